From an optimization exercise on the open Yosys and OpenROAD flow, aimed at small area; shortcuts taken in it are not production practice. Function was checked by simulation only, so behaviour that the tests miss may differ from the original. Order is by start time. A run may have started before the one above it ended, and the first run may already hold edits. Some runs may be left out. An edit can pass the tests and still lose a function that they never use. The clock port is modelled as an ideal driver; clocking choices that lean on that would not hold on a real chip.

### flow/config.mk
export PLATFORM = sky130hd
export DESIGN_NAME = dct_top
export DESIGN_NICKNAME = dct_top
export VERILOG_FILES = /design/flow/design.v
export SDC_FILE = /design/flow/constraint.sdc
export NUM_CORES = 4
export LEC_CHECK = 0
export CAP_MARGIN = 20
export CORE_MARGIN = 2
export CORE_UTILIZATION = 40
export SLEW_MARGIN = 20
### flow/constraint.sdc
create_clock -name core_clock -period 12.0 [get_ports {clk}]
set_input_delay 2.4000 -clock core_clock [delete_from_list [all_inputs] [get_ports {clk}]]
set_output_delay 2.4000 -clock core_clock [all_outputs]
set_load 0.01 [all_outputs]
### flow/design.v
`timescale 1ns / 1ps
module apad0b1(
    input A,
    input B,
    input Cin,
    output S,
    output Cout
    );
assign S = A ^ B ^ Cin;
assign Cout = (A & B) | (A & Cin) | (B & Cin);
endmodule
module apad1b1(
    input A,
    input B,
    input Cin,
    output S,
    output Cout
    );
assign S = (A ==0  & B ==0 & Cin ==0 ) ? 1'b0 : 
           (A ==0  & B ==0 & Cin ==1 ) ? 1'b0 : 
			  (A ==0  & B ==1 & Cin ==0 ) ? 1'b1 : 
           (A ==0  & B ==1 & Cin ==1 ) ? 1'b0 : 
			  (A ==1  & B ==0 & Cin ==0 ) ? 1'b1 : 
           (A ==1  & B ==0 & Cin ==1 ) ? 1'b0 : 
			  (A ==1  & B ==1 & Cin ==0 ) ? 1'b0 : 
           (A ==1  & B ==1 & Cin ==1 ) ? 1'b1 : 
			  0;
assign Cout = (A ==0  & B ==0 & Cin ==0 ) ? 1'b0 : 
				  (A ==0  & B ==0 & Cin ==1 ) ? 1'b1 : 
				  (A ==0  & B ==1 & Cin ==0 ) ? 1'b0 : 
				  (A ==0  & B ==1 & Cin ==1 ) ? 1'b1 : 
				  (A ==1  & B ==0 & Cin ==0 ) ? 1'b0 : 
				  (A ==1  & B ==0 & Cin ==1 ) ? 1'b1 : 
				  (A ==1  & B ==1 & Cin ==0 ) ? 1'b1 : 
				  (A ==1  & B ==1 & Cin ==1 ) ? 1'b1 : 
				  0;
endmodule
module apad2b1(
    input A,
    input B,
    input Cin,
    output S,
    output Cout
    );
assign S = (A ==0  & B ==0 & Cin ==0 ) ? 1'b0 : 
           (A ==0  & B ==0 & Cin ==1 ) ? 1'b1 : 
			  (A ==0  & B ==1 & Cin ==0 ) ? 1'b1 : 
           (A ==0  & B ==1 & Cin ==1 ) ? 1'b1 : 
			  (A ==1  & B ==0 & Cin ==0 ) ? 1'b0 : 
           (A ==1  & B ==0 & Cin ==1 ) ? 1'b0 : 
			  (A ==1  & B ==1 & Cin ==0 ) ? 1'b0 : 
           (A ==1  & B ==1 & Cin ==1 ) ? 1'b1 : 
			  0;
assign Cout = (A ==0  & B ==0 & Cin ==0 ) ? 1'b0 : 
				  (A ==0  & B ==0 & Cin ==1 ) ? 1'b0 : 
				  (A ==0  & B ==1 & Cin ==0 ) ? 1'b0 : 
				  (A ==0  & B ==1 & Cin ==1 ) ? 1'b0 : 
				  (A ==1  & B ==0 & Cin ==0 ) ? 1'b1 : 
				  (A ==1  & B ==0 & Cin ==1 ) ? 1'b1 : 
				  (A ==1  & B ==1 & Cin ==0 ) ? 1'b1 : 
				  (A ==1  & B ==1 & Cin ==1 ) ? 1'b1 : 
				  0;
endmodule
module apad3b1( input A,
    input B,
    input Cin,
    output S,
    output Cout
    );
assign S = (A ==0  & B ==0 & Cin ==0 ) ? 1'b0 : 
           (A ==0  & B ==0 & Cin ==1 ) ? 1'b1 : 
			  (A ==0  & B ==1 & Cin ==0 ) ? 1'b1 : 
           (A ==0  & B ==1 & Cin ==1 ) ? 1'b1 : 
			  (A ==1  & B ==0 & Cin ==0 ) ? 1'b0 : 
           (A ==1  & B ==0 & Cin ==1 ) ? 1'b0 : 
			  (A ==1  & B ==1 & Cin ==0 ) ? 1'b1 : 
           (A ==1  & B ==1 & Cin ==1 ) ? 1'b1 : 
			  0;
assign Cout = (A ==0  & B ==0 & Cin ==0 ) ? 1'b0 : 
				  (A ==0  & B ==0 & Cin ==1 ) ? 1'b0 : 
				  (A ==0  & B ==1 & Cin ==0 ) ? 1'b0 : 
				  (A ==0  & B ==1 & Cin ==1 ) ? 1'b0 : 
				  (A ==1  & B ==0 & Cin ==0 ) ? 1'b1 : 
				  (A ==1  & B ==0 & Cin ==1 ) ? 1'b1 : 
				  (A ==1  & B ==1 & Cin ==0 ) ? 1'b1 : 
				  (A ==1  & B ==1 & Cin ==1 ) ? 1'b1 : 
				  0;
endmodule
module apad4b1( input A,
   input B,
    input Cin,
    output S,
    output Cout
    );
assign S = B;
assign Cout = A;
endmodule
`timescale 1ns / 1ps
module apads2000_(
    input [12:0] A,
    input [12:0] B,
    input Cin,
    output [12:0] S,
    output Cout
    );
	(*KEEP="TRUE"*)wire S0 , S1 ,  S2 ,  S3 , S4 , S5 ,  S6 ,  S7 , S8 , S9 , S10 ,S11 , S12;
	(*KEEP="TRUE"*)wire Cout0 , Cout1 , Cout2 , Cout3 ,  Cout4  , Cout5 , Cout6 ,  Cout7, Cout8,	
							  Cout9 , Cout10 , Cout11 , Cout12 ;
(*KEEP_HIERARCHY="TRUE"*)
apad2b1 ins0 (
    .A(A[0]), 
    .B(B[0]^Cin), 
    .Cin(Cin), 
    .S(S0), 
    .Cout(Cout0)
    );
(*KEEP_HIERARCHY="TRUE"*) 
apad0b1 inst1 (
    .A(A[1]), 
    .B(B[1]^Cin), 
    .Cin(Cout0), 
    .S(S1), 
    .Cout(Cout1)
    );
(*KEEP_HIERARCHY="TRUE"*)
apad0b1 inst2 (
    .A(A[2]), 
    .B(B[2]^Cin), 
    .Cin(Cout1), 
    .S(S2), 
    .Cout(Cout2)
    );
(*KEEP_HIERARCHY="TRUE"*)	 
apad0b1 inst3 (
    .A(A[3]), 
    .B(B[3]^Cin), 
    .Cin(Cout2), 
    .S(S3), 
    .Cout(Cout3)
    );
(*KEEP_HIERARCHY="TRUE"*)	 
apad0b1 inst4 (
    .A(A[4]), 
    .B(B[4]^Cin), 
    .Cin(Cout3), 
    .S(S4), 
    .Cout(Cout4)
    );
(*KEEP_HIERARCHY="TRUE"*)	 
apad0b1 inst5 (
    .A(A[5]), 
    .B(B[5]^Cin), 
    .Cin(Cout4), 
    .S(S5), 
    .Cout(Cout5)
    );
(*KEEP_HIERARCHY="TRUE"*)	 
apad0b1 inst6 (
    .A(A[6]), 
    .B(B[6]^Cin), 
    .Cin(Cout5), 
    .S(S6), 
    .Cout(Cout6)
    );
(*KEEP_HIERARCHY="TRUE"*)	 
apad0b1 inst7 (
    .A(A[7]), 
    .B(B[7]^Cin), 
    .Cin(Cout6), 
    .S(S7), 
    .Cout(Cout7)
    );
(*KEEP_HIERARCHY="TRUE"*)	 
apad0b1 inst8 (
    .A(A[8]), 
    .B(B[8]^Cin), 
    .Cin(Cout7), 
    .S(S8), 
    .Cout(Cout8)
    );
(*KEEP_HIERARCHY="TRUE"*)	 
apad0b1 inst9 (
    .A(A[9]), 
    .B(B[9]^Cin), 
    .Cin(Cout8), 
    .S(S9), 
    .Cout(Cout9)
    );
(*KEEP_HIERARCHY="TRUE"*)	 
apad0b1 inst10 (
    .A(A[10]), 
    .B(B[10]^Cin), 
    .Cin(Cout9), 
    .S(S10), 
    .Cout(Cout10)
    );
(*KEEP_HIERARCHY="TRUE"*)	 
apad0b1 inst11 (
    .A(A[11]), 
    .B(B[11]^Cin), 
    .Cin(Cout10), 
    .S(S11), 
    .Cout(Cout11)
    );
(*KEEP_HIERARCHY="TRUE"*)	 
apad0b1 inst12 (
    .A(A[12]), 
    .B(B[12]^Cin), 
    .Cin(Cout11), 
    .S(S12), 
    .Cout(Cout12)
    );
assign Cout = ((A[12]^B[12])^Cout12)^Cin ;
 assign S = {S12, S11, S10, S9 , S8, S7 , S6 ,  S5 ,  S4 , S3 , S2 ,  S1 ,  S0 };
endmodule
module apads4000_(
    input [12:0] A,
    input [12:0] B,
    input Cin,
    output [12:0] S,
    output Cout
    );
	(*KEEP="TRUE"*)wire S0 , S1 ,  S2 ,  S3 , S4 , S5 ,  S6 ,  S7 , S8 , S9 , S10 ,S11 , S12;
	(*KEEP="TRUE"*)wire Cout0 , Cout1 , Cout2 , Cout3 ,  Cout4  , Cout5 , Cout6 ,  Cout7, Cout8,	
							  Cout9 , Cout10 , Cout11 , Cout12 ;
	(*KEEP="TRUE"*)wire cin_w;
	assign cin_w = Cin;
(*KEEP_HIERARCHY="TRUE"*)
apad4b1 ins0 (
    .A(A[0]), 
    .B(B[0]^Cin), 
    .Cin(cin_w), 
    .S(S0), 
    .Cout(Cout0)
    );
apad0b1 inst1 (
    .A(A[1]), 
    .B(B[1]^Cin), 
    .Cin(Cout0), 
    .S(S1), 
    .Cout(Cout1)
    );
apad0b1 inst2 (
    .A(A[2]), 
    .B(B[2]^Cin), 
    .Cin(Cout1), 
    .S(S2), 
    .Cout(Cout2)
    );
apad0b1 inst3 (
    .A(A[3]), 
    .B(B[3]^Cin), 
    .Cin(Cout2), 
    .S(S3), 
    .Cout(Cout3)
    );
apad0b1 inst4 (
    .A(A[4]), 
    .B(B[4]^Cin), 
    .Cin(Cout3), 
    .S(S4), 
    .Cout(Cout4)
    );
apad0b1 inst5 (
    .A(A[5]), 
    .B(B[5]^Cin), 
    .Cin(Cout4), 
    .S(S5), 
    .Cout(Cout5)
    );
apad0b1 inst6 (
    .A(A[6]), 
    .B(B[6]^Cin), 
    .Cin(Cout5), 
    .S(S6), 
    .Cout(Cout6)
    );
apad0b1 inst7 (
    .A(A[7]), 
    .B(B[7]^Cin), 
    .Cin(Cout6), 
    .S(S7), 
    .Cout(Cout7)
    );
(*KEEP_HIERARCHY="TRUE"*)	 
apad0b1 inst8 (
    .A(A[8]), 
    .B(B[8]^Cin), 
    .Cin(Cout7), 
    .S(S8), 
    .Cout(Cout8)
    );
(*KEEP_HIERARCHY="TRUE"*)	 
apad0b1 inst9 (
    .A(A[9]), 
    .B(B[9]^Cin), 
    .Cin(Cout8), 
    .S(S9), 
    .Cout(Cout9)
    );
(*KEEP_HIERARCHY="TRUE"*)	 
apad0b1 inst10 (
    .A(A[10]), 
    .B(B[10]^Cin), 
    .Cin(Cout9), 
    .S(S10), 
    .Cout(Cout10)
    );
(*KEEP_HIERARCHY="TRUE"*)	 
apad0b1 inst11 (
    .A(A[11]), 
    .B(B[11]^Cin), 
    .Cin(Cout10), 
    .S(S11), 
    .Cout(Cout11)
    );
(*KEEP_HIERARCHY="TRUE"*)	 
apad0b1 inst12 (
    .A(A[12]), 
    .B(B[12]^Cin), 
    .Cin(Cout11), 
    .S(S12), 
    .Cout(Cout12)
    );
 assign Cout = ((A[12]^B[12])^Cout12)^Cin ;
 assign S = {S12, S11, S10, S9 , S8, S7 , S6 ,  S5 ,  S4 , S3 , S2 ,  S1 ,  S0 };
endmodule
module apads4443(
    input [12:0] A,
    input [12:0] B,
    input Cin,
    output [12:0] S,
    output Cout
    );
	(*KEEP="TRUE"*)wire S0 , S1 ,  S2 ,  S3 , S4 , S5 ,  S6 ,  S7 , S8 , S9 , S10 ,S11 , S12;
	(*KEEP="TRUE"*)wire Cout0 , Cout1 , Cout2 , Cout3 ,  Cout4  , Cout5 , Cout6 ,  Cout7, Cout8,	
							  Cout9 , Cout10 , Cout11 , Cout12 ;
(*KEEP_HIERARCHY="TRUE"*)
apad4b1 ins0 (
    .A(A[0]), 
    .B(B[0]^Cin), 
    .Cin(Cin), 
    .S(S0), 
    .Cout(Cout0)
    );
(*KEEP_HIERARCHY="TRUE"*) 
apad4b1 inst1 (
    .A(A[1]), 
    .B(B[1]^Cin), 
    .Cin(Cout0), 
    .S(S1), 
    .Cout(Cout1)
    );
(*KEEP_HIERARCHY="TRUE"*)
apad4b1 inst2 (
    .A(A[2]), 
    .B(B[2]^Cin), 
    .Cin(Cout1), 
    .S(S2), 
    .Cout(Cout2)
    );
(*KEEP_HIERARCHY="TRUE"*)	 
apad3b1 inst3 (
    .A(A[3]), 
    .B(B[3]^Cin), 
    .Cin(Cout2), 
    .S(S3), 
    .Cout(Cout3)
    );
(*KEEP_HIERARCHY="TRUE"*)	 
apad0b1 inst4 (
    .A(A[4]), 
    .B(B[4]^Cin), 
    .Cin(Cout3), 
    .S(S4), 
    .Cout(Cout4)
    );
(*KEEP_HIERARCHY="TRUE"*)	 
apad0b1 inst5 (
    .A(A[5]), 
    .B(B[5]^Cin), 
    .Cin(Cout4), 
    .S(S5), 
    .Cout(Cout5)
    );
(*KEEP_HIERARCHY="TRUE"*)	 
apad0b1 inst6 (
    .A(A[6]), 
    .B(B[6]^Cin), 
    .Cin(Cout5), 
    .S(S6), 
    .Cout(Cout6)
    );
(*KEEP_HIERARCHY="TRUE"*)	 
apad0b1 inst7 (
    .A(A[7]), 
    .B(B[7]^Cin), 
    .Cin(Cout6), 
    .S(S7), 
    .Cout(Cout7)
    );
(*KEEP_HIERARCHY="TRUE"*)	 
apad0b1 inst8 (
    .A(A[8]), 
    .B(B[8]^Cin), 
    .Cin(Cout7), 
    .S(S8), 
    .Cout(Cout8)
    );
(*KEEP_HIERARCHY="TRUE"*)	 
apad0b1 inst9 (
    .A(A[9]), 
    .B(B[9]^Cin), 
    .Cin(Cout8), 
    .S(S9), 
    .Cout(Cout9)
    );
(*KEEP_HIERARCHY="TRUE"*)	 
apad0b1 inst10 (
    .A(A[10]), 
    .B(B[10]^Cin), 
    .Cin(Cout9), 
    .S(S10), 
    .Cout(Cout10)
    );
(*KEEP_HIERARCHY="TRUE"*)	 
apad0b1 inst11 (
    .A(A[11]), 
    .B(B[11]^Cin), 
    .Cin(Cout10), 
    .S(S11), 
    .Cout(Cout11)
    );
(*KEEP_HIERARCHY="TRUE"*)	 
apad0b1 inst12 (
    .A(A[12]), 
    .B(B[12]^Cin), 
    .Cin(Cout11), 
    .S(S12), 
    .Cout(Cout12)
    );
 assign Cout = ((A[12]^B[12])^Cout12)^Cin ;
 assign S = {S12, S11, S10, S9 , S8, S7 , S6 ,  S5 ,  S4 , S3 , S2 ,  S1 ,  S0 };
endmodule
module apads221(
    input [12:0] A,
    input [12:0] B,
    input Cin,
    output [12:0] S,
    output Cout
    );
	(*KEEP="TRUE"*)wire S0 , S1 ,  S2 ,  S3 , S4 , S5 ,  S6 ,  S7 , S8 , S9 , S10 ,S11 , S12;
	(*KEEP="TRUE"*)wire Cout0 , Cout1 , Cout2 , Cout3 ,  Cout4  , Cout5 , Cout6 ,  Cout7, Cout8,	
							  Cout9 , Cout10 , Cout11 , Cout12 ;
(*KEEP_HIERARCHY="TRUE"*)
apad2b1 ins0 (
    .A(A[0]), 
    .B(B[0]^Cin), 
    .Cin(Cin), 
    .S(S0), 
    .Cout(Cout0)
    );
(*KEEP_HIERARCHY="TRUE"*) 
apad2b1 inst1 (
    .A(A[1]), 
    .B(B[1]^Cin), 
    .Cin(Cout0), 
    .S(S1), 
    .Cout(Cout1)
    );
(*KEEP_HIERARCHY="TRUE"*)
apad1b1 inst2 (
    .A(A[2]), 
    .B(B[2]^Cin), 
    .Cin(Cout1), 
    .S(S2), 
    .Cout(Cout2)
    );
(*KEEP_HIERARCHY="TRUE"*)	 
apad0b1 inst3 (
    .A(A[3]), 
    .B(B[3]^Cin), 
    .Cin(Cout2), 
    .S(S3), 
    .Cout(Cout3)
    );
(*KEEP_HIERARCHY="TRUE"*)	 
apad0b1 inst4 (
    .A(A[4]), 
    .B(B[4]^Cin), 
    .Cin(Cout3), 
    .S(S4), 
    .Cout(Cout4)
    );
(*KEEP_HIERARCHY="TRUE"*)	 
apad0b1 inst5 (
    .A(A[5]), 
    .B(B[5]^Cin), 
    .Cin(Cout4), 
    .S(S5), 
    .Cout(Cout5)
    );
(*KEEP_HIERARCHY="TRUE"*)	 
apad0b1 inst6 (
    .A(A[6]), 
    .B(B[6]^Cin), 
    .Cin(Cout5), 
    .S(S6), 
    .Cout(Cout6)
    );
(*KEEP_HIERARCHY="TRUE"*)	 
apad0b1 inst7 (
    .A(A[7]), 
    .B(B[7]^Cin), 
    .Cin(Cout6), 
    .S(S7), 
    .Cout(Cout7)
    );
(*KEEP_HIERARCHY="TRUE"*)	 
apad0b1 inst8 (
    .A(A[8]), 
    .B(B[8]^Cin), 
    .Cin(Cout7), 
    .S(S8), 
    .Cout(Cout8)
    );
(*KEEP_HIERARCHY="TRUE"*)	 
apad0b1 inst9 (
    .A(A[9]), 
    .B(B[9]^Cin), 
    .Cin(Cout8), 
    .S(S9), 
    .Cout(Cout9)
    );
(*KEEP_HIERARCHY="TRUE"*)	 
apad0b1 inst10 (
    .A(A[10]), 
    .B(B[10]^Cin), 
    .Cin(Cout9), 
    .S(S10), 
    .Cout(Cout10)
    );
(*KEEP_HIERARCHY="TRUE"*)	 
apad0b1 inst11 (
    .A(A[11]), 
    .B(B[11]^Cin), 
    .Cin(Cout10), 
    .S(S11), 
    .Cout(Cout11)
    );
(*KEEP_HIERARCHY="TRUE"*)	 
apad0b1 inst12 (
    .A(A[12]), 
    .B(B[12]^Cin), 
    .Cin(Cout11), 
    .S(S12), 
    .Cout(Cout12)
    );
 assign Cout = ((A[12]^B[12])^Cout12)^Cin ;
 assign S = {S12, S11, S10, S9 , S8, S7 , S6 ,  S5 ,  S4 , S3 , S2 ,  S1 ,  S0 };
endmodule
module uns_apads2000_(
    input [12:0] A,
    input [12:0] B,
    input Cin,
    output [12:0] S,
    output Cout
    );
	(*KEEP="TRUE"*)wire S0 , S1 ,  S2 ,  S3 , S4 , S5 ,  S6 ,  S7 , S8 , S9 , S10 ,S11 , S12;
	(*KEEP="TRUE"*)wire Cout0 , Cout1 , Cout2 , Cout3 ,  Cout4  , Cout5 , Cout6 ,  Cout7, Cout8,	
							  Cout9 , Cout10 , Cout11 , Cout12 ;
(*KEEP_HIERARCHY="TRUE"*)
apad2b1 ins0 (
    .A(A[0]), 
    .B(B[0]^Cin), 
    .Cin(Cin), 
    .S(S0), 
    .Cout(Cout0)
    );
(*KEEP_HIERARCHY="TRUE"*) 
apad0b1 inst1 (
    .A(A[1]), 
    .B(B[1]^Cin), 
    .Cin(Cout0), 
    .S(S1), 
    .Cout(Cout1)
    );
(*KEEP_HIERARCHY="TRUE"*)
apad0b1 inst2 (
    .A(A[2]), 
    .B(B[2]^Cin), 
    .Cin(Cout1), 
    .S(S2), 
    .Cout(Cout2)
    );
(*KEEP_HIERARCHY="TRUE"*)	 
apad0b1 inst3 (
    .A(A[3]), 
    .B(B[3]^Cin), 
    .Cin(Cout2), 
    .S(S3), 
    .Cout(Cout3)
    );
(*KEEP_HIERARCHY="TRUE"*)	 
apad0b1 inst4 (
    .A(A[4]), 
    .B(B[4]^Cin), 
    .Cin(Cout3), 
    .S(S4), 
    .Cout(Cout4)
    );
(*KEEP_HIERARCHY="TRUE"*)	 
apad0b1 inst5 (
    .A(A[5]), 
    .B(B[5]^Cin), 
    .Cin(Cout4), 
    .S(S5), 
    .Cout(Cout5)
    );
(*KEEP_HIERARCHY="TRUE"*)	 
apad0b1 inst6 (
    .A(A[6]), 
    .B(B[6]^Cin), 
    .Cin(Cout5), 
    .S(S6), 
    .Cout(Cout6)
    );
(*KEEP_HIERARCHY="TRUE"*)	 
apad0b1 inst7 (
    .A(A[7]), 
    .B(B[7]^Cin), 
    .Cin(Cout6), 
    .S(S7), 
    .Cout(Cout7)
    );
(*KEEP_HIERARCHY="TRUE"*)	 
apad0b1 inst8 (
    .A(A[8]), 
    .B(B[8]^Cin), 
    .Cin(Cout7), 
    .S(S8), 
    .Cout(Cout8)
    );
(*KEEP_HIERARCHY="TRUE"*)	 
apad0b1 inst9 (
    .A(A[9]), 
    .B(B[9]^Cin), 
    .Cin(Cout8), 
    .S(S9), 
    .Cout(Cout9)
    );
(*KEEP_HIERARCHY="TRUE"*)	 
apad0b1 inst10 (
    .A(A[10]), 
    .B(B[10]^Cin), 
    .Cin(Cout9), 
    .S(S10), 
    .Cout(Cout10)
    );
(*KEEP_HIERARCHY="TRUE"*)	 
apad0b1 inst11 (
    .A(A[11]), 
    .B(B[11]^Cin), 
    .Cin(Cout10), 
    .S(S11), 
    .Cout(Cout11)
    );
(*KEEP_HIERARCHY="TRUE"*)	 
apad0b1 inst12 (
    .A(A[12]), 
    .B(B[12]^Cin), 
    .Cin(Cout11), 
    .S(S12), 
    .Cout(Cout12)
    );
 assign Cout = (B==13'b0) ? Cout12: 
					  (Cin && ~Cout12) || (~Cin && Cout12);
 assign S = {S12, S11, S10, S9 , S8, S7 , S6 ,  S5 ,  S4 , S3 , S2 ,  S1 ,  S0 };
endmodule
module uns_apads4443(
    input [12:0] A,
    input [12:0] B,
    input Cin,
    output [12:0] S,
    output Cout
    );
	(*KEEP="TRUE"*)wire S0 , S1 ,  S2 ,  S3 , S4 , S5 ,  S6 ,  S7 , S8 , S9 , S10 ,S11 , S12;
	(*KEEP="TRUE"*)wire Cout0 , Cout1 , Cout2 , Cout3 ,  Cout4  , Cout5 , Cout6 ,  Cout7, Cout8,	
							  Cout9 , Cout10 , Cout11 , Cout12 ;
(*KEEP_HIERARCHY="TRUE"*)
apad4b1 ins0 (
    .A(A[0]), 
    .B(B[0]^Cin), 
    .Cin(Cin), 
    .S(S0), 
    .Cout(Cout0)
    );
(*KEEP_HIERARCHY="TRUE"*) 
apad4b1 inst1 (
    .A(A[1]), 
    .B(B[1]^Cin), 
    .Cin(Cout0), 
    .S(S1), 
    .Cout(Cout1)
    );
(*KEEP_HIERARCHY="TRUE"*)
apad4b1 inst2 (
    .A(A[2]), 
    .B(B[2]^Cin), 
    .Cin(Cout1), 
    .S(S2), 
    .Cout(Cout2)
    );
(*KEEP_HIERARCHY="TRUE"*)	 
apad3b1 inst3 (
    .A(A[3]), 
    .B(B[3]^Cin), 
    .Cin(Cout2), 
    .S(S3), 
    .Cout(Cout3)
    );
(*KEEP_HIERARCHY="TRUE"*)	 
apad0b1 inst4 (
    .A(A[4]), 
    .B(B[4]^Cin), 
    .Cin(Cout3), 
    .S(S4), 
    .Cout(Cout4)
    );
(*KEEP_HIERARCHY="TRUE"*)	 
apad0b1 inst5 (
    .A(A[5]), 
    .B(B[5]^Cin), 
    .Cin(Cout4), 
    .S(S5), 
    .Cout(Cout5)
    );
(*KEEP_HIERARCHY="TRUE"*)	 
apad0b1 inst6 (
    .A(A[6]), 
    .B(B[6]^Cin), 
    .Cin(Cout5), 
    .S(S6), 
    .Cout(Cout6)
    );
(*KEEP_HIERARCHY="TRUE"*)	 
apad0b1 inst7 (
    .A(A[7]), 
    .B(B[7]^Cin), 
    .Cin(Cout6), 
    .S(S7), 
    .Cout(Cout7)
    );
(*KEEP_HIERARCHY="TRUE"*)	 
apad0b1 inst8 (
    .A(A[8]), 
    .B(B[8]^Cin), 
    .Cin(Cout7), 
    .S(S8), 
    .Cout(Cout8)
    );
(*KEEP_HIERARCHY="TRUE"*)	 
apad0b1 inst9 (
    .A(A[9]), 
    .B(B[9]^Cin), 
    .Cin(Cout8), 
    .S(S9), 
    .Cout(Cout9)
    );
(*KEEP_HIERARCHY="TRUE"*)	 
apad0b1 inst10 (
    .A(A[10]), 
    .B(B[10]^Cin), 
    .Cin(Cout9), 
    .S(S10), 
    .Cout(Cout10)
    );
(*KEEP_HIERARCHY="TRUE"*)	 
apad0b1 inst11 (
    .A(A[11]), 
    .B(B[11]^Cin), 
    .Cin(Cout10), 
    .S(S11), 
    .Cout(Cout11)
    );
(*KEEP_HIERARCHY="TRUE"*)	 
apad0b1 inst12 (
    .A(A[12]), 
    .B(B[12]^Cin), 
    .Cin(Cout11), 
    .S(S12), 
    .Cout(Cout12)
    );
 assign Cout = (B==13'b0) ? Cout12: 
					  (Cin && ~Cout12) || (~Cin && Cout12);
 assign S = {S12, S11, S10, S9 , S8, S7 , S6 ,  S5 ,  S4 , S3 , S2 ,  S1 ,  S0 };
endmodule
module apads9 (
    input [12:0] A,
    input [12:0] B,
    input Cin,
    output [12:0] S,
    output Cout
    );
	(*KEEP="TRUE"*)wire S0 , S1 ,  S2 ,  S3 , S4 , S5 ,  S6 ,  S7 , S8 , S9 , S10 ,S11 , S12;
	(*KEEP="TRUE"*)wire Cout0 , Cout1 , Cout2 , Cout3 ,  Cout4  , Cout5 , Cout6 ,  Cout7, Cout8,	
							  Cout9 , Cout10 , Cout11 , Cout12 ;
(*KEEP_HIERARCHY="TRUE"*)
apad2b1 ins0 (
    .A(A[0]), 
    .B(B[0]^Cin), 
    .Cin(Cin), 
    .S(S0), 
    .Cout(Cout0)
    );
(*KEEP_HIERARCHY="TRUE"*) 
apad0b1 inst1 (
    .A(A[1]), 
    .B(B[1]^Cin), 
    .Cin(1'b0), 
    .S(S1), 
    .Cout(Cout1)
    );
(*KEEP_HIERARCHY="TRUE"*)
apad0b1 inst2 (
    .A(A[2]), 
    .B(B[2]^Cin), 
    .Cin(Cout1), 
    .S(S2), 
    .Cout(Cout2)
    );
(*KEEP_HIERARCHY="TRUE"*)	 
apad0b1 inst3 (
    .A(A[3]), 
    .B(B[3]^Cin), 
    .Cin(Cout2), 
    .S(S3), 
    .Cout(Cout3)
    );
(*KEEP_HIERARCHY="TRUE"*)	 
apad0b1 inst4 (
    .A(A[4]), 
    .B(B[4]^Cin), 
    .Cin(Cout3), 
    .S(S4), 
    .Cout(Cout4)
    );
(*KEEP_HIERARCHY="TRUE"*)	 
apad0b1 inst5 (
    .A(A[5]), 
    .B(B[5]^Cin), 
    .Cin(Cout4), 
    .S(S5), 
    .Cout(Cout5)
    );
(*KEEP_HIERARCHY="TRUE"*)	 
apad0b1 inst6 (
    .A(A[6]), 
    .B(B[6]^Cin), 
    .Cin(Cout5), 
    .S(S6), 
    .Cout(Cout6)
    );
(*KEEP_HIERARCHY="TRUE"*)	 
apad0b1 inst7 (
    .A(A[7]), 
    .B(B[7]^Cin), 
    .Cin(Cout6), 
    .S(S7), 
    .Cout(Cout7)
    );
(*KEEP_HIERARCHY="TRUE"*)	 
apad0b1 inst8 (
    .A(A[8]), 
    .B(B[8]^Cin), 
    .Cin(Cout7), 
    .S(S8), 
    .Cout(Cout8)
    );
(*KEEP_HIERARCHY="TRUE"*)	 
apad0b1 inst9 (
    .A(A[9]), 
    .B(B[9]^Cin), 
    .Cin(Cout8), 
    .S(S9), 
    .Cout(Cout9)
    );
(*KEEP_HIERARCHY="TRUE"*)	 
apad0b1 inst10 (
    .A(A[10]), 
    .B(B[10]^Cin), 
    .Cin(Cout9), 
    .S(S10), 
    .Cout(Cout10)
    );
(*KEEP_HIERARCHY="TRUE"*)	 
apad0b1 inst11 (
    .A(A[11]), 
    .B(B[11]^Cin), 
    .Cin(Cout10), 
    .S(S11), 
    .Cout(Cout11)
    );
(*KEEP_HIERARCHY="TRUE"*)	 
apad0b1 inst12 (
    .A(A[12]), 
    .B(B[12]^Cin), 
    .Cin(Cout11), 
    .S(S12), 
    .Cout(Cout12)
    );
assign Cout = ((A[12]^B[12])^Cout12)^Cin ;
 assign S = {S12, S11, S10, S9 , S8, S7 , S6 ,  S5 ,  S4 , S3 , S2 ,  S1 ,  1'b0};
endmodule
module apad_exact (
    input [12:0] A,
    input [12:0] B,
    input Cin,
    output [12:0] S,
    output Cout
    );
	(*KEEP="TRUE"*)wire S0 , S1 ,  S2 ,  S3 , S4 , S5 ,  S6 ,  S7 , S8 , S9 , S10 ,S11 , S12;
	(*KEEP="TRUE"*)wire Cout0 , Cout1 , Cout2 , Cout3 ,  Cout4  , Cout5 , Cout6 ,  Cout7, Cout8,	
							  Cout9 , Cout10 , Cout11 , Cout12 ;
(*KEEP_HIERARCHY="TRUE"*)
apad0b1 ins0 (
    .A(A[0]), 
    .B(B[0]^Cin), 
    .Cin(Cin), 
    .S(S0), 
    .Cout(Cout0)
    );
(*KEEP_HIERARCHY="TRUE"*) 
apad0b1 inst1 (
    .A(A[1]), 
    .B(B[1]^Cin), 
    .Cin(Cout0), 
    .S(S1), 
    .Cout(Cout1)
    );
(*KEEP_HIERARCHY="TRUE"*)
apad0b1 inst2 (
    .A(A[2]), 
    .B(B[2]^Cin), 
    .Cin(Cout1), 
    .S(S2), 
    .Cout(Cout2)
    );
(*KEEP_HIERARCHY="TRUE"*)	 
apad0b1 inst3 (
    .A(A[3]), 
    .B(B[3]^Cin), 
    .Cin(Cout2), 
    .S(S3), 
    .Cout(Cout3)
    );
(*KEEP_HIERARCHY="TRUE"*)	 
apad0b1 inst4 (
    .A(A[4]), 
    .B(B[4]^Cin), 
    .Cin(Cout3), 
    .S(S4), 
    .Cout(Cout4)
    );
(*KEEP_HIERARCHY="TRUE"*)	 
apad0b1 inst5 (
    .A(A[5]), 
    .B(B[5]^Cin), 
    .Cin(Cout4), 
    .S(S5), 
    .Cout(Cout5)
    );
(*KEEP_HIERARCHY="TRUE"*)	 
apad0b1 inst6 (
    .A(A[6]), 
    .B(B[6]^Cin), 
    .Cin(Cout5), 
    .S(S6), 
    .Cout(Cout6)
    );
(*KEEP_HIERARCHY="TRUE"*)	 
apad0b1 inst7 (
    .A(A[7]), 
    .B(B[7]^Cin), 
    .Cin(Cout6), 
    .S(S7), 
    .Cout(Cout7)
    );
(*KEEP_HIERARCHY="TRUE"*)	 
apad0b1 inst8 (
    .A(A[8]), 
    .B(B[8]^Cin), 
    .Cin(Cout7), 
    .S(S8), 
    .Cout(Cout8)
    );
(*KEEP_HIERARCHY="TRUE"*)	 
apad0b1 inst9 (
    .A(A[9]), 
    .B(B[9]^Cin), 
    .Cin(Cout8), 
    .S(S9), 
    .Cout(Cout9)
    );
(*KEEP_HIERARCHY="TRUE"*)	 
apad0b1 inst10 (
    .A(A[10]), 
    .B(B[10]^Cin), 
    .Cin(Cout9), 
    .S(S10), 
    .Cout(Cout10)
    );
(*KEEP_HIERARCHY="TRUE"*)	 
apad0b1 inst11 (
    .A(A[11]), 
    .B(B[11]^Cin), 
    .Cin(Cout10), 
    .S(S11), 
    .Cout(Cout11)
    );
(*KEEP_HIERARCHY="TRUE"*)	 
apad0b1 inst12 (
    .A(A[12]), 
    .B(B[12]^Cin), 
    .Cin(Cout11), 
    .S(S12), 
    .Cout(Cout12)
    );
assign Cout = ((A[12]^B[12])^Cout12)^Cin ;
 assign S = {S12, S11, S10, S9 , S8, S7 , S6 ,  S5 ,  S4 , S3 , S2 ,  S1 ,  S0};
 endmodule
module apads4(input [12:0] A, input [12:0] B, input Cin, output [12:0] S, output Cout);
(*KEEP="TRUE"*)wire S0 , S1 ,  S2 ,  S3 , S4 , S5 ,  S6 ,  S7 , S8 , S9 , S10 ,S11 , S12;
(*KEEP="TRUE"*)wire Cout0 , Cout1 , Cout2 , Cout3 ,  Cout4  , Cout5 , Cout6 ,  Cout7, Cout8, Cout9 , Cout10 , Cout11 , Cout12;
(*KEEP_HIERARCHY="TRUE"*)
apad4b1 ins0 (
    .A(A[0]),
    .B(B[0]^Cin),
    .Cin(Cin),
    .S(S0),
    .Cout(Cout0) );
(*KEEP_HIERARCHY="TRUE"*)
apad0b1 ins1 (
    .A(A[1]),
    .B(B[1]^Cin),
    .Cin(Cout0),
    .S(S1),
    .Cout(Cout1) );
(*KEEP_HIERARCHY="TRUE"*)
apad0b1 ins2 (
    .A(A[2]),
    .B(B[2]^Cin),
    .Cin(Cout1),
    .S(S2),
    .Cout(Cout2) );
(*KEEP_HIERARCHY="TRUE"*)
apad0b1 ins3 (
    .A(A[3]),
    .B(B[3]^Cin),
    .Cin(Cout2),
    .S(S3),
    .Cout(Cout3) );
(*KEEP_HIERARCHY="TRUE"*)
apad0b1 ins4 (
    .A(A[4]),
    .B(B[4]^Cin),
    .Cin(Cout3),
    .S(S4),
    .Cout(Cout4) );
(*KEEP_HIERARCHY="TRUE"*)
apad0b1 ins5 (
    .A(A[5]),
    .B(B[5]^Cin),
    .Cin(Cout4),
    .S(S5),
    .Cout(Cout5) );
(*KEEP_HIERARCHY="TRUE"*)
apad0b1 ins6 (
    .A(A[6]),
    .B(B[6]^Cin),
    .Cin(Cout5),
    .S(S6),
    .Cout(Cout6) );
(*KEEP_HIERARCHY="TRUE"*)
apad0b1 ins7 (
    .A(A[7]),
    .B(B[7]^Cin),
    .Cin(Cout6),
    .S(S7),
    .Cout(Cout7) );
(*KEEP_HIERARCHY="TRUE"*)
apad0b1 ins8 (
    .A(A[8]),
    .B(B[8]^Cin),
    .Cin(Cout7),
    .S(S8),
    .Cout(Cout8) );
(*KEEP_HIERARCHY="TRUE"*)
apad0b1 ins9 (
    .A(A[9]),
    .B(B[9]^Cin),
    .Cin(Cout8),
    .S(S9),
    .Cout(Cout9) );
(*KEEP_HIERARCHY="TRUE"*)
apad0b1 ins10 (
    .A(A[10]),
    .B(B[10]^Cin),
    .Cin(Cout9),
    .S(S10),
    .Cout(Cout10) );
(*KEEP_HIERARCHY="TRUE"*)
apad0b1 ins11 (
    .A(A[11]),
    .B(B[11]^Cin),
    .Cin(Cout10),
    .S(S11),
    .Cout(Cout11) );
(*KEEP_HIERARCHY="TRUE"*)
apad0b1 ins12 (
    .A(A[12]),
    .B(B[12]^Cin),
    .Cin(Cout11),
    .S(S12),
    .Cout(Cout12) );
 assign Cout = ((A[12]^B[12])^Cout12)^Cin ;
assign S = {S12, S11, S10, S9 , S8, S7 , S6 ,  S5 ,  S4 , S3 , S2 ,  S1 ,  S0 };
endmodule
module uns_apads44433(input [12:0] A, input [12:0] B, input Cin, output [12:0] S, output Cout);
(*KEEP="TRUE"*)wire S0 , S1 ,  S2 ,  S3 , S4 , S5 ,  S6 ,  S7 , S8 , S9 , S10 ,S11 , S12;
(*KEEP="TRUE"*)wire Cout0 , Cout1 , Cout2 , Cout3 ,  Cout4  , Cout5 , Cout6 ,  Cout7, Cout8, Cout9 , Cout10 , Cout11 , Cout12;
(*KEEP_HIERARCHY="TRUE"*)
apad4b1 inst0(
.A(A[0]),
.B(B[0]^Cin),
.Cin(Cin),
.S(S0),
.Cout(Cout0) );
(*KEEP_HIERARCHY="TRUE"*)
apad4b1 inst1(
.A(A[1]),
.B(B[1]^Cin),
.Cin(Cout0),
.S(S1),
.Cout(Cout1) );
(*KEEP_HIERARCHY="TRUE"*)
apad4b1 inst2(
.A(A[2]),
.B(B[2]^Cin),
.Cin(Cout1),
.S(S2),
.Cout(Cout2) );
(*KEEP_HIERARCHY="TRUE"*)
apad3b1 inst3(
.A(A[3]),
.B(B[3]^Cin),
.Cin(Cout2),
.S(S3),
.Cout(Cout3) );
(*KEEP_HIERARCHY="TRUE"*)
apad3b1 inst4(
.A(A[4]),
.B(B[4]^Cin),
.Cin(Cout3),
.S(S4),
.Cout(Cout4) );
(*KEEP_HIERARCHY="TRUE"*)
apad0b1 inst5(
.A(A[5]),
.B(B[5]^Cin),
.Cin(Cout4),
.S(S5),
.Cout(Cout5) );
(*KEEP_HIERARCHY="TRUE"*)
apad0b1 inst6(
.A(A[6]),
.B(B[6]^Cin),
.Cin(Cout5),
.S(S6),
.Cout(Cout6) );
(*KEEP_HIERARCHY="TRUE"*)
apad0b1 inst7(
.A(A[7]),
.B(B[7]^Cin),
.Cin(Cout6),
.S(S7),
.Cout(Cout7) );
(*KEEP_HIERARCHY="TRUE"*)
apad0b1 inst8(
.A(A[8]),
.B(B[8]^Cin),
.Cin(Cout7),
.S(S8),
.Cout(Cout8) );
(*KEEP_HIERARCHY="TRUE"*)
apad0b1 inst9(
.A(A[9]),
.B(B[9]^Cin),
.Cin(Cout8),
.S(S9),
.Cout(Cout9) );
(*KEEP_HIERARCHY="TRUE"*)
apad0b1 inst10(
.A(A[10]),
.B(B[10]^Cin),
.Cin(Cout9),
.S(S10),
.Cout(Cout10) );
(*KEEP_HIERARCHY="TRUE"*)
apad0b1 inst11(
.A(A[11]),
.B(B[11]^Cin),
.Cin(Cout10),
.S(S11),
.Cout(Cout11) );
(*KEEP_HIERARCHY="TRUE"*)
apad0b1 inst12(
.A(A[12]),
.B(B[12]^Cin),
.Cin(Cout11),
.S(S12),
.Cout(Cout12) );
 assign Cout = (B==13'b0) ? Cout12: 
 (Cin && ~Cout12) || (~Cin && Cout12);
assign S = {S12, S11, S10, S9 , S8, S7 , S6 ,  S5 ,  S4 , S3 , S2 ,  S1 ,  S0 };
endmodule
module uns_apads44(input [12:0] A, input [12:0] B, input Cin, output [12:0] S, output Cout);
(*KEEP="TRUE"*)wire S0 , S1 ,  S2 ,  S3 , S4 , S5 ,  S6 ,  S7 , S8 , S9 , S10 ,S11 , S12;
(*KEEP="TRUE"*)wire Cout0 , Cout1 , Cout2 , Cout3 ,  Cout4  , Cout5 , Cout6 ,  Cout7, Cout8, Cout9 , Cout10 , Cout11 , Cout12;
(*KEEP_HIERARCHY="TRUE"*)
apad4b1 inst0(
.A(A[0]),
.B(B[0]^Cin),
.Cin(Cin),
.S(S0),
.Cout(Cout0) );
(*KEEP_HIERARCHY="TRUE"*)
apad4b1 inst1(
.A(A[1]),
.B(B[1]^Cin),
.Cin(Cout0),
.S(S1),
.Cout(Cout1) );
(*KEEP_HIERARCHY="TRUE"*)
apad0b1 inst2(
.A(A[2]),
.B(B[2]^Cin),
.Cin(Cout1),
.S(S2),
.Cout(Cout2) );
(*KEEP_HIERARCHY="TRUE"*)
apad0b1 inst3(
.A(A[3]),
.B(B[3]^Cin),
.Cin(Cout2),
.S(S3),
.Cout(Cout3) );
(*KEEP_HIERARCHY="TRUE"*)
apad0b1 inst4(
.A(A[4]),
.B(B[4]^Cin),
.Cin(Cout3),
.S(S4),
.Cout(Cout4) );
(*KEEP_HIERARCHY="TRUE"*)
apad0b1 inst5(
.A(A[5]),
.B(B[5]^Cin),
.Cin(Cout4),
.S(S5),
.Cout(Cout5) );
(*KEEP_HIERARCHY="TRUE"*)
apad0b1 inst6(
.A(A[6]),
.B(B[6]^Cin),
.Cin(Cout5),
.S(S6),
.Cout(Cout6) );
(*KEEP_HIERARCHY="TRUE"*)
apad0b1 inst7(
.A(A[7]),
.B(B[7]^Cin),
.Cin(Cout6),
.S(S7),
.Cout(Cout7) );
(*KEEP_HIERARCHY="TRUE"*)
apad0b1 inst8(
.A(A[8]),
.B(B[8]^Cin),
.Cin(Cout7),
.S(S8),
.Cout(Cout8) );
(*KEEP_HIERARCHY="TRUE"*)
apad0b1 inst9(
.A(A[9]),
.B(B[9]^Cin),
.Cin(Cout8),
.S(S9),
.Cout(Cout9) );
(*KEEP_HIERARCHY="TRUE"*)
apad0b1 inst10(
.A(A[10]),
.B(B[10]^Cin),
.Cin(Cout9),
.S(S10),
.Cout(Cout10) );
(*KEEP_HIERARCHY="TRUE"*)
apad0b1 inst11(
.A(A[11]),
.B(B[11]^Cin),
.Cin(Cout10),
.S(S11),
.Cout(Cout11) );
(*KEEP_HIERARCHY="TRUE"*)
apad0b1 inst12(
.A(A[12]),
.B(B[12]^Cin),
.Cin(Cout11),
.S(S12),
.Cout(Cout12) );
 assign Cout = (B==13'b0) ? Cout12: 
 (Cin && ~Cout12) || (~Cin && Cout12);
assign S = {S12, S11, S10, S9 , S8, S7 , S6 ,  S5 ,  S4 , S3 , S2 ,  S1 ,  S0 };
endmodule
module apads43(input [12:0] A, input [12:0] B, input Cin, output [12:0] S, output Cout);
(*KEEP="TRUE"*)wire S0 , S1 ,  S2 ,  S3 , S4 , S5 ,  S6 ,  S7 , S8 , S9 , S10 ,S11 , S12;
(*KEEP="TRUE"*)wire Cout0 , Cout1 , Cout2 , Cout3 ,  Cout4  , Cout5 , Cout6 ,  Cout7, Cout8, Cout9 , Cout10 , Cout11 , Cout12;
(*KEEP_HIERARCHY="TRUE"*)
apad4b1 ins0 (
    .A(A[0]),
    .B(B[0]^Cin),
    .Cin(Cin),
    .S(S0),
    .Cout(Cout0) );
(*KEEP_HIERARCHY="TRUE"*)
apad3b1 ins1 (
    .A(A[1]),
    .B(B[1]^Cin),
    .Cin(Cout0),
    .S(S1),
    .Cout(Cout1) );
(*KEEP_HIERARCHY="TRUE"*)
apad0b1 ins2 (
    .A(A[2]),
    .B(B[2]^Cin),
    .Cin(Cout1),
    .S(S2),
    .Cout(Cout2) );
(*KEEP_HIERARCHY="TRUE"*)
apad0b1 ins3 (
    .A(A[3]),
    .B(B[3]^Cin),
    .Cin(Cout2),
    .S(S3),
    .Cout(Cout3) );
(*KEEP_HIERARCHY="TRUE"*)
apad0b1 ins4 (
    .A(A[4]),
    .B(B[4]^Cin),
    .Cin(Cout3),
    .S(S4),
    .Cout(Cout4) );
(*KEEP_HIERARCHY="TRUE"*)
apad0b1 ins5 (
    .A(A[5]),
    .B(B[5]^Cin),
    .Cin(Cout4),
    .S(S5),
    .Cout(Cout5) );
(*KEEP_HIERARCHY="TRUE"*)
apad0b1 ins6 (
    .A(A[6]),
    .B(B[6]^Cin),
    .Cin(Cout5),
    .S(S6),
    .Cout(Cout6) );
(*KEEP_HIERARCHY="TRUE"*)
apad0b1 ins7 (
    .A(A[7]),
    .B(B[7]^Cin),
    .Cin(Cout6),
    .S(S7),
    .Cout(Cout7) );
(*KEEP_HIERARCHY="TRUE"*)
apad0b1 ins8 (
    .A(A[8]),
    .B(B[8]^Cin),
    .Cin(Cout7),
    .S(S8),
    .Cout(Cout8) );
(*KEEP_HIERARCHY="TRUE"*)
apad0b1 ins9 (
    .A(A[9]),
    .B(B[9]^Cin),
    .Cin(Cout8),
    .S(S9),
    .Cout(Cout9) );
(*KEEP_HIERARCHY="TRUE"*)
apad0b1 ins10 (
    .A(A[10]),
    .B(B[10]^Cin),
    .Cin(Cout9),
    .S(S10),
    .Cout(Cout10) );
(*KEEP_HIERARCHY="TRUE"*)
apad0b1 ins11 (
    .A(A[11]),
    .B(B[11]^Cin),
    .Cin(Cout10),
    .S(S11),
    .Cout(Cout11) );
(*KEEP_HIERARCHY="TRUE"*)
apad0b1 ins12 (
    .A(A[12]),
    .B(B[12]^Cin),
    .Cin(Cout11),
    .S(S12),
    .Cout(Cout12) );
 assign Cout = ((A[12]^B[12])^Cout12)^Cin ;
assign S = {S12, S11, S10, S9 , S8, S7 , S6 ,  S5 ,  S4 , S3 , S2 ,  S1 ,  S0 };
endmodule
module apads4444(input [12:0] A, input [12:0] B, input Cin, output [12:0] S, output Cout);
(*KEEP="TRUE"*)wire S0 , S1 ,  S2 ,  S3 , S4 , S5 ,  S6 ,  S7 , S8 , S9 , S10 ,S11 , S12;
(*KEEP="TRUE"*)wire Cout0 , Cout1 , Cout2 , Cout3 ,  Cout4  , Cout5 , Cout6 ,  Cout7, Cout8, Cout9 , Cout10 , Cout11 , Cout12;
(*KEEP_HIERARCHY="TRUE"*)
apad4b1 ins0 (
    .A(A[0]),
    .B(B[0]^Cin),
    .Cin(Cin),
    .S(S0),
    .Cout(Cout0) );
(*KEEP_HIERARCHY="TRUE"*)
apad4b1 ins1 (
    .A(A[1]),
    .B(B[1]^Cin),
    .Cin(Cout0),
    .S(S1),
    .Cout(Cout1) );
(*KEEP_HIERARCHY="TRUE"*)
apad4b1 ins2 (
    .A(A[2]),
    .B(B[2]^Cin),
    .Cin(Cout1),
    .S(S2),
    .Cout(Cout2) );
(*KEEP_HIERARCHY="TRUE"*)
apad4b1 ins3 (
    .A(A[3]),
    .B(B[3]^Cin),
    .Cin(Cout2),
    .S(S3),
    .Cout(Cout3) );
(*KEEP_HIERARCHY="TRUE"*)
apad0b1 ins4 (
    .A(A[4]),
    .B(B[4]^Cin),
    .Cin(Cout3),
    .S(S4),
    .Cout(Cout4) );
(*KEEP_HIERARCHY="TRUE"*)
apad0b1 ins5 (
    .A(A[5]),
    .B(B[5]^Cin),
    .Cin(Cout4),
    .S(S5),
    .Cout(Cout5) );
(*KEEP_HIERARCHY="TRUE"*)
apad0b1 ins6 (
    .A(A[6]),
    .B(B[6]^Cin),
    .Cin(Cout5),
    .S(S6),
    .Cout(Cout6) );
(*KEEP_HIERARCHY="TRUE"*)
apad0b1 ins7 (
    .A(A[7]),
    .B(B[7]^Cin),
    .Cin(Cout6),
    .S(S7),
    .Cout(Cout7) );
(*KEEP_HIERARCHY="TRUE"*)
apad0b1 ins8 (
    .A(A[8]),
    .B(B[8]^Cin),
    .Cin(Cout7),
    .S(S8),
    .Cout(Cout8) );
(*KEEP_HIERARCHY="TRUE"*)
apad0b1 ins9 (
    .A(A[9]),
    .B(B[9]^Cin),
    .Cin(Cout8),
    .S(S9),
    .Cout(Cout9) );
(*KEEP_HIERARCHY="TRUE"*)
apad0b1 ins10 (
    .A(A[10]),
    .B(B[10]^Cin),
    .Cin(Cout9),
    .S(S10),
    .Cout(Cout10) );
(*KEEP_HIERARCHY="TRUE"*)
apad0b1 ins11 (
    .A(A[11]),
    .B(B[11]^Cin),
    .Cin(Cout10),
    .S(S11),
    .Cout(Cout11) );
(*KEEP_HIERARCHY="TRUE"*)
apad0b1 ins12 (
    .A(A[12]),
    .B(B[12]^Cin),
    .Cin(Cout11),
    .S(S12),
    .Cout(Cout12) );
 assign Cout = ((A[12]^B[12])^Cout12)^Cin ;
assign S = {S12, S11, S10, S9 , S8, S7 , S6 ,  S5 ,  S4 , S3 , S2 ,  S1 ,  S0 };
endmodule
module apads42(input [12:0] A, input [12:0] B, input Cin, output [12:0] S, output Cout);
(*KEEP="TRUE"*)wire S0 , S1 ,  S2 ,  S3 , S4 , S5 ,  S6 ,  S7 , S8 , S9 , S10 ,S11 , S12;
(*KEEP="TRUE"*)wire Cout0 , Cout1 , Cout2 , Cout3 ,  Cout4  , Cout5 , Cout6 ,  Cout7, Cout8, Cout9 , Cout10 , Cout11 , Cout12;
(*KEEP_HIERARCHY="TRUE"*)
apad4b1 ins0 (
    .A(A[0]),
    .B(B[0]^Cin),
    .Cin(Cin),
    .S(S0),
    .Cout(Cout0) );
(*KEEP_HIERARCHY="TRUE"*)
apad2b1 ins1 (
    .A(A[1]),
    .B(B[1]^Cin),
    .Cin(Cout0),
    .S(S1),
    .Cout(Cout1) );
(*KEEP_HIERARCHY="TRUE"*)
apad0b1 ins2 (
    .A(A[2]),
    .B(B[2]^Cin),
    .Cin(Cout1),
    .S(S2),
    .Cout(Cout2) );
(*KEEP_HIERARCHY="TRUE"*)
apad0b1 ins3 (
    .A(A[3]),
    .B(B[3]^Cin),
    .Cin(Cout2),
    .S(S3),
    .Cout(Cout3) );
(*KEEP_HIERARCHY="TRUE"*)
apad0b1 ins4 (
    .A(A[4]),
    .B(B[4]^Cin),
    .Cin(Cout3),
    .S(S4),
    .Cout(Cout4) );
(*KEEP_HIERARCHY="TRUE"*)
apad0b1 ins5 (
    .A(A[5]),
    .B(B[5]^Cin),
    .Cin(Cout4),
    .S(S5),
    .Cout(Cout5) );
(*KEEP_HIERARCHY="TRUE"*)
apad0b1 ins6 (
    .A(A[6]),
    .B(B[6]^Cin),
    .Cin(Cout5),
    .S(S6),
    .Cout(Cout6) );
(*KEEP_HIERARCHY="TRUE"*)
apad0b1 ins7 (
    .A(A[7]),
    .B(B[7]^Cin),
    .Cin(Cout6),
    .S(S7),
    .Cout(Cout7) );
(*KEEP_HIERARCHY="TRUE"*)
apad0b1 ins8 (
    .A(A[8]),
    .B(B[8]^Cin),
    .Cin(Cout7),
    .S(S8),
    .Cout(Cout8) );
(*KEEP_HIERARCHY="TRUE"*)
apad0b1 ins9 (
    .A(A[9]),
    .B(B[9]^Cin),
    .Cin(Cout8),
    .S(S9),
    .Cout(Cout9) );
(*KEEP_HIERARCHY="TRUE"*)
apad0b1 ins10 (
    .A(A[10]),
    .B(B[10]^Cin),
    .Cin(Cout9),
    .S(S10),
    .Cout(Cout10) );
(*KEEP_HIERARCHY="TRUE"*)
apad0b1 ins11 (
    .A(A[11]),
    .B(B[11]^Cin),
    .Cin(Cout10),
    .S(S11),
    .Cout(Cout11) );
(*KEEP_HIERARCHY="TRUE"*)
apad0b1 ins12 (
    .A(A[12]),
    .B(B[12]^Cin),
    .Cin(Cout11),
    .S(S12),
    .Cout(Cout12) );
 assign Cout = ((A[12]^B[12])^Cout12)^Cin ;
assign S = {S12, S11, S10, S9 , S8, S7 , S6 ,  S5 ,  S4 , S3 , S2 ,  S1 ,  S0 };
endmodule
module apads443(input [12:0] A, input [12:0] B, input Cin, output [12:0] S, output Cout);
(*KEEP="TRUE"*)wire S0 , S1 ,  S2 ,  S3 , S4 , S5 ,  S6 ,  S7 , S8 , S9 , S10 ,S11 , S12;
(*KEEP="TRUE"*)wire Cout0 , Cout1 , Cout2 , Cout3 ,  Cout4  , Cout5 , Cout6 ,  Cout7, Cout8, Cout9 , Cout10 , Cout11 , Cout12;
(*KEEP_HIERARCHY="TRUE"*)
apad4b1 ins0 (
    .A(A[0]),
    .B(B[0]^Cin),
    .Cin(Cin),
    .S(S0),
    .Cout(Cout0) );
(*KEEP_HIERARCHY="TRUE"*)
apad4b1 ins1 (
    .A(A[1]),
    .B(B[1]^Cin),
    .Cin(Cout0),
    .S(S1),
    .Cout(Cout1) );
(*KEEP_HIERARCHY="TRUE"*)
apad3b1 ins2 (
    .A(A[2]),
    .B(B[2]^Cin),
    .Cin(Cout1),
    .S(S2),
    .Cout(Cout2) );
(*KEEP_HIERARCHY="TRUE"*)
apad0b1 ins3 (
    .A(A[3]),
    .B(B[3]^Cin),
    .Cin(Cout2),
    .S(S3),
    .Cout(Cout3) );
(*KEEP_HIERARCHY="TRUE"*)
apad0b1 ins4 (
    .A(A[4]),
    .B(B[4]^Cin),
    .Cin(Cout3),
    .S(S4),
    .Cout(Cout4) );
(*KEEP_HIERARCHY="TRUE"*)
apad0b1 ins5 (
    .A(A[5]),
    .B(B[5]^Cin),
    .Cin(Cout4),
    .S(S5),
    .Cout(Cout5) );
(*KEEP_HIERARCHY="TRUE"*)
apad0b1 ins6 (
    .A(A[6]),
    .B(B[6]^Cin),
    .Cin(Cout5),
    .S(S6),
    .Cout(Cout6) );
(*KEEP_HIERARCHY="TRUE"*)
apad0b1 ins7 (
    .A(A[7]),
    .B(B[7]^Cin),
    .Cin(Cout6),
    .S(S7),
    .Cout(Cout7) );
(*KEEP_HIERARCHY="TRUE"*)
apad0b1 ins8 (
    .A(A[8]),
    .B(B[8]^Cin),
    .Cin(Cout7),
    .S(S8),
    .Cout(Cout8) );
(*KEEP_HIERARCHY="TRUE"*)
apad0b1 ins9 (
    .A(A[9]),
    .B(B[9]^Cin),
    .Cin(Cout8),
    .S(S9),
    .Cout(Cout9) );
(*KEEP_HIERARCHY="TRUE"*)
apad0b1 ins10 (
    .A(A[10]),
    .B(B[10]^Cin),
    .Cin(Cout9),
    .S(S10),
    .Cout(Cout10) );
(*KEEP_HIERARCHY="TRUE"*)
apad0b1 ins11 (
    .A(A[11]),
    .B(B[11]^Cin),
    .Cin(Cout10),
    .S(S11),
    .Cout(Cout11) );
(*KEEP_HIERARCHY="TRUE"*)
apad0b1 ins12 (
    .A(A[12]),
    .B(B[12]^Cin),
    .Cin(Cout11),
    .S(S12),
    .Cout(Cout12) );
 assign Cout = ((A[12]^B[12])^Cout12)^Cin ;
assign S = {S12, S11, S10, S9 , S8, S7 , S6 ,  S5 ,  S4 , S3 , S2 ,  S1 ,  S0 };
endmodule
module apads44433(input [12:0] A, input [12:0] B, input Cin, output [12:0] S, output Cout);
(*KEEP="TRUE"*)wire S0 , S1 ,  S2 ,  S3 , S4 , S5 ,  S6 ,  S7 , S8 , S9 , S10 ,S11 , S12;
(*KEEP="TRUE"*)wire Cout0 , Cout1 , Cout2 , Cout3 ,  Cout4  , Cout5 , Cout6 ,  Cout7, Cout8, Cout9 , Cout10 , Cout11 , Cout12;
(*KEEP_HIERARCHY="TRUE"*)
apad4b1 ins0 (
    .A(A[0]),
    .B(B[0]^Cin),
    .Cin(Cin),
    .S(S0),
    .Cout(Cout0) );
(*KEEP_HIERARCHY="TRUE"*)
apad4b1 ins1 (
    .A(A[1]),
    .B(B[1]^Cin),
    .Cin(Cout0),
    .S(S1),
    .Cout(Cout1) );
(*KEEP_HIERARCHY="TRUE"*)
apad4b1 ins2 (
    .A(A[2]),
    .B(B[2]^Cin),
    .Cin(Cout1),
    .S(S2),
    .Cout(Cout2) );
(*KEEP_HIERARCHY="TRUE"*)
apad3b1 ins3 (
    .A(A[3]),
    .B(B[3]^Cin),
    .Cin(Cout2),
    .S(S3),
    .Cout(Cout3) );
(*KEEP_HIERARCHY="TRUE"*)
apad3b1 ins4 (
    .A(A[4]),
    .B(B[4]^Cin),
    .Cin(Cout3),
    .S(S4),
    .Cout(Cout4) );
(*KEEP_HIERARCHY="TRUE"*)
apad0b1 ins5 (
    .A(A[5]),
    .B(B[5]^Cin),
    .Cin(Cout4),
    .S(S5),
    .Cout(Cout5) );
(*KEEP_HIERARCHY="TRUE"*)
apad0b1 ins6 (
    .A(A[6]),
    .B(B[6]^Cin),
    .Cin(Cout5),
    .S(S6),
    .Cout(Cout6) );
(*KEEP_HIERARCHY="TRUE"*)
apad0b1 ins7 (
    .A(A[7]),
    .B(B[7]^Cin),
    .Cin(Cout6),
    .S(S7),
    .Cout(Cout7) );
(*KEEP_HIERARCHY="TRUE"*)
apad0b1 ins8 (
    .A(A[8]),
    .B(B[8]^Cin),
    .Cin(Cout7),
    .S(S8),
    .Cout(Cout8) );
(*KEEP_HIERARCHY="TRUE"*)
apad0b1 ins9 (
    .A(A[9]),
    .B(B[9]^Cin),
    .Cin(Cout8),
    .S(S9),
    .Cout(Cout9) );
(*KEEP_HIERARCHY="TRUE"*)
apad0b1 ins10 (
    .A(A[10]),
    .B(B[10]^Cin),
    .Cin(Cout9),
    .S(S10),
    .Cout(Cout10) );
(*KEEP_HIERARCHY="TRUE"*)
apad0b1 ins11 (
    .A(A[11]),
    .B(B[11]^Cin),
    .Cin(Cout10),
    .S(S11),
    .Cout(Cout11) );
(*KEEP_HIERARCHY="TRUE"*)
apad0b1 ins12 (
    .A(A[12]),
    .B(B[12]^Cin),
    .Cin(Cout11),
    .S(S12),
    .Cout(Cout12) );
 assign Cout = ((A[12]^B[12])^Cout12)^Cin ;
assign S = {S12, S11, S10, S9 , S8, S7 , S6 ,  S5 ,  S4 , S3 , S2 ,  S1 ,  S0 };
endmodule
module apads44(input [12:0] A, input [12:0] B, input Cin, output [12:0] S, output Cout);
(*KEEP="TRUE"*)wire S0 , S1 ,  S2 ,  S3 , S4 , S5 ,  S6 ,  S7 , S8 , S9 , S10 ,S11 , S12;
(*KEEP="TRUE"*)wire Cout0 , Cout1 , Cout2 , Cout3 ,  Cout4  , Cout5 , Cout6 ,  Cout7, Cout8, Cout9 , Cout10 , Cout11 , Cout12;
(*KEEP_HIERARCHY="TRUE"*)
apad4b1 ins0 (
    .A(A[0]),
    .B(B[0]^Cin),
    .Cin(Cin),
    .S(S0),
    .Cout(Cout0) );
(*KEEP_HIERARCHY="TRUE"*)
apad4b1 ins1 (
    .A(A[1]),
    .B(B[1]^Cin),
    .Cin(Cout0),
    .S(S1),
    .Cout(Cout1) );
(*KEEP_HIERARCHY="TRUE"*)
apad0b1 ins2 (
    .A(A[2]),
    .B(B[2]^Cin),
    .Cin(Cout1),
    .S(S2),
    .Cout(Cout2) );
(*KEEP_HIERARCHY="TRUE"*)
apad0b1 ins3 (
    .A(A[3]),
    .B(B[3]^Cin),
    .Cin(Cout2),
    .S(S3),
    .Cout(Cout3) );
(*KEEP_HIERARCHY="TRUE"*)
apad0b1 ins4 (
    .A(A[4]),
    .B(B[4]^Cin),
    .Cin(Cout3),
    .S(S4),
    .Cout(Cout4) );
(*KEEP_HIERARCHY="TRUE"*)
apad0b1 ins5 (
    .A(A[5]),
    .B(B[5]^Cin),
    .Cin(Cout4),
    .S(S5),
    .Cout(Cout5) );
(*KEEP_HIERARCHY="TRUE"*)
apad0b1 ins6 (
    .A(A[6]),
    .B(B[6]^Cin),
    .Cin(Cout5),
    .S(S6),
    .Cout(Cout6) );
(*KEEP_HIERARCHY="TRUE"*)
apad0b1 ins7 (
    .A(A[7]),
    .B(B[7]^Cin),
    .Cin(Cout6),
    .S(S7),
    .Cout(Cout7) );
(*KEEP_HIERARCHY="TRUE"*)
apad0b1 ins8 (
    .A(A[8]),
    .B(B[8]^Cin),
    .Cin(Cout7),
    .S(S8),
    .Cout(Cout8) );
(*KEEP_HIERARCHY="TRUE"*)
apad0b1 ins9 (
    .A(A[9]),
    .B(B[9]^Cin),
    .Cin(Cout8),
    .S(S9),
    .Cout(Cout9) );
(*KEEP_HIERARCHY="TRUE"*)
apad0b1 ins10 (
    .A(A[10]),
    .B(B[10]^Cin),
    .Cin(Cout9),
    .S(S10),
    .Cout(Cout10) );
(*KEEP_HIERARCHY="TRUE"*)
apad0b1 ins11 (
    .A(A[11]),
    .B(B[11]^Cin),
    .Cin(Cout10),
    .S(S11),
    .Cout(Cout11) );
(*KEEP_HIERARCHY="TRUE"*)
apad0b1 ins12 (
    .A(A[12]),
    .B(B[12]^Cin),
    .Cin(Cout11),
    .S(S12),
    .Cout(Cout12) );
 assign Cout = ((A[12]^B[12])^Cout12)^Cin ;
assign S = {S12, S11, S10, S9 , S8, S7 , S6 ,  S5 ,  S4 , S3 , S2 ,  S1 ,  S0 };
endmodule
module apads44444(input [12:0] A, input [12:0] B, input Cin, output [12:0] S, output Cout);
(*KEEP="TRUE"*)wire S0 , S1 ,  S2 ,  S3 , S4 , S5 ,  S6 ,  S7 , S8 , S9 , S10 ,S11 , S12;
(*KEEP="TRUE"*)wire Cout0 , Cout1 , Cout2 , Cout3 ,  Cout4  , Cout5 , Cout6 ,  Cout7, Cout8, Cout9 , Cout10 , Cout11 , Cout12;
(*KEEP_HIERARCHY="TRUE"*)
apad4b1 ins0 (
    .A(A[0]),
    .B(B[0]^Cin),
    .Cin(Cin),
    .S(S0),
    .Cout(Cout0) );
(*KEEP_HIERARCHY="TRUE"*)
apad4b1 ins1 (
    .A(A[1]),
    .B(B[1]^Cin),
    .Cin(Cout0),
    .S(S1),
    .Cout(Cout1) );
(*KEEP_HIERARCHY="TRUE"*)
apad4b1 ins2 (
    .A(A[2]),
    .B(B[2]^Cin),
    .Cin(Cout1),
    .S(S2),
    .Cout(Cout2) );
(*KEEP_HIERARCHY="TRUE"*)
apad4b1 ins3 (
    .A(A[3]),
    .B(B[3]^Cin),
    .Cin(Cout2),
    .S(S3),
    .Cout(Cout3) );
(*KEEP_HIERARCHY="TRUE"*)
apad4b1 ins4 (
    .A(A[4]),
    .B(B[4]^Cin),
    .Cin(Cout3),
    .S(S4),
    .Cout(Cout4) );
(*KEEP_HIERARCHY="TRUE"*)
apad0b1 ins5 (
    .A(A[5]),
    .B(B[5]^Cin),
    .Cin(Cout4),
    .S(S5),
    .Cout(Cout5) );
(*KEEP_HIERARCHY="TRUE"*)
apad0b1 ins6 (
    .A(A[6]),
    .B(B[6]^Cin),
    .Cin(Cout5),
    .S(S6),
    .Cout(Cout6) );
(*KEEP_HIERARCHY="TRUE"*)
apad0b1 ins7 (
    .A(A[7]),
    .B(B[7]^Cin),
    .Cin(Cout6),
    .S(S7),
    .Cout(Cout7) );
(*KEEP_HIERARCHY="TRUE"*)
apad0b1 ins8 (
    .A(A[8]),
    .B(B[8]^Cin),
    .Cin(Cout7),
    .S(S8),
    .Cout(Cout8) );
(*KEEP_HIERARCHY="TRUE"*)
apad0b1 ins9 (
    .A(A[9]),
    .B(B[9]^Cin),
    .Cin(Cout8),
    .S(S9),
    .Cout(Cout9) );
(*KEEP_HIERARCHY="TRUE"*)
apad0b1 ins10 (
    .A(A[10]),
    .B(B[10]^Cin),
    .Cin(Cout9),
    .S(S10),
    .Cout(Cout10) );
(*KEEP_HIERARCHY="TRUE"*)
apad0b1 ins11 (
    .A(A[11]),
    .B(B[11]^Cin),
    .Cin(Cout10),
    .S(S11),
    .Cout(Cout11) );
(*KEEP_HIERARCHY="TRUE"*)
apad0b1 ins12 (
    .A(A[12]),
    .B(B[12]^Cin),
    .Cin(Cout11),
    .S(S12),
    .Cout(Cout12) );
 assign Cout = ((A[12]^B[12])^Cout12)^Cin ;
assign S = {S12, S11, S10, S9 , S8, S7 , S6 ,  S5 ,  S4 , S3 , S2 ,  S1 ,  S0 };
endmodule
module apads442(input [12:0] A, input [12:0] B, input Cin, output [12:0] S, output Cout);
(*KEEP="TRUE"*)wire S0 , S1 ,  S2 ,  S3 , S4 , S5 ,  S6 ,  S7 , S8 , S9 , S10 ,S11 , S12;
(*KEEP="TRUE"*)wire Cout0 , Cout1 , Cout2 , Cout3 ,  Cout4  , Cout5 , Cout6 ,  Cout7, Cout8, Cout9 , Cout10 , Cout11 , Cout12;
(*KEEP_HIERARCHY="TRUE"*)
apad4b1 ins0 (
    .A(A[0]),
    .B(B[0]^Cin),
    .Cin(Cin),
    .S(S0),
    .Cout(Cout0) );
(*KEEP_HIERARCHY="TRUE"*)
apad4b1 ins1 (
    .A(A[1]),
    .B(B[1]^Cin),
    .Cin(Cout0),
    .S(S1),
    .Cout(Cout1) );
(*KEEP_HIERARCHY="TRUE"*)
apad2b1 ins2 (
    .A(A[2]),
    .B(B[2]^Cin),
    .Cin(Cout1),
    .S(S2),
    .Cout(Cout2) );
(*KEEP_HIERARCHY="TRUE"*)
apad0b1 ins3 (
    .A(A[3]),
    .B(B[3]^Cin),
    .Cin(Cout2),
    .S(S3),
    .Cout(Cout3) );
(*KEEP_HIERARCHY="TRUE"*)
apad0b1 ins4 (
    .A(A[4]),
    .B(B[4]^Cin),
    .Cin(Cout3),
    .S(S4),
    .Cout(Cout4) );
(*KEEP_HIERARCHY="TRUE"*)
apad0b1 ins5 (
    .A(A[5]),
    .B(B[5]^Cin),
    .Cin(Cout4),
    .S(S5),
    .Cout(Cout5) );
(*KEEP_HIERARCHY="TRUE"*)
apad0b1 ins6 (
    .A(A[6]),
    .B(B[6]^Cin),
    .Cin(Cout5),
    .S(S6),
    .Cout(Cout6) );
(*KEEP_HIERARCHY="TRUE"*)
apad0b1 ins7 (
    .A(A[7]),
    .B(B[7]^Cin),
    .Cin(Cout6),
    .S(S7),
    .Cout(Cout7) );
(*KEEP_HIERARCHY="TRUE"*)
apad0b1 ins8 (
    .A(A[8]),
    .B(B[8]^Cin),
    .Cin(Cout7),
    .S(S8),
    .Cout(Cout8) );
(*KEEP_HIERARCHY="TRUE"*)
apad0b1 ins9 (
    .A(A[9]),
    .B(B[9]^Cin),
    .Cin(Cout8),
    .S(S9),
    .Cout(Cout9) );
(*KEEP_HIERARCHY="TRUE"*)
apad0b1 ins10 (
    .A(A[10]),
    .B(B[10]^Cin),
    .Cin(Cout9),
    .S(S10),
    .Cout(Cout10) );
(*KEEP_HIERARCHY="TRUE"*)
apad0b1 ins11 (
    .A(A[11]),
    .B(B[11]^Cin),
    .Cin(Cout10),
    .S(S11),
    .Cout(Cout11) );
(*KEEP_HIERARCHY="TRUE"*)
apad0b1 ins12 (
    .A(A[12]),
    .B(B[12]^Cin),
    .Cin(Cout11),
    .S(S12),
    .Cout(Cout12) );
 assign Cout = ((A[12]^B[12])^Cout12)^Cin ;
assign S = {S12, S11, S10, S9 , S8, S7 , S6 ,  S5 ,  S4 , S3 , S2 ,  S1 ,  S0 };
endmodule
module apads444433(input [12:0] A, input [12:0] B, input Cin, output [12:0] S, output Cout);
(*KEEP="TRUE"*)wire S0 , S1 ,  S2 ,  S3 , S4 , S5 ,  S6 ,  S7 , S8 , S9 , S10 ,S11 , S12;
(*KEEP="TRUE"*)wire Cout0 , Cout1 , Cout2 , Cout3 ,  Cout4  , Cout5 , Cout6 ,  Cout7, Cout8, Cout9 , Cout10 , Cout11 , Cout12;
(*KEEP_HIERARCHY="TRUE"*)
apad4b1 ins0 (
    .A(A[0]),
    .B(B[0]^Cin),
    .Cin(Cin),
    .S(S0),
    .Cout(Cout0) );
(*KEEP_HIERARCHY="TRUE"*)
apad4b1 ins1 (
    .A(A[1]),
    .B(B[1]^Cin),
    .Cin(Cout0),
    .S(S1),
    .Cout(Cout1) );
(*KEEP_HIERARCHY="TRUE"*)
apad4b1 ins2 (
    .A(A[2]),
    .B(B[2]^Cin),
    .Cin(Cout1),
    .S(S2),
    .Cout(Cout2) );
(*KEEP_HIERARCHY="TRUE"*)
apad4b1 ins3 (
    .A(A[3]),
    .B(B[3]^Cin),
    .Cin(Cout2),
    .S(S3),
    .Cout(Cout3) );
(*KEEP_HIERARCHY="TRUE"*)
apad3b1 ins4 (
    .A(A[4]),
    .B(B[4]^Cin),
    .Cin(Cout3),
    .S(S4),
    .Cout(Cout4) );
(*KEEP_HIERARCHY="TRUE"*)
apad3b1 ins5 (
    .A(A[5]),
    .B(B[5]^Cin),
    .Cin(Cout4),
    .S(S5),
    .Cout(Cout5) );
(*KEEP_HIERARCHY="TRUE"*)
apad0b1 ins6 (
    .A(A[6]),
    .B(B[6]^Cin),
    .Cin(Cout5),
    .S(S6),
    .Cout(Cout6) );
(*KEEP_HIERARCHY="TRUE"*)
apad0b1 ins7 (
    .A(A[7]),
    .B(B[7]^Cin),
    .Cin(Cout6),
    .S(S7),
    .Cout(Cout7) );
(*KEEP_HIERARCHY="TRUE"*)
apad0b1 ins8 (
    .A(A[8]),
    .B(B[8]^Cin),
    .Cin(Cout7),
    .S(S8),
    .Cout(Cout8) );
(*KEEP_HIERARCHY="TRUE"*)
apad0b1 ins9 (
    .A(A[9]),
    .B(B[9]^Cin),
    .Cin(Cout8),
    .S(S9),
    .Cout(Cout9) );
(*KEEP_HIERARCHY="TRUE"*)
apad0b1 ins10 (
    .A(A[10]),
    .B(B[10]^Cin),
    .Cin(Cout9),
    .S(S10),
    .Cout(Cout10) );
(*KEEP_HIERARCHY="TRUE"*)
apad0b1 ins11 (
    .A(A[11]),
    .B(B[11]^Cin),
    .Cin(Cout10),
    .S(S11),
    .Cout(Cout11) );
(*KEEP_HIERARCHY="TRUE"*)
apad0b1 ins12 (
    .A(A[12]),
    .B(B[12]^Cin),
    .Cin(Cout11),
    .S(S12),
    .Cout(Cout12) );
 assign Cout = ((A[12]^B[12])^Cout12)^Cin ;
assign S = {S12, S11, S10, S9 , S8, S7 , S6 ,  S5 ,  S4 , S3 , S2 ,  S1 ,  S0 };
endmodule
module apads444(input [12:0] A, input [12:0] B, input Cin, output [12:0] S, output Cout);
(*KEEP="TRUE"*)wire S0 , S1 ,  S2 ,  S3 , S4 , S5 ,  S6 ,  S7 , S8 , S9 , S10 ,S11 , S12;
(*KEEP="TRUE"*)wire Cout0 , Cout1 , Cout2 , Cout3 ,  Cout4  , Cout5 , Cout6 ,  Cout7, Cout8, Cout9 , Cout10 , Cout11 , Cout12;
(*KEEP_HIERARCHY="TRUE"*)
apad4b1 ins0 (
    .A(A[0]),
    .B(B[0]^Cin),
    .Cin(Cin),
    .S(S0),
    .Cout(Cout0) );
(*KEEP_HIERARCHY="TRUE"*)
apad4b1 ins1 (
    .A(A[1]),
    .B(B[1]^Cin),
    .Cin(Cout0),
    .S(S1),
    .Cout(Cout1) );
(*KEEP_HIERARCHY="TRUE"*)
apad4b1 ins2 (
    .A(A[2]),
    .B(B[2]^Cin),
    .Cin(Cout1),
    .S(S2),
    .Cout(Cout2) );
(*KEEP_HIERARCHY="TRUE"*)
apad0b1 ins3 (
    .A(A[3]),
    .B(B[3]^Cin),
    .Cin(Cout2),
    .S(S3),
    .Cout(Cout3) );
(*KEEP_HIERARCHY="TRUE"*)
apad0b1 ins4 (
    .A(A[4]),
    .B(B[4]^Cin),
    .Cin(Cout3),
    .S(S4),
    .Cout(Cout4) );
(*KEEP_HIERARCHY="TRUE"*)
apad0b1 ins5 (
    .A(A[5]),
    .B(B[5]^Cin),
    .Cin(Cout4),
    .S(S5),
    .Cout(Cout5) );
(*KEEP_HIERARCHY="TRUE"*)
apad0b1 ins6 (
    .A(A[6]),
    .B(B[6]^Cin),
    .Cin(Cout5),
    .S(S6),
    .Cout(Cout6) );
(*KEEP_HIERARCHY="TRUE"*)
apad0b1 ins7 (
    .A(A[7]),
    .B(B[7]^Cin),
    .Cin(Cout6),
    .S(S7),
    .Cout(Cout7) );
(*KEEP_HIERARCHY="TRUE"*)
apad0b1 ins8 (
    .A(A[8]),
    .B(B[8]^Cin),
    .Cin(Cout7),
    .S(S8),
    .Cout(Cout8) );
(*KEEP_HIERARCHY="TRUE"*)
apad0b1 ins9 (
    .A(A[9]),
    .B(B[9]^Cin),
    .Cin(Cout8),
    .S(S9),
    .Cout(Cout9) );
(*KEEP_HIERARCHY="TRUE"*)
apad0b1 ins10 (
    .A(A[10]),
    .B(B[10]^Cin),
    .Cin(Cout9),
    .S(S10),
    .Cout(Cout10) );
(*KEEP_HIERARCHY="TRUE"*)
apad0b1 ins11 (
    .A(A[11]),
    .B(B[11]^Cin),
    .Cin(Cout10),
    .S(S11),
    .Cout(Cout11) );
(*KEEP_HIERARCHY="TRUE"*)
apad0b1 ins12 (
    .A(A[12]),
    .B(B[12]^Cin),
    .Cin(Cout11),
    .S(S12),
    .Cout(Cout12) );
 assign Cout = ((A[12]^B[12])^Cout12)^Cin ;
assign S = {S12, S11, S10, S9 , S8, S7 , S6 ,  S5 ,  S4 , S3 , S2 ,  S1 ,  S0 };
endmodule
module uns_apads444(input [12:0] A, input [12:0] B, input Cin, output [12:0] S, output Cout);
(*KEEP="TRUE"*)wire S0 , S1 ,  S2 ,  S3 , S4 , S5 ,  S6 ,  S7 , S8 , S9 , S10 ,S11 , S12;
(*KEEP="TRUE"*)wire Cout0 , Cout1 , Cout2 , Cout3 ,  Cout4  , Cout5 , Cout6 ,  Cout7, Cout8, Cout9 , Cout10 , Cout11 , Cout12;
(*KEEP_HIERARCHY="TRUE"*)
apad4b1 inst0(
.A(A[0]),
.B(B[0]^Cin),
.Cin(Cin),
.S(S0),
.Cout(Cout0) );
(*KEEP_HIERARCHY="TRUE"*)
apad4b1 inst1(
.A(A[1]),
.B(B[1]^Cin),
.Cin(Cout0),
.S(S1),
.Cout(Cout1) );
(*KEEP_HIERARCHY="TRUE"*)
apad4b1 inst2(
.A(A[2]),
.B(B[2]^Cin),
.Cin(Cout1),
.S(S2),
.Cout(Cout2) );
(*KEEP_HIERARCHY="TRUE"*)
apad0b1 inst3(
.A(A[3]),
.B(B[3]^Cin),
.Cin(Cout2),
.S(S3),
.Cout(Cout3) );
(*KEEP_HIERARCHY="TRUE"*)
apad0b1 inst4(
.A(A[4]),
.B(B[4]^Cin),
.Cin(Cout3),
.S(S4),
.Cout(Cout4) );
(*KEEP_HIERARCHY="TRUE"*)
apad0b1 inst5(
.A(A[5]),
.B(B[5]^Cin),
.Cin(Cout4),
.S(S5),
.Cout(Cout5) );
(*KEEP_HIERARCHY="TRUE"*)
apad0b1 inst6(
.A(A[6]),
.B(B[6]^Cin),
.Cin(Cout5),
.S(S6),
.Cout(Cout6) );
(*KEEP_HIERARCHY="TRUE"*)
apad0b1 inst7(
.A(A[7]),
.B(B[7]^Cin),
.Cin(Cout6),
.S(S7),
.Cout(Cout7) );
(*KEEP_HIERARCHY="TRUE"*)
apad0b1 inst8(
.A(A[8]),
.B(B[8]^Cin),
.Cin(Cout7),
.S(S8),
.Cout(Cout8) );
(*KEEP_HIERARCHY="TRUE"*)
apad0b1 inst9(
.A(A[9]),
.B(B[9]^Cin),
.Cin(Cout8),
.S(S9),
.Cout(Cout9) );
(*KEEP_HIERARCHY="TRUE"*)
apad0b1 inst10(
.A(A[10]),
.B(B[10]^Cin),
.Cin(Cout9),
.S(S10),
.Cout(Cout10) );
(*KEEP_HIERARCHY="TRUE"*)
apad0b1 inst11(
.A(A[11]),
.B(B[11]^Cin),
.Cin(Cout10),
.S(S11),
.Cout(Cout11) );
(*KEEP_HIERARCHY="TRUE"*)
apad0b1 inst12(
.A(A[12]),
.B(B[12]^Cin),
.Cin(Cout11),
.S(S12),
.Cout(Cout12) );
 assign Cout = (B==13'b0) ? Cout12: 
 (Cin && ~Cout12) || (~Cin && Cout12);
assign S = {S12, S11, S10, S9 , S8, S7 , S6 ,  S5 ,  S4 , S3 , S2 ,  S1 ,  S0 };
endmodule
module uns_apads444433(input [12:0] A, input [12:0] B, input Cin, output [12:0] S, output Cout);
(*KEEP="TRUE"*)wire S0 , S1 ,  S2 ,  S3 , S4 , S5 ,  S6 ,  S7 , S8 , S9 , S10 ,S11 , S12;
(*KEEP="TRUE"*)wire Cout0 , Cout1 , Cout2 , Cout3 ,  Cout4  , Cout5 , Cout6 ,  Cout7, Cout8, Cout9 , Cout10 , Cout11 , Cout12;
(*KEEP_HIERARCHY="TRUE"*)
apad4b1 inst0(
.A(A[0]),
.B(B[0]^Cin),
.Cin(Cin),
.S(S0),
.Cout(Cout0) );
(*KEEP_HIERARCHY="TRUE"*)
apad4b1 inst1(
.A(A[1]),
.B(B[1]^Cin),
.Cin(Cout0),
.S(S1),
.Cout(Cout1) );
(*KEEP_HIERARCHY="TRUE"*)
apad4b1 inst2(
.A(A[2]),
.B(B[2]^Cin),
.Cin(Cout1),
.S(S2),
.Cout(Cout2) );
(*KEEP_HIERARCHY="TRUE"*)
apad4b1 inst3(
.A(A[3]),
.B(B[3]^Cin),
.Cin(Cout2),
.S(S3),
.Cout(Cout3) );
(*KEEP_HIERARCHY="TRUE"*)
apad3b1 inst4(
.A(A[4]),
.B(B[4]^Cin),
.Cin(Cout3),
.S(S4),
.Cout(Cout4) );
(*KEEP_HIERARCHY="TRUE"*)
apad3b1 inst5(
.A(A[5]),
.B(B[5]^Cin),
.Cin(Cout4),
.S(S5),
.Cout(Cout5) );
(*KEEP_HIERARCHY="TRUE"*)
apad0b1 inst6(
.A(A[6]),
.B(B[6]^Cin),
.Cin(Cout5),
.S(S6),
.Cout(Cout6) );
(*KEEP_HIERARCHY="TRUE"*)
apad0b1 inst7(
.A(A[7]),
.B(B[7]^Cin),
.Cin(Cout6),
.S(S7),
.Cout(Cout7) );
(*KEEP_HIERARCHY="TRUE"*)
apad0b1 inst8(
.A(A[8]),
.B(B[8]^Cin),
.Cin(Cout7),
.S(S8),
.Cout(Cout8) );
(*KEEP_HIERARCHY="TRUE"*)
apad0b1 inst9(
.A(A[9]),
.B(B[9]^Cin),
.Cin(Cout8),
.S(S9),
.Cout(Cout9) );
(*KEEP_HIERARCHY="TRUE"*)
apad0b1 inst10(
.A(A[10]),
.B(B[10]^Cin),
.Cin(Cout9),
.S(S10),
.Cout(Cout10) );
(*KEEP_HIERARCHY="TRUE"*)
apad0b1 inst11(
.A(A[11]),
.B(B[11]^Cin),
.Cin(Cout10),
.S(S11),
.Cout(Cout11) );
(*KEEP_HIERARCHY="TRUE"*)
apad0b1 inst12(
.A(A[12]),
.B(B[12]^Cin),
.Cin(Cout11),
.S(S12),
.Cout(Cout12) );
 assign Cout = (B==13'b0) ? Cout12: 
 (Cin && ~Cout12) || (~Cin && Cout12);
assign S = {S12, S11, S10, S9 , S8, S7 , S6 ,  S5 ,  S4 , S3 , S2 ,  S1 ,  S0 };
endmodule
module apads99 (
    input [12:0] A,
    input [12:0] B,
    input Cin,
    output [12:0] S,
    output Cout
    );
    (*KEEP="TRUE"*)wire S2 ,  S3 , S4 , S5 ,  S6 ,  S7 , S8 , S9 , S10 ,S11 , S12;
    (*KEEP="TRUE"*)wire Cout2 , Cout3 ,  Cout4  , Cout5 , Cout6 ,  Cout7, Cout8,   
                              Cout9 , Cout10 , Cout11 , Cout12 ;
(*KEEP_HIERARCHY="TRUE"*)
apad0b1 inst2 (
    .A(A[2]),
    .B(B[2]^Cin),
    .Cin(1'b0),
    .S(S2),
    .Cout(Cout2)
    );
(*KEEP_HIERARCHY="TRUE"*)     
apad0b1 inst3 (
    .A(A[3]),
    .B(B[3]^Cin),
    .Cin(Cout2),
    .S(S3),
    .Cout(Cout3)
    );
(*KEEP_HIERARCHY="TRUE"*)     
apad0b1 inst4 (
    .A(A[4]),
    .B(B[4]^Cin),
    .Cin(Cout3),
    .S(S4),
    .Cout(Cout4)
    );
(*KEEP_HIERARCHY="TRUE"*)     
apad0b1 inst5 (
    .A(A[5]),
    .B(B[5]^Cin),
    .Cin(Cout4),
    .S(S5),
    .Cout(Cout5)
    );
(*KEEP_HIERARCHY="TRUE"*)     
apad0b1 inst6 (
    .A(A[6]),
    .B(B[6]^Cin),
    .Cin(Cout5),
    .S(S6),
    .Cout(Cout6)
    );
(*KEEP_HIERARCHY="TRUE"*)     
apad0b1 inst7 (
    .A(A[7]),
    .B(B[7]^Cin),
    .Cin(Cout6),
    .S(S7),
    .Cout(Cout7)
    );
(*KEEP_HIERARCHY="TRUE"*)     
apad0b1 inst8 (
    .A(A[8]),
    .B(B[8]^Cin),
    .Cin(Cout7),
    .S(S8),
    .Cout(Cout8)
    );
(*KEEP_HIERARCHY="TRUE"*)     
apad0b1 inst9 (
    .A(A[9]),
    .B(B[9]^Cin),
    .Cin(Cout8),
    .S(S9),
    .Cout(Cout9)
    );
(*KEEP_HIERARCHY="TRUE"*)     
apad0b1 inst10 (
    .A(A[10]),
    .B(B[10]^Cin),
    .Cin(Cout9),
    .S(S10),
    .Cout(Cout10)
    );
(*KEEP_HIERARCHY="TRUE"*)     
apad0b1 inst11 (
    .A(A[11]),
    .B(B[11]^Cin),
    .Cin(Cout10),
    .S(S11),
    .Cout(Cout11)
    );
(*KEEP_HIERARCHY="TRUE"*)     
apad0b1 inst12 (
    .A(A[12]),
    .B(B[12]^Cin),
    .Cin(Cout11),
    .S(S12),
    .Cout(Cout12)
    );
assign Cout = ((A[12]^B[12])^Cout12)^Cin ;
 assign S = {S12, S11, S10, S9 , S8, S7 , S6 ,  S5 ,  S4 , S3 , S2 , 1'b0 ,  1'b0};
endmodule
module apads999 (
    input [12:0] A,
    input [12:0] B,
    input Cin,
    output [12:0] S,
    output Cout
    );
    (*KEEP="TRUE"*)wire S3 , S4 , S5 ,  S6 ,  S7 , S8 , S9 , S10 ,S11 , S12;
    (*KEEP="TRUE"*)wire Cout3 ,  Cout4  , Cout5 , Cout6 ,  Cout7, Cout8,   
                              Cout9 , Cout10 , Cout11 , Cout12 ;
(*KEEP_HIERARCHY="TRUE"*)     
apad0b1 inst3 (
    .A(A[3]),
    .B(B[3]^Cin),
    .Cin(1'b0),
    .S(S3),
    .Cout(Cout3)
    );
(*KEEP_HIERARCHY="TRUE"*)     
apad0b1 inst4 (
    .A(A[4]),
    .B(B[4]^Cin),
    .Cin(Cout3),
    .S(S4),
    .Cout(Cout4)
    );
(*KEEP_HIERARCHY="TRUE"*)     
apad0b1 inst5 (
    .A(A[5]),
    .B(B[5]^Cin),
    .Cin(Cout4),
    .S(S5),
    .Cout(Cout5)
    );
(*KEEP_HIERARCHY="TRUE"*)     
apad0b1 inst6 (
    .A(A[6]),
    .B(B[6]^Cin),
    .Cin(Cout5),
    .S(S6),
    .Cout(Cout6)
    );
(*KEEP_HIERARCHY="TRUE"*)     
apad0b1 inst7 (
    .A(A[7]),
    .B(B[7]^Cin),
    .Cin(Cout6),
    .S(S7),
    .Cout(Cout7)
    );
(*KEEP_HIERARCHY="TRUE"*)     
apad0b1 inst8 (
    .A(A[8]),
    .B(B[8]^Cin),
    .Cin(Cout7),
    .S(S8),
    .Cout(Cout8)
    );
(*KEEP_HIERARCHY="TRUE"*)     
apad0b1 inst9 (
    .A(A[9]),
    .B(B[9]^Cin),
    .Cin(Cout8),
    .S(S9),
    .Cout(Cout9)
    );
(*KEEP_HIERARCHY="TRUE"*)     
apad0b1 inst10 (
    .A(A[10]),
    .B(B[10]^Cin),
    .Cin(Cout9),
    .S(S10),
    .Cout(Cout10)
    );
(*KEEP_HIERARCHY="TRUE"*)     
apad0b1 inst11 (
    .A(A[11]),
    .B(B[11]^Cin),
    .Cin(Cout10),
    .S(S11),
    .Cout(Cout11)
    );
(*KEEP_HIERARCHY="TRUE"*)     
apad0b1 inst12 (
    .A(A[12]),
    .B(B[12]^Cin),
    .Cin(Cout11),
    .S(S12),
    .Cout(Cout12)
    );
assign Cout = ((A[12]^B[12])^Cout12)^Cin ;
 assign S = {S12, S11, S10, S9 , S8, S7 , S6 ,  S5 ,  S4 , S3 , 1'b0  , 1'b0 ,  1'b0};
endmodule
module apads9999 (
    input [12:0] A,
    input [12:0] B,
    input Cin,
    output [12:0] S,
    output Cout
    );
    (*KEEP="TRUE"*)wire S4 , S5 ,  S6 ,  S7 , S8 , S9 , S10 ,S11 , S12;
    (*KEEP="TRUE"*)wire Cout4  , Cout5 , Cout6 ,  Cout7, Cout8,   
                              Cout9 , Cout10 , Cout11 , Cout12 ;
(*KEEP_HIERARCHY="TRUE"*)     
apad0b1 inst4 (
    .A(A[4]),
    .B(B[4]^Cin),
    .Cin(1'b0),
    .S(S4),
    .Cout(Cout4)
    );
(*KEEP_HIERARCHY="TRUE"*)     
apad0b1 inst5 (
    .A(A[5]),
    .B(B[5]^Cin),
    .Cin(Cout4),
    .S(S5),
    .Cout(Cout5)
    );
(*KEEP_HIERARCHY="TRUE"*)     
apad0b1 inst6 (
    .A(A[6]),
    .B(B[6]^Cin),
    .Cin(Cout5),
    .S(S6),
    .Cout(Cout6)
    );
(*KEEP_HIERARCHY="TRUE"*)     
apad0b1 inst7 (
    .A(A[7]),
    .B(B[7]^Cin),
    .Cin(Cout6),
    .S(S7),
    .Cout(Cout7)
    );
(*KEEP_HIERARCHY="TRUE"*)     
apad0b1 inst8 (
    .A(A[8]),
    .B(B[8]^Cin),
    .Cin(Cout7),
    .S(S8),
    .Cout(Cout8)
    );
(*KEEP_HIERARCHY="TRUE"*)     
apad0b1 inst9 (
    .A(A[9]),
    .B(B[9]^Cin),
    .Cin(Cout8),
    .S(S9),
    .Cout(Cout9)
    );
(*KEEP_HIERARCHY="TRUE"*)     
apad0b1 inst10 (
    .A(A[10]),
    .B(B[10]^Cin),
    .Cin(Cout9),
    .S(S10),
    .Cout(Cout10)
    );
(*KEEP_HIERARCHY="TRUE"*)     
apad0b1 inst11 (
    .A(A[11]),
    .B(B[11]^Cin),
    .Cin(Cout10),
    .S(S11),
    .Cout(Cout11)
    );
(*KEEP_HIERARCHY="TRUE"*)     
apad0b1 inst12 (
    .A(A[12]),
    .B(B[12]^Cin),
    .Cin(Cout11),
    .S(S12),
    .Cout(Cout12)
    );
assign Cout = ((A[12]^B[12])^Cout12)^Cin ;
 assign S = {S12, S11, S10, S9 , S8, S7 , S6 ,  S5 ,  S4 , 1'b0  , 1'b0  , 1'b0 ,  1'b0};
endmodule
module apads99999 (
    input [12:0] A,
    input [12:0] B,
    input Cin,
    output [12:0] S,
    output Cout
    );
    (*KEEP="TRUE"*)wire S5 ,  S6 ,  S7 , S8 , S9 , S10 ,S11 , S12;
    (*KEEP="TRUE"*)wire Cout5 , Cout6 ,  Cout7, Cout8,    Cout9 , Cout10 , Cout11 , Cout12 ;
(*KEEP_HIERARCHY="TRUE"*)     
apad0b1 inst5 (
    .A(A[5]),
    .B(B[5]^Cin),
    .Cin(1'b0),
    .S(S5),
    .Cout(Cout5)
    );
(*KEEP_HIERARCHY="TRUE"*)     
apad0b1 inst6 (
    .A(A[6]),
    .B(B[6]^Cin),
    .Cin(Cout5),
    .S(S6),
    .Cout(Cout6)
    );
(*KEEP_HIERARCHY="TRUE"*)     
apad0b1 inst7 (
    .A(A[7]),
    .B(B[7]^Cin),
    .Cin(Cout6),
    .S(S7),
    .Cout(Cout7)
    );
(*KEEP_HIERARCHY="TRUE"*)     
apad0b1 inst8 (
    .A(A[8]),
    .B(B[8]^Cin),
    .Cin(Cout7),
    .S(S8),
    .Cout(Cout8)
    );
(*KEEP_HIERARCHY="TRUE"*)     
apad0b1 inst9 (
    .A(A[9]),
    .B(B[9]^Cin),
    .Cin(Cout8),
    .S(S9),
    .Cout(Cout9)
    );
(*KEEP_HIERARCHY="TRUE"*)     
apad0b1 inst10 (
    .A(A[10]),
    .B(B[10]^Cin),
    .Cin(Cout9),
    .S(S10),
    .Cout(Cout10)
    );
(*KEEP_HIERARCHY="TRUE"*)     
apad0b1 inst11 (
    .A(A[11]),
    .B(B[11]^Cin),
    .Cin(Cout10),
    .S(S11),
    .Cout(Cout11)
    );
(*KEEP_HIERARCHY="TRUE"*)     
apad0b1 inst12 (
    .A(A[12]),
    .B(B[12]^Cin),
    .Cin(Cout11),
    .S(S12),
    .Cout(Cout12)
    );
assign Cout = ((A[12]^B[12])^Cout12)^Cin ;
 assign S = {S12, S11, S10, S9 , S8, S7 , S6 ,  S5 ,  1'b0  , 1'b0  , 1'b0  , 1'b0 ,  1'b0};
endmodule
module apads99933(input [12:0] A, input [12:0] B, input Cin, output [12:0] S, output Cout);
(*KEEP="TRUE"*)wire S3, S4, S5, S6, S7, S8, S9, S10, S11, Cout12;
(*KEEP="TRUE"*)wire Cout3, Cout4, Cout5, Cout6, Cout7, Cout8, Cout9, Cout10, Cout11, S12;
(*KEEP_HIERARCHY="TRUE"*)
apad3b1 ins3 (
    .A(A[3]),
    .B(B[3]^Cin),
    .Cin(Cin),
    .S(S3),
    .Cout(Cout3) );
(*KEEP_HIERARCHY="TRUE"*)
apad3b1 ins4 (
    .A(A[4]),
    .B(B[4]^Cin),
    .Cin(Cout3),
    .S(S4),
    .Cout(Cout4) );
(*KEEP_HIERARCHY="TRUE"*)
apad0b1 ins5 (
    .A(A[5]),
    .B(B[5]^Cin),
    .Cin(Cout4),
    .S(S5),
    .Cout(Cout5) );
(*KEEP_HIERARCHY="TRUE"*)
apad0b1 ins6 (
    .A(A[6]),
    .B(B[6]^Cin),
    .Cin(Cout5),
    .S(S6),
    .Cout(Cout6) );
(*KEEP_HIERARCHY="TRUE"*)
apad0b1 ins7 (
    .A(A[7]),
    .B(B[7]^Cin),
    .Cin(Cout6),
    .S(S7),
    .Cout(Cout7) );
(*KEEP_HIERARCHY="TRUE"*)
apad0b1 ins8 (
    .A(A[8]),
    .B(B[8]^Cin),
    .Cin(Cout7),
    .S(S8),
    .Cout(Cout8) );
(*KEEP_HIERARCHY="TRUE"*)
apad0b1 ins9 (
    .A(A[9]),
    .B(B[9]^Cin),
    .Cin(Cout8),
    .S(S9),
    .Cout(Cout9) );
(*KEEP_HIERARCHY="TRUE"*)
apad0b1 ins10 (
    .A(A[10]),
    .B(B[10]^Cin),
    .Cin(Cout9),
    .S(S10),
    .Cout(Cout10) );
(*KEEP_HIERARCHY="TRUE"*)
apad0b1 ins11 (
    .A(A[11]),
    .B(B[11]^Cin),
    .Cin(Cout10),
    .S(S11),
    .Cout(Cout11) );
(*KEEP_HIERARCHY="TRUE"*)
apad0b1 ins12 (
    .A(A[12]),
    .B(B[12]^Cin),
    .Cin(Cout11),
    .S(S12),
    .Cout(Cout12) );
 assign Cout = ((A[12]^B[12])^Cout12)^Cin ;
assign S = {S12, S11, S10, S9, S8, S7, S6, S5, S4, S3, 1'b0,1'b0,1'b0};
endmodule
module apads993(input [12:0] A, input [12:0] B, input Cin, output [12:0] S, output Cout);
(*KEEP="TRUE"*)wire S2, S3, S4, S5, S6, S7, S8, S9, S10, S11, Cout12;
(*KEEP="TRUE"*)wire Cout2, Cout3, Cout4, Cout5, Cout6, Cout7, Cout8, Cout9, Cout10, Cout11, S12;
(*KEEP_HIERARCHY="TRUE"*)
apad3b1 ins2 (
    .A(A[2]),
    .B(B[2]^Cin),
    .Cin(Cin),
    .S(S2),
    .Cout(Cout2) );
(*KEEP_HIERARCHY="TRUE"*)
apad0b1 ins3 (
    .A(A[3]),
    .B(B[3]^Cin),
    .Cin(Cout2),
    .S(S3),
    .Cout(Cout3) );
(*KEEP_HIERARCHY="TRUE"*)
apad0b1 ins4 (
    .A(A[4]),
    .B(B[4]^Cin),
    .Cin(Cout3),
    .S(S4),
    .Cout(Cout4) );
(*KEEP_HIERARCHY="TRUE"*)
apad0b1 ins5 (
    .A(A[5]),
    .B(B[5]^Cin),
    .Cin(Cout4),
    .S(S5),
    .Cout(Cout5) );
(*KEEP_HIERARCHY="TRUE"*)
apad0b1 ins6 (
    .A(A[6]),
    .B(B[6]^Cin),
    .Cin(Cout5),
    .S(S6),
    .Cout(Cout6) );
(*KEEP_HIERARCHY="TRUE"*)
apad0b1 ins7 (
    .A(A[7]),
    .B(B[7]^Cin),
    .Cin(Cout6),
    .S(S7),
    .Cout(Cout7) );
(*KEEP_HIERARCHY="TRUE"*)
apad0b1 ins8 (
    .A(A[8]),
    .B(B[8]^Cin),
    .Cin(Cout7),
    .S(S8),
    .Cout(Cout8) );
(*KEEP_HIERARCHY="TRUE"*)
apad0b1 ins9 (
    .A(A[9]),
    .B(B[9]^Cin),
    .Cin(Cout8),
    .S(S9),
    .Cout(Cout9) );
(*KEEP_HIERARCHY="TRUE"*)
apad0b1 ins10 (
    .A(A[10]),
    .B(B[10]^Cin),
    .Cin(Cout9),
    .S(S10),
    .Cout(Cout10) );
(*KEEP_HIERARCHY="TRUE"*)
apad0b1 ins11 (
    .A(A[11]),
    .B(B[11]^Cin),
    .Cin(Cout10),
    .S(S11),
    .Cout(Cout11) );
(*KEEP_HIERARCHY="TRUE"*)
apad0b1 ins12 (
    .A(A[12]),
    .B(B[12]^Cin),
    .Cin(Cout11),
    .S(S12),
    .Cout(Cout12) );
 assign Cout = ((A[12]^B[12])^Cout12)^Cin ;
assign S = {S12, S11, S10, S9, S8, S7, S6, S5, S4, S3, S2, 1'b0,1'b0};
endmodule
module apads9993(input [12:0] A, input [12:0] B, input Cin, output [12:0] S, output Cout);
(*KEEP="TRUE"*)wire S3, S4, S5, S6, S7, S8, S9, S10, S11, Cout12;
(*KEEP="TRUE"*)wire Cout3, Cout4, Cout5, Cout6, Cout7, Cout8, Cout9, Cout10, Cout11, S12;
(*KEEP_HIERARCHY="TRUE"*)
apad3b1 ins3 (
    .A(A[3]),
    .B(B[3]^Cin),
    .Cin(Cin),
    .S(S3),
    .Cout(Cout3) );
(*KEEP_HIERARCHY="TRUE"*)
apad0b1 ins4 (
    .A(A[4]),
    .B(B[4]^Cin),
    .Cin(Cout3),
    .S(S4),
    .Cout(Cout4) );
(*KEEP_HIERARCHY="TRUE"*)
apad0b1 ins5 (
    .A(A[5]),
    .B(B[5]^Cin),
    .Cin(Cout4),
    .S(S5),
    .Cout(Cout5) );
(*KEEP_HIERARCHY="TRUE"*)
apad0b1 ins6 (
    .A(A[6]),
    .B(B[6]^Cin),
    .Cin(Cout5),
    .S(S6),
    .Cout(Cout6) );
(*KEEP_HIERARCHY="TRUE"*)
apad0b1 ins7 (
    .A(A[7]),
    .B(B[7]^Cin),
    .Cin(Cout6),
    .S(S7),
    .Cout(Cout7) );
(*KEEP_HIERARCHY="TRUE"*)
apad0b1 ins8 (
    .A(A[8]),
    .B(B[8]^Cin),
    .Cin(Cout7),
    .S(S8),
    .Cout(Cout8) );
(*KEEP_HIERARCHY="TRUE"*)
apad0b1 ins9 (
    .A(A[9]),
    .B(B[9]^Cin),
    .Cin(Cout8),
    .S(S9),
    .Cout(Cout9) );
(*KEEP_HIERARCHY="TRUE"*)
apad0b1 ins10 (
    .A(A[10]),
    .B(B[10]^Cin),
    .Cin(Cout9),
    .S(S10),
    .Cout(Cout10) );
(*KEEP_HIERARCHY="TRUE"*)
apad0b1 ins11 (
    .A(A[11]),
    .B(B[11]^Cin),
    .Cin(Cout10),
    .S(S11),
    .Cout(Cout11) );
(*KEEP_HIERARCHY="TRUE"*)
apad0b1 ins12 (
    .A(A[12]),
    .B(B[12]^Cin),
    .Cin(Cout11),
    .S(S12),
    .Cout(Cout12) );
 assign Cout = ((A[12]^B[12])^Cout12)^Cin ;
assign S = {S12, S11, S10, S9, S8, S7, S6, S5, S4, S3, 1'b0,1'b0,1'b0};
endmodule
`timescale 1ns / 1ps
module DCT_app(
	 input [7:0]x0,
	 input [7:0]x1,
	 input [7:0]x2,
	 input [7:0]x3,
	 input [7:0]x4,
	 input [7:0]x5,
	 input [7:0]x6,
	 input [7:0]x7,
	 output signed [12:0]y0,
	 output signed [12:0]y1,
	 output signed [12:0]y2,
	 output signed [12:0]y3,
	 output signed [12:0]y4,
	 output signed [12:0]y5, 
	 output signed [12:0]y6,
	 output signed [12:0]y7
    );
	wire signed [12:0]w1[7:0];
	wire signed [12:0]w2[7:0];
	wire signed [12:0]w3[7:0];
apads44   add1({5'd0,x7},{5'd0,x0},1'b0,w1[0],);
apads44   add2({5'd0,x6},{5'd0,x1},1'b0,w1[1],);
apads44   add3({5'd0,x5},{5'd0,x2},1'b0,w1[2],);
apads44   add4({5'd0,x4},{5'd0,x3},1'b0,w1[3],);
apads44   add5({5'd0,x3},{5'd0,x4},1'b1,w1[4],);
apads44   add6({5'd0,x2},{5'd0,x5},1'b1,w1[5],);
apads44   add7({5'd0,x1},{5'd0,x6},1'b1,w1[6],);
apads44   add8({5'd0,x0},{5'd0,x7},1'b1,w1[7],);
apads44   add9( w1[0],w1[3],1'b0,w2[0],);
apads44   add10(w1[1],w1[2],1'b0,w2[1],);
apads44   add11(w1[1],w1[2],1'b1,w2[2],);
apads44   add12(w1[0],w1[3],1'b1,w2[3],);
 assign w2[4] = w1[4];
 assign w2[5] = w1[5];
apads44   add13(w1[6],w1[7],1'b0,w2[6],);
apads44   add14(w1[6],w1[7],1'b1,w2[7],);
apads44   add15(w2[0],w2[1],1'b0,w3[0],);
apads44	add16(w2[0],w2[1],1'b1,w3[1],);
	assign w3[2] = w2[2];
	assign w3[3] = w2[3];
	assign w3[4] = w2[4];
	assign w3[5] = w2[5];
	assign w3[6] = w2[6];
	assign w3[7] = w2[7];
	assign y0 = w3[0];
	assign y1 = w3[6];
	assign y2 = w3[3];
	assign y3 = w3[5];
	assign y4 = w3[1];
	assign y5 = w3[4];
	assign y6 = -w3[7];
	assign y7 = -w3[2];
endmodule
`timescale 1ns / 1ps
module DCT2_app(
	 input [12:0]x0,
	 input [12:0]x1,
	 input [12:0]x2,
	 input [12:0]x3,
	 input [12:0]x4,
	 input [12:0]x5,
	 input [12:0]x6,
	 input [12:0]x7, 
	 input [2:0]addr,
	 output signed [13:0]y0,
	 output signed [13:0]y1,
	 output signed [13:0]y2,
	 output signed [13:0]y3,
	 output signed [13:0]y4,
	 output signed [13:0]y5,
	 output signed [13:0]y6,
	 output signed [13:0]y7
    );
	wire signed [12:0]w1[7:0];
	wire signed [12:0]w2[7:0];
	wire signed [13:0]w3[7:0];
	(*KEEP="TRUE"*)wire [13:0]w3u[1:0];
	uns_apads44 addu15(w2[0],w2[1],1'b0,w3u[0][12:0],w3u[0][13]);
	uns_apads44 addu16(w2[0],w2[1],1'b1,w3u[1][12:0],w3u[1][13]);
apads44   add1(x7,x0,1'b0,w1[0],);
apads44   add2(x6,x1,1'b0,w1[1],);
apads44   add3(x5,x2,1'b0,w1[2],);
apads44   add4(x4,x3,1'b0,w1[3],);
apads44   add5(x3,x4,1'b1,w1[4],); 
apads44   add6(x2,x5,1'b1,w1[5],);
apads44   add7(x1,x6,1'b1,w1[6],);
apads44   add8(x0,x7,1'b1,w1[7],);
apads44   add9( w1[0],w1[3],1'b0,w2[0],);
apads44    add10(w1[1],w1[2],1'b0,w2[1],);
apads44      add11(w1[1],w1[2],1'b1,w2[2],);
apads44     add12(w1[0],w1[3],1'b1,w2[3],);
 assign w2[4] = w1[4];
 assign w2[5] = w1[5];
apads44     add13(w1[6],w1[7],1'b0,w2[6],);
apads44    add14(w1[6],w1[7],1'b1,w2[7],);
apads44   add15(w2[0],w2[1],1'b0,w3[0][12:0],w3[0][13]);
apads44   add16(w2[0],w2[1],1'b1,w3[1][12:0],w3[1][13]);
	assign w3[2] = {w2[2][12],w2[2]};
	assign w3[3] = {w2[3][12],w2[3]};
	assign w3[4] = {w2[4][12],w2[4]};
	assign w3[5] = {w2[5][12],w2[5]};
	assign w3[6] = {w2[6][12],w2[6]};
	assign w3[7] = {w2[7][12],w2[7]};
	assign y0 = (addr==8'b1) ? w3u[0] : w3[0];
	assign y1 = w3[6];
	assign y2 = w3[3];
	assign y3 = w3[5];
	assign y4 = (addr==8'b1) ? w3u[1] : w3[1];
	assign y5 = w3[4];
	assign y6 = -w3[7];
	assign y7 = -w3[2];
endmodule
`timescale 1ns / 1ps
module dct_ram(
	input [12:0]in0,
	input [12:0]in1,
	input [12:0]in2,
	input [12:0]in3,
	input [12:0]in4,
	input [12:0]in5,
	input [12:0]in6,
	input [12:0]in7, 
	input clk,
	input we,
	input [2:0]addr,
	output reg [12:0]out0,
	output reg [12:0]out1,
	output reg [12:0]out2,
	output reg [12:0]out3,
	output reg [12:0]out4,
	output reg [12:0]out5,
	output reg [12:0]out6,
	output reg [12:0]out7
    );
	 reg [12:0]r_0[7:0];
	 reg [12:0]r_1[7:0];
	 reg [12:0]r_2[7:0];
	 reg [12:0]r_3[7:0];
	 reg [12:0]r_4[7:0];
	 reg [12:0]r_5[7:0];
	 reg [12:0]r_6[7:0];
	 reg [12:0]r_7[7:0];
	 always@(posedge clk) 
	 begin
			case(addr)
				0: begin
					if(we) begin
					r_0[0] = in0; r_0[1] = in1; r_0[2] = in2; r_0[3] = in3; 
					r_0[4] = in4; r_0[5] = in5; r_0[6] = in6; r_0[7] = in7;
					end
					else begin
					out0 <= r_0[0]; out1 <= r_1[0]; out2 <= r_2[0]; out3 <= r_3[0];
					out4 <= r_4[0]; out5 <= r_5[0]; out6 <= r_6[0]; out7 <= r_7[0];
					end
				end
				1:begin
				  if(we) begin
					r_1[0] = in0; r_1[1] = in1; r_1[2] = in2; r_1[3] = in3; 
					r_1[4] = in4; r_1[5] = in5; r_1[6] = in6; r_1[7] = in7; 
					end
					else begin
					out0 <= r_0[1]; out1 <= r_1[1]; out2 <= r_2[1]; out3 <= r_3[1];
					out4 <= r_4[1]; out5 <= r_5[1]; out6 <= r_6[1]; out7 <= r_7[1];
					end
				end
				2:begin
					if(we) begin
					r_2[0] = in0; r_2[1] = in1; r_2[2] = in2; r_2[3] = in3; 
					r_2[4] = in4; r_2[5] = in5; r_2[6] = in6; r_2[7] = in7; 
					end
					else begin
					out0 <= r_0[2]; out1 <= r_1[2]; out2 <= r_2[2]; out3 <= r_3[2];
					out4 <= r_4[2]; out5 <= r_5[2]; out6 <= r_6[2]; out7 <= r_7[2];
					end
				end
				3:begin
					if(we) begin
					r_3[0] = in0; r_3[1] = in1; r_3[2] = in2; r_3[3] = in3; 
					r_3[4] = in4; r_3[5] = in5; r_3[6] = in6; r_3[7] = in7; 
					end
					else begin
					out0 <= r_0[3]; out1 <= r_1[3]; out2 <= r_2[3]; out3 <= r_3[3];
					out4 <= r_4[3]; out5 <= r_5[3]; out6 <= r_6[3]; out7 <= r_7[3];
					end
				end
				4:begin
					if(we) begin
					r_4[0] = in0; r_4[1] = in1; r_4[2] = in2; r_4[3] = in3; 
					r_4[4] = in4; r_4[5] = in5; r_4[6] = in6; r_4[7] = in7;
					end
					else begin
					out0 <= r_0[4]; out1 <= r_1[4]; out2 <= r_2[4]; out3 <= r_3[4];
					out4 <= r_4[4]; out5 <= r_5[4]; out6 <= r_6[4]; out7 <= r_7[4];
					end
				end
				5:begin
					if(we) begin
					r_5[0] = in0; r_5[1] = in1; r_5[2] = in2; r_5[3] = in3; 
					r_5[4] = in4; r_5[5] = in5; r_5[6] = in6; r_5[7] = in7;
					end
					else begin
					out0 <= r_0[5]; out1 <= r_1[5]; out2 <= r_2[5]; out3 <= r_3[5];
					out4 <= r_4[5]; out5 <= r_5[5]; out6 <= r_6[5]; out7 <= r_7[5];
					end
				end
				6:begin
					if(we) begin
					r_6[0] = in0; r_6[1] = in1; r_6[2] = in2; r_6[3] = in3; 
					r_6[4] = in4; r_6[5] = in5; r_6[6] = in6; r_6[7] = in7; 
					end
					else begin
					out0 <= r_0[6]; out1 <= r_1[6]; out2 <= r_2[6]; out3 <= r_3[6];
					out4 <= r_4[6]; out5 <= r_5[6]; out6 <= r_6[6]; out7 <= r_7[6];
					end
				end
				7:begin
					if(we) begin
					r_7[0] = in0; r_7[1] = in1; r_7[2] = in2; r_7[3] = in3; 
					r_7[4] = in4; r_7[5] = in5; r_7[6] = in6; r_7[7] = in7; 
					end
					else begin
					out0 <= r_0[7]; out1 <= r_1[7]; out2 <= r_2[7]; out3 <= r_3[7];
					out4 <= r_4[7]; out5 <= r_5[7]; out6 <= r_6[7]; out7 <= r_7[7];
					end
				end
			endcase
	 end
endmodule
`timescale 1ns / 1ps
module dct_top(
	 input [7:0]x0,
	 input [7:0]x1,
	 input [7:0]x2,
	 input [7:0]x3,
	 input [7:0]x4,
	 input [7:0]x5,
	 input [7:0]x6,
	 input [7:0]x7,
	 input en,
	 input clk,
	 input rst,
	 output [13:0]y0,
	 output [13:0]y1,
	 output [13:0]y2,
	 output [13:0]y3,
	 output [13:0]y4,
	 output [13:0]y5,
	 output [13:0]y6,
	 output [13:0]y7 
    );
	reg [2:0]addr;
	wire [12:0]w_0[7:0];
	wire [12:0]w_1[7:0];
	DCT_app dct1(x0,x1,x2,x3,x4,x5,x6,x7,w_0[0],w_0[1],w_0[2],w_0[3],w_0[4],w_0[5],w_0[6],w_0[7]);
	dct_ram dctRAM(w_0[0],w_0[1],w_0[2],w_0[3],w_0[4],w_0[5],w_0[6],w_0[7],clk,en,addr,
						w_1[0],w_1[1],w_1[2],w_1[3],w_1[4],w_1[5],w_1[6],w_1[7]);
	DCT2_app dct2(w_1[0],w_1[1],w_1[2],w_1[3],w_1[4],w_1[5],w_1[6],w_1[7],addr,y0,y1,y2,y3,y4,y5,y6,y7);
	always@(posedge clk) begin
		if (rst) addr <= 3'd0;
		else addr <= addr+1;
	end
endmodule
### flow/run.sh
#!/bin/bash
# synth_recipe.tcl (not shown) runs the flow's synth.tcl, then flattens the netlist and writes it again
# the make line also repeats each setting of config.mk as NAME=value (left out here)
make -C /OpenROAD-flow-scripts/flow DESIGN_CONFIG=/design/flow/config.mk WORK_HOME=/design/flow/orfs CLKGATE_MAP_FILE= SYNTH_SCRIPT=/design/flow/synth_recipe.tcl finish
==> results of run 1 <==
==> layer usage <==
layer / vias up / wire (µm) / track usage, %
met5: - / 0 / 0
met4: 0 / 1540 / 4.65
met3: 88 / 7520 / 2.82
met2: 867 / 43600 / 31.5
met1: 10300 / 40300 / 28.6
li1: 8855 / - / -
==> area by class of cell <==
class / count / area (µm²)
Antenna cell: 2 / 5.00
Clock buffer: 94 / 1990
Clock inverter: 32 / 338
Fill cell: 7942 / 49600
Inverter: 311 / 1170
Multi-Input combinational cell: 1152 / 11800
Sequential cell: 779 / 23400
Tap cell: 1243 / 1560
Timing Repair Buffer: 208 / 2020
==> kinds of logic (layout without fill, tap and decap cells) <==
family | Yosys count | after routing | synth area share (%)
adders and majority gates | 288 | 288 | 14.8
other | 0 | 2 | 0
xor gates and xnor gates | 93 | 93 | 2.25
DFF | 779 | 779 | 62.9
buffers and inverters | 485 | 645 | 5.75
muxes | 131 | 131 | 3.96
and+or+nand+nor | 352 | 352 | 3.98
AOI/OAI and AO/OA | 288 | 288 | 6.40
==> worst paths after layout <==
kind / start / endpoint / slack [ps]
min: addr[0]$_SDFF_PP0_ / addr[0]$_SDFF_PP0_ / 520
min reg2reg: addr[0]$_SDFF_PP0_ / addr[0]$_SDFF_PP0_ / 520
max reg2reg: addr[1]$_SDFF_PP0_ / dctRAM.out4[7]$_DFFE_PP_ / 7700
max: dctRAM.out7[1]$_DFFE_PP_ / y0[13] / 550
==> flip-flops by register name, indices dropped and copies added (netlist names), 13 cells and up <==
signal and flops:
dctRAM.out5 13, dctRAM.out3 13, dctRAM.r_1 80, dctRAM.r_6 80, dctRAM.r_3 87, dctRAM.out7 13, dctRAM.r_4 87, dctRAM.r_5 87
dctRAM.r_7 87, dctRAM.out2 13, dctRAM.out4 13, dctRAM.r_0 80, dctRAM.r_2 87
==> layout by cell type (no fill, tap or decap), types with 5 or more instances in the layout <==
master,n
nand2_1,153
maj3_1,6
fa_1,253
a222oi_1,74
nor2b_1,7
a22oi_1,32
nand3_1,10
a31oi_1,22
nand2b_1,5
a22o_1,7
inv_1,311
clkbuf_1,17
a21boi_0,8
ha_1,22
a211oi_1,5
a41oi_1,65
bufinv_16,7
a221oi_1,16
clkdlybuf4s50_1,175
xnor2_1,63
a21oi_1,27
buf_4,31
clkinv_2,7
mux2_2,128
edfxtp_1,776
nor3_1,12
clkbuf_16,77
xor2_1,26
nor2_1,130
clkinv_1,13
nand4_1,9
==> through the flow <==
step | setup WS, ps | area, µm² | TNS [ps] | hold WS, ps
global placement | 1120 | 39800 | 0 | 486
global route | 38.4 | 42200 | 0 | 554
detailed placement | 1080 | 39800 | 0 | 513
finish | 554 | 42200 | 0 | 518
CTS | 415 | 42200 | 0 | 524
floorplan | -720 | 37100 | -181160 | 454
==> flow_summary_export.csv, run 1 <==
group,metric,value,unit
outcome,status,"complete, no violations",
clock_network,ctsResizeCount,0,
cells_and_area,drive_gt1_share,11.0,%
clock_network,postCtsSetupBuffers,0,
setup_path,r2r.worst_path.cells,9,
cells_and_area,fin_cells,3821,
clock_network,cts-htree-levels,3,
setup_path,path_depth,21,
clock_network,cts_tree,"built",
global_routing,grt_first_pass_wirelength,137000,µm
yosys,synth-edff-count,776,
worst_hold_path,whs_path_depth,1,
clock_network,cts.clk_slew.worst_paths,60,ps
clock_network,insertion_delay,620,ps
yosys,synth.avg_cell_area,15.4,µm²
yosys,synthCells,2416,
timing,setup_viol,0,
setup_path,crit_fanout,8,
route,vias,20100,
run,maxCapViolCount,0,
die,num_rows,111,
timing,fin_crit_sh,95.4,%
yosys,synthTopCellsByArea,"edfxtp_1 (63%), fa_1 (14%), mux2_2 (3.9%)",
place,io_buffers,175,
die,io_pins,179,
yosys,async_reset_ff_share,0,%
clock_network,clockBufferDepth,3,
place,place_inst,3691,
timing,finalHoldViolCount,0,
die,die_y,309,µm
yosys,yosys.area.top_type,"edfxtp_1",
timing,slew_headroom,22.9,%
global_routing,grt_max_degree,82,
worst_hold_path,hold_path.class,"reg2reg",
yosys,ys_seq_area_share,62.9,%
die,die_area,95300,µm²
route,wirelength,92900,µm
yosys,syn_area,37100,µm²
global_routing,grt_pass1_vias,20900,
place,place.gp.congestion,0.874,
setup_path,crit_arrival,9050,ps
global_routing,gr-total-overflow,0,
timing,drv_slew,0,
place,dp_hpwl,65200,µm
setup_path,crit_path_start_kind,"flop",
global_routing,track_usage,19.7,%
route,drt_pre_antenna_iters,6,
setup_path,crit_top_cell,"fa_1",
setup_path,worstPathRequired,9600,ps
setup_path,critPathBufInv,3,
timing,fin_crit,11450,ps
clock_network,cts_hold_buf,0,
cells_and_area,nets,2873,
route,drt_iter0_drc,2283,
setup_path,worst-setup-path-type,"reg2out",
yosys,synthFlopType,"edfxtp_1",
clock_network,clock_sinks,779,
yosys,syn_nets,2762,
global_routing,antenna_found_initial,7,
yosys,yosys_warnings,12,
setup_path,cp_cell_sequence,"fa_1, fa_1, fa_1, fa_1, fa_1, fa_1, fa_1, fa_1, fa_1, fa_1, inv_1, fa_1, xor2_1, inv_1, ha_1, nor2b_1, nor4_1, a21oi_1, o311ai_0, a211oi_1, clkdlybuf4s50_1",
route,wire_per_inst,24.3,µm
route,vias_per_cell,5.26,
yosys,yosysTopAreaCellShare,62.7,%
die,die_w,309,µm
route,drtAntennaViolNets,0,
setup_path,cp_top_family,"adder cells",
die,coreArea,91800,µm²
setup_path,crit_slowest_cell,"clkdlybuf4s50_1",
timing,finalClockSkew,22.0,ps
cells_and_area,fin_util,46.0,%
yosys,yosysMostFrequentCell,"edfxtp_1",
setup_path,slowest_delay,610,ps
clock_network,cts_buffers,75,
timing,rsz0062_at_grt,"false",
timing,fmax,87.4,MHz
timing,worstMarginPinSlew,1160,ps
clock_network,root_buffer,"clkbuf_16",
route,route.detailed.drc,0,
yosys,ys_seq_elements,779,
cells_and_area,syn2layout_area_growth,13.6,%
yosys,synth_cell_types,58,
yosys,synth_commonest_cells,"edfxtp_1 (776), inv_1 (311), fa_1 (253)",
setup_path,crit_path_end_kind,"primary output",
die,start_util,40.5,%
Power of run 1 is left out: the tool's default activity adds up to more than one toggle a clock period on the data nets, which glitch-free logic cannot reach.
==> run 2, diff against run 1 <==
==> flow/design.v (replaced) <==
`timescale 1ns / 1ps
module apadd #(parameter W = 13, parameter SUB = 0) (
    input  [W-1:0] A,
    input  [W-1:0] B,
    output [W-1:0] S,
    output C
);
    wire [W-1:0] Bp = SUB ? ~B : B;
    wire [W:2] c;
    assign c[2] = A[1];
    assign S[1:0] = Bp[1:0];
    genvar i;
    generate for (i = 2; i < W; i = i + 1) begin : g
        assign S[i] = A[i] ^ Bp[i] ^ c[i];
        assign c[i+1] = (A[i] & Bp[i]) | (A[i] & c[i]) | (Bp[i] & c[i]);
    end endgenerate
    assign C = c[W];
endmodule
module negw #(parameter W = 8) (
    input  [W-1:0] A,
    output [W-1:0] Y
);
    wire [W:0] c;
    assign c[0] = 1'b1;
    genvar i;
    generate for (i = 0; i < W; i = i + 1) begin : g
        assign Y[i] = ~A[i] ^ c[i];
        assign c[i+1] = ~A[i] & c[i];
    end endgenerate
endmodule
`timescale 1ns / 1ps
module DCT_app(
    input [7:0] x0, input [7:0] x1, input [7:0] x2, input [7:0] x3,
    input [7:0] x4, input [7:0] x5, input [7:0] x6, input [7:0] x7,
    output [74:0] row
);
  wire [8:0] a1_0;
  apadd #(.W(9), .SUB(0)) u_a1_0 (.A({{1{1'b0}}, x7}), .B({{1{1'b0}}, x0}), .S(a1_0), .C());
  wire [8:0] a1_1;
  apadd #(.W(9), .SUB(0)) u_a1_1 (.A({{1{1'b0}}, x6}), .B({{1{1'b0}}, x1}), .S(a1_1), .C());
  wire [8:0] a1_2;
  apadd #(.W(9), .SUB(0)) u_a1_2 (.A({{1{1'b0}}, x5}), .B({{1{1'b0}}, x2}), .S(a1_2), .C());
  wire [8:0] a1_3;
  apadd #(.W(9), .SUB(0)) u_a1_3 (.A({{1{1'b0}}, x4}), .B({{1{1'b0}}, x3}), .S(a1_3), .C());
  wire [8:0] a1_4;
  apadd #(.W(9), .SUB(1)) u_a1_4 (.A({{1{1'b0}}, x3}), .B({{1{1'b0}}, x4}), .S(a1_4), .C());
  wire [8:0] a1_5;
  apadd #(.W(9), .SUB(1)) u_a1_5 (.A({{1{1'b0}}, x2}), .B({{1{1'b0}}, x5}), .S(a1_5), .C());
  wire [8:0] a1_6;
  apadd #(.W(9), .SUB(1)) u_a1_6 (.A({{1{1'b0}}, x1}), .B({{1{1'b0}}, x6}), .S(a1_6), .C());
  wire [8:0] a1_7;
  apadd #(.W(9), .SUB(1)) u_a1_7 (.A({{1{1'b0}}, x0}), .B({{1{1'b0}}, x7}), .S(a1_7), .C());
  wire [9:0] a2_0;
  apadd #(.W(10), .SUB(0)) u_a2_0 (.A({{1{1'b0}}, a1_0}), .B({{1{1'b0}}, a1_3}), .S(a2_0), .C());
  wire [9:0] a2_1;
  apadd #(.W(10), .SUB(0)) u_a2_1 (.A({{1{1'b0}}, a1_1}), .B({{1{1'b0}}, a1_2}), .S(a2_1), .C());
  wire [9:0] a2_2;
  apadd #(.W(10), .SUB(1)) u_a2_2 (.A({{1{1'b0}}, a1_1}), .B({{1{1'b0}}, a1_2}), .S(a2_2), .C());
  wire [9:0] a2_3;
  apadd #(.W(10), .SUB(1)) u_a2_3 (.A({{1{1'b0}}, a1_0}), .B({{1{1'b0}}, a1_3}), .S(a2_3), .C());
  wire [9:0] a2_6;
  apadd #(.W(10), .SUB(0)) u_a2_6 (.A({{1{a1_6[8]}}, a1_6}), .B({{1{a1_7[8]}}, a1_7}), .S(a2_6), .C());
  wire [9:0] a2_7;
  apadd #(.W(10), .SUB(1)) u_a2_7 (.A({{1{a1_6[8]}}, a1_6}), .B({{1{a1_7[8]}}, a1_7}), .S(a2_7), .C());
  wire [10:0] a3_0;
  apadd #(.W(11), .SUB(0)) u_a3_0 (.A({{1{1'b0}}, a2_0}), .B({{1{1'b0}}, a2_1}), .S(a3_0), .C());
  wire [10:0] a3_1;
  apadd #(.W(11), .SUB(1)) u_a3_1 (.A({{1{1'b0}}, a2_0}), .B({{1{1'b0}}, a2_1}), .S(a3_1), .C());
  wire [10:0] n_7;
  negw #(.W(11)) u_n_7 (.A({{1{a2_7[9]}}, a2_7}), .Y(n_7));
  wire [10:0] n_2;
  negw #(.W(11)) u_n_2 (.A({{1{a2_2[9]}}, a2_2}), .Y(n_2));
  assign row = {n_2[10:2], n_7[10:2], a1_4[8:0], a3_1[10:3], a1_5[8:0], a2_3[9:0], a2_6[9:0], a3_0[10:0]};
endmodule
`timescale 1ns / 1ps
module DCT2_app(
    input [11:0] x0, input [11:0] x1, input [11:0] x2, input [11:0] x3,
    input [11:0] x4, input [11:0] x5, input [11:0] x6, input [11:0] x7,
    input col0,
    output [13:0] y0, output [13:0] y1, output [13:0] y2, output [13:0] y3,
    output [13:0] y4, output [13:0] y5, output [13:0] y6, output [13:0] y7
);
  wire [12:0] a1_0;
  apadd #(.W(13), .SUB(0)) u_a1_0 (.A({{1{x7[11]}}, x7}), .B({{1{x0[11]}}, x0}), .S(a1_0), .C());
  wire [12:0] a1_1;
  apadd #(.W(13), .SUB(0)) u_a1_1 (.A({{1{x6[11]}}, x6}), .B({{1{x1[11]}}, x1}), .S(a1_1), .C());
  wire [12:0] a1_2;
  apadd #(.W(13), .SUB(0)) u_a1_2 (.A({{1{x5[11]}}, x5}), .B({{1{x2[11]}}, x2}), .S(a1_2), .C());
  wire [12:0] a1_3;
  apadd #(.W(13), .SUB(0)) u_a1_3 (.A({{1{x4[11]}}, x4}), .B({{1{x3[11]}}, x3}), .S(a1_3), .C());
  wire [11:0] a1_4;
  apadd #(.W(12), .SUB(1)) u_a1_4 (.A(x3), .B(x4), .S(a1_4), .C());
  wire [11:0] a1_5;
  apadd #(.W(12), .SUB(1)) u_a1_5 (.A(x2), .B(x5), .S(a1_5), .C());
  wire [11:0] a1_6;
  apadd #(.W(12), .SUB(1)) u_a1_6 (.A(x1), .B(x6), .S(a1_6), .C());
  wire [11:0] a1_7;
  apadd #(.W(12), .SUB(1)) u_a1_7 (.A(x0), .B(x7), .S(a1_7), .C());
  wire [12:0] a2_0;
  apadd #(.W(13), .SUB(0)) u_a2_0 (.A(a1_0), .B(a1_3), .S(a2_0), .C());
  wire [12:0] a2_1;
  apadd #(.W(13), .SUB(0)) u_a2_1 (.A(a1_1), .B(a1_2), .S(a2_1), .C());
  wire [12:0] a2_2;
  apadd #(.W(13), .SUB(1)) u_a2_2 (.A(a1_1), .B(a1_2), .S(a2_2), .C());
  wire [12:0] a2_3;
  apadd #(.W(13), .SUB(1)) u_a2_3 (.A(a1_0), .B(a1_3), .S(a2_3), .C());
  wire [12:0] a2_6;
  apadd #(.W(13), .SUB(0)) u_a2_6 (.A({{1{a1_6[11]}}, a1_6}), .B({{1{a1_7[11]}}, a1_7}), .S(a2_6), .C());
  wire [12:0] a2_7;
  apadd #(.W(13), .SUB(1)) u_a2_7 (.A({{1{a1_6[11]}}, a1_6}), .B({{1{a1_7[11]}}, a1_7}), .S(a2_7), .C());
  wire [12:0] p0 = a2_0;
  wire [12:0] p1 = a2_1;
  wire [12:0] s0, s1; wire k0, k1;
  apadd #(.W(13), .SUB(0)) u_s0 (.A(p0), .B(p1), .S(s0), .C(k0));
  apadd #(.W(13), .SUB(1)) u_s1 (.A(p0), .B(p1), .S(s1), .C(k1));
  wire [13:0] n_7;
  negw #(.W(14)) u_n_7 (.A({{1{a2_7[12]}}, a2_7}), .Y(n_7));
  wire [13:0] n_2;
  negw #(.W(14)) u_n_2 (.A({{1{a2_2[12]}}, a2_2}), .Y(n_2));
  assign y0 = {col0 ? k0 : (p0[12] ^ p1[12] ^ k0), s0};
  assign y4 = {col0 ? (k1 ^ (p1 != 13'd0)) : (p0[12] ^ ~p1[12] ^ k1), s1};
  assign y1 = {{1{a2_6[12]}}, a2_6};
  assign y2 = {{1{a2_3[12]}}, a2_3};
  assign y3 = {{2{a1_5[11]}}, a1_5};
  assign y5 = {{2{a1_4[11]}}, a1_4};
  assign y6 = n_7;
  assign y7 = n_2;
endmodule
`timescale 1ns / 1ps
module dct_ram(
    input clk,
    input we,
    input [74:0] din,
    input [7:0] col,
    output [11:0] c0, output [11:0] c1, output [11:0] c2, output [11:0] c3,
    output [11:0] c4, output [11:0] c5, output [11:0] c6, output [11:0] c7
);
  reg [74:0] st0, st1, st2, st3, st4, st5, st6, st7;
  always @(posedge clk) begin
    st0 <= we ? din : st7;
    st1 <= st0;
    st2 <= st1;
    st3 <= st2;
    st4 <= st3;
    st5 <= st4;
    st6 <= st5;
    st7 <= st6;
  end
  assign c0 =
      ({12{col[0]}} & {1'b0, st0[10], st0[9], st0[8], st0[7], st0[6], st0[5], st0[4], st0[3], st0[2], st0[1], st0[0]})
    | ({12{col[1]}} & {st1[20], st1[20], st1[20], st1[19], st1[18], st1[17], st1[16], st1[15], st1[14], st1[13], st1[12], st1[11]})
    | ({12{col[2]}} & {st2[30], st2[30], st2[30], st2[29], st2[28], st2[27], st2[26], st2[25], st2[24], st2[23], st2[22], st2[21]})
    | ({12{col[3]}} & {st3[39], st3[39], st3[39], st3[39], st3[38], st3[37], st3[36], st3[35], st3[34], st3[33], st3[32], st3[31]})
    | ({12{col[4]}} & {st4[47], st4[47], st4[46], st4[45], st4[44], st4[43], st4[42], st4[41], st4[40], ~st4[2], ~st4[1], ~st4[0]})
    | ({12{col[5]}} & {st5[56], st5[56], st5[56], st5[56], st5[55], st5[54], st5[53], st5[52], st5[51], st5[50], st5[49], st5[48]})
    | ({12{col[6]}} & {st6[65], st6[65], st6[64], st6[63], st6[62], st6[61], st6[60], st6[59], st6[58], st6[57], (st6[12] ^ st6[11]), ~st6[11]})
    | ({12{col[7]}} & {st7[74], st7[74], st7[73], st7[72], st7[71], st7[70], st7[69], st7[68], st7[67], st7[66], (st7[1] ^ st7[0]), ~st7[0]});
  assign c1 =
      ({12{col[0]}} & {1'b0, st7[10], st7[9], st7[8], st7[7], st7[6], st7[5], st7[4], st7[3], st7[2], st7[1], st7[0]})
    | ({12{col[1]}} & {st0[20], st0[20], st0[20], st0[19], st0[18], st0[17], st0[16], st0[15], st0[14], st0[13], st0[12], st0[11]})
    | ({12{col[2]}} & {st1[30], st1[30], st1[30], st1[29], st1[28], st1[27], st1[26], st1[25], st1[24], st1[23], st1[22], st1[21]})
    | ({12{col[3]}} & {st2[39], st2[39], st2[39], st2[39], st2[38], st2[37], st2[36], st2[35], st2[34], st2[33], st2[32], st2[31]})
    | ({12{col[4]}} & {st3[47], st3[47], st3[46], st3[45], st3[44], st3[43], st3[42], st3[41], st3[40], ~st3[2], ~st3[1], ~st3[0]})
    | ({12{col[5]}} & {st4[56], st4[56], st4[56], st4[56], st4[55], st4[54], st4[53], st4[52], st4[51], st4[50], st4[49], st4[48]})
    | ({12{col[6]}} & {st5[65], st5[65], st5[64], st5[63], st5[62], st5[61], st5[60], st5[59], st5[58], st5[57], (st5[12] ^ st5[11]), ~st5[11]})
    | ({12{col[7]}} & {st6[74], st6[74], st6[73], st6[72], st6[71], st6[70], st6[69], st6[68], st6[67], st6[66], (st6[1] ^ st6[0]), ~st6[0]});
  assign c2 =
      ({12{col[0]}} & {1'b0, st6[10], st6[9], st6[8], st6[7], st6[6], st6[5], st6[4], st6[3], st6[2], st6[1], st6[0]})
    | ({12{col[1]}} & {st7[20], st7[20], st7[20], st7[19], st7[18], st7[17], st7[16], st7[15], st7[14], st7[13], st7[12], st7[11]})
    | ({12{col[2]}} & {st0[30], st0[30], st0[30], st0[29], st0[28], st0[27], st0[26], st0[25], st0[24], st0[23], st0[22], st0[21]})
    | ({12{col[3]}} & {st1[39], st1[39], st1[39], st1[39], st1[38], st1[37], st1[36], st1[35], st1[34], st1[33], st1[32], st1[31]})
    | ({12{col[4]}} & {st2[47], st2[47], st2[46], st2[45], st2[44], st2[43], st2[42], st2[41], st2[40], ~st2[2], ~st2[1], ~st2[0]})
    | ({12{col[5]}} & {st3[56], st3[56], st3[56], st3[56], st3[55], st3[54], st3[53], st3[52], st3[51], st3[50], st3[49], st3[48]})
    | ({12{col[6]}} & {st4[65], st4[65], st4[64], st4[63], st4[62], st4[61], st4[60], st4[59], st4[58], st4[57], (st4[12] ^ st4[11]), ~st4[11]})
    | ({12{col[7]}} & {st5[74], st5[74], st5[73], st5[72], st5[71], st5[70], st5[69], st5[68], st5[67], st5[66], (st5[1] ^ st5[0]), ~st5[0]});
  assign c3 =
      ({12{col[0]}} & {1'b0, st5[10], st5[9], st5[8], st5[7], st5[6], st5[5], st5[4], st5[3], st5[2], st5[1], st5[0]})
    | ({12{col[1]}} & {st6[20], st6[20], st6[20], st6[19], st6[18], st6[17], st6[16], st6[15], st6[14], st6[13], st6[12], st6[11]})
    | ({12{col[2]}} & {st7[30], st7[30], st7[30], st7[29], st7[28], st7[27], st7[26], st7[25], st7[24], st7[23], st7[22], st7[21]})
    | ({12{col[3]}} & {st0[39], st0[39], st0[39], st0[39], st0[38], st0[37], st0[36], st0[35], st0[34], st0[33], st0[32], st0[31]})
    | ({12{col[4]}} & {st1[47], st1[47], st1[46], st1[45], st1[44], st1[43], st1[42], st1[41], st1[40], ~st1[2], ~st1[1], ~st1[0]})
    | ({12{col[5]}} & {st2[56], st2[56], st2[56], st2[56], st2[55], st2[54], st2[53], st2[52], st2[51], st2[50], st2[49], st2[48]})
    | ({12{col[6]}} & {st3[65], st3[65], st3[64], st3[63], st3[62], st3[61], st3[60], st3[59], st3[58], st3[57], (st3[12] ^ st3[11]), ~st3[11]})
    | ({12{col[7]}} & {st4[74], st4[74], st4[73], st4[72], st4[71], st4[70], st4[69], st4[68], st4[67], st4[66], (st4[1] ^ st4[0]), ~st4[0]});
  assign c4 =
      ({12{col[0]}} & {1'b0, st4[10], st4[9], st4[8], st4[7], st4[6], st4[5], st4[4], st4[3], st4[2], st4[1], st4[0]})
    | ({12{col[1]}} & {st5[20], st5[20], st5[20], st5[19], st5[18], st5[17], st5[16], st5[15], st5[14], st5[13], st5[12], st5[11]})
    | ({12{col[2]}} & {st6[30], st6[30], st6[30], st6[29], st6[28], st6[27], st6[26], st6[25], st6[24], st6[23], st6[22], st6[21]})
    | ({12{col[3]}} & {st7[39], st7[39], st7[39], st7[39], st7[38], st7[37], st7[36], st7[35], st7[34], st7[33], st7[32], st7[31]})
    | ({12{col[4]}} & {st0[47], st0[47], st0[46], st0[45], st0[44], st0[43], st0[42], st0[41], st0[40], ~st0[2], ~st0[1], ~st0[0]})
    | ({12{col[5]}} & {st1[56], st1[56], st1[56], st1[56], st1[55], st1[54], st1[53], st1[52], st1[51], st1[50], st1[49], st1[48]})
    | ({12{col[6]}} & {st2[65], st2[65], st2[64], st2[63], st2[62], st2[61], st2[60], st2[59], st2[58], st2[57], (st2[12] ^ st2[11]), ~st2[11]})
    | ({12{col[7]}} & {st3[74], st3[74], st3[73], st3[72], st3[71], st3[70], st3[69], st3[68], st3[67], st3[66], (st3[1] ^ st3[0]), ~st3[0]});
  assign c5 =
      ({12{col[0]}} & {1'b0, st3[10], st3[9], st3[8], st3[7], st3[6], st3[5], st3[4], st3[3], st3[2], st3[1], st3[0]})
    | ({12{col[1]}} & {st4[20], st4[20], st4[20], st4[19], st4[18], st4[17], st4[16], st4[15], st4[14], st4[13], st4[12], st4[11]})
    | ({12{col[2]}} & {st5[30], st5[30], st5[30], st5[29], st5[28], st5[27], st5[26], st5[25], st5[24], st5[23], st5[22], st5[21]})
    | ({12{col[3]}} & {st6[39], st6[39], st6[39], st6[39], st6[38], st6[37], st6[36], st6[35], st6[34], st6[33], st6[32], st6[31]})
    | ({12{col[4]}} & {st7[47], st7[47], st7[46], st7[45], st7[44], st7[43], st7[42], st7[41], st7[40], ~st7[2], ~st7[1], ~st7[0]})
    | ({12{col[5]}} & {st0[56], st0[56], st0[56], st0[56], st0[55], st0[54], st0[53], st0[52], st0[51], st0[50], st0[49], st0[48]})
    | ({12{col[6]}} & {st1[65], st1[65], st1[64], st1[63], st1[62], st1[61], st1[60], st1[59], st1[58], st1[57], (st1[12] ^ st1[11]), ~st1[11]})
    | ({12{col[7]}} & {st2[74], st2[74], st2[73], st2[72], st2[71], st2[70], st2[69], st2[68], st2[67], st2[66], (st2[1] ^ st2[0]), ~st2[0]});
  assign c6 =
      ({12{col[0]}} & {1'b0, st2[10], st2[9], st2[8], st2[7], st2[6], st2[5], st2[4], st2[3], st2[2], st2[1], st2[0]})
    | ({12{col[1]}} & {st3[20], st3[20], st3[20], st3[19], st3[18], st3[17], st3[16], st3[15], st3[14], st3[13], st3[12], st3[11]})
    | ({12{col[2]}} & {st4[30], st4[30], st4[30], st4[29], st4[28], st4[27], st4[26], st4[25], st4[24], st4[23], st4[22], st4[21]})
    | ({12{col[3]}} & {st5[39], st5[39], st5[39], st5[39], st5[38], st5[37], st5[36], st5[35], st5[34], st5[33], st5[32], st5[31]})
    | ({12{col[4]}} & {st6[47], st6[47], st6[46], st6[45], st6[44], st6[43], st6[42], st6[41], st6[40], ~st6[2], ~st6[1], ~st6[0]})
    | ({12{col[5]}} & {st7[56], st7[56], st7[56], st7[56], st7[55], st7[54], st7[53], st7[52], st7[51], st7[50], st7[49], st7[48]})
    | ({12{col[6]}} & {st0[65], st0[65], st0[64], st0[63], st0[62], st0[61], st0[60], st0[59], st0[58], st0[57], (st0[12] ^ st0[11]), ~st0[11]})
    | ({12{col[7]}} & {st1[74], st1[74], st1[73], st1[72], st1[71], st1[70], st1[69], st1[68], st1[67], st1[66], (st1[1] ^ st1[0]), ~st1[0]});
  assign c7 =
      ({12{col[0]}} & {1'b0, st1[10], st1[9], st1[8], st1[7], st1[6], st1[5], st1[4], st1[3], st1[2], st1[1], st1[0]})
    | ({12{col[1]}} & {st2[20], st2[20], st2[20], st2[19], st2[18], st2[17], st2[16], st2[15], st2[14], st2[13], st2[12], st2[11]})
    | ({12{col[2]}} & {st3[30], st3[30], st3[30], st3[29], st3[28], st3[27], st3[26], st3[25], st3[24], st3[23], st3[22], st3[21]})
    | ({12{col[3]}} & {st4[39], st4[39], st4[39], st4[39], st4[38], st4[37], st4[36], st4[35], st4[34], st4[33], st4[32], st4[31]})
    | ({12{col[4]}} & {st5[47], st5[47], st5[46], st5[45], st5[44], st5[43], st5[42], st5[41], st5[40], ~st5[2], ~st5[1], ~st5[0]})
    | ({12{col[5]}} & {st6[56], st6[56], st6[56], st6[56], st6[55], st6[54], st6[53], st6[52], st6[51], st6[50], st6[49], st6[48]})
    | ({12{col[6]}} & {st7[65], st7[65], st7[64], st7[63], st7[62], st7[61], st7[60], st7[59], st7[58], st7[57], (st7[12] ^ st7[11]), ~st7[11]})
    | ({12{col[7]}} & {st0[74], st0[74], st0[73], st0[72], st0[71], st0[70], st0[69], st0[68], st0[67], st0[66], (st0[1] ^ st0[0]), ~st0[0]});
endmodule
`timescale 1ns / 1ps
module dct_top(
	 input [7:0]x0,
	 input [7:0]x1,
	 input [7:0]x2,
	 input [7:0]x3,
	 input [7:0]x4,
	 input [7:0]x5,
	 input [7:0]x6,
	 input [7:0]x7,
	 input en,
	 input clk,
	 input rst,
	 output [13:0]y0,
	 output [13:0]y1,
	 output [13:0]y2,
	 output [13:0]y3,
	 output [13:0]y4,
	 output [13:0]y5,
	 output [13:0]y6,
	 output [13:0]y7
    );
	reg [2:0]addr;
	wire [74:0] row;
	wire [11:0] c0, c1, c2, c3, c4, c5, c6, c7;
	wire [7:0] col;
	genvar i;
	generate for (i = 0; i < 8; i = i + 1) begin : g
		assign col[i] = (addr == ((i + 1) & 7));
	end endgenerate
	DCT_app dct1(x0,x1,x2,x3,x4,x5,x6,x7,row);
	dct_ram dctRAM(clk,en,row,col,c0,c1,c2,c3,c4,c5,c6,c7);
	DCT2_app dct2(c0,c1,c2,c3,c4,c5,c6,c7,col[0],y0,y1,y2,y3,y4,y5,y6,y7);
	always@(posedge clk) begin
		if (rst) addr <= 3'd0;
		else addr <= addr+1;
	end
endmodule
==> flow_summary_export.csv, run 2 <==
group,metric,value,unit
outcome,status,"complete, no violations",
cells_and_area,final_common_cell,"dfxtp_1",
clock_network,cts_buffers,51,
yosys,yosysTopAreaCellShare,49.2,%
clock_network,clock_sinks,603,
run,maxCapViolCount,0,
setup_path,worst-setup-path-type,"reg2out",
die,die_w,252,µm
setup_path,worstPathRequired,9600,ps
route,drt_pre_antenna_iters,11,
global_routing,grt_max_degree,89,
die,num_rows,90,
worst_hold_path,whs_path_depth,0,
place,dp_hpwl,48600,µm
place,placed_cell_area,27000,µm²
yosys,yosys_warnings,2,
clock_network,root_buffer,"clkbuf_16",
clock_network,insertion_delay,570,ps
yosys,yosys.area.top_type,"dfxtp_1",
timing,rsz0062_at_grt,"false",
cells_and_area,final_area,28700,µm²
place,io_buffers,175,
yosys,synth-edff-count,0,
route,met1_length,24700,µm
route,dr_wl_met3,2540,µm
route,wire_per_inst,21.3,µm
global_routing,track_usage,20.1,%
setup_path,crit_path_start_kind,"flop",
global_routing,gr-total-overflow,0,
die,start_util,40.6,%
yosys,synthFlopType,"dfxtp_1",
route,wirelength,63200,µm
route,route.detailed.drc,0,
timing,worst_slack,461,ps
clock_network,cts.clk_slew.worst_paths,70,ps
timing,fmax,86.7,MHz
global_routing,grt_pass1_vias,16400,
cells_and_area,nets,2535,
setup_path,crit_start,"addr[0]$_SDFF_PP0_",
clock_network,cts_tree,"built",
setup_path,crit_path_end_kind,"primary output",
timing,drv_slew,0,
setup_path,crit_fanout,57,
yosys,syn_nets,2394,
timing,setup_tns,0,ps
timing,slew_headroom,27.7,%
route,drt_iter0_drc,1420,
route,vias,15300,
worst_hold_path,hold_path.class,"reg2reg",
cells_and_area,antennaDiodeCount,0,
yosys,synth_cell_types,55,
setup_path,worst_r2r_endpoint,"addr[2]$_SDFF_PP0_",
cells_and_area,syn2layout_area_growth,16.9,%
worst_hold_path,min_to,"dctRAM.st6[48]$_DFF_P_",
place,dpl_worst_slack,879,ps
die,io_pins,179,
timing,worstMarginPinSlew,1080,ps
timing,fin_crit,11540,ps
die,coreArea,60500,µm²
yosys,synth.avg_cell_area,12.2,µm²
clock_network,cts-htree-levels,2,
yosys,yosysMostFrequentCell,"dfxtp_1",
timing,fin_crit_sh,96.2,%
route,highest_layer,"met4",
yosys,synthCells,2012,
die,die_area,63300,µm²
timing,setup_viol,0,
timing,finalHoldViolCount,0,
worst_hold_path,hold_path.startpoint,"dctRAM.st5[48]$_DFF_P_",
setup_path,ff2ff_setup_slack,10550,ps
setup_path,r2r-start,"addr[2]$_SDFF_PP0_",
yosys,ys_seq_elements,603,
yosys,synth_commonest_cells,"dfxtp_1 (603), inv_1 (300), fa_1 (242)",
timing,finalClockSkew,10.6,ps
die,die_y,252,µm
clock_network,clockBufferDepth,3,
yosys,syn_area,24500,µm²
global_routing,antenna_found_initial,1,
cells_and_area,fin_util,47.4,%
place,place.gp.congestion,0.864,
global_routing,grt_first_pass_wirelength,96900,µm
cells_and_area,drive_gt1_share,7.63,%
yosys,synthTopCellsByArea,"dfxtp_1 (49%), fa_1 (20%), a222oi_1 (6.2%)",
route,drtAntennaViolNets,0,
setup_path,r2r.worst_path.cells,3,
setup_path,crit_arrival,9140,ps
cells_and_area,layout_common_cells,"dfxtp_1 (602), inv_1 (300), fa_1 (242)",
yosys,ys_seq_area_share,49.2,%
route,vias_per_cell,5.16,
yosys,async_reset_ff_share,0,%
route,wl_met2,33200,µm
[run 2: changes by cell type after synthesis, sizes merged, moves of 14 or more]
cell	change
buf	-75
dfxtp	+600
a31oi	-22
a222oi	+79
nor2	-71
mux2	-68
nand2	-38
xnor2	-42
ha	+47
edfxtp	-776
a221o	+14
a41oi	-64
mux2i	+26
a21oi	+43
[run 2: worst max-delay path, cell delays in order (launching register included)]
cell and delay, ps:
dfxtp_1 430, inv_1 150, ha_4 370, a222oi_1 470
mux2i_1 200, a221oi_1 660, inv_1 170, fa_1 570
inv_1 80, fa_1 410, fa_1 400, fa_1 390
fa_1 410, fa_1 420, fa_1 390, fa_1 400
fa_1 390, fa_1 530, inv_1 80, ha_1 210
or3_1 380, o21a_1 140, a21oi_2 130, xnor2_1 150
clkdlybuf4s50_1 590
[run 2: final cells by class]
cell class                      count  area, µm²
Inverter                          301       1130
Clock inverter                     12        165
Sequential cell                   603      12100
Clock buffer                       76       1490
Fill cell                        5327      31800
Tap cell                          782        978
Timing Repair Buffer              189       1870
Multi-Input combinational cell   1007      11000
[run 2: kinds of logic (layout without fill, tap and decap cells)]
logic type / Yosys count / in the layout / synth area share (%)
fa+ha+maj: 316 / 316 / 23.5
mux: 89 / 89 / 3.94
compound gates: 328 / 328 / 11.3
flops: 603 / 603 / 49.2
simple gates: 221 / 221 / 3.90
xor+xnor: 53 / 53 / 1.89
buf+inv: 402 / 578 / 6.26
[run 2: timing repair]
item                       4_1_cts  5_1_grt
hold buffers                     0        0
resized for setup                0        1
setup buffers                    0        0
setup endpoints to repair        0        3
[run 2: through the flow]
step,cells,hold slack (ps)
after floorplan,2012,310
after global placement,2882,312
after detailed placement,2882,312
after CTS,2970,326
after global routing,2970,338
final,2970,325
[run 2: worst max-delay path by stage]
stage,end,slack [ps]
after floorplan,y0[13],1750
after global placement,y0[13],980
after detailed placement,y0[13],880
after CTS,y0[13],240
after global routing,y4[13],7
final,y0[13],460
[run 2: layer usage]
layer	up-vias	global-route usage, %
li1	7100	-
met1	7689	23.9
met2	425	36.7
met3	112	2.21
met4	0	8.32
met5	-	0
Power of run 2 is left out for the same reason.
==> run 3, diff against run 2 <==
--- a/flow/config.mk
+++ b/flow/config.mk
@@ -8,4 +8,6 @@
 export CAP_MARGIN = 20
 export CORE_MARGIN = 2
 export CORE_UTILIZATION = 40
+export CTS_BUF_LIST = sky130_fd_sc_hd__clkbuf_8
+export CTS_CLUSTER_SIZE = 30
 export SLEW_MARGIN = 20
==> flow_summary_export.csv, run 3 <==
group,metric,value,unit
yosys,yosys_warnings,2,
yosys,synthAdderAreaFrac,23.5,%
timing,hold_ws,324,ps
yosys,yosys.area.top_type,"dfxtp_1",
clock_network,insertion_delay,650,ps
timing,fin_crit,11610,ps
setup_path,worstPathRequired,9600,ps
yosys,synth-edff-count,0,
yosys,yosysMostFrequentCell,"dfxtp_1",
cells_and_area,final_area,28900,µm²
setup_path,crit_path_end_kind,"primary output",
place,placed_cell_area,27000,µm²
clock_network,cts_hold_buf,0,
global_routing,gr-total-overflow,0,
route,wirelength,64100,µm
global_routing,track_usage,20.4,%
cells_and_area,drive_gt1_share,9.99,%
cells_and_area,nets,2573,
cells_and_area,layout_common_cells,"dfxtp_1 (602), inv_1 (330), fa_1 (242)",
route,vias,15600,
yosys,ys_seq_elements,603,
die,die_area,63300,µm²
clock_network,clockBufferDepth,3,
setup_path,crit_top_cell,"fa_1",
route,drtAntennaViolNets,0,
yosys,syn_area,24500,µm²
timing,worstMarginPinSlew,1090,ps
route,drt_pre_antenna_iters,9,
global_routing,grt_pass1_vias,16800,
clock_network,cts_tree,"built",
setup_path,crit_slowest_cell,"a221oi_1",
die,die_w,252,µm
global_routing,grt_first_pass_wirelength,98600,µm
yosys,yosysTopAreaCellShare,49.2,%
clock_network,clock_sinks,603,
place,io_buffers,175,
setup_path,crit_fanout,30,
clock_network,cts-htree-levels,3,
yosys,synthTopCellsByArea,"dfxtp_1 (49%), fa_1 (20%), a222oi_1 (6.2%)",
cells_and_area,final_common_cell,"dfxtp_1",
clock_network,cts_buffers,88,
yosys,synth_commonest_cells,"dfxtp_1 (603), inv_1 (300), fa_1 (242)",
global_routing,antenna_found_initial,1,
route,drt_iter0_drc,1367,
global_routing,grt_max_degree,89,
outcome,status,"complete, no violations",
worst_hold_path,hold_path.class,"reg2reg",
cells_and_area,antennaDiodeCount,0,
die,coreArea,60500,µm²
timing,drv_slew,0,
timing,fin_crit_sh,96.7,%
timing,finalClockSkew,30.9,ps
yosys,ys_seq_area_share,49.2,%
yosys,synth_compound_area_share,11.3,%
die,start_util,40.6,%
route,wire_per_inst,21.1,µm
yosys,async_reset_ff_share,0,%
setup_path,cp_top_family,"adder cells",
timing,setup_viol,0,
die,num_rows,90,
setup_path,worst-setup-path-type,"reg2out",
die,die_y,252,µm
setup_path,critPathBufInv,6,
yosys,synthFlopType,"dfxtp_1",
timing,slew_headroom,27.2,%
route,route.detailed.drc,0,
setup_path,crit_path_start_kind,"flop",
clock_network,root_buffer,"clkbuf_8",
die,io_pins,179,
yosys,syn_nets,2394,
place,dp_hpwl,48600,µm
setup_path,slowest_delay,680,ps
yosys,synthSimpleGateAreaFrac,3.90,%
cells_and_area,syn2layout_area_growth,17.7,%
yosys,synth_mux_area_share,3.94,%
timing,fmax,86.2,MHz
yosys,synthCells,2012,
timing,finalHoldViolCount,0,
yosys,synth.avg_cell_area,12.2,µm²
clock_network,cts.clk_slew.worst_paths,60,ps
route,vias_per_cell,5.13,
place,place.gp.congestion,0.864,
yosys,synth_top_family_by_area,"adder cells",
setup_path,crit_arrival,9210,ps
yosys,synthXorXnorAreaFrac,1.89,%
run,maxCapViolCount,0,
yosys,synth_cell_types,55,
==> run 3: worst register-to-register path, stage by stage, from the launching register on <==
cell and delay (ps):
dfxtp_2 690, inv_2 240, ha_2 370, nor2_1 40
==> run 3: what timing repair did <==
action                                  in CTS  in global routing
gates resized for setup                      0                  1
setup buffers                                0                  1
endpoints found under the hold margin        0                  0
endpoints found under the setup margin       0                  3
==> run 3: cell type report <==
| cell class | instances | area, µm² |
|---|---|---|
| inverters | 301 | 1130 |
| flip-flops and latches | 603 | 12100 |
| repair buffers | 190 | 1890 |
| fillers | 5353 | 31600 |
| multi-input cells | 1007 | 11000 |
| well taps | 782 | 978 |
| clock buffers | 113 | 1560 |
| clock inverters | 48 | 274 |
==> run 3: cells by family after synthesis <==
logic type / count (synthesis)
fa+ha+maj: 316
compound gates: 328
flops: 603
simple gates: 221
mux: 89
buf+inv: 402
xor+xnor: 53
==> run 3: metrics by stage <==
step	setup slack [ps]	std cells	TNS [ps]	util [%]
2_1_floorplan	1750	2012	0	-
3_3_place_gp	984	2882	0	44.7
3_5_place_dp	879	2882	0	44.7
4_1_cts	161	3043	0	47.7
5_1_grt	-2.12	3044	-2.12	47.7
6_report	394	3044	0	47.7
==> run 3: worst paths after layout <==
kind / startpoint / slack [ps] / endpoint / depth (start not counted)
max: addr[0]$_SDFF_PP0_ / 390 / y0[13] / 25
max reg2reg: addr[2]$_SDFF_PP0_ / 10550 / addr[2]$_SDFF_PP0_ / 3
min reg2reg: dctRAM.st5[48]$_DFF_P_ / 320 / dctRAM.st6[48]$_DFF_P_ / 0
min: dctRAM.st5[48]$_DFF_P_ / 320 / dctRAM.st6[48]$_DFF_P_ / 0
==> run 3: metal layers <==
metal  GRT usage (%)  wire (µm)  vias to the layer above
li1                -          -                     7207
met1            24.2      25200                     7904
met2            38.1      34600                      399
met3            2.53       2270                       93
met4            6.80       1980                        0
met5               0          0                        -
Power of run 3 is left out for the same reason.
==> run 4, diff against run 3 <==
--- a/flow/config.mk
+++ b/flow/config.mk
@@ -8,6 +8,6 @@
 export CAP_MARGIN = 20
 export CORE_MARGIN = 2
 export CORE_UTILIZATION = 40
-export CTS_BUF_LIST = sky130_fd_sc_hd__clkbuf_8
-export CTS_CLUSTER_SIZE = 30
+export CTS_BUF_LIST = sky130_fd_sc_hd__clkbuf_4
+export CTS_CLUSTER_SIZE = 20
 export SLEW_MARGIN = 20
==> flow_summary_export.csv, run 4 <==
group,metric,value,unit
outcome,status,"complete, no violations",
yosys,synthTopCellsByArea,"dfxtp_1 (49%), fa_1 (20%), a222oi_1 (6.2%)",
yosys,synth.avg_cell_area,12.2,µm²
global_routing,antenna_found_initial,2,
run,maxCapViolCount,0,
route,drtAntennaViolNets,0,
setup_path,slowest_delay,600,ps
yosys,synthCells,2012,
cells_and_area,nets,2628,
timing,fin_crit,11630,ps
setup_path,crit_slowest_cell,"fa_1",
cells_and_area,fin_cells,3118,
clock_network,cts_hold_buf,0,
timing,finalClockSkew,75.5,ps
setup_path,worstPathRequired,9600,ps
timing,setup_viol,0,
route,vias_per_cell,5.10,
yosys,yosys_warnings,2,
setup_path,cp_cell_sequence,"inv_1, ha_4, a222oi_1, mux2i_1, a221o_1, fa_1, inv_1, fa_1, fa_1, fa_1, fa_1, fa_1, fa_1, fa_1, fa_1, fa_1, fa_1, inv_1, ha_1, or3_1, o21a_1, a21oi_2, xnor2_1, clkdlybuf4s50_1",
yosys,syn_area,24500,µm²
yosys,synthFlopType,"dfxtp_1",
cells_and_area,fin_util,47.7,%
global_routing,gr-total-overflow,0,
setup_path,crit_fanout,30,
die,num_rows,90,
cells_and_area,layout_common_cells,"dfxtp_1 (602), inv_1 (300), fa_1 (242)",
timing,worst_slack,375,ps
yosys,async_reset_ff_share,0,%
clock_network,clockBufferDepth,3,
timing,slew_headroom,27.5,%
timing,fin_crit_sh,96.9,%
yosys,ys_seq_elements,603,
timing,worstMarginPinSlew,1090,ps
global_routing,grt_max_degree,89,
route,wirelength,65000,µm
die,die_w,252,µm
yosys,yosysTopAreaCellShare,49.2,%
cells_and_area,nFillCells,5385,
die,start_util,40.6,%
worst_hold_path,hold_path.class,"reg2reg",
clock_network,cts_buffers,140,
timing,hold_ws,291,ps
timing,fmax,86.0,MHz
clock_network,insertion_delay,860,ps
place,place.gp.congestion,0.864,
global_routing,track_usage,20.6,%
route,vias,15900,
place,dp_hpwl,48600,µm
die,coreArea,60500,µm²
yosys,yosys.area.top_type,"dfxtp_1",
yosys,yosysMostFrequentCell,"dfxtp_1",
setup_path,critPathBufInv,4,
clock_network,cts.clk_slew.worst_paths,90,ps
route,wire_per_inst,20.8,µm
clock_network,cts_tree,"built",
place,place_inst,2882,
setup_path,cp_top_family,"adder cells",
setup_path,crit_top_cell,"fa_1",
setup_path,crit_arrival,9230,ps
cells_and_area,final_common_cell,"dfxtp_1",
place,dpl_worst_slack,879,ps
yosys,syn_nets,2394,
yosys,synth_cell_types,55,
timing,drv_slew,0,
clock_network,clock_sinks,603,
die,die_area,63300,µm²
global_routing,grt_first_pass_wirelength,99500,µm
die,die_y,252,µm
die,io_pins,179,
cells_and_area,drive_gt1_share,13.5,%
yosys,ys_seq_area_share,49.2,%
cells_and_area,syn2layout_area_growth,17.7,%
yosys,synth-edff-count,0,
timing,finalHoldViolCount,0,
setup_path,crit_path_start_kind,"flop",
route,drt_pre_antenna_iters,9,
place,io_buffers,175,
route,route.detailed.drc,0,
clock_network,cts-htree-levels,4,
yosys,synth_commonest_cells,"dfxtp_1 (603), inv_1 (300), fa_1 (242)",
clock_network,root_buffer,"clkbuf_4",
route,drt_iter0_drc,1639,
setup_path,worst-setup-path-type,"reg2out",
global_routing,grt_pass1_vias,17200,
setup_path,crit_path_end_kind,"primary output",
==> run 4: path summary, 6_finish.rpt <==
kind                          startpoint                endpoint  slack, ps  cells after the start
setup / recovery      addr[0]$_SDFF_PP0_                  y0[13]        370                     24
hold / removal    dctRAM.st3[29]$_DFF_P_  dctRAM.st4[29]$_DFF_P_        290                      0
setup reg to reg      addr[2]$_SDFF_PP0_      addr[2]$_SDFF_PP0_      10800                      3
hold reg to reg   dctRAM.st3[29]$_DFF_P_  dctRAM.st4[29]$_DFF_P_        290                      0
==> run 4: cell families after synthesis <==
kind of cell / share of synthesized area (%)
AND/OR/NAND/NOR: 3.90
flip-flops: 49.2
buffers and inverters: 6.26
multiplexers: 3.94
adder cells (fa/ha/maj): 23.5
XOR/XNOR: 1.89
AO/OA/AOI/OAI: 11.3
==> run 4: layout make-up <==
type	count	area, µm²	share of cell area (%)
tap	782	978	3.39
inverter	301	1130	3.91
antenna	1	2.50	0.00867
clock buffer	193	1450	5.02
clock inverter	38	285	0.988
timing repair buffer	193	1950	6.74
multi-input combinational	1007	11000	38.1
sequential	603	12100	41.8
==> run 4: what timing repair did <==
action                                  CTS  global route
gates resized for setup                   1             7
setup buffers                             0             4
endpoints found under the setup margin    1             4
pin swaps                                 0             2
==> run 4: worst reg2reg max path, cell delays in order, from the launching register on <==
cell     delay (ps)
dfxtp_4         560
inv_2           210
ha_4            300
nor2_1           30
==> run 4: metal layers <==
metal / routed length (µm) / part of all wire (%) / track usage (%)
met1: 25200 / 39 / 24.1
met2: 34800 / 54 / 38.1
met3: 3030 / 4.7 / 3.49
met4: 1940 / 3.0 / 7.16
met5: 0 / 0 / 0
==> run 4: metrics by stage <==
stage	setup TNS [ps]	instance area, µm²
6_report	0	28900
5_1_grt	-9.21	28900
4_1_cts	0	28700
3_5_place_dp	0	27000
3_3_place_gp	0	27000
2_1_floorplan	0	24500
Power of run 4 is left out for the same reason.
==> run 5, diff against run 4 <==
==> flow/design.v (replaced) <==
`timescale 1ns / 1ps
module apadd #(parameter W = 13, parameter SUB = 0) (
    input  [W-1:0] A,
    input  [W-1:0] B,
    output [W-1:0] S,
    output C
);
    wire [W-1:0] Bp = SUB ? ~B : B;
    wire [W:2] c;
    assign c[2] = A[1];
    assign S[1:0] = Bp[1:0];
    genvar i;
    generate for (i = 2; i < W; i = i + 1) begin : g
        assign S[i] = A[i] ^ Bp[i] ^ c[i];
        assign c[i+1] = (A[i] & Bp[i]) | (A[i] & c[i]) | (Bp[i] & c[i]);
    end endgenerate
    assign C = c[W];
endmodule
module negw #(parameter W = 8) (
    input  [W-1:0] A,
    output [W-1:0] Y
);
    wire [W:0] c;
    assign c[0] = 1'b1;
    genvar i;
    generate for (i = 0; i < W; i = i + 1) begin : g
        assign Y[i] = ~A[i] ^ c[i];
        assign c[i+1] = ~A[i] & c[i];
    end endgenerate
endmodule
`timescale 1ns / 1ps
module DCT_app(
    input [7:0] x0, input [7:0] x1, input [7:0] x2, input [7:0] x3,
    input [7:0] x4, input [7:0] x5, input [7:0] x6, input [7:0] x7,
    output [74:0] row
);
  wire [8:0] a1_0;
  apadd #(.W(9), .SUB(0)) u_a1_0 (.A({{1{1'b0}}, x7}), .B({{1{1'b0}}, x0}), .S(a1_0), .C());
  wire [8:0] a1_1;
  apadd #(.W(9), .SUB(0)) u_a1_1 (.A({{1{1'b0}}, x6}), .B({{1{1'b0}}, x1}), .S(a1_1), .C());
  wire [8:0] a1_2;
  apadd #(.W(9), .SUB(0)) u_a1_2 (.A({{1{1'b0}}, x5}), .B({{1{1'b0}}, x2}), .S(a1_2), .C());
  wire [8:0] a1_3;
  apadd #(.W(9), .SUB(0)) u_a1_3 (.A({{1{1'b0}}, x4}), .B({{1{1'b0}}, x3}), .S(a1_3), .C());
  wire [8:0] a1_4;
  apadd #(.W(9), .SUB(1)) u_a1_4 (.A({{1{1'b0}}, x3}), .B({{1{1'b0}}, x4}), .S(a1_4), .C());
  wire [8:0] a1_5;
  apadd #(.W(9), .SUB(1)) u_a1_5 (.A({{1{1'b0}}, x2}), .B({{1{1'b0}}, x5}), .S(a1_5), .C());
  wire [8:0] a1_6;
  apadd #(.W(9), .SUB(1)) u_a1_6 (.A({{1{1'b0}}, x1}), .B({{1{1'b0}}, x6}), .S(a1_6), .C());
  wire [8:0] a1_7;
  apadd #(.W(9), .SUB(1)) u_a1_7 (.A({{1{1'b0}}, x0}), .B({{1{1'b0}}, x7}), .S(a1_7), .C());
  wire [9:0] a2_0;
  apadd #(.W(10), .SUB(0)) u_a2_0 (.A({{1{1'b0}}, a1_0}), .B({{1{1'b0}}, a1_3}), .S(a2_0), .C());
  wire [9:0] a2_1;
  apadd #(.W(10), .SUB(0)) u_a2_1 (.A({{1{1'b0}}, a1_1}), .B({{1{1'b0}}, a1_2}), .S(a2_1), .C());
  wire [9:0] a2_2;
  apadd #(.W(10), .SUB(1)) u_a2_2 (.A({{1{1'b0}}, a1_1}), .B({{1{1'b0}}, a1_2}), .S(a2_2), .C());
  wire [9:0] a2_3;
  apadd #(.W(10), .SUB(1)) u_a2_3 (.A({{1{1'b0}}, a1_0}), .B({{1{1'b0}}, a1_3}), .S(a2_3), .C());
  wire [9:0] a2_6;
  apadd #(.W(10), .SUB(0)) u_a2_6 (.A({{1{a1_6[8]}}, a1_6}), .B({{1{a1_7[8]}}, a1_7}), .S(a2_6), .C());
  wire [9:0] a2_7;
  apadd #(.W(10), .SUB(1)) u_a2_7 (.A({{1{a1_6[8]}}, a1_6}), .B({{1{a1_7[8]}}, a1_7}), .S(a2_7), .C());
  wire [10:0] a3_0;
  apadd #(.W(11), .SUB(0)) u_a3_0 (.A({{1{1'b0}}, a2_0}), .B({{1{1'b0}}, a2_1}), .S(a3_0), .C());
  wire [10:0] a3_1;
  apadd #(.W(11), .SUB(1)) u_a3_1 (.A({{1{1'b0}}, a2_0}), .B({{1{1'b0}}, a2_1}), .S(a3_1), .C());
  wire [10:0] n_7;
  negw #(.W(11)) u_n_7 (.A({{1{a2_7[9]}}, a2_7}), .Y(n_7));
  wire [10:0] n_2;
  negw #(.W(11)) u_n_2 (.A({{1{a2_2[9]}}, a2_2}), .Y(n_2));
  assign row = {n_2[10:2], n_7[10:2], a1_4[8:0], a3_1[10:3], a1_5[8:0], a2_3[9:0], a2_6[9:0], a3_0[10:0]};
endmodule
`timescale 1ns / 1ps
module DCT2_app(
    input [10:0] x0, input [10:0] x1, input [10:0] x2, input [10:0] x3,
    input [10:0] x4, input [10:0] x5, input [10:0] x6, input [10:0] x7,
    input col0,
    output [13:0] y0, output [13:0] y1, output [13:0] y2, output [13:0] y3,
    output [13:0] y4, output [13:0] y5, output [13:0] y6, output [13:0] y7
);
  wire [11:0] a1_0;
  apadd #(.W(12), .SUB(0)) u_a1_0 (.A({{1{x7[10]}}, x7}), .B({{1{x0[10]}}, x0}), .S(a1_0), .C());
  wire [11:0] a1_1;
  apadd #(.W(12), .SUB(0)) u_a1_1 (.A({{1{x6[10]}}, x6}), .B({{1{x1[10]}}, x1}), .S(a1_1), .C());
  wire [11:0] a1_2;
  apadd #(.W(12), .SUB(0)) u_a1_2 (.A({{1{x5[10]}}, x5}), .B({{1{x2[10]}}, x2}), .S(a1_2), .C());
  wire [11:0] a1_3;
  apadd #(.W(12), .SUB(0)) u_a1_3 (.A({{1{x4[10]}}, x4}), .B({{1{x3[10]}}, x3}), .S(a1_3), .C());
  wire [11:0] a1_4;
  apadd #(.W(12), .SUB(1)) u_a1_4 (.A({{1{x3[10]}}, x3}), .B({{1{x4[10]}}, x4}), .S(a1_4), .C());
  wire [11:0] a1_5;
  apadd #(.W(12), .SUB(1)) u_a1_5 (.A({{1{x2[10]}}, x2}), .B({{1{x5[10]}}, x5}), .S(a1_5), .C());
  wire [11:0] a1_6;
  apadd #(.W(12), .SUB(1)) u_a1_6 (.A({{1{x1[10]}}, x1}), .B({{1{x6[10]}}, x6}), .S(a1_6), .C());
  wire [11:0] a1_7;
  apadd #(.W(12), .SUB(1)) u_a1_7 (.A({{1{x0[10]}}, x0}), .B({{1{x7[10]}}, x7}), .S(a1_7), .C());
  wire [12:0] a2_0;
  apadd #(.W(13), .SUB(0)) u_a2_0 (.A({{1{a1_0[11]}}, a1_0}), .B({{1{a1_3[11]}}, a1_3}), .S(a2_0), .C());
  wire [12:0] a2_1;
  apadd #(.W(13), .SUB(0)) u_a2_1 (.A({{1{a1_1[11]}}, a1_1}), .B({{1{a1_2[11]}}, a1_2}), .S(a2_1), .C());
  wire [12:0] a2_2;
  apadd #(.W(13), .SUB(1)) u_a2_2 (.A({{1{a1_1[11]}}, a1_1}), .B({{1{a1_2[11]}}, a1_2}), .S(a2_2), .C());
  wire [12:0] a2_3;
  apadd #(.W(13), .SUB(1)) u_a2_3 (.A({{1{a1_0[11]}}, a1_0}), .B({{1{a1_3[11]}}, a1_3}), .S(a2_3), .C());
  wire [12:0] a2_6;
  apadd #(.W(13), .SUB(0)) u_a2_6 (.A({{1{a1_6[11]}}, a1_6}), .B({{1{a1_7[11]}}, a1_7}), .S(a2_6), .C());
  wire [12:0] a2_7;
  apadd #(.W(13), .SUB(1)) u_a2_7 (.A({{1{a1_6[11]}}, a1_6}), .B({{1{a1_7[11]}}, a1_7}), .S(a2_7), .C());
  wire [12:0] p0 = a2_0;
  wire [12:0] p1 = a2_1;
  wire [12:0] s0, s1; wire k0, k1;
  apadd #(.W(13), .SUB(0)) u_s0 (.A(p0), .B(p1), .S(s0), .C(k0));
  apadd #(.W(13), .SUB(1)) u_s1 (.A(p0), .B(p1), .S(s1), .C(k1));
  wire [13:0] n_7;
  negw #(.W(14)) u_n_7 (.A({{1{a2_7[12]}}, a2_7}), .Y(n_7));
  wire [13:0] n_2;
  negw #(.W(14)) u_n_2 (.A({{1{a2_2[12]}}, a2_2}), .Y(n_2));
  wire ci0 = s0[12] ^ p0[12] ^ p1[12];
  wire ci1 = s1[12] ^ p0[12] ^ ~p1[12];
  wire u0 = (~p0[12] & ~p1[12]) | (~p0[12] & ci0) | (~p1[12] & ci0);
  wire u1 = (~p0[12] & p1[12]) | (~p0[12] & ci1) | (p1[12] & ci1);
  assign y0 = {col0 ? u0 : (p0[12] ^ p1[12] ^ k0), s0};
  assign y4 = {col0 ? (u1 ^ (p1 != 13'h1000)) : (p0[12] ^ ~p1[12] ^ k1), s1};
  assign y1 = {{1{a2_6[12]}}, a2_6};
  assign y2 = {{1{a2_3[12]}}, a2_3};
  assign y3 = {{2{a1_5[11]}}, a1_5};
  assign y5 = {{2{a1_4[11]}}, a1_4};
  assign y6 = n_7;
  assign y7 = n_2;
endmodule
`timescale 1ns / 1ps
module dct_ram(
    input clk,
    input we,
    input [74:0] din,
    input [7:0] col,
    input [2:0] addr,
    output [10:0] c0, output [10:0] c1, output [10:0] c2, output [10:0] c3,
    output [10:0] c4, output [10:0] c5, output [10:0] c6, output [10:0] c7
);
  reg [74:0] st0, st1, st2, st3, st4, st5, st6, st7;
  always @(posedge clk) begin
    st0 <= we ? din : st7;
    st1 <= st0;
    st2 <= st1;
    st3 <= st2;
    st4 <= st3;
    st5 <= st4;
    st6 <= st5;
    st7 <= st6;
  end
  assign c0 =
      ({11{col[0]}} & {~st0[10], st0[9], st0[8], st0[7], st0[6], st0[5], st0[4], st0[3], st0[2], st0[1], st0[0]})
    | ({11{col[1]}} & {st1[20], st1[20], st1[19], st1[18], st1[17], st1[16], st1[15], st1[14], st1[13], st1[12], st1[11]})
    | ({11{col[2]}} & {st2[30], st2[30], st2[29], st2[28], st2[27], st2[26], st2[25], st2[24], st2[23], st2[22], st2[21]})
    | ({11{col[3]}} & {st3[39], st3[39], st3[39], st3[38], st3[37], st3[36], st3[35], st3[34], st3[33], st3[32], st3[31]})
    | ({11{col[4]}} & {st4[47], st4[46], st4[45], st4[44], st4[43], st4[42], st4[41], st4[40], ~st4[2], ~st4[1], ~st4[0]})
    | ({11{col[5]}} & {st5[56], st5[56], st5[56], st5[55], st5[54], st5[53], st5[52], st5[51], st5[50], st5[49], st5[48]})
    | ({11{col[6]}} & {st6[65], st6[64], st6[63], st6[62], st6[61], st6[60], st6[59], st6[58], st6[57], (st6[12] ^ st6[11]), ~st6[11]})
    | ({11{col[7]}} & {st7[74], st7[73], st7[72], st7[71], st7[70], st7[69], st7[68], st7[67], st7[66], (st7[1] ^ st7[0]), ~st7[0]});
  assign c1 =
      ({11{col[0]}} & {~st7[10], st7[9], st7[8], st7[7], st7[6], st7[5], st7[4], st7[3], st7[2], st7[1], st7[0]})
    | ({11{col[1]}} & {st0[20], st0[20], st0[19], st0[18], st0[17], st0[16], st0[15], st0[14], st0[13], st0[12], st0[11]})
    | ({11{col[2]}} & {st1[30], st1[30], st1[29], st1[28], st1[27], st1[26], st1[25], st1[24], st1[23], st1[22], st1[21]})
    | ({11{col[3]}} & {st2[39], st2[39], st2[39], st2[38], st2[37], st2[36], st2[35], st2[34], st2[33], st2[32], st2[31]})
    | ({11{col[4]}} & {st3[47], st3[46], st3[45], st3[44], st3[43], st3[42], st3[41], st3[40], ~st3[2], ~st3[1], ~st3[0]})
    | ({11{col[5]}} & {st4[56], st4[56], st4[56], st4[55], st4[54], st4[53], st4[52], st4[51], st4[50], st4[49], st4[48]})
    | ({11{col[6]}} & {st5[65], st5[64], st5[63], st5[62], st5[61], st5[60], st5[59], st5[58], st5[57], (st5[12] ^ st5[11]), ~st5[11]})
    | ({11{col[7]}} & {st6[74], st6[73], st6[72], st6[71], st6[70], st6[69], st6[68], st6[67], st6[66], (st6[1] ^ st6[0]), ~st6[0]});
  assign c2 =
      ({11{col[0]}} & {~st6[10], st6[9], st6[8], st6[7], st6[6], st6[5], st6[4], st6[3], st6[2], st6[1], st6[0]})
    | ({11{col[1]}} & {st7[20], st7[20], st7[19], st7[18], st7[17], st7[16], st7[15], st7[14], st7[13], st7[12], st7[11]})
    | ({11{col[2]}} & {st0[30], st0[30], st0[29], st0[28], st0[27], st0[26], st0[25], st0[24], st0[23], st0[22], st0[21]})
    | ({11{col[3]}} & {st1[39], st1[39], st1[39], st1[38], st1[37], st1[36], st1[35], st1[34], st1[33], st1[32], st1[31]})
    | ({11{col[4]}} & {st2[47], st2[46], st2[45], st2[44], st2[43], st2[42], st2[41], st2[40], ~st2[2], ~st2[1], ~st2[0]})
    | ({11{col[5]}} & {st3[56], st3[56], st3[56], st3[55], st3[54], st3[53], st3[52], st3[51], st3[50], st3[49], st3[48]})
    | ({11{col[6]}} & {st4[65], st4[64], st4[63], st4[62], st4[61], st4[60], st4[59], st4[58], st4[57], (st4[12] ^ st4[11]), ~st4[11]})
    | ({11{col[7]}} & {st5[74], st5[73], st5[72], st5[71], st5[70], st5[69], st5[68], st5[67], st5[66], (st5[1] ^ st5[0]), ~st5[0]});
  assign c3 =
      ({11{col[0]}} & {~st5[10], st5[9], st5[8], st5[7], st5[6], st5[5], st5[4], st5[3], st5[2], st5[1], st5[0]})
    | ({11{col[1]}} & {st6[20], st6[20], st6[19], st6[18], st6[17], st6[16], st6[15], st6[14], st6[13], st6[12], st6[11]})
    | ({11{col[2]}} & {st7[30], st7[30], st7[29], st7[28], st7[27], st7[26], st7[25], st7[24], st7[23], st7[22], st7[21]})
    | ({11{col[3]}} & {st0[39], st0[39], st0[39], st0[38], st0[37], st0[36], st0[35], st0[34], st0[33], st0[32], st0[31]})
    | ({11{col[4]}} & {st1[47], st1[46], st1[45], st1[44], st1[43], st1[42], st1[41], st1[40], ~st1[2], ~st1[1], ~st1[0]})
    | ({11{col[5]}} & {st2[56], st2[56], st2[56], st2[55], st2[54], st2[53], st2[52], st2[51], st2[50], st2[49], st2[48]})
    | ({11{col[6]}} & {st3[65], st3[64], st3[63], st3[62], st3[61], st3[60], st3[59], st3[58], st3[57], (st3[12] ^ st3[11]), ~st3[11]})
    | ({11{col[7]}} & {st4[74], st4[73], st4[72], st4[71], st4[70], st4[69], st4[68], st4[67], st4[66], (st4[1] ^ st4[0]), ~st4[0]});
  assign c4 =
      ({11{col[0]}} & {~st4[10], st4[9], st4[8], st4[7], st4[6], st4[5], st4[4], st4[3], st4[2], st4[1], st4[0]})
    | ({11{col[1]}} & {st5[20], st5[20], st5[19], st5[18], st5[17], st5[16], st5[15], st5[14], st5[13], st5[12], st5[11]})
    | ({11{col[2]}} & {st6[30], st6[30], st6[29], st6[28], st6[27], st6[26], st6[25], st6[24], st6[23], st6[22], st6[21]})
    | ({11{col[3]}} & {st7[39], st7[39], st7[39], st7[38], st7[37], st7[36], st7[35], st7[34], st7[33], st7[32], st7[31]})
    | ({11{col[4]}} & {st0[47], st0[46], st0[45], st0[44], st0[43], st0[42], st0[41], st0[40], ~st0[2], ~st0[1], ~st0[0]})
    | ({11{col[5]}} & {st1[56], st1[56], st1[56], st1[55], st1[54], st1[53], st1[52], st1[51], st1[50], st1[49], st1[48]})
    | ({11{col[6]}} & {st2[65], st2[64], st2[63], st2[62], st2[61], st2[60], st2[59], st2[58], st2[57], (st2[12] ^ st2[11]), ~st2[11]})
    | ({11{col[7]}} & {st3[74], st3[73], st3[72], st3[71], st3[70], st3[69], st3[68], st3[67], st3[66], (st3[1] ^ st3[0]), ~st3[0]});
  assign c5 =
      ({11{col[0]}} & {~st3[10], st3[9], st3[8], st3[7], st3[6], st3[5], st3[4], st3[3], st3[2], st3[1], st3[0]})
    | ({11{col[1]}} & {st4[20], st4[20], st4[19], st4[18], st4[17], st4[16], st4[15], st4[14], st4[13], st4[12], st4[11]})
    | ({11{col[2]}} & {st5[30], st5[30], st5[29], st5[28], st5[27], st5[26], st5[25], st5[24], st5[23], st5[22], st5[21]})
    | ({11{col[3]}} & {st6[39], st6[39], st6[39], st6[38], st6[37], st6[36], st6[35], st6[34], st6[33], st6[32], st6[31]})
    | ({11{col[4]}} & {st7[47], st7[46], st7[45], st7[44], st7[43], st7[42], st7[41], st7[40], ~st7[2], ~st7[1], ~st7[0]})
    | ({11{col[5]}} & {st0[56], st0[56], st0[56], st0[55], st0[54], st0[53], st0[52], st0[51], st0[50], st0[49], st0[48]})
    | ({11{col[6]}} & {st1[65], st1[64], st1[63], st1[62], st1[61], st1[60], st1[59], st1[58], st1[57], (st1[12] ^ st1[11]), ~st1[11]})
    | ({11{col[7]}} & {st2[74], st2[73], st2[72], st2[71], st2[70], st2[69], st2[68], st2[67], st2[66], (st2[1] ^ st2[0]), ~st2[0]});
  assign c6 =
      ({11{col[0]}} & {~st2[10], st2[9], st2[8], st2[7], st2[6], st2[5], st2[4], st2[3], st2[2], st2[1], st2[0]})
    | ({11{col[1]}} & {st3[20], st3[20], st3[19], st3[18], st3[17], st3[16], st3[15], st3[14], st3[13], st3[12], st3[11]})
    | ({11{col[2]}} & {st4[30], st4[30], st4[29], st4[28], st4[27], st4[26], st4[25], st4[24], st4[23], st4[22], st4[21]})
    | ({11{col[3]}} & {st5[39], st5[39], st5[39], st5[38], st5[37], st5[36], st5[35], st5[34], st5[33], st5[32], st5[31]})
    | ({11{col[4]}} & {st6[47], st6[46], st6[45], st6[44], st6[43], st6[42], st6[41], st6[40], ~st6[2], ~st6[1], ~st6[0]})
    | ({11{col[5]}} & {st7[56], st7[56], st7[56], st7[55], st7[54], st7[53], st7[52], st7[51], st7[50], st7[49], st7[48]})
    | ({11{col[6]}} & {st0[65], st0[64], st0[63], st0[62], st0[61], st0[60], st0[59], st0[58], st0[57], (st0[12] ^ st0[11]), ~st0[11]})
    | ({11{col[7]}} & {st1[74], st1[73], st1[72], st1[71], st1[70], st1[69], st1[68], st1[67], st1[66], (st1[1] ^ st1[0]), ~st1[0]});
  assign c7 =
      ({11{col[0]}} & {~st1[10], st1[9], st1[8], st1[7], st1[6], st1[5], st1[4], st1[3], st1[2], st1[1], st1[0]})
    | ({11{col[1]}} & {st2[20], st2[20], st2[19], st2[18], st2[17], st2[16], st2[15], st2[14], st2[13], st2[12], st2[11]})
    | ({11{col[2]}} & {st3[30], st3[30], st3[29], st3[28], st3[27], st3[26], st3[25], st3[24], st3[23], st3[22], st3[21]})
    | ({11{col[3]}} & {st4[39], st4[39], st4[39], st4[38], st4[37], st4[36], st4[35], st4[34], st4[33], st4[32], st4[31]})
    | ({11{col[4]}} & {st5[47], st5[46], st5[45], st5[44], st5[43], st5[42], st5[41], st5[40], ~st5[2], ~st5[1], ~st5[0]})
    | ({11{col[5]}} & {st6[56], st6[56], st6[56], st6[55], st6[54], st6[53], st6[52], st6[51], st6[50], st6[49], st6[48]})
    | ({11{col[6]}} & {st7[65], st7[64], st7[63], st7[62], st7[61], st7[60], st7[59], st7[58], st7[57], (st7[12] ^ st7[11]), ~st7[11]})
    | ({11{col[7]}} & {st0[74], st0[73], st0[72], st0[71], st0[70], st0[69], st0[68], st0[67], st0[66], (st0[1] ^ st0[0]), ~st0[0]});
endmodule
`timescale 1ns / 1ps
module dct_top(
	 input [7:0]x0,
	 input [7:0]x1,
	 input [7:0]x2,
	 input [7:0]x3,
	 input [7:0]x4,
	 input [7:0]x5,
	 input [7:0]x6,
	 input [7:0]x7,
	 input en,
	 input clk,
	 input rst,
	 output [13:0]y0,
	 output [13:0]y1,
	 output [13:0]y2,
	 output [13:0]y3,
	 output [13:0]y4,
	 output [13:0]y5,
	 output [13:0]y6,
	 output [13:0]y7
    );
	reg [7:0]addr;
	wire [74:0] row;
	wire [10:0] c0, c1, c2, c3, c4, c5, c6, c7;
	wire [7:0] col = {addr[0], addr[7:1]};
	DCT_app dct1(x0,x1,x2,x3,x4,x5,x6,x7,row);
	dct_ram dctRAM(clk,en,row,col,3'd0,c0,c1,c2,c3,c4,c5,c6,c7);
	DCT2_app dct2(c0,c1,c2,c3,c4,c5,c6,c7,col[0],y0,y1,y2,y3,y4,y5,y6,y7);
	always@(posedge clk) begin
		if (rst) addr <= 8'd1;
		else addr <= {addr[6:0], addr[7]};
	end
endmodule
==> flow/flow/run.sh (new file) <==
#!/bin/bash
# Standard ORFS layout (standard.sh, unchanged synthesis), with two changes:
#  - port buffers use the smallest buffer cell (buf_1) instead of the default choice;
#  - clock tree: larger sink clusters and no dummy loads, so fewer clock buffers.
set -euo pipefail
bash standard.sh \
  BUFFER_PORTS_ARGS="-buffer_cell sky130_fd_sc_hd__buf_1" \
  CTS_ARGS="-sink_clustering_enable -repair_clock_nets -dont_use_dummy_load -sink_clustering_size 25 -sink_clustering_max_diameter 80" \
  finish > standard_make.log 2>&1
==> flow/standard.sh (new file) <==
#!/bin/bash
# synth_recipe.tcl (not shown) runs the flow's synth.tcl, then flattens the netlist and writes it again
# the make line also repeats each setting of config.mk as NAME=value (left out here)
make -C /OpenROAD-flow-scripts/flow DESIGN_CONFIG=/design/flow/config.mk WORK_HOME=/design/flow/orfs CLKGATE_MAP_FILE= SYNTH_SCRIPT=/design/flow/synth_recipe.tcl "${@:-finish}"
--- a/flow/config.mk
+++ b/flow/config.mk
@@ -8,6 +8,4 @@
 export CAP_MARGIN = 20
 export CORE_MARGIN = 2
 export CORE_UTILIZATION = 40
-export CTS_BUF_LIST = sky130_fd_sc_hd__clkbuf_4
-export CTS_CLUSTER_SIZE = 20
 export SLEW_MARGIN = 20
removed: flow/run.sh
==> flow_summary_export.csv, run 5 <==
group,metric,value,unit
place,place.gp.congestion,0.877,
yosys,synthFlopType,"dfxtp_1",
clock_network,cts_tree,"built",
route,wirelength,65000,µm
global_routing,gr-total-overflow,0,
worst_hold_path,hold_path.class,"reg2reg",
timing,fmax,88.0,MHz
timing,fin_crit_sh,94.7,%
clock_network,insertion_delay,590,ps
global_routing,grt_max_degree,59,
clock_network,root_buffer,"clkbuf_16",
timing,worstMarginPinSlew,959,ps
timing,slew_headroom,36.1,%
yosys,yosysMostFrequentCell,"dfxtp_1",
route,route.detailed.drc,0,
yosys,synth.avg_cell_area,12.1,µm²
global_routing,top_usage_layer,"met2",
setup_path,crit_top_cell,"fa_1",
route,wire_per_inst,22.3,µm
timing,setup_tns,0,ps
setup_path,crit_path_end_kind,"primary output",
global_routing,grt_first_pass_wirelength,97900,µm
clock_network,clockBufferDepth,3,
global_routing,grt_use_met2,36.5,%
place,dp_hpwl,50700,µm
die,die_w,250,µm
setup_path,slowest_delay,580,ps
setup_path,worstPathRequired,9600,ps
setup_path,r2r.worst_path.cells,2,
setup_path,crit_path_start_kind,"flop",
yosys,syn_nets,2367,
die,die_area,62700,µm²
die,io_pins,179,
timing,rsz0062_at_grt,"false",
global_routing,antenna_found_initial,3,
route,drt_iter0_drc,1023,
die,die_y,250,µm
place,io_buffers,175,
cells_and_area,syn2layout_area_growth,8.66,%
setup_path,crit_arrival,8960,ps
die,start_util,40.3,%
yosys,async_reset_ff_share,0,%
yosys,syn_area,24300,µm²
global_routing,grt_use_met1,27.1,%
route,drt_pre_antenna_iters,7,
cells_and_area,final_common_cell,"dfxtp_1",
setup_path,r2r-start,"addr[0]$_SDFF_PP1_",
timing,setup_viol,0,
yosys,ys_seq_area_share,50.1,%
global_routing,grt.met3_usage,2.77,%
route,vias,15100,
outcome,status,"complete, no violations",
setup_path,crit_slowest_cell,"dfxtp_2",
timing,fin_crit,11360,ps
timing,finalClockSkew,52.6,ps
clock_network,clock_sinks,608,
place,placed_cell_area,25700,µm²
run,maxCapViolCount,0,
die,coreArea,60200,µm²
yosys,synthCells,2003,
die,num_rows,90,
yosys,yosys_warnings,2,
worst_hold_path,min_to,"dctRAM.st2[71]$_DFF_P_",
clock_network,cts.clk_slew.worst_paths,90,ps
cells_and_area,drive_gt1_share,5.50,%
setup_path,crit_fanout,13,
timing,finalHoldViolCount,0,
route,vias_per_cell,5.18,
yosys,ys_seq_elements,608,
yosys,synth_commonest_cells,"dfxtp_1 (608), inv_1 (296), a22oi_1 (258)",
route,drtAntennaViolNets,0,
cells_and_area,antennaDiodeCount,0,
worst_hold_path,hold_path.startpoint,"dctRAM.st1[71]$_DFF_P_",
setup_path,ff2ff_setup_slack,10200,ps
global_routing,grt_pass1_vias,16000,
yosys,yosysTopAreaCellShare,50.1,%
global_routing,track_usage,20.7,%
timing,drv_slew,0,
yosys,yosys.area.top_type,"dfxtp_1",
yosys,synthTopCellsByArea,"dfxtp_1 (50%), fa_1 (19%), a22oi_1 (8.0%)",
setup_path,worst_r2r_endpoint,"addr[1]$_SDFF_PP0_",
yosys,synth_cell_types,62,
clock_network,cts_buffers,29,
cells_and_area,layout_common_cells,"dfxtp_1 (600), inv_1 (295), a22oi_1 (258)",
cells_and_area,final_area,26400,µm²
cells_and_area,nFillCells,5579,
setup_path,worst-setup-path-type,"reg2out",
clock_network,cts-htree-levels,1,
worst_hold_path,whs_path_depth,0,
cells_and_area,nets,2495,
yosys,synth-edff-count,0,
==> run 5: changes by cell type after synthesis, sizes merged, moves of 16 or more <==
| cell | previous run | this run |
|---|---|---|
| a222oi | 153 | 0 |
| clkbuf | 84 | 64 |
| a22oi | 27 | 258 |
| and4 | 1 | 34 |
| a21oi | 70 | 50 |
| mux2 | 60 | 39 |
| nand2 | 115 | 42 |
| mux2i | 29 | 6 |
| and3 | 1 | 17 |
==> run 5: worst max-delay path by stage <==
stage	to	from	cells past startpoint	slack, ps
floorplan	y4[13]	addr[2]$_SDFF_PP0_	29	1850
global placement	y4[13]	addr[5]$_SDFF_PP0_	29	1220
detailed placement	y4[13]	addr[5]$_SDFF_PP0_	29	1120
CTS	y4[13]	addr[5]$_SDFF_PP0_	29	500
global route	y4[13]	addr[5]$_SDFF_PP0_	30	90
finish	y4[13]	addr[5]$_SDFF_PP0_	30	640
==> run 5: worst max-delay path: cells and delay by family, from the launching register on <==
family / cells / cell delay, ps
xor gates and xnor gates: 2 / 380
buffers and inverters: 5 / 670
and+or+nand+nor: 5 / 830
adders and majority gates: 11 / 4480
AOI/OAI and AO/OA: 7 / 1420
DFF: 1 / 580
==> run 5: metal layers <==
metal	vias up	share of wire [%]
li1	6935	-
met1	7677	43
met2	387	50
met3	74	4.8
met4	6	2.2
met5	-	0.045
==> run 5: metrics by stage <==
step                instances  hold WS, ps  setup WS, ps  util (%)
detailed placement       2879          312          1120      42.6
global route             2911          311          85.9      43.8
floorplan                2003          310          1850         -
global placement         2879          314          1220      42.6
CTS                      2908          306           497      43.8
finish                   2911          311           639      43.8
==> run 5: what timing repair did <==
action / in CTS / in global routing
setup endpoints to repair: 0 / 1
buffers inserted: 0 / 2
hold buffers: 0 / 0
gates resized for setup: 0 / 1
==> run 5: area by class of cell <==
class	count	area [µm²]	area share [%]
repair inverters	1	5.00	0.0190
flip-flops and latches	608	12200	46.1
clock buffers	29	726	2.75
repair buffers	191	781	2.96
inverters	299	1130	4.26
multi-input cells	1001	10600	40.2
well taps	782	978	3.70
==> run 5: cell families after synthesis <==
kind of cell | Yosys count | share of synthesized area, %
adders and majority gates | 304 | 22.8
muxes | 45 | 2.05
buffers and inverters | 394 | 6.26
DFF | 608 | 50.1
AOI/OAI and AO/OA | 393 | 12.0
xor gates and xnor gates | 61 | 2.23
and+or+nand+nor | 198 | 4.56
Power of run 5 is left out for the same reason.
==> run 6, diff against run 5 <==
==> flow/design.v (replaced) <==
`timescale 1ns / 1ps
module apadd #(parameter W = 13, parameter SUB = 0) (
    input  [W-1:0] A,
    input  [W-1:0] B,
    output [W-1:0] S,
    output C
);
    wire [W-1:0] Bp = SUB ? ~B : B;
    wire [W:2] c;
    assign c[2] = A[1];
    assign S[1:0] = Bp[1:0];
    genvar i;
    generate for (i = 2; i < W; i = i + 1) begin : g
        assign S[i] = A[i] ^ Bp[i] ^ c[i];
        assign c[i+1] = (A[i] & Bp[i]) | (A[i] & c[i]) | (Bp[i] & c[i]);
    end endgenerate
    assign C = c[W];
endmodule
module apnegsub #(parameter W = 13) (
    input  [W-1:0] A,
    input  [W-1:0] B,
    output [W-1:0] Y
);
    wire [W-1:2] h;
    wire [W:2] c, d;
    assign c[2] = ~A[1];
    assign d[2] = B[1] & B[0];
    assign Y[1:0] = {B[1] ^ B[0], ~B[0]};
    genvar i;
    generate for (i = 2; i < W; i = i + 1) begin : g
        assign h[i] = ~A[i] ^ B[i] ^ c[i];
        assign c[i+1] = (~A[i] & B[i]) | (~A[i] & c[i]) | (B[i] & c[i]);
        assign Y[i] = h[i] ^ d[i];
        assign d[i+1] = h[i] & d[i];
    end endgenerate
endmodule
module negw #(parameter W = 8) (
    input  [W-1:0] A,
    output [W-1:0] Y
);
    wire [W:0] c;
    assign c[0] = 1'b1;
    genvar i;
    generate for (i = 0; i < W; i = i + 1) begin : g
        assign Y[i] = ~A[i] ^ c[i];
        assign c[i+1] = ~A[i] & c[i];
    end endgenerate
endmodule
`timescale 1ns / 1ps
module DCT_app(
    input [7:0] x0, input [7:0] x1, input [7:0] x2, input [7:0] x3,
    input [7:0] x4, input [7:0] x5, input [7:0] x6, input [7:0] x7,
    output [74:0] row
);
  wire [8:0] a1_0;
  apadd #(.W(9), .SUB(0)) u_a1_0 (.A({{1{1'b0}}, x7}), .B({{1{1'b0}}, x0}), .S(a1_0), .C());
  wire [8:0] a1_1;
  apadd #(.W(9), .SUB(0)) u_a1_1 (.A({{1{1'b0}}, x6}), .B({{1{1'b0}}, x1}), .S(a1_1), .C());
  wire [8:0] a1_2;
  apadd #(.W(9), .SUB(0)) u_a1_2 (.A({{1{1'b0}}, x5}), .B({{1{1'b0}}, x2}), .S(a1_2), .C());
  wire [8:0] a1_3;
  apadd #(.W(9), .SUB(0)) u_a1_3 (.A({{1{1'b0}}, x4}), .B({{1{1'b0}}, x3}), .S(a1_3), .C());
  wire [8:0] a1_4;
  apadd #(.W(9), .SUB(1)) u_a1_4 (.A({{1{1'b0}}, x3}), .B({{1{1'b0}}, x4}), .S(a1_4), .C());
  wire [8:0] a1_5;
  apadd #(.W(9), .SUB(1)) u_a1_5 (.A({{1{1'b0}}, x2}), .B({{1{1'b0}}, x5}), .S(a1_5), .C());
  wire [8:0] a1_6;
  apadd #(.W(9), .SUB(1)) u_a1_6 (.A({{1{1'b0}}, x1}), .B({{1{1'b0}}, x6}), .S(a1_6), .C());
  wire [8:0] a1_7;
  apadd #(.W(9), .SUB(1)) u_a1_7 (.A({{1{1'b0}}, x0}), .B({{1{1'b0}}, x7}), .S(a1_7), .C());
  wire [9:0] a2_0;
  apadd #(.W(10), .SUB(0)) u_a2_0 (.A({{1{1'b0}}, a1_0}), .B({{1{1'b0}}, a1_3}), .S(a2_0), .C());
  wire [9:0] a2_1;
  apadd #(.W(10), .SUB(0)) u_a2_1 (.A({{1{1'b0}}, a1_1}), .B({{1{1'b0}}, a1_2}), .S(a2_1), .C());
  wire [9:0] a2_3;
  apadd #(.W(10), .SUB(1)) u_a2_3 (.A({{1{1'b0}}, a1_0}), .B({{1{1'b0}}, a1_3}), .S(a2_3), .C());
  wire [9:0] a2_6;
  apadd #(.W(10), .SUB(0)) u_a2_6 (.A({{1{a1_6[8]}}, a1_6}), .B({{1{a1_7[8]}}, a1_7}), .S(a2_6), .C());
  wire [10:0] a3_0;
  apadd #(.W(11), .SUB(0)) u_a3_0 (.A({{1{1'b0}}, a2_0}), .B({{1{1'b0}}, a2_1}), .S(a3_0), .C());
  wire [10:0] a3_1;
  apadd #(.W(11), .SUB(1)) u_a3_1 (.A({{1{1'b0}}, a2_0}), .B({{1{1'b0}}, a2_1}), .S(a3_1), .C());
  wire [10:0] n_7;
  apnegsub #(.W(11)) u_n_7 (.A({{2{a1_6[8]}}, a1_6}), .B({{2{a1_7[8]}}, a1_7}), .Y(n_7));
  wire [10:0] n_2;
  apnegsub #(.W(11)) u_n_2 (.A({{2{1'b0}}, a1_1}), .B({{2{1'b0}}, a1_2}), .Y(n_2));
  assign row = {n_2[10:2], n_7[10:2], a1_4[8:0], a3_1[10:3], a1_5[8:0], a2_3[9:0], a2_6[9:0], a3_0[10:0]};
endmodule
`timescale 1ns / 1ps
module DCT2_app(
    input [10:0] x0, input [10:0] x1, input [10:0] x2, input [10:0] x3,
    input [10:0] x4, input [10:0] x5, input [10:0] x6, input [10:0] x7,
    input col0,
    output [13:0] y0, output [13:0] y1, output [13:0] y2, output [13:0] y3,
    output [13:0] y4, output [13:0] y5, output [13:0] y6, output [13:0] y7
);
  wire [11:0] a1_0;
  apadd #(.W(12), .SUB(0)) u_a1_0 (.A({{1{x7[10]}}, x7}), .B({{1{x0[10]}}, x0}), .S(a1_0), .C());
  wire [11:0] a1_1;
  apadd #(.W(12), .SUB(0)) u_a1_1 (.A({{1{x6[10]}}, x6}), .B({{1{x1[10]}}, x1}), .S(a1_1), .C());
  wire [11:0] a1_2;
  apadd #(.W(12), .SUB(0)) u_a1_2 (.A({{1{x5[10]}}, x5}), .B({{1{x2[10]}}, x2}), .S(a1_2), .C());
  wire [11:0] a1_3;
  apadd #(.W(12), .SUB(0)) u_a1_3 (.A({{1{x4[10]}}, x4}), .B({{1{x3[10]}}, x3}), .S(a1_3), .C());
  wire [11:0] a1_4;
  apadd #(.W(12), .SUB(1)) u_a1_4 (.A({{1{x3[10]}}, x3}), .B({{1{x4[10]}}, x4}), .S(a1_4), .C());
  wire [11:0] a1_5;
  apadd #(.W(12), .SUB(1)) u_a1_5 (.A({{1{x2[10]}}, x2}), .B({{1{x5[10]}}, x5}), .S(a1_5), .C());
  wire [11:0] a1_6;
  apadd #(.W(12), .SUB(1)) u_a1_6 (.A({{1{x1[10]}}, x1}), .B({{1{x6[10]}}, x6}), .S(a1_6), .C());
  wire [11:0] a1_7;
  apadd #(.W(12), .SUB(1)) u_a1_7 (.A({{1{x0[10]}}, x0}), .B({{1{x7[10]}}, x7}), .S(a1_7), .C());
  wire [12:0] a2_0;
  apadd #(.W(13), .SUB(0)) u_a2_0 (.A({{1{a1_0[11]}}, a1_0}), .B({{1{a1_3[11]}}, a1_3}), .S(a2_0), .C());
  wire [12:0] a2_1;
  apadd #(.W(13), .SUB(0)) u_a2_1 (.A({{1{a1_1[11]}}, a1_1}), .B({{1{a1_2[11]}}, a1_2}), .S(a2_1), .C());
  wire [12:0] a2_3;
  apadd #(.W(13), .SUB(1)) u_a2_3 (.A({{1{a1_0[11]}}, a1_0}), .B({{1{a1_3[11]}}, a1_3}), .S(a2_3), .C());
  wire [12:0] a2_6;
  apadd #(.W(13), .SUB(0)) u_a2_6 (.A({{1{a1_6[11]}}, a1_6}), .B({{1{a1_7[11]}}, a1_7}), .S(a2_6), .C());
  wire [12:0] p0 = a2_0;
  wire [12:0] p1 = a2_1;
  wire [12:0] s0, s1; wire k0, k1;
  apadd #(.W(13), .SUB(0)) u_s0 (.A(p0), .B(p1), .S(s0), .C(k0));
  apadd #(.W(13), .SUB(1)) u_s1 (.A(p0), .B(p1), .S(s1), .C(k1));
  wire [13:0] n_7;
  apnegsub #(.W(14)) u_n_7 (.A({{2{a1_6[11]}}, a1_6}), .B({{2{a1_7[11]}}, a1_7}), .Y(n_7));
  wire [13:0] n_2;
  apnegsub #(.W(14)) u_n_2 (.A({{2{a1_1[11]}}, a1_1}), .B({{2{a1_2[11]}}, a1_2}), .Y(n_2));
  wire ci0 = s0[12] ^ p0[12] ^ p1[12];
  wire ci1 = s1[12] ^ p0[12] ^ ~p1[12];
  wire u0 = (~p0[12] & ~p1[12]) | (~p0[12] & ci0) | (~p1[12] & ci0);
  wire u1 = (~p0[12] & p1[12]) | (~p0[12] & ci1) | (p1[12] & ci1);
  assign y0 = {col0 ? u0 : (p0[12] ^ p1[12] ^ k0), s0};
  assign y4 = {col0 ? (u1 ^ (p1 != 13'h1000)) : (p0[12] ^ ~p1[12] ^ k1), s1};
  assign y1 = {{1{a2_6[12]}}, a2_6};
  assign y2 = {{1{a2_3[12]}}, a2_3};
  assign y3 = {{2{a1_5[11]}}, a1_5};
  assign y5 = {{2{a1_4[11]}}, a1_4};
  assign y6 = n_7;
  assign y7 = n_2;
endmodule
`timescale 1ns / 1ps
module dct_ram(
    input clk,
    input we,
    input [74:0] din,
    input [7:0] col,
    input [2:0] addr,
    output [10:0] c0, output [10:0] c1, output [10:0] c2, output [10:0] c3,
    output [10:0] c4, output [10:0] c5, output [10:0] c6, output [10:0] c7
);
  reg [74:0] st0, st1, st2, st3, st4, st5, st6, st7;
  always @(posedge clk) begin
    st0 <= we ? din : st7;
    st1 <= st0;
    st2 <= st1;
    st3 <= st2;
    st4 <= st3;
    st5 <= st4;
    st6 <= st5;
    st7 <= st6;
  end
  wire [10:0] o0;
  assign o0[0] = (col[0] & st0[0])
      | (col[1] & st1[11])
      | (col[2] & st2[21])
      | (col[3] & st3[31])
      | (col[4] & ~st4[0])
      | (col[5] & st5[48])
      | (col[6] & ~st6[11])
      | (col[7] & ~st7[0]);
  assign o0[1] = (col[0] & st0[1])
      | (col[1] & st1[12])
      | (col[2] & st2[22])
      | (col[3] & st3[32])
      | (col[4] & ~st4[1])
      | (col[5] & st5[49])
      | (col[6] & (st6[12] ^ st6[11]))
      | (col[7] & (st7[1] ^ st7[0]));
  assign o0[2] = (col[0] & st0[2])
      | (col[1] & st1[13])
      | (col[2] & st2[23])
      | (col[3] & st3[33])
      | (col[4] & ~st4[2])
      | (col[5] & st5[50])
      | (col[6] & st6[57])
      | (col[7] & st7[66]);
  assign o0[3] = (col[0] & st0[3])
      | (col[1] & st1[14])
      | (col[2] & st2[24])
      | (col[3] & st3[34])
      | (col[4] & st4[40])
      | (col[5] & st5[51])
      | (col[6] & st6[58])
      | (col[7] & st7[67]);
  assign o0[4] = (col[0] & st0[4])
      | (col[1] & st1[15])
      | (col[2] & st2[25])
      | (col[3] & st3[35])
      | (col[4] & st4[41])
      | (col[5] & st5[52])
      | (col[6] & st6[59])
      | (col[7] & st7[68]);
  assign o0[5] = (col[0] & st0[5])
      | (col[1] & st1[16])
      | (col[2] & st2[26])
      | (col[3] & st3[36])
      | (col[4] & st4[42])
      | (col[5] & st5[53])
      | (col[6] & st6[60])
      | (col[7] & st7[69]);
  assign o0[6] = (col[0] & st0[6])
      | (col[1] & st1[17])
      | (col[2] & st2[27])
      | (col[3] & st3[37])
      | (col[4] & st4[43])
      | (col[5] & st5[54])
      | (col[6] & st6[61])
      | (col[7] & st7[70]);
  assign o0[7] = (col[0] & st0[7])
      | (col[1] & st1[18])
      | (col[2] & st2[28])
      | (col[3] & st3[38])
      | (col[4] & st4[44])
      | (col[5] & st5[55])
      | (col[6] & st6[62])
      | (col[7] & st7[71]);
  wire g0_8 = (col[3] & st3[39]) | (col[5] & st5[56]);
  assign o0[8] = (col[0] & st0[8])
      | (col[1] & st1[19])
      | (col[2] & st2[29])
      | (col[4] & st4[45])
      | (col[6] & st6[63])
      | (col[7] & st7[72])
      | g0_8;
  wire g0_9 = g0_8 | (col[1] & st1[20]) | (col[2] & st2[30]);
  assign o0[9] = (col[0] & st0[9])
      | (col[4] & st4[46])
      | (col[6] & st6[64])
      | (col[7] & st7[73])
      | g0_9;
  wire g0_10 = g0_9 | (col[0] & ~st0[10]) | (col[4] & st4[47]) | (col[6] & st6[65]) | (col[7] & st7[74]);
  assign o0[10] = g0_10;
  assign c0 = o0;
  wire [10:0] o1;
  assign o1[0] = (col[0] & st7[0])
      | (col[1] & st0[11])
      | (col[2] & st1[21])
      | (col[3] & st2[31])
      | (col[4] & ~st3[0])
      | (col[5] & st4[48])
      | (col[6] & ~st5[11])
      | (col[7] & ~st6[0]);
  assign o1[1] = (col[0] & st7[1])
      | (col[1] & st0[12])
      | (col[2] & st1[22])
      | (col[3] & st2[32])
      | (col[4] & ~st3[1])
      | (col[5] & st4[49])
      | (col[6] & (st5[12] ^ st5[11]))
      | (col[7] & (st6[1] ^ st6[0]));
  assign o1[2] = (col[0] & st7[2])
      | (col[1] & st0[13])
      | (col[2] & st1[23])
      | (col[3] & st2[33])
      | (col[4] & ~st3[2])
      | (col[5] & st4[50])
      | (col[6] & st5[57])
      | (col[7] & st6[66]);
  assign o1[3] = (col[0] & st7[3])
      | (col[1] & st0[14])
      | (col[2] & st1[24])
      | (col[3] & st2[34])
      | (col[4] & st3[40])
      | (col[5] & st4[51])
      | (col[6] & st5[58])
      | (col[7] & st6[67]);
  assign o1[4] = (col[0] & st7[4])
      | (col[1] & st0[15])
      | (col[2] & st1[25])
      | (col[3] & st2[35])
      | (col[4] & st3[41])
      | (col[5] & st4[52])
      | (col[6] & st5[59])
      | (col[7] & st6[68]);
  assign o1[5] = (col[0] & st7[5])
      | (col[1] & st0[16])
      | (col[2] & st1[26])
      | (col[3] & st2[36])
      | (col[4] & st3[42])
      | (col[5] & st4[53])
      | (col[6] & st5[60])
      | (col[7] & st6[69]);
  assign o1[6] = (col[0] & st7[6])
      | (col[1] & st0[17])
      | (col[2] & st1[27])
      | (col[3] & st2[37])
      | (col[4] & st3[43])
      | (col[5] & st4[54])
      | (col[6] & st5[61])
      | (col[7] & st6[70]);
  assign o1[7] = (col[0] & st7[7])
      | (col[1] & st0[18])
      | (col[2] & st1[28])
      | (col[3] & st2[38])
      | (col[4] & st3[44])
      | (col[5] & st4[55])
      | (col[6] & st5[62])
      | (col[7] & st6[71]);
  wire g1_8 = (col[3] & st2[39]) | (col[5] & st4[56]);
  assign o1[8] = (col[0] & st7[8])
      | (col[1] & st0[19])
      | (col[2] & st1[29])
      | (col[4] & st3[45])
      | (col[6] & st5[63])
      | (col[7] & st6[72])
      | g1_8;
  wire g1_9 = g1_8 | (col[1] & st0[20]) | (col[2] & st1[30]);
  assign o1[9] = (col[0] & st7[9])
      | (col[4] & st3[46])
      | (col[6] & st5[64])
      | (col[7] & st6[73])
      | g1_9;
  wire g1_10 = g1_9 | (col[0] & ~st7[10]) | (col[4] & st3[47]) | (col[6] & st5[65]) | (col[7] & st6[74]);
  assign o1[10] = g1_10;
  assign c1 = o1;
  wire [10:0] o2;
  assign o2[0] = (col[0] & st6[0])
      | (col[1] & st7[11])
      | (col[2] & st0[21])
      | (col[3] & st1[31])
      | (col[4] & ~st2[0])
      | (col[5] & st3[48])
      | (col[6] & ~st4[11])
      | (col[7] & ~st5[0]);
  assign o2[1] = (col[0] & st6[1])
      | (col[1] & st7[12])
      | (col[2] & st0[22])
      | (col[3] & st1[32])
      | (col[4] & ~st2[1])
      | (col[5] & st3[49])
      | (col[6] & (st4[12] ^ st4[11]))
      | (col[7] & (st5[1] ^ st5[0]));
  assign o2[2] = (col[0] & st6[2])
      | (col[1] & st7[13])
      | (col[2] & st0[23])
      | (col[3] & st1[33])
      | (col[4] & ~st2[2])
      | (col[5] & st3[50])
      | (col[6] & st4[57])
      | (col[7] & st5[66]);
  assign o2[3] = (col[0] & st6[3])
      | (col[1] & st7[14])
      | (col[2] & st0[24])
      | (col[3] & st1[34])
      | (col[4] & st2[40])
      | (col[5] & st3[51])
      | (col[6] & st4[58])
      | (col[7] & st5[67]);
  assign o2[4] = (col[0] & st6[4])
      | (col[1] & st7[15])
      | (col[2] & st0[25])
      | (col[3] & st1[35])
      | (col[4] & st2[41])
      | (col[5] & st3[52])
      | (col[6] & st4[59])
      | (col[7] & st5[68]);
  assign o2[5] = (col[0] & st6[5])
      | (col[1] & st7[16])
      | (col[2] & st0[26])
      | (col[3] & st1[36])
      | (col[4] & st2[42])
      | (col[5] & st3[53])
      | (col[6] & st4[60])
      | (col[7] & st5[69]);
  assign o2[6] = (col[0] & st6[6])
      | (col[1] & st7[17])
      | (col[2] & st0[27])
      | (col[3] & st1[37])
      | (col[4] & st2[43])
      | (col[5] & st3[54])
      | (col[6] & st4[61])
      | (col[7] & st5[70]);
  assign o2[7] = (col[0] & st6[7])
      | (col[1] & st7[18])
      | (col[2] & st0[28])
      | (col[3] & st1[38])
      | (col[4] & st2[44])
      | (col[5] & st3[55])
      | (col[6] & st4[62])
      | (col[7] & st5[71]);
  wire g2_8 = (col[3] & st1[39]) | (col[5] & st3[56]);
  assign o2[8] = (col[0] & st6[8])
      | (col[1] & st7[19])
      | (col[2] & st0[29])
      | (col[4] & st2[45])
      | (col[6] & st4[63])
      | (col[7] & st5[72])
      | g2_8;
  wire g2_9 = g2_8 | (col[1] & st7[20]) | (col[2] & st0[30]);
  assign o2[9] = (col[0] & st6[9])
      | (col[4] & st2[46])
      | (col[6] & st4[64])
      | (col[7] & st5[73])
      | g2_9;
  wire g2_10 = g2_9 | (col[0] & ~st6[10]) | (col[4] & st2[47]) | (col[6] & st4[65]) | (col[7] & st5[74]);
  assign o2[10] = g2_10;
  assign c2 = o2;
  wire [10:0] o3;
  assign o3[0] = (col[0] & st5[0])
      | (col[1] & st6[11])
      | (col[2] & st7[21])
      | (col[3] & st0[31])
      | (col[4] & ~st1[0])
      | (col[5] & st2[48])
      | (col[6] & ~st3[11])
      | (col[7] & ~st4[0]);
  assign o3[1] = (col[0] & st5[1])
      | (col[1] & st6[12])
      | (col[2] & st7[22])
      | (col[3] & st0[32])
      | (col[4] & ~st1[1])
      | (col[5] & st2[49])
      | (col[6] & (st3[12] ^ st3[11]))
      | (col[7] & (st4[1] ^ st4[0]));
  assign o3[2] = (col[0] & st5[2])
      | (col[1] & st6[13])
      | (col[2] & st7[23])
      | (col[3] & st0[33])
      | (col[4] & ~st1[2])
      | (col[5] & st2[50])
      | (col[6] & st3[57])
      | (col[7] & st4[66]);
  assign o3[3] = (col[0] & st5[3])
      | (col[1] & st6[14])
      | (col[2] & st7[24])
      | (col[3] & st0[34])
      | (col[4] & st1[40])
      | (col[5] & st2[51])
      | (col[6] & st3[58])
      | (col[7] & st4[67]);
  assign o3[4] = (col[0] & st5[4])
      | (col[1] & st6[15])
      | (col[2] & st7[25])
      | (col[3] & st0[35])
      | (col[4] & st1[41])
      | (col[5] & st2[52])
      | (col[6] & st3[59])
      | (col[7] & st4[68]);
  assign o3[5] = (col[0] & st5[5])
      | (col[1] & st6[16])
      | (col[2] & st7[26])
      | (col[3] & st0[36])
      | (col[4] & st1[42])
      | (col[5] & st2[53])
      | (col[6] & st3[60])
      | (col[7] & st4[69]);
  assign o3[6] = (col[0] & st5[6])
      | (col[1] & st6[17])
      | (col[2] & st7[27])
      | (col[3] & st0[37])
      | (col[4] & st1[43])
      | (col[5] & st2[54])
      | (col[6] & st3[61])
      | (col[7] & st4[70]);
  assign o3[7] = (col[0] & st5[7])
      | (col[1] & st6[18])
      | (col[2] & st7[28])
      | (col[3] & st0[38])
      | (col[4] & st1[44])
      | (col[5] & st2[55])
      | (col[6] & st3[62])
      | (col[7] & st4[71]);
  wire g3_8 = (col[3] & st0[39]) | (col[5] & st2[56]);
  assign o3[8] = (col[0] & st5[8])
      | (col[1] & st6[19])
      | (col[2] & st7[29])
      | (col[4] & st1[45])
      | (col[6] & st3[63])
      | (col[7] & st4[72])
      | g3_8;
  wire g3_9 = g3_8 | (col[1] & st6[20]) | (col[2] & st7[30]);
  assign o3[9] = (col[0] & st5[9])
      | (col[4] & st1[46])
      | (col[6] & st3[64])
      | (col[7] & st4[73])
      | g3_9;
  wire g3_10 = g3_9 | (col[0] & ~st5[10]) | (col[4] & st1[47]) | (col[6] & st3[65]) | (col[7] & st4[74]);
  assign o3[10] = g3_10;
  assign c3 = o3;
  wire [10:0] o4;
  assign o4[0] = (col[0] & st4[0])
      | (col[1] & st5[11])
      | (col[2] & st6[21])
      | (col[3] & st7[31])
      | (col[4] & ~st0[0])
      | (col[5] & st1[48])
      | (col[6] & ~st2[11])
      | (col[7] & ~st3[0]);
  assign o4[1] = (col[0] & st4[1])
      | (col[1] & st5[12])
      | (col[2] & st6[22])
      | (col[3] & st7[32])
      | (col[4] & ~st0[1])
      | (col[5] & st1[49])
      | (col[6] & (st2[12] ^ st2[11]))
      | (col[7] & (st3[1] ^ st3[0]));
  assign o4[2] = (col[0] & st4[2])
      | (col[1] & st5[13])
      | (col[2] & st6[23])
      | (col[3] & st7[33])
      | (col[4] & ~st0[2])
      | (col[5] & st1[50])
      | (col[6] & st2[57])
      | (col[7] & st3[66]);
  assign o4[3] = (col[0] & st4[3])
      | (col[1] & st5[14])
      | (col[2] & st6[24])
      | (col[3] & st7[34])
      | (col[4] & st0[40])
      | (col[5] & st1[51])
      | (col[6] & st2[58])
      | (col[7] & st3[67]);
  assign o4[4] = (col[0] & st4[4])
      | (col[1] & st5[15])
      | (col[2] & st6[25])
      | (col[3] & st7[35])
      | (col[4] & st0[41])
      | (col[5] & st1[52])
      | (col[6] & st2[59])
      | (col[7] & st3[68]);
  assign o4[5] = (col[0] & st4[5])
      | (col[1] & st5[16])
      | (col[2] & st6[26])
      | (col[3] & st7[36])
      | (col[4] & st0[42])
      | (col[5] & st1[53])
      | (col[6] & st2[60])
      | (col[7] & st3[69]);
  assign o4[6] = (col[0] & st4[6])
      | (col[1] & st5[17])
      | (col[2] & st6[27])
      | (col[3] & st7[37])
      | (col[4] & st0[43])
      | (col[5] & st1[54])
      | (col[6] & st2[61])
      | (col[7] & st3[70]);
  assign o4[7] = (col[0] & st4[7])
      | (col[1] & st5[18])
      | (col[2] & st6[28])
      | (col[3] & st7[38])
      | (col[4] & st0[44])
      | (col[5] & st1[55])
      | (col[6] & st2[62])
      | (col[7] & st3[71]);
  wire g4_8 = (col[3] & st7[39]) | (col[5] & st1[56]);
  assign o4[8] = (col[0] & st4[8])
      | (col[1] & st5[19])
      | (col[2] & st6[29])
      | (col[4] & st0[45])
      | (col[6] & st2[63])
      | (col[7] & st3[72])
      | g4_8;
  wire g4_9 = g4_8 | (col[1] & st5[20]) | (col[2] & st6[30]);
  assign o4[9] = (col[0] & st4[9])
      | (col[4] & st0[46])
      | (col[6] & st2[64])
      | (col[7] & st3[73])
      | g4_9;
  wire g4_10 = g4_9 | (col[0] & ~st4[10]) | (col[4] & st0[47]) | (col[6] & st2[65]) | (col[7] & st3[74]);
  assign o4[10] = g4_10;
  assign c4 = o4;
  wire [10:0] o5;
  assign o5[0] = (col[0] & st3[0])
      | (col[1] & st4[11])
      | (col[2] & st5[21])
      | (col[3] & st6[31])
      | (col[4] & ~st7[0])
      | (col[5] & st0[48])
      | (col[6] & ~st1[11])
      | (col[7] & ~st2[0]);
  assign o5[1] = (col[0] & st3[1])
      | (col[1] & st4[12])
      | (col[2] & st5[22])
      | (col[3] & st6[32])
      | (col[4] & ~st7[1])
      | (col[5] & st0[49])
      | (col[6] & (st1[12] ^ st1[11]))
      | (col[7] & (st2[1] ^ st2[0]));
  assign o5[2] = (col[0] & st3[2])
      | (col[1] & st4[13])
      | (col[2] & st5[23])
      | (col[3] & st6[33])
      | (col[4] & ~st7[2])
      | (col[5] & st0[50])
      | (col[6] & st1[57])
      | (col[7] & st2[66]);
  assign o5[3] = (col[0] & st3[3])
      | (col[1] & st4[14])
      | (col[2] & st5[24])
      | (col[3] & st6[34])
      | (col[4] & st7[40])
      | (col[5] & st0[51])
      | (col[6] & st1[58])
      | (col[7] & st2[67]);
  assign o5[4] = (col[0] & st3[4])
      | (col[1] & st4[15])
      | (col[2] & st5[25])
      | (col[3] & st6[35])
      | (col[4] & st7[41])
      | (col[5] & st0[52])
      | (col[6] & st1[59])
      | (col[7] & st2[68]);
  assign o5[5] = (col[0] & st3[5])
      | (col[1] & st4[16])
      | (col[2] & st5[26])
      | (col[3] & st6[36])
      | (col[4] & st7[42])
      | (col[5] & st0[53])
      | (col[6] & st1[60])
      | (col[7] & st2[69]);
  assign o5[6] = (col[0] & st3[6])
      | (col[1] & st4[17])
      | (col[2] & st5[27])
      | (col[3] & st6[37])
      | (col[4] & st7[43])
      | (col[5] & st0[54])
      | (col[6] & st1[61])
      | (col[7] & st2[70]);
  assign o5[7] = (col[0] & st3[7])
      | (col[1] & st4[18])
      | (col[2] & st5[28])
      | (col[3] & st6[38])
      | (col[4] & st7[44])
      | (col[5] & st0[55])
      | (col[6] & st1[62])
      | (col[7] & st2[71]);
  wire g5_8 = (col[3] & st6[39]) | (col[5] & st0[56]);
  assign o5[8] = (col[0] & st3[8])
      | (col[1] & st4[19])
      | (col[2] & st5[29])
      | (col[4] & st7[45])
      | (col[6] & st1[63])
      | (col[7] & st2[72])
      | g5_8;
  wire g5_9 = g5_8 | (col[1] & st4[20]) | (col[2] & st5[30]);
  assign o5[9] = (col[0] & st3[9])
      | (col[4] & st7[46])
      | (col[6] & st1[64])
      | (col[7] & st2[73])
      | g5_9;
  wire g5_10 = g5_9 | (col[0] & ~st3[10]) | (col[4] & st7[47]) | (col[6] & st1[65]) | (col[7] & st2[74]);
  assign o5[10] = g5_10;
  assign c5 = o5;
  wire [10:0] o6;
  assign o6[0] = (col[0] & st2[0])
      | (col[1] & st3[11])
      | (col[2] & st4[21])
      | (col[3] & st5[31])
      | (col[4] & ~st6[0])
      | (col[5] & st7[48])
      | (col[6] & ~st0[11])
      | (col[7] & ~st1[0]);
  assign o6[1] = (col[0] & st2[1])
      | (col[1] & st3[12])
      | (col[2] & st4[22])
      | (col[3] & st5[32])
      | (col[4] & ~st6[1])
      | (col[5] & st7[49])
      | (col[6] & (st0[12] ^ st0[11]))
      | (col[7] & (st1[1] ^ st1[0]));
  assign o6[2] = (col[0] & st2[2])
      | (col[1] & st3[13])
      | (col[2] & st4[23])
      | (col[3] & st5[33])
      | (col[4] & ~st6[2])
      | (col[5] & st7[50])
      | (col[6] & st0[57])
      | (col[7] & st1[66]);
  assign o6[3] = (col[0] & st2[3])
      | (col[1] & st3[14])
      | (col[2] & st4[24])
      | (col[3] & st5[34])
      | (col[4] & st6[40])
      | (col[5] & st7[51])
      | (col[6] & st0[58])
      | (col[7] & st1[67]);
  assign o6[4] = (col[0] & st2[4])
      | (col[1] & st3[15])
      | (col[2] & st4[25])
      | (col[3] & st5[35])
      | (col[4] & st6[41])
      | (col[5] & st7[52])
      | (col[6] & st0[59])
      | (col[7] & st1[68]);
  assign o6[5] = (col[0] & st2[5])
      | (col[1] & st3[16])
      | (col[2] & st4[26])
      | (col[3] & st5[36])
      | (col[4] & st6[42])
      | (col[5] & st7[53])
      | (col[6] & st0[60])
      | (col[7] & st1[69]);
  assign o6[6] = (col[0] & st2[6])
      | (col[1] & st3[17])
      | (col[2] & st4[27])
      | (col[3] & st5[37])
      | (col[4] & st6[43])
      | (col[5] & st7[54])
      | (col[6] & st0[61])
      | (col[7] & st1[70]);
  assign o6[7] = (col[0] & st2[7])
      | (col[1] & st3[18])
      | (col[2] & st4[28])
      | (col[3] & st5[38])
      | (col[4] & st6[44])
      | (col[5] & st7[55])
      | (col[6] & st0[62])
      | (col[7] & st1[71]);
  wire g6_8 = (col[3] & st5[39]) | (col[5] & st7[56]);
  assign o6[8] = (col[0] & st2[8])
      | (col[1] & st3[19])
      | (col[2] & st4[29])
      | (col[4] & st6[45])
      | (col[6] & st0[63])
      | (col[7] & st1[72])
      | g6_8;
  wire g6_9 = g6_8 | (col[1] & st3[20]) | (col[2] & st4[30]);
  assign o6[9] = (col[0] & st2[9])
      | (col[4] & st6[46])
      | (col[6] & st0[64])
      | (col[7] & st1[73])
      | g6_9;
  wire g6_10 = g6_9 | (col[0] & ~st2[10]) | (col[4] & st6[47]) | (col[6] & st0[65]) | (col[7] & st1[74]);
  assign o6[10] = g6_10;
  assign c6 = o6;
  wire [10:0] o7;
  assign o7[0] = (col[0] & st1[0])
      | (col[1] & st2[11])
      | (col[2] & st3[21])
      | (col[3] & st4[31])
      | (col[4] & ~st5[0])
      | (col[5] & st6[48])
      | (col[6] & ~st7[11])
      | (col[7] & ~st0[0]);
  assign o7[1] = (col[0] & st1[1])
      | (col[1] & st2[12])
      | (col[2] & st3[22])
      | (col[3] & st4[32])
      | (col[4] & ~st5[1])
      | (col[5] & st6[49])
      | (col[6] & (st7[12] ^ st7[11]))
      | (col[7] & (st0[1] ^ st0[0]));
  assign o7[2] = (col[0] & st1[2])
      | (col[1] & st2[13])
      | (col[2] & st3[23])
      | (col[3] & st4[33])
      | (col[4] & ~st5[2])
      | (col[5] & st6[50])
      | (col[6] & st7[57])
      | (col[7] & st0[66]);
  assign o7[3] = (col[0] & st1[3])
      | (col[1] & st2[14])
      | (col[2] & st3[24])
      | (col[3] & st4[34])
      | (col[4] & st5[40])
      | (col[5] & st6[51])
      | (col[6] & st7[58])
      | (col[7] & st0[67]);
  assign o7[4] = (col[0] & st1[4])
      | (col[1] & st2[15])
      | (col[2] & st3[25])
      | (col[3] & st4[35])
      | (col[4] & st5[41])
      | (col[5] & st6[52])
      | (col[6] & st7[59])
      | (col[7] & st0[68]);
  assign o7[5] = (col[0] & st1[5])
      | (col[1] & st2[16])
      | (col[2] & st3[26])
      | (col[3] & st4[36])
      | (col[4] & st5[42])
      | (col[5] & st6[53])
      | (col[6] & st7[60])
      | (col[7] & st0[69]);
  assign o7[6] = (col[0] & st1[6])
      | (col[1] & st2[17])
      | (col[2] & st3[27])
      | (col[3] & st4[37])
      | (col[4] & st5[43])
      | (col[5] & st6[54])
      | (col[6] & st7[61])
      | (col[7] & st0[70]);
  assign o7[7] = (col[0] & st1[7])
      | (col[1] & st2[18])
      | (col[2] & st3[28])
      | (col[3] & st4[38])
      | (col[4] & st5[44])
      | (col[5] & st6[55])
      | (col[6] & st7[62])
      | (col[7] & st0[71]);
  wire g7_8 = (col[3] & st4[39]) | (col[5] & st6[56]);
  assign o7[8] = (col[0] & st1[8])
      | (col[1] & st2[19])
      | (col[2] & st3[29])
      | (col[4] & st5[45])
      | (col[6] & st7[63])
      | (col[7] & st0[72])
      | g7_8;
  wire g7_9 = g7_8 | (col[1] & st2[20]) | (col[2] & st3[30]);
  assign o7[9] = (col[0] & st1[9])
      | (col[4] & st5[46])
      | (col[6] & st7[64])
      | (col[7] & st0[73])
      | g7_9;
  wire g7_10 = g7_9 | (col[0] & ~st1[10]) | (col[4] & st5[47]) | (col[6] & st7[65]) | (col[7] & st0[74]);
  assign o7[10] = g7_10;
  assign c7 = o7;
endmodule
`timescale 1ns / 1ps
module dct_top(
	 input [7:0]x0,
	 input [7:0]x1,
	 input [7:0]x2,
	 input [7:0]x3,
	 input [7:0]x4,
	 input [7:0]x5,
	 input [7:0]x6,
	 input [7:0]x7,
	 input en,
	 input clk,
	 input rst,
	 output [13:0]y0,
	 output [13:0]y1,
	 output [13:0]y2,
	 output [13:0]y3,
	 output [13:0]y4,
	 output [13:0]y5,
	 output [13:0]y6,
	 output [13:0]y7
    );
	reg [7:0]addr;
	wire [74:0] row;
	wire [10:0] c0, c1, c2, c3, c4, c5, c6, c7;
	wire [7:0] col = {addr[0], addr[7:1]};
	DCT_app dct1(x0,x1,x2,x3,x4,x5,x6,x7,row);
	dct_ram dctRAM(clk,en,row,col,3'd0,c0,c1,c2,c3,c4,c5,c6,c7);
	DCT2_app dct2(c0,c1,c2,c3,c4,c5,c6,c7,col[0],y0,y1,y2,y3,y4,y5,y6,y7);
	always@(posedge clk) begin
		if (rst) addr <= 8'd1;
		else addr <= {addr[6:0], addr[7]};
	end
endmodule
--- a/flow/flow/run.sh
+++ b/flow/flow/run.sh
@@ -5,5 +5,5 @@
 set -euo pipefail
 bash standard.sh \
   BUFFER_PORTS_ARGS="-buffer_cell sky130_fd_sc_hd__buf_1" \
-  CTS_ARGS="-sink_clustering_enable -repair_clock_nets -dont_use_dummy_load -sink_clustering_size 25 -sink_clustering_max_diameter 80" \
+  CTS_ARGS="-sink_clustering_enable -repair_clock_nets -dont_use_dummy_load -sink_clustering_size 30 -sink_clustering_max_diameter 100" \
   finish > standard_make.log 2>&1
==> flow_summary_export.csv, run 6 <==
group,metric,value,unit
setup_path,crit_slowest_cell,"dfxtp_2",
clock_network,cts_hold_buf,0,
clock_network,insertion_delay,600,ps
die,die_w,251,µm
timing,setup_tns,0,ps
die,die_area,62800,µm²
timing,fin_crit,11260,ps
global_routing,antenna_found_initial,0,
clock_network,postCtsSetupBuffers,0,
yosys,yosysTopAreaCellShare,50.0,%
die,num_rows,90,
die,die_y,251,µm
place,place.gp.congestion,0.889,
cells_and_area,nets,2489,
setup_path,crit_fanout,29,
setup_path,cp_top_family,"adder cells",
cells_and_area,nFillCells,5520,
setup_path,crit_path_start_kind,"flop",
route,vias,15000,
clock_network,root_buffer,"clkbuf_16",
setup_path,crit_arrival,8860,ps
cells_and_area,final_common_cell,"dfxtp_1",
route,wire_per_inst,22.5,µm
clock_network,cts_buffers,24,
run,maxCapViolCount,0,
setup_path,worst-setup-path-type,"reg2out",
yosys,ys_seq_area_share,50.0,%
global_routing,grt_max_degree,60,
yosys,synthTopCellsByArea,"dfxtp_1 (50%), fa_1 (19%), a22oi_1 (7.8%)",
setup_path,slowest_delay,820,ps
timing,slew_headroom,37.2,%
yosys,syn_area,24300,µm²
yosys,synth_commonest_cells,"dfxtp_1 (608), inv_1 (282), a22oi_1 (254)",
yosys,synthCells,1998,
global_routing,grt_first_pass_wirelength,98800,µm
route,drtAntennaViolNets,0,
route,wirelength,65400,µm
route,drt_pre_antenna_iters,6,
global_routing,gr-total-overflow,0,
route,vias_per_cell,5.19,
timing,finalClockSkew,47.9,ps
place,dp_hpwl,50700,µm
clock_network,clock_sinks,608,
timing,fin_crit_sh,93.9,%
clock_network,cts.clk_slew.worst_paths,110,ps
die,io_pins,179,
timing,worstMarginPinSlew,942,ps
route,drt_iter0_drc,971,
setup_path,crit_path_end_kind,"primary output",
setup_path,critPathBufInv,5,
yosys,synth-edff-count,0,
yosys,async_reset_ff_share,0,%
cells_and_area,antennaDiodeCount,0,
clock_network,cts_tree,"built",
timing,fmax,88.8,MHz
yosys,synth_cell_types,64,
yosys,syn_nets,2366,
yosys,synthFlopType,"dfxtp_1",
cells_and_area,drive_gt1_share,4.81,%
cells_and_area,layout_common_cells,"dfxtp_1 (600), inv_1 (282), a22oi_1 (254)",
setup_path,crit_top_cell,"fa_1",
clock_network,clockBufferDepth,3,
yosys,ys_seq_elements,608,
yosys,synth.avg_cell_area,12.2,µm²
yosys,yosys_warnings,2,
clock_network,cts-htree-levels,1,
die,start_util,40.4,%
setup_path,worstPathRequired,9600,ps
worst_hold_path,hold_path.class,"reg2reg",
global_routing,track_usage,20.8,%
timing,finalHoldViolCount,0,
yosys,yosysMostFrequentCell,"dfxtp_1",
timing,rsz0062_at_grt,"false",
global_routing,grt_pass1_vias,16100,
die,coreArea,60200,µm²
outcome,status,"complete, no violations",
cells_and_area,syn2layout_area_growth,8.07,%
place,io_buffers,175,
route,route.detailed.drc,0,
timing,drv_slew,0,
yosys,yosys.area.top_type,"dfxtp_1",
clock_network,ctsResizeCount,0,
timing,setup_viol,0,
-- run 6: layout make-up --
class / count / area (µm²) / share of cell area, %
Sequential cell: 608 / 12200 / 46.3
Multi-Input combinational cell: 1015 / 10700 / 40.7
Inverter: 284 / 1070 / 4.05
Tap cell: 782 / 978 / 3.72
Timing Repair Buffer: 188 / 758 / 2.88
Clock buffer: 24 / 601 / 2.28
-- run 6: kinds of logic (layout without fill, tap and decap cells) --
group | count (synthesis) | in the layout | synth area share (%)
flops | 608 | 608 | 50.0
compound gates | 398 | 398 | 12.1
buf+inv | 375 | 496 | 5.96
fa+ha+maj | 306 | 306 | 23.0
simple gates | 198 | 198 | 4.43
xor+xnor | 68 | 68 | 2.45
mux | 45 | 45 | 2.06
-- run 6: final timing paths --
kind / slack, ps / cells past startpoint / endpoint / startpoint
worst max-delay path: 740 / 26 / y0[13] / addr[7]$_SDFF_PP0_
worst min-delay path: 300 / 0 / dctRAM.st2[44]$_DFF_P_ / dctRAM.st1[44]$_DFF_P_
worst max register to register: 9580 / 3 / addr[2]$_SDFF_PP0_ / addr[1]$_SDFF_PP0_
worst min register to register: 300 / 0 / dctRAM.st2[44]$_DFF_P_ / dctRAM.st1[44]$_DFF_P_
-- run 6: per-layer routing --
layer	vias up	wire [µm]	global-route usage (%)
li1	6911	-	-
met1	7598	26300	25.4
met2	432	33500	37.7
met3	104	2740	2.21
met4	0	2870	7.97
met5	-	0	0
-- run 6: metrics by stage --
| step | util, % | worst slack (ps) | hold slack, ps | cell area [µm²] | instances |
|---|---|---|---|---|---|
| finish | 43.6 | 736 | 303 | 26300 | 2901 |
| CTS | 43.6 | 739 | 304 | 26300 | 2901 |
| floorplan | - | 2310 | 310 | 24300 | 1998 |
| global route | 43.6 | 282 | 304 | 26300 | 2901 |
| detailed placement | 42.6 | 1340 | 313 | 25700 | 2877 |
| global placement | 42.6 | 1530 | 311 | 25700 | 2877 |
Power of run 6 is left out for the same reason.
==> run 7, diff against run 6 <==
==> flow/design.v (replaced) <==
`timescale 1ns / 1ps
module apadd #(parameter W = 13, parameter SUB = 0) (
    input  [W-1:0] A,
    input  [W-1:0] B,
    output [W-1:0] S,
    output C
);
    wire [W-1:0] Bp = SUB ? ~B : B;
    wire [W:2] c;
    assign c[2] = A[1];
    assign S[1:0] = Bp[1:0];
    genvar i;
    generate for (i = 2; i < W; i = i + 1) begin : g
        assign S[i] = A[i] ^ Bp[i] ^ c[i];
        assign c[i+1] = (A[i] & Bp[i]) | (A[i] & c[i]) | (Bp[i] & c[i]);
    end endgenerate
    assign C = c[W];
endmodule
module apnegsub #(parameter W = 13) (
    input  [W-1:0] A,
    input  [W-1:0] B,
    output [W-1:0] Y
);
    wire [W-1:2] h;
    wire [W:2] c, d;
    assign c[2] = ~A[1];
    assign d[2] = B[1] & B[0];
    assign Y[1:0] = {B[1] ^ B[0], ~B[0]};
    genvar i;
    generate for (i = 2; i < W; i = i + 1) begin : g
        assign h[i] = ~A[i] ^ B[i] ^ c[i];
        assign c[i+1] = (~A[i] & B[i]) | (~A[i] & c[i]) | (B[i] & c[i]);
        assign Y[i] = h[i] ^ d[i];
        assign d[i+1] = h[i] & d[i];
    end endgenerate
endmodule
module negw #(parameter W = 8) (
    input  [W-1:0] A,
    output [W-1:0] Y
);
    wire [W:0] c;
    assign c[0] = 1'b1;
    genvar i;
    generate for (i = 0; i < W; i = i + 1) begin : g
        assign Y[i] = ~A[i] ^ c[i];
        assign c[i+1] = ~A[i] & c[i];
    end endgenerate
endmodule
`timescale 1ns / 1ps
module DCT2_app(
    input [10:0] x0, input [10:0] x1, input [10:0] x2, input [10:0] x3,
    input [10:0] x4, input [10:0] x5, input [10:0] x6, input [10:0] x7,
    input col0,
    output [13:0] y0, output [13:0] y1, output [13:0] y2, output [13:0] y3,
    output [13:0] y4, output [13:0] y5, output [13:0] y6, output [13:0] y7,
    output [74:0] row
);
  wire [11:0] a1_0;
  apadd #(.W(12), .SUB(0)) u_a1_0 (.A({{1{x7[10]}}, x7}), .B({{1{x0[10]}}, x0}), .S(a1_0), .C());
  wire [11:0] a1_1;
  apadd #(.W(12), .SUB(0)) u_a1_1 (.A({{1{x6[10]}}, x6}), .B({{1{x1[10]}}, x1}), .S(a1_1), .C());
  wire [11:0] a1_2;
  apadd #(.W(12), .SUB(0)) u_a1_2 (.A({{1{x5[10]}}, x5}), .B({{1{x2[10]}}, x2}), .S(a1_2), .C());
  wire [11:0] a1_3;
  apadd #(.W(12), .SUB(0)) u_a1_3 (.A({{1{x4[10]}}, x4}), .B({{1{x3[10]}}, x3}), .S(a1_3), .C());
  wire [11:0] a1_4;
  apadd #(.W(12), .SUB(1)) u_a1_4 (.A({{1{x3[10]}}, x3}), .B({{1{x4[10]}}, x4}), .S(a1_4), .C());
  wire [11:0] a1_5;
  apadd #(.W(12), .SUB(1)) u_a1_5 (.A({{1{x2[10]}}, x2}), .B({{1{x5[10]}}, x5}), .S(a1_5), .C());
  wire [11:0] a1_6;
  apadd #(.W(12), .SUB(1)) u_a1_6 (.A({{1{x1[10]}}, x1}), .B({{1{x6[10]}}, x6}), .S(a1_6), .C());
  wire [11:0] a1_7;
  apadd #(.W(12), .SUB(1)) u_a1_7 (.A({{1{x0[10]}}, x0}), .B({{1{x7[10]}}, x7}), .S(a1_7), .C());
  wire [12:0] a2_0;
  apadd #(.W(13), .SUB(0)) u_a2_0 (.A({{1{a1_0[11]}}, a1_0}), .B({{1{a1_3[11]}}, a1_3}), .S(a2_0), .C());
  wire [12:0] a2_1;
  apadd #(.W(13), .SUB(0)) u_a2_1 (.A({{1{a1_1[11]}}, a1_1}), .B({{1{a1_2[11]}}, a1_2}), .S(a2_1), .C());
  wire [12:0] a2_3;
  apadd #(.W(13), .SUB(1)) u_a2_3 (.A({{1{a1_0[11]}}, a1_0}), .B({{1{a1_3[11]}}, a1_3}), .S(a2_3), .C());
  wire [12:0] a2_6;
  apadd #(.W(13), .SUB(0)) u_a2_6 (.A({{1{a1_6[11]}}, a1_6}), .B({{1{a1_7[11]}}, a1_7}), .S(a2_6), .C());
  wire [12:0] p0 = a2_0;
  wire [12:0] p1 = a2_1;
  wire [12:0] s0, s1; wire k0, k1;
  apadd #(.W(13), .SUB(0)) u_s0 (.A(p0), .B(p1), .S(s0), .C(k0));
  apadd #(.W(13), .SUB(1)) u_s1 (.A(p0), .B(p1), .S(s1), .C(k1));
  wire [13:0] n_7;
  apnegsub #(.W(14)) u_n_7 (.A({{2{a1_6[11]}}, a1_6}), .B({{2{a1_7[11]}}, a1_7}), .Y(n_7));
  wire [13:0] n_2;
  apnegsub #(.W(14)) u_n_2 (.A({{2{a1_1[11]}}, a1_1}), .B({{2{a1_2[11]}}, a1_2}), .Y(n_2));
  wire ci0 = s0[12] ^ p0[12] ^ p1[12];
  wire ci1 = s1[12] ^ p0[12] ^ ~p1[12];
  wire u0 = (~p0[12] & ~p1[12]) | (~p0[12] & ci0) | (~p1[12] & ci0);
  wire u1 = (~p0[12] & p1[12]) | (~p0[12] & ci1) | (p1[12] & ci1);
  assign y0 = {col0 ? u0 : (p0[12] ^ p1[12] ^ k0), s0};
  assign y4 = {col0 ? (u1 ^ (p1 != 13'h1000)) : (p0[12] ^ ~p1[12] ^ k1), s1};
  assign y1 = {{1{a2_6[12]}}, a2_6};
  assign y2 = {{1{a2_3[12]}}, a2_3};
  assign y3 = {{2{a1_5[11]}}, a1_5};
  assign y5 = {{2{a1_4[11]}}, a1_4};
  assign y6 = n_7;
  assign y7 = n_2;
  assign row = {n_2[10:2], n_7[10:2], a1_4[8:0], s1[10:3], a1_5[8:0], a2_3[9:0], a2_6[9:0], s0[10:0]};
endmodule
`timescale 1ns / 1ps
module dct_ram(
    input clk,
    input we,
    input [74:0] din,
    input [7:0] col,
    input pix,
    input [63:0] px,
    output [10:0] c0, output [10:0] c1, output [10:0] c2, output [10:0] c3,
    output [10:0] c4, output [10:0] c5, output [10:0] c6, output [10:0] c7
);
  reg [74:0] st0, st1, st2, st3, st4, st5, st6, st7;
  always @(posedge clk) begin
    st0 <= we ? din : st7;
    st1 <= st0;
    st2 <= st1;
    st3 <= st2;
    st4 <= st3;
    st5 <= st4;
    st6 <= st5;
    st7 <= st6;
  end
  wire [10:0] o0;
  assign o0[0] = (col[0] & st7[0])
      | (col[1] & st0[11])
      | (col[2] & st1[21])
      | (col[3] & st2[31])
      | (col[4] & ~st3[0])
      | (col[5] & st4[48])
      | (col[6] & ~st5[11])
      | (col[7] & ~st6[0])
      | (pix & px[0]);
  assign o0[1] = (col[0] & st7[1])
      | (col[1] & st0[12])
      | (col[2] & st1[22])
      | (col[3] & st2[32])
      | (col[4] & ~st3[1])
      | (col[5] & st4[49])
      | (col[6] & (st5[12] ^ st5[11]))
      | (col[7] & (st6[1] ^ st6[0]))
      | (pix & px[1]);
  assign o0[2] = (col[0] & st7[2])
      | (col[1] & st0[13])
      | (col[2] & st1[23])
      | (col[3] & st2[33])
      | (col[4] & ~st3[2])
      | (col[5] & st4[50])
      | (col[6] & st5[57])
      | (col[7] & st6[66])
      | (pix & px[2]);
  assign o0[3] = (col[0] & st7[3])
      | (col[1] & st0[14])
      | (col[2] & st1[24])
      | (col[3] & st2[34])
      | (col[4] & st3[40])
      | (col[5] & st4[51])
      | (col[6] & st5[58])
      | (col[7] & st6[67])
      | (pix & px[3]);
  assign o0[4] = (col[0] & st7[4])
      | (col[1] & st0[15])
      | (col[2] & st1[25])
      | (col[3] & st2[35])
      | (col[4] & st3[41])
      | (col[5] & st4[52])
      | (col[6] & st5[59])
      | (col[7] & st6[68])
      | (pix & px[4]);
  assign o0[5] = (col[0] & st7[5])
      | (col[1] & st0[16])
      | (col[2] & st1[26])
      | (col[3] & st2[36])
      | (col[4] & st3[42])
      | (col[5] & st4[53])
      | (col[6] & st5[60])
      | (col[7] & st6[69])
      | (pix & px[5]);
  assign o0[6] = (col[0] & st7[6])
      | (col[1] & st0[17])
      | (col[2] & st1[27])
      | (col[3] & st2[37])
      | (col[4] & st3[43])
      | (col[5] & st4[54])
      | (col[6] & st5[61])
      | (col[7] & st6[70])
      | (pix & px[6]);
  assign o0[7] = (col[0] & st7[7])
      | (col[1] & st0[18])
      | (col[2] & st1[28])
      | (col[3] & st2[38])
      | (col[4] & st3[44])
      | (col[5] & st4[55])
      | (col[6] & st5[62])
      | (col[7] & st6[71])
      | (pix & px[7]);
  wire g0_8 = (col[3] & st2[39]) | (col[5] & st4[56]);
  assign o0[8] = (col[0] & st7[8])
      | (col[1] & st0[19])
      | (col[2] & st1[29])
      | (col[4] & st3[45])
      | (col[6] & st5[63])
      | (col[7] & st6[72])
      | g0_8;
  wire g0_9 = g0_8 | (col[1] & st0[20]) | (col[2] & st1[30]);
  assign o0[9] = (col[0] & st7[9])
      | (col[4] & st3[46])
      | (col[6] & st5[64])
      | (col[7] & st6[73])
      | g0_9;
  wire g0_10 = g0_9 | (col[0] & ~st7[10]) | (col[4] & st3[47]) | (col[6] & st5[65]) | (col[7] & st6[74]);
  assign o0[10] = g0_10;
  assign c0 = o0;
  wire [10:0] o1;
  assign o1[0] = (col[0] & st6[0])
      | (col[1] & st7[11])
      | (col[2] & st0[21])
      | (col[3] & st1[31])
      | (col[4] & ~st2[0])
      | (col[5] & st3[48])
      | (col[6] & ~st4[11])
      | (col[7] & ~st5[0])
      | (pix & px[8]);
  assign o1[1] = (col[0] & st6[1])
      | (col[1] & st7[12])
      | (col[2] & st0[22])
      | (col[3] & st1[32])
      | (col[4] & ~st2[1])
      | (col[5] & st3[49])
      | (col[6] & (st4[12] ^ st4[11]))
      | (col[7] & (st5[1] ^ st5[0]))
      | (pix & px[9]);
  assign o1[2] = (col[0] & st6[2])
      | (col[1] & st7[13])
      | (col[2] & st0[23])
      | (col[3] & st1[33])
      | (col[4] & ~st2[2])
      | (col[5] & st3[50])
      | (col[6] & st4[57])
      | (col[7] & st5[66])
      | (pix & px[10]);
  assign o1[3] = (col[0] & st6[3])
      | (col[1] & st7[14])
      | (col[2] & st0[24])
      | (col[3] & st1[34])
      | (col[4] & st2[40])
      | (col[5] & st3[51])
      | (col[6] & st4[58])
      | (col[7] & st5[67])
      | (pix & px[11]);
  assign o1[4] = (col[0] & st6[4])
      | (col[1] & st7[15])
      | (col[2] & st0[25])
      | (col[3] & st1[35])
      | (col[4] & st2[41])
      | (col[5] & st3[52])
      | (col[6] & st4[59])
      | (col[7] & st5[68])
      | (pix & px[12]);
  assign o1[5] = (col[0] & st6[5])
      | (col[1] & st7[16])
      | (col[2] & st0[26])
      | (col[3] & st1[36])
      | (col[4] & st2[42])
      | (col[5] & st3[53])
      | (col[6] & st4[60])
      | (col[7] & st5[69])
      | (pix & px[13]);
  assign o1[6] = (col[0] & st6[6])
      | (col[1] & st7[17])
      | (col[2] & st0[27])
      | (col[3] & st1[37])
      | (col[4] & st2[43])
      | (col[5] & st3[54])
      | (col[6] & st4[61])
      | (col[7] & st5[70])
      | (pix & px[14]);
  assign o1[7] = (col[0] & st6[7])
      | (col[1] & st7[18])
      | (col[2] & st0[28])
      | (col[3] & st1[38])
      | (col[4] & st2[44])
      | (col[5] & st3[55])
      | (col[6] & st4[62])
      | (col[7] & st5[71])
      | (pix & px[15]);
  wire g1_8 = (col[3] & st1[39]) | (col[5] & st3[56]);
  assign o1[8] = (col[0] & st6[8])
      | (col[1] & st7[19])
      | (col[2] & st0[29])
      | (col[4] & st2[45])
      | (col[6] & st4[63])
      | (col[7] & st5[72])
      | g1_8;
  wire g1_9 = g1_8 | (col[1] & st7[20]) | (col[2] & st0[30]);
  assign o1[9] = (col[0] & st6[9])
      | (col[4] & st2[46])
      | (col[6] & st4[64])
      | (col[7] & st5[73])
      | g1_9;
  wire g1_10 = g1_9 | (col[0] & ~st6[10]) | (col[4] & st2[47]) | (col[6] & st4[65]) | (col[7] & st5[74]);
  assign o1[10] = g1_10;
  assign c1 = o1;
  wire [10:0] o2;
  assign o2[0] = (col[0] & st5[0])
      | (col[1] & st6[11])
      | (col[2] & st7[21])
      | (col[3] & st0[31])
      | (col[4] & ~st1[0])
      | (col[5] & st2[48])
      | (col[6] & ~st3[11])
      | (col[7] & ~st4[0])
      | (pix & px[16]);
  assign o2[1] = (col[0] & st5[1])
      | (col[1] & st6[12])
      | (col[2] & st7[22])
      | (col[3] & st0[32])
      | (col[4] & ~st1[1])
      | (col[5] & st2[49])
      | (col[6] & (st3[12] ^ st3[11]))
      | (col[7] & (st4[1] ^ st4[0]))
      | (pix & px[17]);
  assign o2[2] = (col[0] & st5[2])
      | (col[1] & st6[13])
      | (col[2] & st7[23])
      | (col[3] & st0[33])
      | (col[4] & ~st1[2])
      | (col[5] & st2[50])
      | (col[6] & st3[57])
      | (col[7] & st4[66])
      | (pix & px[18]);
  assign o2[3] = (col[0] & st5[3])
      | (col[1] & st6[14])
      | (col[2] & st7[24])
      | (col[3] & st0[34])
      | (col[4] & st1[40])
      | (col[5] & st2[51])
      | (col[6] & st3[58])
      | (col[7] & st4[67])
      | (pix & px[19]);
  assign o2[4] = (col[0] & st5[4])
      | (col[1] & st6[15])
      | (col[2] & st7[25])
      | (col[3] & st0[35])
      | (col[4] & st1[41])
      | (col[5] & st2[52])
      | (col[6] & st3[59])
      | (col[7] & st4[68])
      | (pix & px[20]);
  assign o2[5] = (col[0] & st5[5])
      | (col[1] & st6[16])
      | (col[2] & st7[26])
      | (col[3] & st0[36])
      | (col[4] & st1[42])
      | (col[5] & st2[53])
      | (col[6] & st3[60])
      | (col[7] & st4[69])
      | (pix & px[21]);
  assign o2[6] = (col[0] & st5[6])
      | (col[1] & st6[17])
      | (col[2] & st7[27])
      | (col[3] & st0[37])
      | (col[4] & st1[43])
      | (col[5] & st2[54])
      | (col[6] & st3[61])
      | (col[7] & st4[70])
      | (pix & px[22]);
  assign o2[7] = (col[0] & st5[7])
      | (col[1] & st6[18])
      | (col[2] & st7[28])
      | (col[3] & st0[38])
      | (col[4] & st1[44])
      | (col[5] & st2[55])
      | (col[6] & st3[62])
      | (col[7] & st4[71])
      | (pix & px[23]);
  wire g2_8 = (col[3] & st0[39]) | (col[5] & st2[56]);
  assign o2[8] = (col[0] & st5[8])
      | (col[1] & st6[19])
      | (col[2] & st7[29])
      | (col[4] & st1[45])
      | (col[6] & st3[63])
      | (col[7] & st4[72])
      | g2_8;
  wire g2_9 = g2_8 | (col[1] & st6[20]) | (col[2] & st7[30]);
  assign o2[9] = (col[0] & st5[9])
      | (col[4] & st1[46])
      | (col[6] & st3[64])
      | (col[7] & st4[73])
      | g2_9;
  wire g2_10 = g2_9 | (col[0] & ~st5[10]) | (col[4] & st1[47]) | (col[6] & st3[65]) | (col[7] & st4[74]);
  assign o2[10] = g2_10;
  assign c2 = o2;
  wire [10:0] o3;
  assign o3[0] = (col[0] & st4[0])
      | (col[1] & st5[11])
      | (col[2] & st6[21])
      | (col[3] & st7[31])
      | (col[4] & ~st0[0])
      | (col[5] & st1[48])
      | (col[6] & ~st2[11])
      | (col[7] & ~st3[0])
      | (pix & px[24]);
  assign o3[1] = (col[0] & st4[1])
      | (col[1] & st5[12])
      | (col[2] & st6[22])
      | (col[3] & st7[32])
      | (col[4] & ~st0[1])
      | (col[5] & st1[49])
      | (col[6] & (st2[12] ^ st2[11]))
      | (col[7] & (st3[1] ^ st3[0]))
      | (pix & px[25]);
  assign o3[2] = (col[0] & st4[2])
      | (col[1] & st5[13])
      | (col[2] & st6[23])
      | (col[3] & st7[33])
      | (col[4] & ~st0[2])
      | (col[5] & st1[50])
      | (col[6] & st2[57])
      | (col[7] & st3[66])
      | (pix & px[26]);
  assign o3[3] = (col[0] & st4[3])
      | (col[1] & st5[14])
      | (col[2] & st6[24])
      | (col[3] & st7[34])
      | (col[4] & st0[40])
      | (col[5] & st1[51])
      | (col[6] & st2[58])
      | (col[7] & st3[67])
      | (pix & px[27]);
  assign o3[4] = (col[0] & st4[4])
      | (col[1] & st5[15])
      | (col[2] & st6[25])
      | (col[3] & st7[35])
      | (col[4] & st0[41])
      | (col[5] & st1[52])
      | (col[6] & st2[59])
      | (col[7] & st3[68])
      | (pix & px[28]);
  assign o3[5] = (col[0] & st4[5])
      | (col[1] & st5[16])
      | (col[2] & st6[26])
      | (col[3] & st7[36])
      | (col[4] & st0[42])
      | (col[5] & st1[53])
      | (col[6] & st2[60])
      | (col[7] & st3[69])
      | (pix & px[29]);
  assign o3[6] = (col[0] & st4[6])
      | (col[1] & st5[17])
      | (col[2] & st6[27])
      | (col[3] & st7[37])
      | (col[4] & st0[43])
      | (col[5] & st1[54])
      | (col[6] & st2[61])
      | (col[7] & st3[70])
      | (pix & px[30]);
  assign o3[7] = (col[0] & st4[7])
      | (col[1] & st5[18])
      | (col[2] & st6[28])
      | (col[3] & st7[38])
      | (col[4] & st0[44])
      | (col[5] & st1[55])
      | (col[6] & st2[62])
      | (col[7] & st3[71])
      | (pix & px[31]);
  wire g3_8 = (col[3] & st7[39]) | (col[5] & st1[56]);
  assign o3[8] = (col[0] & st4[8])
      | (col[1] & st5[19])
      | (col[2] & st6[29])
      | (col[4] & st0[45])
      | (col[6] & st2[63])
      | (col[7] & st3[72])
      | g3_8;
  wire g3_9 = g3_8 | (col[1] & st5[20]) | (col[2] & st6[30]);
  assign o3[9] = (col[0] & st4[9])
      | (col[4] & st0[46])
      | (col[6] & st2[64])
      | (col[7] & st3[73])
      | g3_9;
  wire g3_10 = g3_9 | (col[0] & ~st4[10]) | (col[4] & st0[47]) | (col[6] & st2[65]) | (col[7] & st3[74]);
  assign o3[10] = g3_10;
  assign c3 = o3;
  wire [10:0] o4;
  assign o4[0] = (col[0] & st3[0])
      | (col[1] & st4[11])
      | (col[2] & st5[21])
      | (col[3] & st6[31])
      | (col[4] & ~st7[0])
      | (col[5] & st0[48])
      | (col[6] & ~st1[11])
      | (col[7] & ~st2[0])
      | (pix & px[32]);
  assign o4[1] = (col[0] & st3[1])
      | (col[1] & st4[12])
      | (col[2] & st5[22])
      | (col[3] & st6[32])
      | (col[4] & ~st7[1])
      | (col[5] & st0[49])
      | (col[6] & (st1[12] ^ st1[11]))
      | (col[7] & (st2[1] ^ st2[0]))
      | (pix & px[33]);
  assign o4[2] = (col[0] & st3[2])
      | (col[1] & st4[13])
      | (col[2] & st5[23])
      | (col[3] & st6[33])
      | (col[4] & ~st7[2])
      | (col[5] & st0[50])
      | (col[6] & st1[57])
      | (col[7] & st2[66])
      | (pix & px[34]);
  assign o4[3] = (col[0] & st3[3])
      | (col[1] & st4[14])
      | (col[2] & st5[24])
      | (col[3] & st6[34])
      | (col[4] & st7[40])
      | (col[5] & st0[51])
      | (col[6] & st1[58])
      | (col[7] & st2[67])
      | (pix & px[35]);
  assign o4[4] = (col[0] & st3[4])
      | (col[1] & st4[15])
      | (col[2] & st5[25])
      | (col[3] & st6[35])
      | (col[4] & st7[41])
      | (col[5] & st0[52])
      | (col[6] & st1[59])
      | (col[7] & st2[68])
      | (pix & px[36]);
  assign o4[5] = (col[0] & st3[5])
      | (col[1] & st4[16])
      | (col[2] & st5[26])
      | (col[3] & st6[36])
      | (col[4] & st7[42])
      | (col[5] & st0[53])
      | (col[6] & st1[60])
      | (col[7] & st2[69])
      | (pix & px[37]);
  assign o4[6] = (col[0] & st3[6])
      | (col[1] & st4[17])
      | (col[2] & st5[27])
      | (col[3] & st6[37])
      | (col[4] & st7[43])
      | (col[5] & st0[54])
      | (col[6] & st1[61])
      | (col[7] & st2[70])
      | (pix & px[38]);
  assign o4[7] = (col[0] & st3[7])
      | (col[1] & st4[18])
      | (col[2] & st5[28])
      | (col[3] & st6[38])
      | (col[4] & st7[44])
      | (col[5] & st0[55])
      | (col[6] & st1[62])
      | (col[7] & st2[71])
      | (pix & px[39]);
  wire g4_8 = (col[3] & st6[39]) | (col[5] & st0[56]);
  assign o4[8] = (col[0] & st3[8])
      | (col[1] & st4[19])
      | (col[2] & st5[29])
      | (col[4] & st7[45])
      | (col[6] & st1[63])
      | (col[7] & st2[72])
      | g4_8;
  wire g4_9 = g4_8 | (col[1] & st4[20]) | (col[2] & st5[30]);
  assign o4[9] = (col[0] & st3[9])
      | (col[4] & st7[46])
      | (col[6] & st1[64])
      | (col[7] & st2[73])
      | g4_9;
  wire g4_10 = g4_9 | (col[0] & ~st3[10]) | (col[4] & st7[47]) | (col[6] & st1[65]) | (col[7] & st2[74]);
  assign o4[10] = g4_10;
  assign c4 = o4;
  wire [10:0] o5;
  assign o5[0] = (col[0] & st2[0])
      | (col[1] & st3[11])
      | (col[2] & st4[21])
      | (col[3] & st5[31])
      | (col[4] & ~st6[0])
      | (col[5] & st7[48])
      | (col[6] & ~st0[11])
      | (col[7] & ~st1[0])
      | (pix & px[40]);
  assign o5[1] = (col[0] & st2[1])
      | (col[1] & st3[12])
      | (col[2] & st4[22])
      | (col[3] & st5[32])
      | (col[4] & ~st6[1])
      | (col[5] & st7[49])
      | (col[6] & (st0[12] ^ st0[11]))
      | (col[7] & (st1[1] ^ st1[0]))
      | (pix & px[41]);
  assign o5[2] = (col[0] & st2[2])
      | (col[1] & st3[13])
      | (col[2] & st4[23])
      | (col[3] & st5[33])
      | (col[4] & ~st6[2])
      | (col[5] & st7[50])
      | (col[6] & st0[57])
      | (col[7] & st1[66])
      | (pix & px[42]);
  assign o5[3] = (col[0] & st2[3])
      | (col[1] & st3[14])
      | (col[2] & st4[24])
      | (col[3] & st5[34])
      | (col[4] & st6[40])
      | (col[5] & st7[51])
      | (col[6] & st0[58])
      | (col[7] & st1[67])
      | (pix & px[43]);
  assign o5[4] = (col[0] & st2[4])
      | (col[1] & st3[15])
      | (col[2] & st4[25])
      | (col[3] & st5[35])
      | (col[4] & st6[41])
      | (col[5] & st7[52])
      | (col[6] & st0[59])
      | (col[7] & st1[68])
      | (pix & px[44]);
  assign o5[5] = (col[0] & st2[5])
      | (col[1] & st3[16])
      | (col[2] & st4[26])
      | (col[3] & st5[36])
      | (col[4] & st6[42])
      | (col[5] & st7[53])
      | (col[6] & st0[60])
      | (col[7] & st1[69])
      | (pix & px[45]);
  assign o5[6] = (col[0] & st2[6])
      | (col[1] & st3[17])
      | (col[2] & st4[27])
      | (col[3] & st5[37])
      | (col[4] & st6[43])
      | (col[5] & st7[54])
      | (col[6] & st0[61])
      | (col[7] & st1[70])
      | (pix & px[46]);
  assign o5[7] = (col[0] & st2[7])
      | (col[1] & st3[18])
      | (col[2] & st4[28])
      | (col[3] & st5[38])
      | (col[4] & st6[44])
      | (col[5] & st7[55])
      | (col[6] & st0[62])
      | (col[7] & st1[71])
      | (pix & px[47]);
  wire g5_8 = (col[3] & st5[39]) | (col[5] & st7[56]);
  assign o5[8] = (col[0] & st2[8])
      | (col[1] & st3[19])
      | (col[2] & st4[29])
      | (col[4] & st6[45])
      | (col[6] & st0[63])
      | (col[7] & st1[72])
      | g5_8;
  wire g5_9 = g5_8 | (col[1] & st3[20]) | (col[2] & st4[30]);
  assign o5[9] = (col[0] & st2[9])
      | (col[4] & st6[46])
      | (col[6] & st0[64])
      | (col[7] & st1[73])
      | g5_9;
  wire g5_10 = g5_9 | (col[0] & ~st2[10]) | (col[4] & st6[47]) | (col[6] & st0[65]) | (col[7] & st1[74]);
  assign o5[10] = g5_10;
  assign c5 = o5;
  wire [10:0] o6;
  assign o6[0] = (col[0] & st1[0])
      | (col[1] & st2[11])
      | (col[2] & st3[21])
      | (col[3] & st4[31])
      | (col[4] & ~st5[0])
      | (col[5] & st6[48])
      | (col[6] & ~st7[11])
      | (col[7] & ~st0[0])
      | (pix & px[48]);
  assign o6[1] = (col[0] & st1[1])
      | (col[1] & st2[12])
      | (col[2] & st3[22])
      | (col[3] & st4[32])
      | (col[4] & ~st5[1])
      | (col[5] & st6[49])
      | (col[6] & (st7[12] ^ st7[11]))
      | (col[7] & (st0[1] ^ st0[0]))
      | (pix & px[49]);
  assign o6[2] = (col[0] & st1[2])
      | (col[1] & st2[13])
      | (col[2] & st3[23])
      | (col[3] & st4[33])
      | (col[4] & ~st5[2])
      | (col[5] & st6[50])
      | (col[6] & st7[57])
      | (col[7] & st0[66])
      | (pix & px[50]);
  assign o6[3] = (col[0] & st1[3])
      | (col[1] & st2[14])
      | (col[2] & st3[24])
      | (col[3] & st4[34])
      | (col[4] & st5[40])
      | (col[5] & st6[51])
      | (col[6] & st7[58])
      | (col[7] & st0[67])
      | (pix & px[51]);
  assign o6[4] = (col[0] & st1[4])
      | (col[1] & st2[15])
      | (col[2] & st3[25])
      | (col[3] & st4[35])
      | (col[4] & st5[41])
      | (col[5] & st6[52])
      | (col[6] & st7[59])
      | (col[7] & st0[68])
      | (pix & px[52]);
  assign o6[5] = (col[0] & st1[5])
      | (col[1] & st2[16])
      | (col[2] & st3[26])
      | (col[3] & st4[36])
      | (col[4] & st5[42])
      | (col[5] & st6[53])
      | (col[6] & st7[60])
      | (col[7] & st0[69])
      | (pix & px[53]);
  assign o6[6] = (col[0] & st1[6])
      | (col[1] & st2[17])
      | (col[2] & st3[27])
      | (col[3] & st4[37])
      | (col[4] & st5[43])
      | (col[5] & st6[54])
      | (col[6] & st7[61])
      | (col[7] & st0[70])
      | (pix & px[54]);
  assign o6[7] = (col[0] & st1[7])
      | (col[1] & st2[18])
      | (col[2] & st3[28])
      | (col[3] & st4[38])
      | (col[4] & st5[44])
      | (col[5] & st6[55])
      | (col[6] & st7[62])
      | (col[7] & st0[71])
      | (pix & px[55]);
  wire g6_8 = (col[3] & st4[39]) | (col[5] & st6[56]);
  assign o6[8] = (col[0] & st1[8])
      | (col[1] & st2[19])
      | (col[2] & st3[29])
      | (col[4] & st5[45])
      | (col[6] & st7[63])
      | (col[7] & st0[72])
      | g6_8;
  wire g6_9 = g6_8 | (col[1] & st2[20]) | (col[2] & st3[30]);
  assign o6[9] = (col[0] & st1[9])
      | (col[4] & st5[46])
      | (col[6] & st7[64])
      | (col[7] & st0[73])
      | g6_9;
  wire g6_10 = g6_9 | (col[0] & ~st1[10]) | (col[4] & st5[47]) | (col[6] & st7[65]) | (col[7] & st0[74]);
  assign o6[10] = g6_10;
  assign c6 = o6;
  wire [10:0] o7;
  assign o7[0] = (col[0] & st0[0])
      | (col[1] & st1[11])
      | (col[2] & st2[21])
      | (col[3] & st3[31])
      | (col[4] & ~st4[0])
      | (col[5] & st5[48])
      | (col[6] & ~st6[11])
      | (col[7] & ~st7[0])
      | (pix & px[56]);
  assign o7[1] = (col[0] & st0[1])
      | (col[1] & st1[12])
      | (col[2] & st2[22])
      | (col[3] & st3[32])
      | (col[4] & ~st4[1])
      | (col[5] & st5[49])
      | (col[6] & (st6[12] ^ st6[11]))
      | (col[7] & (st7[1] ^ st7[0]))
      | (pix & px[57]);
  assign o7[2] = (col[0] & st0[2])
      | (col[1] & st1[13])
      | (col[2] & st2[23])
      | (col[3] & st3[33])
      | (col[4] & ~st4[2])
      | (col[5] & st5[50])
      | (col[6] & st6[57])
      | (col[7] & st7[66])
      | (pix & px[58]);
  assign o7[3] = (col[0] & st0[3])
      | (col[1] & st1[14])
      | (col[2] & st2[24])
      | (col[3] & st3[34])
      | (col[4] & st4[40])
      | (col[5] & st5[51])
      | (col[6] & st6[58])
      | (col[7] & st7[67])
      | (pix & px[59]);
  assign o7[4] = (col[0] & st0[4])
      | (col[1] & st1[15])
      | (col[2] & st2[25])
      | (col[3] & st3[35])
      | (col[4] & st4[41])
      | (col[5] & st5[52])
      | (col[6] & st6[59])
      | (col[7] & st7[68])
      | (pix & px[60]);
  assign o7[5] = (col[0] & st0[5])
      | (col[1] & st1[16])
      | (col[2] & st2[26])
      | (col[3] & st3[36])
      | (col[4] & st4[42])
      | (col[5] & st5[53])
      | (col[6] & st6[60])
      | (col[7] & st7[69])
      | (pix & px[61]);
  assign o7[6] = (col[0] & st0[6])
      | (col[1] & st1[17])
      | (col[2] & st2[27])
      | (col[3] & st3[37])
      | (col[4] & st4[43])
      | (col[5] & st5[54])
      | (col[6] & st6[61])
      | (col[7] & st7[70])
      | (pix & px[62]);
  assign o7[7] = (col[0] & st0[7])
      | (col[1] & st1[18])
      | (col[2] & st2[28])
      | (col[3] & st3[38])
      | (col[4] & st4[44])
      | (col[5] & st5[55])
      | (col[6] & st6[62])
      | (col[7] & st7[71])
      | (pix & px[63]);
  wire g7_8 = (col[3] & st3[39]) | (col[5] & st5[56]);
  assign o7[8] = (col[0] & st0[8])
      | (col[1] & st1[19])
      | (col[2] & st2[29])
      | (col[4] & st4[45])
      | (col[6] & st6[63])
      | (col[7] & st7[72])
      | g7_8;
  wire g7_9 = g7_8 | (col[1] & st1[20]) | (col[2] & st2[30]);
  assign o7[9] = (col[0] & st0[9])
      | (col[4] & st4[46])
      | (col[6] & st6[64])
      | (col[7] & st7[73])
      | g7_9;
  wire g7_10 = g7_9 | (col[0] & ~st0[10]) | (col[4] & st4[47]) | (col[6] & st6[65]) | (col[7] & st7[74]);
  assign o7[10] = g7_10;
  assign c7 = o7;
endmodule
`timescale 1ns / 1ps
module dct_top(
	 input [7:0]x0,
	 input [7:0]x1,
	 input [7:0]x2,
	 input [7:0]x3,
	 input [7:0]x4,
	 input [7:0]x5,
	 input [7:0]x6,
	 input [7:0]x7,
	 input en,
	 input clk,
	 input rst,
	 output [13:0]y0,
	 output [13:0]y1,
	 output [13:0]y2,
	 output [13:0]y3,
	 output [13:0]y4,
	 output [13:0]y5,
	 output [13:0]y6,
	 output [13:0]y7
    );
	reg [7:0]addr;
	reg [63:0]xr;
	reg wr;
	wire [74:0] row;
	wire [10:0] c0, c1, c2, c3, c4, c5, c6, c7;
	wire [7:0] col = {addr[0], addr[7:1]} & {8{~wr}};
	dct_ram dctRAM(clk,wr,row,col,wr,xr,c0,c1,c2,c3,c4,c5,c6,c7);
	DCT2_app dct2(c0,c1,c2,c3,c4,c5,c6,c7,col[0],y0,y1,y2,y3,y4,y5,y6,y7,row);
	always@(posedge clk) begin
		if (rst) addr <= 8'd1;
		else addr <= {addr[6:0], addr[7]};
		xr <= {x7,x6,x5,x4,x3,x2,x1,x0};
		wr <= en;
	end
endmodule
==> flow_summary_export.csv, run 7 <==
group,metric,value,unit
timing,slew_headroom,37.5,%
yosys,ys_seq_elements,670,
clock_network,clockBufferDepth,3,
die,num_rows,88,
global_routing,top_usage_layer,"met2",
clock_network,cts_hold_buf,0,
clock_network,cts_tree,"built",
outcome,status,"complete, no violations",
route,drt_pre_antenna_iters,5,
timing,setup_tns,0,ps
global_routing,grt_max_degree,52,
route,drtAntennaViolNets,0,
yosys,async_reset_ff_share,0,%
setup_path,worst_r2r_endpoint,"dctRAM.st0[10]$_DFF_P_",
cells_and_area,drive_gt1_share,7.20,%
global_routing,track_usage,21.5,%
yosys,syn_nets,2217,
setup_path,r2r.worst_path.cells,22,
timing,rsz0062_at_grt,"false",
yosys,yosys.area.top_type,"dfxtp_1",
run,maxCapViolCount,0,
cells_and_area,multi_input_area,9190,µm²
yosys,yosysMostFrequentCell,"dfxtp_1",
setup_path,worstPathRequired,9600,ps
die,coreArea,58000,µm²
setup_path,slowest_delay,600,ps
setup_path,ff2ff_setup_slack,4300,ps
die,die_area,60900,µm²
place,dp_hpwl,50300,µm
yosys,synthFlopType,"dfxtp_1",
setup_path,crit_path_end_kind,"primary output",
yosys,yosysTopAreaCellShare,56.9,%
timing,worstMarginPinSlew,938,ps
timing,fmax,85.9,MHz
route,wirelength,66600,µm
cells_and_area,nets,2355,
cells_and_area,final_common_cell,"dfxtp_1",
global_routing,grt_use_met2,33.8,%
cells_and_area,antennaDiodeCount,0,
yosys,synthTopCellsByArea,"dfxtp_1 (57%), fa_1 (10%), a22oi_1 (3.8%)",
setup_path,r2r-start,"wr$_DFF_P_",
cells_and_area,syn2layout_area_growth,9.29,%
yosys,ys_seq_area_share,56.9,%
global_routing,grt_pass1_vias,15700,
yosys,synth_cell_types,71,
route,route.detailed.drc,0,
route,drt_iter0_drc,1253,
global_routing,grt.met3_usage,3.97,%
die,io_pins,179,
timing,fin_crit_sh,97.0,%
route,vias_per_cell,5.35,
route,vias,15400,
place,place.gp.congestion,0.918,
worst_hold_path,hold_path.class,"reg2reg",
setup_path,worst-setup-path-type,"reg2out",
global_routing,gr-total-overflow,0,
yosys,syn_area,23600,µm²
clock_network,cts.clk_slew.worst_paths,110,ps
setup_path,crit_start,"wr$_DFF_P_",
yosys,synthCells,1976,
setup_path,crit_path_start_kind,"flop",
timing,drv_slew,0,
clock_network,insertion_delay,630,ps
timing,finalClockSkew,115,ps
yosys,synth-edff-count,0,
timing,setup_viol,0,
setup_path,crit_slowest_cell,"dfxtp_4",
die,die_w,247,µm
global_routing,grt_first_pass_wirelength,97100,µm
setup_path,crit_top_cell,"fa_1",
yosys,synth.avg_cell_area,11.9,µm²
route,wire_per_inst,23.1,µm
cells_and_area,layout_common_cells,"dfxtp_1 (668), buf_1 (175), inv_1 (166)",
cells_and_area,regArea,13400,µm²
yosys,yosys_warnings,2,
die,start_util,40.6,%
cells_and_area,nFillCells,5335,
setup_path,crit_arrival,9250,ps
timing,finalHoldViolCount,0,
global_routing,antenna_found_initial,1,
clock_network,root_buffer,"clkbuf_16",
timing,fin_crit,11650,ps
die,die_y,247,µm
setup_path,crit_end,"y0[13]",
place,io_buffers,175,
yosys,synth_commonest_cells,"dfxtp_1 (670), inv_1 (167), fa_1 (120)",
clock_network,cts_buffers,27,
global_routing,grt_use_met1,29.6,%
setup_path,crit_fanout,18,
clock_network,cts-htree-levels,1,
clock_network,clock_sinks,670,
## run 7: cell count changes in the layout (fill, tap and decap cells not counted), sizes merged, moves of 25 or more
cell   change
nand2     +73
dfxtp     +62
nor2      +25
a22oi    -136
fa       -116
a22o      +58
a221o     +32
and4      -31
inv      -114
## run 7: how the worst min path moves through the flow
stage | startpoint | cells after the start | to | slack (ps)
after global routing | dctRAM.st2[21]$_DFF_P_ | 0 | dctRAM.st3[21]$_DFF_P_ | 300
after floorplan | dctRAM.st0[21]$_DFF_P_ | 0 | dctRAM.st1[21]$_DFF_P_ | 310
final | dctRAM.st3[31]$_DFF_P_ | 0 | dctRAM.st4[31]$_DFF_P_ | 300
after detailed placement | dctRAM.st1[21]$_DFF_P_ | 0 | dctRAM.st2[21]$_DFF_P_ | 310
after global placement | dctRAM.st6[48]$_DFF_P_ | 0 | dctRAM.st7[48]$_DFF_P_ | 310
after CTS | dctRAM.st2[21]$_DFF_P_ | 0 | dctRAM.st3[21]$_DFF_P_ | 300
## run 7: routing by layer
| layer | up-vias | routed length [µm] | part of all wire (%) |
|---|---|---|---|
| met5 | - | 0 | 0 |
| met4 | 0 | 2570 | 3.9 |
| met3 | 109 | 5290 | 7.9 |
| met2 | 619 | 29600 | 44 |
| met1 | 7599 | 29100 | 44 |
| li1 | 7068 | - | - |
## run 7: layout make-up
cell class / count / area share [%]
repair buffers: 206 / 3.48
well taps: 765 / 3.71
multi-input cells: 1040 / 35.6
clock buffers: 27 / 2.62
flip-flops and latches: 670 / 52.1
inverters: 169 / 2.46
## run 7: cells by family after synthesis
logic type,Yosys count,synth area share [%]
simple gates,317,6.28
mux,59,2.83
buf+inv,266,4.40
xor+xnor,69,2.56
fa+ha+maj,175,13.1
flops,670,56.9
compound gates,420,13.9
## run 7: per-stage QoR
| step | std cells | hold WS [ps] | util, % | cell area, µm² | setup slack [ps] |
|---|---|---|---|---|---|
| 6_report | 2877 | 304 | 44.4 | 25800 | 355 |
| 4_1_cts | 2876 | 301 | 44.4 | 25800 | 125 |
| 5_1_grt | 2877 | 300 | 44.4 | 25800 | 10.5 |
| 3_3_place_gp | 2849 | 310 | 43.2 | 25100 | 960 |
| 3_5_place_dp | 2849 | 314 | 43.2 | 25100 | 815 |
| 2_1_floorplan | 1976 | 310 | - | 23600 | 2000 |
## run 7: worst max-delay path: cells and delay by family, from the launching register on
kind                     cells  cell delay [ps]
flip-flops                   1              600
XOR/XNOR                     1              300
adder cells (fa/ha/maj)     12             4880
buffers and inverters        7             1030
AO/OA/AOI/OAI                4              960
AND/OR/NAND/NOR              4              820
## run 7: timing repair
item,in CTS,in global routing
resized for setup,0,1
setup endpoints to repair,0,2
setup buffers,0,1
Power of run 7 is left out for the same reason.
==> run 8, diff against run 7 <==
==> flow/design.v (replaced) <==
`timescale 1ns / 1ps
module apadd #(parameter W = 13, parameter SUB = 0) (
    input  [W-1:0] A,
    input  [W-1:0] B,
    output [W-1:0] S,
    output C
);
    wire [W-1:0] Bp = SUB ? ~B : B;
    wire [W:2] c;
    assign c[2] = A[1];
    assign S[1:0] = Bp[1:0];
    genvar i;
    generate for (i = 2; i < W; i = i + 1) begin : g
        assign S[i] = A[i] ^ Bp[i] ^ c[i];
        assign c[i+1] = (A[i] & Bp[i]) | (A[i] & c[i]) | (Bp[i] & c[i]);
    end endgenerate
    assign C = c[W];
endmodule
module apnegsub #(parameter W = 13) (
    input  [W-1:0] A,
    input  [W-1:0] B,
    output [W-1:0] Y
);
    wire [W-1:2] h;
    wire [W:2] c, d;
    assign c[2] = ~A[1];
    assign d[2] = B[1] & B[0];
    assign Y[1:0] = {B[1] ^ B[0], ~B[0]};
    genvar i;
    generate for (i = 2; i < W; i = i + 1) begin : g
        assign h[i] = ~A[i] ^ B[i] ^ c[i];
        assign c[i+1] = (~A[i] & B[i]) | (~A[i] & c[i]) | (B[i] & c[i]);
        assign Y[i] = h[i] ^ d[i];
        assign d[i+1] = h[i] & d[i];
    end endgenerate
endmodule
module negw #(parameter W = 8) (
    input  [W-1:0] A,
    output [W-1:0] Y
);
    wire [W:0] c;
    assign c[0] = 1'b1;
    genvar i;
    generate for (i = 0; i < W; i = i + 1) begin : g
        assign Y[i] = ~A[i] ^ c[i];
        assign c[i+1] = ~A[i] & c[i];
    end endgenerate
endmodule
`timescale 1ns / 1ps
module DCT2_app(
    input [10:0] x0, input [10:0] x1, input [10:0] x2, input [10:0] x3,
    input [10:0] x4, input [10:0] x5, input [10:0] x6, input [10:0] x7,
    input col0,
    output [13:0] y0, output [13:0] y1, output [13:0] y2, output [13:0] y3,
    output [13:0] y4, output [13:0] y5, output [13:0] y6, output [13:0] y7,
    output [74:0] row
);
  wire [11:0] a1_0;
  apadd #(.W(12), .SUB(0)) u_a1_0 (.A({{1{x7[10]}}, x7}), .B({{1{x0[10]}}, x0}), .S(a1_0), .C());
  wire [11:0] a1_1;
  apadd #(.W(12), .SUB(0)) u_a1_1 (.A({{1{x6[10]}}, x6}), .B({{1{x1[10]}}, x1}), .S(a1_1), .C());
  wire [11:0] a1_2;
  apadd #(.W(12), .SUB(0)) u_a1_2 (.A({{1{x5[10]}}, x5}), .B({{1{x2[10]}}, x2}), .S(a1_2), .C());
  wire [11:0] a1_3;
  apadd #(.W(12), .SUB(0)) u_a1_3 (.A({{1{x4[10]}}, x4}), .B({{1{x3[10]}}, x3}), .S(a1_3), .C());
  wire [11:0] a1_4;
  apadd #(.W(12), .SUB(1)) u_a1_4 (.A({{1{x3[10]}}, x3}), .B({{1{x4[10]}}, x4}), .S(a1_4), .C());
  wire [11:0] a1_5;
  apadd #(.W(12), .SUB(1)) u_a1_5 (.A({{1{x2[10]}}, x2}), .B({{1{x5[10]}}, x5}), .S(a1_5), .C());
  wire [11:0] a1_6;
  apadd #(.W(12), .SUB(1)) u_a1_6 (.A({{1{x1[10]}}, x1}), .B({{1{x6[10]}}, x6}), .S(a1_6), .C());
  wire [11:0] a1_7;
  apadd #(.W(12), .SUB(1)) u_a1_7 (.A({{1{x0[10]}}, x0}), .B({{1{x7[10]}}, x7}), .S(a1_7), .C());
  wire [12:0] a2_0;
  apadd #(.W(13), .SUB(0)) u_a2_0 (.A({{1{a1_0[11]}}, a1_0}), .B({{1{a1_3[11]}}, a1_3}), .S(a2_0), .C());
  wire [12:0] a2_1;
  apadd #(.W(13), .SUB(0)) u_a2_1 (.A({{1{a1_1[11]}}, a1_1}), .B({{1{a1_2[11]}}, a1_2}), .S(a2_1), .C());
  wire [12:0] a2_3;
  apadd #(.W(13), .SUB(1)) u_a2_3 (.A({{1{a1_0[11]}}, a1_0}), .B({{1{a1_3[11]}}, a1_3}), .S(a2_3), .C());
  wire [12:0] a2_6;
  apadd #(.W(13), .SUB(0)) u_a2_6 (.A({{1{a1_6[11]}}, a1_6}), .B({{1{a1_7[11]}}, a1_7}), .S(a2_6), .C());
  wire [12:0] p0 = a2_0;
  wire [12:0] p1 = a2_1;
  wire [12:0] s0, s1; wire k0, k1;
  apadd #(.W(13), .SUB(0)) u_s0 (.A(p0), .B(p1), .S(s0), .C(k0));
  apadd #(.W(13), .SUB(1)) u_s1 (.A(p0), .B(p1), .S(s1), .C(k1));
  wire [13:0] n_7;
  apnegsub #(.W(14)) u_n_7 (.A({{2{a1_6[11]}}, a1_6}), .B({{2{a1_7[11]}}, a1_7}), .Y(n_7));
  wire [13:0] n_2;
  apnegsub #(.W(14)) u_n_2 (.A({{2{a1_1[11]}}, a1_1}), .B({{2{a1_2[11]}}, a1_2}), .Y(n_2));
  wire ci0 = s0[12] ^ p0[12] ^ p1[12];
  wire ci1 = s1[12] ^ p0[12] ^ ~p1[12];
  wire u0 = (~p0[12] & ~p1[12]) | (~p0[12] & ci0) | (~p1[12] & ci0);
  wire u1 = (~p0[12] & p1[12]) | (~p0[12] & ci1) | (p1[12] & ci1);
  assign y0 = {col0 ? u0 : (p0[12] ^ p1[12] ^ k0), s0};
  assign y4 = {col0 ? (u1 ^ (p1 != 13'h1000)) : (p0[12] ^ ~p1[12] ^ k1), s1};
  assign y1 = {{1{a2_6[12]}}, a2_6};
  assign y2 = {{1{a2_3[12]}}, a2_3};
  assign y3 = {{2{a1_5[11]}}, a1_5};
  assign y5 = {{2{a1_4[11]}}, a1_4};
  assign y6 = n_7;
  assign y7 = n_2;
  assign row = {n_2[10:2], n_7[10:2], a1_4[8:0], s1[10:3], a1_5[8:0], a2_3[9:0], a2_6[9:0], s0[10:0]};
endmodule
`timescale 1ns / 1ps
module dct_ram(
    input clk,
    input wp,
    input we,
    input [74:0] din,
    input [7:0] col,
    input pix,
    input [63:0] px,
    output [10:0] c0, output [10:0] c1, output [10:0] c2, output [10:0] c3,
    output [10:0] c4, output [10:0] c5, output [10:0] c6, output [10:0] c7
);
  reg [74:0] st0, st1, st2, st3, st4, st5, st6, st7;
  always @(posedge clk) begin
    st0 <= wp ? {st7[74:64], px} : st7;
    st1 <= we ? din : st0;
    st2 <= st1;
    st3 <= st2;
    st4 <= st3;
    st5 <= st4;
    st6 <= st5;
    st7 <= st6;
  end
  wire [10:0] o0;
  assign o0[0] = (col[0] & st0[0])
      | (col[1] & st1[11])
      | (col[2] & st2[21])
      | (col[3] & st3[31])
      | (col[4] & ~st4[0])
      | (col[5] & st5[48])
      | (col[6] & ~st6[11])
      | (col[7] & ~st7[0])
      | (pix & st0[0]);
  assign o0[1] = (col[0] & st0[1])
      | (col[1] & st1[12])
      | (col[2] & st2[22])
      | (col[3] & st3[32])
      | (col[4] & ~st4[1])
      | (col[5] & st5[49])
      | (col[6] & (st6[12] ^ st6[11]))
      | (col[7] & (st7[1] ^ st7[0]))
      | (pix & st0[1]);
  assign o0[2] = (col[0] & st0[2])
      | (col[1] & st1[13])
      | (col[2] & st2[23])
      | (col[3] & st3[33])
      | (col[4] & ~st4[2])
      | (col[5] & st5[50])
      | (col[6] & st6[57])
      | (col[7] & st7[66])
      | (pix & st0[2]);
  assign o0[3] = (col[0] & st0[3])
      | (col[1] & st1[14])
      | (col[2] & st2[24])
      | (col[3] & st3[34])
      | (col[4] & st4[40])
      | (col[5] & st5[51])
      | (col[6] & st6[58])
      | (col[7] & st7[67])
      | (pix & st0[3]);
  assign o0[4] = (col[0] & st0[4])
      | (col[1] & st1[15])
      | (col[2] & st2[25])
      | (col[3] & st3[35])
      | (col[4] & st4[41])
      | (col[5] & st5[52])
      | (col[6] & st6[59])
      | (col[7] & st7[68])
      | (pix & st0[4]);
  assign o0[5] = (col[0] & st0[5])
      | (col[1] & st1[16])
      | (col[2] & st2[26])
      | (col[3] & st3[36])
      | (col[4] & st4[42])
      | (col[5] & st5[53])
      | (col[6] & st6[60])
      | (col[7] & st7[69])
      | (pix & st0[5]);
  assign o0[6] = (col[0] & st0[6])
      | (col[1] & st1[17])
      | (col[2] & st2[27])
      | (col[3] & st3[37])
      | (col[4] & st4[43])
      | (col[5] & st5[54])
      | (col[6] & st6[61])
      | (col[7] & st7[70])
      | (pix & st0[6]);
  assign o0[7] = (col[0] & st0[7])
      | (col[1] & st1[18])
      | (col[2] & st2[28])
      | (col[3] & st3[38])
      | (col[4] & st4[44])
      | (col[5] & st5[55])
      | (col[6] & st6[62])
      | (col[7] & st7[71])
      | (pix & st0[7]);
  wire g0_8 = (col[3] & st3[39]) | (col[5] & st5[56]);
  assign o0[8] = (col[0] & st0[8])
      | (col[1] & st1[19])
      | (col[2] & st2[29])
      | (col[4] & st4[45])
      | (col[6] & st6[63])
      | (col[7] & st7[72])
      | g0_8;
  wire g0_9 = g0_8 | (col[1] & st1[20]) | (col[2] & st2[30]);
  assign o0[9] = (col[0] & st0[9])
      | (col[4] & st4[46])
      | (col[6] & st6[64])
      | (col[7] & st7[73])
      | g0_9;
  wire g0_10 = g0_9 | (col[0] & ~st0[10]) | (col[4] & st4[47]) | (col[6] & st6[65]) | (col[7] & st7[74]);
  assign o0[10] = g0_10;
  assign c0 = o0;
  wire [10:0] o1;
  assign o1[0] = (col[0] & st7[0])
      | (col[1] & st0[11])
      | (col[2] & st1[21])
      | (col[3] & st2[31])
      | (col[4] & ~st3[0])
      | (col[5] & st4[48])
      | (col[6] & ~st5[11])
      | (col[7] & ~st6[0])
      | (pix & st0[8]);
  assign o1[1] = (col[0] & st7[1])
      | (col[1] & st0[12])
      | (col[2] & st1[22])
      | (col[3] & st2[32])
      | (col[4] & ~st3[1])
      | (col[5] & st4[49])
      | (col[6] & (st5[12] ^ st5[11]))
      | (col[7] & (st6[1] ^ st6[0]))
      | (pix & st0[9]);
  assign o1[2] = (col[0] & st7[2])
      | (col[1] & st0[13])
      | (col[2] & st1[23])
      | (col[3] & st2[33])
      | (col[4] & ~st3[2])
      | (col[5] & st4[50])
      | (col[6] & st5[57])
      | (col[7] & st6[66])
      | (pix & st0[10]);
  assign o1[3] = (col[0] & st7[3])
      | (col[1] & st0[14])
      | (col[2] & st1[24])
      | (col[3] & st2[34])
      | (col[4] & st3[40])
      | (col[5] & st4[51])
      | (col[6] & st5[58])
      | (col[7] & st6[67])
      | (pix & st0[11]);
  assign o1[4] = (col[0] & st7[4])
      | (col[1] & st0[15])
      | (col[2] & st1[25])
      | (col[3] & st2[35])
      | (col[4] & st3[41])
      | (col[5] & st4[52])
      | (col[6] & st5[59])
      | (col[7] & st6[68])
      | (pix & st0[12]);
  assign o1[5] = (col[0] & st7[5])
      | (col[1] & st0[16])
      | (col[2] & st1[26])
      | (col[3] & st2[36])
      | (col[4] & st3[42])
      | (col[5] & st4[53])
      | (col[6] & st5[60])
      | (col[7] & st6[69])
      | (pix & st0[13]);
  assign o1[6] = (col[0] & st7[6])
      | (col[1] & st0[17])
      | (col[2] & st1[27])
      | (col[3] & st2[37])
      | (col[4] & st3[43])
      | (col[5] & st4[54])
      | (col[6] & st5[61])
      | (col[7] & st6[70])
      | (pix & st0[14]);
  assign o1[7] = (col[0] & st7[7])
      | (col[1] & st0[18])
      | (col[2] & st1[28])
      | (col[3] & st2[38])
      | (col[4] & st3[44])
      | (col[5] & st4[55])
      | (col[6] & st5[62])
      | (col[7] & st6[71])
      | (pix & st0[15]);
  wire g1_8 = (col[3] & st2[39]) | (col[5] & st4[56]);
  assign o1[8] = (col[0] & st7[8])
      | (col[1] & st0[19])
      | (col[2] & st1[29])
      | (col[4] & st3[45])
      | (col[6] & st5[63])
      | (col[7] & st6[72])
      | g1_8;
  wire g1_9 = g1_8 | (col[1] & st0[20]) | (col[2] & st1[30]);
  assign o1[9] = (col[0] & st7[9])
      | (col[4] & st3[46])
      | (col[6] & st5[64])
      | (col[7] & st6[73])
      | g1_9;
  wire g1_10 = g1_9 | (col[0] & ~st7[10]) | (col[4] & st3[47]) | (col[6] & st5[65]) | (col[7] & st6[74]);
  assign o1[10] = g1_10;
  assign c1 = o1;
  wire [10:0] o2;
  assign o2[0] = (col[0] & st6[0])
      | (col[1] & st7[11])
      | (col[2] & st0[21])
      | (col[3] & st1[31])
      | (col[4] & ~st2[0])
      | (col[5] & st3[48])
      | (col[6] & ~st4[11])
      | (col[7] & ~st5[0])
      | (pix & st0[16]);
  assign o2[1] = (col[0] & st6[1])
      | (col[1] & st7[12])
      | (col[2] & st0[22])
      | (col[3] & st1[32])
      | (col[4] & ~st2[1])
      | (col[5] & st3[49])
      | (col[6] & (st4[12] ^ st4[11]))
      | (col[7] & (st5[1] ^ st5[0]))
      | (pix & st0[17]);
  assign o2[2] = (col[0] & st6[2])
      | (col[1] & st7[13])
      | (col[2] & st0[23])
      | (col[3] & st1[33])
      | (col[4] & ~st2[2])
      | (col[5] & st3[50])
      | (col[6] & st4[57])
      | (col[7] & st5[66])
      | (pix & st0[18]);
  assign o2[3] = (col[0] & st6[3])
      | (col[1] & st7[14])
      | (col[2] & st0[24])
      | (col[3] & st1[34])
      | (col[4] & st2[40])
      | (col[5] & st3[51])
      | (col[6] & st4[58])
      | (col[7] & st5[67])
      | (pix & st0[19]);
  assign o2[4] = (col[0] & st6[4])
      | (col[1] & st7[15])
      | (col[2] & st0[25])
      | (col[3] & st1[35])
      | (col[4] & st2[41])
      | (col[5] & st3[52])
      | (col[6] & st4[59])
      | (col[7] & st5[68])
      | (pix & st0[20]);
  assign o2[5] = (col[0] & st6[5])
      | (col[1] & st7[16])
      | (col[2] & st0[26])
      | (col[3] & st1[36])
      | (col[4] & st2[42])
      | (col[5] & st3[53])
      | (col[6] & st4[60])
      | (col[7] & st5[69])
      | (pix & st0[21]);
  assign o2[6] = (col[0] & st6[6])
      | (col[1] & st7[17])
      | (col[2] & st0[27])
      | (col[3] & st1[37])
      | (col[4] & st2[43])
      | (col[5] & st3[54])
      | (col[6] & st4[61])
      | (col[7] & st5[70])
      | (pix & st0[22]);
  assign o2[7] = (col[0] & st6[7])
      | (col[1] & st7[18])
      | (col[2] & st0[28])
      | (col[3] & st1[38])
      | (col[4] & st2[44])
      | (col[5] & st3[55])
      | (col[6] & st4[62])
      | (col[7] & st5[71])
      | (pix & st0[23]);
  wire g2_8 = (col[3] & st1[39]) | (col[5] & st3[56]);
  assign o2[8] = (col[0] & st6[8])
      | (col[1] & st7[19])
      | (col[2] & st0[29])
      | (col[4] & st2[45])
      | (col[6] & st4[63])
      | (col[7] & st5[72])
      | g2_8;
  wire g2_9 = g2_8 | (col[1] & st7[20]) | (col[2] & st0[30]);
  assign o2[9] = (col[0] & st6[9])
      | (col[4] & st2[46])
      | (col[6] & st4[64])
      | (col[7] & st5[73])
      | g2_9;
  wire g2_10 = g2_9 | (col[0] & ~st6[10]) | (col[4] & st2[47]) | (col[6] & st4[65]) | (col[7] & st5[74]);
  assign o2[10] = g2_10;
  assign c2 = o2;
  wire [10:0] o3;
  assign o3[0] = (col[0] & st5[0])
      | (col[1] & st6[11])
      | (col[2] & st7[21])
      | (col[3] & st0[31])
      | (col[4] & ~st1[0])
      | (col[5] & st2[48])
      | (col[6] & ~st3[11])
      | (col[7] & ~st4[0])
      | (pix & st0[24]);
  assign o3[1] = (col[0] & st5[1])
      | (col[1] & st6[12])
      | (col[2] & st7[22])
      | (col[3] & st0[32])
      | (col[4] & ~st1[1])
      | (col[5] & st2[49])
      | (col[6] & (st3[12] ^ st3[11]))
      | (col[7] & (st4[1] ^ st4[0]))
      | (pix & st0[25]);
  assign o3[2] = (col[0] & st5[2])
      | (col[1] & st6[13])
      | (col[2] & st7[23])
      | (col[3] & st0[33])
      | (col[4] & ~st1[2])
      | (col[5] & st2[50])
      | (col[6] & st3[57])
      | (col[7] & st4[66])
      | (pix & st0[26]);
  assign o3[3] = (col[0] & st5[3])
      | (col[1] & st6[14])
      | (col[2] & st7[24])
      | (col[3] & st0[34])
      | (col[4] & st1[40])
      | (col[5] & st2[51])
      | (col[6] & st3[58])
      | (col[7] & st4[67])
      | (pix & st0[27]);
  assign o3[4] = (col[0] & st5[4])
      | (col[1] & st6[15])
      | (col[2] & st7[25])
      | (col[3] & st0[35])
      | (col[4] & st1[41])
      | (col[5] & st2[52])
      | (col[6] & st3[59])
      | (col[7] & st4[68])
      | (pix & st0[28]);
  assign o3[5] = (col[0] & st5[5])
      | (col[1] & st6[16])
      | (col[2] & st7[26])
      | (col[3] & st0[36])
      | (col[4] & st1[42])
      | (col[5] & st2[53])
      | (col[6] & st3[60])
      | (col[7] & st4[69])
      | (pix & st0[29]);
  assign o3[6] = (col[0] & st5[6])
      | (col[1] & st6[17])
      | (col[2] & st7[27])
      | (col[3] & st0[37])
      | (col[4] & st1[43])
      | (col[5] & st2[54])
      | (col[6] & st3[61])
      | (col[7] & st4[70])
      | (pix & st0[30]);
  assign o3[7] = (col[0] & st5[7])
      | (col[1] & st6[18])
      | (col[2] & st7[28])
      | (col[3] & st0[38])
      | (col[4] & st1[44])
      | (col[5] & st2[55])
      | (col[6] & st3[62])
      | (col[7] & st4[71])
      | (pix & st0[31]);
  wire g3_8 = (col[3] & st0[39]) | (col[5] & st2[56]);
  assign o3[8] = (col[0] & st5[8])
      | (col[1] & st6[19])
      | (col[2] & st7[29])
      | (col[4] & st1[45])
      | (col[6] & st3[63])
      | (col[7] & st4[72])
      | g3_8;
  wire g3_9 = g3_8 | (col[1] & st6[20]) | (col[2] & st7[30]);
  assign o3[9] = (col[0] & st5[9])
      | (col[4] & st1[46])
      | (col[6] & st3[64])
      | (col[7] & st4[73])
      | g3_9;
  wire g3_10 = g3_9 | (col[0] & ~st5[10]) | (col[4] & st1[47]) | (col[6] & st3[65]) | (col[7] & st4[74]);
  assign o3[10] = g3_10;
  assign c3 = o3;
  wire [10:0] o4;
  assign o4[0] = (col[0] & st4[0])
      | (col[1] & st5[11])
      | (col[2] & st6[21])
      | (col[3] & st7[31])
      | (col[4] & ~st0[0])
      | (col[5] & st1[48])
      | (col[6] & ~st2[11])
      | (col[7] & ~st3[0])
      | (pix & st0[32]);
  assign o4[1] = (col[0] & st4[1])
      | (col[1] & st5[12])
      | (col[2] & st6[22])
      | (col[3] & st7[32])
      | (col[4] & ~st0[1])
      | (col[5] & st1[49])
      | (col[6] & (st2[12] ^ st2[11]))
      | (col[7] & (st3[1] ^ st3[0]))
      | (pix & st0[33]);
  assign o4[2] = (col[0] & st4[2])
      | (col[1] & st5[13])
      | (col[2] & st6[23])
      | (col[3] & st7[33])
      | (col[4] & ~st0[2])
      | (col[5] & st1[50])
      | (col[6] & st2[57])
      | (col[7] & st3[66])
      | (pix & st0[34]);
  assign o4[3] = (col[0] & st4[3])
      | (col[1] & st5[14])
      | (col[2] & st6[24])
      | (col[3] & st7[34])
      | (col[4] & st0[40])
      | (col[5] & st1[51])
      | (col[6] & st2[58])
      | (col[7] & st3[67])
      | (pix & st0[35]);
  assign o4[4] = (col[0] & st4[4])
      | (col[1] & st5[15])
      | (col[2] & st6[25])
      | (col[3] & st7[35])
      | (col[4] & st0[41])
      | (col[5] & st1[52])
      | (col[6] & st2[59])
      | (col[7] & st3[68])
      | (pix & st0[36]);
  assign o4[5] = (col[0] & st4[5])
      | (col[1] & st5[16])
      | (col[2] & st6[26])
      | (col[3] & st7[36])
      | (col[4] & st0[42])
      | (col[5] & st1[53])
      | (col[6] & st2[60])
      | (col[7] & st3[69])
      | (pix & st0[37]);
  assign o4[6] = (col[0] & st4[6])
      | (col[1] & st5[17])
      | (col[2] & st6[27])
      | (col[3] & st7[37])
      | (col[4] & st0[43])
      | (col[5] & st1[54])
      | (col[6] & st2[61])
      | (col[7] & st3[70])
      | (pix & st0[38]);
  assign o4[7] = (col[0] & st4[7])
      | (col[1] & st5[18])
      | (col[2] & st6[28])
      | (col[3] & st7[38])
      | (col[4] & st0[44])
      | (col[5] & st1[55])
      | (col[6] & st2[62])
      | (col[7] & st3[71])
      | (pix & st0[39]);
  wire g4_8 = (col[3] & st7[39]) | (col[5] & st1[56]);
  assign o4[8] = (col[0] & st4[8])
      | (col[1] & st5[19])
      | (col[2] & st6[29])
      | (col[4] & st0[45])
      | (col[6] & st2[63])
      | (col[7] & st3[72])
      | g4_8;
  wire g4_9 = g4_8 | (col[1] & st5[20]) | (col[2] & st6[30]);
  assign o4[9] = (col[0] & st4[9])
      | (col[4] & st0[46])
      | (col[6] & st2[64])
      | (col[7] & st3[73])
      | g4_9;
  wire g4_10 = g4_9 | (col[0] & ~st4[10]) | (col[4] & st0[47]) | (col[6] & st2[65]) | (col[7] & st3[74]);
  assign o4[10] = g4_10;
  assign c4 = o4;
  wire [10:0] o5;
  assign o5[0] = (col[0] & st3[0])
      | (col[1] & st4[11])
      | (col[2] & st5[21])
      | (col[3] & st6[31])
      | (col[4] & ~st7[0])
      | (col[5] & st0[48])
      | (col[6] & ~st1[11])
      | (col[7] & ~st2[0])
      | (pix & st0[40]);
  assign o5[1] = (col[0] & st3[1])
      | (col[1] & st4[12])
      | (col[2] & st5[22])
      | (col[3] & st6[32])
      | (col[4] & ~st7[1])
      | (col[5] & st0[49])
      | (col[6] & (st1[12] ^ st1[11]))
      | (col[7] & (st2[1] ^ st2[0]))
      | (pix & st0[41]);
  assign o5[2] = (col[0] & st3[2])
      | (col[1] & st4[13])
      | (col[2] & st5[23])
      | (col[3] & st6[33])
      | (col[4] & ~st7[2])
      | (col[5] & st0[50])
      | (col[6] & st1[57])
      | (col[7] & st2[66])
      | (pix & st0[42]);
  assign o5[3] = (col[0] & st3[3])
      | (col[1] & st4[14])
      | (col[2] & st5[24])
      | (col[3] & st6[34])
      | (col[4] & st7[40])
      | (col[5] & st0[51])
      | (col[6] & st1[58])
      | (col[7] & st2[67])
      | (pix & st0[43]);
  assign o5[4] = (col[0] & st3[4])
      | (col[1] & st4[15])
      | (col[2] & st5[25])
      | (col[3] & st6[35])
      | (col[4] & st7[41])
      | (col[5] & st0[52])
      | (col[6] & st1[59])
      | (col[7] & st2[68])
      | (pix & st0[44]);
  assign o5[5] = (col[0] & st3[5])
      | (col[1] & st4[16])
      | (col[2] & st5[26])
      | (col[3] & st6[36])
      | (col[4] & st7[42])
      | (col[5] & st0[53])
      | (col[6] & st1[60])
      | (col[7] & st2[69])
      | (pix & st0[45]);
  assign o5[6] = (col[0] & st3[6])
      | (col[1] & st4[17])
      | (col[2] & st5[27])
      | (col[3] & st6[37])
      | (col[4] & st7[43])
      | (col[5] & st0[54])
      | (col[6] & st1[61])
      | (col[7] & st2[70])
      | (pix & st0[46]);
  assign o5[7] = (col[0] & st3[7])
      | (col[1] & st4[18])
      | (col[2] & st5[28])
      | (col[3] & st6[38])
      | (col[4] & st7[44])
      | (col[5] & st0[55])
      | (col[6] & st1[62])
      | (col[7] & st2[71])
      | (pix & st0[47]);
  wire g5_8 = (col[3] & st6[39]) | (col[5] & st0[56]);
  assign o5[8] = (col[0] & st3[8])
      | (col[1] & st4[19])
      | (col[2] & st5[29])
      | (col[4] & st7[45])
      | (col[6] & st1[63])
      | (col[7] & st2[72])
      | g5_8;
  wire g5_9 = g5_8 | (col[1] & st4[20]) | (col[2] & st5[30]);
  assign o5[9] = (col[0] & st3[9])
      | (col[4] & st7[46])
      | (col[6] & st1[64])
      | (col[7] & st2[73])
      | g5_9;
  wire g5_10 = g5_9 | (col[0] & ~st3[10]) | (col[4] & st7[47]) | (col[6] & st1[65]) | (col[7] & st2[74]);
  assign o5[10] = g5_10;
  assign c5 = o5;
  wire [10:0] o6;
  assign o6[0] = (col[0] & st2[0])
      | (col[1] & st3[11])
      | (col[2] & st4[21])
      | (col[3] & st5[31])
      | (col[4] & ~st6[0])
      | (col[5] & st7[48])
      | (col[6] & ~st0[11])
      | (col[7] & ~st1[0])
      | (pix & st0[48]);
  assign o6[1] = (col[0] & st2[1])
      | (col[1] & st3[12])
      | (col[2] & st4[22])
      | (col[3] & st5[32])
      | (col[4] & ~st6[1])
      | (col[5] & st7[49])
      | (col[6] & (st0[12] ^ st0[11]))
      | (col[7] & (st1[1] ^ st1[0]))
      | (pix & st0[49]);
  assign o6[2] = (col[0] & st2[2])
      | (col[1] & st3[13])
      | (col[2] & st4[23])
      | (col[3] & st5[33])
      | (col[4] & ~st6[2])
      | (col[5] & st7[50])
      | (col[6] & st0[57])
      | (col[7] & st1[66])
      | (pix & st0[50]);
  assign o6[3] = (col[0] & st2[3])
      | (col[1] & st3[14])
      | (col[2] & st4[24])
      | (col[3] & st5[34])
      | (col[4] & st6[40])
      | (col[5] & st7[51])
      | (col[6] & st0[58])
      | (col[7] & st1[67])
      | (pix & st0[51]);
  assign o6[4] = (col[0] & st2[4])
      | (col[1] & st3[15])
      | (col[2] & st4[25])
      | (col[3] & st5[35])
      | (col[4] & st6[41])
      | (col[5] & st7[52])
      | (col[6] & st0[59])
      | (col[7] & st1[68])
      | (pix & st0[52]);
  assign o6[5] = (col[0] & st2[5])
      | (col[1] & st3[16])
      | (col[2] & st4[26])
      | (col[3] & st5[36])
      | (col[4] & st6[42])
      | (col[5] & st7[53])
      | (col[6] & st0[60])
      | (col[7] & st1[69])
      | (pix & st0[53]);
  assign o6[6] = (col[0] & st2[6])
      | (col[1] & st3[17])
      | (col[2] & st4[27])
      | (col[3] & st5[37])
      | (col[4] & st6[43])
      | (col[5] & st7[54])
      | (col[6] & st0[61])
      | (col[7] & st1[70])
      | (pix & st0[54]);
  assign o6[7] = (col[0] & st2[7])
      | (col[1] & st3[18])
      | (col[2] & st4[28])
      | (col[3] & st5[38])
      | (col[4] & st6[44])
      | (col[5] & st7[55])
      | (col[6] & st0[62])
      | (col[7] & st1[71])
      | (pix & st0[55]);
  wire g6_8 = (col[3] & st5[39]) | (col[5] & st7[56]);
  assign o6[8] = (col[0] & st2[8])
      | (col[1] & st3[19])
      | (col[2] & st4[29])
      | (col[4] & st6[45])
      | (col[6] & st0[63])
      | (col[7] & st1[72])
      | g6_8;
  wire g6_9 = g6_8 | (col[1] & st3[20]) | (col[2] & st4[30]);
  assign o6[9] = (col[0] & st2[9])
      | (col[4] & st6[46])
      | (col[6] & st0[64])
      | (col[7] & st1[73])
      | g6_9;
  wire g6_10 = g6_9 | (col[0] & ~st2[10]) | (col[4] & st6[47]) | (col[6] & st0[65]) | (col[7] & st1[74]);
  assign o6[10] = g6_10;
  assign c6 = o6;
  wire [10:0] o7;
  assign o7[0] = (col[0] & st1[0])
      | (col[1] & st2[11])
      | (col[2] & st3[21])
      | (col[3] & st4[31])
      | (col[4] & ~st5[0])
      | (col[5] & st6[48])
      | (col[6] & ~st7[11])
      | (col[7] & ~st0[0])
      | (pix & st0[56]);
  assign o7[1] = (col[0] & st1[1])
      | (col[1] & st2[12])
      | (col[2] & st3[22])
      | (col[3] & st4[32])
      | (col[4] & ~st5[1])
      | (col[5] & st6[49])
      | (col[6] & (st7[12] ^ st7[11]))
      | (col[7] & (st0[1] ^ st0[0]))
      | (pix & st0[57]);
  assign o7[2] = (col[0] & st1[2])
      | (col[1] & st2[13])
      | (col[2] & st3[23])
      | (col[3] & st4[33])
      | (col[4] & ~st5[2])
      | (col[5] & st6[50])
      | (col[6] & st7[57])
      | (col[7] & st0[66])
      | (pix & st0[58]);
  assign o7[3] = (col[0] & st1[3])
      | (col[1] & st2[14])
      | (col[2] & st3[24])
      | (col[3] & st4[34])
      | (col[4] & st5[40])
      | (col[5] & st6[51])
      | (col[6] & st7[58])
      | (col[7] & st0[67])
      | (pix & st0[59]);
  assign o7[4] = (col[0] & st1[4])
      | (col[1] & st2[15])
      | (col[2] & st3[25])
      | (col[3] & st4[35])
      | (col[4] & st5[41])
      | (col[5] & st6[52])
      | (col[6] & st7[59])
      | (col[7] & st0[68])
      | (pix & st0[60]);
  assign o7[5] = (col[0] & st1[5])
      | (col[1] & st2[16])
      | (col[2] & st3[26])
      | (col[3] & st4[36])
      | (col[4] & st5[42])
      | (col[5] & st6[53])
      | (col[6] & st7[60])
      | (col[7] & st0[69])
      | (pix & st0[61]);
  assign o7[6] = (col[0] & st1[6])
      | (col[1] & st2[17])
      | (col[2] & st3[27])
      | (col[3] & st4[37])
      | (col[4] & st5[43])
      | (col[5] & st6[54])
      | (col[6] & st7[61])
      | (col[7] & st0[70])
      | (pix & st0[62]);
  assign o7[7] = (col[0] & st1[7])
      | (col[1] & st2[18])
      | (col[2] & st3[28])
      | (col[3] & st4[38])
      | (col[4] & st5[44])
      | (col[5] & st6[55])
      | (col[6] & st7[62])
      | (col[7] & st0[71])
      | (pix & st0[63]);
  wire g7_8 = (col[3] & st4[39]) | (col[5] & st6[56]);
  assign o7[8] = (col[0] & st1[8])
      | (col[1] & st2[19])
      | (col[2] & st3[29])
      | (col[4] & st5[45])
      | (col[6] & st7[63])
      | (col[7] & st0[72])
      | g7_8;
  wire g7_9 = g7_8 | (col[1] & st2[20]) | (col[2] & st3[30]);
  assign o7[9] = (col[0] & st1[9])
      | (col[4] & st5[46])
      | (col[6] & st7[64])
      | (col[7] & st0[73])
      | g7_9;
  wire g7_10 = g7_9 | (col[0] & ~st1[10]) | (col[4] & st5[47]) | (col[6] & st7[65]) | (col[7] & st0[74]);
  assign o7[10] = g7_10;
  assign c7 = o7;
endmodule
`timescale 1ns / 1ps
module dct_top(
	 input [7:0]x0,
	 input [7:0]x1,
	 input [7:0]x2,
	 input [7:0]x3,
	 input [7:0]x4,
	 input [7:0]x5,
	 input [7:0]x6,
	 input [7:0]x7,
	 input en,
	 input clk,
	 input rst,
	 output [13:0]y0,
	 output [13:0]y1,
	 output [13:0]y2,
	 output [13:0]y3,
	 output [13:0]y4,
	 output [13:0]y5,
	 output [13:0]y6,
	 output [13:0]y7
    );
	reg [7:0]addr;
	reg wr;
	wire [74:0] row;
	wire [10:0] c0, c1, c2, c3, c4, c5, c6, c7;
	wire [7:0] col = {addr[0], addr[7:1]} & {8{~wr}};
	dct_ram dctRAM(clk,en,wr,row,col,wr,{x7,x6,x5,x4,x3,x2,x1,x0},c0,c1,c2,c3,c4,c5,c6,c7);
	DCT2_app dct2(c0,c1,c2,c3,c4,c5,c6,c7,col[0],y0,y1,y2,y3,y4,y5,y6,y7,row);
	always@(posedge clk) begin
		if (rst) addr <= 8'd1;
		else addr <= {addr[6:0], addr[7]};
		wr <= en;
	end
endmodule
==> flow_summary_export.csv, run 8 <==
group,metric,value,unit
global_routing,antenna_found_initial,4,
place,place.gp.congestion,0.940,
yosys,syn_area,23300,µm²
yosys,synth-edff-count,0,
clock_network,ctsResizeCount,0,
die,io_pins,179,
die,start_util,40.5,%
timing,slew_headroom,24.4,%
timing,setup_viol,0,
global_routing,grt_first_pass_wirelength,105000,µm
timing,finalClockSkew,66.3,ps
yosys,synthTopCellsByArea,"dfxtp_1 (52%), fa_1 (9.8%), mux2_2 (5.9%)",
cells_and_area,nets,2376,
run,maxCapViolCount,0,
die,die_area,60200,µm²
clock_network,cts.clk_slew.worst_paths,110,ps
route,wire_per_inst,24.8,µm
route,drtAntennaViolNets,0,
global_routing,gr-total-overflow,0,
yosys,ys_seq_elements,609,
global_routing,grt_max_degree,64,
timing,setup_tns,0,ps
yosys,synthCells,2016,
cells_and_area,layout_common_cells,"dfxtp_1 (608), buf_1 (177), inv_1 (154)",
setup_path,worstPathRequired,9600,ps
die,coreArea,57600,µm²
cells_and_area,syn2layout_area_growth,8.73,%
yosys,ys_seq_area_share,52.3,%
setup_path,crit_arrival,8850,ps
clock_network,clock_sinks,609,
route,wirelength,71900,µm
timing,hold_ws,271,ps
die,die_y,245,µm
yosys,async_reset_ff_share,0,%
place,io_buffers,178,
yosys,synth_commonest_cells,"dfxtp_1 (609), inv_1 (154), a22oi_1 (137)",
place,dp_hpwl,55200,µm
timing,fin_crit_sh,93.7,%
yosys,synth.avg_cell_area,11.6,µm²
clock_network,root_buffer,"clkbuf_16",
clock_network,cts_tree,"built",
timing,finalHoldViolCount,0,
route,vias_per_cell,5.47,
route,route.detailed.drc,0,
setup_path,crit_path_end_kind,"primary output",
clock_network,cts-htree-levels,1,
yosys,syn_nets,2255,
clock_network,postCtsSetupBuffers,0,
route,drt_iter0_drc,1316,
clock_network,insertion_delay,600,ps
yosys,synth_cell_types,77,
setup_path,ff2ff_setup_slack,4360,ps
cells_and_area,nFillCells,5416,
route,vias,15900,
clock_network,cts_hold_buf,0,
clock_network,clockBufferDepth,3,
timing,fmax,88.9,MHz
die,num_rows,88,
cells_and_area,drive_gt1_share,9.60,%
setup_path,crit_fanout,40,
timing,drv_slew,0,
cells_and_area,final_common_cell,"dfxtp_1",
yosys,yosysTopAreaCellShare,52.3,%
timing,fin_crit,11250,ps
clock_network,cts_buffers,25,
setup_path,worst-setup-path-type,"reg2out",
timing,rsz0062_at_grt,"false",
global_routing,track_usage,23.6,%
yosys,yosysMostFrequentCell,"dfxtp_1",
yosys,yosys_warnings,2,
setup_path,crit_path_start_kind,"flop",
die,die_w,245,µm
yosys,synthFlopType,"dfxtp_1",
worst_hold_path,hold_path.class,"reg2reg",
global_routing,grt_pass1_vias,16100,
timing,worstMarginPinSlew,1130,ps
outcome,status,"complete, no violations",
yosys,yosys.area.top_type,"dfxtp_1",
route,drt_pre_antenna_iters,7,
## run 8: cell count changes in the layout (fill, tap and decap cells not counted), sizes merged, moves of 13 or more
cell	change
a211oi	-14
a221oi	+13
dfxtp	-61
a22oi	+17
and3	-17
o21ai	-16
mux2	+66
a221o	-22
nand2	+24
nor2	+14
## run 8: metrics by stage
step	instance area [µm²]	instances	utilization, %	setup slack [ps]
after global placement	24700	2875	42.9	1480
after CTS	25300	2900	44.0	736
after floorplan	23300	2016	-	2120
after detailed placement	24700	2875	42.9	1410
final	25300	2901	44.0	754
after global routing	25300	2901	44.0	260
## run 8: layer usage
metal | part of all wire [%] | global-route usage [%] | vias up
li1 | - | - | 7231
met1 | 42 | 30.1 | 7924
met2 | 48 | 39.4 | 573
met3 | 6.2 | 4.04 | 127
met4 | 4.5 | 9.70 | 4
met5 | 0.038 | 0 | -
## run 8: layout make-up
| class | count | area (µm²) | area share, % |
|---|---|---|---|
| Tap cell | 765 | 957 | 3.78 |
| Timing Repair Buffer | 196 | 807 | 3.19 |
| Sequential cell | 609 | 12200 | 48.1 |
| Inverter | 157 | 589 | 2.33 |
| Multi-Input combinational cell | 1148 | 10200 | 40.1 |
| Clock buffer | 25 | 626 | 2.47 |
| Antenna cell | 1 | 2.50 | 0.00988 |
## run 8: worst paths after layout
check	from	endpoint	depth (start not counted)
min	dctRAM.st2[64]$_DFF_P_	dctRAM.st3[64]$_DFF_P_	0
min reg2reg	dctRAM.st2[64]$_DFF_P_	dctRAM.st3[64]$_DFF_P_	0
max	wr$_DFF_P_	y0[13]	24
max reg2reg	wr$_DFF_P_	dctRAM.st1[47]$_DFF_P_	22
## run 8: logic make-up after synthesis
kind of cell / synth area share [%]
xor gates and xnor gates: 2.97
AOI/OAI and AO/OA: 13.7
buffers and inverters: 4.34
muxes: 6.27
adders and majority gates: 13.1
and+or+nand+nor: 7.28
DFF: 52.3
## run 8: critical path: stages (launching register included)
cell	delay [ps]
dfxtp_4	820
inv_1	120
nand2_1	490
o21ai_0	140
a221o_1	270
or3_1	350
fa_1	420
fa_1	400
fa_1	440
fa_1	430
fa_1	400
fa_1	430
fa_1	390
inv_1	80
fa_1	190
inv_1	60
fa_1	520
inv_1	70
fa_1	470
fa_1	400
xnor2_1	490
xnor2_1	230
mux2_1	350
mux2i_1	130
buf_1	170
Power of run 8 is left out for the same reason.
==> run 9, diff against run 8 <==
--- a/flow/design.v
+++ b/flow/design.v
@@ -115,8 +115,9 @@
     output [10:0] c4, output [10:0] c5, output [10:0] c6, output [10:0] c7
 );
   reg [74:0] st0, st1, st2, st3, st4, st5, st6, st7;
+  wire [74:0] pxrow = {st7[74], st7[73], st7[72], px[63], px[62], px[61], px[60], px[59], px[58], st7[65], st7[64], st7[63], px[55], px[54], px[53], px[52], px[51], px[50], st7[56], px[47], px[46], px[45], px[44], px[43], px[42], px[41], px[40], st7[47], st7[46], st7[45], px[39], px[38], px[37], px[36], px[35], st7[39], px[31], px[30], px[29], px[28], px[27], px[26], px[25], px[24], px[57], px[56], px[23], px[22], px[21], px[20], px[19], px[18], px[17], px[16], px[49], px[48], px[15], px[14], px[13], px[12], px[11], px[10], px[9], px[8], px[34], px[33], px[32], px[7], px[6], px[5], px[4], px[3], px[2], px[1], px[0]};
   always @(posedge clk) begin
-    st0 <= wp ? {st7[74:64], px} : st7;
+    st0 <= wp ? pxrow : st7;
     st1 <= we ? din : st0;
     st2 <= st1;
     st3 <= st2;
@@ -125,79 +126,79 @@
     st6 <= st5;
     st7 <= st6;
   end
+  wire cp0 = col[0] | pix;
+  wire cp1 = col[1] | pix;
+  wire cp2 = col[2] | pix;
+  wire cp3 = col[3] | pix;
+  wire cp4 = col[4] | pix;
+  wire cp5 = col[5] | pix;
+  wire cp6 = col[6] | pix;
+  wire cp7 = col[7] | pix;
   wire [10:0] o0;
-  assign o0[0] = (col[0] & st0[0])
+  assign o0[0] = (cp0 & st0[0])
       | (col[1] & st1[11])
       | (col[2] & st2[21])
       | (col[3] & st3[31])
       | (col[4] & ~st4[0])
       | (col[5] & st5[48])
       | (col[6] & ~st6[11])
-      | (col[7] & ~st7[0])
-      | (pix & st0[0]);
-  assign o0[1] = (col[0] & st0[1])
+      | (col[7] & ~st7[0]);
+  assign o0[1] = (cp0 & st0[1])
       | (col[1] & st1[12])
       | (col[2] & st2[22])
       | (col[3] & st3[32])
       | (col[4] & ~st4[1])
       | (col[5] & st5[49])
       | (col[6] & (st6[12] ^ st6[11]))
-      | (col[7] & (st7[1] ^ st7[0]))
-      | (pix & st0[1]);
-  assign o0[2] = (col[0] & st0[2])
+      | (col[7] & (st7[1] ^ st7[0]));
+  assign o0[2] = (cp0 & st0[2])
       | (col[1] & st1[13])
       | (col[2] & st2[23])
       | (col[3] & st3[33])
       | (col[4] & ~st4[2])
       | (col[5] & st5[50])
       | (col[6] & st6[57])
-      | (col[7] & st7[66])
-      | (pix & st0[2]);
-  assign o0[3] = (col[0] & st0[3])
+      | (col[7] & st7[66]);
+  assign o0[3] = (cp0 & st0[3])
       | (col[1] & st1[14])
       | (col[2] & st2[24])
       | (col[3] & st3[34])
       | (col[4] & st4[40])
       | (col[5] & st5[51])
       | (col[6] & st6[58])
-      | (col[7] & st7[67])
-      | (pix & st0[3]);
-  assign o0[4] = (col[0] & st0[4])
+      | (col[7] & st7[67]);
+  assign o0[4] = (cp0 & st0[4])
       | (col[1] & st1[15])
       | (col[2] & st2[25])
       | (col[3] & st3[35])
       | (col[4] & st4[41])
       | (col[5] & st5[52])
       | (col[6] & st6[59])
-      | (col[7] & st7[68])
-      | (pix & st0[4]);
-  assign o0[5] = (col[0] & st0[5])
+      | (col[7] & st7[68]);
+  assign o0[5] = (cp0 & st0[5])
       | (col[1] & st1[16])
       | (col[2] & st2[26])
       | (col[3] & st3[36])
       | (col[4] & st4[42])
       | (col[5] & st5[53])
       | (col[6] & st6[60])
-      | (col[7] & st7[69])
-      | (pix & st0[5]);
-  assign o0[6] = (col[0] & st0[6])
+      | (col[7] & st7[69]);
+  assign o0[6] = (cp0 & st0[6])
       | (col[1] & st1[17])
       | (col[2] & st2[27])
       | (col[3] & st3[37])
       | (col[4] & st4[43])
       | (col[5] & st5[54])
       | (col[6] & st6[61])
-      | (col[7] & st7[70])
-      | (pix & st0[6]);
-  assign o0[7] = (col[0] & st0[7])
+      | (col[7] & st7[70]);
+  assign o0[7] = (cp0 & st0[7])
       | (col[1] & st1[18])
       | (col[2] & st2[28])
       | (col[3] & st3[38])
       | (col[4] & st4[44])
       | (col[5] & st5[55])
       | (col[6] & st6[62])
-      | (col[7] & st7[71])
-      | (pix & st0[7]);
+      | (col[7] & st7[71]);
   wire g0_8 = (col[3] & st3[39]) | (col[5] & st5[56]);
   assign o0[8] = (col[0] & st0[8])
       | (col[1] & st1[19])
@@ -217,77 +218,69 @@
   assign c0 = o0;
   wire [10:0] o1;
   assign o1[0] = (col[0] & st7[0])
-      | (col[1] & st0[11])
+      | (cp1 & st0[11])
       | (col[2] & st1[21])
       | (col[3] & st2[31])
       | (col[4] & ~st3[0])
       | (col[5] & st4[48])
       | (col[6] & ~st5[11])
-      | (col[7] & ~st6[0])
-      | (pix & st0[8]);
+      | (col[7] & ~st6[0]);
   assign o1[1] = (col[0] & st7[1])
-      | (col[1] & st0[12])
+      | (cp1 & st0[12])
       | (col[2] & st1[22])
       | (col[3] & st2[32])
       | (col[4] & ~st3[1])
       | (col[5] & st4[49])
       | (col[6] & (st5[12] ^ st5[11]))
-      | (col[7] & (st6[1] ^ st6[0]))
-      | (pix & st0[9]);
+      | (col[7] & (st6[1] ^ st6[0]));
   assign o1[2] = (col[0] & st7[2])
-      | (col[1] & st0[13])
+      | (cp1 & st0[13])
       | (col[2] & st1[23])
       | (col[3] & st2[33])
       | (col[4] & ~st3[2])
       | (col[5] & st4[50])
       | (col[6] & st5[57])
-      | (col[7] & st6[66])
-      | (pix & st0[10]);
+      | (col[7] & st6[66]);
   assign o1[3] = (col[0] & st7[3])
-      | (col[1] & st0[14])
+      | (cp1 & st0[14])
       | (col[2] & st1[24])
       | (col[3] & st2[34])
       | (col[4] & st3[40])
       | (col[5] & st4[51])
       | (col[6] & st5[58])
-      | (col[7] & st6[67])
-      | (pix & st0[11]);
+      | (col[7] & st6[67]);
   assign o1[4] = (col[0] & st7[4])
-      | (col[1] & st0[15])
+      | (cp1 & st0[15])
       | (col[2] & st1[25])
       | (col[3] & st2[35])
       | (col[4] & st3[41])
       | (col[5] & st4[52])
       | (col[6] & st5[59])
-      | (col[7] & st6[68])
-      | (pix & st0[12]);
+      | (col[7] & st6[68]);
   assign o1[5] = (col[0] & st7[5])
-      | (col[1] & st0[16])
+      | (cp1 & st0[16])
       | (col[2] & st1[26])
       | (col[3] & st2[36])
       | (col[4] & st3[42])
       | (col[5] & st4[53])
       | (col[6] & st5[60])
-      | (col[7] & st6[69])
-      | (pix & st0[13]);
+      | (col[7] & st6[69]);
   assign o1[6] = (col[0] & st7[6])
-      | (col[1] & st0[17])
+      | (cp1 & st0[17])
       | (col[2] & st1[27])
       | (col[3] & st2[37])
       | (col[4] & st3[43])
       | (col[5] & st4[54])
       | (col[6] & st5[61])
-      | (col[7] & st6[70])
-      | (pix & st0[14]);
+      | (col[7] & st6[70]);
   assign o1[7] = (col[0] & st7[7])
-      | (col[1] & st0[18])
+      | (cp1 & st0[18])
       | (col[2] & st1[28])
       | (col[3] & st2[38])
       | (col[4] & st3[44])
       | (col[5] & st4[55])
       | (col[6] & st5[62])
-      | (col[7] & st6[71])
-      | (pix & st0[15]);
+      | (col[7] & st6[71]);
   wire g1_8 = (col[3] & st2[39]) | (col[5] & st4[56]);
   assign o1[8] = (col[0] & st7[8])
       | (col[1] & st0[19])
@@ -308,76 +301,68 @@
   wire [10:0] o2;
   assign o2[0] = (col[0] & st6[0])
       | (col[1] & st7[11])
-      | (col[2] & st0[21])
+      | (cp2 & st0[21])
       | (col[3] & st1[31])
       | (col[4] & ~st2[0])
       | (col[5] & st3[48])
       | (col[6] & ~st4[11])
-      | (col[7] & ~st5[0])
-      | (pix & st0[16]);
+      | (col[7] & ~st5[0]);
   assign o2[1] = (col[0] & st6[1])
       | (col[1] & st7[12])
-      | (col[2] & st0[22])
+      | (cp2 & st0[22])
       | (col[3] & st1[32])
       | (col[4] & ~st2[1])
       | (col[5] & st3[49])
       | (col[6] & (st4[12] ^ st4[11]))
-      | (col[7] & (st5[1] ^ st5[0]))
-      | (pix & st0[17]);
+      | (col[7] & (st5[1] ^ st5[0]));
   assign o2[2] = (col[0] & st6[2])
       | (col[1] & st7[13])
-      | (col[2] & st0[23])
+      | (cp2 & st0[23])
       | (col[3] & st1[33])
       | (col[4] & ~st2[2])
       | (col[5] & st3[50])
       | (col[6] & st4[57])
-      | (col[7] & st5[66])
-      | (pix & st0[18]);
+      | (col[7] & st5[66]);
   assign o2[3] = (col[0] & st6[3])
       | (col[1] & st7[14])
-      | (col[2] & st0[24])
+      | (cp2 & st0[24])
       | (col[3] & st1[34])
       | (col[4] & st2[40])
       | (col[5] & st3[51])
       | (col[6] & st4[58])
-      | (col[7] & st5[67])
-      | (pix & st0[19]);
+      | (col[7] & st5[67]);
   assign o2[4] = (col[0] & st6[4])
       | (col[1] & st7[15])
-      | (col[2] & st0[25])
+      | (cp2 & st0[25])
       | (col[3] & st1[35])
       | (col[4] & st2[41])
       | (col[5] & st3[52])
       | (col[6] & st4[59])
-      | (col[7] & st5[68])
-      | (pix & st0[20]);
+      | (col[7] & st5[68]);
   assign o2[5] = (col[0] & st6[5])
       | (col[1] & st7[16])
-      | (col[2] & st0[26])
+      | (cp2 & st0[26])
       | (col[3] & st1[36])
       | (col[4] & st2[42])
       | (col[5] & st3[53])
       | (col[6] & st4[60])
-      | (col[7] & st5[69])
-      | (pix & st0[21]);
+      | (col[7] & st5[69]);
   assign o2[6] = (col[0] & st6[6])
       | (col[1] & st7[17])
-      | (col[2] & st0[27])
+      | (cp2 & st0[27])
       | (col[3] & st1[37])
       | (col[4] & st2[43])
       | (col[5] & st3[54])
       | (col[6] & st4[61])
-      | (col[7] & st5[70])
-      | (pix & st0[22]);
+      | (col[7] & st5[70]);
   assign o2[7] = (col[0] & st6[7])
       | (col[1] & st7[18])
-      | (col[2] & st0[28])
+      | (cp2 & st0[28])
       | (col[3] & st1[38])
       | (col[4] & st2[44])
       | (col[5] & st3[55])
       | (col[6] & st4[62])
-      | (col[7] & st5[71])
-      | (pix & st0[23]);
+      | (col[7] & st5[71]);
   wire g2_8 = (col[3] & st1[39]) | (col[5] & st3[56]);
   assign o2[8] = (col[0] & st6[8])
       | (col[1] & st7[19])
@@ -399,75 +384,67 @@
   assign o3[0] = (col[0] & st5[0])
       | (col[1] & st6[11])
       | (col[2] & st7[21])
-      | (col[3] & st0[31])
+      | (cp3 & st0[31])
       | (col[4] & ~st1[0])
       | (col[5] & st2[48])
       | (col[6] & ~st3[11])
-      | (col[7] & ~st4[0])
-      | (pix & st0[24]);
+      | (col[7] & ~st4[0]);
   assign o3[1] = (col[0] & st5[1])
       | (col[1] & st6[12])
       | (col[2] & st7[22])
-      | (col[3] & st0[32])
+      | (cp3 & st0[32])
       | (col[4] & ~st1[1])
       | (col[5] & st2[49])
       | (col[6] & (st3[12] ^ st3[11]))
-      | (col[7] & (st4[1] ^ st4[0]))
-      | (pix & st0[25]);
+      | (col[7] & (st4[1] ^ st4[0]));
   assign o3[2] = (col[0] & st5[2])
       | (col[1] & st6[13])
       | (col[2] & st7[23])
-      | (col[3] & st0[33])
+      | (cp3 & st0[33])
       | (col[4] & ~st1[2])
       | (col[5] & st2[50])
       | (col[6] & st3[57])
-      | (col[7] & st4[66])
-      | (pix & st0[26]);
+      | (col[7] & st4[66]);
   assign o3[3] = (col[0] & st5[3])
       | (col[1] & st6[14])
       | (col[2] & st7[24])
-      | (col[3] & st0[34])
+      | (cp3 & st0[34])
       | (col[4] & st1[40])
       | (col[5] & st2[51])
       | (col[6] & st3[58])
-      | (col[7] & st4[67])
-      | (pix & st0[27]);
+      | (col[7] & st4[67]);
   assign o3[4] = (col[0] & st5[4])
       | (col[1] & st6[15])
       | (col[2] & st7[25])
-      | (col[3] & st0[35])
+      | (cp3 & st0[35])
       | (col[4] & st1[41])
       | (col[5] & st2[52])
       | (col[6] & st3[59])
-      | (col[7] & st4[68])
-      | (pix & st0[28]);
+      | (col[7] & st4[68]);
   assign o3[5] = (col[0] & st5[5])
       | (col[1] & st6[16])
       | (col[2] & st7[26])
-      | (col[3] & st0[36])
+      | (cp3 & st0[36])
       | (col[4] & st1[42])
       | (col[5] & st2[53])
       | (col[6] & st3[60])
-      | (col[7] & st4[69])
-      | (pix & st0[29]);
+      | (col[7] & st4[69]);
   assign o3[6] = (col[0] & st5[6])
       | (col[1] & st6[17])
       | (col[2] & st7[27])
-      | (col[3] & st0[37])
+      | (cp3 & st0[37])
       | (col[4] & st1[43])
       | (col[5] & st2[54])
       | (col[6] & st3[61])
-      | (col[7] & st4[70])
-      | (pix & st0[30]);
+      | (col[7] & st4[70]);
   assign o3[7] = (col[0] & st5[7])
       | (col[1] & st6[18])
       | (col[2] & st7[28])
-      | (col[3] & st0[38])
+      | (cp3 & st0[38])
       | (col[4] & st1[44])
       | (col[5] & st2[55])
       | (col[6] & st3[62])
-      | (col[7] & st4[71])
-      | (pix & st0[31]);
+      | (col[7] & st4[71]);
   wire g3_8 = (col[3] & st0[39]) | (col[5] & st2[56]);
   assign o3[8] = (col[0] & st5[8])
       | (col[1] & st6[19])
@@ -494,7 +471,7 @@
       | (col[5] & st1[48])
       | (col[6] & ~st2[11])
       | (col[7] & ~st3[0])
-      | (pix & st0[32]);
+      | (pix & st0[8]);
   assign o4[1] = (col[0] & st4[1])
       | (col[1] & st5[12])
       | (col[2] & st6[22])
@@ -503,7 +480,7 @@
       | (col[5] & st1[49])
       | (col[6] & (st2[12] ^ st2[11]))
       | (col[7] & (st3[1] ^ st3[0]))
-      | (pix & st0[33]);
+      | (pix & st0[9]);
   assign o4[2] = (col[0] & st4[2])
       | (col[1] & st5[13])
       | (col[2] & st6[23])
@@ -512,52 +489,47 @@
       | (col[5] & st1[50])
       | (col[6] & st2[57])
       | (col[7] & st3[66])
-      | (pix & st0[34]);
+      | (pix & st0[10]);
   assign o4[3] = (col[0] & st4[3])
       | (col[1] & st5[14])
       | (col[2] & st6[24])
       | (col[3] & st7[34])
-      | (col[4] & st0[40])
+      | (cp4 & st0[40])
       | (col[5] & st1[51])
       | (col[6] & st2[58])
-      | (col[7] & st3[67])
-      | (pix & st0[35]);
+      | (col[7] & st3[67]);
   assign o4[4] = (col[0] & st4[4])
       | (col[1] & st5[15])
       | (col[2] & st6[25])
       | (col[3] & st7[35])
-      | (col[4] & st0[41])
+      | (cp4 & st0[41])
       | (col[5] & st1[52])
       | (col[6] & st2[59])
-      | (col[7] & st3[68])
-      | (pix & st0[36]);
+      | (col[7] & st3[68]);
   assign o4[5] = (col[0] & st4[5])
       | (col[1] & st5[16])
       | (col[2] & st6[26])
       | (col[3] & st7[36])
-      | (col[4] & st0[42])
+      | (cp4 & st0[42])
       | (col[5] & st1[53])
       | (col[6] & st2[60])
-      | (col[7] & st3[69])
-      | (pix & st0[37]);
+      | (col[7] & st3[69]);
   assign o4[6] = (col[0] & st4[6])
       | (col[1] & st5[17])
       | (col[2] & st6[27])
       | (col[3] & st7[37])
-      | (col[4] & st0[43])
+      | (cp4 & st0[43])
       | (col[5] & st1[54])
       | (col[6] & st2[61])
-      | (col[7] & st3[70])
-      | (pix & st0[38]);
+      | (col[7] & st3[70]);
   assign o4[7] = (col[0] & st4[7])
       | (col[1] & st5[18])
       | (col[2] & st6[28])
       | (col[3] & st7[38])
-      | (col[4] & st0[44])
+      | (cp4 & st0[44])
       | (col[5] & st1[55])
       | (col[6] & st2[62])
-      | (col[7] & st3[71])
-      | (pix & st0[39]);
+      | (col[7] & st3[71]);
   wire g4_8 = (col[3] & st7[39]) | (col[5] & st1[56]);
   assign o4[8] = (col[0] & st4[8])
       | (col[1] & st5[19])
@@ -581,73 +553,65 @@
       | (col[2] & st5[21])
       | (col[3] & st6[31])
       | (col[4] & ~st7[0])
-      | (col[5] & st0[48])
+      | (cp5 & st0[48])
       | (col[6] & ~st1[11])
-      | (col[7] & ~st2[0])
-      | (pix & st0[40]);
+      | (col[7] & ~st2[0]);
   assign o5[1] = (col[0] & st3[1])
       | (col[1] & st4[12])
       | (col[2] & st5[22])
       | (col[3] & st6[32])
       | (col[4] & ~st7[1])
-      | (col[5] & st0[49])
+      | (cp5 & st0[49])
       | (col[6] & (st1[12] ^ st1[11]))
-      | (col[7] & (st2[1] ^ st2[0]))
-      | (pix & st0[41]);
+      | (col[7] & (st2[1] ^ st2[0]));
   assign o5[2] = (col[0] & st3[2])
       | (col[1] & st4[13])
       | (col[2] & st5[23])
       | (col[3] & st6[33])
       | (col[4] & ~st7[2])
-      | (col[5] & st0[50])
+      | (cp5 & st0[50])
       | (col[6] & st1[57])
-      | (col[7] & st2[66])
-      | (pix & st0[42]);
+      | (col[7] & st2[66]);
   assign o5[3] = (col[0] & st3[3])
       | (col[1] & st4[14])
       | (col[2] & st5[24])
       | (col[3] & st6[34])
       | (col[4] & st7[40])
-      | (col[5] & st0[51])
+      | (cp5 & st0[51])
       | (col[6] & st1[58])
-      | (col[7] & st2[67])
-      | (pix & st0[43]);
+      | (col[7] & st2[67]);
   assign o5[4] = (col[0] & st3[4])
       | (col[1] & st4[15])
       | (col[2] & st5[25])
       | (col[3] & st6[35])
       | (col[4] & st7[41])
-      | (col[5] & st0[52])
+      | (cp5 & st0[52])
       | (col[6] & st1[59])
-      | (col[7] & st2[68])
-      | (pix & st0[44]);
+      | (col[7] & st2[68]);
   assign o5[5] = (col[0] & st3[5])
       | (col[1] & st4[16])
       | (col[2] & st5[26])
       | (col[3] & st6[36])
       | (col[4] & st7[42])
-      | (col[5] & st0[53])
+      | (cp5 & st0[53])
       | (col[6] & st1[60])
-      | (col[7] & st2[69])
-      | (pix & st0[45]);
+      | (col[7] & st2[69]);
   assign o5[6] = (col[0] & st3[6])
       | (col[1] & st4[17])
       | (col[2] & st5[27])
       | (col[3] & st6[37])
       | (col[4] & st7[43])
-      | (col[5] & st0[54])
+      | (cp5 & st0[54])
       | (col[6] & st1[61])
-      | (col[7] & st2[70])
-      | (pix & st0[46]);
+      | (col[7] & st2[70]);
   assign o5[7] = (col[0] & st3[7])
       | (col[1] & st4[18])
       | (col[2] & st5[28])
       | (col[3] & st6[38])
       | (col[4] & st7[44])
-      | (col[5] & st0[55])
+      | (cp5 & st0[55])
       | (col[6] & st1[62])
-      | (col[7] & st2[71])
-      | (pix & st0[47]);
+      | (col[7] & st2[71]);
   wire g5_8 = (col[3] & st6[39]) | (col[5] & st0[56]);
   assign o5[8] = (col[0] & st3[8])
       | (col[1] & st4[19])
@@ -674,7 +638,7 @@
       | (col[5] & st7[48])
       | (col[6] & ~st0[11])
       | (col[7] & ~st1[0])
-      | (pix & st0[48]);
+      | (pix & st0[19]);
   assign o6[1] = (col[0] & st2[1])
       | (col[1] & st3[12])
       | (col[2] & st4[22])
@@ -683,61 +647,55 @@
       | (col[5] & st7[49])
       | (col[6] & (st0[12] ^ st0[11]))
       | (col[7] & (st1[1] ^ st1[0]))
-      | (pix & st0[49]);
+      | (pix & st0[20]);
   assign o6[2] = (col[0] & st2[2])
       | (col[1] & st3[13])
       | (col[2] & st4[23])
       | (col[3] & st5[33])
       | (col[4] & ~st6[2])
       | (col[5] & st7[50])
-      | (col[6] & st0[57])
-      | (col[7] & st1[66])
-      | (pix & st0[50]);
+      | (cp6 & st0[57])
+      | (col[7] & st1[66]);
   assign o6[3] = (col[0] & st2[3])
       | (col[1] & st3[14])
       | (col[2] & st4[24])
       | (col[3] & st5[34])
       | (col[4] & st6[40])
       | (col[5] & st7[51])
-      | (col[6] & st0[58])
-      | (col[7] & st1[67])
-      | (pix & st0[51]);
+      | (cp6 & st0[58])
+      | (col[7] & st1[67]);
   assign o6[4] = (col[0] & st2[4])
       | (col[1] & st3[15])
       | (col[2] & st4[25])
       | (col[3] & st5[35])
       | (col[4] & st6[41])
       | (col[5] & st7[52])
-      | (col[6] & st0[59])
-      | (col[7] & st1[68])
-      | (pix & st0[52]);
+      | (cp6 & st0[59])
+      | (col[7] & st1[68]);
   assign o6[5] = (col[0] & st2[5])
       | (col[1] & st3[16])
       | (col[2] & st4[26])
       | (col[3] & st5[36])
       | (col[4] & st6[42])
       | (col[5] & st7[53])
-      | (col[6] & st0[60])
-      | (col[7] & st1[69])
-      | (pix & st0[53]);
+      | (cp6 & st0[60])
+      | (col[7] & st1[69]);
   assign o6[6] = (col[0] & st2[6])
       | (col[1] & st3[17])
       | (col[2] & st4[27])
       | (col[3] & st5[37])
       | (col[4] & st6[43])
       | (col[5] & st7[54])
-      | (col[6] & st0[61])
-      | (col[7] & st1[70])
-      | (pix & st0[54]);
+      | (cp6 & st0[61])
+      | (col[7] & st1[70]);
   assign o6[7] = (col[0] & st2[7])
       | (col[1] & st3[18])
       | (col[2] & st4[28])
       | (col[3] & st5[38])
       | (col[4] & st6[44])
       | (col[5] & st7[55])
-      | (col[6] & st0[62])
-      | (col[7] & st1[71])
-      | (pix & st0[55]);
+      | (cp6 & st0[62])
+      | (col[7] & st1[71]);
   wire g6_8 = (col[3] & st5[39]) | (col[5] & st7[56]);
   assign o6[8] = (col[0] & st2[8])
       | (col[1] & st3[19])
@@ -764,7 +722,7 @@
       | (col[5] & st6[48])
       | (col[6] & ~st7[11])
       | (col[7] & ~st0[0])
-      | (pix & st0[56]);
+      | (pix & st0[29]);
   assign o7[1] = (col[0] & st1[1])
       | (col[1] & st2[12])
       | (col[2] & st3[22])
@@ -773,7 +731,7 @@
       | (col[5] & st6[49])
       | (col[6] & (st7[12] ^ st7[11]))
       | (col[7] & (st0[1] ^ st0[0]))
-      | (pix & st0[57]);
+      | (pix & st0[30]);
   assign o7[2] = (col[0] & st1[2])
       | (col[1] & st2[13])
       | (col[2] & st3[23])
@@ -781,8 +739,7 @@
       | (col[4] & ~st5[2])
       | (col[5] & st6[50])
       | (col[6] & st7[57])
-      | (col[7] & st0[66])
-      | (pix & st0[58]);
+      | (cp7 & st0[66]);
   assign o7[3] = (col[0] & st1[3])
       | (col[1] & st2[14])
       | (col[2] & st3[24])
@@ -790,8 +747,7 @@
       | (col[4] & st5[40])
       | (col[5] & st6[51])
       | (col[6] & st7[58])
-      | (col[7] & st0[67])
-      | (pix & st0[59]);
+      | (cp7 & st0[67]);
   assign o7[4] = (col[0] & st1[4])
       | (col[1] & st2[15])
       | (col[2] & st3[25])
@@ -799,8 +755,7 @@
       | (col[4] & st5[41])
       | (col[5] & st6[52])
       | (col[6] & st7[59])
-      | (col[7] & st0[68])
-      | (pix & st0[60]);
+      | (cp7 & st0[68]);
   assign o7[5] = (col[0] & st1[5])
       | (col[1] & st2[16])
       | (col[2] & st3[26])
@@ -808,8 +763,7 @@
       | (col[4] & st5[42])
       | (col[5] & st6[53])
       | (col[6] & st7[60])
-      | (col[7] & st0[69])
-      | (pix & st0[61]);
+      | (cp7 & st0[69]);
   assign o7[6] = (col[0] & st1[6])
       | (col[1] & st2[17])
       | (col[2] & st3[27])
@@ -817,8 +771,7 @@
       | (col[4] & st5[43])
       | (col[5] & st6[54])
       | (col[6] & st7[61])
-      | (col[7] & st0[70])
-      | (pix & st0[62]);
+      | (cp7 & st0[70]);
   assign o7[7] = (col[0] & st1[7])
       | (col[1] & st2[18])
       | (col[2] & st3[28])
@@ -826,8 +779,7 @@
       | (col[4] & st5[44])
       | (col[5] & st6[55])
       | (col[6] & st7[62])
-      | (col[7] & st0[71])
-      | (pix & st0[63]);
+      | (cp7 & st0[71]);
   wire g7_8 = (col[3] & st4[39]) | (col[5] & st6[56]);
   assign o7[8] = (col[0] & st1[8])
       | (col[1] & st2[19])
==> flow_summary_export.csv, run 9 <==
group,metric,value,unit
cells_and_area,syn2layout_area_growth,8.95,%
place,place.gp.congestion,0.909,
timing,rsz0062_at_grt,"false",
yosys,yosys.area.top_type,"dfxtp_1",
die,coreArea,56200,µm²
setup_path,r2r-start,"wr$_DFF_P_",
clock_network,clock_sinks,609,
clock_network,cts.clk_slew.worst_paths,110,ps
global_routing,grt_pass1_vias,15300,
setup_path,worstPathRequired,9600,ps
cells_and_area,layout_common_cells,"dfxtp_1 (608), buf_1 (177), inv_1 (158)",
clock_network,root_buffer,"clkbuf_16",
yosys,synthTopCellsByArea,"dfxtp_1 (54%), fa_1 (10%), mux2_2 (6.2%)",
die,io_pins,179,
die,start_util,40.3,%
global_routing,grt_first_pass_wirelength,99700,µm
timing,finalClockSkew,48.3,ps
route,wire_per_inst,24.5,µm
clock_network,ctsResizeCount,0,
clock_network,clockBufferDepth,3,
route,drt_pre_antenna_iters,6,
die,die_y,242,µm
cells_and_area,nFillCells,5304,
cells_and_area,nets,2241,
route,route.detailed.drc,0,
global_routing,track_usage,22.7,%
yosys,synthSimpleGateAreaFrac,6.11,%
place,dp_hpwl,51200,µm
global_routing,grt_max_degree,66,
yosys,yosysTopAreaCellShare,53.9,%
die,die_w,242,µm
clock_network,cts_hold_buf,0,
route,vias_per_cell,5.40,
timing,slew_headroom,30.4,%
route,drt_iter0_drc,1546,
timing,setup_viol,0,
clock_network,cts_tree,"built",
yosys,synth.avg_cell_area,12.0,µm²
global_routing,gr-total-overflow,0,
yosys,synthAdderAreaFrac,13.5,%
timing,setup_tns,0,ps
yosys,yosys_warnings,2,
place,io_buffers,178,
yosys,synthFlopType,"dfxtp_1",
timing,fin_crit,11540,ps
timing,finalHoldViolCount,0,
yosys,synth_mux_area_share,6.17,%
yosys,yosysMostFrequentCell,"dfxtp_1",
setup_path,crit_start,"wr$_DFF_P_",
worst_hold_path,hold_path.class,"reg2reg",
route,vias,14900,
cells_and_area,multi_input_area,9490,µm²
yosys,syn_area,22600,µm²
route,wirelength,67700,µm
global_routing,antenna_found_initial,1,
setup_path,crit_fanout,49,
setup_path,worst-setup-path-type,"reg2out",
route,drtAntennaViolNets,0,
yosys,synth_cell_types,60,
timing,fin_crit_sh,96.2,%
yosys,synth-edff-count,0,
worst_hold_path,hold_path.startpoint,"dctRAM.st5[47]$_DFF_P_",
yosys,ys_seq_elements,609,
die,num_rows,87,
cells_and_area,drive_gt1_share,10.0,%
clock_network,insertion_delay,590,ps
yosys,synthXorXnorAreaFrac,2.89,%
yosys,syn_nets,2114,
outcome,status,"complete, no violations",
setup_path,crit_path_start_kind,"flop",
timing,worstMarginPinSlew,1040,ps
setup_path,crit_arrival,9140,ps
clock_network,postCtsSetupBuffers,0,
yosys,synth_compound_area_share,13.0,%
clock_network,cts-htree-levels,1,
yosys,synth_top_family_by_area,"adder cells",
clock_network,cts_buffers,24,
yosys,synthCells,1877,
cells_and_area,regArea,12200,µm²
run,maxCapViolCount,0,
timing,drv_slew,0,
yosys,async_reset_ff_share,0,%
timing,fmax,86.6,MHz
yosys,ys_seq_area_share,53.9,%
die,die_area,58500,µm²
setup_path,crit_path_end_kind,"primary output",
cells_and_area,final_common_cell,"dfxtp_1",
yosys,synth_commonest_cells,"dfxtp_1 (609), inv_1 (158), a22oi_1 (124), mux2_2 (124), a22o_1 (116)",
-- run 9: cell count changes in the layout (fill, tap and decap cells not counted), moves of 6 or more --
| cell | previous run | this run |
|---|---|---|
| a221oi_1 | 48 | 23 |
| or4_1 | 1 | 26 |
| o21ai_0 | 19 | 25 |
| or2_2 | 5 | 15 |
| mux2i_1 | 6 | 0 |
| nand3_1 | 35 | 9 |
| and4_1 | 5 | 14 |
| nand2_1 | 132 | 53 |
| or3_1 | 28 | 7 |
| nor2_1 | 91 | 73 |
| a22oi_1 | 137 | 124 |
| a22o_1 | 74 | 116 |
-- run 9: layout make-up --
cell class              count  area share (%)
diodes                      1          0.0102
repair buffers            196            3.28
inverters                 159            2.42
flip-flops and latches    609            49.5
clock buffers              24            2.44
multi-input cells        1014            38.5
well taps                 756            3.84
-- run 9: final timing paths --
| kind | to | slack (ps) | depth (start not counted) |
|---|---|---|---|
| max | y4[13] | 460 | 27 |
| min | dctRAM.st6[47]$_DFF_P_ | 290 | 0 |
| max reg2reg | dctRAM.st1[47]$_DFF_P_ | 4110 | 23 |
| min reg2reg | dctRAM.st6[47]$_DFF_P_ | 290 | 0 |
-- run 9: metrics by stage --
| stage | instance area [µm²] | instances | setup slack, ps | util (%) | hold WS, ps |
|---|---|---|---|---|---|
| global placement | 24000 | 2734 | 1300 | 42.8 | 310 |
| detailed placement | 24000 | 2734 | 1090 | 42.8 | 313 |
| global route | 24600 | 2759 | 30.9 | 43.9 | 292 |
| CTS | 24600 | 2758 | 438 | 43.9 | 302 |
| finish | 24600 | 2759 | 458 | 43.9 | 293 |
| floorplan | 22600 | 1877 | 1870 | - | 310 |
-- run 9: cell families after synthesis --
| kind of cell | after synthesis |
|---|---|
| buf+inv | 254 |
| simple gates | 261 |
| flops | 609 |
| fa+ha+maj | 177 |
| mux | 124 |
| compound gates | 379 |
| xor+xnor | 73 |
-- run 9: worst max-delay path, cell delays in order, from the launching register on --
cell	delay (ps)
dfxtp_4	810
nor2b_4	350
a22oi_1	270
nand2_1	70
or4_1	570
fa_1	490
fa_1	410
fa_1	400
fa_1	430
fa_1	430
fa_1	400
fa_1	370
inv_1	80
fa_1	170
inv_1	60
fa_1	530
inv_1	70
fa_1	460
a21oi_1	140
nor2_1	80
xnor2_1	350
ha_1	370
xor2_1	190
or3_1	370
a21o_1	220
a211oi_2	210
nor3b_2	70
buf_1	130
-- run 9: routing by layer --
| layer | GRT usage [%] | part of all wire [%] | up-vias |
|---|---|---|---|
| li1 | - | - | 6745 |
| met1 | 31.2 | 43 | 7392 |
| met2 | 36.0 | 45 | 667 |
| met3 | 4.87 | 8.2 | 97 |
| met4 | 6.81 | 3.3 | 0 |
| met5 | 0 | 0 | - |
Power of run 9 is left out for the same reason.
==> run 10, diff against run 9 <==
==> flow/design.v (replaced) <==
`timescale 1ns / 1ps
module apadd #(parameter W = 13, parameter SUB = 0) (
    input  [W-1:0] A,
    input  [W-1:0] B,
    output [W-1:0] S,
    output C
);
    wire [W-1:0] Bp = SUB ? ~B : B;
    wire [W:2] c;
    assign c[2] = A[1];
    assign S[1:0] = Bp[1:0];
    genvar i;
    generate for (i = 2; i < W; i = i + 1) begin : g
        assign S[i] = A[i] ^ Bp[i] ^ c[i];
        assign c[i+1] = (A[i] & Bp[i]) | (A[i] & c[i]) | (Bp[i] & c[i]);
    end endgenerate
    assign C = c[W];
endmodule
module apnegsub #(parameter W = 13) (
    input  [W-1:0] A,
    input  [W-1:0] B,
    output [W-1:0] Y
);
    wire [W-1:2] h;
    wire [W:2] c, d;
    assign c[2] = ~A[1];
    assign d[2] = B[1] & B[0];
    assign Y[1:0] = {B[1] ^ B[0], ~B[0]};
    genvar i;
    generate for (i = 2; i < W; i = i + 1) begin : g
        assign h[i] = ~A[i] ^ B[i] ^ c[i];
        assign c[i+1] = (~A[i] & B[i]) | (~A[i] & c[i]) | (B[i] & c[i]);
        assign Y[i] = h[i] ^ d[i];
        assign d[i+1] = h[i] & d[i];
    end endgenerate
endmodule
module negw #(parameter W = 8) (
    input  [W-1:0] A,
    output [W-1:0] Y
);
    wire [W:0] c;
    assign c[0] = 1'b1;
    genvar i;
    generate for (i = 0; i < W; i = i + 1) begin : g
        assign Y[i] = ~A[i] ^ c[i];
        assign c[i+1] = ~A[i] & c[i];
    end endgenerate
endmodule
`timescale 1ns / 1ps
module DCT2_app(
    input [10:0] x0, input [10:0] x1, input [10:0] x2, input [10:0] x3,
    input [10:0] x4, input [10:0] x5, input [10:0] x6, input [10:0] x7,
    input col0,
    output [13:0] y0, output [13:0] y1, output [13:0] y2, output [13:0] y3,
    output [13:0] y4, output [13:0] y5, output [13:0] y6, output [13:0] y7,
    output [72:0] row
);
  wire [11:0] a1_0;
  apadd #(.W(12), .SUB(0)) u_a1_0 (.A({{1{x7[10]}}, x7}), .B({{1{x0[10]}}, x0}), .S(a1_0), .C());
  wire [11:0] a1_1;
  apadd #(.W(12), .SUB(0)) u_a1_1 (.A({{1{x6[10]}}, x6}), .B({{1{x1[10]}}, x1}), .S(a1_1), .C());
  wire [11:0] a1_2;
  apadd #(.W(12), .SUB(0)) u_a1_2 (.A({{1{x5[10]}}, x5}), .B({{1{x2[10]}}, x2}), .S(a1_2), .C());
  wire [11:0] a1_3;
  apadd #(.W(12), .SUB(0)) u_a1_3 (.A({{1{x4[10]}}, x4}), .B({{1{x3[10]}}, x3}), .S(a1_3), .C());
  wire [11:0] a1_4;
  apadd #(.W(12), .SUB(1)) u_a1_4 (.A({{1{x3[10]}}, x3}), .B({{1{x4[10]}}, x4}), .S(a1_4), .C());
  wire [11:0] a1_5;
  apadd #(.W(12), .SUB(1)) u_a1_5 (.A({{1{x2[10]}}, x2}), .B({{1{x5[10]}}, x5}), .S(a1_5), .C());
  wire [11:0] a1_6;
  apadd #(.W(12), .SUB(1)) u_a1_6 (.A({{1{x1[10]}}, x1}), .B({{1{x6[10]}}, x6}), .S(a1_6), .C());
  wire [11:0] a1_7;
  apadd #(.W(12), .SUB(1)) u_a1_7 (.A({{1{x0[10]}}, x0}), .B({{1{x7[10]}}, x7}), .S(a1_7), .C());
  wire [12:0] a2_0;
  apadd #(.W(13), .SUB(0)) u_a2_0 (.A({{1{a1_0[11]}}, a1_0}), .B({{1{a1_3[11]}}, a1_3}), .S(a2_0), .C());
  wire [12:0] a2_1;
  apadd #(.W(13), .SUB(0)) u_a2_1 (.A({{1{a1_1[11]}}, a1_1}), .B({{1{a1_2[11]}}, a1_2}), .S(a2_1), .C());
  wire [12:0] a2_3;
  apadd #(.W(13), .SUB(1)) u_a2_3 (.A({{1{a1_0[11]}}, a1_0}), .B({{1{a1_3[11]}}, a1_3}), .S(a2_3), .C());
  wire [12:0] a2_6;
  apadd #(.W(13), .SUB(0)) u_a2_6 (.A({{1{a1_6[11]}}, a1_6}), .B({{1{a1_7[11]}}, a1_7}), .S(a2_6), .C());
  wire [12:0] p0 = a2_0;
  wire [12:0] p1 = a2_1;
  wire [12:0] s0, s1; wire k0, k1;
  apadd #(.W(13), .SUB(0)) u_s0 (.A(p0), .B(p1), .S(s0), .C(k0));
  apadd #(.W(13), .SUB(1)) u_s1 (.A(p0), .B(p1), .S(s1), .C(k1));
  wire [13:0] n_7;
  apnegsub #(.W(14)) u_n_7 (.A({{2{a1_6[11]}}, a1_6}), .B({{2{a1_7[11]}}, a1_7}), .Y(n_7));
  wire [13:0] n_2;
  apnegsub #(.W(14)) u_n_2 (.A({{2{a1_1[11]}}, a1_1}), .B({{2{a1_2[11]}}, a1_2}), .Y(n_2));
  wire ci0 = s0[12] ^ p0[12] ^ p1[12];
  wire ci1 = s1[12] ^ p0[12] ^ ~p1[12];
  wire u0 = (~p0[12] & ~p1[12]) | (~p0[12] & ci0) | (~p1[12] & ci0);
  wire u1 = (~p0[12] & p1[12]) | (~p0[12] & ci1) | (p1[12] & ci1);
  assign y0 = {col0 ? u0 : (p0[12] ^ p1[12] ^ k0), s0};
  assign y4 = {col0 ? (u1 ^ (p1 != 13'h1000)) : (p0[12] ^ ~p1[12] ^ k1), s1};
  assign y1 = {{1{a2_6[12]}}, a2_6};
  assign y2 = {{1{a2_3[12]}}, a2_3};
  assign y3 = {{2{a1_5[11]}}, a1_5};
  assign y5 = {{2{a1_4[11]}}, a1_4};
  assign y6 = n_7;
  assign y7 = n_2;
  assign row = {n_2[10:2], n_7[10:3], a1_4[8:0], s1[10:4], a1_5[8:0], a2_3[9:0], a2_6[9:0], s0[10:0]};
endmodule
`timescale 1ns / 1ps
module dct_ram(
    input clk,
    input wp,
    input we,
    input [72:0] din,
    input [7:0] col,
    input pix,
    input [63:0] px,
    output [10:0] c0, output [10:0] c1, output [10:0] c2, output [10:0] c3,
    output [10:0] c4, output [10:0] c5, output [10:0] c6, output [10:0] c7
);
  reg [72:0] st0, st1, st2, st3, st4, st5, st6, st7;
  wire [72:0] pxrow = {st7[72], st7[71], st7[70], px[63], px[62], px[61], px[60], px[59], px[58], st7[63], st7[62], st7[61], px[55], px[54], px[53], px[52], px[51], st7[55], px[47], px[46], px[45], px[44], px[43], px[42], px[41], px[40], st7[46], st7[45], px[57], px[39], px[38], px[37], px[36], px[56], px[31], px[30], px[29], px[28], px[27], px[26], px[25], px[24], px[50], px[49], px[23], px[22], px[21], px[20], px[19], px[18], px[17], px[16], px[48], px[35], px[15], px[14], px[13], px[12], px[11], px[10], px[9], px[8], px[34], px[33], px[32], px[7], px[6], px[5], px[4], px[3], px[2], px[1], px[0]};
  always @(posedge clk) begin
    st0 <= wp ? pxrow : st7;
    st1 <= we ? din : st0;
    st2 <= st1;
    st3 <= st2;
    st4 <= st3;
    st5 <= st4;
    st6 <= st5;
    st7 <= st6;
  end
  wire cp0 = col[0] | pix;
  wire cp1 = col[1] | pix;
  wire cp2 = col[2] | pix;
  wire cp3 = col[3] | pix;
  wire cp4 = col[4] | pix;
  wire cp5 = col[5] | pix;
  wire cp6 = col[6] | pix;
  wire cp7 = col[7] | pix;
  wire [10:0] o0;
  assign o0[0] = (cp0 & st0[0])
      | (col[1] & st1[11])
      | (col[2] & st2[21])
      | (col[3] & st3[31])
      | (col[4] & ~st4[0])
      | (col[5] & st5[47])
      | (col[6] & ~st6[11])
      | (col[7] & ~st7[0]);
  assign o0[1] = (cp0 & st0[1])
      | (col[1] & st1[12])
      | (col[2] & st2[22])
      | (col[3] & st3[32])
      | (col[4] & ~st4[1])
      | (col[5] & st5[48])
      | (col[6] & (st6[12] ^ st6[11]))
      | (col[7] & (st7[1] ^ st7[0]));
  assign o0[2] = (cp0 & st0[2])
      | (col[1] & st1[13])
      | (col[2] & st2[23])
      | (col[3] & st3[33])
      | (col[4] & ~st4[2])
      | (col[5] & st5[49])
      | (col[6] & (st6[13] ^ (st6[12] & st6[11])))
      | (col[7] & st7[64]);
  assign o0[3] = (cp0 & st0[3])
      | (col[1] & st1[14])
      | (col[2] & st2[24])
      | (col[3] & st3[34])
      | (col[4] & ~(st4[3] ^ st4[22] ^ st4[23]))
      | (col[5] & st5[50])
      | (col[6] & st6[56])
      | (col[7] & st7[65]);
  assign o0[4] = (cp0 & st0[4])
      | (col[1] & st1[15])
      | (col[2] & st2[25])
      | (col[3] & st3[35])
      | (col[4] & st4[40])
      | (col[5] & st5[51])
      | (col[6] & st6[57])
      | (col[7] & st7[66]);
  assign o0[5] = (cp0 & st0[5])
      | (col[1] & st1[16])
      | (col[2] & st2[26])
      | (col[3] & st3[36])
      | (col[4] & st4[41])
      | (col[5] & st5[52])
      | (col[6] & st6[58])
      | (col[7] & st7[67]);
  assign o0[6] = (cp0 & st0[6])
      | (col[1] & st1[17])
      | (col[2] & st2[27])
      | (col[3] & st3[37])
      | (col[4] & st4[42])
      | (col[5] & st5[53])
      | (col[6] & st6[59])
      | (col[7] & st7[68]);
  assign o0[7] = (cp0 & st0[7])
      | (col[1] & st1[18])
      | (col[2] & st2[28])
      | (col[3] & st3[38])
      | (col[4] & st4[43])
      | (col[5] & st5[54])
      | (col[6] & st6[60])
      | (col[7] & st7[69]);
  wire g0_8 = (col[3] & st3[39]) | (col[5] & st5[55]);
  assign o0[8] = (col[0] & st0[8])
      | (col[1] & st1[19])
      | (col[2] & st2[29])
      | (col[4] & st4[44])
      | (col[6] & st6[61])
      | (col[7] & st7[70])
      | g0_8;
  wire g0_9 = g0_8 | (col[1] & st1[20]) | (col[2] & st2[30]);
  assign o0[9] = (col[0] & st0[9])
      | (col[4] & st4[45])
      | (col[6] & st6[62])
      | (col[7] & st7[71])
      | g0_9;
  wire g0_10 = g0_9 | (col[0] & ~st0[10]) | (col[4] & st4[46]) | (col[6] & st6[63]) | (col[7] & st7[72]);
  assign o0[10] = g0_10;
  assign c0 = o0;
  wire [10:0] o1;
  assign o1[0] = (col[0] & st7[0])
      | (cp1 & st0[11])
      | (col[2] & st1[21])
      | (col[3] & st2[31])
      | (col[4] & ~st3[0])
      | (col[5] & st4[47])
      | (col[6] & ~st5[11])
      | (col[7] & ~st6[0]);
  assign o1[1] = (col[0] & st7[1])
      | (cp1 & st0[12])
      | (col[2] & st1[22])
      | (col[3] & st2[32])
      | (col[4] & ~st3[1])
      | (col[5] & st4[48])
      | (col[6] & (st5[12] ^ st5[11]))
      | (col[7] & (st6[1] ^ st6[0]));
  assign o1[2] = (col[0] & st7[2])
      | (cp1 & st0[13])
      | (col[2] & st1[23])
      | (col[3] & st2[33])
      | (col[4] & ~st3[2])
      | (col[5] & st4[49])
      | (col[6] & (st5[13] ^ (st5[12] & st5[11])))
      | (col[7] & st6[64]);
  assign o1[3] = (col[0] & st7[3])
      | (cp1 & st0[14])
      | (col[2] & st1[24])
      | (col[3] & st2[34])
      | (col[4] & ~(st3[3] ^ st3[22] ^ st3[23]))
      | (col[5] & st4[50])
      | (col[6] & st5[56])
      | (col[7] & st6[65]);
  assign o1[4] = (col[0] & st7[4])
      | (cp1 & st0[15])
      | (col[2] & st1[25])
      | (col[3] & st2[35])
      | (col[4] & st3[40])
      | (col[5] & st4[51])
      | (col[6] & st5[57])
      | (col[7] & st6[66]);
  assign o1[5] = (col[0] & st7[5])
      | (cp1 & st0[16])
      | (col[2] & st1[26])
      | (col[3] & st2[36])
      | (col[4] & st3[41])
      | (col[5] & st4[52])
      | (col[6] & st5[58])
      | (col[7] & st6[67]);
  assign o1[6] = (col[0] & st7[6])
      | (cp1 & st0[17])
      | (col[2] & st1[27])
      | (col[3] & st2[37])
      | (col[4] & st3[42])
      | (col[5] & st4[53])
      | (col[6] & st5[59])
      | (col[7] & st6[68]);
  assign o1[7] = (col[0] & st7[7])
      | (cp1 & st0[18])
      | (col[2] & st1[28])
      | (col[3] & st2[38])
      | (col[4] & st3[43])
      | (col[5] & st4[54])
      | (col[6] & st5[60])
      | (col[7] & st6[69]);
  wire g1_8 = (col[3] & st2[39]) | (col[5] & st4[55]);
  assign o1[8] = (col[0] & st7[8])
      | (col[1] & st0[19])
      | (col[2] & st1[29])
      | (col[4] & st3[44])
      | (col[6] & st5[61])
      | (col[7] & st6[70])
      | g1_8;
  wire g1_9 = g1_8 | (col[1] & st0[20]) | (col[2] & st1[30]);
  assign o1[9] = (col[0] & st7[9])
      | (col[4] & st3[45])
      | (col[6] & st5[62])
      | (col[7] & st6[71])
      | g1_9;
  wire g1_10 = g1_9 | (col[0] & ~st7[10]) | (col[4] & st3[46]) | (col[6] & st5[63]) | (col[7] & st6[72]);
  assign o1[10] = g1_10;
  assign c1 = o1;
  wire [10:0] o2;
  assign o2[0] = (col[0] & st6[0])
      | (col[1] & st7[11])
      | (cp2 & st0[21])
      | (col[3] & st1[31])
      | (col[4] & ~st2[0])
      | (col[5] & st3[47])
      | (col[6] & ~st4[11])
      | (col[7] & ~st5[0]);
  assign o2[1] = (col[0] & st6[1])
      | (col[1] & st7[12])
      | (cp2 & st0[22])
      | (col[3] & st1[32])
      | (col[4] & ~st2[1])
      | (col[5] & st3[48])
      | (col[6] & (st4[12] ^ st4[11]))
      | (col[7] & (st5[1] ^ st5[0]));
  assign o2[2] = (col[0] & st6[2])
      | (col[1] & st7[13])
      | (cp2 & st0[23])
      | (col[3] & st1[33])
      | (col[4] & ~st2[2])
      | (col[5] & st3[49])
      | (col[6] & (st4[13] ^ (st4[12] & st4[11])))
      | (col[7] & st5[64]);
  assign o2[3] = (col[0] & st6[3])
      | (col[1] & st7[14])
      | (cp2 & st0[24])
      | (col[3] & st1[34])
      | (col[4] & ~(st2[3] ^ st2[22] ^ st2[23]))
      | (col[5] & st3[50])
      | (col[6] & st4[56])
      | (col[7] & st5[65]);
  assign o2[4] = (col[0] & st6[4])
      | (col[1] & st7[15])
      | (cp2 & st0[25])
      | (col[3] & st1[35])
      | (col[4] & st2[40])
      | (col[5] & st3[51])
      | (col[6] & st4[57])
      | (col[7] & st5[66]);
  assign o2[5] = (col[0] & st6[5])
      | (col[1] & st7[16])
      | (cp2 & st0[26])
      | (col[3] & st1[36])
      | (col[4] & st2[41])
      | (col[5] & st3[52])
      | (col[6] & st4[58])
      | (col[7] & st5[67]);
  assign o2[6] = (col[0] & st6[6])
      | (col[1] & st7[17])
      | (cp2 & st0[27])
      | (col[3] & st1[37])
      | (col[4] & st2[42])
      | (col[5] & st3[53])
      | (col[6] & st4[59])
      | (col[7] & st5[68]);
  assign o2[7] = (col[0] & st6[7])
      | (col[1] & st7[18])
      | (cp2 & st0[28])
      | (col[3] & st1[38])
      | (col[4] & st2[43])
      | (col[5] & st3[54])
      | (col[6] & st4[60])
      | (col[7] & st5[69]);
  wire g2_8 = (col[3] & st1[39]) | (col[5] & st3[55]);
  assign o2[8] = (col[0] & st6[8])
      | (col[1] & st7[19])
      | (col[2] & st0[29])
      | (col[4] & st2[44])
      | (col[6] & st4[61])
      | (col[7] & st5[70])
      | g2_8;
  wire g2_9 = g2_8 | (col[1] & st7[20]) | (col[2] & st0[30]);
  assign o2[9] = (col[0] & st6[9])
      | (col[4] & st2[45])
      | (col[6] & st4[62])
      | (col[7] & st5[71])
      | g2_9;
  wire g2_10 = g2_9 | (col[0] & ~st6[10]) | (col[4] & st2[46]) | (col[6] & st4[63]) | (col[7] & st5[72]);
  assign o2[10] = g2_10;
  assign c2 = o2;
  wire [10:0] o3;
  assign o3[0] = (col[0] & st5[0])
      | (col[1] & st6[11])
      | (col[2] & st7[21])
      | (cp3 & st0[31])
      | (col[4] & ~st1[0])
      | (col[5] & st2[47])
      | (col[6] & ~st3[11])
      | (col[7] & ~st4[0]);
  assign o3[1] = (col[0] & st5[1])
      | (col[1] & st6[12])
      | (col[2] & st7[22])
      | (cp3 & st0[32])
      | (col[4] & ~st1[1])
      | (col[5] & st2[48])
      | (col[6] & (st3[12] ^ st3[11]))
      | (col[7] & (st4[1] ^ st4[0]));
  assign o3[2] = (col[0] & st5[2])
      | (col[1] & st6[13])
      | (col[2] & st7[23])
      | (cp3 & st0[33])
      | (col[4] & ~st1[2])
      | (col[5] & st2[49])
      | (col[6] & (st3[13] ^ (st3[12] & st3[11])))
      | (col[7] & st4[64]);
  assign o3[3] = (col[0] & st5[3])
      | (col[1] & st6[14])
      | (col[2] & st7[24])
      | (cp3 & st0[34])
      | (col[4] & ~(st1[3] ^ st1[22] ^ st1[23]))
      | (col[5] & st2[50])
      | (col[6] & st3[56])
      | (col[7] & st4[65]);
  assign o3[4] = (col[0] & st5[4])
      | (col[1] & st6[15])
      | (col[2] & st7[25])
      | (cp3 & st0[35])
      | (col[4] & st1[40])
      | (col[5] & st2[51])
      | (col[6] & st3[57])
      | (col[7] & st4[66]);
  assign o3[5] = (col[0] & st5[5])
      | (col[1] & st6[16])
      | (col[2] & st7[26])
      | (cp3 & st0[36])
      | (col[4] & st1[41])
      | (col[5] & st2[52])
      | (col[6] & st3[58])
      | (col[7] & st4[67]);
  assign o3[6] = (col[0] & st5[6])
      | (col[1] & st6[17])
      | (col[2] & st7[27])
      | (cp3 & st0[37])
      | (col[4] & st1[42])
      | (col[5] & st2[53])
      | (col[6] & st3[59])
      | (col[7] & st4[68]);
  assign o3[7] = (col[0] & st5[7])
      | (col[1] & st6[18])
      | (col[2] & st7[28])
      | (cp3 & st0[38])
      | (col[4] & st1[43])
      | (col[5] & st2[54])
      | (col[6] & st3[60])
      | (col[7] & st4[69]);
  wire g3_8 = (col[3] & st0[39]) | (col[5] & st2[55]);
  assign o3[8] = (col[0] & st5[8])
      | (col[1] & st6[19])
      | (col[2] & st7[29])
      | (col[4] & st1[44])
      | (col[6] & st3[61])
      | (col[7] & st4[70])
      | g3_8;
  wire g3_9 = g3_8 | (col[1] & st6[20]) | (col[2] & st7[30]);
  assign o3[9] = (col[0] & st5[9])
      | (col[4] & st1[45])
      | (col[6] & st3[62])
      | (col[7] & st4[71])
      | g3_9;
  wire g3_10 = g3_9 | (col[0] & ~st5[10]) | (col[4] & st1[46]) | (col[6] & st3[63]) | (col[7] & st4[72]);
  assign o3[10] = g3_10;
  assign c3 = o3;
  wire [10:0] o4;
  assign o4[0] = (col[0] & st4[0])
      | (col[1] & st5[11])
      | (col[2] & st6[21])
      | (col[3] & st7[31])
      | (col[4] & ~st0[0])
      | (col[5] & st1[47])
      | (col[6] & ~st2[11])
      | (col[7] & ~st3[0])
      | (pix & st0[8]);
  assign o4[1] = (col[0] & st4[1])
      | (col[1] & st5[12])
      | (col[2] & st6[22])
      | (col[3] & st7[32])
      | (col[4] & ~st0[1])
      | (col[5] & st1[48])
      | (col[6] & (st2[12] ^ st2[11]))
      | (col[7] & (st3[1] ^ st3[0]))
      | (pix & st0[9]);
  assign o4[2] = (col[0] & st4[2])
      | (col[1] & st5[13])
      | (col[2] & st6[23])
      | (col[3] & st7[33])
      | (col[4] & ~st0[2])
      | (col[5] & st1[49])
      | (col[6] & (st2[13] ^ (st2[12] & st2[11])))
      | (col[7] & st3[64])
      | (pix & st0[10]);
  assign o4[3] = (col[0] & st4[3])
      | (col[1] & st5[14])
      | (col[2] & st6[24])
      | (col[3] & st7[34])
      | (col[4] & ~(st0[3] ^ st0[22] ^ st0[23]))
      | (col[5] & st1[50])
      | (col[6] & st2[56])
      | (col[7] & st3[65])
      | (pix & st0[19]);
  assign o4[4] = (col[0] & st4[4])
      | (col[1] & st5[15])
      | (col[2] & st6[25])
      | (col[3] & st7[35])
      | (cp4 & st0[40])
      | (col[5] & st1[51])
      | (col[6] & st2[57])
      | (col[7] & st3[66]);
  assign o4[5] = (col[0] & st4[5])
      | (col[1] & st5[16])
      | (col[2] & st6[26])
      | (col[3] & st7[36])
      | (cp4 & st0[41])
      | (col[5] & st1[52])
      | (col[6] & st2[58])
      | (col[7] & st3[67]);
  assign o4[6] = (col[0] & st4[6])
      | (col[1] & st5[17])
      | (col[2] & st6[27])
      | (col[3] & st7[37])
      | (cp4 & st0[42])
      | (col[5] & st1[53])
      | (col[6] & st2[59])
      | (col[7] & st3[68]);
  assign o4[7] = (col[0] & st4[7])
      | (col[1] & st5[18])
      | (col[2] & st6[28])
      | (col[3] & st7[38])
      | (cp4 & st0[43])
      | (col[5] & st1[54])
      | (col[6] & st2[60])
      | (col[7] & st3[69]);
  wire g4_8 = (col[3] & st7[39]) | (col[5] & st1[55]);
  assign o4[8] = (col[0] & st4[8])
      | (col[1] & st5[19])
      | (col[2] & st6[29])
      | (col[4] & st0[44])
      | (col[6] & st2[61])
      | (col[7] & st3[70])
      | g4_8;
  wire g4_9 = g4_8 | (col[1] & st5[20]) | (col[2] & st6[30]);
  assign o4[9] = (col[0] & st4[9])
      | (col[4] & st0[45])
      | (col[6] & st2[62])
      | (col[7] & st3[71])
      | g4_9;
  wire g4_10 = g4_9 | (col[0] & ~st4[10]) | (col[4] & st0[46]) | (col[6] & st2[63]) | (col[7] & st3[72]);
  assign o4[10] = g4_10;
  assign c4 = o4;
  wire [10:0] o5;
  assign o5[0] = (col[0] & st3[0])
      | (col[1] & st4[11])
      | (col[2] & st5[21])
      | (col[3] & st6[31])
      | (col[4] & ~st7[0])
      | (cp5 & st0[47])
      | (col[6] & ~st1[11])
      | (col[7] & ~st2[0]);
  assign o5[1] = (col[0] & st3[1])
      | (col[1] & st4[12])
      | (col[2] & st5[22])
      | (col[3] & st6[32])
      | (col[4] & ~st7[1])
      | (cp5 & st0[48])
      | (col[6] & (st1[12] ^ st1[11]))
      | (col[7] & (st2[1] ^ st2[0]));
  assign o5[2] = (col[0] & st3[2])
      | (col[1] & st4[13])
      | (col[2] & st5[23])
      | (col[3] & st6[33])
      | (col[4] & ~st7[2])
      | (cp5 & st0[49])
      | (col[6] & (st1[13] ^ (st1[12] & st1[11])))
      | (col[7] & st2[64]);
  assign o5[3] = (col[0] & st3[3])
      | (col[1] & st4[14])
      | (col[2] & st5[24])
      | (col[3] & st6[34])
      | (col[4] & ~(st7[3] ^ st7[22] ^ st7[23]))
      | (cp5 & st0[50])
      | (col[6] & st1[56])
      | (col[7] & st2[65]);
  assign o5[4] = (col[0] & st3[4])
      | (col[1] & st4[15])
      | (col[2] & st5[25])
      | (col[3] & st6[35])
      | (col[4] & st7[40])
      | (cp5 & st0[51])
      | (col[6] & st1[57])
      | (col[7] & st2[66]);
  assign o5[5] = (col[0] & st3[5])
      | (col[1] & st4[16])
      | (col[2] & st5[26])
      | (col[3] & st6[36])
      | (col[4] & st7[41])
      | (cp5 & st0[52])
      | (col[6] & st1[58])
      | (col[7] & st2[67]);
  assign o5[6] = (col[0] & st3[6])
      | (col[1] & st4[17])
      | (col[2] & st5[27])
      | (col[3] & st6[37])
      | (col[4] & st7[42])
      | (cp5 & st0[53])
      | (col[6] & st1[59])
      | (col[7] & st2[68]);
  assign o5[7] = (col[0] & st3[7])
      | (col[1] & st4[18])
      | (col[2] & st5[28])
      | (col[3] & st6[38])
      | (col[4] & st7[43])
      | (cp5 & st0[54])
      | (col[6] & st1[60])
      | (col[7] & st2[69]);
  wire g5_8 = (col[3] & st6[39]) | (col[5] & st0[55]);
  assign o5[8] = (col[0] & st3[8])
      | (col[1] & st4[19])
      | (col[2] & st5[29])
      | (col[4] & st7[44])
      | (col[6] & st1[61])
      | (col[7] & st2[70])
      | g5_8;
  wire g5_9 = g5_8 | (col[1] & st4[20]) | (col[2] & st5[30]);
  assign o5[9] = (col[0] & st3[9])
      | (col[4] & st7[45])
      | (col[6] & st1[62])
      | (col[7] & st2[71])
      | g5_9;
  wire g5_10 = g5_9 | (col[0] & ~st3[10]) | (col[4] & st7[46]) | (col[6] & st1[63]) | (col[7] & st2[72]);
  assign o5[10] = g5_10;
  assign c5 = o5;
  wire [10:0] o6;
  assign o6[0] = (col[0] & st2[0])
      | (col[1] & st3[11])
      | (col[2] & st4[21])
      | (col[3] & st5[31])
      | (col[4] & ~st6[0])
      | (col[5] & st7[47])
      | (col[6] & ~st0[11])
      | (col[7] & ~st1[0])
      | (pix & st0[20]);
  assign o6[1] = (col[0] & st2[1])
      | (col[1] & st3[12])
      | (col[2] & st4[22])
      | (col[3] & st5[32])
      | (col[4] & ~st6[1])
      | (col[5] & st7[48])
      | (col[6] & (st0[12] ^ st0[11]))
      | (col[7] & (st1[1] ^ st1[0]))
      | (pix & st0[29]);
  assign o6[2] = (col[0] & st2[2])
      | (col[1] & st3[13])
      | (col[2] & st4[23])
      | (col[3] & st5[33])
      | (col[4] & ~st6[2])
      | (col[5] & st7[49])
      | (col[6] & (st0[13] ^ (st0[12] & st0[11])))
      | (col[7] & st1[64])
      | (pix & st0[30]);
  assign o6[3] = (col[0] & st2[3])
      | (col[1] & st3[14])
      | (col[2] & st4[24])
      | (col[3] & st5[34])
      | (col[4] & ~(st6[3] ^ st6[22] ^ st6[23]))
      | (col[5] & st7[50])
      | (cp6 & st0[56])
      | (col[7] & st1[65]);
  assign o6[4] = (col[0] & st2[4])
      | (col[1] & st3[15])
      | (col[2] & st4[25])
      | (col[3] & st5[35])
      | (col[4] & st6[40])
      | (col[5] & st7[51])
      | (cp6 & st0[57])
      | (col[7] & st1[66]);
  assign o6[5] = (col[0] & st2[5])
      | (col[1] & st3[16])
      | (col[2] & st4[26])
      | (col[3] & st5[36])
      | (col[4] & st6[41])
      | (col[5] & st7[52])
      | (cp6 & st0[58])
      | (col[7] & st1[67]);
  assign o6[6] = (col[0] & st2[6])
      | (col[1] & st3[17])
      | (col[2] & st4[27])
      | (col[3] & st5[37])
      | (col[4] & st6[42])
      | (col[5] & st7[53])
      | (cp6 & st0[59])
      | (col[7] & st1[68]);
  assign o6[7] = (col[0] & st2[7])
      | (col[1] & st3[18])
      | (col[2] & st4[28])
      | (col[3] & st5[38])
      | (col[4] & st6[43])
      | (col[5] & st7[54])
      | (cp6 & st0[60])
      | (col[7] & st1[69]);
  wire g6_8 = (col[3] & st5[39]) | (col[5] & st7[55]);
  assign o6[8] = (col[0] & st2[8])
      | (col[1] & st3[19])
      | (col[2] & st4[29])
      | (col[4] & st6[44])
      | (col[6] & st0[61])
      | (col[7] & st1[70])
      | g6_8;
  wire g6_9 = g6_8 | (col[1] & st3[20]) | (col[2] & st4[30]);
  assign o6[9] = (col[0] & st2[9])
      | (col[4] & st6[45])
      | (col[6] & st0[62])
      | (col[7] & st1[71])
      | g6_9;
  wire g6_10 = g6_9 | (col[0] & ~st2[10]) | (col[4] & st6[46]) | (col[6] & st0[63]) | (col[7] & st1[72]);
  assign o6[10] = g6_10;
  assign c6 = o6;
  wire [10:0] o7;
  assign o7[0] = (col[0] & st1[0])
      | (col[1] & st2[11])
      | (col[2] & st3[21])
      | (col[3] & st4[31])
      | (col[4] & ~st5[0])
      | (col[5] & st6[47])
      | (col[6] & ~st7[11])
      | (col[7] & ~st0[0])
      | (pix & st0[39]);
  assign o7[1] = (col[0] & st1[1])
      | (col[1] & st2[12])
      | (col[2] & st3[22])
      | (col[3] & st4[32])
      | (col[4] & ~st5[1])
      | (col[5] & st6[48])
      | (col[6] & (st7[12] ^ st7[11]))
      | (col[7] & (st0[1] ^ st0[0]))
      | (pix & st0[44]);
  assign o7[2] = (col[0] & st1[2])
      | (col[1] & st2[13])
      | (col[2] & st3[23])
      | (col[3] & st4[33])
      | (col[4] & ~st5[2])
      | (col[5] & st6[49])
      | (col[6] & (st7[13] ^ (st7[12] & st7[11])))
      | (cp7 & st0[64]);
  assign o7[3] = (col[0] & st1[3])
      | (col[1] & st2[14])
      | (col[2] & st3[24])
      | (col[3] & st4[34])
      | (col[4] & ~(st5[3] ^ st5[22] ^ st5[23]))
      | (col[5] & st6[50])
      | (col[6] & st7[56])
      | (cp7 & st0[65]);
  assign o7[4] = (col[0] & st1[4])
      | (col[1] & st2[15])
      | (col[2] & st3[25])
      | (col[3] & st4[35])
      | (col[4] & st5[40])
      | (col[5] & st6[51])
      | (col[6] & st7[57])
      | (cp7 & st0[66]);
  assign o7[5] = (col[0] & st1[5])
      | (col[1] & st2[16])
      | (col[2] & st3[26])
      | (col[3] & st4[36])
      | (col[4] & st5[41])
      | (col[5] & st6[52])
      | (col[6] & st7[58])
      | (cp7 & st0[67]);
  assign o7[6] = (col[0] & st1[6])
      | (col[1] & st2[17])
      | (col[2] & st3[27])
      | (col[3] & st4[37])
      | (col[4] & st5[42])
      | (col[5] & st6[53])
      | (col[6] & st7[59])
      | (cp7 & st0[68]);
  assign o7[7] = (col[0] & st1[7])
      | (col[1] & st2[18])
      | (col[2] & st3[28])
      | (col[3] & st4[38])
      | (col[4] & st5[43])
      | (col[5] & st6[54])
      | (col[6] & st7[60])
      | (cp7 & st0[69]);
  wire g7_8 = (col[3] & st4[39]) | (col[5] & st6[55]);
  assign o7[8] = (col[0] & st1[8])
      | (col[1] & st2[19])
      | (col[2] & st3[29])
      | (col[4] & st5[44])
      | (col[6] & st7[61])
      | (col[7] & st0[70])
      | g7_8;
  wire g7_9 = g7_8 | (col[1] & st2[20]) | (col[2] & st3[30]);
  assign o7[9] = (col[0] & st1[9])
      | (col[4] & st5[45])
      | (col[6] & st7[62])
      | (col[7] & st0[71])
      | g7_9;
  wire g7_10 = g7_9 | (col[0] & ~st1[10]) | (col[4] & st5[46]) | (col[6] & st7[63]) | (col[7] & st0[72]);
  assign o7[10] = g7_10;
  assign c7 = o7;
endmodule
`timescale 1ns / 1ps
module dct_top(
	 input [7:0]x0,
	 input [7:0]x1,
	 input [7:0]x2,
	 input [7:0]x3,
	 input [7:0]x4,
	 input [7:0]x5,
	 input [7:0]x6,
	 input [7:0]x7,
	 input en,
	 input clk,
	 input rst,
	 output [13:0]y0,
	 output [13:0]y1,
	 output [13:0]y2,
	 output [13:0]y3,
	 output [13:0]y4,
	 output [13:0]y5,
	 output [13:0]y6,
	 output [13:0]y7
    );
	reg [7:0]addr;
	reg wr;
	wire [72:0] row;
	wire [10:0] c0, c1, c2, c3, c4, c5, c6, c7;
	wire [7:0] col = {addr[0], addr[7:1]} & {8{~wr}};
	dct_ram dctRAM(clk,en,wr,row,col,wr,{x7,x6,x5,x4,x3,x2,x1,x0},c0,c1,c2,c3,c4,c5,c6,c7);
	DCT2_app dct2(c0,c1,c2,c3,c4,c5,c6,c7,col[0],y0,y1,y2,y3,y4,y5,y6,y7,row);
	always@(posedge clk) begin
		if (rst) addr <= 8'd1;
		else addr <= {addr[6:0], addr[7]};
		wr <= en;
	end
endmodule
==> flow_summary_export.csv, run 10 <==
group,metric,value,unit
timing,slew_headroom,27.2,%
cells_and_area,final_common_cell,"dfxtp_1",
yosys,yosysMostFrequentCell,"dfxtp_1",
clock_network,clockBufferDepth,3,
route,route.detailed.drc,0,
setup_path,critPathBufInv,4,
setup_path,worst-setup-path-type,"reg2out",
global_routing,antenna_found_initial,0,
global_routing,track_usage,22.9,%
yosys,synth_cell_types,73,
clock_network,cts_buffers,24,
clock_network,cts-htree-levels,1,
setup_path,crit_fanout,26,
route,wirelength,68900,µm
place,io_buffers,178,
setup_path,worstPathRequired,9600,ps
clock_network,insertion_delay,600,ps
cells_and_area,drive_gt1_share,10.9,%
yosys,synth_commonest_cells,"dfxtp_1 (593), inv_1 (155), mux2_2 (131)",
die,die_w,242,µm
yosys,async_reset_ff_share,0,%
route,vias,15200,
cells_and_area,syn2layout_area_growth,9.06,%
die,coreArea,56300,µm²
timing,finalHoldViolCount,0,
timing,rsz0062_at_grt,"false",
global_routing,grt_max_degree,66,
route,drt_iter0_drc,1682,
yosys,yosys.area.top_type,"dfxtp_1",
yosys,synthCells,1891,
cells_and_area,final_area,24800,µm²
clock_network,cts_tree,"built",
timing,setup_tns,0,ps
clock_network,root_buffer,"clkbuf_16",
die,io_pins,179,
place,dp_hpwl,52700,µm
die,die_area,58700,µm²
outcome,status,"complete, no violations",
cells_and_area,nets,2267,
route,drtAntennaViolNets,0,
die,die_y,242,µm
run,maxCapViolCount,0,
yosys,synth.avg_cell_area,12.0,µm²
route,wire_per_inst,24.8,µm
yosys,synthTopCellsByArea,"dfxtp_1 (52%), fa_1 (9.9%), mux2_2 (6.5%)",
yosys,ys_seq_area_share,52.3,%
place,place.gp.congestion,0.921,
setup_path,crit_path_start_kind,"flop",
setup_path,crit_slowest_cell,"dfxtp_4",
yosys,ys_seq_elements,593,
setup_path,slowest_delay,620,ps
setup_path,crit_path_end_kind,"primary output",
cells_and_area,layout_common_cells,"dfxtp_1 (592), buf_1 (177), inv_1 (155)",
clock_network,cts_hold_buf,0,
timing,setup_viol,0,
yosys,syn_nets,2136,
timing,fin_crit_sh,95.9,%
timing,finalClockSkew,43.6,ps
clock_network,clock_sinks,593,
timing,fin_crit,11510,ps
clock_network,postCtsSetupBuffers,0,
route,vias_per_cell,5.48,
clock_network,ctsResizeCount,0,
cells_and_area,antennaDiodeCount,0,
die,num_rows,87,
yosys,yosysTopAreaCellShare,52.3,%
yosys,synthFlopType,"dfxtp_1",
global_routing,grt_first_pass_wirelength,101000,µm
place,placed_cell_area,24100,µm²
setup_path,crit_arrival,9110,ps
yosys,synth-edff-count,0,
setup_path,cp_top_family,"adder cells",
yosys,yosys_warnings,2,
route,drt_pre_antenna_iters,6,
timing,drv_slew,0,
die,start_util,40.4,%
yosys,syn_area,22700,µm²
global_routing,gr-total-overflow,0,
clock_network,cts.clk_slew.worst_paths,110,ps
timing,fmax,86.9,MHz
cells_and_area,nFillCells,5337,
timing,worstMarginPinSlew,1090,ps
global_routing,grt_pass1_vias,15400,
worst_hold_path,hold_path.class,"reg2reg",
setup_path,crit_top_cell,"fa_1",
run 10: cell count changes after synthesis, sizes merged, moves of 6 or more:
| cell | previous run | this run |
|---|---|---|
| mux2 | 124 | 131 |
| xor2 | 32 | 39 |
| dfxtp | 609 | 593 |
| xnor2 | 40 | 59 |
| a222oi | 2 | 8 |
| and4 | 14 | 3 |
| and3 | 7 | 15 |
| ha | 56 | 66 |
| a22oi | 124 | 90 |
| or4 | 26 | 19 |
| nor2 | 73 | 61 |
| a221oi | 23 | 34 |
| a221o | 12 | 20 |
run 10: logic make-up (layout without fill, tap and decap cells):
kind of cell | count (synthesis) | after routing | synth area share (%)
simple gates | 248 | 248 | 5.74
xor+xnor | 98 | 98 | 3.85
mux | 132 | 132 | 6.54
buf+inv | 251 | 380 | 4.34
flops | 593 | 593 | 52.3
fa+ha+maj | 185 | 185 | 13.9
compound gates | 384 | 384 | 13.4
run 10: final timing paths:
path / start / end / slack, ps / depth (start not counted)
worst max-delay path: wr$_DFF_P_ / y4[13] / 490 / 28
worst min-delay path: dctRAM.st3[56]$_DFF_P_ / dctRAM.st4[56]$_DFF_P_ / 310 / 0
worst max register to register: wr$_DFF_P_ / dctRAM.st1[46]$_DFF_P_ / 4040 / 24
worst min register to register: dctRAM.st3[56]$_DFF_P_ / dctRAM.st4[56]$_DFF_P_ / 310 / 0
run 10: cell type report:
| cell class | count | area [µm²] | share of cell area (%) |
|---|---|---|---|
| flip-flops and latches | 593 | 11900 | 47.9 |
| multi-input cells | 1047 | 9910 | 40.0 |
| well taps | 756 | 946 | 3.82 |
| repair buffers | 200 | 850 | 3.43 |
| clock buffers | 24 | 601 | 2.42 |
| inverters | 156 | 586 | 2.36 |
run 10: routing by layer:
layer  track usage (%)  routed length, µm
met5                 0                  0
met4              7.53               2480
met3              3.66               4820
met2              36.5              31600
met1              31.8              30000
run 10: per-stage QoR:
stage                     setup slack [ps]  cells  utilization (%)  hold slack (ps)
after floorplan                       1700   1891                -              310
after global placement                1150   2751             42.9              310
after detailed placement               925   2751             42.9              312
after CTS                              275   2775             44.0              309
after global routing                  34.7   2776             44.0              303
final                                  490   2776             44.0              311
Power of run 10 is left out for the same reason.
==> run 11, diff against run 10 <==
==> flow/design.v: back to that of run 9 <==
==> flow/flow/run.sh (replaced) <==
#!/bin/bash
# Standard ORFS layout (standard.sh: ORFS synthesis and place-and-route), with:
#  - an area-oriented ABC mapping script (flow/abc_area_nf.script) in place of ORFS's
#    abc_speed.script, in a copy of ORFS's scripts folder; everything else in that
#    copy is ORFS's own, so the registers and the rest of synthesis are unchanged;
#  - port buffers of the smallest buffer cell (buf_1);
#  - clock tree: larger sink clusters and no dummy loads, so fewer clock buffers.
set -euo pipefail
SM="$PWD/scripts_abc"
rm -rf "$SM"
cp -r "$FLOW_HOME/scripts" "$SM"
cp flow/abc_area_nf.script "$SM/abc_speed.script"
bash standard.sh \
  SCRIPTS_DIR="$SM" \
  BUFFER_PORTS_ARGS="-buffer_cell sky130_fd_sc_hd__buf_1" \
  CTS_ARGS="-sink_clustering_enable -repair_clock_nets -dont_use_dummy_load -sink_clustering_size 30 -sink_clustering_max_diameter 100" \
  finish > standard_make.log 2>&1
==> flow/flow/abc_area_nf.script (new file) <==
&get -n
&st
&dch -f
&nf -a -F 4 -A 4
&put
topo
stime -c
==> flow_summary_export.csv, run 11 <==
group,metric,value,unit
cells_and_area,nFillCells,5059,
global_routing,grt_first_pass_wirelength,97400,µm
run,maxCapViolCount,0,
setup_path,worst_r2r_endpoint,"dctRAM.st1[65]$_DFF_P_",
yosys,async_reset_ff_share,0,%
worst_hold_path,min_to,"dctRAM.st5[64]$_DFF_P_",
route,drtAntennaViolNets,0,
yosys,synthFlopType,"dfxtp_1",
cells_and_area,layout_common_cells,"dfxtp_1 (608), buf_1 (177), nand2_1 (165)",
setup_path,crit_path_end_kind,"primary output",
route,wire_per_inst,24.1,µm
timing,fin_crit,11460,ps
yosys,synth_cell_types,51,
yosys,syn_area,22000,µm²
clock_network,insertion_delay,590,ps
cells_and_area,nets,2278,
cells_and_area,syn2layout_area_growth,11.0,%
yosys,syn_nets,2052,
die,die_y,239,µm
die,io_pins,179,
cells_and_area,final_common_cell,"dfxtp_1",
timing,setup_tns,0,ps
route,vias,14900,
timing,slew_headroom,34.6,%
timing,drv_slew,0,
global_routing,grt_max_degree,54,
timing,worstMarginPinSlew,977,ps
timing,fmax,87.2,MHz
yosys,synthCells,1815,
clock_network,root_buffer,"clkbuf_16",
cells_and_area,antennaDiodeCount,0,
clock_network,cts.clk_slew.worst_paths,100,ps
die,coreArea,54100,µm²
clock_network,clockBufferDepth,3,
setup_path,crit_fanout,30,
route,drt_pre_antenna_iters,8,
worst_hold_path,hold_path.class,"reg2reg",
cells_and_area,drive_gt1_share,3.24,%
global_routing,gr-total-overflow,0,
yosys,synth-edff-count,0,
place,place.gp.congestion,0.933,
die,start_util,40.7,%
die,die_w,239,µm
die,die_area,56900,µm²
timing,setup_viol,0,
route,route.detailed.drc,0,
setup_path,ff2ff_setup_slack,4400,ps
setup_path,r2r.worst_path.cells,20,
setup_path,worst-setup-path-type,"reg2out",
yosys,synthTopCellsByArea,"dfxtp_1 (55%), fa_1 (10%), mux2_1 (6.3%)",
clock_network,cts_hold_buf,0,
clock_network,cts-htree-levels,1,
setup_path,crit_path_start_kind,"flop",
yosys,yosys_warnings,2,
worst_hold_path,whs_path_depth,0,
setup_path,crit_arrival,9060,ps
yosys,yosysMostFrequentCell,"dfxtp_1",
clock_network,cts_tree,"built",
place,io_buffers,178,
setup_path,r2r-start,"wr$_DFF_P_",
die,num_rows,85,
setup_path,worstPathRequired,9600,ps
outcome,status,"complete, no violations",
place,dp_hpwl,50600,µm
yosys,ys_seq_area_share,55.4,%
route,wirelength,65800,µm
yosys,yosys.area.top_type,"dfxtp_1",
timing,finalHoldViolCount,0,
global_routing,track_usage,22.9,%
yosys,synth_commonest_cells,"dfxtp_1 (609), nand2_1 (165), clkinv_1 (156)",
route,vias_per_cell,5.46,
clock_network,clock_sinks,609,
global_routing,grt_pass1_vias,15100,
route,drt_iter0_drc,1563,
yosys,yosysTopAreaCellShare,55.4,%
global_routing,antenna_found_initial,4,
yosys,ys_seq_elements,609,
timing,fin_crit_sh,95.5,%
yosys,synth.avg_cell_area,12.1,µm²
timing,finalClockSkew,33.0,ps
timing,rsz0062_at_grt,"false",
clock_network,cts_buffers,24,
worst_hold_path,hold_path.startpoint,"dctRAM.st4[64]$_DFF_P_",
## run 11: cell types whose count changed after synthesis, sizes merged, moves of 20 or more
cell | before | now
a222oi | 8 | 69
a22o | 114 | 42
a22oi | 90 | 43
buf | 36 | 7
clkbuf | 59 | 0
clkinv | 0 | 156
inv | 156 | 0
nand2 | 57 | 165
xnor2 | 59 | 39
## run 11: cell type report
class / count / area, µm² / share of cell area (%)
Sequential cell: 609 / 12200 / 49.9
Multi-Input combinational cell: 1044 / 9270 / 37.9
Timing Repair Buffer: 206 / 906 / 3.71
Tap cell: 696 / 871 / 3.57
Clock buffer: 24 / 601 / 2.46
Inverter: 156 / 586 / 2.40
## run 11: what timing repair did
action | 4_1_cts | 5_1_grt
setup endpoints to repair | 0 | 1
resized for setup | 0 | 3
buffers inserted | 0 | 1
## run 11: metrics by stage
step                      hold WS [ps]  setup slack, ps  cell area, µm²  utilization [%]  std cells
final                              326              539           24400             45.1       2735
after global routing               330              112           24400             45.1       2735
after CTS                          327              202           24400             45.0       2733
after detailed placement           312              854           23800             43.9       2709
after global placement             311             1140           23800             43.9       2709
after floorplan                    310             56.0           22000                -       1815
## run 11: cells by family (layout without fill, tap and decap cells)
logic type	count (synthesis)	in the layout	share of synthesized area, %
flops	609	609	55.4
simple gates	365	366	7.76
compound gates	317	317	11.3
fa+ha+maj	174	174	13.7
buf+inv	163	386	2.90
mux	124	124	6.34
xor+xnor	63	63	2.57
## run 11: metal layers
metal / vias up / part of all wire, % / routed length (µm) / track usage [%]
li1: 6833 / - / - / -
met1: 7428 / 45 / 29600 / 32.1
met4: 0 / 2.5 / 1680 / 5.49
met5: - / 0 / 0 / 0
met2: 582 / 46 / 30200 / 37.0
met3: 92 / 6.6 / 4370 / 3.87
## run 11: worst max-delay path by stage
stage	from	to	slack (ps)	cells past startpoint
CTS	wr$_DFF_P_	y4[13]	200	28
floorplan	wr$_DFF_P_	y4[13]	60	27
finish	wr$_DFF_P_	y4[13]	540	27
detailed placement	wr$_DFF_P_	y4[13]	850	28
global placement	wr$_DFF_P_	y4[13]	1140	28
global route	wr$_DFF_P_	y4[13]	110	26
## run 11: critical path: stages, from the launching register on
cell and delay, ps:
dfxtp_4 510, nor2b_4 750, a221oi_1 210, nand3b_1 240
clkinv_1 180, fa_1 450, fa_1 400, fa_1 420
fa_1 390, fa_1 410, fa_1 390, clkinv_1 70
fa_1 180, clkinv_1 80, fa_1 390, fa_1 530
clkinv_1 90, ha_1 200, o21bai_1 180, a21oi_1 230
xnor2_2 220, clkinv_1 200, or4_1 510, or4_1 400
nor3_1 320, xnor2_1 110, o21ai_0 170, buf_1 180
Power of run 11 is left out for the same reason.
==> run 12, diff against run 11 <==
==> flow/design.v (replaced) <==
`timescale 1ns / 1ps
module apadd #(parameter W = 13, parameter SUB = 0) (
    input  [W-1:0] A,
    input  [W-1:0] B,
    output [W-1:0] S,
    output C
);
    wire [W-1:0] Bp = SUB ? ~B : B;
    wire [W:2] c;
    assign c[2] = A[1];
    assign S[1:0] = Bp[1:0];
    genvar i;
    generate for (i = 2; i < W; i = i + 1) begin : g
        assign S[i] = A[i] ^ Bp[i] ^ c[i];
        assign c[i+1] = (A[i] & Bp[i]) | (A[i] & c[i]) | (Bp[i] & c[i]);
    end endgenerate
    assign C = c[W];
endmodule
module apnegsub #(parameter W = 13) (
    input  [W-1:0] A,
    input  [W-1:0] B,
    output [W-1:0] Y
);
    wire [W-1:2] h;
    wire [W:2] c, d;
    assign c[2] = ~A[1];
    assign d[2] = B[1] & B[0];
    assign Y[1:0] = {B[1] ^ B[0], ~B[0]};
    genvar i;
    generate for (i = 2; i < W; i = i + 1) begin : g
        assign h[i] = ~A[i] ^ B[i] ^ c[i];
        assign c[i+1] = (~A[i] & B[i]) | (~A[i] & c[i]) | (B[i] & c[i]);
        assign Y[i] = h[i] ^ d[i];
        assign d[i+1] = h[i] & d[i];
    end endgenerate
endmodule
module negw #(parameter W = 8) (
    input  [W-1:0] A,
    output [W-1:0] Y
);
    wire [W:0] c;
    assign c[0] = 1'b1;
    genvar i;
    generate for (i = 0; i < W; i = i + 1) begin : g
        assign Y[i] = ~A[i] ^ c[i];
        assign c[i+1] = ~A[i] & c[i];
    end endgenerate
endmodule
`timescale 1ns / 1ps
module DCT2_app(
    input [10:0] x0, input [10:0] x1, input [10:0] x2, input [10:0] x3,
    input [10:0] x4, input [10:0] x5, input [10:0] x6, input [10:0] x7,
    input col0,
    output [13:0] y0, output [13:0] y1, output [13:0] y2, output [13:0] y3,
    output [13:0] y4, output [13:0] y5, output [13:0] y6, output [13:0] y7,
    output [72:0] row
);
  wire [11:0] a1_0;
  apadd #(.W(12), .SUB(0)) u_a1_0 (.A({{1{x7[10]}}, x7}), .B({{1{x0[10]}}, x0}), .S(a1_0), .C());
  wire [11:0] a1_1;
  apadd #(.W(12), .SUB(0)) u_a1_1 (.A({{1{x6[10]}}, x6}), .B({{1{x1[10]}}, x1}), .S(a1_1), .C());
  wire [11:0] a1_2;
  apadd #(.W(12), .SUB(0)) u_a1_2 (.A({{1{x5[10]}}, x5}), .B({{1{x2[10]}}, x2}), .S(a1_2), .C());
  wire [11:0] a1_3;
  apadd #(.W(12), .SUB(0)) u_a1_3 (.A({{1{x4[10]}}, x4}), .B({{1{x3[10]}}, x3}), .S(a1_3), .C());
  wire [11:0] a1_4;
  apadd #(.W(12), .SUB(1)) u_a1_4 (.A({{1{x3[10]}}, x3}), .B({{1{x4[10]}}, x4}), .S(a1_4), .C());
  wire [11:0] a1_5;
  apadd #(.W(12), .SUB(1)) u_a1_5 (.A({{1{x2[10]}}, x2}), .B({{1{x5[10]}}, x5}), .S(a1_5), .C());
  wire [11:0] a1_6;
  apadd #(.W(12), .SUB(1)) u_a1_6 (.A({{1{x1[10]}}, x1}), .B({{1{x6[10]}}, x6}), .S(a1_6), .C());
  wire [11:0] a1_7;
  apadd #(.W(12), .SUB(1)) u_a1_7 (.A({{1{x0[10]}}, x0}), .B({{1{x7[10]}}, x7}), .S(a1_7), .C());
  wire [12:0] a2_0;
  apadd #(.W(13), .SUB(0)) u_a2_0 (.A({{1{a1_0[11]}}, a1_0}), .B({{1{a1_3[11]}}, a1_3}), .S(a2_0), .C());
  wire [12:0] a2_1;
  apadd #(.W(13), .SUB(0)) u_a2_1 (.A({{1{a1_1[11]}}, a1_1}), .B({{1{a1_2[11]}}, a1_2}), .S(a2_1), .C());
  wire [12:0] a2_3;
  apadd #(.W(13), .SUB(1)) u_a2_3 (.A({{1{a1_0[11]}}, a1_0}), .B({{1{a1_3[11]}}, a1_3}), .S(a2_3), .C());
  wire [12:0] a2_6;
  apadd #(.W(13), .SUB(0)) u_a2_6 (.A({{1{a1_6[11]}}, a1_6}), .B({{1{a1_7[11]}}, a1_7}), .S(a2_6), .C());
  wire [12:0] p0 = a2_0;
  wire [12:0] p1 = a2_1;
  wire [12:0] s0, s1; wire k0, k1;
  apadd #(.W(13), .SUB(0)) u_s0 (.A(p0), .B(p1), .S(s0), .C(k0));
  apadd #(.W(13), .SUB(1)) u_s1 (.A(p0), .B(p1), .S(s1), .C(k1));
  wire [13:0] n_7;
  apnegsub #(.W(14)) u_n_7 (.A({{2{a1_6[11]}}, a1_6}), .B({{2{a1_7[11]}}, a1_7}), .Y(n_7));
  wire [13:0] n_2;
  apnegsub #(.W(14)) u_n_2 (.A({{2{a1_1[11]}}, a1_1}), .B({{2{a1_2[11]}}, a1_2}), .Y(n_2));
  wire ci0 = s0[12] ^ p0[12] ^ p1[12];
  wire ci1 = s1[12] ^ p0[12] ^ ~p1[12];
  wire u0 = (~p0[12] & ~p1[12]) | (~p0[12] & ci0) | (~p1[12] & ci0);
  wire u1 = (~p0[12] & p1[12]) | (~p0[12] & ci1) | (p1[12] & ci1);
  assign y0 = {col0 ? u0 : (p0[12] ^ p1[12] ^ k0), s0};
  assign y4 = {col0 ? (u1 ^ (p1 != 13'h1000)) : (p0[12] ^ ~p1[12] ^ k1), s1};
  assign y1 = {{1{a2_6[12]}}, a2_6};
  assign y2 = {{1{a2_3[12]}}, a2_3};
  assign y3 = {{2{a1_5[11]}}, a1_5};
  assign y5 = {{2{a1_4[11]}}, a1_4};
  assign y6 = n_7;
  assign y7 = n_2;
  assign row = {n_2[10:2], n_7[10:3], a1_4[8:0], s1[10:4], a1_5[8:0], a2_3[9:0], a2_6[9:0], s0[10:0]};
endmodule
`timescale 1ns / 1ps
module dct_ram(
    input clk,
    input wp,
    input we,
    input [72:0] din,
    input [7:0] col,
    input pix,
    input [63:0] px,
    output [10:0] c0, output [10:0] c1, output [10:0] c2, output [10:0] c3,
    output [10:0] c4, output [10:0] c5, output [10:0] c6, output [10:0] c7
);
  reg [72:0] st0, st1, st2, st3, st4, st5, st6, st7;
  wire [72:0] pxrow = {st7[72], st7[71], st7[70], px[63], px[62], px[61], px[60], px[59], px[58], st7[63], st7[62], st7[61], px[55], px[54], px[53], px[52], px[51], st7[55], px[47], px[46], px[45], px[44], px[43], px[42], px[41], px[40], st7[46], st7[45], px[57], px[39], px[38], px[37], px[36], px[56], px[31], px[30], px[29], px[28], px[27], px[26], px[25], px[24], px[50], px[49], px[23], px[22], px[21], px[20], px[19], px[18], px[17], px[16], st7[20], px[35], px[15], px[14], px[13], px[12], px[11], px[10], px[9], st7[11], px[34], px[33], px[32], px[7], px[6], px[5], px[4], px[3], px[2], px[1], st7[0]};
  always @(posedge clk) begin
    st0 <= wp ? pxrow : st7;
    st1 <= we ? din : st0;
    st2 <= st1;
    st3 <= st2;
    st4 <= st3;
    st5 <= st4;
    st6 <= st5;
    st7 <= st6;
  end
  wire cp0 = col[0] | pix;
  wire cp1 = col[1] | pix;
  wire cp2 = col[2] | pix;
  wire cp3 = col[3] | pix;
  wire cp4 = col[4] | pix;
  wire cp5 = col[5] | pix;
  wire cp6 = col[6] | pix;
  wire cp7 = col[7] | pix;
  wire [10:0] o0;
  assign o0[0] = (cp0 & st0[0])
      | (col[1] & st1[11])
      | (col[2] & st2[21])
      | (col[3] & st3[31])
      | (col[4] & ~st4[0])
      | (col[5] & st5[47])
      | (col[6] & ~st6[11])
      | (col[7] & ~st7[0]);
  assign o0[1] = (cp0 & st0[1])
      | (col[1] & st1[12])
      | (col[2] & st2[22])
      | (col[3] & st3[32])
      | (col[4] & ~st4[1])
      | (col[5] & st5[48])
      | (col[6] & (st6[12] ^ st6[11]))
      | (col[7] & (st7[1] ^ st7[0]));
  assign o0[2] = (cp0 & st0[2])
      | (col[1] & st1[13])
      | (col[2] & st2[23])
      | (col[3] & st3[33])
      | (col[4] & ~st4[2])
      | (col[5] & st5[49])
      | (col[6] & (st6[13] ^ (st6[12] & st6[11])))
      | (col[7] & st7[64]);
  assign o0[3] = (cp0 & st0[3])
      | (col[1] & st1[14])
      | (col[2] & st2[24])
      | (col[3] & st3[34])
      | (col[4] & ~(st4[3] ^ st4[22] ^ st4[23]))
      | (col[5] & st5[50])
      | (col[6] & st6[56])
      | (col[7] & st7[65]);
  assign o0[4] = (cp0 & st0[4])
      | (col[1] & st1[15])
      | (col[2] & st2[25])
      | (col[3] & st3[35])
      | (col[4] & st4[40])
      | (col[5] & st5[51])
      | (col[6] & st6[57])
      | (col[7] & st7[66]);
  assign o0[5] = (cp0 & st0[5])
      | (col[1] & st1[16])
      | (col[2] & st2[26])
      | (col[3] & st3[36])
      | (col[4] & st4[41])
      | (col[5] & st5[52])
      | (col[6] & st6[58])
      | (col[7] & st7[67]);
  assign o0[6] = (cp0 & st0[6])
      | (col[1] & st1[17])
      | (col[2] & st2[27])
      | (col[3] & st3[37])
      | (col[4] & st4[42])
      | (col[5] & st5[53])
      | (col[6] & st6[59])
      | (col[7] & st7[68]);
  assign o0[7] = (cp0 & st0[7])
      | (col[1] & st1[18])
      | (col[2] & st2[28])
      | (col[3] & st3[38])
      | (col[4] & st4[43])
      | (col[5] & st5[54])
      | (col[6] & st6[60])
      | (col[7] & st7[69]);
  wire g0_8 = (col[3] & st3[39]) | (col[5] & st5[55]);
  assign o0[8] = (col[0] & st0[8])
      | (col[1] & st1[19])
      | (col[2] & st2[29])
      | (col[4] & st4[44])
      | (col[6] & st6[61])
      | (col[7] & st7[70])
      | g0_8;
  wire g0_9 = g0_8 | (col[1] & st1[20]) | (col[2] & st2[30]);
  assign o0[9] = (col[0] & st0[9])
      | (col[4] & st4[45])
      | (col[6] & st6[62])
      | (col[7] & st7[71])
      | g0_9;
  wire g0_10 = g0_9 | (col[0] & ~st0[10]) | (col[4] & st4[46]) | (col[6] & st6[63]) | (col[7] & st7[72]);
  assign o0[10] = g0_10;
  assign c0 = o0;
  wire [10:0] o1;
  assign o1[0] = (col[0] & st7[0])
      | (cp1 & st0[11])
      | (col[2] & st1[21])
      | (col[3] & st2[31])
      | (col[4] & ~st3[0])
      | (col[5] & st4[47])
      | (col[6] & ~st5[11])
      | (col[7] & ~st6[0]);
  assign o1[1] = (col[0] & st7[1])
      | (cp1 & st0[12])
      | (col[2] & st1[22])
      | (col[3] & st2[32])
      | (col[4] & ~st3[1])
      | (col[5] & st4[48])
      | (col[6] & (st5[12] ^ st5[11]))
      | (col[7] & (st6[1] ^ st6[0]));
  assign o1[2] = (col[0] & st7[2])
      | (cp1 & st0[13])
      | (col[2] & st1[23])
      | (col[3] & st2[33])
      | (col[4] & ~st3[2])
      | (col[5] & st4[49])
      | (col[6] & (st5[13] ^ (st5[12] & st5[11])))
      | (col[7] & st6[64]);
  assign o1[3] = (col[0] & st7[3])
      | (cp1 & st0[14])
      | (col[2] & st1[24])
      | (col[3] & st2[34])
      | (col[4] & ~(st3[3] ^ st3[22] ^ st3[23]))
      | (col[5] & st4[50])
      | (col[6] & st5[56])
      | (col[7] & st6[65]);
  assign o1[4] = (col[0] & st7[4])
      | (cp1 & st0[15])
      | (col[2] & st1[25])
      | (col[3] & st2[35])
      | (col[4] & st3[40])
      | (col[5] & st4[51])
      | (col[6] & st5[57])
      | (col[7] & st6[66]);
  assign o1[5] = (col[0] & st7[5])
      | (cp1 & st0[16])
      | (col[2] & st1[26])
      | (col[3] & st2[36])
      | (col[4] & st3[41])
      | (col[5] & st4[52])
      | (col[6] & st5[58])
      | (col[7] & st6[67]);
  assign o1[6] = (col[0] & st7[6])
      | (cp1 & st0[17])
      | (col[2] & st1[27])
      | (col[3] & st2[37])
      | (col[4] & st3[42])
      | (col[5] & st4[53])
      | (col[6] & st5[59])
      | (col[7] & st6[68]);
  assign o1[7] = (col[0] & st7[7])
      | (cp1 & st0[18])
      | (col[2] & st1[28])
      | (col[3] & st2[38])
      | (col[4] & st3[43])
      | (col[5] & st4[54])
      | (col[6] & st5[60])
      | (col[7] & st6[69]);
  wire g1_8 = (col[3] & st2[39]) | (col[5] & st4[55]);
  assign o1[8] = (col[0] & st7[8])
      | (col[1] & st0[19])
      | (col[2] & st1[29])
      | (col[4] & st3[44])
      | (col[6] & st5[61])
      | (col[7] & st6[70])
      | g1_8;
  wire g1_9 = g1_8 | (col[1] & st0[20]) | (col[2] & st1[30]);
  assign o1[9] = (col[0] & st7[9])
      | (col[4] & st3[45])
      | (col[6] & st5[62])
      | (col[7] & st6[71])
      | g1_9;
  wire g1_10 = g1_9 | (col[0] & ~st7[10]) | (col[4] & st3[46]) | (col[6] & st5[63]) | (col[7] & st6[72]);
  assign o1[10] = g1_10;
  assign c1 = o1;
  wire [10:0] o2;
  assign o2[0] = (col[0] & st6[0])
      | (col[1] & st7[11])
      | (cp2 & st0[21])
      | (col[3] & st1[31])
      | (col[4] & ~st2[0])
      | (col[5] & st3[47])
      | (col[6] & ~st4[11])
      | (col[7] & ~st5[0]);
  assign o2[1] = (col[0] & st6[1])
      | (col[1] & st7[12])
      | (cp2 & st0[22])
      | (col[3] & st1[32])
      | (col[4] & ~st2[1])
      | (col[5] & st3[48])
      | (col[6] & (st4[12] ^ st4[11]))
      | (col[7] & (st5[1] ^ st5[0]));
  assign o2[2] = (col[0] & st6[2])
      | (col[1] & st7[13])
      | (cp2 & st0[23])
      | (col[3] & st1[33])
      | (col[4] & ~st2[2])
      | (col[5] & st3[49])
      | (col[6] & (st4[13] ^ (st4[12] & st4[11])))
      | (col[7] & st5[64]);
  assign o2[3] = (col[0] & st6[3])
      | (col[1] & st7[14])
      | (cp2 & st0[24])
      | (col[3] & st1[34])
      | (col[4] & ~(st2[3] ^ st2[22] ^ st2[23]))
      | (col[5] & st3[50])
      | (col[6] & st4[56])
      | (col[7] & st5[65]);
  assign o2[4] = (col[0] & st6[4])
      | (col[1] & st7[15])
      | (cp2 & st0[25])
      | (col[3] & st1[35])
      | (col[4] & st2[40])
      | (col[5] & st3[51])
      | (col[6] & st4[57])
      | (col[7] & st5[66]);
  assign o2[5] = (col[0] & st6[5])
      | (col[1] & st7[16])
      | (cp2 & st0[26])
      | (col[3] & st1[36])
      | (col[4] & st2[41])
      | (col[5] & st3[52])
      | (col[6] & st4[58])
      | (col[7] & st5[67]);
  assign o2[6] = (col[0] & st6[6])
      | (col[1] & st7[17])
      | (cp2 & st0[27])
      | (col[3] & st1[37])
      | (col[4] & st2[42])
      | (col[5] & st3[53])
      | (col[6] & st4[59])
      | (col[7] & st5[68]);
  assign o2[7] = (col[0] & st6[7])
      | (col[1] & st7[18])
      | (cp2 & st0[28])
      | (col[3] & st1[38])
      | (col[4] & st2[43])
      | (col[5] & st3[54])
      | (col[6] & st4[60])
      | (col[7] & st5[69]);
  wire g2_8 = (col[3] & st1[39]) | (col[5] & st3[55]);
  assign o2[8] = (col[0] & st6[8])
      | (col[1] & st7[19])
      | (col[2] & st0[29])
      | (col[4] & st2[44])
      | (col[6] & st4[61])
      | (col[7] & st5[70])
      | g2_8;
  wire g2_9 = g2_8 | (col[1] & st7[20]) | (col[2] & st0[30]);
  assign o2[9] = (col[0] & st6[9])
      | (col[4] & st2[45])
      | (col[6] & st4[62])
      | (col[7] & st5[71])
      | g2_9;
  wire g2_10 = g2_9 | (col[0] & ~st6[10]) | (col[4] & st2[46]) | (col[6] & st4[63]) | (col[7] & st5[72]);
  assign o2[10] = g2_10;
  assign c2 = o2;
  wire [10:0] o3;
  assign o3[0] = (col[0] & st5[0])
      | (col[1] & st6[11])
      | (col[2] & st7[21])
      | (cp3 & st0[31])
      | (col[4] & ~st1[0])
      | (col[5] & st2[47])
      | (col[6] & ~st3[11])
      | (col[7] & ~st4[0]);
  assign o3[1] = (col[0] & st5[1])
      | (col[1] & st6[12])
      | (col[2] & st7[22])
      | (cp3 & st0[32])
      | (col[4] & ~st1[1])
      | (col[5] & st2[48])
      | (col[6] & (st3[12] ^ st3[11]))
      | (col[7] & (st4[1] ^ st4[0]));
  assign o3[2] = (col[0] & st5[2])
      | (col[1] & st6[13])
      | (col[2] & st7[23])
      | (cp3 & st0[33])
      | (col[4] & ~st1[2])
      | (col[5] & st2[49])
      | (col[6] & (st3[13] ^ (st3[12] & st3[11])))
      | (col[7] & st4[64]);
  assign o3[3] = (col[0] & st5[3])
      | (col[1] & st6[14])
      | (col[2] & st7[24])
      | (cp3 & st0[34])
      | (col[4] & ~(st1[3] ^ st1[22] ^ st1[23]))
      | (col[5] & st2[50])
      | (col[6] & st3[56])
      | (col[7] & st4[65]);
  assign o3[4] = (col[0] & st5[4])
      | (col[1] & st6[15])
      | (col[2] & st7[25])
      | (cp3 & st0[35])
      | (col[4] & st1[40])
      | (col[5] & st2[51])
      | (col[6] & st3[57])
      | (col[7] & st4[66]);
  assign o3[5] = (col[0] & st5[5])
      | (col[1] & st6[16])
      | (col[2] & st7[26])
      | (cp3 & st0[36])
      | (col[4] & st1[41])
      | (col[5] & st2[52])
      | (col[6] & st3[58])
      | (col[7] & st4[67]);
  assign o3[6] = (col[0] & st5[6])
      | (col[1] & st6[17])
      | (col[2] & st7[27])
      | (cp3 & st0[37])
      | (col[4] & st1[42])
      | (col[5] & st2[53])
      | (col[6] & st3[59])
      | (col[7] & st4[68]);
  assign o3[7] = (col[0] & st5[7])
      | (col[1] & st6[18])
      | (col[2] & st7[28])
      | (cp3 & st0[38])
      | (col[4] & st1[43])
      | (col[5] & st2[54])
      | (col[6] & st3[60])
      | (col[7] & st4[69]);
  wire g3_8 = (col[3] & st0[39]) | (col[5] & st2[55]);
  assign o3[8] = (col[0] & st5[8])
      | (col[1] & st6[19])
      | (col[2] & st7[29])
      | (col[4] & st1[44])
      | (col[6] & st3[61])
      | (col[7] & st4[70])
      | g3_8;
  wire g3_9 = g3_8 | (col[1] & st6[20]) | (col[2] & st7[30]);
  assign o3[9] = (col[0] & st5[9])
      | (col[4] & st1[45])
      | (col[6] & st3[62])
      | (col[7] & st4[71])
      | g3_9;
  wire g3_10 = g3_9 | (col[0] & ~st5[10]) | (col[4] & st1[46]) | (col[6] & st3[63]) | (col[7] & st4[72]);
  assign o3[10] = g3_10;
  assign c3 = o3;
  wire [10:0] o4;
  assign o4[0] = (col[0] & st4[0])
      | (col[1] & st5[11])
      | (col[2] & st6[21])
      | (col[3] & st7[31])
      | (col[4] & ~st0[0])
      | (col[5] & st1[47])
      | (col[6] & ~st2[11])
      | (col[7] & ~st3[0])
      | (pix & st0[8]);
  assign o4[1] = (col[0] & st4[1])
      | (col[1] & st5[12])
      | (col[2] & st6[22])
      | (col[3] & st7[32])
      | (col[4] & ~st0[1])
      | (col[5] & st1[48])
      | (col[6] & (st2[12] ^ st2[11]))
      | (col[7] & (st3[1] ^ st3[0]))
      | (pix & st0[9]);
  assign o4[2] = (col[0] & st4[2])
      | (col[1] & st5[13])
      | (col[2] & st6[23])
      | (col[3] & st7[33])
      | (col[4] & ~st0[2])
      | (col[5] & st1[49])
      | (col[6] & (st2[13] ^ (st2[12] & st2[11])))
      | (col[7] & st3[64])
      | (pix & st0[10]);
  assign o4[3] = (col[0] & st4[3])
      | (col[1] & st5[14])
      | (col[2] & st6[24])
      | (col[3] & st7[34])
      | (col[4] & ~(st0[3] ^ st0[22] ^ st0[23]))
      | (col[5] & st1[50])
      | (col[6] & st2[56])
      | (col[7] & st3[65])
      | (pix & st0[19]);
  assign o4[4] = (col[0] & st4[4])
      | (col[1] & st5[15])
      | (col[2] & st6[25])
      | (col[3] & st7[35])
      | (cp4 & st0[40])
      | (col[5] & st1[51])
      | (col[6] & st2[57])
      | (col[7] & st3[66]);
  assign o4[5] = (col[0] & st4[5])
      | (col[1] & st5[16])
      | (col[2] & st6[26])
      | (col[3] & st7[36])
      | (cp4 & st0[41])
      | (col[5] & st1[52])
      | (col[6] & st2[58])
      | (col[7] & st3[67]);
  assign o4[6] = (col[0] & st4[6])
      | (col[1] & st5[17])
      | (col[2] & st6[27])
      | (col[3] & st7[37])
      | (cp4 & st0[42])
      | (col[5] & st1[53])
      | (col[6] & st2[59])
      | (col[7] & st3[68]);
  assign o4[7] = (col[0] & st4[7])
      | (col[1] & st5[18])
      | (col[2] & st6[28])
      | (col[3] & st7[38])
      | (cp4 & st0[43])
      | (col[5] & st1[54])
      | (col[6] & st2[60])
      | (col[7] & st3[69]);
  wire g4_8 = (col[3] & st7[39]) | (col[5] & st1[55]);
  assign o4[8] = (col[0] & st4[8])
      | (col[1] & st5[19])
      | (col[2] & st6[29])
      | (col[4] & st0[44])
      | (col[6] & st2[61])
      | (col[7] & st3[70])
      | g4_8;
  wire g4_9 = g4_8 | (col[1] & st5[20]) | (col[2] & st6[30]);
  assign o4[9] = (col[0] & st4[9])
      | (col[4] & st0[45])
      | (col[6] & st2[62])
      | (col[7] & st3[71])
      | g4_9;
  wire g4_10 = g4_9 | (col[0] & ~st4[10]) | (col[4] & st0[46]) | (col[6] & st2[63]) | (col[7] & st3[72]);
  assign o4[10] = g4_10;
  assign c4 = o4;
  wire [10:0] o5;
  assign o5[0] = (col[0] & st3[0])
      | (col[1] & st4[11])
      | (col[2] & st5[21])
      | (col[3] & st6[31])
      | (col[4] & ~st7[0])
      | (cp5 & st0[47])
      | (col[6] & ~st1[11])
      | (col[7] & ~st2[0]);
  assign o5[1] = (col[0] & st3[1])
      | (col[1] & st4[12])
      | (col[2] & st5[22])
      | (col[3] & st6[32])
      | (col[4] & ~st7[1])
      | (cp5 & st0[48])
      | (col[6] & (st1[12] ^ st1[11]))
      | (col[7] & (st2[1] ^ st2[0]));
  assign o5[2] = (col[0] & st3[2])
      | (col[1] & st4[13])
      | (col[2] & st5[23])
      | (col[3] & st6[33])
      | (col[4] & ~st7[2])
      | (cp5 & st0[49])
      | (col[6] & (st1[13] ^ (st1[12] & st1[11])))
      | (col[7] & st2[64]);
  assign o5[3] = (col[0] & st3[3])
      | (col[1] & st4[14])
      | (col[2] & st5[24])
      | (col[3] & st6[34])
      | (col[4] & ~(st7[3] ^ st7[22] ^ st7[23]))
      | (cp5 & st0[50])
      | (col[6] & st1[56])
      | (col[7] & st2[65]);
  assign o5[4] = (col[0] & st3[4])
      | (col[1] & st4[15])
      | (col[2] & st5[25])
      | (col[3] & st6[35])
      | (col[4] & st7[40])
      | (cp5 & st0[51])
      | (col[6] & st1[57])
      | (col[7] & st2[66]);
  assign o5[5] = (col[0] & st3[5])
      | (col[1] & st4[16])
      | (col[2] & st5[26])
      | (col[3] & st6[36])
      | (col[4] & st7[41])
      | (cp5 & st0[52])
      | (col[6] & st1[58])
      | (col[7] & st2[67]);
  assign o5[6] = (col[0] & st3[6])
      | (col[1] & st4[17])
      | (col[2] & st5[27])
      | (col[3] & st6[37])
      | (col[4] & st7[42])
      | (cp5 & st0[53])
      | (col[6] & st1[59])
      | (col[7] & st2[68]);
  assign o5[7] = (col[0] & st3[7])
      | (col[1] & st4[18])
      | (col[2] & st5[28])
      | (col[3] & st6[38])
      | (col[4] & st7[43])
      | (cp5 & st0[54])
      | (col[6] & st1[60])
      | (col[7] & st2[69]);
  wire g5_8 = (col[3] & st6[39]) | (col[5] & st0[55]);
  assign o5[8] = (col[0] & st3[8])
      | (col[1] & st4[19])
      | (col[2] & st5[29])
      | (col[4] & st7[44])
      | (col[6] & st1[61])
      | (col[7] & st2[70])
      | g5_8;
  wire g5_9 = g5_8 | (col[1] & st4[20]) | (col[2] & st5[30]);
  assign o5[9] = (col[0] & st3[9])
      | (col[4] & st7[45])
      | (col[6] & st1[62])
      | (col[7] & st2[71])
      | g5_9;
  wire g5_10 = g5_9 | (col[0] & ~st3[10]) | (col[4] & st7[46]) | (col[6] & st1[63]) | (col[7] & st2[72]);
  assign o5[10] = g5_10;
  assign c5 = o5;
  wire [10:0] o6;
  assign o6[0] = (col[0] & st2[0])
      | (col[1] & st3[11])
      | (col[2] & st4[21])
      | (col[3] & st5[31])
      | (col[4] & ~st6[0])
      | (col[5] & st7[47])
      | (col[6] & ~st0[11])
      | (col[7] & ~st1[0])
      | (pix & st0[20]);
  assign o6[1] = (col[0] & st2[1])
      | (col[1] & st3[12])
      | (col[2] & st4[22])
      | (col[3] & st5[32])
      | (col[4] & ~st6[1])
      | (col[5] & st7[48])
      | (col[6] & (st0[12] ^ st0[11]))
      | (col[7] & (st1[1] ^ st1[0]))
      | (pix & st0[29]);
  assign o6[2] = (col[0] & st2[2])
      | (col[1] & st3[13])
      | (col[2] & st4[23])
      | (col[3] & st5[33])
      | (col[4] & ~st6[2])
      | (col[5] & st7[49])
      | (col[6] & (st0[13] ^ (st0[12] & st0[11])))
      | (col[7] & st1[64])
      | (pix & st0[30]);
  assign o6[3] = (col[0] & st2[3])
      | (col[1] & st3[14])
      | (col[2] & st4[24])
      | (col[3] & st5[34])
      | (col[4] & ~(st6[3] ^ st6[22] ^ st6[23]))
      | (col[5] & st7[50])
      | (cp6 & st0[56])
      | (col[7] & st1[65]);
  assign o6[4] = (col[0] & st2[4])
      | (col[1] & st3[15])
      | (col[2] & st4[25])
      | (col[3] & st5[35])
      | (col[4] & st6[40])
      | (col[5] & st7[51])
      | (cp6 & st0[57])
      | (col[7] & st1[66]);
  assign o6[5] = (col[0] & st2[5])
      | (col[1] & st3[16])
      | (col[2] & st4[26])
      | (col[3] & st5[36])
      | (col[4] & st6[41])
      | (col[5] & st7[52])
      | (cp6 & st0[58])
      | (col[7] & st1[67]);
  assign o6[6] = (col[0] & st2[6])
      | (col[1] & st3[17])
      | (col[2] & st4[27])
      | (col[3] & st5[37])
      | (col[4] & st6[42])
      | (col[5] & st7[53])
      | (cp6 & st0[59])
      | (col[7] & st1[68]);
  assign o6[7] = (col[0] & st2[7])
      | (col[1] & st3[18])
      | (col[2] & st4[28])
      | (col[3] & st5[38])
      | (col[4] & st6[43])
      | (col[5] & st7[54])
      | (cp6 & st0[60])
      | (col[7] & st1[69]);
  wire g6_8 = (col[3] & st5[39]) | (col[5] & st7[55]);
  assign o6[8] = (col[0] & st2[8])
      | (col[1] & st3[19])
      | (col[2] & st4[29])
      | (col[4] & st6[44])
      | (col[6] & st0[61])
      | (col[7] & st1[70])
      | g6_8;
  wire g6_9 = g6_8 | (col[1] & st3[20]) | (col[2] & st4[30]);
  assign o6[9] = (col[0] & st2[9])
      | (col[4] & st6[45])
      | (col[6] & st0[62])
      | (col[7] & st1[71])
      | g6_9;
  wire g6_10 = g6_9 | (col[0] & ~st2[10]) | (col[4] & st6[46]) | (col[6] & st0[63]) | (col[7] & st1[72]);
  assign o6[10] = g6_10;
  assign c6 = o6;
  wire [10:0] o7;
  assign o7[0] = (col[0] & st1[0])
      | (col[1] & st2[11])
      | (col[2] & st3[21])
      | (col[3] & st4[31])
      | (col[4] & ~st5[0])
      | (col[5] & st6[47])
      | (col[6] & ~st7[11])
      | (col[7] & ~st0[0])
      | (pix & st0[39]);
  assign o7[1] = (col[0] & st1[1])
      | (col[1] & st2[12])
      | (col[2] & st3[22])
      | (col[3] & st4[32])
      | (col[4] & ~st5[1])
      | (col[5] & st6[48])
      | (col[6] & (st7[12] ^ st7[11]))
      | (col[7] & (st0[1] ^ st0[0]))
      | (pix & st0[44]);
  assign o7[2] = (col[0] & st1[2])
      | (col[1] & st2[13])
      | (col[2] & st3[23])
      | (col[3] & st4[33])
      | (col[4] & ~st5[2])
      | (col[5] & st6[49])
      | (col[6] & (st7[13] ^ (st7[12] & st7[11])))
      | (cp7 & st0[64]);
  assign o7[3] = (col[0] & st1[3])
      | (col[1] & st2[14])
      | (col[2] & st3[24])
      | (col[3] & st4[34])
      | (col[4] & ~(st5[3] ^ st5[22] ^ st5[23]))
      | (col[5] & st6[50])
      | (col[6] & st7[56])
      | (cp7 & st0[65]);
  assign o7[4] = (col[0] & st1[4])
      | (col[1] & st2[15])
      | (col[2] & st3[25])
      | (col[3] & st4[35])
      | (col[4] & st5[40])
      | (col[5] & st6[51])
      | (col[6] & st7[57])
      | (cp7 & st0[66]);
  assign o7[5] = (col[0] & st1[5])
      | (col[1] & st2[16])
      | (col[2] & st3[26])
      | (col[3] & st4[36])
      | (col[4] & st5[41])
      | (col[5] & st6[52])
      | (col[6] & st7[58])
      | (cp7 & st0[67]);
  assign o7[6] = (col[0] & st1[6])
      | (col[1] & st2[17])
      | (col[2] & st3[27])
      | (col[3] & st4[37])
      | (col[4] & st5[42])
      | (col[5] & st6[53])
      | (col[6] & st7[59])
      | (cp7 & st0[68]);
  assign o7[7] = (col[0] & st1[7])
      | (col[1] & st2[18])
      | (col[2] & st3[28])
      | (col[3] & st4[38])
      | (col[4] & st5[43])
      | (col[5] & st6[54])
      | (col[6] & st7[60])
      | (cp7 & st0[69]);
  wire g7_8 = (col[3] & st4[39]) | (col[5] & st6[55]);
  assign o7[8] = (col[0] & st1[8])
      | (col[1] & st2[19])
      | (col[2] & st3[29])
      | (col[4] & st5[44])
      | (col[6] & st7[61])
      | (col[7] & st0[70])
      | g7_8;
  wire g7_9 = g7_8 | (col[1] & st2[20]) | (col[2] & st3[30]);
  assign o7[9] = (col[0] & st1[9])
      | (col[4] & st5[45])
      | (col[6] & st7[62])
      | (col[7] & st0[71])
      | g7_9;
  wire g7_10 = g7_9 | (col[0] & ~st1[10]) | (col[4] & st5[46]) | (col[6] & st7[63]) | (col[7] & st0[72]);
  assign o7[10] = g7_10;
  assign c7 = o7;
endmodule
`timescale 1ns / 1ps
module dct_top(
	 input [7:0]x0,
	 input [7:0]x1,
	 input [7:0]x2,
	 input [7:0]x3,
	 input [7:0]x4,
	 input [7:0]x5,
	 input [7:0]x6,
	 input [7:0]x7,
	 input en,
	 input clk,
	 input rst,
	 output [13:0]y0,
	 output [13:0]y1,
	 output [13:0]y2,
	 output [13:0]y3,
	 output [13:0]y4,
	 output [13:0]y5,
	 output [13:0]y6,
	 output [13:0]y7
    );
	reg [2:0]addr;
	reg wr;
	wire [72:0] row;
	wire [10:0] c0, c1, c2, c3, c4, c5, c6, c7;
	wire [7:0] col;
	genvar i;
	generate for (i = 0; i < 8; i = i + 1) begin : g
		assign col[i] = ~wr & (addr == ((i + 1) & 7));
	end endgenerate
	dct_ram dctRAM(clk,en,wr,row,col,wr,{x7,x6,x5,x4,x3,x2,x1,x0},c0,c1,c2,c3,c4,c5,c6,c7);
	DCT2_app dct2(c0,c1,c2,c3,c4,c5,c6,c7,col[0],y0,y1,y2,y3,y4,y5,y6,y7,row);
	always@(posedge clk) begin
		if (rst) addr <= 3'd0;
		else addr <= addr + 3'd1;
		wr <= en;
	end
endmodule
==> flow_summary_export.csv, run 12 <==
group,metric,value,unit
setup_path,crit_top_cell,"fa_1",
cells_and_area,layout_common_cells,"dfxtp_1 (586), buf_1 (174), nand2_1 (161), clkinv_1 (161), mux2_1 (119)",
yosys,synth.avg_cell_area,12.1,µm²
place,place.gp.congestion,0.899,
clock_network,cts_buffers,23,
setup_path,worstPathRequired,9600,ps
setup_path,worst-setup-path-type,"reg2out",
die,coreArea,53800,µm²
yosys,ys_seq_elements,588,
setup_path,slowest_delay,550,ps
route,wirelength,63400,µm
yosys,yosys_warnings,2,
place,dp_hpwl,48600,µm
global_routing,top_usage_layer,"met2",
clock_network,cts_tree,"built",
yosys,yosysTopAreaCellShare,54.2,%
run,maxCapViolCount,0,
route,drt_iter0_drc,1745,
worst_hold_path,hold_path.class,"reg2reg",
die,start_util,40.4,%
global_routing,grt_pass1_vias,15000,
setup_path,crit_path_end_kind,"primary output",
die,die_y,237,µm
setup_path,crit_arrival,9120,ps
place,io_buffers,175,
clock_network,root_buffer,"clkbuf_16",
place,dpl_worst_slack,849,ps
yosys,ys_seq_area_share,54.2,%
timing,slew_headroom,42.1,%
cells_and_area,syn2layout_area_growth,10.8,%
route,drtAntennaViolNets,0,
die,die_w,237,µm
yosys,synth-edff-count,0,
yosys,synthCells,1790,
yosys,yosysMostFrequentCell,"dfxtp_1",
die,io_pins,179,
setup_path,ff2ff_setup_slack,4150,ps
die,die_area,56200,µm²
clock_network,cts.clk_slew.worst_paths,110,ps
route,wire_per_inst,23.4,µm
setup_path,crit_slowest_cell,"nor3b_4",
yosys,synth_cell_types,55,
timing,worst_slack,479,ps
outcome,status,"complete, no violations",
global_routing,track_usage,22.4,%
global_routing,grt_use_met2,36.1,%
cells_and_area,drive_gt1_share,3.23,%
timing,fin_crit_sh,96.0,%
yosys,synth_commonest_cells,"dfxtp_1 (588), clkinv_1 (161), nand2_1 (161)",
die,num_rows,85,
timing,setup_viol,0,
yosys,yosys.area.top_type,"dfxtp_1",
cells_and_area,nFillCells,5014,
yosys,syn_area,21700,µm²
route,vias_per_cell,5.45,
cells_and_area,nets,2267,
clock_network,insertion_delay,600,ps
route,vias,14800,
route,route.detailed.drc,0,
timing,finalHoldViolCount,0,
global_routing,grt_first_pass_wirelength,93900,µm
yosys,synthTopCellsByArea,"dfxtp_1 (54%), fa_1 (11%), mux2_1 (6.2%)",
setup_path,crit_path_start_kind,"flop",
timing,fmax,86.8,MHz
yosys,syn_nets,2043,
global_routing,antenna_found_initial,3,
global_routing,gr-total-overflow,0,
clock_network,cts-htree-levels,1,
clock_network,clockBufferDepth,3,
timing,setup_tns,0,ps
timing,finalClockSkew,48.6,ps
global_routing,grt.met3_usage,4.06,%
setup_path,crit_fanout,11,
clock_network,cts_hold_buf,0,
timing,rsz0062_at_grt,"false",
yosys,synthFlopType,"dfxtp_1",
global_routing,grt_max_degree,47,
route,drt_pre_antenna_iters,7,
cells_and_area,final_common_cell,"dfxtp_1",
timing,fin_crit,11520,ps
global_routing,grt_use_met1,30.7,%
clock_network,clock_sinks,588,
yosys,async_reset_ff_share,0,%
timing,drv_slew,0,
timing,worstMarginPinSlew,868,ps
run 12: cell types whose count changed in the layout (fill, tap and decap cells not counted), moves of 8 or more:
cell | previous run | this run
a22o_1 | 42 | 20
dfxtp_1 | 608 | 586
a222oi_1 | 69 | 90
xor2_1 | 23 | 40
ha_1 | 56 | 72
or3_1 | 16 | 1
o21ai_0 | 29 | 15
a22oi_1 | 43 | 32
or2_0 | 15 | 4
a21boi_0 | 9 | 0
a21oi_1 | 49 | 58
nand4_1 | 20 | 28
xnor2_1 | 38 | 46
run 12: path summary, 6_finish.rpt:
check             cells past startpoint                endpoint                   start
setup / recovery                     29                  y4[13]      addr[0]$_SDFF_PP0_
hold / removal                        0  dctRAM.st4[45]$_DFF_P_  dctRAM.st3[45]$_DFF_P_
setup reg to reg                     24  dctRAM.st1[46]$_DFF_P_      addr[2]$_SDFF_PP0_
hold reg to reg                       0  dctRAM.st4[45]$_DFF_P_  dctRAM.st3[45]$_DFF_P_
run 12: area by class of cell:
class / instances / area, µm² / share of cell area [%]
Timing Repair Buffer: 206 / 893 / 3.71
Multi-Input combinational cell: 1034 / 9360 / 38.9
Antenna cell: 1 / 2.50 / 0.0104
Inverter: 161 / 604 / 2.51
Sequential cell: 588 / 11800 / 48.9
Clock buffer: 23 / 576 / 2.39
Tap cell: 696 / 871 / 3.62
run 12: cell families (layout without fill, tap and decap cells):
logic type,Yosys count,after routing,share of synthesized area [%]
XOR/XNOR,87,87,3.57
other,0,1,0
adder cells (fa/ha/maj),192,192,14.9
buffers and inverters,168,390,3.02
flip-flops,588,588,54.2
AND/OR/NAND/NOR,335,335,7.08
AO/OA/AOI/OAI,300,300,11.0
multiplexers,120,120,6.21
run 12: metal layers:
metal  routed length (µm)  up-vias
met5                   12        -
met4                 1990        2
met3                 5020      102
met2                29000      581
met1                27400     7321
li1                     -     6763
run 12: through the flow:
step | cells | instance area, µm² | hold slack [ps] | util, %
floorplan | 1790 | 21700 | 310 | -
global placement | 2679 | 23500 | 310 | 43.6
detailed placement | 2679 | 23500 | 316 | 43.6
CTS | 2702 | 24000 | 336 | 44.7
global route | 2708 | 24100 | 343 | 44.8
finish | 2709 | 24100 | 334 | 44.8
run 12: repair_timing:
action | in CTS | in global routing
gates resized for setup | 0 | 1
buffers inserted | 0 | 6
endpoints found under the setup margin | 0 | 3
run 12: worst max-delay path, delay by kind of cell, from the launching register on:
family          cells  cell delay, ps
fa+ha+maj          12            4370
buf+inv             7            1060
xor+xnor            3            1020
mux                 1             140
compound gates      4             750
flops               1             360
simple gates        2             840
Power of run 12 is left out for the same reason.
==> run 13, diff against run 12 <==
--- a/flow/flow/run.sh
+++ b/flow/flow/run.sh
@@ -13,5 +13,5 @@
 bash standard.sh \
   SCRIPTS_DIR="$SM" \
   BUFFER_PORTS_ARGS="-buffer_cell sky130_fd_sc_hd__buf_1" \
-  CTS_ARGS="-sink_clustering_enable -repair_clock_nets -dont_use_dummy_load -sink_clustering_size 30 -sink_clustering_max_diameter 100" \
+  CTS_ARGS="-sink_clustering_enable -repair_clock_nets -dont_use_dummy_load -sink_clustering_size 28 -sink_clustering_max_diameter 90" \
   finish > standard_make.log 2>&1
==> flow_summary_export.csv, run 13 <==
group,metric,value,unit
outcome,status,"complete, no violations",
yosys,syn_nets,2043,
yosys,synth_cell_types,55,
route,drtAntennaViolNets,0,
setup_path,r2r.worst_path.cells,24,
cells_and_area,multi_input_area,9360,µm²
route,drt_pre_antenna_iters,6,
setup_path,cp_top_family,"adder cells",
clock_network,clock_sinks,588,
route,drt_iter0_drc,1796,
worst_hold_path,hold_path.class,"reg2reg",
global_routing,gr-total-overflow,0,
global_routing,grt_pass1_vias,15000,
clock_network,cts_tree,"built",
clock_network,cts-htree-levels,1,
setup_path,crit_path_start_kind,"flop",
die,start_util,40.4,%
place,place.gp.congestion,0.899,
timing,worstMarginPinSlew,848,ps
route,vias_per_cell,5.49,
timing,rsz0062_at_grt,"false",
setup_path,slowest_delay,550,ps
yosys,ys_seq_elements,588,
timing,fmax,87.0,MHz
clock_network,cts_hold_buf,0,
setup_path,ff2ff_setup_slack,4240,ps
setup_path,crit_slowest_cell,"nor3b_4",
route,wire_per_inst,23.4,µm
yosys,yosysMostFrequentCell,"dfxtp_1",
yosys,synthTopCellsByArea,"dfxtp_1 (54%), fa_1 (11%), mux2_1 (6.2%)",
global_routing,track_usage,22.4,%
worst_hold_path,whs_path_depth,0,
die,num_rows,85,
timing,finalClockSkew,35.9,ps
cells_and_area,regArea,11800,µm²
die,coreArea,53800,µm²
cells_and_area,nFillCells,5018,
worst_hold_path,hold_path.startpoint,"dctRAM.st1[61]$_DFF_P_",
die,die_area,56200,µm²
die,die_y,237,µm
yosys,syn_area,21700,µm²
cells_and_area,layout_common_cells,"dfxtp_1 (586), buf_1 (174), nand2_1 (161), clkinv_1 (161), mux2_1 (119)",
worst_hold_path,min_to,"dctRAM.st2[61]$_DFF_P_",
setup_path,r2r-start,"addr[2]$_SDFF_PP0_",
yosys,synthFlopType,"dfxtp_1",
setup_path,path_depth,29,
setup_path,worst_r2r_endpoint,"dctRAM.st1[46]$_DFF_P_",
yosys,synth.avg_cell_area,12.1,µm²
setup_path,worst-setup-path-type,"reg2out",
global_routing,grt_max_degree,47,
cells_and_area,nets,2269,
clock_network,cts_buffers,26,
die,die_w,237,µm
route,wirelength,63500,µm
cells_and_area,syn2layout_area_growth,11.1,%
clock_network,clockBufferDepth,3,
die,io_pins,179,
setup_path,crit_fanout,11,
place,io_buffers,175,
setup_path,crit_arrival,9090,ps
run,maxCapViolCount,0,
place,dp_hpwl,48600,µm
cells_and_area,drive_gt1_share,3.33,%
yosys,async_reset_ff_share,0,%
timing,finalHoldViolCount,0,
timing,drv_slew,0,
timing,fin_crit,11490,ps
global_routing,antenna_found_initial,3,
timing,fin_crit_sh,95.7,%
yosys,yosysTopAreaCellShare,54.2,%
clock_network,root_buffer,"clkbuf_16",
yosys,yosys.area.top_type,"dfxtp_1",
clock_network,cts.clk_slew.worst_paths,100,ps
route,route.detailed.drc,0,
cells_and_area,final_common_cell,"dfxtp_1",
global_routing,grt_first_pass_wirelength,94000,µm
yosys,yosys_warnings,2,
yosys,synth-edff-count,0,
route,vias,14900,
yosys,ys_seq_area_share,54.2,%
timing,setup_tns,0,ps
yosys,synthCells,1790,
setup_path,critPathBufInv,7,
setup_path,crit_path_end_kind,"primary output",
setup_path,worstPathRequired,9600,ps
setup_path,crit_top_cell,"fa_1",
timing,setup_viol,0,
timing,slew_headroom,42.0,%
clock_network,insertion_delay,590,ps
yosys,synth_commonest_cells,"dfxtp_1 (588), clkinv_1 (161), nand2_1 (161)",
-- run 13: cell counts after synthesis --
Identical to the previous run, type by type.
-- run 13: layout make-up --
type | instances | area share (%)
Antenna cell | 1 | 0.0104
Clock buffer | 26 | 2.69
Inverter | 161 | 2.50
Multi-Input combinational cell | 1034 | 38.8
Sequential cell | 588 | 48.8
Tap cell | 696 | 3.61
Timing Repair Buffer | 205 | 3.67
-- run 13: layer usage --
| layer | global-route usage [%] | share of wire (%) | vias to the layer above |
|---|---|---|---|
| met5 | 0 | 0.019 | - |
| li1 | - | - | 6778 |
| met4 | 6.33 | 3.0 | 2 |
| met1 | 30.8 | 43 | 7354 |
| met3 | 3.98 | 8.0 | 100 |
| met2 | 36.2 | 46 | 655 |
-- run 13: cell families (layout without fill, tap and decap cells) --
family | count (synthesis) | count (layout) | share of synthesized area [%]
adder cells (fa/ha/maj) | 192 | 192 | 14.9
flip-flops | 588 | 588 | 54.2
AO/OA/AOI/OAI | 300 | 300 | 11.0
buffers and inverters | 168 | 392 | 3.02
XOR/XNOR | 87 | 87 | 3.57
other | 0 | 1 | 0
AND/OR/NAND/NOR | 335 | 335 | 7.08
multiplexers | 120 | 120 | 6.21
-- run 13: worst register-to-register path: stages, from the launching register on --
cell and delay [ps]:
dfxtp_2 540, clkinv_1 250, ha_1 250, nor2b_4 200, a222oi_1 380, o211ai_1 200
a21oi_1 180, nand4_1 170, fa_1 440, fa_1 460, fa_1 430, fa_1 450
fa_1 400, fa_1 430, fa_1 400, clkinv_1 70, fa_1 170, clkinv_1 90
fa_1 540, clkinv_1 110, fa_1 570, clkinv_1 100, ha_1 310, xor2_1 210
mux2_1 330
-- run 13: how the worst max path moves through the flow --
stage	slack, ps	to	start
2_1_floorplan	20	y4[13]	addr[2]$_SDFF_PP0_
3_3_place_gp	1030	y4[13]	addr[2]$_SDFF_PP0_
3_5_place_dp	850	y4[13]	addr[2]$_SDFF_PP0_
4_1_cts	210	y4[13]	addr[2]$_SDFF_PP0_
5_1_grt	50	y4[13]	addr[1]$_SDFF_PP0_
6_report	510	y4[13]	addr[0]$_SDFF_PP0_
-- run 13: timing repair --
| item | CTS | global route |
|---|---|---|
| setup endpoints to repair | 0 | 2 |
| buffers inserted | 0 | 5 |
| endpoints found under the hold margin | 0 | 0 |
| resized for setup | 0 | 1 |
-- run 13: stage by stage --
step / setup slack, ps / hold WS (ps) / instance area (µm²) / util [%] / std cells
floorplan: 15.1 / 310 / 21700 / - / 1790
global placement: 1030 / 310 / 23500 / 43.6 / 2679
detailed placement: 849 / 316 / 23500 / 43.6 / 2679
CTS: 212 / 319 / 24100 / 44.8 / 2705
global route: 52.9 / 327 / 24100 / 44.9 / 2710
finish: 511 / 318 / 24200 / 44.9 / 2711
Power of run 13 is left out for the same reason.
==> run 14, diff against run 13 <==
==> flow/flow/run.sh (replaced) <==
#!/bin/bash
# Standard ORFS layout (standard.sh: ORFS synthesis and place-and-route), with:
#  - an area-oriented ABC mapping script (flow/abc_area_nf.script) in place of ORFS's
#    abc_speed.script, in a copy of ORFS's scripts folder; everything else in that
#    copy is ORFS's own, so the registers and the rest of synthesis are unchanged;
#  - port buffers of the smallest buffer cell (buf_1);
#  - clock tree: clkbuf_8 buffers, sink clusters of up to 18, no dummy loads.
set -euo pipefail
SM="$PWD/scripts_abc"
rm -rf "$SM"
cp -r "$FLOW_HOME/scripts" "$SM"
cp flow/abc_area_nf.script "$SM/abc_speed.script"
bash standard.sh \
  SCRIPTS_DIR="$SM" \
  BUFFER_PORTS_ARGS="-buffer_cell sky130_fd_sc_hd__buf_1" \
  CTS_ARGS="-sink_clustering_enable -repair_clock_nets -dont_use_dummy_load -buf_list sky130_fd_sc_hd__clkbuf_8 -sink_clustering_size 18 -sink_clustering_max_diameter 60" \
  finish > standard_make.log 2>&1
==> flow_summary_export.csv, run 14 <==
group,metric,value,unit
yosys,yosys_warnings,2,
cells_and_area,final_area,24100,µm²
yosys,synthAdderAreaFrac,14.9,%
yosys,synth_commonest_cells,"dfxtp_1 (588), clkinv_1 (161), nand2_1 (161)",
cells_and_area,layout_common_cells,"dfxtp_1 (586), buf_1 (174), nand2_1 (161), clkinv_1 (161), mux2_1 (119)",
global_routing,gr-total-overflow,0,
clock_network,root_buffer,"clkbuf_8",
die,coreArea,53800,µm²
setup_path,crit_top_cell,"fa_1",
yosys,synthTopCellsByArea,"dfxtp_1 (54%), fa_1 (11%), mux2_1 (6.2%)",
route,drtAntennaViolNets,0,
global_routing,top_usage_layer,"met2",
die,start_util,40.4,%
worst_hold_path,min_to,"dctRAM.st7[8]$_DFF_P_",
route,drt_iter0_drc,1843,
place,io_buffers,175,
yosys,synth.avg_cell_area,12.1,µm²
cells_and_area,nets,2285,
yosys,synthCells,1790,
timing,worstMarginPinSlew,831,ps
yosys,syn_area,21700,µm²
place,dp_hpwl,48600,µm
global_routing,grt.met3_usage,4.12,%
route,vias,14900,
yosys,synthFlopType,"dfxtp_1",
timing,drv_slew,0,
timing,setup_viol,0,
global_routing,grt_pass1_vias,15100,
timing,fin_crit,11560,ps
yosys,synth_cell_types,55,
timing,rsz0062_at_grt,"false",
worst_hold_path,whs_path_depth,0,
yosys,syn_nets,2043,
yosys,synth_compound_area_share,11.0,%
timing,slew_headroom,43.2,%
global_routing,grt_first_pass_wirelength,94400,µm
clock_network,cts-htree-levels,2,
cells_and_area,drive_gt1_share,4.09,%
route,vias_per_cell,5.48,
yosys,yosysTopAreaCellShare,54.2,%
yosys,ys_seq_area_share,54.2,%
timing,finalClockSkew,88.7,ps
global_routing,grt_max_degree,47,
setup_path,crit_path_end_kind,"primary output",
worst_hold_path,hold_path.class,"reg2reg",
route,route.detailed.drc,0,
setup_path,worst-setup-path-type,"reg2out",
worst_hold_path,hold_path.startpoint,"dctRAM.st6[8]$_DFF_P_",
setup_path,r2r.worst_path.cells,24,
yosys,yosys.area.top_type,"dfxtp_1",
clock_network,cts.clk_slew.worst_paths,100,ps
cells_and_area,nFillCells,5036,
die,die_w,237,µm
setup_path,r2r-start,"addr[2]$_SDFF_PP0_",
global_routing,track_usage,22.6,%
yosys,synth-edff-count,0,
yosys,synth_top_family_by_area,"adder cells",
die,die_area,56200,µm²
timing,fmax,86.5,MHz
setup_path,slowest_delay,550,ps
yosys,async_reset_ff_share,0,%
setup_path,crit_fanout,11,
cells_and_area,syn2layout_area_growth,10.8,%
yosys,synthXorXnorAreaFrac,3.57,%
setup_path,worst_r2r_endpoint,"dctRAM.st1[46]$_DFF_P_",
setup_path,crit_path_start_kind,"flop",
yosys,synthSimpleGateAreaFrac,7.08,%
setup_path,crit_slowest_cell,"nor3b_4",
global_routing,grt_use_met2,36.7,%
run,maxCapViolCount,0,
die,num_rows,85,
yosys,synth_mux_area_share,6.21,%
clock_network,clock_sinks,588,
yosys,yosysMostFrequentCell,"dfxtp_1",
setup_path,crit_arrival,9160,ps
place,place.gp.congestion,0.899,
route,wirelength,63900,µm
clock_network,cts_buffers,42,
route,drt_pre_antenna_iters,9,
route,wire_per_inst,23.4,µm
timing,setup_tns,0,ps
die,die_y,237,µm
cells_and_area,final_common_cell,"dfxtp_1",
setup_path,worstPathRequired,9600,ps
clock_network,insertion_delay,670,ps
global_routing,antenna_found_initial,3,
outcome,status,"complete, no violations",
yosys,ys_seq_elements,588,
setup_path,ff2ff_setup_slack,4200,ps
die,io_pins,179,
timing,finalHoldViolCount,0,
clock_network,cts_tree,"built",
clock_network,clockBufferDepth,3,
place,placed_cell_area,23500,µm²
timing,fin_crit_sh,96.4,%
global_routing,grt_use_met1,30.8,%
## run 14: cell counts after synthesis
Identical to the previous run, type by type.
## run 14: logic make-up after synthesis
group                      after synthesis
buffers and inverters                  168
muxes                                  120
adders and majority gates              192
DFF                                    588
xor gates and xnor gates                87
AOI/OAI and AO/OA                      300
and+or+nand+nor                        335
## run 14: area by class of cell
class                      count  area [µm²]  area share [%]
sequential                   588       11800            48.9
tap                          696         871            3.62
clock buffer                  42         578            2.40
antenna                        1        2.50          0.0104
timing repair buffer         205         886            3.68
inverter                     161         604            2.51
multi-input combinational   1034        9360            38.9
## run 14: worst max path at each step
stage,startpoint,endpoint,slack [ps],cells past startpoint
2_1_floorplan,addr[2]$_SDFF_PP0_,y4[13],20,30
3_3_place_gp,addr[2]$_SDFF_PP0_,y4[13],1030,28
3_5_place_dp,addr[2]$_SDFF_PP0_,y4[13],850,28
4_1_cts,addr[2]$_SDFF_PP0_,y4[13],160,28
5_1_grt,addr[1]$_SDFF_PP0_,y4[13],0.4,31
6_report,addr[1]$_SDFF_PP0_,y4[13],440,28
## run 14: repair_timing
action                                  CTS  global route
resized for setup                         0             2
hold buffers                              0             0
endpoints found under the setup margin    0             2
buffers inserted                          0             5
## run 14: per-layer routing
layer,vias up,routed length (µm)
li1,6801,-
met1,7361,27400
met2,670,29500
met3,98,5230
met4,2,1730
met5,-,12
## run 14: stage by stage
step	setup slack, ps	hold slack, ps	cells	util [%]
floorplan	15.1	310	1790	-
global placement	1030	310	2679	43.6
detailed placement	849	316	2679	43.6
CTS	163	298	2721	44.7
global route	0.431	299	2726	44.7
finish	437	294	2727	44.8
## run 14: critical path, delay by kind of cell, from the launching register on
family | cells | cell delay [ps]
xor gates and xnor gates | 3 | 1020
DFF | 1 | 380
buffers and inverters | 6 | 980
and+or+nand+nor | 2 | 840
AOI/OAI and AO/OA | 4 | 750
muxes | 1 | 140
adders and majority gates | 12 | 4370
Power of run 14 is left out for the same reason.
==> run 15, diff against run 14 <==
==> flow/flow/run.sh (replaced) <==
#!/bin/bash
# Standard ORFS layout (standard.sh, unchanged synthesis), with two changes:
#  - port buffers use the smallest buffer cell (buf_1) instead of the default choice;
#  - clock tree: clkbuf_8 buffers, sink clusters of up to 18, no dummy loads.
set -euo pipefail
bash standard.sh \
  BUFFER_PORTS_ARGS="-buffer_cell sky130_fd_sc_hd__buf_1" \
  CTS_ARGS="-sink_clustering_enable -repair_clock_nets -dont_use_dummy_load -buf_list sky130_fd_sc_hd__clkbuf_8 -sink_clustering_size 18 -sink_clustering_max_diameter 60" \
  finish > standard_make.log 2>&1
removed: flow/flow/abc_area_nf.script
==> flow_summary_export.csv, run 15 <==
group,metric,value,unit
outcome,status,"complete, no violations",
route,route.detailed.drc,0,
setup_path,crit_arrival,9220,ps
global_routing,grt_max_degree,63,
timing,finalClockSkew,70.4,ps
timing,setup_viol,0,
worst_hold_path,hold_path.class,"reg2reg",
timing,finalHoldViolCount,0,
cells_and_area,fin_cells,2827,
yosys,synth.avg_cell_area,11.9,µm²
global_routing,grt_pass1_vias,15800,
setup_path,crit_slowest_cell,"fa_1",
global_routing,gr-total-overflow,0,
yosys,synthCells,1896,
clock_network,cts.clk_slew.worst_paths,110,ps
die,coreArea,56100,µm²
timing,fin_crit,11620,ps
clock_network,cts_buffers,45,
yosys,yosysMostFrequentCell,"dfxtp_1",
setup_path,crit_path_start_kind,"flop",
setup_path,worst-setup-path-type,"reg2out",
yosys,yosys.area.top_type,"dfxtp_1",
setup_path,slowest_delay,550,ps
die,start_util,40.3,%
timing,fin_crit_sh,96.9,%
die,num_rows,87,
setup_path,crit_fanout,16,
yosys,synth-edff-count,0,
clock_network,insertion_delay,670,ps
cells_and_area,drive_gt1_share,11.9,%
yosys,synthFlopType,"dfxtp_1",
run,maxCapViolCount,0,
yosys,async_reset_ff_share,0,%
route,drt_iter0_drc,1879,
clock_network,cts_hold_buf,0,
die,die_y,242,µm
route,vias,15700,
yosys,synth_cell_types,80,
yosys,synth_commonest_cells,"dfxtp_1 (588), inv_1 (160), mux2_2 (122)",
cells_and_area,syn2layout_area_growth,10.1,%
die,die_area,58300,µm²
die,die_w,242,µm
clock_network,cts-htree-levels,2,
yosys,syn_nets,2149,
route,drt_pre_antenna_iters,8,
setup_path,critPathBufInv,5,
clock_network,clock_sinks,588,
cells_and_area,final_common_cell,"dfxtp_1",
place,place_inst,2769,
global_routing,antenna_found_initial,2,
timing,fmax,86.0,MHz
global_routing,grt_first_pass_wirelength,102000,µm
cells_and_area,layout_common_cells,"dfxtp_1 (586), buf_1 (174), inv_1 (160)",
yosys,synthTopCellsByArea,"dfxtp_1 (52%), fa_1 (10%), mux2_2 (6.1%)",
route,wirelength,69500,µm
setup_path,crit_top_cell,"fa_1",
route,vias_per_cell,5.55,
place,dp_hpwl,51800,µm
yosys,ys_seq_area_share,52.2,%
place,place.gp.congestion,0.918,
cells_and_area,nets,2325,
setup_path,crit_path_end_kind,"primary output",
setup_path,worstPathRequired,9600,ps
cells_and_area,nFillCells,5254,
clock_network,root_buffer,"clkbuf_8",
yosys,yosys_warnings,2,
global_routing,track_usage,23.3,%
route,drtAntennaViolNets,0,
timing,slew_headroom,25.8,%
yosys,ys_seq_elements,588,
route,wire_per_inst,24.6,µm
timing,worstMarginPinSlew,1110,ps
clock_network,clockBufferDepth,3,
yosys,yosysTopAreaCellShare,52.2,%
place,io_buffers,175,
yosys,syn_area,22600,µm²
setup_path,cp_top_family,"adder cells",
timing,drv_slew,0,
die,io_pins,179,
clock_network,cts_tree,"built",
run 15: worst register-to-register path: cells and delay by family, from the launching register on:
kind / cells / cell delay (ps)
adder cells (fa/ha/maj): 12 / 5150
AND/OR/NAND/NOR: 2 / 690
buffers and inverters: 4 / 640
AO/OA/AOI/OAI: 3 / 580
flip-flops: 1 / 350
XOR/XNOR: 1 / 350
multiplexers: 1 / 220
run 15: final timing paths:
kind                                from  cells past startpoint                endpoint  slack [ps]
setup reg to reg      addr[0]$_SDFF_PP0_                     23  dctRAM.st1[46]$_DFF_P_        3980
hold / removal    dctRAM.st6[62]$_DFF_P_                      0  dctRAM.st7[62]$_DFF_P_         280
hold reg to reg   dctRAM.st6[62]$_DFF_P_                      0  dctRAM.st7[62]$_DFF_P_         280
setup / recovery      addr[0]$_SDFF_PP0_                     28                  y0[13]         380
run 15: layout make-up:
class	instances	area [µm²]	area share, %
Clock buffer	45	619	2.49
Antenna cell	1	2.50	0.0101
Inverter	161	608	2.45
Tap cell	756	946	3.81
Multi-Input combinational cell	1059	9910	39.9
Sequential cell	588	11800	47.4
Timing Repair Buffer	217	988	3.98
run 15: cell families after synthesis:
group           after synthesis  share of synthesized area, %
buf+inv                     250                          4.31
simple gates                288                          6.22
fa+ha+maj                   190                          14.3
flops                       588                          52.2
xor+xnor                     89                          3.51
mux                         126                          6.26
compound gates              365                          13.3
run 15: layer usage:
layer  global-route usage, %  up-vias  routed length [µm]
met2                    38.0      686               32400
met5                       0        -                   0
met4                    7.07        0                2020
met1                    31.6     7882               30000
li1                        -     7010                   -
met3                    4.02      112                5110
run 15: timing repair:
action / CTS / global route
setup endpoints to repair: 2 / 2
gates cloned: 0 / 1
pin swaps: 0 / 3
gates resized for setup: 4 / 2
setup buffers: 0 / 11
run 15: stage by stage:
stage	util [%]	setup TNS, ps	hold slack [ps]	setup slack (ps)	cell area (µm²)
after CTS	44.1	0	281	112	24700
after floorplan	-	0	310	1460	22600
after global routing	44.3	-7.08	276	-7.08	24900
after detailed placement	43.0	0	314	511	24100
final	44.3	0	283	378	24900
after global placement	43.0	0	310	647	24100
Power of run 15 is left out for the same reason.

==> static timing again, ports no longer ideal <==
The results above use ideal ports. As a check the final layouts listed here were re-extracted and re-timed, cells and wires unchanged. Step 1, drivers: a clkbuf_16 drives clk and a buf_2 each remaining input, both assumed. Step 2 moves the port delays by t, midway between the first and last clock arrival at a register: inputs arrive t later, outputs are due t later. That takes back most of the time a late clock gives input paths. Slacks: no drivers / after step 1 / after step 2; pairs: no drivers / after step 1.
run | t, ns | setup slack, ns | worst hold slack (ns) | worst setup path after step 2 | clock arrival spread, ns
run 1 | 0.669 | 0.554 / 0.491 / 1.159 | 0.518 / 0.518 / 0.518 | register to output | 0.023 / 0.023
run 2 | 0.621 | 0.461 / 0.404 / 1.026 | 0.325 / 0.325 / 0.325 | register to output | 0.013 / 0.013
run 3 | 0.689 | 0.394 / 0.340 / 1.029 | 0.324 / 0.324 / 0.324 | register to output | 0.036 / 0.036
run 4 | 0.875 | 0.375 / 0.316 / 1.191 | 0.291 / 0.291 / 0.291 | register to output | 0.083 / 0.084
run 5 | 0.621 | 0.639 / 0.581 / 1.202 | 0.311 / 0.311 / 0.311 | register to output | 0.057 / 0.056
run 6 | 0.623 | 0.736 / 0.683 / 1.306 | 0.303 / 0.303 / 0.303 | register to output | 0.058 / 0.058
run 7 | 0.632 | 0.355 / 0.299 / 0.932 | 0.304 / 0.304 / 0.304 | register to output | 0.116 / 0.115
run 8 | 0.623 | 0.754 / 0.695 / 1.318 | 0.271 / 0.271 / 0.271 | register to output | 0.070 / 0.069
run 9 | 0.628 | 0.458 / 0.399 / 1.027 | 0.293 / 0.293 / 0.293 | register to output | 0.048 / 0.048
run 10 | 0.634 | 0.490 / 0.431 / 1.065 | 0.311 / 0.311 / 0.311 | register to output | 0.045 / 0.044
run 11 | 0.636 | 0.539 / 0.478 / 1.114 | 0.326 / 0.326 / 0.326 | register to output | 0.034 / 0.034
run 12 | 0.636 | 0.479 / 0.422 / 1.058 | 0.334 / 0.334 / 0.334 | register to output | 0.048 / 0.048
run 13 | 0.628 | 0.511 / 0.454 / 1.082 | 0.318 / 0.318 / 0.318 | register to output | 0.038 / 0.038
run 14 | 0.681 | 0.437 / 0.384 / 1.065 | 0.294 / 0.294 / 0.294 | register to output | 0.089 / 0.089
run 15 | 0.686 | 0.378 / 0.324 / 1.010 | 0.283 / 0.283 / 0.283 | register to output | 0.070 / 0.070
After both steps setup and hold are still met in every run listed.
